What follows belongs to an exercise in optimizing a design on an open flow for small area; a production flow would make more cautious choices.
At most, simulation tests tie the RTL to the original design; equivalence was not proved.
Order is by start time. A run may have started before the one above it ended, and the first run may already hold edits.
The series may have gaps, and a smaller design here may also do less where the tests do not look.
Only the layout flow was run in runs 1, 3 to 7, 10 and 11; the RTL was not checked for function there.

==> flow/design.v <==
`timescale 1ns/1ps
module divdiv ( dividend, divisor,div_state, clk, rstn, enable, result);
input	[31:0] dividend;
input	[31:0] divisor;
input	clk;
input	rstn;
input	enable;
output reg div_state;
output	reg[13:0]result;
reg [31:0]temp, counter;
reg [13:0]result_pre;
always@(posedge clk or negedge rstn)
begin
	if (!rstn) 
		temp <=  32'd0;
	else if (enable && (temp > divisor) )
		temp <=  temp - divisor;
	else if (enable)
		temp <=  temp;
	else
		temp <=  dividend;
end
always@(posedge clk or negedge rstn)
begin
	if (!rstn) 
		counter <=  32'd0;
	else if (enable && (temp > divisor) )
		counter <=  counter + 32'd1;
	else if (enable)
		counter <=  counter;
	else
		counter <=  32'd0;
end
always@(posedge clk or negedge rstn)
begin
	if (!rstn) 
		result_pre <=  14'd0;
	else if ( enable )
		result_pre <=  counter;
	else 
		result_pre <=  result_pre;
end
always@(posedge clk or negedge rstn)
begin
	if (!rstn) 
		div_state <=  1'b0;
	else if (temp <divisor)
		div_state <=  1'b1;
	else 
		div_state <=  1'b0;
end
always@(posedge clk or negedge rstn)
begin
	if (!rstn) 
		result <=  14'b0;
	else if (div_state==1)
		result <=  result_pre;
	else 
		result <=  result;
end
endmodule
`timescale 1ns/1ps
module adaptive_filter(adap_filter_state, rstn, clk, reff_0, reff_1, reff_2, reff_3, reff_4, reff_5, reff_6, reff_7, reff_8, reff_9, reff_10, reff_11, reff_12, reff_13, reff_14, reff_15, reff_16, reff_17, reff_18, reff_19, reff_20, reff_21, reff_22, reff_23, reff_24, reff_25, reff_26, reff_27, reff_28, reff_29, reff_30, reff_31, reff_32, buffer_in_0, buffer_in_1, buffer_in_2, buffer_in_3, buffer_in_4, buffer_in_5, buffer_in_6, buffer_in_7, buffer_in_8, buffer_in_9, buffer_in_10, buffer_in_11, buffer_in_12, buffer_in_13, buffer_in_14, buffer_in_15, buffer_in_16, buffer_in_17, buffer_in_18, buffer_in_19, buffer_in_20, buffer_in_21, buffer_in_22, buffer_in_23, buffer_in_24, buffer_in_25, buffer_in_26, buffer_in_27, buffer_in_28, buffer_in_29, buffer_in_30, buffer_in_31, buffer_in_32, weight_in_0, weight_in_1, weight_in_2, weight_in_3, weight_in_4, weight_in_5, weight_in_6, weight_in_7, weight_in_8, weight_in_9, weight_in_10, weight_in_11, weight_in_12, weight_in_13, weight_in_14, weight_in_15, weight_in_16, weight_in_17, weight_in_18, weight_in_19, weight_in_20, weight_in_21, weight_in_22, weight_in_23, weight_in_24, weight_in_25, weight_in_26, weight_in_27, weight_in_28, weight_in_29, weight_in_30, weight_in_31, d, e);
input rstn, clk, adap_filter_state;
input [13:0] reff_0;
input [13:0] reff_1;
input [13:0] reff_2;
input [13:0] reff_3;
input [13:0] reff_4;
input [13:0] reff_5;
input [13:0] reff_6;
input [13:0] reff_7;
input [13:0] reff_8;
input [13:0] reff_9;
input [13:0] reff_10;
input [13:0] reff_11;
input [13:0] reff_12;
input [13:0] reff_13;
input [13:0] reff_14;
input [13:0] reff_15;
input [13:0] reff_16;
input [13:0] reff_17;
input [13:0] reff_18;
input [13:0] reff_19;
input [13:0] reff_20;
input [13:0] reff_21;
input [13:0] reff_22;
input [13:0] reff_23;
input [13:0] reff_24;
input [13:0] reff_25;
input [13:0] reff_26;
input [13:0] reff_27;
input [13:0] reff_28;
input [13:0] reff_29;
input [13:0] reff_30;
input [13:0] reff_31;
input [13:0] reff_32;
input [13:0] buffer_in_0;
input [13:0] buffer_in_1;
input [13:0] buffer_in_2;
input [13:0] buffer_in_3;
input [13:0] buffer_in_4;
input [13:0] buffer_in_5;
input [13:0] buffer_in_6;
input [13:0] buffer_in_7;
input [13:0] buffer_in_8;
input [13:0] buffer_in_9;
input [13:0] buffer_in_10;
input [13:0] buffer_in_11;
input [13:0] buffer_in_12;
input [13:0] buffer_in_13;
input [13:0] buffer_in_14;
input [13:0] buffer_in_15;
input [13:0] buffer_in_16;
input [13:0] buffer_in_17;
input [13:0] buffer_in_18;
input [13:0] buffer_in_19;
input [13:0] buffer_in_20;
input [13:0] buffer_in_21;
input [13:0] buffer_in_22;
input [13:0] buffer_in_23;
input [13:0] buffer_in_24;
input [13:0] buffer_in_25;
input [13:0] buffer_in_26;
input [13:0] buffer_in_27;
input [13:0] buffer_in_28;
input [13:0] buffer_in_29;
input [13:0] buffer_in_30;
input [13:0] buffer_in_31;
input [13:0] buffer_in_32;
input [31:0] weight_in_0;
input [31:0] weight_in_1;
input [31:0] weight_in_2;
input [31:0] weight_in_3;
input [31:0] weight_in_4;
input [31:0] weight_in_5;
input [31:0] weight_in_6;
input [31:0] weight_in_7;
input [31:0] weight_in_8;
input [31:0] weight_in_9;
input [31:0] weight_in_10;
input [31:0] weight_in_11;
input [31:0] weight_in_12;
input [31:0] weight_in_13;
input [31:0] weight_in_14;
input [31:0] weight_in_15;
input [31:0] weight_in_16;
input [31:0] weight_in_17;
input [31:0] weight_in_18;
input [31:0] weight_in_19;
input [31:0] weight_in_20;
input [31:0] weight_in_21;
input [31:0] weight_in_22;
input [31:0] weight_in_23;
input [31:0] weight_in_24;
input [31:0] weight_in_25;
input [31:0] weight_in_26;
input [31:0] weight_in_27;
input [31:0] weight_in_28;
input [31:0] weight_in_29;
input [31:0] weight_in_30;
input [31:0] weight_in_31;
output reg [13:0] e;   
output [13:0] d ;   
wire [13:0] d;
reg [31:0] dreg;
reg [31:0] rreg;
reg [5:0]counter;
always@(posedge clk or negedge rstn)
begin
if (rstn == 0)
	counter <=    6'd0;
else if (adap_filter_state == 1'b0)
	counter <=    6'd0;	
else if (counter == 6'd34)
	counter <=   counter;
else
	counter <=   counter + 1'd1;
end
wire div_state;
wire flag_15;
wire flag_n;
reg flag_16;
assign flag_15 = (counter == 6'd33) ? 1'd1 : 1'd0;
assign flag_n =|buffer_in_32;
always@(posedge clk or negedge rstn)
begin
if (rstn == 0)
	flag_16 <=   1'd0;
else
	flag_16 <=   flag_15;
end
reg [13:0] reff;
	always@(posedge clk or negedge rstn)
	begin
	if (rstn == 0)
		reff <=    14'd1;
	else	
		case (counter) 
		6'd0      :	reff <=  buffer_in_32;
		6'd1      :	reff <=  buffer_in_31;
		6'd2      :	reff <=  buffer_in_30;
		6'd3      :	reff <=  buffer_in_29;
		6'd4      :	reff <=  buffer_in_28;
		6'd5      :	reff <=  buffer_in_27;
		6'd6      :	reff <=  buffer_in_26;
		6'd7      :	reff <=  buffer_in_25;
		6'd8      :	reff <=  buffer_in_24;
		6'd9      :	reff <=  buffer_in_23;
		6'd10      :	reff <=  buffer_in_22;
		6'd11      :	reff <=  buffer_in_21;
		6'd12      :	reff <=  buffer_in_20;
		6'd13      :	reff <=  buffer_in_19;
		6'd14      :	reff <=  buffer_in_18;
		6'd15      :	reff <=  buffer_in_17;
		6'd16      :	reff <=  buffer_in_16;
		6'd17      :	reff <=  buffer_in_15;
		6'd18      :	reff <=  buffer_in_14;
		6'd19      :	reff <=  buffer_in_13;
		6'd20      :	reff <=  buffer_in_12;
		6'd21      :	reff <=  buffer_in_11;
		6'd22      :	reff <=  buffer_in_10;
		6'd23      :	reff <=  buffer_in_9;
		6'd24      :	reff <=  buffer_in_8;
		6'd25      :	reff <=  buffer_in_7;
		6'd26      :	reff <=  buffer_in_6;
		6'd27      :	reff <=  buffer_in_5;
		6'd28      :	reff <=  buffer_in_4;
		6'd29      :	reff <=  buffer_in_3;
		6'd30      :	reff <=  buffer_in_2;
		6'd31      :	reff <=  buffer_in_1;
		default	   :	reff <=  14'd1;
		endcase
	end	
reg [31:0] weight_in;	
	always@(posedge clk or negedge rstn)
	begin
	if (rstn == 0)
		weight_in <=    32'd1;
	else	
		case (counter) 
		6'd0      :	weight_in <= weight_in_31;
		6'd1      :	weight_in <= weight_in_30;
		6'd2      :	weight_in <= weight_in_29;
		6'd3      :	weight_in <= weight_in_28;
		6'd4      :	weight_in <= weight_in_27;
		6'd5      :	weight_in <= weight_in_26;
		6'd6      :	weight_in <= weight_in_25;
		6'd7      :	weight_in <= weight_in_24;
		6'd8      :	weight_in <= weight_in_23;
		6'd9      :	weight_in <= weight_in_22;
		6'd10      :	weight_in <= weight_in_21;
		6'd11      :	weight_in <= weight_in_20;
		6'd12      :	weight_in <= weight_in_19;
		6'd13      :	weight_in <= weight_in_18;
		6'd14      :	weight_in <= weight_in_17;
		6'd15      :	weight_in <= weight_in_16;
		6'd16      :	weight_in <= weight_in_15;
		6'd17      :	weight_in <= weight_in_14;
		6'd18      :	weight_in <= weight_in_13;
		6'd19      :	weight_in <= weight_in_12;
		6'd20      :	weight_in <= weight_in_11;
		6'd21      :	weight_in <= weight_in_10;
		6'd22      :	weight_in <= weight_in_9;
		6'd23      :	weight_in <= weight_in_8;
		6'd24      :	weight_in <= weight_in_7;
		6'd25      :	weight_in <= weight_in_6;
		6'd26      :	weight_in <= weight_in_5;
		6'd27      :	weight_in <= weight_in_4;
		6'd28      :	weight_in <= weight_in_3;
		6'd29      :	weight_in <= weight_in_2;
		6'd30      :	weight_in <= weight_in_1;
		6'd31      :	weight_in <= weight_in_0;
		default	   :	weight_in <=  32'd1;
		endcase
	end		
reg [45:0] multiple;
reg [31:0] nref;
reg [31:0] n;
reg [31:0] d_sum;
wire counter_flag;
reg adap_filter_state_dly;			
	always@(posedge clk or negedge rstn)
	begin
	if (rstn == 0)
		adap_filter_state_dly <=   45'd0;
	else
		adap_filter_state_dly <=    adap_filter_state;
	end			
always@(posedge clk or negedge rstn)
begin
if (rstn == 0)
	multiple <=   45'd0;
else if (adap_filter_state_dly == 1'b0)
	multiple <=   45'd0;
else if (counter<6'd34)
	multiple <=    weight_in * {17'd0, reff};
else
	multiple <=    multiple;
end
always@(posedge clk or negedge rstn)
begin
if (rstn == 0)
	dreg <=   32'd0;
else if (adap_filter_state_dly == 1'b1 && counter<6'd34)
	dreg <=   dreg + multiple[45:5];
else if (adap_filter_state_dly == 1'b0)
	dreg <=   32'd0;
else
	dreg <=   dreg;
end
always@(posedge clk or negedge rstn)
begin
if (rstn == 0)
	nref <=   32'd0;
else if (adap_filter_state_dly == 1'b0)
	nref <=   32'd0;
else if (counter<6'd34)
	nref <=  {17'd0, reff} * {17'd0, reff};
else
	nref <=   nref;
end
always@(posedge clk or negedge rstn)
begin
if (rstn == 0)
	rreg <=   32'd0;
else if (adap_filter_state_dly == 1'b0)
	rreg <=   32'd0;
else if (adap_filter_state_dly == 1'b1 && counter<6'd34)
	rreg <=   rreg + nref ;
else
	rreg <=   rreg;
end
always@(posedge clk or negedge rstn)
begin
if(rstn==0)
	n <= 14'd0;	
else if (counter == 6'd33&&flag_15==1&&flag_n==1)
	n <=   rreg + nref;
else
	n <=  n;
end
always@(posedge clk or negedge rstn)
begin
if(rstn==0)
	d_sum <= 14'd0;	
else if (counter == 6'd33&&flag_15==1&&flag_n==1)
	d_sum <=   dreg + multiple[45:5];
else
	d_sum <=  d_sum;
end
always@(posedge clk or negedge rstn)
begin
if (rstn == 0)
	e <=   14'd0;
else if (div_state == 1'b1 && adap_filter_state_dly == 1'b1 && counter == 6'd34 && d[13] == 0)
	e <=   reff_31 - d;	
else if (div_state == 1'b1 && adap_filter_state_dly == 1'b1 && counter == 6'd34 && d[13] == 1)
	e <=   reff_31 + d;	
else
	e <=   e;
end
divdiv divdiv_1(.dividend(d_sum), .divisor(n),.div_state(div_state) ,.clk(clk), .rstn(rstn), .enable(~flag_16&flag_n), .result(d));
endmodule
`timescale 1ns/1ps
module ram_weight (counter, weight_cal_state, rstn, clk, e, reff_0, reff_1, reff_2, reff_3, reff_4, reff_5, reff_6, reff_7, reff_8, reff_9, reff_10, reff_11, reff_12, reff_13, reff_14, reff_15,reff_16,reff_17,reff_18,reff_19,reff_20,reff_21,reff_22,reff_23,reff_24,reff_25,reff_26,reff_27,reff_28,reff_29,reff_30,reff_31, weight_in_0, weight_in_1, weight_in_2, weight_in_3, weight_in_4, weight_in_5, weight_in_6, weight_in_7, weight_in_8, weight_in_9, weight_in_10, weight_in_11, weight_in_12, weight_in_13, weight_in_14, weight_in_15 ,weight_in_16,weight_in_17,weight_in_18,weight_in_19,weight_in_20,weight_in_21,weight_in_22,weight_in_23,weight_in_24,weight_in_25,weight_in_26,weight_in_27,weight_in_28,weight_in_29,weight_in_30,weight_in_31);
input [11:0] counter;
input rstn, clk, weight_cal_state;
input [13:0] e;
input [13:0] reff_0;
input [13:0] reff_1;
input [13:0] reff_2;
input [13:0] reff_3;
input [13:0] reff_4;
input [13:0] reff_5;
input [13:0] reff_6;
input [13:0] reff_7;
input [13:0] reff_8;
input [13:0] reff_9;
input [13:0] reff_10;
input [13:0] reff_11;
input [13:0] reff_12;
input [13:0] reff_13;
input [13:0] reff_14;
input [13:0] reff_15;
input [13:0] reff_16;
input [13:0] reff_17;
input [13:0] reff_18;
input [13:0] reff_19;
input [13:0] reff_20;
input [13:0] reff_21;
input [13:0] reff_22;
input [13:0] reff_23;
input [13:0] reff_24;
input [13:0] reff_25;
input [13:0] reff_26;
input [13:0] reff_27;
input [13:0] reff_28;
input [13:0] reff_29;
input [13:0] reff_30;
input [13:0] reff_31;
output reg [31:0] weight_in_0;
output reg [31:0] weight_in_1;
output reg [31:0] weight_in_2;
output reg [31:0] weight_in_3;
output reg [31:0] weight_in_4;
output reg [31:0] weight_in_5;
output reg [31:0] weight_in_6;
output reg [31:0] weight_in_7;
output reg [31:0] weight_in_8;
output reg [31:0] weight_in_9;
output reg [31:0] weight_in_10;
output reg [31:0] weight_in_11;
output reg [31:0] weight_in_12;
output reg [31:0] weight_in_13;
output reg [31:0] weight_in_14;
output reg [31:0] weight_in_15;
output reg [31:0] weight_in_16;
output reg [31:0] weight_in_17;
output reg [31:0] weight_in_18;
output reg [31:0] weight_in_19;
output reg [31:0] weight_in_20;
output reg [31:0] weight_in_21;
output reg [31:0] weight_in_22;
output reg [31:0] weight_in_23;
output reg [31:0] weight_in_24;
output reg [31:0] weight_in_25;
output reg [31:0] weight_in_26;
output reg [31:0] weight_in_27;
output reg [31:0] weight_in_28;
output reg [31:0] weight_in_29;
output reg [31:0] weight_in_30;
output reg [31:0] weight_in_31;
reg [32:0]counter_dly;	
	always@(posedge clk or negedge rstn)
	begin
	if (rstn == 0)
		counter_dly <=    32'd0;
	else if (weight_cal_state == 1'b0)
		counter_dly <= 32'd0;	
	else
		counter_dly <= {counter_dly[31:0],weight_cal_state};
	end
wire [31:0]pipeline_sel;
	assign pipeline_sel[0] = counter_dly[0] & ~counter_dly[1];
	assign pipeline_sel[1] = counter_dly[1] & ~counter_dly[2];
	assign pipeline_sel[2] = counter_dly[2] & ~counter_dly[3];
	assign pipeline_sel[3] = counter_dly[3] & ~counter_dly[4];
	assign pipeline_sel[4] = counter_dly[4] & ~counter_dly[5];
	assign pipeline_sel[5] = counter_dly[5] & ~counter_dly[6];
	assign pipeline_sel[6] = counter_dly[6] & ~counter_dly[7];
	assign pipeline_sel[7] = counter_dly[7] & ~counter_dly[8];	
	assign pipeline_sel[8] = counter_dly[8] & ~counter_dly[9];
	assign pipeline_sel[9] = counter_dly[9] & ~counter_dly[10];
	assign pipeline_sel[10] = counter_dly[10] & ~counter_dly[11];
	assign pipeline_sel[11] = counter_dly[11] & ~counter_dly[12];
	assign pipeline_sel[12] = counter_dly[12] & ~counter_dly[13];
	assign pipeline_sel[13] = counter_dly[13] & ~counter_dly[14];
	assign pipeline_sel[14] = counter_dly[14] & ~counter_dly[15];
	assign pipeline_sel[15] = counter_dly[15] & ~counter_dly[16];		
	assign pipeline_sel[16] = counter_dly[16] & ~counter_dly[17];
	assign pipeline_sel[17] = counter_dly[17] & ~counter_dly[18];
	assign pipeline_sel[18] = counter_dly[18] & ~counter_dly[19];
	assign pipeline_sel[19] = counter_dly[19] & ~counter_dly[20];
	assign pipeline_sel[20] = counter_dly[20] & ~counter_dly[21];
	assign pipeline_sel[21] = counter_dly[21] & ~counter_dly[22];
	assign pipeline_sel[22] = counter_dly[22] & ~counter_dly[23];
	assign pipeline_sel[23] = counter_dly[23] & ~counter_dly[24];	
	assign pipeline_sel[24] = counter_dly[24] & ~counter_dly[25];
	assign pipeline_sel[25] = counter_dly[25] & ~counter_dly[26];
	assign pipeline_sel[26] = counter_dly[26] & ~counter_dly[27];
	assign pipeline_sel[27] = counter_dly[27] & ~counter_dly[28];
	assign pipeline_sel[28] = counter_dly[28] & ~counter_dly[29];
	assign pipeline_sel[29] = counter_dly[29] & ~counter_dly[30];
	assign pipeline_sel[30] = counter_dly[30] & ~counter_dly[31];
	assign pipeline_sel[31] = counter_dly[31] & ~counter_dly[32];	
wire [13:0] reff;
wire [31:0] weight_pre;
assign reff =   {14{pipeline_sel[0]}} & reff_0 |
		{14{pipeline_sel[1]}} & reff_1 |
		{14{pipeline_sel[2]}} & reff_2 |		
		{14{pipeline_sel[3]}} & reff_3 |
		{14{pipeline_sel[4]}} & reff_4 |
		{14{pipeline_sel[5]}} & reff_5 |		
		{14{pipeline_sel[6]}} & reff_6 |	
		{14{pipeline_sel[7]}} & reff_7 |
		{14{pipeline_sel[8]}} & reff_8 |		
		{14{pipeline_sel[9]}} & reff_9 |
		{14{pipeline_sel[10]}} & reff_10 |
		{14{pipeline_sel[11]}} & reff_11 |		
		{14{pipeline_sel[12]}} & reff_12 |			
		{14{pipeline_sel[13]}} & reff_13 |
		{14{pipeline_sel[14]}} & reff_14 |
		{14{pipeline_sel[15]}} & reff_15 |
		{14{pipeline_sel[16]}} & reff_16 |
		{14{pipeline_sel[17]}} & reff_17 |		
		{14{pipeline_sel[18]}} & reff_18 |
		{14{pipeline_sel[19]}} & reff_19 |
		{14{pipeline_sel[20]}} & reff_20 |		
		{14{pipeline_sel[21]}} & reff_21 |	
		{14{pipeline_sel[22]}} & reff_22 |
		{14{pipeline_sel[23]}} & reff_23 |		
		{14{pipeline_sel[24]}} & reff_24 |
		{14{pipeline_sel[25]}} & reff_25 |
		{14{pipeline_sel[26]}} & reff_26 |		
		{14{pipeline_sel[27]}} & reff_27 |			
		{14{pipeline_sel[28]}} & reff_28 |
		{14{pipeline_sel[29]}} & reff_29 |
		{14{pipeline_sel[30]}} & reff_30 |
		{14{pipeline_sel[31]}} & reff_31;
assign weight_pre ={32{pipeline_sel[0]}} & weight_in_0 |
			{32{pipeline_sel[1]}} & weight_in_1 |
			{32{pipeline_sel[2]}} & weight_in_2 |		
			{32{pipeline_sel[3]}} & weight_in_3 |
			{32{pipeline_sel[4]}} & weight_in_4 |
			{32{pipeline_sel[5]}} & weight_in_5 |		
			{32{pipeline_sel[6]}} & weight_in_6 |	
			{32{pipeline_sel[7]}} & weight_in_7 |
			{32{pipeline_sel[8]}} & weight_in_8 |		
			{32{pipeline_sel[9]}} & weight_in_9 |
			{32{pipeline_sel[10]}} & weight_in_10 |
			{32{pipeline_sel[11]}} & weight_in_11 |		
			{32{pipeline_sel[12]}} & weight_in_12 |			
			{32{pipeline_sel[13]}} & weight_in_13 |
			{32{pipeline_sel[14]}} & weight_in_14 |		
			{32{pipeline_sel[15]}} & weight_in_15 |
			{32{pipeline_sel[16]}} & weight_in_16 |
			{32{pipeline_sel[17]}} & weight_in_17 |		
			{32{pipeline_sel[18]}} & weight_in_18 |
			{32{pipeline_sel[19]}} & weight_in_19 |
			{32{pipeline_sel[20]}} & weight_in_20 |		
			{32{pipeline_sel[21]}} & weight_in_21 |	
			{32{pipeline_sel[22]}} & weight_in_22 |
			{32{pipeline_sel[23]}} & weight_in_23 |		
			{32{pipeline_sel[24]}} & weight_in_24 |
			{32{pipeline_sel[25]}} & weight_in_25 |
			{32{pipeline_sel[26]}} & weight_in_26 |		
			{32{pipeline_sel[27]}} & weight_in_27 |			
			{32{pipeline_sel[28]}} & weight_in_28 |
			{32{pipeline_sel[29]}} & weight_in_29 |		
			{32{pipeline_sel[30]}} & weight_in_30 |
			{32{pipeline_sel[31]}} & weight_in_31;	
reg [31:0] weight;
wire [24:0] multiple;
wire [31:0] dsp_result;
assign multiple = {11'd0, e} * {11'd0, reff};
assign dsp_result = weight_pre + {7'd0, multiple};
    always@(posedge clk or negedge rstn)
    begin
    if (rstn == 0)
        weight <=   32'd0;
    else if(weight_cal_state == 1'b1)
	weight <=  dsp_result;
    else
        weight <=   weight;
    end 
    always@(posedge clk or negedge rstn)
    begin
    if (rstn == 0)
        weight_in_0 <=  32'd0;
    else if(counter == 12'd2082)
	weight_in_0 <=  weight;
    else
        weight_in_0 <=  weight_in_0;
    end 
    always@(posedge clk or negedge rstn)
    begin
    if (rstn == 0)
        weight_in_1 <=  32'd0;
    else if(counter == 12'd2083)
	weight_in_1 <=  weight;
    else
        weight_in_1 <=  weight_in_1;
    end 
    always@(posedge clk or negedge rstn)
    begin
    if (rstn == 0)
        weight_in_2 <=  32'd0;
    else if(counter == 12'd2084)
	weight_in_2 <=  weight;
    else
        weight_in_2 <=  weight_in_2;
    end 
    always@(posedge clk or negedge rstn)
    begin
    if (rstn == 0)
        weight_in_3 <=  32'd0;
    else if(counter == 12'd2085)
	weight_in_3 <=  weight;
    else
        weight_in_3 <=  weight_in_3;
    end 
    always@(posedge clk or negedge rstn)
    begin
    if (rstn == 0)
        weight_in_4 <=  32'd0;
    else if(counter == 12'd2086)
	weight_in_4 <=  weight;
    else
        weight_in_4 <=  weight_in_4;
    end 
    always@(posedge clk or negedge rstn)
    begin
    if (rstn == 0)
        weight_in_5 <=  32'd0;
    else if(counter == 12'd2087)
	weight_in_5 <=  weight;
    else
        weight_in_5 <=  weight_in_5;
    end 
    always@(posedge clk or negedge rstn)
    begin
    if (rstn == 0)
        weight_in_6 <=  32'd0;
    else if(counter == 12'd2088)
	weight_in_6 <=  weight;
    else
        weight_in_6 <=  weight_in_6;
    end 
    always@(posedge clk or negedge rstn)
    begin
    if (rstn == 0)
        weight_in_7 <=  32'd0;
    else if(counter == 12'd2089)
	weight_in_7 <=  weight;
    else
        weight_in_7 <=  weight_in_7;
    end 
    always@(posedge clk or negedge rstn)
    begin
    if (rstn == 0)
        weight_in_8 <=  32'd0;
    else if(counter == 12'd2090)
	weight_in_8 <=  weight;
    else
        weight_in_8 <=  weight_in_8;
    end 
    always@(posedge clk or negedge rstn)
    begin
    if (rstn == 0)
        weight_in_9 <=  32'd0;
    else if(counter == 12'd2091)
	weight_in_9 <=  weight;
    else
        weight_in_9 <=  weight_in_9;
    end 
    always@(posedge clk or negedge rstn)
    begin
    if (rstn == 0)
        weight_in_10 <=  32'd0;
    else if(counter == 12'd2092)
	weight_in_10 <=  weight;
    else
        weight_in_10 <=  weight_in_10;
    end 
    always@(posedge clk or negedge rstn)
    begin
    if (rstn == 0)
        weight_in_11 <=  32'd0;
    else if(counter == 12'd2093)
	weight_in_11 <=  weight;
    else
        weight_in_11 <=  weight_in_11;
    end 
    always@(posedge clk or negedge rstn)
    begin
    if (rstn == 0)
        weight_in_12 <=  32'd0;
    else if(counter == 12'd2094)
	weight_in_12 <=  weight;
    else
        weight_in_12 <=  weight_in_12;
    end 
    always@(posedge clk or negedge rstn)
    begin
    if (rstn == 0)
        weight_in_13 <=  32'd0;
    else if(counter == 12'd2095)
	weight_in_13 <=  weight;
    else
        weight_in_13 <=  weight_in_13;
    end 
    always@(posedge clk or negedge rstn)
    begin
    if (rstn == 0)
        weight_in_14 <=  32'd0;
    else if(counter == 12'd2096)
	weight_in_14 <=  weight;
    else
        weight_in_14 <=  weight_in_14;
    end 
    always@(posedge clk or negedge rstn)
    begin
    if (rstn == 0)
        weight_in_15 <=  32'd0;
    else if(counter == 12'd2097)
	weight_in_15 <=  weight;
    else
        weight_in_15 <=  weight_in_15;
    end 
   always@(posedge clk or negedge rstn)
    begin
    if (rstn == 0)
        weight_in_16 <=  32'd0;
    else if(counter == 12'd2098)
	weight_in_16 <=  weight;
    else
        weight_in_16 <=  weight_in_16;
    end 
    always@(posedge clk or negedge rstn)
    begin
    if (rstn == 0)
        weight_in_17 <=  32'd0;
    else if(counter == 12'd2099)
	weight_in_17 <=  weight;
    else
        weight_in_17 <=  weight_in_17;
    end 
    always@(posedge clk or negedge rstn)
    begin
    if (rstn == 0)
        weight_in_18 <=  32'd0;
    else if(counter == 12'd2100)
	weight_in_18 <=  weight;
    else
        weight_in_18 <=  weight_in_18;
    end 
    always@(posedge clk or negedge rstn)
    begin
    if (rstn == 0)
        weight_in_19 <=  32'd0;
    else if(counter == 12'd2101)
	weight_in_19 <=  weight;
    else
        weight_in_19 <=  weight_in_19;
    end 
    always@(posedge clk or negedge rstn)
    begin
    if (rstn == 0)
        weight_in_20 <=  32'd0;
    else if(counter == 12'd2102)
	weight_in_20 <=  weight;
    else
        weight_in_20 <=  weight_in_20;
    end 
    always@(posedge clk or negedge rstn)
    begin
    if (rstn == 0)
        weight_in_21 <=  32'd0;
    else if(counter == 12'd2103)
	weight_in_21 <=  weight;
    else
        weight_in_21 <=  weight_in_21;
    end 
    always@(posedge clk or negedge rstn)
    begin
    if (rstn == 0)
        weight_in_22 <=  32'd0;
    else if(counter == 12'd2104)
	weight_in_22 <=  weight;
    else
        weight_in_22 <=  weight_in_22;
    end 
    always@(posedge clk or negedge rstn)
    begin
    if (rstn == 0)
        weight_in_23 <=  32'd0;
    else if(counter == 12'd2105)
	weight_in_23 <=  weight;
    else
        weight_in_23 <=  weight_in_23;
    end 
    always@(posedge clk or negedge rstn)
    begin
    if (rstn == 0)
        weight_in_24 <=  32'd0;
    else if(counter == 12'd2106)
	weight_in_24 <=  weight;
    else
        weight_in_24 <=  weight_in_24;
    end 
    always@(posedge clk or negedge rstn)
    begin
    if (rstn == 0)
        weight_in_25 <=  32'd0;
    else if(counter == 12'd2107)
	weight_in_25 <=  weight;
    else
        weight_in_25 <=  weight_in_25;
    end 
    always@(posedge clk or negedge rstn)
    begin
    if (rstn == 0)
        weight_in_26 <=  32'd0;
    else if(counter == 12'd2108)
	weight_in_26 <=  weight;
    else
        weight_in_26 <=  weight_in_26;
    end 
    always@(posedge clk or negedge rstn)
    begin
    if (rstn == 0)
        weight_in_27 <=  32'd0;
    else if(counter == 12'd2109)
	weight_in_27 <=  weight;
    else
        weight_in_27 <=  weight_in_27;
    end 
    always@(posedge clk or negedge rstn)
    begin
    if (rstn == 0)
        weight_in_28 <=  32'd0;
    else if(counter == 12'd2110)
	weight_in_28 <=  weight;
    else
        weight_in_28 <=  weight_in_28;
    end 
    always@(posedge clk or negedge rstn)
    begin
    if (rstn == 0)
        weight_in_29 <=  32'd0;
    else if(counter == 12'd2111)
	weight_in_29 <=  weight;
    else
        weight_in_29 <=  weight_in_29;
    end 
    always@(posedge clk or negedge rstn)
    begin
    if (rstn == 0)
        weight_in_30 <=  32'd0;
    else if(counter == 12'd2112)
	weight_in_30 <=  weight;
    else
        weight_in_30 <=  weight_in_30;
    end 
    always@(posedge clk or negedge rstn)
    begin
    if (rstn == 0)
        weight_in_31 <=  32'd0;
    else if(counter == 12'd2113)
	weight_in_31 <=  weight;
    else
        weight_in_31 <=  weight_in_31;
    end 
endmodule
`timescale 1ns/1ps
module ram_data (shift_data_state, rstn, clk, in, head_flag, ram_tmp_0, ram_tmp_1, ram_tmp_2, ram_tmp_3, ram_tmp_4, ram_tmp_5, ram_tmp_6, ram_tmp_7, ram_tmp_8, ram_tmp_9, ram_tmp_10, ram_tmp_11, ram_tmp_12, ram_tmp_13, ram_tmp_14, ram_tmp_15,ram_tmp_16,ram_tmp_17,ram_tmp_18,ram_tmp_19,ram_tmp_20,ram_tmp_21,ram_tmp_22,ram_tmp_23,ram_tmp_24,ram_tmp_25,ram_tmp_26,ram_tmp_27,ram_tmp_28,ram_tmp_29,ram_tmp_30,ram_tmp_31,ram_tmp_32);
input rstn, clk, head_flag, shift_data_state;
input [13:0] in;
output reg [13:0] ram_tmp_0;
output reg [13:0] ram_tmp_1;
output reg [13:0] ram_tmp_2;
output reg [13:0] ram_tmp_3;
output reg [13:0] ram_tmp_4;
output reg [13:0] ram_tmp_5;
output reg [13:0] ram_tmp_6;
output reg [13:0] ram_tmp_7;
output reg [13:0] ram_tmp_8;
output reg [13:0] ram_tmp_9;
output reg [13:0] ram_tmp_10;
output reg [13:0] ram_tmp_11;
output reg [13:0] ram_tmp_12;
output reg [13:0] ram_tmp_13;
output reg [13:0] ram_tmp_14;
output reg [13:0] ram_tmp_15;
output reg [13:0] ram_tmp_16;
output reg [13:0] ram_tmp_17;
output reg [13:0] ram_tmp_18;
output reg [13:0] ram_tmp_19;
output reg [13:0] ram_tmp_20;
output reg [13:0] ram_tmp_21;
output reg [13:0] ram_tmp_22;
output reg [13:0] ram_tmp_23;
output reg [13:0] ram_tmp_24;
output reg [13:0] ram_tmp_25;
output reg [13:0] ram_tmp_26;
output reg [13:0] ram_tmp_27;
output reg [13:0] ram_tmp_28;
output reg [13:0] ram_tmp_29;
output reg [13:0] ram_tmp_30;
output reg [13:0] ram_tmp_31;
output reg [13:0] ram_tmp_32;
    always@(posedge clk or negedge rstn)
    begin
    if (rstn == 1'b0)
        ram_tmp_0 <=   14'd0;
    else if (shift_data_state == 1'b1)
        ram_tmp_0 <=   in;
    else
	ram_tmp_0 <=   ram_tmp_0;
    end  
    always@(posedge clk or negedge rstn)
    begin
    if (rstn == 1'b0)
        ram_tmp_1 <=   14'd0;
    else if (shift_data_state == 1'b1)
        ram_tmp_1 <=   ram_tmp_0;
    else
	ram_tmp_1 <=   ram_tmp_1;
    end    
    always@(posedge clk or negedge rstn)
    begin
    if (rstn == 1'b0)
        ram_tmp_2 <=   14'd0;
    else if (shift_data_state == 1'b1)
        ram_tmp_2 <=   ram_tmp_1;
    else
	ram_tmp_2 <=   ram_tmp_2;
    end    
    always@(posedge clk or negedge rstn)
    begin
    if (rstn == 1'b0)
        ram_tmp_3 <=   14'd0;
    else if (shift_data_state == 1'b1)
        ram_tmp_3 <=   ram_tmp_2;
    else
	ram_tmp_3 <=   ram_tmp_3;
    end    
    always@(posedge clk or negedge rstn)
    begin
    if (rstn == 1'b0)
        ram_tmp_4 <=   14'd0;
    else if (shift_data_state == 1'b1)
        ram_tmp_4 <=   ram_tmp_3;
    else
	ram_tmp_4 <=   ram_tmp_4;
    end    
    always@(posedge clk or negedge rstn)
    begin
    if (rstn == 1'b0)
        ram_tmp_5 <=   14'd0;
    else if (shift_data_state == 1'b1)
        ram_tmp_5 <=   ram_tmp_4;
    else
	ram_tmp_5 <=   ram_tmp_5;
    end    
    always@(posedge clk or negedge rstn)
    begin
    if (rstn == 1'b0)
        ram_tmp_6 <=   14'd0;
    else if (shift_data_state == 1'b1)
        ram_tmp_6 <=   ram_tmp_5;
    else
	ram_tmp_6 <=   ram_tmp_6;
    end    
    always@(posedge clk or negedge rstn)
    begin
    if (rstn == 1'b0)
        ram_tmp_7 <=   14'd0;
    else if (shift_data_state == 1'b1)
        ram_tmp_7 <=   ram_tmp_6;
    else
	ram_tmp_7 <=   ram_tmp_7;
    end    
    always@(posedge clk or negedge rstn)
    begin
    if (rstn == 1'b0)
        ram_tmp_8 <=   14'd0;
    else if (shift_data_state == 1'b1)
        ram_tmp_8 <=   ram_tmp_7;
    else
	ram_tmp_8 <=   ram_tmp_8;
    end    
    always@(posedge clk or negedge rstn)
    begin
    if (rstn == 1'b0)
        ram_tmp_9 <=   14'd0;
    else if (shift_data_state == 1'b1)
        ram_tmp_9 <=   ram_tmp_8;
    else
	ram_tmp_9 <=   ram_tmp_9;
    end    
    always@(posedge clk or negedge rstn)
    begin
    if (rstn == 1'b0)
        ram_tmp_10 <=   14'd0;
    else if (shift_data_state == 1'b1)
        ram_tmp_10 <=   ram_tmp_9;
    else
	ram_tmp_10 <=   ram_tmp_10;
    end    
    always@(posedge clk or negedge rstn)
    begin
    if (rstn == 1'b0)
        ram_tmp_11 <=   14'd0;
    else if (shift_data_state == 1'b1)
        ram_tmp_11 <=   ram_tmp_10;
    else
	ram_tmp_11 <=   ram_tmp_11;
    end    
    always@(posedge clk or negedge rstn)
    begin
    if (rstn == 1'b0)
        ram_tmp_12 <=   14'd0;
    else if (shift_data_state == 1'b1)
        ram_tmp_12 <=   ram_tmp_11;
    else
	ram_tmp_12 <=   ram_tmp_12;
    end    
    always@(posedge clk or negedge rstn)
    begin
    if (rstn == 1'b0)
        ram_tmp_13 <=   14'd0;
    else if (shift_data_state == 1'b1)
        ram_tmp_13 <=   ram_tmp_12;
    else
	ram_tmp_13 <=   ram_tmp_13;
    end    
    always@(posedge clk or negedge rstn)
    begin
    if (rstn == 1'b0)
        ram_tmp_14 <=   14'd0;
    else if (shift_data_state == 1'b1)
        ram_tmp_14 <=   ram_tmp_13;
    else
	ram_tmp_14 <=   ram_tmp_14;
    end    
    always@(posedge clk or negedge rstn)
    begin
    if (rstn == 1'b0)
        ram_tmp_15 <=   14'd0;
    else if (shift_data_state == 1'b1)
        ram_tmp_15 <=   ram_tmp_14;
    else
	ram_tmp_15 <=   ram_tmp_15;
    end
	always@(posedge clk or negedge rstn)
    begin
    if (rstn == 1'b0)
        ram_tmp_16 <=   14'd0;
    else if (shift_data_state == 1'b1)
        ram_tmp_16 <=   ram_tmp_15;
    else
	ram_tmp_16 <=   ram_tmp_16;
    end
	always@(posedge clk or negedge rstn)
    begin
    if (rstn == 1'b0)
        ram_tmp_17 <=   14'd0;
    else if (shift_data_state == 1'b1)
        ram_tmp_17 <=   ram_tmp_16;
    else
	ram_tmp_17 <=   ram_tmp_17;
    end  
    always@(posedge clk or negedge rstn)
    begin
    if (rstn == 1'b0)
        ram_tmp_18 <=   14'd0;
    else if (shift_data_state == 1'b1)
        ram_tmp_18 <=   ram_tmp_17;
    else
	ram_tmp_18 <=   ram_tmp_18;
    end    
    always@(posedge clk or negedge rstn)
    begin
    if (rstn == 1'b0)
        ram_tmp_19 <=   14'd0;
    else if (shift_data_state == 1'b1)
        ram_tmp_19 <=   ram_tmp_18;
    else
	ram_tmp_19 <=   ram_tmp_19;
    end    
    always@(posedge clk or negedge rstn)
    begin
    if (rstn == 1'b0)
        ram_tmp_20 <=   14'd0;
    else if (shift_data_state == 1'b1)
        ram_tmp_20 <=   ram_tmp_19;
    else
	ram_tmp_20 <=   ram_tmp_20;
    end    
    always@(posedge clk or negedge rstn)
    begin
    if (rstn == 1'b0)
        ram_tmp_21 <=   14'd0;
    else if (shift_data_state == 1'b1)
        ram_tmp_21 <=   ram_tmp_20;
    else
	ram_tmp_21 <=   ram_tmp_21;
    end    
    always@(posedge clk or negedge rstn)
    begin
    if (rstn == 1'b0)
        ram_tmp_22 <=   14'd0;
    else if (shift_data_state == 1'b1)
        ram_tmp_22 <=   ram_tmp_21;
    else
	ram_tmp_22 <=   ram_tmp_22;
    end    
    always@(posedge clk or negedge rstn)
    begin
    if (rstn == 1'b0)
        ram_tmp_23 <=   14'd0;
    else if (shift_data_state == 1'b1)
        ram_tmp_23 <=   ram_tmp_22;
    else
	ram_tmp_23 <=   ram_tmp_23;
    end    
    always@(posedge clk or negedge rstn)
    begin
    if (rstn == 1'b0)
        ram_tmp_24 <=   14'd0;
    else if (shift_data_state == 1'b1)
        ram_tmp_24 <=   ram_tmp_23;
    else
	ram_tmp_24 <=   ram_tmp_24;
    end    
    always@(posedge clk or negedge rstn)
    begin
    if (rstn == 1'b0)
        ram_tmp_25 <=   14'd0;
    else if (shift_data_state == 1'b1)
        ram_tmp_25 <=   ram_tmp_24;
    else
	ram_tmp_25 <=   ram_tmp_25;
    end    
    always@(posedge clk or negedge rstn)
    begin
    if (rstn == 1'b0)
        ram_tmp_26 <=   14'd0;
    else if (shift_data_state == 1'b1)
        ram_tmp_26 <=   ram_tmp_25;
    else
	ram_tmp_26 <=   ram_tmp_26;
    end    
    always@(posedge clk or negedge rstn)
    begin
    if (rstn == 1'b0)
        ram_tmp_27 <=   14'd0;
    else if (shift_data_state == 1'b1)
        ram_tmp_27 <=   ram_tmp_26;
    else
	ram_tmp_27 <=   ram_tmp_27;
    end    
    always@(posedge clk or negedge rstn)
    begin
    if (rstn == 1'b0)
        ram_tmp_28 <=   14'd0;
    else if (shift_data_state == 1'b1)
        ram_tmp_28 <=   ram_tmp_27;
    else
	ram_tmp_28 <=   ram_tmp_28;
    end    
    always@(posedge clk or negedge rstn)
    begin
    if (rstn == 1'b0)
        ram_tmp_29 <=   14'd0;
    else if (shift_data_state == 1'b1)
        ram_tmp_29 <=   ram_tmp_28;
    else
	ram_tmp_29 <=   ram_tmp_29;
    end    
    always@(posedge clk or negedge rstn)
    begin
    if (rstn == 1'b0)
        ram_tmp_30 <=   14'd0;
    else if (shift_data_state == 1'b1)
        ram_tmp_30 <=   ram_tmp_29;
    else
	ram_tmp_30 <=   ram_tmp_30;
    end    
    always@(posedge clk or negedge rstn)
    begin
    if (rstn == 1'b0)
        ram_tmp_31 <=   14'd0;
    else if (shift_data_state == 1'b1)
        ram_tmp_31 <=   ram_tmp_30;
    else
	ram_tmp_31 <=   ram_tmp_31;
    end    
    always@(posedge clk or negedge rstn)
    begin
    if (rstn == 1'b0)
        ram_tmp_32 <=   14'd0;
    else if (shift_data_state == 1'b1)
        ram_tmp_32 <=   ram_tmp_31;
    else
	ram_tmp_32 <=   ram_tmp_32;
    end
endmodule
`timescale 1ns/1ps
module alog_top (rstn, clk,buffer_2,buffer_3,reff,head_flag,dout,weight_2_in_0);
input rstn, clk, head_flag;
input [13:0] buffer_2,buffer_3,reff;
output [31:0] weight_2_in_0;
output reg [13:0] dout;
wire [13:0]d_2, d_3;
wire [13:0]e_2, e_3;
wire [13:0] buffer_2_in_0;
wire [13:0] buffer_2_in_1;
wire [13:0] buffer_2_in_2;
wire [13:0] buffer_2_in_3;
wire [13:0] buffer_2_in_4;
wire [13:0] buffer_2_in_5;
wire [13:0] buffer_2_in_6;
wire [13:0] buffer_2_in_7;
wire [13:0] buffer_2_in_8;
wire [13:0] buffer_2_in_9;
wire [13:0] buffer_2_in_10;
wire [13:0] buffer_2_in_11;
wire [13:0] buffer_2_in_12;
wire [13:0] buffer_2_in_13;
wire [13:0] buffer_2_in_14;
wire [13:0] buffer_2_in_15;
wire [13:0] buffer_2_in_16;
wire [13:0] buffer_2_in_17;
wire [13:0] buffer_2_in_18;
wire [13:0] buffer_2_in_19;
wire [13:0] buffer_2_in_20;
wire [13:0] buffer_2_in_21;
wire [13:0] buffer_2_in_22;
wire [13:0] buffer_2_in_23;
wire [13:0] buffer_2_in_24;
wire [13:0] buffer_2_in_25;
wire [13:0] buffer_2_in_26;
wire [13:0] buffer_2_in_27;
wire [13:0] buffer_2_in_28;
wire [13:0] buffer_2_in_29;
wire [13:0] buffer_2_in_30;
wire [13:0] buffer_2_in_31;
wire [13:0] buffer_2_in_32;
wire [13:0] buffer_3_in_0;
wire [13:0] buffer_3_in_1;
wire [13:0] buffer_3_in_2;
wire [13:0] buffer_3_in_3;
wire [13:0] buffer_3_in_4;
wire [13:0] buffer_3_in_5;
wire [13:0] buffer_3_in_6;
wire [13:0] buffer_3_in_7;
wire [13:0] buffer_3_in_8;
wire [13:0] buffer_3_in_9;
wire [13:0] buffer_3_in_10;
wire [13:0] buffer_3_in_11;
wire [13:0] buffer_3_in_12;
wire [13:0] buffer_3_in_13;
wire [13:0] buffer_3_in_14;
wire [13:0] buffer_3_in_15;
wire [13:0] buffer_3_in_16;
wire [13:0] buffer_3_in_17;
wire [13:0] buffer_3_in_18;
wire [13:0] buffer_3_in_19;
wire [13:0] buffer_3_in_20;
wire [13:0] buffer_3_in_21;
wire [13:0] buffer_3_in_22;
wire [13:0] buffer_3_in_23;
wire [13:0] buffer_3_in_24;
wire [13:0] buffer_3_in_25;
wire [13:0] buffer_3_in_26;
wire [13:0] buffer_3_in_27;
wire [13:0] buffer_3_in_28;
wire [13:0] buffer_3_in_29;
wire [13:0] buffer_3_in_30;
wire [13:0] buffer_3_in_31;
wire [13:0] buffer_3_in_32;
wire [31:0] weight_2_in_0;
wire [31:0] weight_2_in_1;
wire [31:0] weight_2_in_2;
wire [31:0] weight_2_in_3;
wire [31:0] weight_2_in_4;
wire [31:0] weight_2_in_5;
wire [31:0] weight_2_in_6;
wire [31:0] weight_2_in_7;
wire [31:0] weight_2_in_8;
wire [31:0] weight_2_in_9;
wire [31:0] weight_2_in_10;
wire [31:0] weight_2_in_11;
wire [31:0] weight_2_in_12;
wire [31:0] weight_2_in_13;
wire [31:0] weight_2_in_14;
wire [31:0] weight_2_in_15;
wire [31:0] weight_2_in_16;
wire [31:0] weight_2_in_17;
wire [31:0] weight_2_in_18;
wire [31:0] weight_2_in_19;
wire [31:0] weight_2_in_20;
wire [31:0] weight_2_in_21;
wire [31:0] weight_2_in_22;
wire [31:0] weight_2_in_23;
wire [31:0] weight_2_in_24;
wire [31:0] weight_2_in_25;
wire [31:0] weight_2_in_26;
wire [31:0] weight_2_in_27;
wire [31:0] weight_2_in_28;
wire [31:0] weight_2_in_29;
wire [31:0] weight_2_in_30;
wire [31:0] weight_2_in_31;
wire [31:0] weight_3_in_0;
wire [31:0] weight_3_in_1;
wire [31:0] weight_3_in_2;
wire [31:0] weight_3_in_3;
wire [31:0] weight_3_in_4;
wire [31:0] weight_3_in_5;
wire [31:0] weight_3_in_6;
wire [31:0] weight_3_in_7;
wire [31:0] weight_3_in_8;
wire [31:0] weight_3_in_9;
wire [31:0] weight_3_in_10;
wire [31:0] weight_3_in_11;
wire [31:0] weight_3_in_12;
wire [31:0] weight_3_in_13;
wire [31:0] weight_3_in_14;
wire [31:0] weight_3_in_15;
wire [31:0] weight_3_in_16;
wire [31:0] weight_3_in_17;
wire [31:0] weight_3_in_18;
wire [31:0] weight_3_in_19;
wire [31:0] weight_3_in_20;
wire [31:0] weight_3_in_21;
wire [31:0] weight_3_in_22;
wire [31:0] weight_3_in_23;
wire [31:0] weight_3_in_24;
wire [31:0] weight_3_in_25;
wire [31:0] weight_3_in_26;
wire [31:0] weight_3_in_27;
wire [31:0] weight_3_in_28;
wire [31:0] weight_3_in_29;
wire [31:0] weight_3_in_30;
wire [31:0] weight_3_in_31;
wire [13:0] reff_0;
wire [13:0] reff_1;
wire [13:0] reff_2;
wire [13:0] reff_3;
wire [13:0] reff_4;
wire [13:0] reff_5;
wire [13:0] reff_6;
wire [13:0] reff_7;
wire [13:0] reff_8;
wire [13:0] reff_9;
wire [13:0] reff_10;
wire [13:0] reff_11;
wire [13:0] reff_12;
wire [13:0] reff_13;
wire [13:0] reff_14;
wire [13:0] reff_15;
wire [13:0] reff_16;
wire [13:0] reff_17;
wire [13:0] reff_18;
wire [13:0] reff_19;
wire [13:0] reff_20;
wire [13:0] reff_21;
wire [13:0] reff_22;
wire [13:0] reff_23;
wire [13:0] reff_24;
wire [13:0] reff_25;
wire [13:0] reff_26;
wire [13:0] reff_27;
wire [13:0] reff_28;
wire [13:0] reff_29;
wire [13:0] reff_30;
wire [13:0] reff_31;
wire [13:0] reff_32;
reg [11:0]counter, counter_pre;
reg [5:0]curr_state, next_state;
reg stop_state, stb_state, adap_filter_state, weight_cal_state, shift_data_state;
    always @(posedge clk or negedge rstn)
    begin
        if (rstn == 0)
             {stb_state, shift_data_state, weight_cal_state, adap_filter_state, stop_state} <=   6'd0;
   	else
		{stb_state, shift_data_state, weight_cal_state, adap_filter_state, stop_state} <=   curr_state;
    end
    always @(posedge clk or negedge rstn)
    begin
        if (rstn == 0)
             counter_pre <=   12'd0;
        else if (counter_pre == 12'd2128)
             counter_pre <=   12'd0;
	else if (stop_state | stb_state)
		counter_pre <=   12'd0;
	else
		counter_pre <=   counter_pre + 12'd1;
    end	
    always @(posedge clk or negedge rstn)
    begin
        if (rstn == 0)
             counter <=   12'd0;
   	else
		counter <=   counter_pre;
    end
    always @(posedge clk or negedge rstn)
    begin
        if (rstn == 0)
             curr_state <=   6'd1;
        else 
             curr_state <=   next_state;
    end
  always@(*)
    case (curr_state)  
    6'd1      : if (head_flag) 		next_state = 6'd2;
           		     else        next_state = 6'd1;
    6'd2      : if (counter == 12'd2078) next_state = 6'd4;
            		     else        next_state = 6'd2;
    6'd4      : if (counter == 12'd2113) next_state = 6'd8;
              		     else        next_state = 6'd4;
    6'd8      : if (counter == 12'd2114) next_state = 6'd16;
              		     else 	 next_state = 6'd8;
    6'd16     : if (~head_flag)		next_state = 6'd1;
              		     else     	next_state = 6'd16;
    default   :        		      next_state = 6'd1;
  endcase 
    always @(posedge clk or negedge rstn)
    begin
        if (rstn == 0)
             dout <=   14'd0;
        else
             dout <=   d_2 + d_3;
    end
adaptive_filter adaptive_filter_2 (
				.adap_filter_state(adap_filter_state),
				.rstn(rstn),
				.clk(clk),
				.reff_0(reff_0),
				.reff_1(reff_1),
				.reff_2(reff_2),
				.reff_3(reff_3),
				.reff_4(reff_4),
				.reff_5(reff_5),
				.reff_6(reff_6),
				.reff_7(reff_7),
				.reff_8(reff_8),
				.reff_9(reff_9),
				.reff_10(reff_10),
				.reff_11(reff_11),
				.reff_12(reff_12),
				.reff_13(reff_13),
				.reff_14(reff_14),
				.reff_15(reff_15),
				.reff_16(reff_16),
				.reff_17(reff_17),
				.reff_18(reff_18),
				.reff_19(reff_19),
				.reff_20(reff_20),
				.reff_21(reff_21),
				.reff_22(reff_22),
				.reff_23(reff_23),
				.reff_24(reff_24),
				.reff_25(reff_25),
				.reff_26(reff_26),
				.reff_27(reff_27),
				.reff_28(reff_28),
				.reff_29(reff_29),
				.reff_30(reff_30),
				.reff_31(reff_31),
				.reff_32(reff_32),
				.buffer_in_0(buffer_2_in_0),
				.buffer_in_1(buffer_2_in_1),
				.buffer_in_2(buffer_2_in_2),
				.buffer_in_3(buffer_2_in_3),
				.buffer_in_4(buffer_2_in_4),
				.buffer_in_5(buffer_2_in_5),
				.buffer_in_6(buffer_2_in_6),
				.buffer_in_7(buffer_2_in_7),
				.buffer_in_8(buffer_2_in_8),
				.buffer_in_9(buffer_2_in_9),
				.buffer_in_10(buffer_2_in_10),
				.buffer_in_11(buffer_2_in_11),
				.buffer_in_12(buffer_2_in_12),
				.buffer_in_13(buffer_2_in_13),
				.buffer_in_14(buffer_2_in_14),
				.buffer_in_15(buffer_2_in_15),
				.buffer_in_16(buffer_2_in_16),
				.buffer_in_17(buffer_2_in_17),
				.buffer_in_18(buffer_2_in_18),
				.buffer_in_19(buffer_2_in_19),
				.buffer_in_20(buffer_2_in_20),
				.buffer_in_21(buffer_2_in_21),
				.buffer_in_22(buffer_2_in_22),
				.buffer_in_23(buffer_2_in_23),
				.buffer_in_24(buffer_2_in_24),
				.buffer_in_25(buffer_2_in_25),
				.buffer_in_26(buffer_2_in_26),
				.buffer_in_27(buffer_2_in_27),
				.buffer_in_28(buffer_2_in_28),
				.buffer_in_29(buffer_2_in_29),
				.buffer_in_30(buffer_2_in_30),
				.buffer_in_31(buffer_2_in_31),
				.buffer_in_32(buffer_2_in_32),
				.weight_in_0(weight_2_in_0),
				.weight_in_1(weight_2_in_1),
				.weight_in_2(weight_2_in_2),
				.weight_in_3(weight_2_in_3),
				.weight_in_4(weight_2_in_4),
				.weight_in_5(weight_2_in_5),
				.weight_in_6(weight_2_in_6),
				.weight_in_7(weight_2_in_7),
				.weight_in_8(weight_2_in_8),
				.weight_in_9(weight_2_in_9),
				.weight_in_10(weight_2_in_10),
				.weight_in_11(weight_2_in_11),
				.weight_in_12(weight_2_in_12),
				.weight_in_13(weight_2_in_13),
				.weight_in_14(weight_2_in_14),
				.weight_in_15(weight_2_in_15),
				.weight_in_16(weight_2_in_16),
				.weight_in_17(weight_2_in_17),
				.weight_in_18(weight_2_in_18),
				.weight_in_19(weight_2_in_19),
				.weight_in_20(weight_2_in_20),
				.weight_in_21(weight_2_in_21),
				.weight_in_22(weight_2_in_22),
				.weight_in_23(weight_2_in_23),
				.weight_in_24(weight_2_in_24),
				.weight_in_25(weight_2_in_25),
				.weight_in_26(weight_2_in_26),
				.weight_in_27(weight_2_in_27),
				.weight_in_28(weight_2_in_28),
				.weight_in_29(weight_2_in_29),
				.weight_in_30(weight_2_in_30),
				.weight_in_31(weight_2_in_31),
				.d(d_2),
				.e(e_2)
);
adaptive_filter adaptive_filter_3 (
				.adap_filter_state(adap_filter_state),
				.rstn(rstn),
				.clk(clk),
				.reff_0(reff_0),
				.reff_1(reff_1),
				.reff_2(reff_2),
				.reff_3(reff_3),
				.reff_4(reff_4),
				.reff_5(reff_5),
				.reff_6(reff_6),
				.reff_7(reff_7),
				.reff_8(reff_8),
				.reff_9(reff_9),
				.reff_10(reff_10),
				.reff_11(reff_11),
				.reff_12(reff_12),
				.reff_13(reff_13),
				.reff_14(reff_14),
				.reff_15(reff_15),
				.reff_16(reff_16),
				.reff_17(reff_17),
				.reff_18(reff_18),
				.reff_19(reff_19),
				.reff_20(reff_20),
				.reff_21(reff_21),
				.reff_22(reff_22),
				.reff_23(reff_23),
				.reff_24(reff_24),
				.reff_25(reff_25),
				.reff_26(reff_26),
				.reff_27(reff_27),
				.reff_28(reff_28),
				.reff_29(reff_29),
				.reff_30(reff_30),
				.reff_31(reff_31),
				.reff_32(reff_32),
				.buffer_in_0(buffer_3_in_0),
				.buffer_in_1(buffer_3_in_1),
				.buffer_in_2(buffer_3_in_2),
				.buffer_in_3(buffer_3_in_3),
				.buffer_in_4(buffer_3_in_4),
				.buffer_in_5(buffer_3_in_5),
				.buffer_in_6(buffer_3_in_6),
				.buffer_in_7(buffer_3_in_7),
				.buffer_in_8(buffer_3_in_8),
				.buffer_in_9(buffer_3_in_9),
				.buffer_in_10(buffer_3_in_10),
				.buffer_in_11(buffer_3_in_11),
				.buffer_in_12(buffer_3_in_12),
				.buffer_in_13(buffer_3_in_13),
				.buffer_in_14(buffer_3_in_14),
				.buffer_in_15(buffer_3_in_15),
				.buffer_in_16(buffer_3_in_16),
				.buffer_in_17(buffer_3_in_17),
				.buffer_in_18(buffer_3_in_18),
				.buffer_in_19(buffer_3_in_19),
				.buffer_in_20(buffer_3_in_20),
				.buffer_in_21(buffer_3_in_21),
				.buffer_in_22(buffer_3_in_22),
				.buffer_in_23(buffer_3_in_23),
				.buffer_in_24(buffer_3_in_24),
				.buffer_in_25(buffer_3_in_25),
				.buffer_in_26(buffer_3_in_26),
				.buffer_in_27(buffer_3_in_27),
				.buffer_in_28(buffer_3_in_28),
				.buffer_in_29(buffer_3_in_29),
				.buffer_in_30(buffer_3_in_30),
				.buffer_in_31(buffer_3_in_31),
				.buffer_in_32(buffer_3_in_32),
				.weight_in_0(weight_3_in_0),
				.weight_in_1(weight_3_in_1),
				.weight_in_2(weight_3_in_2),
				.weight_in_3(weight_3_in_3),
				.weight_in_4(weight_3_in_4),
				.weight_in_5(weight_3_in_5),
				.weight_in_6(weight_3_in_6),
				.weight_in_7(weight_3_in_7),
				.weight_in_8(weight_3_in_8),
				.weight_in_9(weight_3_in_9),
				.weight_in_10(weight_3_in_10),
				.weight_in_11(weight_3_in_11),
				.weight_in_12(weight_3_in_12),
				.weight_in_13(weight_3_in_13),
				.weight_in_14(weight_3_in_14),
				.weight_in_15(weight_3_in_15),
				.weight_in_16(weight_3_in_16),
				.weight_in_17(weight_3_in_17),
				.weight_in_18(weight_3_in_18),
				.weight_in_19(weight_3_in_19),
				.weight_in_20(weight_3_in_20),
				.weight_in_21(weight_3_in_21),
				.weight_in_22(weight_3_in_22),
				.weight_in_23(weight_3_in_23),
				.weight_in_24(weight_3_in_24),
				.weight_in_25(weight_3_in_25),
				.weight_in_26(weight_3_in_26),
				.weight_in_27(weight_3_in_27),
				.weight_in_28(weight_3_in_28),
				.weight_in_29(weight_3_in_29),
				.weight_in_30(weight_3_in_30),
				.weight_in_31(weight_3_in_31),
				.d(d_3),
				.e(e_3)
);
ram_weight ram_weight_2 (.counter(counter),
			.weight_cal_state(weight_cal_state),
			.rstn(rstn),
			.clk(clk),
			.e(e_2),
			.reff_0(buffer_2_in_1),
			.reff_1(buffer_2_in_2),
			.reff_2(buffer_2_in_3),
			.reff_3(buffer_2_in_4),
			.reff_4(buffer_2_in_5),
			.reff_5(buffer_2_in_6),
			.reff_6(buffer_2_in_7),
			.reff_7(buffer_2_in_8),
			.reff_8(buffer_2_in_9),
			.reff_9(buffer_2_in_10),
			.reff_10(buffer_2_in_11),
			.reff_11(buffer_2_in_12),
			.reff_12(buffer_2_in_13),
			.reff_13(buffer_2_in_14),
			.reff_14(buffer_2_in_15),
			.reff_15(buffer_2_in_16),
			.reff_16(buffer_2_in_17),
			.reff_17(buffer_2_in_18),
			.reff_18(buffer_2_in_19),
			.reff_19(buffer_2_in_20),
			.reff_20(buffer_2_in_21),
			.reff_21(buffer_2_in_22),
			.reff_22(buffer_2_in_23),
			.reff_23(buffer_2_in_24),
			.reff_24(buffer_2_in_25),
			.reff_25(buffer_2_in_26),
			.reff_26(buffer_2_in_27),
			.reff_27(buffer_2_in_28),
			.reff_28(buffer_2_in_29),
			.reff_29(buffer_2_in_30),
			.reff_30(buffer_2_in_31),
			.reff_31(buffer_2_in_32),
			.weight_in_0(weight_2_in_0),
			.weight_in_1(weight_2_in_1),
			.weight_in_2(weight_2_in_2),
			.weight_in_3(weight_2_in_3),
			.weight_in_4(weight_2_in_4),
			.weight_in_5(weight_2_in_5),
			.weight_in_6(weight_2_in_6),
			.weight_in_7(weight_2_in_7),
			.weight_in_8(weight_2_in_8),
			.weight_in_9(weight_2_in_9),
			.weight_in_10(weight_2_in_10),
			.weight_in_11(weight_2_in_11),
			.weight_in_12(weight_2_in_12),
			.weight_in_13(weight_2_in_13),
			.weight_in_14(weight_2_in_14),
			.weight_in_15(weight_2_in_15),
			.weight_in_16(weight_2_in_16),
			.weight_in_17(weight_2_in_17),
			.weight_in_18(weight_2_in_18),
			.weight_in_19(weight_2_in_19),
			.weight_in_20(weight_2_in_20),
			.weight_in_21(weight_2_in_21),
			.weight_in_22(weight_2_in_22),
			.weight_in_23(weight_2_in_23),
			.weight_in_24(weight_2_in_24),
			.weight_in_25(weight_2_in_25),
			.weight_in_26(weight_2_in_26),
			.weight_in_27(weight_2_in_27),
			.weight_in_28(weight_2_in_28),
			.weight_in_29(weight_2_in_29),
			.weight_in_30(weight_2_in_30),
			.weight_in_31(weight_2_in_31)
);
ram_weight ram_weight_3 (.counter(counter),
			.weight_cal_state(weight_cal_state),
			.rstn(rstn),
			.clk(clk),
			.e(e_3),
			.reff_0(buffer_3_in_1),
			.reff_1(buffer_3_in_2),
			.reff_2(buffer_3_in_3),
			.reff_3(buffer_3_in_4),
			.reff_4(buffer_3_in_5),
			.reff_5(buffer_3_in_6),
			.reff_6(buffer_3_in_7),
			.reff_7(buffer_3_in_8),
			.reff_8(buffer_3_in_9),
			.reff_9(buffer_3_in_10),
			.reff_10(buffer_3_in_11),
			.reff_11(buffer_3_in_12),
			.reff_12(buffer_3_in_13),
			.reff_13(buffer_3_in_14),
			.reff_14(buffer_3_in_15),
			.reff_15(buffer_3_in_16),
			.reff_16(buffer_3_in_17),
			.reff_17(buffer_3_in_18),
			.reff_18(buffer_3_in_19),
			.reff_19(buffer_3_in_20),
			.reff_20(buffer_3_in_21),
			.reff_21(buffer_3_in_22),
			.reff_22(buffer_3_in_23),
			.reff_23(buffer_3_in_24),
			.reff_24(buffer_3_in_25),
			.reff_25(buffer_3_in_26),
			.reff_26(buffer_3_in_27),
			.reff_27(buffer_3_in_28),
			.reff_28(buffer_3_in_29),
			.reff_29(buffer_3_in_30),
			.reff_30(buffer_3_in_31),
			.reff_31(buffer_3_in_32),
			.weight_in_0(weight_3_in_0),
			.weight_in_1(weight_3_in_1),
			.weight_in_2(weight_3_in_2),
			.weight_in_3(weight_3_in_3),
			.weight_in_4(weight_3_in_4),
			.weight_in_5(weight_3_in_5),
			.weight_in_6(weight_3_in_6),
			.weight_in_7(weight_3_in_7),
			.weight_in_8(weight_3_in_8),
			.weight_in_9(weight_3_in_9),
			.weight_in_10(weight_3_in_10),
			.weight_in_11(weight_3_in_11),
			.weight_in_12(weight_3_in_12),
			.weight_in_13(weight_3_in_13),
			.weight_in_14(weight_3_in_14),
			.weight_in_15(weight_3_in_15),
			.weight_in_16(weight_3_in_16),
			.weight_in_17(weight_3_in_17),
			.weight_in_18(weight_3_in_18),
			.weight_in_19(weight_3_in_19),
			.weight_in_20(weight_3_in_20),
			.weight_in_21(weight_3_in_21),
			.weight_in_22(weight_3_in_22),
			.weight_in_23(weight_3_in_23),
			.weight_in_24(weight_3_in_24),
			.weight_in_25(weight_3_in_25),
			.weight_in_26(weight_3_in_26),
			.weight_in_27(weight_3_in_27),
			.weight_in_28(weight_3_in_28),
			.weight_in_29(weight_3_in_29),
			.weight_in_30(weight_3_in_30),
			.weight_in_31(weight_3_in_31)
);
ram_data ram_data_2 (
			.shift_data_state(shift_data_state),
			.rstn(rstn),
			.clk(clk),
			.in(buffer_2),
			.head_flag(head_flag),
			.ram_tmp_0(buffer_2_in_0),
			.ram_tmp_1(buffer_2_in_1),
			.ram_tmp_2(buffer_2_in_2),
			.ram_tmp_3(buffer_2_in_3),
			.ram_tmp_4(buffer_2_in_4),
			.ram_tmp_5(buffer_2_in_5),
			.ram_tmp_6(buffer_2_in_6),
			.ram_tmp_7(buffer_2_in_7),
			.ram_tmp_8(buffer_2_in_8),
			.ram_tmp_9(buffer_2_in_9),
			.ram_tmp_10(buffer_2_in_10),
			.ram_tmp_11(buffer_2_in_11),
			.ram_tmp_12(buffer_2_in_12),
			.ram_tmp_13(buffer_2_in_13),
			.ram_tmp_14(buffer_2_in_14),
			.ram_tmp_15(buffer_2_in_15),
			.ram_tmp_16(buffer_2_in_16),
			.ram_tmp_17(buffer_2_in_17),
			.ram_tmp_18(buffer_2_in_18),
			.ram_tmp_19(buffer_2_in_19),
			.ram_tmp_20(buffer_2_in_20),
			.ram_tmp_21(buffer_2_in_21),
			.ram_tmp_22(buffer_2_in_22),
			.ram_tmp_23(buffer_2_in_23),
			.ram_tmp_24(buffer_2_in_24),
			.ram_tmp_25(buffer_2_in_25),
			.ram_tmp_26(buffer_2_in_26),
			.ram_tmp_27(buffer_2_in_27),
			.ram_tmp_28(buffer_2_in_28),
			.ram_tmp_29(buffer_2_in_29),
			.ram_tmp_30(buffer_2_in_30),
			.ram_tmp_31(buffer_2_in_31),
			.ram_tmp_32(buffer_2_in_32)
);   
ram_data ram_data_3 (
			.shift_data_state(shift_data_state),
			.rstn(rstn),
			.clk(clk),
			.in(buffer_3),
			.head_flag(head_flag),
			.ram_tmp_0(buffer_3_in_0),
			.ram_tmp_1(buffer_3_in_1),
			.ram_tmp_2(buffer_3_in_2),
			.ram_tmp_3(buffer_3_in_3),
			.ram_tmp_4(buffer_3_in_4),
			.ram_tmp_5(buffer_3_in_5),
			.ram_tmp_6(buffer_3_in_6),
			.ram_tmp_7(buffer_3_in_7),
			.ram_tmp_8(buffer_3_in_8),
			.ram_tmp_9(buffer_3_in_9),
			.ram_tmp_10(buffer_3_in_10),
			.ram_tmp_11(buffer_3_in_11),
			.ram_tmp_12(buffer_3_in_12),
			.ram_tmp_13(buffer_3_in_13),
			.ram_tmp_14(buffer_3_in_14),
			.ram_tmp_15(buffer_3_in_15),
			.ram_tmp_16(buffer_3_in_16),
			.ram_tmp_17(buffer_3_in_17),
			.ram_tmp_18(buffer_3_in_18),
			.ram_tmp_19(buffer_3_in_19),
			.ram_tmp_20(buffer_3_in_20),
			.ram_tmp_21(buffer_3_in_21),
			.ram_tmp_22(buffer_3_in_22),
			.ram_tmp_23(buffer_3_in_23),
			.ram_tmp_24(buffer_3_in_24),
			.ram_tmp_25(buffer_3_in_25),
			.ram_tmp_26(buffer_3_in_26),
			.ram_tmp_27(buffer_3_in_27),
			.ram_tmp_28(buffer_3_in_28),
			.ram_tmp_29(buffer_3_in_29),
			.ram_tmp_30(buffer_3_in_30),
			.ram_tmp_31(buffer_3_in_31),
			.ram_tmp_32(buffer_3_in_32)			
);   
ram_data ram_data_r (
			.shift_data_state(shift_data_state),
			.rstn(rstn),
			.clk(clk),
			.in(reff),
			.head_flag(head_flag),
			.ram_tmp_0(reff_0),		
			.ram_tmp_1(reff_1),
			.ram_tmp_2(reff_2),
			.ram_tmp_3(reff_3),
			.ram_tmp_4(reff_4),
			.ram_tmp_5(reff_5),
			.ram_tmp_6(reff_6),
			.ram_tmp_7(reff_7),
			.ram_tmp_8(reff_8),
			.ram_tmp_9(reff_9),
			.ram_tmp_10(reff_10),
			.ram_tmp_11(reff_11),
			.ram_tmp_12(reff_12),
			.ram_tmp_13(reff_13),
			.ram_tmp_14(reff_14),
			.ram_tmp_15(reff_15),
			.ram_tmp_16(reff_16),
			.ram_tmp_17(reff_17),		
			.ram_tmp_18(reff_18),
			.ram_tmp_19(reff_19),
			.ram_tmp_20(reff_20),
			.ram_tmp_21(reff_21),
			.ram_tmp_22(reff_22),
			.ram_tmp_23(reff_23),
			.ram_tmp_24(reff_24),
			.ram_tmp_25(reff_25),
			.ram_tmp_26(reff_26),
			.ram_tmp_27(reff_27),
			.ram_tmp_28(reff_28),
			.ram_tmp_29(reff_29),
			.ram_tmp_30(reff_30),
			.ram_tmp_31(reff_31),
			.ram_tmp_32(reff_32)
);   
endmodule
==> flow/run.sh <==
#!/bin/bash
# synth_recipe.tcl (not shown) runs the flow's synth.tcl, then flattens the netlist and writes it again
# the make line also repeats each setting of config.mk as NAME=value (left out here)
make -C /OpenROAD-flow-scripts/flow DESIGN_CONFIG=/design/flow/config.mk WORK_HOME=/design/flow/orfs CLKGATE_MAP_FILE= SYNTH_SCRIPT=/design/flow/synth_recipe.tcl finish
==> flow/config.mk <==
export PLATFORM = sky130hd
export DESIGN_NAME = alog_top
export DESIGN_NICKNAME = alog_top
export VERILOG_FILES = /design/flow/design.v
export SDC_FILE = /design/flow/constraint.sdc
export NUM_CORES = 4
export LEC_CHECK = 0
export CAP_MARGIN = 20
export CORE_MARGIN = 2
export CORE_UTILIZATION = 25
export PLACE_DENSITY = 0.35
export SLEW_MARGIN = 20
==> flow/constraint.sdc <==
create_clock -name core_clock -period 12.0 [get_ports {clk}]
set_input_delay 2.4000 -clock core_clock [delete_from_list [all_inputs] [get_ports {clk}]]
set_output_delay 2.4000 -clock core_clock [all_outputs]
set_load 0.01 [all_outputs]
==> impl_metrics.toml, run 1 <==
[clock_tree]
numCtsBuffers = 560
postCtsHoldBufs = 0
cts.sinks = 4224
cts_resized = 0
cts_tree = "built"
post_cts_buffers = 0
clockBufferDepth = 5
htreeDepth = 6
clk_latency_ns = 1.14
clk_pin_slew_ns = 0.06
cts_root_buf = "clkbuf_16"

[timing]
tightest_slew_ns = 1.30
fin_tns_setup_ns = 0
setup_viol = 0
final_max_slew_viol_count = 0
final_hold_viol_count = 0
skew_ns = 0.162
final.min_clock_period_ns = 11.02
finalCritPeriodShare = 0.919
layout_setup_ws_ns = 0.976
rsz0062_at_grt = "false"
max_freq_mhz = 90.7
relSlewSlack = 0.137

[drt]
ant_nets = 0
wl_mm = 1250
avgRoutedWirePerCell_um = 35.5
drtPass1Iterations = 9
viasPerCell = 5.54
vias = 194690
drtIter0Drc = 21648
post-route-drc-count = 0

[flow_run]
maxCapViolCount = 0

[setup_path]
r2r-end = "ram_weight_3.weight[29]"
endpoint = "ram_weight_3.weight[29]"
cp-end-kind = "register"
path_max_fanout = 17
crit_required_ns = 13.00
cp.arrival_ns = 12.02
r2r_cells = 37
slowest_delay_ns = 0.91
critPathLaunch = "ram_weight_3.counter_dly[24]"
path_delay_family = "adder cells"
worst_setup_path_start_kind = "register"
cp_num_cells = 37
r2r-start = "ram_weight_3.counter_dly[24]"
critPathBufInv = 8
critical_path_class = "register to register"
cp_slowest_cell = "or4_1"
regToRegSetupSlack_ns = 0.98

[logic_synthesis]
synth-async-reset-ratio = 1.00
synth_area_per_cell_um2 = 11.4
synth_top_area_frac = 0.426
yosys.cell_types.count = 98
synth-edff-count = 0
netlist_instances = 21794
synth_seq_cells = 4224
synthFlopType = "dfrtp_1"
synth_fp_nets = 23746
netlist_area_um2 = 248000
yosysTopAreaCell = "dfrtp_1"
yosysSeqAreaShare = 0.427
synth_area_leaders = "dfrtp_1 43%, mux2_2 16%, fa_1 9.4%"
yosys_warnings = 5

[run_status]
status = "no timing/DRC/antenna violations"

[layout]
drive_above_1_share = 0.241
fin_nets = 23366
syn_to_final_growth_pct = 14.6
instances_no_fill = 35130

[floorplanning]
pin_count = 91
fp.dieH_um = 999
initial_utilization = 0.251
rows = 365
core_um2 = 988000
die_area_um2 = 999000
die_w_um = 999

[grt]
grtUsageTotal = 0.244
grt_pass1_vias = 196449
antenna_found_initial = 130
grt_max_degree = 175
grt_pass1_wl_mm = 1710
gr-total-overflow = 0

[placed_design]
dp_cells = 34064
port_buffers = 90
dp_hpwl_mm = 794
place_congestion = 0.869
preCtsSetupSlack_ns = 1.25

[worst_hold_path]
hp-class = "register to register"
==> how the worst min path moves through the flow <==
stage                               from                   endpoint  slack [ns]  cells past startpoint
2_1_floorplan              curr_state[2]           weight_cal_state        0.35                      0
3_3_place_gp              counter_pre[9]                 counter[9]        0.44                      0
3_5_place_dp              counter_pre[9]                 counter[9]        0.44                      0
4_1_cts        ram_data_r.ram_tmp_18[10]  ram_data_r.ram_tmp_19[10]        0.45                      1
5_1_grt         ram_data_r.ram_tmp_11[3]   ram_data_r.ram_tmp_12[3]        0.46                      1
6_report                 counter_pre[11]                counter[11]        0.44                      0
==> synth_stat cells (49+ instances only) <==
master and count:
a31oi_1 57, ha_1 743, a221oi_1 569, inv_1 1323
buf_2 53, clkbuf_1 1381, or3_1 141, fa_1 1164
o21ai_0 322, or4_1 112, o21a_1 60, nand2_1 1551
dfrtp_1 4219, a211oi_1 49, nand3_1 380, nand2b_1 60
and3_1 79, a22oi_1 1805, and2_1 697, a21o_1 159
xnor2_1 289, nand4_1 476, buf_1 206, nor3_1 97
nor2b_1 91, a22o_1 569, a21oi_1 531, nor2_1 413
o31ai_1 52, xor2_1 174, mux2_2 3523
==> worst reg2reg max path: cells and delay by family, from the launching register on <==
family                     cells  cell delay (ns)
AOI/OAI and AO/OA             11             3.01
xor gates and xnor gates       2             0.44
adders and majority gates      8             3.70
buffers and inverters          8             1.05
DFF                            1             0.44
muxes                          1             0.27
and+or+nand+nor                7             2.03
==> cell families (layout without fill, tap and decap cells) <==
family                   after synthesis  after routing  share of synthesized area
buffers and inverters               2963           2994                     0.0452
other                                  0             93                          0
AND/OR/NAND/NOR                     4242           4242                     0.0862
flip-flops                          4224           4224                      0.427
XOR/XNOR                             463            463                     0.0164
adder cells (fa/ha/maj)             1907           1907                      0.132
multiplexers                        3550           3550                      0.161
AO/OA/AOI/OAI                       4445           4445                      0.133
==> cell type report <==
class	instances	area (µm²)
diodes	93	233
clock buffers	791	16100
clock inverters	182	2110
fillers	101946	704000
inverters	1323	4970
multi-input cells	14607	132000
flip-flops and latches	4224	106000
well taps	13212	16500
repair buffers	698	6330
==> metrics by stage <==
| step | cell area (µm²) | util | hold slack, ns |
|---|---|---|---|
| detailed placement | 265000 | 0.269 | 0.441 |
| global placement | 265000 | 0.269 | 0.439 |
| global route | 284000 | 0.287 | 0.457 |
| CTS | 284000 | 0.287 | 0.449 |
| floorplan | 248000 | - | 0.349 |
| finish | 284000 | 0.287 | 0.440 |
==> layout by cell type, fill, tap and decap left out, types with 371 or more instances in the layout <==
cell type and instances:
a21oi_1 531, a221oi_1 569, a22o_1 569, a22oi_1 1805
and2_1 681, buf_4 538, clkbuf_16 568, dfrtp_1 4163
fa_1 1164, ha_1 743, inv_1 1321, mux2_2 3523
nand2_1 1530, nand3_1 371, nand4_1 476, nor2_1 394
==> per-layer routing <==
| metal | track usage | vias to the layer above | share of wire |
|---|---|---|---|
| li1 | - | 78096 | - |
| met1 | 0.336 | 103563 | 0.44 |
| met5 | 0.00350 | - | 0.00040 |
| met3 | 0.0558 | 3029 | 0.080 |
| met4 | 0.0911 | 62 | 0.046 |
| met2 | 0.373 | 9940 | 0.43 |
Power of run 1 is not shown: the default activity estimate is doubtful for this run.
==> run 2, diff against run 1 <==
==> flow/design.v (replaced) <==
`timescale 1ns/1ps
module divdiv (dividend, divisor, div_state, clk, rstn, enable, result);
input  [31:0] dividend;
input  [31:0] divisor;
input  clk;
input  rstn;
input  enable;
output reg div_state;
output reg [13:0] result;
reg [31:0] temp;
reg [13:0] counter;
reg [13:0] result_pre;
wire [32:0] diff = {1'b0, temp} - {1'b0, divisor};
wire lt = diff[32];
wire gt = ~lt & (|diff[31:0]);
always @(posedge clk or negedge rstn)
    if (!rstn)
        temp <= 32'd0;
    else if (!enable)
        temp <= dividend;
    else if (gt)
        temp <= diff[31:0];
always @(posedge clk or negedge rstn)
    if (!rstn)
        counter <= 14'd0;
    else if (!enable)
        counter <= 14'd0;
    else if (gt)
        counter <= counter + 14'd1;
always @(posedge clk or negedge rstn)
    if (!rstn)
        result_pre <= 14'd0;
    else if (enable)
        result_pre <= counter;
always @(posedge clk or negedge rstn)
    if (!rstn)
        div_state <= 1'b0;
    else
        div_state <= lt;
always @(posedge clk or negedge rstn)
    if (!rstn)
        result <= 14'd0;
    else if (div_state)
        result <= result_pre;
endmodule
`timescale 1ns/1ps
module adaptive_filter (clk, rstn, x, flag_n, wv, mac_first, mac_ring, capture, flag_16, flag_17,
                        e_load, upd_w0, upd_ring, reff_31, w0, d);
input clk, rstn;
input [13:0] x;           
input flag_n, wv;
input mac_first, mac_ring, capture, flag_16, flag_17;
input e_load, upd_w0, upd_ring;
input [13:0] reff_31;
output reg [31:0] w0;
output [13:0] d;
reg [13:0] e;
reg [31:0] d_sum, n, sq;
wire [31:0] w_tap;
wire [31:0] w_ring = wv ? w_tap : 32'd0;
wire sq_mode  = flag_16 | flag_17;
wire upd_mode = upd_w0 | upd_ring;
wire [31:0] a = mac_first ? w0 :
                upd_mode  ? {18'd0, e} :
                sq_mode   ? {18'd0, x} : w_ring;
wire [36:0] p = a * x;
wire [31:0] w_new = (upd_w0 ? w0 : w_ring) + {7'd0, p[24:0]};
ram_weight ram_weight_1 (.clk(clk), .wr_en(upd_ring), .wr_data(w_new), .tap(w_tap));
always @(posedge clk or negedge rstn)
    if (rstn == 0)
        w0 <= 32'd0;
    else if (upd_w0)
        w0 <= w_new;
always @(posedge clk or negedge rstn)
    if (rstn == 0)
        d_sum <= 32'd0;
    else if (flag_n & (mac_first | mac_ring))
        d_sum <= (mac_first ? 32'd0 : d_sum) + p[36:5];
always @(posedge clk or negedge rstn)
    if (rstn == 0)
        sq <= 32'd0;
    else if (flag_16)
        sq <= sq + {4'd0, p[27:0]};
    else if (flag_17)
        sq <= sq - {4'd0, p[27:0]};
always @(posedge clk or negedge rstn)
    if (rstn == 0)
        n <= 32'd0;
    else if (capture & flag_n)
        n <= sq;
wire div_state;
divdiv divdiv_1 (.dividend(d_sum), .divisor(n), .div_state(div_state), .clk(clk), .rstn(rstn),
                 .enable(~flag_16 & flag_n), .result(d));
always @(posedge clk or negedge rstn)
    if (rstn == 0)
        e <= 14'd0;
    else if (div_state & e_load)
        e <= d[13] ? reff_31 + d : reff_31 - d;
endmodule
`timescale 1ns/1ps
module ram_weight (clk, wr_en, wr_data, tap);
input clk, wr_en;
input [31:0] wr_data;
output [31:0] tap;
reg [31*32-1:0] ring;
assign tap = ring[31:0];
always @(posedge clk)
    ring <= {wr_en ? wr_data : ring[31:0], ring[31*32-1:32]};
endmodule
`timescale 1ns/1ps
module ram_data (clk, rstn, shift, in, j, sel, q_sel, q_tap);
input clk, rstn, shift;
input [13:0] in;
input [5:0] j;
input [5:0] sel;
output [13:0] q_sel;
output [13:0] q_tap;
reg [13:0] in_q;
always @(posedge clk or negedge rstn)
    if (rstn == 0)
        in_q <= 14'd0;
    else if (shift)
        in_q <= in;
reg [33*14-1:0] ring;
assign q_tap = ring[13:0];
always @(posedge clk)
    ring <= {(j == 6'd0) ? in_q : ring[13:0], ring[33*14-1:14]};
assign q_sel = ring[sel*14 +: 14];
endmodule
`timescale 1ns/1ps
module alog_top (rstn, clk, buffer_2, buffer_3, reff, head_flag, dout, weight_2_in_0);
input rstn, clk, head_flag;
input [13:0] buffer_2, buffer_3, reff;
output [31:0] weight_2_in_0;
output reg [13:0] dout;
wire [13:0] d_2, d_3;
reg [11:0] counter, counter_pre;
reg [5:0] curr_state, next_state;
reg stop_state, stb_state, adap_filter_state, weight_cal_state, shift_data_state;
always @(posedge clk or negedge rstn)
    if (rstn == 0)
        {stb_state, shift_data_state, weight_cal_state, adap_filter_state, stop_state} <= 5'd0;
    else
        {stb_state, shift_data_state, weight_cal_state, adap_filter_state, stop_state} <= curr_state[4:0];
always @(posedge clk or negedge rstn)
    if (rstn == 0)
        counter_pre <= 12'd0;
    else if (counter_pre == 12'd2128)
        counter_pre <= 12'd0;
    else if (stop_state | stb_state)
        counter_pre <= 12'd0;
    else
        counter_pre <= counter_pre + 12'd1;
always @(posedge clk or negedge rstn)
    if (rstn == 0)
        counter <= 12'd0;
    else
        counter <= counter_pre;
always @(posedge clk or negedge rstn)
    if (rstn == 0)
        curr_state <= 6'd1;
    else
        curr_state <= next_state;
always @(*)
    case (curr_state)
    6'd1    : next_state = head_flag ? 6'd2 : 6'd1;
    6'd2    : next_state = (counter == 12'd2078) ? 6'd4 : 6'd2;
    6'd4    : next_state = (counter == 12'd2113) ? 6'd8 : 6'd4;
    6'd8    : next_state = (counter == 12'd2114) ? 6'd16 : 6'd8;
    6'd16   : next_state = (~head_flag) ? 6'd1 : 6'd16;
    default : next_state = 6'd1;
    endcase
always @(posedge clk or negedge rstn)
    if (rstn == 0)
        dout <= 14'd0;
    else
        dout <= d_2 + d_3;
reg [5:0] fcnt;
reg af_dly, flag_16, flag_17;
always @(posedge clk or negedge rstn)
    if (rstn == 0)
        fcnt <= 6'd0;
    else if (adap_filter_state == 1'b0)
        fcnt <= 6'd0;
    else if (fcnt != 6'd34)
        fcnt <= fcnt + 6'd1;
always @(posedge clk or negedge rstn)
    if (rstn == 0) begin
        af_dly <= 1'b0;
        flag_16 <= 1'b0;
        flag_17 <= 1'b0;
    end else begin
        af_dly <= adap_filter_state;
        flag_16 <= (fcnt == 6'd33);
        flag_17 <= flag_16;
    end
wire mac_first = adap_filter_state & (fcnt == 6'd1);                      
wire mac_ring  = adap_filter_state & (fcnt >= 6'd2) & (fcnt <= 6'd32);   
wire capture   = (fcnt == 6'd33);
wire e_load    = af_dly & (fcnt == 6'd34);
wire upd_w0    = (counter == 12'd2082);
wire upd_ring  = (counter >= 12'd2083) & (counter <= 12'd2113);
wire upd_last  = (counter == 12'd2113);
wire shift     = shift_data_state;
reg [4:0] k;
always @(posedge clk or negedge rstn)
    if (rstn == 0)
        k <= 5'd1;
    else
        k <= (k == 5'd31) ? 5'd1 : k + 5'd1;
reg [5:0] j;
wire [5:0] j1 = (j == 6'd32) ? 6'd0 : j + 6'd1;
always @(posedge clk or negedge rstn)
    if (rstn == 0)
        j <= 6'd0;
    else if (shift)
        j <= (j1 == 6'd32) ? 6'd0 : j1 + 6'd1;
    else
        j <= j1;
reg [5:0] v;
always @(posedge clk or negedge rstn)
    if (rstn == 0)
        v <= 6'd0;
    else if (shift && v != 6'd33)
        v <= v + 6'd1;
reg [5:0] lbl;
always @(*)
    if (mac_first | upd_w0)
        lbl = 6'd1;
    else if (flag_16)
        lbl = 6'd0;
    else if (flag_17)
        lbl = 6'd32;
    else if (shift)
        lbl = 6'd31;
    else
        lbl = {1'b0, k} + 6'd1;
wire [6:0] ldiff = {1'b0, lbl} - {1'b0, j};
wire [5:0] sel = ldiff[6] ? ldiff[5:0] + 6'd33 : ldiff[5:0];
wire lvalid = (v > lbl);
wire [13:0] x2_sel, x3_sel, r_tap;
ram_data ram_data_2 (.clk(clk), .rstn(rstn), .shift(shift), .in(buffer_2), .j(j), .sel(sel), .q_sel(x2_sel), .q_tap());
ram_data ram_data_3 (.clk(clk), .rstn(rstn), .shift(shift), .in(buffer_3), .j(j), .sel(sel), .q_sel(x3_sel), .q_tap());
ram_data ram_data_r (.clk(clk), .rstn(rstn), .shift(shift), .in(reff), .j(j), .sel(6'd0), .q_sel(), .q_tap(r_tap));
reg [13:0] reff_31;
always @(posedge clk or negedge rstn)
    if (rstn == 0)
        reff_31 <= 14'd0;
    else if (j == 6'd31)
        reff_31 <= (v >= 6'd32) ? r_tap : 14'd0;
reg flag_n2, flag_n3;
always @(posedge clk or negedge rstn)
    if (rstn == 0) begin
        flag_n2 <= 1'b0;
        flag_n3 <= 1'b0;
    end else if (shift) begin
        flag_n2 <= lvalid & (|x2_sel);
        flag_n3 <= lvalid & (|x3_sel);
    end
reg wv;
always @(posedge clk or negedge rstn)
    if (rstn == 0)
        wv <= 1'b0;
    else if (upd_last)
        wv <= 1'b1;
adaptive_filter adaptive_filter_2 (.clk(clk), .rstn(rstn), .x(lvalid ? x2_sel : 14'd0), .flag_n(flag_n2),
    .wv(wv), .mac_first(mac_first), .mac_ring(mac_ring), .capture(capture), .flag_16(flag_16), .flag_17(flag_17),
    .e_load(e_load), .upd_w0(upd_w0), .upd_ring(upd_ring), .reff_31(reff_31), .w0(weight_2_in_0), .d(d_2));
adaptive_filter adaptive_filter_3 (.clk(clk), .rstn(rstn), .x(lvalid ? x3_sel : 14'd0), .flag_n(flag_n3),
    .wv(wv), .mac_first(mac_first), .mac_ring(mac_ring), .capture(capture), .flag_16(flag_16), .flag_17(flag_17),
    .e_load(e_load), .upd_w0(upd_w0), .upd_ring(upd_ring), .reff_31(reff_31), .w0(), .d(d_3));
endmodule
==> run 2 against run 1 <==
Now fails the layout checks on setup timing. First-iteration DRC count down 76%. Fmax decreased by 19%. Sequential cell count shrank 288. Hold slack got worse by 0.16 ns. Non-clock buffer count up 1143. Clock skew decreased by 0.050 ns. Synthesized cell count is 42% lower. Register-to-register slack got worse by 2.6 ns. Critical path depth grew 30.
==> impl_metrics.toml, run 2 <==
[clock_tree]
cts_tree = "built"
clockBufferDepth = 4
clk_latency_ns = 1.04
htreeDepth = 5
cts.sinks = 3936
postCtsHoldBufs = 0
numCtsBuffers = 418
clk_pin_slew_ns = 0.06
cts_root_buf = "clkbuf_16"

[setup_path]
critPathBufInv = 16
critical_path_class = "register to register"
cp-end-kind = "register"
worst_setup_path_start_kind = "register"
path_delay_family = "adder cells"
cpMostUsedCell = "fa_1"
slowest_delay_ns = 0.57
cp.arrival_ns = 14.50
cp_slowest_cell = "or4_4"
crit_required_ns = 12.93
path_max_fanout = 4

[drt]
avgRoutedWirePerCell_um = 20.0
vias = 94464
post-route-drc-count = 0
wl_mm = 445
viasPerCell = 4.23
drtIter0Drc = 5213
drtPass1Iterations = 5
ant_nets = 0

[logic_synthesis]
synth_top_area_frac = 0.474
yosysTopAreaCell = "dfxtp_1"
netlist_top_cells_count = "3370 x dfxtp_1, 1609 x nand2_1, 843 x inv_1"
synthSimpleGateAreaFrac = 0.112
yosysMostFrequentCell = "dfxtp_1"
synth_fp_nets = 13817
synth.area.mux_share = 0.0254
synth_top_family_by_area = "adder cells"
synth-edff-count = 0
netlist_area_um2 = 142000
synth_xor_area_frac = 0.0295
yosys.cell_types.count = 113
synth_seq_cells = 3936
synthAdderAreaFrac = 0.133
yosys_warnings = 5
synthFlopType = "dfxtp_1"
synth_area_leaders = "dfxtp_1 47%, dfrtp_1 9.9%, fa_1 9.3%"
synth_area_per_cell_um2 = 11.2
netlist_instances = 12658
yosysSeqAreaShare = 0.574
synth-async-reset-ratio = 0.144
synth-compound-area-share = 0.0895

[layout]
fin_nets = 15563
most-common-layout-cells = "3370 x dfxtp_1, 1575 x nand2_1, 1551 x buf_4"
drive_above_1_share = 0.232
final_common_cell = "dfxtp_1"
biggestRegsByFlops = "adaptive_filter_2.ram_weight_1.ring x992, adaptive_filter_3.ram_weight_1.ring x992"
syn_to_final_growth_pct = 29.6
post-route-util = 0.325

[floorplanning]
fp.dieH_um = 758
pin_count = 91
core_um2 = 568000
die_w_um = 758
rows = 277
initial_utilization = 0.251
die_area_um2 = 575000

[grt]
gr-total-overflow = 0
grtUsageTotal = 0.153
grt_util_met1 = 0.212
grt_max_degree = 129
met3_usage = 0.0202
antenna_found_initial = 37
met2_usage = 0.250
grt-busiest-layer = "met2"
grt_pass1_wl_mm = 658
grt_pass1_vias = 97414

[timing]
fin_tns_setup_ns = -105.43
layout_setup_ws_ns = -1.58
relSlewSlack = 0.235
skew_ns = 0.112
final.min_clock_period_ns = 13.58
final_max_slew_viol_count = 0
finalCritPeriodShare = 1.13
final_hold_viol_count = 0
setup_viol = 142
tightest_slew_ns = 1.15
rsz0062_at_grt = "true"
max_freq_mhz = 73.6

[run_status]
violatedChecks = "setup timing"
status = "finished with violations"

[placed_design]
preCtsSetupSlack_ns = -2.71
dp_hpwl_mm = 331
place_congestion = 0.824
port_buffers = 90

[worst_hold_path]
hp-class = "register to register"

[flow_run]
maxCapViolCount = 0
[run 2: changes by cell type after synthesis, moves of 550 or more]
cell,before,now
and2_1,697,147
mux2_2,3523,206
dfrtp_1,4219,564
a221oi_1,569,14
a22oi_1,1805,80
clkbuf_1,1381,326
dfxtp_1,0,3370
[run 2: layout make-up]
| class | instances | area [µm²] |
|---|---|---|
| well taps | 7533 | 9430 |
| fillers | 57767 | 384000 |
| clock buffers | 606 | 12500 |
| flip-flops and latches | 3936 | 81600 |
| diodes | 15 | 37.5 |
| clock inverters | 173 | 2200 |
| inverters | 843 | 3170 |
| multi-input cells | 7364 | 59600 |
| repair buffers | 1841 | 15800 |
[run 2: path summary, 6_finish.rpt]
check	depth (start not counted)	from	slack (ns)	end
worst max-delay path	67	counter[9]	-1.58	adaptive_filter_3.sq[31]
worst min-delay path	0	adaptive_filter_2.ram_weight_1.ring[401]	0.28	adaptive_filter_2.ram_weight_1.ring[369]
worst max register to register	67	counter[9]	-1.58	adaptive_filter_3.sq[31]
worst min register to register	0	adaptive_filter_2.ram_weight_1.ring[401]	0.28	adaptive_filter_2.ram_weight_1.ring[369]
max in group asynchronous	3	rstn	8.39	adaptive_filter_2.divdiv_1.result[7]
min in group asynchronous	1	rstn	1.46	adaptive_filter_2.w0[30]
[run 2: timing repair]
action	CTS	global route
pin swaps	176	232
resized for setup	455	362
setup buffers	139	95
endpoints found under the setup margin	189	180
cloned	4	10
[run 2: layer usage]
| metal | share of wire | up-vias |
|---|---|---|
| li1 | - | 45703 |
| met1 | 0.47 | 46767 |
| met2 | 0.46 | 1477 |
| met3 | 0.039 | 517 |
| met4 | 0.026 | 0 |
| met5 | 0 | - |
[run 2: cells by family (layout without fill, tap and decap cells)]
kind of cell	after synthesis	after routing
AO/OA/AOI/OAI	1944	1944
buffers and inverters	1359	3463
AND/OR/NAND/NOR	3530	3531
other	0	15
adder cells (fa/ha/maj)	1114	1114
XOR/XNOR	470	470
multiplexers	305	305
flip-flops	3936	3936
[run 2: metrics by stage]
stage / hold WS [ns] / cell area [µm²] / instances
2_1_floorplan: 0.310 / 143000 / 12658
3_3_place_gp: 0.309 / 164000 / 21284
3_5_place_dp: 0.312 / 164000 / 21284
4_1_cts: 0.279 / 182000 / 22199
5_1_grt: 0.289 / 184000 / 22299
6_report: 0.277 / 184000 / 22311
Power of run 2 is not shown: the default activity estimate is doubtful for this run.
==> run 3, diff against run 2 <==
==> flow/design.v (replaced) <==
`timescale 1ns/1ps
module divdiv (dividend, divisor, div_state, clk, rstn, enable, result);
input  [31:0] dividend;
input  [31:0] divisor;
input  clk;
input  rstn;
input  enable;
output reg div_state;
output reg [13:0] result;
reg [31:0] temp;
reg [13:0] counter;
reg [13:0] result_pre;
wire [32:0] diff = {1'b0, temp} - {1'b0, divisor};
wire lt = diff[32];
wire gt = ~lt & (|diff[31:0]);
always @(posedge clk or negedge rstn)
    if (!rstn)
        temp <= 32'd0;
    else if (!enable)
        temp <= dividend;
    else if (gt)
        temp <= diff[31:0];
always @(posedge clk or negedge rstn)
    if (!rstn)
        counter <= 14'd0;
    else if (!enable)
        counter <= 14'd0;
    else if (gt)
        counter <= counter + 14'd1;
always @(posedge clk or negedge rstn)
    if (!rstn)
        result_pre <= 14'd0;
    else if (enable)
        result_pre <= counter;
always @(posedge clk or negedge rstn)
    if (!rstn)
        div_state <= 1'b0;
    else
        div_state <= lt;
always @(posedge clk or negedge rstn)
    if (!rstn)
        result <= 14'd0;
    else if (div_state)
        result <= result_pre;
endmodule
`timescale 1ns/1ps
module adaptive_filter (clk, rstn, shift, j, v, x_t0, x_t1, x_in, wv, mac, mac_first, mac_ok,
                        capture, flag_16, e_load, upd_w0, upd, upd_ok, sq_add, sq_sub, byp,
                        reff_31, w0, d);
parameter CH2 = 1;
input clk, rstn, shift;
input [5:0] j, v;
input [13:0] x_t0, x_t1, x_in;
input wv, mac, mac_first, mac_ok, capture, flag_16, e_load, upd_w0, upd, upd_ok, sq_add, sq_sub, byp;
input [13:0] reff_31;
output [31:0] w0;
output [13:0] d;
reg [13:0] e;
reg [31:0] d_sum, n, sq;
reg flag_n, nz31;
wire [31:0] w_tap;
wire [31:0] w_ring = wv ? w_tap : 32'd0;
reg [13:0] x1;
reg [31:0] w0_r;
generate if (CH2) begin : g_w0
    always @(posedge clk or negedge rstn)
        if (rstn == 0)
            x1 <= 14'd0;
        else if (shift)
            x1 <= x_in;
end endgenerate
wire is_w0 = CH2 && (j == 6'd1);
wire [13:0] b = mac      ? (mac_ok ? x_t0 : 14'd0) :
                upd      ? (upd_ok ? x_t1 : 14'd0) :
                upd_w0   ? x1 :
                sq_add   ? x_in :
                sq_sub   ? ((v == 6'd33) ? x_t0 : 14'd0) : 14'd0;
wire [31:0] a = mac ? (is_w0 ? w0_r : w_ring) :
                {18'd0, (upd | upd_w0) ? e : b};
wire [36:0] p = a * b;
wire [31:0] w_new = (upd_w0 ? w0_r : w_ring) + {7'd0, p[24:0]};
wire wr_ring = upd & (j != 6'd32) & !(CH2 && j == 6'd0);
ram_weight ram_weight_1 (.clk(clk), .wr_en(wr_ring), .wr_data(w_new), .byp(byp), .tap(w_tap));
generate if (CH2) begin : g_w0r
    always @(posedge clk or negedge rstn)
        if (rstn == 0)
            w0_r <= 32'd0;
        else if (upd_w0)
            w0_r <= w_new;
end endgenerate
assign w0 = w0_r;
always @(posedge clk or negedge rstn)
    if (rstn == 0)
        d_sum <= 32'd0;
    else if (flag_n & mac)
        d_sum <= (mac_first ? 32'd0 : d_sum) + p[36:5];
always @(posedge clk or negedge rstn)
    if (rstn == 0)
        sq <= 32'd0;
    else if (sq_add)
        sq <= sq + {4'd0, p[27:0]};
    else if (sq_sub)
        sq <= sq - {4'd0, p[27:0]};
always @(posedge clk or negedge rstn)
    if (rstn == 0)
        n <= 32'd0;
    else if (capture & flag_n)
        n <= sq;
always @(posedge clk or negedge rstn)
    if (rstn == 0) begin
        nz31 <= 1'b0;
        flag_n <= 1'b0;
    end else begin
        if (j == 6'd31)
            nz31 <= (v >= 6'd32) & (|x_t0);
        if (shift)
            flag_n <= nz31;
    end
wire div_state;
divdiv divdiv_1 (.dividend(d_sum), .divisor(n), .div_state(div_state), .clk(clk), .rstn(rstn),
                 .enable(~flag_16 & flag_n), .result(d));
always @(posedge clk or negedge rstn)
    if (rstn == 0)
        e <= 14'd0;
    else if (div_state & e_load)
        e <= d[13] ? reff_31 + d : reff_31 - d;
endmodule
`timescale 1ns/1ps
module ram_weight (clk, wr_en, wr_data, byp, tap);
input clk, wr_en, byp;
input [31:0] wr_data;
output [31:0] tap;
reg [33*32-1:0] ring;
assign tap = ring[31:0];
wire [31:0] back = wr_en ? wr_data : ring[31:0];
always @(posedge clk)
    ring <= {back, byp ? ring[31:0] : ring[32*32 +: 32], ring[32*32-1:32]};
endmodule
`timescale 1ns/1ps
module ram_data (clk, rstn, shift, in, wr, in_q, tap0, tap1);
input clk, rstn, shift, wr;
input [13:0] in;
output reg [13:0] in_q;
output [13:0] tap0, tap1;
always @(posedge clk or negedge rstn)
    if (rstn == 0)
        in_q <= 14'd0;
    else if (shift)
        in_q <= in;
reg [33*14-1:0] ring;
assign tap0 = ring[13:0];
assign tap1 = ring[27:14];
always @(posedge clk)
    ring <= {wr ? in_q : ring[13:0], ring[33*14-1:14]};
endmodule
`timescale 1ns/1ps
module alog_top (rstn, clk, buffer_2, buffer_3, reff, head_flag, dout, weight_2_in_0);
input rstn, clk, head_flag;
input [13:0] buffer_2, buffer_3, reff;
output [31:0] weight_2_in_0;
output reg [13:0] dout;
wire [13:0] d_2, d_3;
reg [11:0] counter, counter_pre;
reg [5:0] curr_state, next_state;
reg stop_state, stb_state, adap_filter_state, weight_cal_state, shift_data_state;
always @(posedge clk or negedge rstn)
    if (rstn == 0)
        {stb_state, shift_data_state, weight_cal_state, adap_filter_state, stop_state} <= 5'd0;
    else
        {stb_state, shift_data_state, weight_cal_state, adap_filter_state, stop_state} <= curr_state[4:0];
always @(posedge clk or negedge rstn)
    if (rstn == 0)
        counter_pre <= 12'd0;
    else if (counter_pre == 12'd2128)
        counter_pre <= 12'd0;
    else if (stop_state | stb_state)
        counter_pre <= 12'd0;
    else
        counter_pre <= counter_pre + 12'd1;
always @(posedge clk or negedge rstn)
    if (rstn == 0)
        counter <= 12'd0;
    else
        counter <= counter_pre;
always @(posedge clk or negedge rstn)
    if (rstn == 0)
        curr_state <= 6'd1;
    else
        curr_state <= next_state;
always @(*)
    case (curr_state)
    6'd1    : next_state = head_flag ? 6'd2 : 6'd1;
    6'd2    : next_state = (counter == 12'd2078) ? 6'd4 : 6'd2;
    6'd4    : next_state = (counter == 12'd2113) ? 6'd8 : 6'd4;
    6'd8    : next_state = (counter == 12'd2114) ? 6'd16 : 6'd8;
    6'd16   : next_state = (~head_flag) ? 6'd1 : 6'd16;
    default : next_state = 6'd1;
    endcase
always @(posedge clk or negedge rstn)
    if (rstn == 0)
        dout <= 14'd0;
    else
        dout <= d_2 + d_3;
reg [5:0] fcnt;
reg af_dly, flag_16;
always @(posedge clk or negedge rstn)
    if (rstn == 0)
        fcnt <= 6'd0;
    else if (adap_filter_state == 1'b0)
        fcnt <= 6'd0;
    else if (fcnt != 6'd34)
        fcnt <= fcnt + 6'd1;
always @(posedge clk or negedge rstn)
    if (rstn == 0) begin
        af_dly <= 1'b0;
        flag_16 <= 1'b0;
    end else begin
        af_dly <= adap_filter_state;
        flag_16 <= (fcnt == 6'd33);
    end
wire shift = shift_data_state;
reg [5:0] j;
wire [5:0] j1 = (j == 6'd32) ? 6'd0 : j + 6'd1;
wire [5:0] j2 = (j1 == 6'd32) ? 6'd0 : j1 + 6'd1;
always @(posedge clk or negedge rstn)
    if (rstn == 0)
        j <= 6'd0;
    else
        j <= shift ? j2 : j1;
reg [5:0] v;
always @(posedge clk or negedge rstn)
    if (rstn == 0)
        v <= 6'd0;
    else if (shift && v != 6'd33)
        v <= v + 6'd1;
wire mac     = adap_filter_state & (fcnt != 6'd0) & (fcnt != 6'd34);
wire mac_ok  = (j != 6'd0) & (v > j);
wire capture = (fcnt == 6'd33);
wire e_load  = af_dly & (fcnt == 6'd34);
wire upd_w0  = (counter == 12'd2082);
wire upd     = (counter >= 12'd2083) & (counter <= 12'd2115);
wire upd_end = (counter == 12'd2115);
wire upd_ok  = (v > j1);             
reg sq_pend;
always @(posedge clk or negedge rstn)
    if (rstn == 0)
        sq_pend <= 1'b0;
    else if (flag_16)
        sq_pend <= 1'b1;
    else if (j == 6'd32)
        sq_pend <= 1'b0;
wire sq_add = flag_16;
wire sq_sub = sq_pend & (j == 6'd32);
reg byp_pend;
reg [5:0] byp_cnt;
wire byp_start = byp_pend & (j == 6'd1);
always @(posedge clk or negedge rstn)
    if (rstn == 0) begin
        byp_pend <= 1'b0;
        byp_cnt <= 6'd0;
    end else begin
        if (flag_16)
            byp_pend <= 1'b1;
        else if (byp_start)
            byp_pend <= 1'b0;
        if (byp_start)
            byp_cnt <= 6'd32;
        else if (byp_cnt != 6'd0)
            byp_cnt <= byp_cnt - 6'd1;
    end
wire byp = byp_start | (byp_cnt > 6'd1);
reg wv;
always @(posedge clk or negedge rstn)
    if (rstn == 0)
        wv <= 1'b0;
    else if (upd_end)
        wv <= 1'b1;
wire [13:0] x2_t0, x2_t1, x2_in, x3_t0, x3_t1, x3_in, r_t0;
ram_data ram_data_2 (.clk(clk), .rstn(rstn), .shift(shift), .in(buffer_2), .wr(j == 6'd0), .in_q(x2_in), .tap0(x2_t0), .tap1(x2_t1));
ram_data ram_data_3 (.clk(clk), .rstn(rstn), .shift(shift), .in(buffer_3), .wr(j == 6'd0), .in_q(x3_in), .tap0(x3_t0), .tap1(x3_t1));
ram_data ram_data_r (.clk(clk), .rstn(rstn), .shift(shift), .in(reff), .wr(j == 6'd0), .in_q(), .tap0(r_t0), .tap1());
reg [13:0] reff_31;
always @(posedge clk or negedge rstn)
    if (rstn == 0)
        reff_31 <= 14'd0;
    else if (j == 6'd31)
        reff_31 <= (v >= 6'd32) ? r_t0 : 14'd0;
adaptive_filter #(.CH2(1)) adaptive_filter_2 (.clk(clk), .rstn(rstn), .shift(shift), .j(j), .v(v),
    .x_t0(x2_t0), .x_t1(x2_t1), .x_in(x2_in), .wv(wv), .mac(mac), .mac_first(fcnt == 6'd1), .mac_ok(mac_ok),
    .capture(capture), .flag_16(flag_16), .e_load(e_load), .upd_w0(upd_w0), .upd(upd), .upd_ok(upd_ok),
    .sq_add(sq_add), .sq_sub(sq_sub), .byp(byp), .reff_31(reff_31), .w0(weight_2_in_0), .d(d_2));
adaptive_filter #(.CH2(0)) adaptive_filter_3 (.clk(clk), .rstn(rstn), .shift(shift), .j(j), .v(v),
    .x_t0(x3_t0), .x_t1(x3_t1), .x_in(x3_in), .wv(wv), .mac(mac), .mac_first(fcnt == 6'd1), .mac_ok(mac_ok),
    .capture(capture), .flag_16(flag_16), .e_load(e_load), .upd_w0(upd_w0), .upd(upd), .upd_ok(upd_ok),
    .sq_add(sq_add), .sq_sub(sq_sub), .byp(byp), .reff_31(reff_31), .w0(), .d(d_3));
endmodule
--- a/flow/config.mk
+++ b/flow/config.mk
@@ -7,6 +7,6 @@
 export LEC_CHECK = 0
 export CAP_MARGIN = 20
 export CORE_MARGIN = 2
-export CORE_UTILIZATION = 25
-export PLACE_DENSITY = 0.35
+export CORE_UTILIZATION = 45
+export PLACE_DENSITY = 0.55
 export SLEW_MARGIN = 20
==> run 3 against run 2 <==
The run now finishes clean. Routed wire length is 28% lower. Setup slack improved by 2.1 ns. Final area fell by 12%. Global-route usage grew 5.8 points. Count of clock-buffer cells in the layout decreased by 69. Cell count down 26%. Hold slack barely moved. Register-to-register slack improved by 2.1 ns. Non-clock buffer count shrank 834. Critical endpoint is now adaptive_filter_2.sq[31].
==> impl_metrics.toml, run 3 <==
[run_status]
status = "no timing/DRC/antenna violations"

[logic_synthesis]
synth_area_per_cell_um2 = 12.1
yosysTopAreaCell = "dfxtp_1"
synthFlopType = "dfxtp_1"
netlist_area_um2 = 136000
synth-edff-count = 0
netlist_top_cells_count = "3498 x dfxtp_1, 1160 x nand2_1, 843 x inv_1"
yosys.cell_types.count = 101
synth_top_area_frac = 0.517
synth_fp_nets = 12386
netlist_instances = 11229
synth_seq_cells = 4050
yosysSeqAreaShare = 0.619
synth_area_leaders = "dfxtp_1 52%, dfrtp_1 10%, fa_1 9.7%"
yosysMostFrequentCell = "dfxtp_1"
yosys_warnings = 52
synth-async-reset-ratio = 0.136

[layout]
stdcell_area_um2 = 162000
biggestRegsByFlops = "adaptive_filter_2.ram_weight_1.ring x1056, adaptive_filter_3.ram_weight_1.ring x1056"
post-route-util = 0.540
drive_above_1_share = 0.167
syn_to_final_growth_pct = 19.5
fin_nets = 13467
final_common_cell = "dfxtp_1"
most-common-layout-cells = "3498 x dfxtp_1, 1154 x nand2_1, 885 x buf_4"

[setup_path]
worst_setup_path_start_kind = "register"
regToRegSetupSlack_ns = 0.50
cpMostUsedCell = "fa_1"
path_delay_family = "adder cells"
cp_slowest_cell = "fa_1"
path_max_fanout = 5
crit_required_ns = 12.78
critPathBufInv = 11
critical_path_class = "register to register"
slowest_delay_ns = 0.56
cp-end-kind = "register"
cp.arrival_ns = 12.28

[floorplanning]
core_um2 = 300000
initial_utilization = 0.452
pin_count = 91
fp.dieH_um = 553
rows = 201
die_w_um = 553
die_area_um2 = 306000

[clock_tree]
cts_root_buf = "clkbuf_16"
cts.sinks = 4050
postCtsHoldBufs = 0
cts_tree = "built"
clk_pin_slew_ns = 0.07
htreeDepth = 5
clockBufferDepth = 4
numCtsBuffers = 380
clk_latency_ns = 0.95

[drt]
wl_mm = 321
avgRoutedWirePerCell_um = 19.4
drtPass1Iterations = 6
viasPerCell = 4.84
post-route-drc-count = 0
vias = 80238
ant_nets = 0
drtIter0Drc = 4361

[grt]
antenna_found_initial = 10
gr-total-overflow = 0
grt_max_degree = 111
grtUsageTotal = 0.210
grt_pass1_vias = 83983
grt_pass1_wl_mm = 499

[placed_design]
port_buffers = 90
dp_hpwl_mm = 237
place_congestion = 0.931
place_area_um2 = 147000

[timing]
fin_tns_setup_ns = 0
final.min_clock_period_ns = 11.50
final_max_slew_viol_count = 0
tightest_slew_ns = 1.13
max_freq_mhz = 86.9
finalCritPeriodShare = 0.958
relSlewSlack = 0.244
rsz0062_at_grt = "true"
skew_ns = 0.0680
setup_viol = 0
final_hold_viol_count = 0

[worst_hold_path]
hp-class = "register to register"

[flow_run]
maxCapViolCount = 0
## run 3: changes by cell type after synthesis, moves of 67 or more
cell,before,now
a22oi_1,80,12
nand2_1,1609,1160
nor3_1,182,94
buf_2,89,7
nand3_1,296,209
o22ai_1,134,4
mux2_2,206,273
nand2b_1,154,76
dfxtp_1,3370,3498
a311oi_1,74,7
## run 3: kinds of logic (layout without fill, tap and decap cells)
family	count (synthesis)	in the layout	synth area share
flops	4050	4050	0.619
simple gates	2741	2741	0.0903
compound gates	1414	1414	0.0651
buf+inv	1151	2550	0.0323
fa+ha+maj	1114	1114	0.139
xor+xnor	441	441	0.0285
mux	318	318	0.0260
other cells	0	5	0
## run 3: area by class of cell
cell class | instances | area [µm²]
antenna | 5 | 12.5
sequential | 4050 | 83900
clock buffer | 537 | 11200
clock inverter | 163 | 2310
multi-input combinational | 6028 | 48500
tap | 3958 | 4950
timing repair buffer | 1007 | 8040
fill | 25722 | 138000
inverter | 843 | 3160
## run 3: metrics by stage
step	hold WS, ns	worst slack [ns]	instances
floorplan	0.310	0.147	11229
global placement	0.310	-0.613	15846
detailed placement	0.312	-0.583	15846
CTS	0.263	0.00441	16549
global route	0.270	-0.0665	16587
finish	0.277	0.498	16591
## run 3: repair_timing
item | CTS | global route
setup endpoints to repair | 25 | 44
gates cloned | 0 | 3
gates resized for setup | 37 | 235
pin swaps | 9 | 123
buffers inserted | 3 | 37
endpoints found under the hold margin | 0 | 0
## run 3: layer usage
layer,part of all wire,vias to the layer above,global-route usage
met5,0.000040,-,0
met2,0.46,1554,0.340
met4,0.039,2,0.0794
met1,0.46,39560,0.286
li1,-,38601,-
met3,0.045,521,0.0307
## run 3: path summary, 6_finish.rpt
kind / from / end / depth (start not counted)
min in group asynchronous: rstn / ram_data_3.in_q[7] / 1
hold / removal: adaptive_filter_2.ram_weight_1.ring[534] / adaptive_filter_2.ram_weight_1.ring[502] / 0
max in group asynchronous: rstn / adaptive_filter_3.divdiv_1.temp[3] / 3
setup / recovery: j[0] / adaptive_filter_2.sq[31] / 52
hold reg to reg: adaptive_filter_2.ram_weight_1.ring[534] / adaptive_filter_2.ram_weight_1.ring[502] / 0
setup reg to reg: j[0] / adaptive_filter_2.sq[31] / 52
Power of run 3 is not shown: the default activity estimate is doubtful for this run.
==> run 4, diff against run 3 <==
--- a/flow/config.mk
+++ b/flow/config.mk
@@ -7,6 +7,6 @@
 export LEC_CHECK = 0
 export CAP_MARGIN = 20
 export CORE_MARGIN = 2
-export CORE_UTILIZATION = 45
-export PLACE_DENSITY = 0.55
+export CORE_UTILIZATION = 60
+export PLACE_DENSITY = 0.7
 export SLEW_MARGIN = 20
==> run 4 against run 3 <==
Register-to-register slack got worse by 0.09 ns. Non-clock buffer count down 220. Routed wire length up 1.5%. Final area fell by 2.8%. Via count is 1.1% higher. Synthesized cell count did not move. Setup slack worse by 0.094 ns. Synthesized area stayed put. Die area is 25% lower. Clock skew increased by 0.055 ns. Utilization rose by 16 points.
==> impl_metrics.toml, run 4 <==
[timing]
setup_viol = 0
max_freq_mhz = 86.2
rsz0062_at_grt = "true"
final_max_slew_viol_count = 0
final.min_clock_period_ns = 11.60
tightest_slew_ns = 1.13
relSlewSlack = 0.238
skew_ns = 0.123
finalCritPeriodShare = 0.966
final_hold_viol_count = 0

[grt]
grt_max_degree = 176
antenna_found_initial = 15
grt_pass1_vias = 86173
grtUsageTotal = 0.286
grt_pass1_wl_mm = 503
gr-total-overflow = 0

[setup_path]
worst_setup_path_start_kind = "register"
critPathBufInv = 14
cp_slowest_cell = "fa_1"
slowest_delay_ns = 0.56
critical_path_class = "register to register"
path_delay_family = "adder cells"
cp.arrival_ns = 12.39
path_max_fanout = 5
cp-end-kind = "register"
crit_required_ns = 12.79

[floorplanning]
pin_count = 91
fp.dieH_um = 479
rows = 174
die_w_um = 479
die_area_um2 = 230000
initial_utilization = 0.603
core_um2 = 225000

[placed_design]
port_buffers = 90
place_congestion = 0.955
dp_hpwl_mm = 224

[layout]
fin_nets = 13236
final_common_cell = "dfxtp_1"
most-common-layout-cells = "3498 x dfxtp_1, 1158 x nand2_1, 834 x inv_1"
drive_above_1_share = 0.143
syn_to_final_growth_pct = 16.2
post-route-util = 0.701
fillers = 15638
biggestRegsByFlops = "adaptive_filter_2.ram_weight_1.ring x1056, adaptive_filter_3.ram_weight_1.ring x1056"

[clock_tree]
cts.sinks = 4050
numCtsBuffers = 369
htreeDepth = 5
cts_root_buf = "clkbuf_16"
clk_pin_slew_ns = 0.06
clockBufferDepth = 4
cts_tree = "built"
clk_latency_ns = 0.98

[logic_synthesis]
synth_area_per_cell_um2 = 12.1
netlist_top_cells_count = "3498 x dfxtp_1, 1160 x nand2_1, 843 x inv_1"
yosysMostFrequentCell = "dfxtp_1"
synth_top_area_frac = 0.517
synthFlopType = "dfxtp_1"
yosysTopAreaCell = "dfxtp_1"
synth_area_leaders = "dfxtp_1 52%, dfrtp_1 10%, fa_1 9.7%"
synth-async-reset-ratio = 0.136
netlist_instances = 11229
synth_seq_cells = 4050
yosysSeqAreaShare = 0.619
synth-edff-count = 0
netlist_area_um2 = 136000
yosys_warnings = 52
synth_fp_nets = 12386
yosys.cell_types.count = 101

[drt]
drtIter0Drc = 5421
drtPass1Iterations = 6
vias = 81126
avgRoutedWirePerCell_um = 21.2
post-route-drc-count = 0
wl_mm = 326
ant_nets = 0
viasPerCell = 5.28

[flow_run]
maxCapViolCount = 0

[worst_hold_path]
hp-class = "register to register"

[run_status]
status = "no timing/DRC/antenna violations"
[run 4: cell counts after synthesis]
No cell type changed its count.
[run 4: through the flow]
stage / TNS, ns / area (µm²) / hold WS, ns / worst slack [ns] / cells
floorplan: 0 / 136000 / 0.310 / 0.147 / 11229
global placement: -0.251 / 144000 / 0.310 / -0.251 / 14664
detailed placement: -0.467 / 144000 / 0.312 / -0.369 / 14664
CTS: -0.122 / 156000 / 0.246 / -0.122 / 15312
global route: -0.364 / 157000 / 0.266 / -0.112 / 15348
finish: 0 / 157000 / 0.247 / 0.404 / 15355
[run 4: cell families after synthesis]
logic type	synth area share
muxes	0.0260
and+or+nand+nor	0.0903
adders and majority gates	0.139
buffers and inverters	0.0323
AOI/OAI and AO/OA	0.0651
xor gates and xnor gates	0.0285
DFF	0.619
[run 4: worst paths after layout]
kind                                                     startpoint                                        to  slack [ns]  cells after the start
max                                                            j[1]                  adaptive_filter_3.sq[31]        0.40                     55
min                        adaptive_filter_2.ram_weight_1.ring[268]  adaptive_filter_2.ram_weight_1.ring[236]        0.25                      0
max reg2reg                                                    j[1]                  adaptive_filter_3.sq[31]        0.40                     55
min reg2reg                adaptive_filter_2.ram_weight_1.ring[268]  adaptive_filter_2.ram_weight_1.ring[236]        0.25                      0
max in group asynchronous                                      rstn                   adaptive_filter_2.x1[5]        8.40                      3
min in group asynchronous                                      rstn                       ram_data_3.in_q[11]        1.51                      1
[run 4: per-layer routing]
layer / track usage / vias up / wire length (µm)
met5: 0 / - / 23
met4: 0.128 / 4 / 16600
met3: 0.0406 / 804 / 15700
met2: 0.480 / 2243 / 156000
met1: 0.371 / 39996 / 138000
li1: - / 38079 / -
[run 4: final cells by class]
type | instances | area, µm² | area share
Multi-Input combinational cell | 6028 | 48100 | 0.306
Timing Repair Buffer | 787 | 6340 | 0.0403
Sequential cell | 4050 | 83900 | 0.532
Antenna cell | 8 | 20.0 | 0.000127
Tap cell | 2992 | 3740 | 0.0238
Inverter | 843 | 3160 | 0.0201
Clock inverter | 141 | 1560 | 0.00992
Clock buffer | 506 | 10700 | 0.0678
[run 4: what timing repair did]
| action | CTS | global route |
|---|---|---|
| hold endpoints to repair | 0 | 0 |
| setup endpoints to repair | 8 | 46 |
| gates resized for setup | 6 | 178 |
| pin swaps | 1 | 87 |
| hold buffers | 0 | 0 |
| setup buffers | 1 | 32 |
| gates cloned | 0 | 1 |
Power of run 4 is not shown: the default activity estimate is doubtful for this run.
==> run 5, diff against run 4 <==
--- a/flow/config.mk
+++ b/flow/config.mk
@@ -7,6 +7,7 @@
 export LEC_CHECK = 0
 export CAP_MARGIN = 20
 export CORE_MARGIN = 2
-export CORE_UTILIZATION = 60
-export PLACE_DENSITY = 0.7
+export CORE_UTILIZATION = 45
+export CTS_BUF_LIST = sky130_fd_sc_hd__clkbuf_4 sky130_fd_sc_hd__clkbuf_8
+export PLACE_DENSITY = 0.55
 export SLEW_MARGIN = 20
==> run 5 against run 4 <==
Register-to-register slack better by 0.08 ns. Via count rose by 0.34%. Synthesized cell count did not move. Clock skew down 0.042 ns. Routed wire length decreased by 0.87%. Final area is 2.9% higher.
==> impl_metrics.toml, run 5 <==
[run_status]
status = "no timing/DRC/antenna violations"

[floorplanning]
pin_count = 91
die_w_um = 553
rows = 201
fp.dieH_um = 553
die_area_um2 = 306000
initial_utilization = 0.452
core_um2 = 300000

[placed_design]
dp_cells = 15846
dp_hpwl_mm = 237
place_congestion = 0.931
port_buffers = 90
preCtsSetupSlack_ns = -0.583

[setup_path]
cpMostUsedCell = "fa_1"
path_max_fanout = 5
r2r-start = "j[0]"
cp_slowest_cell = "fa_1"
cp.arrival_ns = 12.54
slowest_delay_ns = 0.56
critical_path_class = "register to register"
cp-end-kind = "register"
worst_setup_path_start_kind = "register"
critPathLaunch = "j[0]"
crit_required_ns = 13.02

[timing]
tightest_slew_ns = 1.13
layout_setup_ws_ns = 0.480
skew_ns = 0.0810
finalCritPeriodShare = 0.960
max_freq_mhz = 86.8
rsz0062_at_grt = "true"
fin_tns_setup_ns = 0
final.min_clock_period_ns = 11.52
relSlewSlack = 0.249
final_hold_viol_count = 0
setup_viol = 0
final_max_slew_viol_count = 0

[logic_synthesis]
yosysTopAreaCell = "dfxtp_1"
yosys_warnings = 52
yosys.cell_types.count = 101
synth-async-reset-ratio = 0.136
synth-edff-count = 0
synth_top_area_frac = 0.517
yosysMostFrequentCell = "dfxtp_1"
yosysSeqAreaShare = 0.619
netlist_top_cells_count = "3498 x dfxtp_1, 1160 x nand2_1, 843 x inv_1"
netlist_area_um2 = 136000
synth_seq_cells = 4050
synth_area_leaders = "dfxtp_1 52%, dfrtp_1 10%, fa_1 9.7%"
synth_area_per_cell_um2 = 12.1
synthFlopType = "dfxtp_1"
netlist_instances = 11229
synth_fp_nets = 12386

[grt]
gr-total-overflow = 0
antenna_found_initial = 12
grtUsageTotal = 0.212
grt_pass1_wl_mm = 503
grt_pass1_vias = 85995
grt_max_degree = 111

[clock_tree]
postCtsHoldBufs = 0
clk_pin_slew_ns = 0.06
cts_root_buf = "clkbuf_8"
cts.sinks = 4050
cts_tree = "built"
numCtsBuffers = 611
htreeDepth = 6
clockBufferDepth = 4
clk_latency_ns = 1.18

[drt]
drtPass1Iterations = 7
vias = 81399
viasPerCell = 4.80
ant_nets = 0
drtIter0Drc = 4263
post-route-drc-count = 0
avgRoutedWirePerCell_um = 19.1
wl_mm = 323

[worst_hold_path]
hp-class = "register to register"
hold_start = "ram_data_r.ring[69]"

[layout]
post-route-util = 0.541
drive_above_1_share = 0.194
most-common-layout-cells = "3498 x dfxtp_1, 1153 x nand2_1, 888 x buf_4"
syn_to_final_growth_pct = 19.6
instances_no_fill = 16956
final_common_cell = "dfxtp_1"
fin_nets = 13695
biggestRegsByFlops = "adaptive_filter_2.ram_weight_1.ring x1056, adaptive_filter_3.ram_weight_1.ring x1056"

[flow_run]
maxCapViolCount = 0
==> run 5: cell counts after synthesis <==
No cell type changed its count.
==> run 5: cell families after synthesis <==
logic type / after synthesis / synth area share
DFF: 4050 / 0.619
xor gates and xnor gates: 441 / 0.0285
AOI/OAI and AO/OA: 1414 / 0.0651
and+or+nand+nor: 2741 / 0.0903
buffers and inverters: 1151 / 0.0323
adders and majority gates: 1114 / 0.139
muxes: 318 / 0.0260
==> run 5: repair_timing <==
action                                  4_1_cts  5_1_grt
pin swaps                                     7      112
gates cloned                                  0        1
gates resized for setup                      29      222
endpoints found under the setup margin       25       48
setup buffers                                 3       35
endpoints found under the hold margin         0        0
==> run 5: layer usage <==
layer	vias to the layer above	wire length, µm	track usage
met4	2	12800	0.0857
met1	39952	149000	0.286
met3	608	14100	0.0341
met5	-	13	0
li1	39181	-	-
met2	1656	147000	0.340
==> run 5: final cells by class <==
class	count	area [µm²]
Fill cell	25936	138000
Antenna cell	3	7.51
Multi-Input combinational cell	6028	48500
Tap cell	3958	4950
Clock inverter	156	2100
Clock buffer	914	11600
Sequential cell	4050	83900
Timing Repair Buffer	1004	7990
Inverter	843	3160
==> run 5: critical path, delay by kind of cell (launching register included) <==
family / cells / cell delay (ns)
compound gates: 14 / 2.04
fa+ha+maj: 9 / 3.59
simple gates: 16 / 3.09
flops: 1 / 0.39
mux: 1 / 0.10
xor+xnor: 3 / 0.56
buf+inv: 14 / 1.60
==> run 5: path summary, 6_finish.rpt <==
kind | end | slack, ns | depth (start not counted)
max in group asynchronous | adaptive_filter_3.divdiv_1.temp[0] | 8.26 | 3
min in group asynchronous | ram_data_3.in_q[5] | 1.34 | 1
hold reg to reg | ram_data_r.ring[55] | 0.28 | 0
setup reg to reg | adaptive_filter_3.sq[31] | 0.48 | 57
hold / removal | ram_data_r.ring[55] | 0.28 | 0
setup / recovery | adaptive_filter_3.sq[31] | 0.48 | 57
==> run 5: metrics by stage <==
stage	cell area [µm²]	hold WS, ns
floorplan	136000	0.310
global placement	147000	0.310
detailed placement	147000	0.312
CTS	161000	0.261
global route	162000	0.272
finish	162000	0.275
Power of run 5 is not shown: the default activity estimate is doubtful for this run.
==> run 6, diff against run 5 <==
--- a/flow/design.v
+++ b/flow/design.v
@@ -44,44 +44,40 @@
         result <= result_pre;
 endmodule
 `timescale 1ns/1ps
-module adaptive_filter (clk, rstn, shift, j, v, x_t0, x_t1, x_in, wv, mac, mac_first, mac_ok,
-                        capture, flag_16, e_load, upd_w0, upd, upd_ok, sq_add, sq_sub, byp,
-                        reff_31, w0, d);
+module adaptive_filter (clk, rstn, shift, x_t0, x_t1, x_in, b_t0, b_t1, b_x1, b_in,
+                        a_e, a_ring, a_w0, wv, mac, mac_first, capture, flag_16, e_load, upd_w0, wr_ring,
+                        sq_add, sq_sub, nz_load, v32, byp, reff_31, w0, d);
 parameter CH2 = 1;
 input clk, rstn, shift;
-input [5:0] j, v;
 input [13:0] x_t0, x_t1, x_in;
-input wv, mac, mac_first, mac_ok, capture, flag_16, e_load, upd_w0, upd, upd_ok, sq_add, sq_sub, byp;
+input b_t0, b_t1, b_x1, b_in, a_e, a_ring, a_w0;
+input wv, mac, mac_first, capture, flag_16, e_load, upd_w0, wr_ring, sq_add, sq_sub, nz_load, v32, byp;
 input [13:0] reff_31;
 output [31:0] w0;
 output [13:0] d;
 reg [13:0] e;
 reg [31:0] d_sum, n, sq;
 reg flag_n, nz31;
-wire [31:0] w_tap;
-wire [31:0] w_ring = wv ? w_tap : 32'd0;
 reg [13:0] x1;
 reg [31:0] w0_r;
-generate if (CH2) begin : g_w0
+wire [31:0] w_tap;
+generate if (CH2) begin : g_x1
     always @(posedge clk or negedge rstn)
         if (rstn == 0)
             x1 <= 14'd0;
         else if (shift)
             x1 <= x_in;
 end endgenerate
-wire is_w0 = CH2 && (j == 6'd1);
-wire [13:0] b = mac      ? (mac_ok ? x_t0 : 14'd0) :
-                upd      ? (upd_ok ? x_t1 : 14'd0) :
-                upd_w0   ? x1 :
-                sq_add   ? x_in :
-                sq_sub   ? ((v == 6'd33) ? x_t0 : 14'd0) : 14'd0;
-wire [31:0] a = mac ? (is_w0 ? w0_r : w_ring) :
-                {18'd0, (upd | upd_w0) ? e : b};
-wire [36:0] p = a * b;
-wire [31:0] w_new = (upd_w0 ? w0_r : w_ring) + {7'd0, p[24:0]};
-wire wr_ring = upd & (j != 6'd32) & !(CH2 && j == 6'd0);
+wire [13:0] b = ({14{b_t0}} & x_t0) | ({14{b_t1}} & x_t1) | ({14{b_in}} & x_in) |
+                ((CH2 != 0) ? ({14{b_x1}} & x1) : 14'd0);
+wire [31:0] a = ({32{a_ring}} & w_tap) | ((CH2 != 0) ? ({32{a_w0}} & w0_r) : 32'd0) |
+                {18'd0, ({14{a_e}} & e) | ({14{sq_add | sq_sub}} & b)};
+wire [36:0] p;
+mul32x14 mul (.a(a), .b(b), .p(p));
+wire [31:0] w_old = ((CH2 != 0) && upd_w0) ? w0_r : (wv ? w_tap : 32'd0);
+wire [31:0] w_new = w_old + {7'd0, p[24:0]};
 ram_weight ram_weight_1 (.clk(clk), .wr_en(wr_ring), .wr_data(w_new), .byp(byp), .tap(w_tap));
-generate if (CH2) begin : g_w0r
+generate if (CH2) begin : g_w0
     always @(posedge clk or negedge rstn)
         if (rstn == 0)
             w0_r <= 32'd0;
@@ -111,8 +107,8 @@
         nz31 <= 1'b0;
         flag_n <= 1'b0;
     end else begin
-        if (j == 6'd31)
-            nz31 <= (v >= 6'd32) & (|x_t0);
+        if (nz_load)
+            nz31 <= v32 & (|x_t0);
         if (shift)
             flag_n <= nz31;
     end
@@ -125,6 +121,34 @@
     else if (div_state & e_load)
         e <= d[13] ? reff_31 + d : reff_31 - d;
 endmodule
+module mul32x14 (a, b, p);
+input [31:0] a;
+input [13:0] b;
+output [36:0] p;
+wire [16:0] bb = {2'b00, b, 1'b0};
+wire [33:0] a2 = {1'b0, a, 1'b0};
+wire [33:0] a1 = {2'b00, a};
+reg [36:0] rows [0:7];
+reg [6:0] neg;
+reg b0, b1, bm, s1, s2, ng;
+reg [33:0] r;
+integer i;
+always @(*) begin
+    for (i = 0; i < 7; i = i + 1) begin
+        bm = bb[2*i]; b0 = bb[2*i+1]; b1 = bb[2*i+2];
+        s1 = b0 ^ bm;                                 
+        s2 = (b1 & ~b0 & ~bm) | (~b1 & b0 & bm);     
+        ng = b1 & ~(b0 & bm);                        
+        r = (({34{s1}} & a1) | ({34{s2}} & a2)) ^ {34{ng}};
+        neg[i] = ng;
+        rows[i] = {3'b000, r[32:0]} << (2*i);
+    end
+    rows[7] = ({37{b[13]}} & {5'd0, a}) << 14;       
+end
+wire [36:0] negs = {23'd0, neg[6], 1'b0, neg[5], 1'b0, neg[4], 1'b0, neg[3], 1'b0, neg[2], 1'b0, neg[1], 1'b0, neg[0]};
+wire [36:0] corr = {neg[0], neg[0], neg[0], neg[0], 33'd0} + {neg[1], neg[1], 35'd0};
+assign p = rows[0] + rows[1] + rows[2] + rows[3] + rows[4] + rows[5] + rows[6] + rows[7] + negs + corr;
+endmodule
 `timescale 1ns/1ps
 module ram_weight (clk, wr_en, wr_data, byp, tap);
 input clk, wr_en, byp;
@@ -233,27 +257,59 @@
         v <= 6'd0;
     else if (shift && v != 6'd33)
         v <= v + 6'd1;
-wire mac     = adap_filter_state & (fcnt != 6'd0) & (fcnt != 6'd34);
-wire mac_ok  = (j != 6'd0) & (v > j);
-wire capture = (fcnt == 6'd33);
-wire e_load  = af_dly & (fcnt == 6'd34);
-wire upd_w0  = (counter == 12'd2082);
-wire upd     = (counter >= 12'd2083) & (counter <= 12'd2115);
-wire upd_end = (counter == 12'd2115);
-wire upd_ok  = (v > j1);             
-reg sq_pend;
-always @(posedge clk or negedge rstn)
-    if (rstn == 0)
-        sq_pend <= 1'b0;
-    else if (flag_16)
-        sq_pend <= 1'b1;
-    else if (j == 6'd32)
-        sq_pend <= 1'b0;
+wire [5:0] j_n = shift ? j2 : j1;
+wire [5:0] j_n1 = (j_n == 6'd32) ? 6'd0 : j_n + 6'd1;
+wire [5:0] v_n = (shift && v != 6'd33) ? v + 6'd1 : v;
+reg jeq0, jeq1, jeq31, jeq32;       
+reg v32, v33;                      
+reg mac, mac_first, capture;       
+reg upd_w0, upd, upd_end;          
+reg sq_pend, sq_sub;               
+reg b_t0, b_t1, b_x1, b_in;        
+reg a_e, a_ring2, a_ring3, a_w0;   
+reg wv;                            
+wire sq_pend_n = flag_16 | (sq_pend & ~jeq32);
+wire wv_n = wv | upd_end;
+wire mac_n = adap_filter_state & (fcnt <= 6'd32);
+wire upd_n = (counter_pre >= 12'd2083) & (counter_pre <= 12'd2115);
+wire upd_w0_n = (counter_pre == 12'd2082);
+wire sq_sub_n = sq_pend_n & (j_n == 6'd32);
+wire sq_add_n = adap_filter_state & (fcnt == 6'd33);      
+always @(posedge clk or negedge rstn)
+    if (rstn == 0) begin
+        {jeq0, jeq1, jeq31, jeq32, v32, v33} <= 6'd0;
+        {mac, mac_first, capture, upd_w0, upd, upd_end, sq_pend, sq_sub} <= 8'd0;
+        {b_t0, b_t1, b_x1, b_in, a_e, a_ring2, a_ring3, a_w0, wv} <= 9'd0;
+    end else begin
+        jeq0 <= (j_n == 6'd0);
+        jeq1 <= (j_n == 6'd1);
+        jeq31 <= (j_n == 6'd31);
+        jeq32 <= (j_n == 6'd32);
+        v32 <= (v_n >= 6'd32);
+        v33 <= (v_n == 6'd33);
+        mac <= mac_n;
+        mac_first <= adap_filter_state & (fcnt == 6'd0);
+        capture <= adap_filter_state & (fcnt == 6'd32);
+        upd_w0 <= upd_w0_n;
+        upd <= upd_n;
+        upd_end <= (counter_pre == 12'd2115);
+        sq_pend <= sq_pend_n;
+        sq_sub <= sq_sub_n;
+        b_t0 <= (mac_n & (j_n != 6'd0) & (v_n > j_n)) | (sq_sub_n & (v_n == 6'd33));
+        b_t1 <= upd_n & (v_n > j_n1);
+        b_x1 <= upd_w0_n;
+        b_in <= sq_add_n;
+        a_e <= upd_n | upd_w0_n;
+        a_ring2 <= mac_n & wv_n & (j_n != 6'd1);
+        a_ring3 <= mac_n & wv_n;
+        a_w0 <= mac_n & (j_n == 6'd1);
+        wv <= wv_n;
+    end
+wire e_load = af_dly & (fcnt == 6'd34);
 wire sq_add = flag_16;
-wire sq_sub = sq_pend & (j == 6'd32);
 reg byp_pend;
 reg [5:0] byp_cnt;
-wire byp_start = byp_pend & (j == 6'd1);
+wire byp_start = byp_pend & jeq1;
 always @(posedge clk or negedge rstn)
     if (rstn == 0) begin
         byp_pend <= 1'b0;
@@ -269,28 +325,24 @@
             byp_cnt <= byp_cnt - 6'd1;
     end
 wire byp = byp_start | (byp_cnt > 6'd1);
-reg wv;
-always @(posedge clk or negedge rstn)
-    if (rstn == 0)
-        wv <= 1'b0;
-    else if (upd_end)
-        wv <= 1'b1;
 wire [13:0] x2_t0, x2_t1, x2_in, x3_t0, x3_t1, x3_in, r_t0;
-ram_data ram_data_2 (.clk(clk), .rstn(rstn), .shift(shift), .in(buffer_2), .wr(j == 6'd0), .in_q(x2_in), .tap0(x2_t0), .tap1(x2_t1));
-ram_data ram_data_3 (.clk(clk), .rstn(rstn), .shift(shift), .in(buffer_3), .wr(j == 6'd0), .in_q(x3_in), .tap0(x3_t0), .tap1(x3_t1));
-ram_data ram_data_r (.clk(clk), .rstn(rstn), .shift(shift), .in(reff), .wr(j == 6'd0), .in_q(), .tap0(r_t0), .tap1());
+ram_data ram_data_2 (.clk(clk), .rstn(rstn), .shift(shift), .in(buffer_2), .wr(jeq0), .in_q(x2_in), .tap0(x2_t0), .tap1(x2_t1));
+ram_data ram_data_3 (.clk(clk), .rstn(rstn), .shift(shift), .in(buffer_3), .wr(jeq0), .in_q(x3_in), .tap0(x3_t0), .tap1(x3_t1));
+ram_data ram_data_r (.clk(clk), .rstn(rstn), .shift(shift), .in(reff), .wr(jeq0), .in_q(), .tap0(r_t0), .tap1());
 reg [13:0] reff_31;
 always @(posedge clk or negedge rstn)
     if (rstn == 0)
         reff_31 <= 14'd0;
-    else if (j == 6'd31)
-        reff_31 <= (v >= 6'd32) ? r_t0 : 14'd0;
-adaptive_filter #(.CH2(1)) adaptive_filter_2 (.clk(clk), .rstn(rstn), .shift(shift), .j(j), .v(v),
-    .x_t0(x2_t0), .x_t1(x2_t1), .x_in(x2_in), .wv(wv), .mac(mac), .mac_first(fcnt == 6'd1), .mac_ok(mac_ok),
-    .capture(capture), .flag_16(flag_16), .e_load(e_load), .upd_w0(upd_w0), .upd(upd), .upd_ok(upd_ok),
-    .sq_add(sq_add), .sq_sub(sq_sub), .byp(byp), .reff_31(reff_31), .w0(weight_2_in_0), .d(d_2));
-adaptive_filter #(.CH2(0)) adaptive_filter_3 (.clk(clk), .rstn(rstn), .shift(shift), .j(j), .v(v),
-    .x_t0(x3_t0), .x_t1(x3_t1), .x_in(x3_in), .wv(wv), .mac(mac), .mac_first(fcnt == 6'd1), .mac_ok(mac_ok),
-    .capture(capture), .flag_16(flag_16), .e_load(e_load), .upd_w0(upd_w0), .upd(upd), .upd_ok(upd_ok),
-    .sq_add(sq_add), .sq_sub(sq_sub), .byp(byp), .reff_31(reff_31), .w0(), .d(d_3));
+    else if (jeq31)
+        reff_31 <= v32 ? r_t0 : 14'd0;
+adaptive_filter #(.CH2(1)) adaptive_filter_2 (.clk(clk), .rstn(rstn), .shift(shift),
+    .x_t0(x2_t0), .x_t1(x2_t1), .x_in(x2_in), .b_t0(b_t0), .b_t1(b_t1), .b_x1(b_x1), .b_in(b_in),
+    .a_e(a_e), .a_ring(a_ring2), .a_w0(a_w0), .wv(wv), .mac(mac), .mac_first(mac_first), .capture(capture),
+    .flag_16(flag_16), .e_load(e_load), .upd_w0(upd_w0), .wr_ring(upd & ~jeq32 & ~jeq0), .sq_add(sq_add), .sq_sub(sq_sub),
+    .nz_load(jeq31), .v32(v32), .byp(byp), .reff_31(reff_31), .w0(weight_2_in_0), .d(d_2));
+adaptive_filter #(.CH2(0)) adaptive_filter_3 (.clk(clk), .rstn(rstn), .shift(shift),
+    .x_t0(x3_t0), .x_t1(x3_t1), .x_in(x3_in), .b_t0(b_t0), .b_t1(b_t1), .b_x1(1'b0), .b_in(b_in),
+    .a_e(a_e), .a_ring(a_ring3), .a_w0(1'b0), .wv(wv), .mac(mac), .mac_first(mac_first), .capture(capture),
+    .flag_16(flag_16), .e_load(e_load), .upd_w0(1'b0), .wr_ring(upd & ~jeq32), .sq_add(sq_add), .sq_sub(sq_sub),
+    .nz_load(jeq31), .v32(v32), .byp(byp), .reff_31(reff_31), .w0(), .d(d_3));
 endmodule
--- a/flow/config.mk
+++ b/flow/config.mk
@@ -7,7 +7,6 @@
 export LEC_CHECK = 0
 export CAP_MARGIN = 20
 export CORE_MARGIN = 2
-export CORE_UTILIZATION = 45
-export CTS_BUF_LIST = sky130_fd_sc_hd__clkbuf_4 sky130_fd_sc_hd__clkbuf_8
-export PLACE_DENSITY = 0.55
+export CORE_UTILIZATION = 60
+export PLACE_DENSITY = 0.7
 export SLEW_MARGIN = 20
==> run 6 against run 5 <==
Sequential cell count up 19. Final area down 6.8%. Largest cell class unchanged. Utilization up 14 points. Die area down 26%. Still clean. Synthesized area down 1.6%. Count of clock-buffer cells in the layout down 389.
==> impl_metrics.toml, run 6 <==
[timing]
setup_viol = 0
max_freq_mhz = 89.0
fin_tns_setup_ns = 0
final_hold_viol_count = 0
finalCritPeriodShare = 0.936
final.min_clock_period_ns = 11.23
final_max_slew_viol_count = 0
layout_setup_ws_ns = 0.770
rsz0062_at_grt = "false"
tightest_slew_ns = 1.26
skew_ns = 0.105
relSlewSlack = 0.154
hold_ws_ns = 0.255

[clock_tree]
clk_pin_slew_ns = 0.07
postCtsHoldBufs = 0
numCtsBuffers = 373
htreeDepth = 5
cts.sinks = 4069
cts_tree = "built"
clockBufferDepth = 4
cts_root_buf = "clkbuf_16"
clk_latency_ns = 1.01

[logic_synthesis]
synth_area_leaders = "dfxtp_1 52%, dfrtp_1 11%, ha_1 5.1%"
synth_fp_nets = 11763
synth_top_area_frac = 0.525
yosys.cell_types.count = 95
yosys_warnings = 8
netlist_instances = 10894
yosysSeqAreaShare = 0.632
yosysMostFrequentCell = "dfxtp_1"
synthFlopType = "dfxtp_1"
synth_area_per_cell_um2 = 12.2
synth-async-reset-ratio = 0.140
synth_seq_cells = 4069
yosysTopAreaCell = "dfxtp_1"
synth-edff-count = 0
netlist_area_um2 = 133000
netlist_top_cells_count = "3498 x dfxtp_1, 665 x nand2_1, 570 x dfrtp_1"

[drt]
vias = 78978
ant_nets = 0
avgRoutedWirePerCell_um = 21.3
wl_mm = 308
drtIter0Drc = 6269
viasPerCell = 5.47
drtPass1Iterations = 10
post-route-drc-count = 0

[setup_path]
path_max_fanout = 21
critical_path_class = "register to register"
cp.arrival_ns = 12.01
crit_required_ns = 12.78
cp-end-kind = "register"
worst_setup_path_start_kind = "register"
cp_slowest_cell = "fa_1"
cpMostUsedCell = "a21oi_1"
slowest_delay_ns = 0.51

[floorplanning]
pin_count = 91
die_area_um2 = 226000
rows = 173
core_um2 = 222000
initial_utilization = 0.602
die_w_um = 476
fp.dieH_um = 476

[grt]
antenna_found_initial = 15
grtUsageTotal = 0.273
grt_pass1_wl_mm = 475
grt_pass1_vias = 80107
grt_max_degree = 132
gr-total-overflow = 0

[worst_hold_path]
hp-class = "register to register"

[placed_design]
place_congestion = 0.947
preCtsSetupSlack_ns = 0.276
dp_hpwl_mm = 206
port_buffers = 90

[layout]
syn_to_final_growth_pct = 13.2
fin_nets = 12053
drive_above_1_share = 0.106
biggestRegsByFlops = "adaptive_filter_2.ram_weight_1.ring x1056, adaptive_filter_3.ram_weight_1.ring x1056"
final_common_cell = "dfxtp_1"
most-common-layout-cells = "3498 x dfxtp_1, 661 x nand2_1, 564 x dfrtp_1"

[run_status]
status = "no timing/DRC/antenna violations"

[flow_run]
maxCapViolCount = 0
[run 6: changes by cell type in the layout (fill, tap and decap cells not counted), moves of 282 or more]
cell | previous run | this run
a22oi_1 | 12 | 335
buf_4 | 888 | 222
fa_1 | 647 | 281
inv_1 | 833 | 543
nor2_1 | 720 | 438
clkbuf_8 | 755 | 82
nand2_1 | 1153 | 661
clkbuf_16 | 1 | 377
[run 6: path summary, 6_finish.rpt]
path                                                               start                                        to  slack [ns]  cells after the start
min in group asynchronous                                           rstn               adaptive_filter_3.d_sum[19]        1.52                      1
worst min-delay path            adaptive_filter_3.ram_weight_1.ring[775]  adaptive_filter_3.ram_weight_1.ring[743]        0.25                      0
max in group asynchronous                                           rstn                          shift_data_state        8.11                      3
worst max register to register                                      b_t1               adaptive_filter_3.d_sum[31]        0.77                     45
worst max-delay path                                                b_t1               adaptive_filter_3.d_sum[31]        0.77                     45
worst min register to register  adaptive_filter_3.ram_weight_1.ring[775]  adaptive_filter_3.ram_weight_1.ring[743]        0.25                      0
[run 6: cell type report]
cell class / instances / area [µm²]
sequential: 4069 / 84300
fill: 15600 / 70600
multi-input combinational: 5873 / 45800
clock buffer: 525 / 10800
tap: 2975 / 3720
timing repair buffer: 319 / 2700
inverter: 548 / 2060
clock inverter: 138 / 1650
antenna: 4 / 10.0
[run 6: metal layers]
layer | vias to the layer above | share of wire | GRT usage
li1 | 37307 | - | -
met1 | 38581 | 0.45 | 0.380
met2 | 2452 | 0.46 | 0.432
met3 | 634 | 0.056 | 0.0393
met4 | 4 | 0.039 | 0.104
met5 | - | 0.000078 | 0
[run 6: repair_timing]
action,in CTS,in global routing
buffers inserted,0,2
endpoints found under the setup margin,0,13
gates resized for setup,0,19
[run 6: through the flow]
step	util	cells	instance area, µm²
floorplan	-	10894	133000
global placement	0.625	13780	138000
detailed placement	0.625	13781	138000
CTS	0.681	14444	151000
global route	0.681	14448	151000
finish	0.681	14451	151000
[run 6: critical path, delay by kind of cell (launching register included)]
family / cells / cell delay [ns]
AOI/OAI and AO/OA: 25 / 5.47
adders and majority gates: 8 / 3.19
buffers and inverters: 5 / 0.90
xor gates and xnor gates: 4 / 0.69
DFF: 1 / 0.46
and+or+nand+nor: 3 / 0.34
[run 6: logic make-up after synthesis]
group | synth area share
DFF | 0.632
AOI/OAI and AO/OA | 0.0972
and+or+nand+nor | 0.0671
buffers and inverters | 0.0271
xor gates and xnor gates | 0.0567
adders and majority gates | 0.0931
muxes | 0.0267
Power of run 6 is not shown: the default activity estimate is doubtful for this run.
==> run 7, diff against run 6 <==
--- a/flow/config.mk
+++ b/flow/config.mk
@@ -8,5 +8,7 @@
 export CAP_MARGIN = 20
 export CORE_MARGIN = 2
 export CORE_UTILIZATION = 60
+export CTS_CLUSTER_DIAMETER = 80
+export CTS_CLUSTER_SIZE = 30
 export PLACE_DENSITY = 0.7
 export SLEW_MARGIN = 20
==> run 7 against run 6 <==
Highest routed layer is now met4. Fmax decreased by 0.49%. Register-to-register slack got worse by 0.06 ns. Non-clock buffer count decreased by 2. Sequential share of layout area increased by 2.6 points. Still clean. Cell count decreased by 2.7%.
==> impl_metrics.toml, run 7 <==
[logic_synthesis]
synth-async-reset-ratio = 0.140
synth_top_family_by_area = "compound AO/OA/AOI/OAI gates"
synth_xor_area_frac = 0.0567
yosys_warnings = 8
synth-compound-area-share = 0.0972
synth_area_leaders = "dfxtp_1 52%, dfrtp_1 11%, ha_1 5.1%"
yosys.cell_types.count = 95
synthAdderAreaFrac = 0.0931
netlist_area_um2 = 133000
synth_area_per_cell_um2 = 12.2
synth_top_area_frac = 0.525
synthSimpleGateAreaFrac = 0.0671
yosysTopAreaCell = "dfxtp_1"
synth_seq_cells = 4069
netlist_instances = 10894
netlist_top_cells_count = "3498 x dfxtp_1, 665 x nand2_1, 570 x dfrtp_1"
synthFlopType = "dfxtp_1"
synth_fp_nets = 11763
synth.area.mux_share = 0.0267
yosysMostFrequentCell = "dfxtp_1"
yosysSeqAreaShare = 0.632
synth-edff-count = 0

[setup_path]
path_max_fanout = 27
slowest_delay_ns = 0.68
r2r-start = "b_t0"
cp.arrival_ns = 12.02
cp-end-kind = "register"
r2r-end = "adaptive_filter_2.sq[31]"
cp_slowest_cell = "a221oi_1"
critical_path_class = "register to register"
r2r_cells = 41
regToRegSetupSlack_ns = 0.71
crit_required_ns = 12.73
worst_setup_path_start_kind = "register"

[timing]
fin_tns_setup_ns = 0
final_max_slew_viol_count = 0
final.min_clock_period_ns = 11.29
skew_ns = 0.104
tightest_slew_ns = 1.26
max_freq_mhz = 88.6
setup_viol = 0
rsz0062_at_grt = "false"
final_hold_viol_count = 0
relSlewSlack = 0.155
finalCritPeriodShare = 0.940

[drt]
wl_mm = 291
drtIter0Drc = 6171
viasPerCell = 5.46
avgRoutedWirePerCell_um = 20.7
drtPass1Iterations = 8
vias = 76782
post-route-drc-count = 0
ant_nets = 0

[grt]
grt_max_degree = 132
gr-total-overflow = 0
grt_pass1_wl_mm = 448
grt_pass1_vias = 76159
grtUsageTotal = 0.257
antenna_found_initial = 11

[placed_design]
dp_hpwl_mm = 206
place_congestion = 0.947
port_buffers = 90

[clock_tree]
postCtsHoldBufs = 0
cts.sinks = 4069
htreeDepth = 4
cts_tree = "built"
numCtsBuffers = 174
clk_pin_slew_ns = 0.11
clockBufferDepth = 3
clk_latency_ns = 0.91
cts_root_buf = "clkbuf_16"

[floorplanning]
pin_count = 91
core_um2 = 222000
die_w_um = 476
fp.dieH_um = 476
initial_utilization = 0.602
rows = 173
die_area_um2 = 226000

[run_status]
status = "no timing/DRC/antenna violations"

[layout]
final_common_cell = "dfxtp_1"
most-common-layout-cells = "3498 x dfxtp_1, 661 x nand2_1, 564 x dfrtp_1"
biggestRegsByFlops = "adaptive_filter_2.ram_weight_1.ring x1056, adaptive_filter_3.ram_weight_1.ring x1056"
syn_to_final_growth_pct = 8.13
drive_above_1_share = 0.0771
fin_nets = 11852

[worst_hold_path]
hp-class = "register to register"
min_to = "adaptive_filter_3.ram_weight_1.ring[305]"
min_path_cells = 0
hold_start = "adaptive_filter_3.ram_weight_1.ring[337]"

[flow_run]
maxCapViolCount = 0
==> run 7: metal layers <==
layer	routed length [µm]	GRT usage	vias up	share of wire
met5	0	0	-	0
met4	9960	0.0864	0	0.034
met3	15100	0.0325	451	0.052
met2	130000	0.401	2084	0.45
met1	135000	0.371	37552	0.47
li1	-	-	36695	-
==> run 7: kinds of logic after synthesis <==
group / after synthesis
flip-flops: 4069
AO/OA/AOI/OAI: 1963
AND/OR/NAND/NOR: 1902
buffers and inverters: 952
XOR/XNOR: 864
adder cells (fa/ha/maj): 824
multiplexers: 320
==> run 7: worst max-delay path: cells and delay by family (launching register included) <==
kind,cells,cell delay (ns)
simple gates,8,2.22
mux,2,0.76
xor+xnor,2,0.34
fa+ha+maj,7,2.89
buf+inv,4,0.55
compound gates,18,3.94
flops,1,0.40
==> run 7: worst max-delay path by stage <==
stage          start                       end  slack (ns)  cells after the start
2_1_floorplan   b_t0  adaptive_filter_2.sq[31]        0.24                     46
3_3_place_gp    b_t1  adaptive_filter_2.sq[31]        0.13                     43
3_5_place_dp    b_t1  adaptive_filter_2.sq[31]        0.28                     42
4_1_cts         b_t1  adaptive_filter_2.sq[31]        0.09                     42
5_1_grt         b_t1  adaptive_filter_2.sq[31]       0.002                     45
6_report        b_t0  adaptive_filter_2.sq[31]        0.71                     41
==> run 7: metrics by stage <==
stage / area, µm² / std cells / util / setup WS, ns / hold slack, ns
2_1_floorplan: 133000 / 10894 / - / 0.240 / 0.310
3_3_place_gp: 138000 / 13780 / 0.625 / 0.125 / 0.309
3_5_place_dp: 138000 / 13781 / 0.625 / 0.276 / 0.312
4_1_cts: 144000 / 14052 / 0.650 / 0.0911 / 0.291
5_1_grt: 144000 / 14054 / 0.651 / 0.00242 / 0.299
6_report: 144000 / 14057 / 0.651 / 0.714 / 0.295
==> run 7: cell type report <==
| cell class | instances | area (µm²) |
|---|---|---|
| sequential | 4069 | 84300 |
| inverter | 548 | 2060 |
| timing repair buffer | 317 | 2670 |
| fill | 16688 | 77400 |
| clock buffer | 216 | 4540 |
| tap | 2975 | 3720 |
| clock inverter | 55 | 1110 |
| multi-input combinational | 5873 | 45800 |
| antenna | 4 | 10.0 |
==> run 7: repair_timing <==
| action | in CTS | in global routing |
|---|---|---|
| buffers inserted | 0 | 1 |
| resized for setup | 0 | 27 |
| setup endpoints to repair | 0 | 14 |
Power of run 7 is not shown: the default activity estimate is doubtful for this run.
==> run 8, diff against run 7 <==
--- a/flow/design.v
+++ b/flow/design.v
@@ -72,8 +72,11 @@
                 ((CH2 != 0) ? ({14{b_x1}} & x1) : 14'd0);
 wire [31:0] a = ({32{a_ring}} & w_tap) | ((CH2 != 0) ? ({32{a_w0}} & w0_r) : 32'd0) |
                 {18'd0, ({14{a_e}} & e) | ({14{sq_add | sq_sub}} & b)};
+wire sq_op = sq_add | sq_sub;
+wire [36:0] addend = mac ? {(mac_first ? 32'd0 : d_sum), 5'd0} :
+                     sq_op ? {5'd0, sq ^ {32{sq_sub}}} : 37'd0;
 wire [36:0] p;
-mul32x14 mul (.a(a), .b(b), .p(p));
+mul32x14 mul (.a(a), .b(b), .c(addend), .p(p));
 wire [31:0] w_old = ((CH2 != 0) && upd_w0) ? w0_r : (wv ? w_tap : 32'd0);
 wire [31:0] w_new = w_old + {7'd0, p[24:0]};
 ram_weight ram_weight_1 (.clk(clk), .wr_en(wr_ring), .wr_data(w_new), .byp(byp), .tap(w_tap));
@@ -89,14 +92,12 @@
     if (rstn == 0)
         d_sum <= 32'd0;
     else if (flag_n & mac)
-        d_sum <= (mac_first ? 32'd0 : d_sum) + p[36:5];
+        d_sum <= p[36:5];
 always @(posedge clk or negedge rstn)
     if (rstn == 0)
         sq <= 32'd0;
-    else if (sq_add)
-        sq <= sq + {4'd0, p[27:0]};
-    else if (sq_sub)
-        sq <= sq - {4'd0, p[27:0]};
+    else if (sq_op)
+        sq <= p[31:0] ^ {32{sq_sub}};
 always @(posedge clk or negedge rstn)
     if (rstn == 0)
         n <= 32'd0;
@@ -121,9 +122,10 @@
     else if (div_state & e_load)
         e <= d[13] ? reff_31 + d : reff_31 - d;
 endmodule
-module mul32x14 (a, b, p);
+module mul32x14 (a, b, c, p);
 input [31:0] a;
 input [13:0] b;
+input [36:0] c;
 output [36:0] p;
 wire [16:0] bb = {2'b00, b, 1'b0};
 wire [33:0] a2 = {1'b0, a, 1'b0};
@@ -147,7 +149,7 @@
 end
 wire [36:0] negs = {23'd0, neg[6], 1'b0, neg[5], 1'b0, neg[4], 1'b0, neg[3], 1'b0, neg[2], 1'b0, neg[1], 1'b0, neg[0]};
 wire [36:0] corr = {neg[0], neg[0], neg[0], neg[0], 33'd0} + {neg[1], neg[1], 35'd0};
-assign p = rows[0] + rows[1] + rows[2] + rows[3] + rows[4] + rows[5] + rows[6] + rows[7] + negs + corr;
+assign p = rows[0] + rows[1] + rows[2] + rows[3] + rows[4] + rows[5] + rows[6] + rows[7] + negs + corr + c;
 endmodule
 `timescale 1ns/1ps
 module ram_weight (clk, wr_en, wr_data, byp, tap);
==> run 8 against run 7 <==
Synthesized area decreased by 0.92%. Largest cell class unchanged. Setup slack gained 0.044 ns. Count of clock-buffer cells in the layout decreased by 4. Still clean on timing, DRC and antenna. Fmax is 0.39% higher. Critical path depth unchanged. Utilization decreased by 0.25 points.
==> impl_metrics.toml, run 8 <==
[run_status]
status = "no timing/DRC/antenna violations"

[setup_path]
cp_slowest_cell = "a21oi_1"
crit_required_ns = 12.72
cp.arrival_ns = 11.97
critical_path_class = "register to register"
worst_setup_path_start_kind = "register"
r2r_cells = 41
cp-end-kind = "register"
regToRegSetupSlack_ns = 0.76
path_max_fanout = 25
cpMostUsedCell = "ha_1"
cp_num_cells = 41
path_delay_family = "compound AO/OA/AOI/OAI gates"
slowest_delay_ns = 0.63
critPathBufInv = 6

[logic_synthesis]
synth_area_leaders = "dfxtp_1 53%, dfrtp_1 11%, fa_1 5.3%"
synth-async-reset-ratio = 0.140
yosysSeqAreaShare = 0.638
yosysTopAreaCell = "dfxtp_1"
netlist_instances = 10671
yosys.cell_types.count = 85
synthFlopType = "dfxtp_1"
synth_area_per_cell_um2 = 12.4
synth_seq_cells = 4069
netlist_top_cells_count = "3498 x dfxtp_1, 661 x nand2_1, 596 x inv_1"
yosysMostFrequentCell = "dfxtp_1"
synth_top_area_frac = 0.530
synth-edff-count = 0
synth_fp_nets = 11542
yosys_warnings = 8
netlist_area_um2 = 132000

[grt]
grt_pass1_vias = 74332
antenna_found_initial = 20
grtUsageTotal = 0.275
gr-total-overflow = 0
grt_max_degree = 150
grt_pass1_wl_mm = 464

[floorplanning]
die_w_um = 473
die_area_um2 = 224000
pin_count = 91
rows = 172
core_um2 = 219000
initial_utilization = 0.603
fp.dieH_um = 473

[drt]
wl_met3_mm = 23.1
vias = 76153
wl_met2_mm = 130
drtIter0Drc = 7256
top_layer_used = "met5"
drtPass1Iterations = 9
ant_nets = 0
avgRoutedWirePerCell_um = 22.7
wl_mm = 309
viasPerCell = 5.59
wl_met1_mm = 144
post-route-drc-count = 0

[timing]
fin_tns_setup_ns = 0
setup_viol = 0
tightest_slew_ns = 1.13
final_max_slew_viol_count = 0
layout_setup_ws_ns = 0.758
hold_ws_ns = 0.272
max_freq_mhz = 89.0
skew_ns = 0.0672
final_hold_viol_count = 0
relSlewSlack = 0.248
final.min_clock_period_ns = 11.24
finalCritPeriodShare = 0.937
rsz0062_at_grt = "false"

[flow_run]
maxCapViolCount = 0

[clock_tree]
cts_root_buf = "clkbuf_16"
postCtsHoldBufs = 0
htreeDepth = 4
numCtsBuffers = 175
clockBufferDepth = 3
clk_latency_ns = 0.90
cts_resized = 0
clk_pin_slew_ns = 0.11
cts.sinks = 4069
post_cts_buffers = 0
cts_tree = "built"

[worst_hold_path]
min_path_cells = 0
hp-class = "register to register"

[placed_design]
preCtsSetupSlack_ns = 0.955
port_buffers = 90
place_congestion = 0.994
dp_hpwl_mm = 221

[layout]
fin_nets = 11527
syn_to_final_growth_pct = 7.56
most-common-layout-cells = "3498 x dfxtp_1, 657 x nand2_1, 596 x inv_1"
biggestRegsByFlops = "adaptive_filter_2.ram_weight_1.ring x1056, adaptive_filter_3.ram_weight_1.ring x1056"
drive_above_1_share = 0.0764
fillers = 16366
final_common_cell = "dfxtp_1"
[run 8: area by class of cell]
class	count	area (µm²)	area share
Timing Repair Buffer	246	2110	0.0148
Sequential cell	4069	84300	0.593
Inverter	602	2260	0.0159
Antenna cell	19	47.5	0.000334
Clock buffer	212	4600	0.0324
Tap cell	2871	3590	0.0253
Clock inverter	52	1060	0.00744
Multi-Input combinational cell	5562	44200	0.311
[run 8: logic make-up after synthesis]
family          after synthesis  synth area share
fa+ha+maj                   826            0.0980
flops                      4069             0.638
buf+inv                    1040            0.0296
xor+xnor                    689            0.0458
compound gates             1816            0.0899
mux                         414            0.0346
simple gates               1817            0.0643
[run 8: metal layers]
layer | vias up | GRT usage
met5 | - | 0
met4 | 6 | 0.104
met3 | 541 | 0.0528
met2 | 2568 | 0.398
met1 | 37457 | 0.409
li1 | 35581 | -
[run 8: worst paths after layout]
check	start	to
min	ram_data_2.ring[190]	ram_data_2.ring[176]
min reg2reg	ram_data_2.ring[190]	ram_data_2.ring[176]
max reg2reg	b_t1	adaptive_filter_2.ram_weight_1.ring[1050]
min in group asynchronous	rstn	adaptive_filter_2.n[17]
max	b_t1	adaptive_filter_2.ram_weight_1.ring[1050]
max in group asynchronous	rstn	dout[7]
[run 8: stage by stage]
stage,util,cell area [µm²],cells
final,0.648,142000,13633
after global routing,0.648,142000,13617
after CTS,0.648,142000,13612
after detailed placement,0.622,136000,13348
after global placement,0.622,136000,13348
after floorplan,-,132000,10671
Power of run 8 is not shown: the default activity estimate is doubtful for this run.
==> run 9, diff against run 8 <==
--- a/flow/config.mk
+++ b/flow/config.mk
@@ -10,5 +10,6 @@
 export CORE_UTILIZATION = 60
 export CTS_CLUSTER_DIAMETER = 80
 export CTS_CLUSTER_SIZE = 30
+export GPL_TIMING_DRIVEN = 0
 export PLACE_DENSITY = 0.7
 export SLEW_MARGIN = 20
==> run 9 against run 8 <==
Non-clock buffer count rose by 313. Die area did not move. Clock skew up 0.0074 ns. Still clean on timing, DRC and antenna. Register-to-register slack worse by 0.51 ns. Via count rose by 4.2%. Routed wire length increased by 16%. Fmax decreased by 4.3%. Cell count is 2.2% higher. Count of clock-buffer cells in the layout shrank 14. Critical path type unchanged. First-iteration DRC count rose by 5.4%.
==> impl_metrics.toml, run 9 <==
[grt]
grt_max_degree = 97
grtUsageTotal = 0.317
grt_pass1_wl_mm = 523
grt_pass1_vias = 79472
gr-total-overflow = 0
antenna_found_initial = 19

[logic_synthesis]
yosysTopAreaCell = "dfxtp_1"
synth_area_leaders = "dfxtp_1 53%, dfrtp_1 11%, fa_1 5.3%"
synth_top_area_frac = 0.530
yosysMostFrequentCell = "dfxtp_1"
synth_seq_cells = 4069
yosysSeqAreaShare = 0.638
yosys.cell_types.count = 85
synth_fp_nets = 11542
synth-async-reset-ratio = 0.140
netlist_area_um2 = 132000
netlist_instances = 10671
netlist_top_cells_count = "3498 x dfxtp_1, 661 x nand2_1, 596 x inv_1"
synthFlopType = "dfxtp_1"
yosys_warnings = 8
synth-edff-count = 0
synth_area_per_cell_um2 = 12.4

[layout]
final_common_cell = "dfxtp_1"
syn_to_final_growth_pct = 8.14
most-common-layout-cells = "3498 x dfxtp_1, 658 x nand2_1, 595 x inv_1"
multi_input_area_um2 = 44300
drive_above_1_share = 0.0692
post-route-util = 0.652
biggestRegsByFlops = "adaptive_filter_2.ram_weight_1.ring x1056, adaptive_filter_3.ram_weight_1.ring x1056"
fin_nets = 11837
seqCellArea_um2 = 84300
fillers = 15819

[clock_tree]
cts_tree = "built"
cts.sinks = 4069
clk_pin_slew_ns = 0.11
numCtsBuffers = 172
cts_root_buf = "clkbuf_16"
clockBufferDepth = 3
htreeDepth = 4
postCtsHoldBufs = 0
clk_latency_ns = 0.89

[drt]
drtPass1Iterations = 10
avgRoutedWirePerCell_um = 25.7
ant_nets = 0
viasPerCell = 5.70
vias = 79333
wl_mm = 358
post-route-drc-count = 0
drtIter0Drc = 7650

[worst_hold_path]
hold_start = "ram_data_2.ring[40]"
min_path_cells = 0
min_to = "ram_data_2.ring[26]"
hp-class = "register to register"

[timing]
final.min_clock_period_ns = 11.75
skew_ns = 0.0746
rsz0062_at_grt = "false"
final_hold_viol_count = 0
finalCritPeriodShare = 0.979
final_max_slew_viol_count = 0
max_freq_mhz = 85.1
tightest_slew_ns = 1.25
relSlewSlack = 0.167
setup_viol = 0

[setup_path]
critical_path_class = "register to register"
worst_setup_path_start_kind = "register"
cp.arrival_ns = 12.47
slowest_delay_ns = 0.86
r2r_cells = 38
cp_slowest_cell = "a222oi_1"
regToRegSetupSlack_ns = 0.25
cp-end-kind = "register"
path_max_fanout = 10
r2r-start = "a_w0"
crit_required_ns = 12.72
r2r-end = "adaptive_filter_2.ram_weight_1.ring[1055]"

[placed_design]
port_buffers = 90
place_congestion = 1.05
dp_hpwl_mm = 261

[floorplanning]
core_um2 = 219000
fp.dieH_um = 473
die_w_um = 473
die_area_um2 = 224000
pin_count = 91
initial_utilization = 0.603
rows = 172

[run_status]
status = "no timing/DRC/antenna violations"

[flow_run]
maxCapViolCount = 0
==> run 9: cell counts after synthesis <==
No cell type changed its count.
==> run 9: cells by family after synthesis <==
logic type,Yosys count,synth area share
mux,414,0.0346
flops,4069,0.638
simple gates,1817,0.0643
compound gates,1816,0.0899
fa+ha+maj,826,0.0980
xor+xnor,689,0.0458
buf+inv,1040,0.0296
==> run 9: through the flow <==
step	setup TNS, ns	std cells	area, µm²	hold WS [ns]	setup slack [ns]
floorplan	0	10671	132000	0.310	1.93
global placement	-	13632	137000	0.309	-17.74
detailed placement	-134.67	13655	137000	0.312	-3.09
CTS	0	13905	143000	0.293	0.0428
global route	0	13921	143000	0.302	0.00487
finish	0	13930	143000	0.295	0.253
==> run 9: timing repair <==
action,4_1_cts,5_1_grt
pin swaps,3,4
setup buffers,7,9
resized for setup,74,71
setup endpoints to repair,122,38
==> run 9: area by class of cell <==
type                            count  area share
Clock buffer                      198      0.0309
Antenna cell                       17    0.000298
Buffer                            429      0.0120
Tap cell                         2871      0.0251
Inverter                          602      0.0158
Multi-Input combinational cell   5562       0.310
Timing Repair Buffer              130     0.00931
Sequential cell                  4069       0.590
Clock inverter                     52     0.00683
==> run 9: routing by layer <==
layer  vias to the layer above  part of all wire  track usage
met1                     39247              0.44        0.445
met4                         8             0.045        0.125
met5                         -           0.00014            0
met3                       702             0.078       0.0609
met2                      3163              0.44        0.488
li1                      36213                 -            -
==> run 9: worst max-delay path by stage <==
stage               from                                         to  slack [ns]  depth (start not counted)
floorplan           b_t0  adaptive_filter_3.ram_weight_1.ring[1055]        1.93                         42
global placement    rstn                         ram_data_2.in_q[6]      -17.74                          1
detailed placement  b_in  adaptive_filter_3.ram_weight_1.ring[1055]       -3.09                         42
CTS                 b_t1  adaptive_filter_3.ram_weight_1.ring[1055]        0.04                         43
global route        b_in  adaptive_filter_2.ram_weight_1.ring[1052]       0.005                         43
finish              a_w0  adaptive_filter_2.ram_weight_1.ring[1055]        0.25                         38
==> run 9: critical path, delay by kind of cell, from the launching register on <==
kind            cells  cell delay, ns
xor+xnor            2            0.55
buf+inv             5            1.19
simple gates        3            0.63
flops               1            0.53
fa+ha+maj           8            3.22
compound gates     19            4.98
mux                 1            0.42
Power of run 9 is not shown: the default activity estimate is doubtful for this run.
==> run 10, diff against run 9 <==
--- a/flow/design.v
+++ b/flow/design.v
@@ -44,60 +44,32 @@
         result <= result_pre;
 endmodule
 `timescale 1ns/1ps
-module adaptive_filter (clk, rstn, shift, x_t0, x_t1, x_in, b_t0, b_t1, b_x1, b_in,
-                        a_e, a_ring, a_w0, wv, mac, mac_first, capture, flag_16, e_load, upd_w0, wr_ring,
-                        sq_add, sq_sub, nz_load, v32, byp, reff_31, w0, d);
-parameter CH2 = 1;
+module adaptive_filter (clk, rstn, shift, w_wr, w_data, byp, sq_ld, sq_d, ds_ld, ds_d, capture,
+                        flag_16, e_load, nz_load, v32, x_t0, reff_31, w_t0, w_t32, sq, e, d, flag_n, d_sum_q);
 input clk, rstn, shift;
-input [13:0] x_t0, x_t1, x_in;
-input b_t0, b_t1, b_x1, b_in, a_e, a_ring, a_w0;
-input wv, mac, mac_first, capture, flag_16, e_load, upd_w0, wr_ring, sq_add, sq_sub, nz_load, v32, byp;
-input [13:0] reff_31;
-output [31:0] w0;
+input w_wr, byp, sq_ld, ds_ld, capture, flag_16, e_load, nz_load, v32;
+input [31:0] w_data, sq_d, ds_d;
+input [13:0] x_t0, reff_31;
+output [31:0] w_t0, w_t32;
+output reg [31:0] sq;
+output reg [13:0] e;
 output [13:0] d;
-reg [13:0] e;
-reg [31:0] d_sum, n, sq;
-reg flag_n, nz31;
-reg [13:0] x1;
-reg [31:0] w0_r;
-wire [31:0] w_tap;
-generate if (CH2) begin : g_x1
-    always @(posedge clk or negedge rstn)
-        if (rstn == 0)
-            x1 <= 14'd0;
-        else if (shift)
-            x1 <= x_in;
-end endgenerate
-wire [13:0] b = ({14{b_t0}} & x_t0) | ({14{b_t1}} & x_t1) | ({14{b_in}} & x_in) |
-                ((CH2 != 0) ? ({14{b_x1}} & x1) : 14'd0);
-wire [31:0] a = ({32{a_ring}} & w_tap) | ((CH2 != 0) ? ({32{a_w0}} & w0_r) : 32'd0) |
-                {18'd0, ({14{a_e}} & e) | ({14{sq_add | sq_sub}} & b)};
-wire sq_op = sq_add | sq_sub;
-wire [36:0] addend = mac ? {(mac_first ? 32'd0 : d_sum), 5'd0} :
-                     sq_op ? {5'd0, sq ^ {32{sq_sub}}} : 37'd0;
-wire [36:0] p;
-mul32x14 mul (.a(a), .b(b), .c(addend), .p(p));
-wire [31:0] w_old = ((CH2 != 0) && upd_w0) ? w0_r : (wv ? w_tap : 32'd0);
-wire [31:0] w_new = w_old + {7'd0, p[24:0]};
-ram_weight ram_weight_1 (.clk(clk), .wr_en(wr_ring), .wr_data(w_new), .byp(byp), .tap(w_tap));
-generate if (CH2) begin : g_w0
-    always @(posedge clk or negedge rstn)
-        if (rstn == 0)
-            w0_r <= 32'd0;
-        else if (upd_w0)
-            w0_r <= w_new;
-end endgenerate
-assign w0 = w0_r;
+output reg flag_n;
+output [31:0] d_sum_q;
+reg [31:0] d_sum, n;
+assign d_sum_q = d_sum;
+reg nz31;
+ram_weight ram_weight_1 (.clk(clk), .wr_en(w_wr), .wr_data(w_data), .byp(byp), .tap(w_t0), .tap32(w_t32));
 always @(posedge clk or negedge rstn)
     if (rstn == 0)
         d_sum <= 32'd0;
-    else if (flag_n & mac)
-        d_sum <= p[36:5];
+    else if (ds_ld)
+        d_sum <= ds_d;
 always @(posedge clk or negedge rstn)
     if (rstn == 0)
         sq <= 32'd0;
-    else if (sq_op)
-        sq <= p[31:0] ^ {32{sq_sub}};
+    else if (sq_ld)
+        sq <= sq_d;
 always @(posedge clk or negedge rstn)
     if (rstn == 0)
         n <= 32'd0;
@@ -152,22 +124,23 @@
 assign p = rows[0] + rows[1] + rows[2] + rows[3] + rows[4] + rows[5] + rows[6] + rows[7] + negs + corr + c;
 endmodule
 `timescale 1ns/1ps
-module ram_weight (clk, wr_en, wr_data, byp, tap);
+module ram_weight (clk, wr_en, wr_data, byp, tap, tap32);
 input clk, wr_en, byp;
 input [31:0] wr_data;
-output [31:0] tap;
+output [31:0] tap, tap32;
 reg [33*32-1:0] ring;
 assign tap = ring[31:0];
+assign tap32 = ring[32*32 +: 32];
 wire [31:0] back = wr_en ? wr_data : ring[31:0];
 always @(posedge clk)
     ring <= {back, byp ? ring[31:0] : ring[32*32 +: 32], ring[32*32-1:32]};
 endmodule
 `timescale 1ns/1ps
-module ram_data (clk, rstn, shift, in, wr, in_q, tap0, tap1);
+module ram_data (clk, rstn, shift, in, wr, in_q, tap0, tap1, tap32);
 input clk, rstn, shift, wr;
 input [13:0] in;
 output reg [13:0] in_q;
-output [13:0] tap0, tap1;
+output [13:0] tap0, tap1, tap32;
 always @(posedge clk or negedge rstn)
     if (rstn == 0)
         in_q <= 14'd0;
@@ -176,6 +149,7 @@
 reg [33*14-1:0] ring;
 assign tap0 = ring[13:0];
 assign tap1 = ring[27:14];
+assign tap32 = ring[32*14 +: 14];
 always @(posedge clk)
     ring <= {wr ? in_q : ring[13:0], ring[33*14-1:14]};
 endmodule
@@ -259,29 +233,31 @@
         v <= 6'd0;
     else if (shift && v != 6'd33)
         v <= v + 6'd1;
+reg [6:0] ps;
+wire [6:0] ps_n = (counter_pre == 12'd2082) ? 7'd1 : ((ps != 7'd0) && (ps != 7'd68)) ? ps + 7'd1 : 7'd0;
+always @(posedge clk or negedge rstn)
+    if (rstn == 0)
+        ps <= 7'd0;
+    else
+        ps <= ps_n;
 wire [5:0] j_n = shift ? j2 : j1;
 wire [5:0] j_n1 = (j_n == 6'd32) ? 6'd0 : j_n + 6'd1;
 wire [5:0] v_n = (shift && v != 6'd33) ? v + 6'd1 : v;
-reg jeq0, jeq1, jeq31, jeq32;       
-reg v32, v33;                      
-reg mac, mac_first, capture;       
-reg upd_w0, upd, upd_end;          
-reg sq_pend, sq_sub;               
-reg b_t0, b_t1, b_x1, b_in;        
-reg a_e, a_ring2, a_ring3, a_w0;   
-reg wv;                            
-wire sq_pend_n = flag_16 | (sq_pend & ~jeq32);
-wire wv_n = wv | upd_end;
-wire mac_n = adap_filter_state & (fcnt <= 6'd32);
-wire upd_n = (counter_pre >= 12'd2083) & (counter_pre <= 12'd2115);
-wire upd_w0_n = (counter_pre == 12'd2082);
-wire sq_sub_n = sq_pend_n & (j_n == 6'd32);
-wire sq_add_n = adap_filter_state & (fcnt == 6'd33);      
+reg vold33;                         
+wire vold33_n = shift ? (v == 6'd33) : vold33;
+reg jeq0, jeq1, jeq31, jeq32, v32, v33;
+reg capture, flag_17;
+reg w0u, m_w0, ua, ma, ub, mb, mb_first, blk;
+reg wa, wb, oku_a, oku_b, okm_a, okm_b;
+reg sq_pend2, sq_pend3, sub2, sub3;
+reg wv;
+wire upd_ab_n = ((ps_n >= 7'd2) && (ps_n <= 7'd34)) | ((ps_n >= 7'd35) && (ps_n <= 7'd67));
 always @(posedge clk or negedge rstn)
     if (rstn == 0) begin
-        {jeq0, jeq1, jeq31, jeq32, v32, v33} <= 6'd0;
-        {mac, mac_first, capture, upd_w0, upd, upd_end, sq_pend, sq_sub} <= 8'd0;
-        {b_t0, b_t1, b_x1, b_in, a_e, a_ring2, a_ring3, a_w0, wv} <= 9'd0;
+        {jeq0, jeq1, jeq31, jeq32, v32, v33, vold33, capture, flag_17} <= 9'd0;
+        {w0u, m_w0, ua, ma, ub, mb, mb_first, blk} <= 8'd0;
+        {wa, wb, oku_a, oku_b, okm_a, okm_b} <= 6'd0;
+        {sq_pend2, sq_pend3, sub2, sub3, wv} <= 5'd0;
     end else begin
         jeq0 <= (j_n == 6'd0);
         jeq1 <= (j_n == 6'd1);
@@ -289,26 +265,31 @@
         jeq32 <= (j_n == 6'd32);
         v32 <= (v_n >= 6'd32);
         v33 <= (v_n == 6'd33);
-        mac <= mac_n;
-        mac_first <= adap_filter_state & (fcnt == 6'd0);
+        vold33 <= vold33_n;
         capture <= adap_filter_state & (fcnt == 6'd32);
-        upd_w0 <= upd_w0_n;
-        upd <= upd_n;
-        upd_end <= (counter_pre == 12'd2115);
-        sq_pend <= sq_pend_n;
-        sq_sub <= sq_sub_n;
-        b_t0 <= (mac_n & (j_n != 6'd0) & (v_n > j_n)) | (sq_sub_n & (v_n == 6'd33));
-        b_t1 <= upd_n & (v_n > j_n1);
-        b_x1 <= upd_w0_n;
-        b_in <= sq_add_n;
-        a_e <= upd_n | upd_w0_n;
-        a_ring2 <= mac_n & wv_n & (j_n != 6'd1);
-        a_ring3 <= mac_n & wv_n;
-        a_w0 <= mac_n & (j_n == 6'd1);
-        wv <= wv_n;
+        flag_17 <= flag_16;
+        w0u <= (ps_n == 7'd1);
+        m_w0 <= (ps_n == 7'd2);
+        ua <= (ps_n >= 7'd2) && (ps_n <= 7'd34);
+        ma <= (ps_n >= 7'd3) && (ps_n <= 7'd35);
+        ub <= (ps_n >= 7'd35) && (ps_n <= 7'd67);
+        mb <= (ps_n >= 7'd36);
+        mb_first <= (ps_n == 7'd36);
+        blk <= (ps_n >= 7'd35);
+        wa <= (ps_n >= 7'd2) && (ps_n <= 7'd34) && (j_n != 6'd0) && (j_n != 6'd32);
+        oku_a <= (v_n > j_n1);
+        wb <= (ps_n >= 7'd35) && (ps_n <= 7'd67) && (j_n != 6'd0);
+        oku_b <= (j_n1 != 6'd0) ? (v_n > j_n1) : vold33_n;
+        okm_a <= (v > j) && (j != 6'd0) && (j != 6'd32);
+        okm_b <= (v > j) && (j != 6'd0);
+        sq_pend2 <= flag_17 | (sq_pend2 & ~sub2);
+        sq_pend3 <= flag_17 | (sq_pend3 & ~sub3);
+        sub2 <= (flag_17 | (sq_pend2 & ~sub2)) & (j_n == 6'd32);
+        sub3 <= (flag_17 | (sq_pend3 & ~sub3)) & (j_n == 6'd31);
+        if (ps_n == 7'd68)
+            wv <= 1'b1;
     end
 wire e_load = af_dly & (fcnt == 6'd34);
-wire sq_add = flag_16;
 reg byp_pend;
 reg [5:0] byp_cnt;
 wire byp_start = byp_pend & jeq1;
@@ -327,24 +308,60 @@
             byp_cnt <= byp_cnt - 6'd1;
     end
 wire byp = byp_start | (byp_cnt > 6'd1);
-wire [13:0] x2_t0, x2_t1, x2_in, x3_t0, x3_t1, x3_in, r_t0;
-ram_data ram_data_2 (.clk(clk), .rstn(rstn), .shift(shift), .in(buffer_2), .wr(jeq0), .in_q(x2_in), .tap0(x2_t0), .tap1(x2_t1));
-ram_data ram_data_3 (.clk(clk), .rstn(rstn), .shift(shift), .in(buffer_3), .wr(jeq0), .in_q(x3_in), .tap0(x3_t0), .tap1(x3_t1));
-ram_data ram_data_r (.clk(clk), .rstn(rstn), .shift(shift), .in(reff), .wr(jeq0), .in_q(), .tap0(r_t0), .tap1());
+wire [13:0] x2_t0, x2_t1, x2_t32, x2_in, x3_t0, x3_t1, x3_t32, x3_in, r_t0;
+wire dwr = jeq0 & ~blk;
+ram_data ram_data_2 (.clk(clk), .rstn(rstn), .shift(shift), .in(buffer_2), .wr(dwr), .in_q(x2_in), .tap0(x2_t0), .tap1(x2_t1), .tap32(x2_t32));
+ram_data ram_data_3 (.clk(clk), .rstn(rstn), .shift(shift), .in(buffer_3), .wr(dwr), .in_q(x3_in), .tap0(x3_t0), .tap1(x3_t1), .tap32(x3_t32));
+ram_data ram_data_r (.clk(clk), .rstn(rstn), .shift(shift), .in(reff), .wr(dwr), .in_q(), .tap0(r_t0), .tap1(), .tap32());
 reg [13:0] reff_31;
 always @(posedge clk or negedge rstn)
     if (rstn == 0)
         reff_31 <= 14'd0;
     else if (jeq31)
         reff_31 <= v32 ? r_t0 : 14'd0;
-adaptive_filter #(.CH2(1)) adaptive_filter_2 (.clk(clk), .rstn(rstn), .shift(shift),
-    .x_t0(x2_t0), .x_t1(x2_t1), .x_in(x2_in), .b_t0(b_t0), .b_t1(b_t1), .b_x1(b_x1), .b_in(b_in),
-    .a_e(a_e), .a_ring(a_ring2), .a_w0(a_w0), .wv(wv), .mac(mac), .mac_first(mac_first), .capture(capture),
-    .flag_16(flag_16), .e_load(e_load), .upd_w0(upd_w0), .wr_ring(upd & ~jeq32 & ~jeq0), .sq_add(sq_add), .sq_sub(sq_sub),
-    .nz_load(jeq31), .v32(v32), .byp(byp), .reff_31(reff_31), .w0(weight_2_in_0), .d(d_2));
-adaptive_filter #(.CH2(0)) adaptive_filter_3 (.clk(clk), .rstn(rstn), .shift(shift),
-    .x_t0(x3_t0), .x_t1(x3_t1), .x_in(x3_in), .b_t0(b_t0), .b_t1(b_t1), .b_x1(1'b0), .b_in(b_in),
-    .a_e(a_e), .a_ring(a_ring3), .a_w0(1'b0), .wv(wv), .mac(mac), .mac_first(mac_first), .capture(capture),
-    .flag_16(flag_16), .e_load(e_load), .upd_w0(1'b0), .wr_ring(upd & ~jeq32), .sq_add(sq_add), .sq_sub(sq_sub),
-    .nz_load(jeq31), .v32(v32), .byp(byp), .reff_31(reff_31), .w0(), .d(d_3));
+reg [13:0] x1;
+always @(posedge clk or negedge rstn)
+    if (rstn == 0)
+        x1 <= 14'd0;
+    else if (shift)
+        x1 <= x2_in;
+wire [31:0] w2_t0, w2_t32, w3_t0, w3_t32, sq2, sq3;
+wire [13:0] e_2, e_3;
+wire flag_n2, flag_n3;
+reg [31:0] w0_r;
+reg [31:0] acc2;
+wire [31:0] d_sum3_q;
+assign weight_2_in_0 = w0_r;
+wire add2 = flag_16, add3 = flag_17;
+wire sq_op = add2 | add3 | sub2 | sub3;
+wire [13:0] bu = ({14{w0u}} & x1) | ({14{ua & oku_a}} & x2_t1) | ({14{ub & oku_b}} & x3_t1) |
+                 ({14{add2}} & x2_in) | ({14{add3}} & x3_in) |
+                 ({14{sub2 & v33}} & x2_t0) | ({14{sub3 & v33}} & x3_t1);
+wire [13:0] au = ({14{w0u | ua}} & e_2) | ({14{ub}} & e_3) | ({14{sq_op}} & bu);
+wire [27:0] pu = au * bu;
+wire [31:0] xu = ({32{w0u}} & w0_r) | ({32{ua & wv}} & w2_t0) | ({32{ub & wv}} & w3_t0) |
+                 ({32{add2}} & sq2) | ({32{sub2}} & ~sq2) | ({32{add3}} & sq3) | ({32{sub3}} & ~sq3);
+wire [31:0] su = xu + (sq_op ? {4'd0, pu} : {7'd0, pu[24:0]});
+wire [31:0] sq_new = su ^ {32{sub2 | sub3}};
+always @(posedge clk or negedge rstn)
+    if (rstn == 0)
+        w0_r <= 32'd0;
+    else if (w0u)
+        w0_r <= su;
+wire [31:0] am = ({32{m_w0}} & w0_r) | ({32{ma}} & w2_t32) | ({32{mb}} & w3_t32);
+wire [13:0] bm = ({14{m_w0}} & x2_in) | ({14{ma & okm_a}} & x2_t32) | ({14{mb & okm_b}} & x3_t32);
+wire [31:0] cm = ({32{ma}} & acc2) | ({32{mb & ~mb_first}} & d_sum3_q);
+wire [36:0] pm;
+mul32x14 mul (.a(am), .b(bm), .c({cm, 5'd0}), .p(pm));
+always @(posedge clk)
+    if (m_w0 | ma)
+        acc2 <= pm[36:5];
+adaptive_filter adaptive_filter_2 (.clk(clk), .rstn(rstn), .shift(shift), .w_wr(wa), .w_data(su), .byp(byp),
+    .sq_ld(add2 | sub2), .sq_d(sq_new), .ds_ld(capture & flag_n2), .ds_d(acc2), .capture(capture),
+    .flag_16(flag_16), .e_load(e_load), .nz_load(jeq31), .v32(v32), .x_t0(x2_t0), .reff_31(reff_31),
+    .w_t0(w2_t0), .w_t32(w2_t32), .sq(sq2), .e(e_2), .d(d_2), .flag_n(flag_n2), .d_sum_q());
+adaptive_filter adaptive_filter_3 (.clk(clk), .rstn(rstn), .shift(shift), .w_wr(wb), .w_data(su), .byp(byp),
+    .sq_ld(add3 | sub3), .sq_d(sq_new), .ds_ld(mb & flag_n3), .ds_d(pm[36:5]), .capture(capture),
+    .flag_16(flag_16), .e_load(e_load), .nz_load(jeq31), .v32(v32), .x_t0(x3_t0), .reff_31(reff_31),
+    .w_t0(w3_t0), .w_t32(w3_t32), .sq(sq3), .e(e_3), .d(d_3), .flag_n(flag_n3), .d_sum_q(d_sum3_q));
 endmodule
--- a/flow/config.mk
+++ b/flow/config.mk
@@ -10,6 +10,5 @@
 export CORE_UTILIZATION = 60
 export CTS_CLUSTER_DIAMETER = 80
 export CTS_CLUSTER_SIZE = 30
-export GPL_TIMING_DRIVEN = 0
 export PLACE_DENSITY = 0.7
 export SLEW_MARGIN = 20
==> run 10 against run 9 <==
The layout now fails its checks (antenna rules). Routed wire length is 20% lower. Hold slack better by 0.0040 ns. Non-clock buffer count shrank 371. Die area down 6.2%. First-iteration DRC count fell by 28%. Synthesized area decreased by 6.2%. Largest cell class unchanged.
==> impl_metrics.toml, run 10 <==
[run_status]
status = "finished with violations"
violatedChecks = "antenna rules"

[logic_synthesis]
synth-edff-count = 32
yosysSeqAreaShare = 0.691
netlist_top_cells_count = "3498 x dfxtp_1, 583 x dfrtp_1, 580 x nand2_1"
synth_seq_cells = 4114
synth_area_leaders = "dfxtp_1 57%, dfrtp_1 12%, fa_1 5.5%"
yosysTopAreaCell = "dfxtp_1"
yosys.cell_types.count = 94
yosys_warnings = 7
synth_fp_nets = 9980
synthFlopType = "dfxtp_1"
synth-async-reset-ratio = 0.142
yosysMostFrequentCell = "dfxtp_1"
netlist_instances = 9282
synth_area_per_cell_um2 = 13.4
synth_top_area_frac = 0.565
netlist_area_um2 = 124000

[clock_tree]
post_cts_buffers = 0
cts_root_buf = "clkbuf_16"
clk_latency_ns = 0.88
postCtsHoldBufs = 0
cts_tree = "built"
htreeDepth = 4
cts_resized = 0
numCtsBuffers = 171
clockBufferDepth = 3
cts.sinks = 4114
clk_pin_slew_ns = 0.11

[setup_path]
cp-end-kind = "register"
regToRegSetupSlack_ns = 1.19
cp_slowest_cell = "a21boi_0"
slowest_delay_ns = 0.84
critPathLaunch = "sub2"
crit_required_ns = 12.70
r2r_cells = 34
worst_setup_path_start_kind = "register"
cp.arrival_ns = 11.51
r2r-end = "adaptive_filter_2.sq[29]"
path_max_fanout = 14
cpMostUsedCell = "fa_1"
r2r-start = "sub2"
critical_path_class = "register to register"

[floorplanning]
die_w_um = 458
rows = 166
core_um2 = 205000
pin_count = 91
die_area_um2 = 210000
fp.dieH_um = 458
initial_utilization = 0.605

[drt]
post-route-drc-count = 0
vias = 66326
drtPass1Iterations = 9
avgRoutedWirePerCell_um = 23.7
ant_nets = 1
viasPerCell = 5.47
wl_mm = 288
drtIter0Drc = 5523

[flow_run]
maxCapViolCount = 0

[timing]
tightest_slew_ns = 1.19
setup_viol = 0
final_hold_viol_count = 0
final.min_clock_period_ns = 10.81
skew_ns = 0.0901
finalCritPeriodShare = 0.901
max_freq_mhz = 92.5
relSlewSlack = 0.199
rsz0062_at_grt = "false"
fin_tns_setup_ns = 0
final_max_slew_viol_count = 0

[layout]
drive_above_1_share = 0.0860
instances_no_fill = 12119
most-common-layout-cells = "3498 x dfxtp_1, 577 x nand2_1, 577 x dfrtp_1"
final_common_cell = "dfxtp_1"
fin_nets = 10034
biggestRegsByFlops = "adaptive_filter_2.ram_weight_1.ring x1056, adaptive_filter_3.ram_weight_1.ring x1056"
post-route-util = 0.651
syn_to_final_growth_pct = 7.67
stdcell_area_um2 = 133000

[placed_design]
dp_cells = 11851
port_buffers = 90
place_area_um2 = 128000
dp_hpwl_mm = 203
place_congestion = 0.961

[worst_hold_path]
hold_start = "ram_data_2.ring[434]"
hp-class = "register to register"
min_to = "ram_data_2.ring[420]"
min_path_cells = 0

[grt]
gr-total-overflow = 0
grt_pass1_wl_mm = 433
grt_pass1_vias = 67491
antenna_found_initial = 12
grtUsageTotal = 0.276
grt_max_degree = 151
-- run 10: cell types whose count changed after synthesis, sizes merged, moves of 80 or more --
cell    before  now
clkbuf     390  259
nand2      661  581
mux2       339  419
a22oi      351  267
xnor2      468  244
ha         477  312
a21oi      434  229
o21ai      393  254
-- run 10: layer usage --
layer / part of all wire / global-route usage / vias up
met3: 0.062 / 0.0506 / 547
met2: 0.45 / 0.434 / 2055
li1: - / - / 30829
met5: 0.00015 / 0 / -
met4: 0.051 / 0.122 / 6
met1: 0.43 / 0.375 / 32889
-- run 10: worst max-delay path: cells and delay by family, from the launching register on --
family	cells	cell delay (ns)
compound gates	13	3.70
xor+xnor	2	0.49
fa+ha+maj	8	3.77
buf+inv	4	0.21
flops	1	0.51
mux	1	0.29
simple gates	6	1.70
-- run 10: kinds of logic (layout without fill, tap and decap cells) --
family,Yosys count,after routing,synth area share
flip-flops,4114,4114,0.691
AND/OR/NAND/NOR,1534,1534,0.0567
AO/OA/AOI/OAI,1268,1268,0.0696
buffers and inverters,837,976,0.0256
adder cells (fa/ha/maj),653,653,0.0866
multiplexers,453,453,0.0408
XOR/XNOR,423,423,0.0299
other,0,10,0
-- run 10: worst max path at each step --
stage | end | slack, ns | depth (start not counted)
after floorplan | adaptive_filter_2.sq[29] | 3.18 | 35
after detailed placement | adaptive_filter_2.sq[29] | 1.36 | 34
after global routing | adaptive_filter_3.sq[29] | 0.59 | 34
after CTS | adaptive_filter_2.sq[29] | 1.30 | 34
after global placement | adaptive_filter_3.sq[31] | 1.51 | 34
final | adaptive_filter_2.sq[29] | 1.19 | 34
-- run 10: final cells by class --
class / instances / area (µm²)
fill: 14855 / 71600
sequential: 4114 / 85600
clock buffer: 215 / 4540
clock inverter: 43 / 926
inverter: 530 / 1990
timing repair buffer: 188 / 1670
antenna: 10 / 25.0
multi-input combinational: 4331 / 35300
tap: 2688 / 3360
-- run 10: through the flow --
stage	worst slack, ns	hold slack, ns
after global routing	0.595	0.300
after global placement	1.51	0.310
after floorplan	3.18	0.310
after detailed placement	1.36	0.312
final	1.19	0.299
after CTS	1.30	0.293
Power of run 10 is not shown: the default activity estimate is doubtful for this run.
==> run 11, diff against run 10 <==
--- a/flow/config.mk
+++ b/flow/config.mk
@@ -8,7 +8,7 @@
 export CAP_MARGIN = 20
 export CORE_MARGIN = 2
 export CORE_UTILIZATION = 60
-export CTS_CLUSTER_DIAMETER = 80
-export CTS_CLUSTER_SIZE = 30
+export CTS_CLUSTER_DIAMETER = 60
+export CTS_CLUSTER_SIZE = 24
 export PLACE_DENSITY = 0.7
 export SLEW_MARGIN = 20
==> run 11 against run 10 <==
The run now finishes clean. Final area grew 0.89%. Utilization rose by 0.58 points. Register-to-register slack better by 0.08 ns. First-iteration DRC count is 0.71% higher. Critical path depth is the same. Synthesized area stayed put. Largest cell class unchanged. Highest routed layer unchanged.
==> impl_metrics.toml, run 11 <==
[floorplanning]
fp.dieH_um = 458
die_w_um = 458
pin_count = 91
rows = 166
initial_utilization = 0.605
die_area_um2 = 210000
core_um2 = 205000

[clock_tree]
postCtsHoldBufs = 0
cts.sinks = 4114
clk_pin_slew_ns = 0.09
cts_resized = 0
htreeDepth = 4
cts_tree = "built"
clockBufferDepth = 3
clk_latency_ns = 0.90
cts_root_buf = "clkbuf_16"
post_cts_buffers = 0
numCtsBuffers = 214

[drt]
drtPass1Iterations = 7
viasPerCell = 5.49
top_layer_used = "met5"
wl_met1_mm = 126
post-route-drc-count = 0
avgRoutedWirePerCell_um = 24.0
vias = 66922
wl_met2_mm = 134
drtIter0Drc = 5562
wl_mm = 293
wl_met3_mm = 18.0
ant_nets = 0

[timing]
rsz0062_at_grt = "false"
tightest_slew_ns = 1.20
final_max_slew_viol_count = 0
hold_ws_ns = 0.285
finalCritPeriodShare = 0.894
final_hold_viol_count = 0
skew_ns = 0.0653
max_freq_mhz = 93.2
layout_setup_ws_ns = 1.27
relSlewSlack = 0.193
fin_tns_setup_ns = 0
setup_viol = 0
final.min_clock_period_ns = 10.73

[layout]
final_common_cell = "dfxtp_1"
drive_above_1_share = 0.0914
most-common-layout-cells = "3498 x dfxtp_1, 577 x nand2_1, 577 x dfrtp_1"
fin_nets = 10077
fillers = 14624
syn_to_final_growth_pct = 8.63
biggestRegsByFlops = "adaptive_filter_2.ram_weight_1.ring x1056, adaptive_filter_3.ram_weight_1.ring x1056"
stdcell_area_um2 = 135000

[run_status]
status = "no timing/DRC/antenna violations"

[setup_path]
slowest_delay_ns = 0.83
cp.arrival_ns = 11.49
crit_required_ns = 12.76
cpMostUsedCell = "fa_1"
cp_slowest_cell = "a21boi_0"
cp-end-kind = "register"
path_max_fanout = 14
critical_path_class = "register to register"
worst_setup_path_start_kind = "register"

[placed_design]
port_buffers = 90
place_area_um2 = 128000
dp_hpwl_mm = 203
preCtsSetupSlack_ns = 1.36
place_congestion = 0.961

[logic_synthesis]
netlist_area_um2 = 124000
synth_area_leaders = "dfxtp_1 57%, dfrtp_1 12%, fa_1 5.5%"
synth_fp_nets = 9980
yosysSeqAreaShare = 0.691
yosys_warnings = 7
netlist_instances = 9282
synth_area_per_cell_um2 = 13.4
synth_top_area_frac = 0.565
synth-async-reset-ratio = 0.142
synthFlopType = "dfxtp_1"
yosysMostFrequentCell = "dfxtp_1"
netlist_top_cells_count = "3498 x dfxtp_1, 583 x dfrtp_1, 580 x nand2_1"
yosys.cell_types.count = 94
yosysTopAreaCell = "dfxtp_1"
synth_seq_cells = 4114
synth-edff-count = 32

[grt]
antenna_found_initial = 19
grt_pass1_vias = 68515
gr-total-overflow = 0
grtUsageTotal = 0.280
grt_max_degree = 151
grt_pass1_wl_mm = 440

[flow_run]
maxCapViolCount = 0

[worst_hold_path]
hp-class = "register to register"
run 11: kinds of logic after synthesis:
| logic type | Yosys count | share of synthesized area |
|---|---|---|
| mux | 453 | 0.0408 |
| simple gates | 1534 | 0.0567 |
| flops | 4114 | 0.691 |
| fa+ha+maj | 653 | 0.0866 |
| xor+xnor | 423 | 0.0299 |
| buf+inv | 837 | 0.0256 |
| compound gates | 1268 | 0.0696 |
run 11: path summary, 6_finish.rpt:
kind,to,cells past startpoint,from,slack [ns]
max,adaptive_filter_2.sq[29],34,sub2,1.27
min,ram_data_3.ring[383],0,ram_data_3.ring[397],0.29
max reg2reg,adaptive_filter_2.sq[29],34,sub2,1.27
min reg2reg,ram_data_3.ring[383],0,ram_data_3.ring[397],0.29
max in group asynchronous,adaptive_filter_3.divdiv_1.temp[6],3,rstn,7.96
min in group asynchronous,w0_r[6],1,rstn,1.57
run 11: critical path: cells and delay by family (launching register included):
kind | cells | cell delay [ns]
multiplexers | 1 | 0.29
AO/OA/AOI/OAI | 13 | 3.68
adder cells (fa/ha/maj) | 8 | 3.77
buffers and inverters | 4 | 0.21
AND/OR/NAND/NOR | 6 | 1.68
XOR/XNOR | 2 | 0.48
flip-flops | 1 | 0.50
run 11: metal layers:
metal / up-vias / global-route usage
met5: - / 0
met4: 8 / 0.128
met3: 606 / 0.0470
met2: 2160 / 0.442
met1: 33194 / 0.382
li1: 30954 / -
run 11: area by class of cell:
class	count	area [µm²]	area share
clock buffer	265	5610	0.0417
multi-input combinational	4331	35300	0.262
timing repair buffer	188	1670	0.0124
antenna	4	10.0	0.0000744
clock inverter	59	1050	0.00783
inverter	530	1990	0.0148
tap	2688	3360	0.0250
sequential	4114	85600	0.636
run 11: metrics by stage:
| step | util | instances |
|---|---|---|
| global route | 0.657 | 12177 |
| finish | 0.657 | 12179 |
| CTS | 0.657 | 12175 |
| floorplan | - | 9282 |
| global placement | 0.624 | 11851 |
| detailed placement | 0.624 | 11851 |
Power of run 11 is not shown: the default activity estimate is doubtful for this run.
==> run 12, diff against run 11 <==
--- a/flow/design.v
+++ b/flow/design.v
@@ -11,19 +11,15 @@
 reg [13:0] counter;
 reg [13:0] result_pre;
 wire [32:0] diff = {1'b0, temp} - {1'b0, divisor};
-wire lt = diff[32];
+wire lt = diff[32] & (|divisor);    
 wire gt = ~lt & (|diff[31:0]);
-always @(posedge clk or negedge rstn)
-    if (!rstn)
-        temp <= 32'd0;
-    else if (!enable)
+always @(posedge clk)
+    if (!enable)
         temp <= dividend;
     else if (gt)
         temp <= diff[31:0];
-always @(posedge clk or negedge rstn)
-    if (!rstn)
-        counter <= 14'd0;
-    else if (!enable)
+always @(posedge clk)
+    if (!enable)
         counter <= 14'd0;
     else if (gt)
         counter <= counter + 14'd1;
@@ -314,10 +310,8 @@
 ram_data ram_data_3 (.clk(clk), .rstn(rstn), .shift(shift), .in(buffer_3), .wr(dwr), .in_q(x3_in), .tap0(x3_t0), .tap1(x3_t1), .tap32(x3_t32));
 ram_data ram_data_r (.clk(clk), .rstn(rstn), .shift(shift), .in(reff), .wr(dwr), .in_q(), .tap0(r_t0), .tap1(), .tap32());
 reg [13:0] reff_31;
-always @(posedge clk or negedge rstn)
-    if (rstn == 0)
-        reff_31 <= 14'd0;
-    else if (jeq31)
+always @(posedge clk)
+    if (jeq31)
         reff_31 <= v32 ? r_t0 : 14'd0;
 reg [13:0] x1;
 always @(posedge clk or negedge rstn)
==> run 12 against run 11 <==
Still clean. Final area is 0.47% lower. Count of clock-buffer cells in the layout is 13 lower. Non-clock buffer count is 14 lower. First-iteration DRC count is 9.7% higher. Die area is 0.57% lower. Clock skew is 0.027 ns higher. Routed wire length is 1.4% lower. Fmax is 1.7% lower. Utilization is 0.11 points lower. Highest routed layer unchanged.
==> impl_metrics.toml, run 12 <==
[setup_path]
cp-end-kind = "register"
critPathLaunch = "sub2"
cp_slowest_cell = "a21boi_0"
crit_required_ns = 12.78
endpoint = "adaptive_filter_2.sq[31]"
r2r-start = "sub2"
r2r-end = "adaptive_filter_2.sq[31]"
regToRegSetupSlack_ns = 1.08
path_max_fanout = 14
cp_num_cells = 35
critical_path_class = "register to register"
critPathBufInv = 4
worst_setup_path_start_kind = "register"
path_delay_family = "adder cells"
slowest_delay_ns = 0.92
r2r_cells = 35
cpMostUsedCell = "fa_1"
cp.arrival_ns = 11.70

[placed_design]
port_buffers = 90
place_area_um2 = 127000
place_congestion = 0.952
dp_hpwl_mm = 200

[logic_synthesis]
synth_seq_cells = 4114
yosys.cell_types.count = 91
netlist_area_um2 = 123000
synth_area_per_cell_um2 = 13.5
synth-edff-count = 110
synth_fp_nets = 9822
synth_top_area_frac = 0.573
yosys_warnings = 7
yosysMostFrequentCell = "dfxtp_1"
synthFlopType = "dfxtp_1"
synth_area_leaders = "dfxtp_1 57%, dfrtp_1 9.7%, fa_1 5.5%"
yosysTopAreaCell = "dfxtp_1"
synth-async-reset-ratio = 0.116
netlist_instances = 9124
netlist_top_cells_count = "3526 x dfxtp_1, 624 x nand2_1, 519 x inv_1"
yosysSeqAreaShare = 0.697

[timing]
fin_tns_setup_ns = 0
final.min_clock_period_ns = 10.92
tightest_slew_ns = 1.12
max_freq_mhz = 91.6
final_max_slew_viol_count = 0
skew_ns = 0.0920
hold_ws_ns = 0.283
rsz0062_at_grt = "false"
relSlewSlack = 0.249
final_hold_viol_count = 0
finalCritPeriodShare = 0.910
setup_viol = 0

[grt]
antenna_found_initial = 35
grtUsageTotal = 0.278
grt_util_met1 = 0.406
grt_pass1_vias = 66275
met2_usage = 0.427
grt_max_degree = 142
grt-busiest-layer = "met2"
grt_pass1_wl_mm = 430
met3_usage = 0.0452
gr-total-overflow = 0

[drt]
vias = 65549
drtIter0Drc = 6102
post-route-drc-count = 0
ant_nets = 0
viasPerCell = 5.45
wl_mm = 289
drtPass1Iterations = 9
avgRoutedWirePerCell_um = 24.0

[run_status]
status = "no timing/DRC/antenna violations"

[clock_tree]
clk_pin_slew_ns = 0.09
cts_root_buf = "clkbuf_16"
cts_tree = "built"
cts.sinks = 4114
cts_resized = 0
post_cts_buffers = 0
postCtsHoldBufs = 0
clockBufferDepth = 3
numCtsBuffers = 216
htreeDepth = 4
clk_latency_ns = 0.92

[floorplanning]
fp.dieH_um = 457
core_um2 = 204000
die_w_um = 457
rows = 166
initial_utilization = 0.603
die_area_um2 = 209000
pin_count = 91

[layout]
drive_above_1_share = 0.0914
stdcell_area_um2 = 134000
biggestRegsByFlops = "adaptive_filter_2.ram_weight_1.ring x1056, adaptive_filter_3.ram_weight_1.ring x1056"
fin_nets = 9935
syn_to_final_growth_pct = 8.74
final_common_cell = "dfxtp_1"
most-common-layout-cells = "3526 x dfxtp_1, 620 x nand2_1, 517 x inv_1"

[flow_run]
maxCapViolCount = 0

[worst_hold_path]
hold_start = "ram_data_r.ring[183]"
hp-class = "register to register"
[run 12: cell types whose count changed in the layout (fill, tap and decap cells not counted), moves of 22 or more]
cell / previous run / this run
a21oi_1: 227 / 201
edfxtp_1: 32 / 110
nand2_1: 577 / 620
dfxtp_1: 3498 / 3526
nor2_1: 403 / 361
nor4_1: 23 / 45
dfrtp_1: 577 / 471
[run 12: cell type report]
cell class                      count  area [µm²]
Fill cell                       14567       70400
Antenna cell                        9        22.5
Tap cell                         2688        3360
Clock inverter                     62        1150
Clock buffer                      252        5580
Sequential cell                  4114       85900
Inverter                          520        1950
Timing Repair Buffer              174        1560
Multi-Input combinational cell   4211       34500
[run 12: stage by stage]
stage	setup WS [ns]	cells	utilization
finish	1.08	12030	0.656
global placement	1.30	11707	0.623
CTS	1.15	12021	0.655
global route	0.252	12022	0.655
floorplan	2.76	9124	-
detailed placement	1.19	11707	0.623
[run 12: logic make-up (layout without fill, tap and decap cells)]
| family | after synthesis | in the layout | synth area share |
|---|---|---|---|
| XOR/XNOR | 428 | 428 | 0.0305 |
| buffers and inverters | 799 | 1008 | 0.0245 |
| flip-flops | 4114 | 4114 | 0.697 |
| AND/OR/NAND/NOR | 1548 | 1548 | 0.0575 |
| other | 0 | 9 | 0 |
| AO/OA/AOI/OAI | 1130 | 1130 | 0.0626 |
| adder cells (fa/ha/maj) | 653 | 653 | 0.0871 |
| multiplexers | 452 | 452 | 0.0410 |
[run 12: worst min path at each step]
stage	to	cells after the start
CTS	ram_data_r.ring[169]	0
detailed placement	adaptive_filter_2.ram_weight_1.ring[722]	0
global route	adaptive_filter_3.ram_weight_1.ring[482]	0
global placement	ram_data_3.ring[418]	0
floorplan	adaptive_filter_2.ram_weight_1.ring[0]	0
finish	ram_data_r.ring[169]	0
[run 12: per-layer routing]
layer | share of wire | vias to the layer above | wire length [µm]
met5 | 0.00019 | - | 56
met2 | 0.45 | 2017 | 129000
li1 | - | 30380 | -
met1 | 0.45 | 32662 | 131000
met4 | 0.033 | 8 | 9380
met3 | 0.067 | 482 | 19400
Power of run 12 is not shown: the default activity estimate is doubtful for this run.
==> run 13, diff against run 12 <==
--- a/flow/config.mk
+++ b/flow/config.mk
@@ -7,8 +7,8 @@
 export LEC_CHECK = 0
 export CAP_MARGIN = 20
 export CORE_MARGIN = 2
-export CORE_UTILIZATION = 60
+export CORE_UTILIZATION = 70
 export CTS_CLUSTER_DIAMETER = 60
 export CTS_CLUSTER_SIZE = 24
-export PLACE_DENSITY = 0.7
+export PLACE_DENSITY = 0.8
 export SLEW_MARGIN = 20
==> run 13 against run 12 <==
Die area down 14%. Count of clock-buffer cells in the layout up 7. First-iteration DRC count up 69%. Synthesized cell count unchanged. Largest cell class unchanged.
==> impl_metrics.toml, run 13 <==
[run_status]
status = "no timing/DRC/antenna violations"

[grt]
grtUsageTotal = 0.392
grt_max_degree = 153
grt_pass1_vias = 74652
grt_pass1_wl_mm = 508
gr-total-overflow = 0
antenna_found_initial = 66

[floorplanning]
initial_utilization = 0.707
die_area_um2 = 179000
pin_count = 91
fp.dieH_um = 424
rows = 153
core_um2 = 174000
die_w_um = 424

[setup_path]
endpoint = "adaptive_filter_3.sq[31]"
path_max_fanout = 16
worst_setup_path_start_kind = "register"
slowest_delay_ns = 0.82
r2r_cells = 37
crit_required_ns = 12.86
r2r-end = "adaptive_filter_3.sq[31]"
cp.arrival_ns = 12.40
cp-end-kind = "register"
critPathLaunch = "ub"
regToRegSetupSlack_ns = 0.46
critical_path_class = "register to register"
r2r-start = "ub"
cp_slowest_cell = "o21ai_1"

[drt]
avgRoutedWirePerCell_um = 29.9
drtIter0Drc = 10327
ant_nets = 0
vias = 71988
post-route-drc-count = 0
wl_mm = 350
viasPerCell = 6.17
drtPass1Iterations = 14

[logic_synthesis]
synth.area.mux_share = 0.0410
synthAdderAreaFrac = 0.0871
synth-compound-area-share = 0.0626
yosys.cell_types.count = 91
synth_top_family_by_area = "adder cells"
netlist_top_cells_count = "3526 x dfxtp_1, 624 x nand2_1, 519 x inv_1"
synth_area_leaders = "dfxtp_1 57%, dfrtp_1 9.7%, fa_1 5.5%"
synth_xor_area_frac = 0.0305
synth-async-reset-ratio = 0.116
synth_area_per_cell_um2 = 13.5
synthFlopType = "dfxtp_1"
yosys_warnings = 7
yosysMostFrequentCell = "dfxtp_1"
synth_fp_nets = 9822
synth_top_area_frac = 0.573
synth_seq_cells = 4114
synth-edff-count = 110
synthSimpleGateAreaFrac = 0.0575
yosysTopAreaCell = "dfxtp_1"
netlist_area_um2 = 123000
yosysSeqAreaShare = 0.697
netlist_instances = 9124

[timing]
final.min_clock_period_ns = 11.54
final_max_slew_viol_count = 0
setup_viol = 0
relSlewSlack = 0.191
skew_ns = 0.0974
tightest_slew_ns = 1.21
fin_tns_setup_ns = 0
hold_ws_ns = 0.282
finalCritPeriodShare = 0.962
rsz0062_at_grt = "false"
final_hold_viol_count = 0
max_freq_mhz = 86.6

[layout]
drive_above_1_share = 0.0896
fillers = 9463
most-common-layout-cells = "3526 x dfxtp_1, 620 x nand2_1, 517 x inv_1"
fin_nets = 9932
final_common_cell = "dfxtp_1"
biggestRegsByFlops = "adaptive_filter_2.ram_weight_1.ring x1056, adaptive_filter_3.ram_weight_1.ring x1056"
syn_to_final_growth_pct = 7.98
post-route-util = 0.763

[clock_tree]
clk_latency_ns = 0.97
numCtsBuffers = 206
postCtsHoldBufs = 0
cts_resized = 0
cts.sinks = 4114
cts_tree = "built"
clk_pin_slew_ns = 0.11
cts_root_buf = "clkbuf_16"
post_cts_buffers = 0
clockBufferDepth = 3
htreeDepth = 4

[placed_design]
place_congestion = 0.981
dp_hpwl_mm = 224
port_buffers = 90

[flow_run]
maxCapViolCount = 0

[worst_hold_path]
hold_start = "adaptive_filter_3.ram_weight_1.ring[308]"
hp-class = "register to register"
==> run 13: cell types whose count changed in the layout (fill, tap and decap cells not counted), moves of 3 or more <==
cell | previous run | this run
clkinv_16 | 16 | 8
inv_16 | 10 | 6
buf_4 | 82 | 88
inv_8 | 7 | 4
clkinv_8 | 8 | 5
diode_2 | 9 | 15
clkbuf_1 | 33 | 48
clkbuf_16 | 217 | 207
==> run 13: worst min-delay path by stage <==
stage	end	slack, ns	depth (start not counted)
2_1_floorplan	adaptive_filter_2.ram_weight_1.ring[0]	0.31	0
3_3_place_gp	adaptive_filter_2.ram_weight_1.ring[612]	0.31	0
3_5_place_dp	adaptive_filter_2.ram_weight_1.ring[940]	0.31	0
4_1_cts	adaptive_filter_2.ram_weight_1.ring[123]	0.28	0
5_1_grt	adaptive_filter_2.ram_weight_1.ring[123]	0.28	0
6_report	adaptive_filter_3.ram_weight_1.ring[276]	0.28	0
==> run 13: cell families (layout without fill, tap and decap cells) <==
| kind of cell | count (synthesis) | after routing |
|---|---|---|
| DFF | 4114 | 4114 |
| and+or+nand+nor | 1548 | 1548 |
| adders and majority gates | 653 | 653 |
| muxes | 452 | 452 |
| xor gates and xnor gates | 428 | 428 |
| AOI/OAI and AO/OA | 1130 | 1130 |
| other | 0 | 15 |
| buffers and inverters | 799 | 1008 |
==> run 13: layer usage <==
layer / vias up / global-route usage / part of all wire
met2: 4779 / 0.608 / 0.45
met4: 50 / 0.212 / 0.066
met5: - / 0.0126 / 0.0017
met3: 1470 / 0.122 / 0.11
li1: 30379 / - / -
met1: 35310 / 0.491 / 0.37
==> run 13: cell type report <==
type                       count  area [µm²]  area share
tap                         2325        2910      0.0219
clock inverter                48         764     0.00575
timing repair buffer         181        1610      0.0121
clock buffer                 259        5420      0.0407
inverter                     520        1950      0.0147
multi-input combinational   4211       34500       0.259
sequential                  4114       85900       0.645
antenna                       15        37.5    0.000282
==> run 13: worst max-delay path: cells and delay by family, from the launching register on <==
family                     cells  cell delay (ns)
AOI/OAI and AO/OA             11             3.43
xor gates and xnor gates       2             0.38
adders and majority gates      7             3.20
buffers and inverters          6             0.47
DFF                            1             0.77
muxes                          2             0.64
and+or+nand+nor                9             2.60
==> run 13: through the flow <==
stage | cell area (µm²) | setup WS, ns | cells
2_1_floorplan | 123000 | 2.76 | 9124
3_3_place_gp | 127000 | 1.47 | 11350
3_5_place_dp | 127000 | 1.16 | 11350
4_1_cts | 133000 | 0.923 | 11657
5_1_grt | 133000 | 0.164 | 11661
6_report | 133000 | 0.456 | 11673
Power of run 13 is not shown: the default activity estimate is doubtful for this run.
==> run 14, diff against run 13 <==
--- a/flow/design.v
+++ b/flow/design.v
@@ -156,7 +156,8 @@
 output [31:0] weight_2_in_0;
 output reg [13:0] dout;
 wire [13:0] d_2, d_3;
-reg [11:0] counter, counter_pre;
+reg [11:0] counter_pre;
+reg c2078, c2113, c2114;    
 reg [5:0] curr_state, next_state;
 reg stop_state, stb_state, adap_filter_state, weight_cal_state, shift_data_state;
 always @(posedge clk or negedge rstn)
@@ -175,9 +176,9 @@
         counter_pre <= counter_pre + 12'd1;
 always @(posedge clk or negedge rstn)
     if (rstn == 0)
-        counter <= 12'd0;
+        {c2078, c2113, c2114} <= 3'd0;
     else
-        counter <= counter_pre;
+        {c2078, c2113, c2114} <= {counter_pre == 12'd2078, counter_pre == 12'd2113, counter_pre == 12'd2114};
 always @(posedge clk or negedge rstn)
     if (rstn == 0)
         curr_state <= 6'd1;
@@ -186,9 +187,9 @@
 always @(*)
     case (curr_state)
     6'd1    : next_state = head_flag ? 6'd2 : 6'd1;
-    6'd2    : next_state = (counter == 12'd2078) ? 6'd4 : 6'd2;
-    6'd4    : next_state = (counter == 12'd2113) ? 6'd8 : 6'd4;
-    6'd8    : next_state = (counter == 12'd2114) ? 6'd16 : 6'd8;
+    6'd2    : next_state = c2078 ? 6'd4 : 6'd2;
+    6'd4    : next_state = c2113 ? 6'd8 : 6'd4;
+    6'd8    : next_state = c2114 ? 6'd16 : 6'd8;
     6'd16   : next_state = (~head_flag) ? 6'd1 : 6'd16;
     default : next_state = 6'd1;
     endcase
--- a/flow/config.mk
+++ b/flow/config.mk
@@ -7,8 +7,8 @@
 export LEC_CHECK = 0
 export CAP_MARGIN = 20
 export CORE_MARGIN = 2
-export CORE_UTILIZATION = 70
+export CORE_UTILIZATION = 60
 export CTS_CLUSTER_DIAMETER = 60
 export CTS_CLUSTER_SIZE = 24
-export PLACE_DENSITY = 0.8
+export PLACE_DENSITY = 0.7
 export SLEW_MARGIN = 20
==> run 14 against run 13 <==
Utilization is 10 points lower. Count of clock-buffer cells in the layout is 7 higher. Via count is 9.4% lower. Still clean. Sequential cell count is 9 lower. Synthesized area is 0.57% lower. Cell count is 2.5% higher. Setup slack better by 0.81 ns. Fmax is 7.5% higher. Die area is 16% higher. Sequential share of layout area is 0.29 points lower. Critical path depth is 4 lower.
==> impl_metrics.toml, run 14 <==
[grt]
grt_pass1_vias = 65247
grtUsageTotal = 0.275
antenna_found_initial = 36
gr-total-overflow = 0
grt_pass1_wl_mm = 424
grt_max_degree = 144

[logic_synthesis]
synth_area_leaders = "dfxtp_1 58%, dfrtp_1 9.6%, fa_1 5.6%"
synth_top_area_frac = 0.576
synthFlopType = "dfxtp_1"
synth-edff-count = 110
synth_seq_cells = 4105
yosysSeqAreaShare = 0.699
yosys.cell_types.count = 78
netlist_top_cells_count = "3526 x dfxtp_1, 605 x nand2_1, 517 x inv_1"
netlist_area_um2 = 123000
yosys_warnings = 7
synth-async-reset-ratio = 0.114
netlist_instances = 9046
synth_area_per_cell_um2 = 13.5
synth_fp_nets = 9745
yosysTopAreaCell = "dfxtp_1"
yosysMostFrequentCell = "dfxtp_1"

[floorplanning]
pin_count = 91
fp.dieH_um = 456
rows = 165
die_w_um = 456
initial_utilization = 0.605
die_area_um2 = 208000
core_um2 = 203000

[clock_tree]
cts.sinks = 4105
clk_latency_ns = 0.91
postCtsHoldBufs = 0
post_cts_buffers = 0
clk_pin_slew_ns = 0.09
numCtsBuffers = 216
cts_root_buf = "clkbuf_16"
cts_resized = 0
cts_tree = "built"
clockBufferDepth = 3
htreeDepth = 4

[timing]
rsz0062_at_grt = "false"
setup_viol = 0
fin_tns_setup_ns = 0
max_freq_mhz = 93.1
final.min_clock_period_ns = 10.74
final_hold_viol_count = 0
relSlewSlack = 0.247
finalCritPeriodShare = 0.895
tightest_slew_ns = 1.13
skew_ns = 0.0852
final_max_slew_viol_count = 0

[drt]
ant_nets = 0
wl_mm = 285
post-route-drc-count = 0
drtIter0Drc = 6156
vias = 65219
viasPerCell = 5.45
drtPass1Iterations = 6
avgRoutedWirePerCell_um = 23.8

[setup_path]
cp-end-kind = "register"
crit_required_ns = 12.71
cp_slowest_cell = "a21boi_0"
slowest_delay_ns = 0.90
path_delay_family = "compound AO/OA/AOI/OAI gates"
cpMostUsedCell = "fa_1"
worst_setup_path_start_kind = "register"
r2r-end = "adaptive_filter_3.sq[28]"
r2r-start = "ub"
path_max_fanout = 16
critPathBufInv = 5
regToRegSetupSlack_ns = 1.26
cp.arrival_ns = 11.45
critical_path_class = "register to register"
r2r_cells = 33

[layout]
drive_above_1_share = 0.0924
final_common_cell = "dfxtp_1"
biggestRegsByFlops = "adaptive_filter_2.ram_weight_1.ring x1056, adaptive_filter_3.ram_weight_1.ring x1056"
most-common-layout-cells = "3526 x dfxtp_1, 602 x nand2_1, 517 x inv_1"
syn_to_final_growth_pct = 8.82
fin_nets = 9855

[placed_design]
dp_hpwl_mm = 201
port_buffers = 90
place_congestion = 0.940

[flow_run]
maxCapViolCount = 0

[worst_hold_path]
min_to = "ram_data_2.ring[67]"
min_path_cells = 0
hp-class = "register to register"
hold_start = "ram_data_2.ring[81]"

[run_status]
status = "no timing/DRC/antenna violations"
run 14: changes by cell type after synthesis, moves of 10 or more:
cell / previous run / this run
and2_1: 64 / 54
or4_1: 26 / 10
nand3_1: 120 / 98
a21oi_1: 202 / 214
o21ai_0: 219 / 195
xnor2_1: 251 / 270
o21ai_1: 16 / 32
nand2_1: 624 / 605
nor2_1: 369 / 385
run 14: through the flow:
step	instances	area [µm²]	setup WS, ns	hold slack, ns	util
after floorplan	9046	123000	3.33	0.310	-
after global placement	11610	127000	1.46	0.309	0.625
after detailed placement	11610	127000	1.40	0.312	0.625
after CTS	11942	133000	1.36	0.277	0.658
after global routing	11944	133000	0.522	0.283	0.658
final	11962	133000	1.26	0.283	0.658
run 14: area by class of cell:
type / instances / area (µm²)
inverter: 519 / 1950
multi-input combinational: 4142 / 34000
tap: 2672 / 3340
antenna: 20 / 50.0
timing repair buffer: 172 / 1540
clock inverter: 66 / 1080
clock buffer: 266 / 5670
fill: 14272 / 69200
sequential: 4105 / 85600
run 14: logic make-up (layout without fill, tap and decap cells):
logic type                 after synthesis  after routing  synth area share
other                                    0             20                 0
adders and majority gates              654            654            0.0877
muxes                                  448            448            0.0409
xor gates and xnor gates               446            446            0.0319
AOI/OAI and AO/OA                     1112           1112            0.0614
and+or+nand+nor                       1482           1482            0.0547
buffers and inverters                  799           1023            0.0245
DFF                                   4105           4105             0.699
run 14: worst max path at each step:
stage | cells after the start | start | endpoint | slack (ns)
after floorplan | 33 | flag_16 | adaptive_filter_2.sq[26] | 3.33
after global placement | 33 | ub | adaptive_filter_2.sq[28] | 1.46
after detailed placement | 31 | ub | adaptive_filter_2.sq[26] | 1.40
after CTS | 31 | ub | adaptive_filter_2.sq[26] | 1.36
after global routing | 33 | ub | adaptive_filter_3.sq[28] | 0.52
final | 33 | ub | adaptive_filter_3.sq[28] | 1.26
run 14: metal layers:
layer / wire length [µm] / global-route usage / vias to the layer above / share of wire
li1: - / - / 30080 / -
met1: 132000 / 0.417 / 32203 / 0.46
met2: 120000 / 0.400 / 2414 / 0.42
met3: 23800 / 0.0537 / 516 / 0.083
met4: 9250 / 0.0808 / 6 / 0.032
met5: 37 / 0 / - / 0.00013
Power of run 14 is not shown: the default activity estimate is doubtful for this run.
==> run 15, diff against run 14 <==
==> flow/config.mk (replaced) <==
export PLATFORM = sky130hd
export DESIGN_NAME = alog_top
export DESIGN_NICKNAME = alog_top
export VERILOG_FILES = /design/flow/design.v
export SDC_FILE = /design/flow/constraint.sdc
export NUM_CORES = 4
export LEC_CHECK = 0
export CAP_MARGIN = 5
export CORE_MARGIN = 2
export CORE_UTILIZATION = 60
export CTS_CLUSTER_DIAMETER = 50
export CTS_CLUSTER_SIZE = 26
export GPL_TIMING_DRIVEN = 0
export PLACE_DENSITY = 0.7
export SLEW_MARGIN = 5
==> run 15 against run 14 <==
Highest routed layer unchanged. Global-route usage up 3.3 points. Critical path depth down 5. Die area unchanged. Still clean on timing, DRC and antenna. Clock skew up 0.022 ns. Cell count up 2.4%.
==> impl_metrics.toml, run 15 <==
[grt]
grt_pass1_wl_mm = 464
gr-total-overflow = 0
grtUsageTotal = 0.308
grt_util_met1 = 0.439
grt_pass1_vias = 68381
grt-busiest-layer = "met2"
antenna_found_initial = 40
met2_usage = 0.476
met3_usage = 0.0496
grt_max_degree = 119

[clock_tree]
cts.sinks = 4105
clk_pin_slew_ns = 0.10
clk_latency_ns = 0.93
htreeDepth = 4
cts_root_buf = "clkbuf_16"
cts_tree = "built"
numCtsBuffers = 240
clockBufferDepth = 3

[setup_path]
critical_path_class = "register to register"
r2r-start = "m_w0"
path_max_fanout = 10
cp.arrival_ns = 12.37
critPathLaunch = "m_w0"
crit_required_ns = 12.72
r2r_cells = 28
regToRegSetupSlack_ns = 0.36
slowest_delay_ns = 1.01
endpoint = "adaptive_filter_3.d_sum[30]"
worst_setup_path_start_kind = "register"
cp-end-kind = "register"
cp_slowest_cell = "buf_1"
cpMostUsedCell = "fa_1"
r2r-end = "adaptive_filter_3.d_sum[30]"

[logic_synthesis]
synth_area_per_cell_um2 = 13.5
synthFlopType = "dfxtp_1"
netlist_top_cells_count = "3526 x dfxtp_1, 605 x nand2_1, 517 x inv_1"
netlist_instances = 9046
synth_xor_area_frac = 0.0319
synth_seq_cells = 4105
synth-async-reset-ratio = 0.114
yosys_warnings = 7
synthSimpleGateAreaFrac = 0.0547
synth-compound-area-share = 0.0614
synth_fp_nets = 9745
synth_area_leaders = "dfxtp_1 58%, dfrtp_1 9.6%, fa_1 5.6%"
yosysMostFrequentCell = "dfxtp_1"
synth_top_family_by_area = "adder cells"
yosysTopAreaCell = "dfxtp_1"
synth-edff-count = 110
yosysSeqAreaShare = 0.699
synth.area.mux_share = 0.0409
synth_top_area_frac = 0.576
netlist_area_um2 = 123000
yosys.cell_types.count = 78
synthAdderAreaFrac = 0.0877

[run_status]
status = "no timing/DRC/antenna violations"

[timing]
finalCritPeriodShare = 0.970
skew_ns = 0.108
setup_viol = 0
relSlewSlack = 0.0919
final.min_clock_period_ns = 11.64
final_hold_viol_count = 0
tightest_slew_ns = 1.36
max_freq_mhz = 85.9
final_max_slew_viol_count = 0
rsz0062_at_grt = "false"

[floorplanning]
fp.dieH_um = 456
rows = 165
pin_count = 91
die_w_um = 456
initial_utilization = 0.605
core_um2 = 203000
die_area_um2 = 208000

[drt]
ant_nets = 0
post-route-drc-count = 0
vias = 67281
drtPass1Iterations = 9
drtIter0Drc = 6481
avgRoutedWirePerCell_um = 26.2
viasPerCell = 5.49
wl_mm = 321

[placed_design]
dp_hpwl_mm = 231
place_congestion = 0.980
port_buffers = 90

[layout]
final_common_cell = "dfxtp_1"
post-route-util = 0.669
syn_to_final_growth_pct = 10.7
fin_nets = 10091
biggestRegsByFlops = "adaptive_filter_2.ram_weight_1.ring x1056, adaptive_filter_3.ram_weight_1.ring x1056"
drive_above_1_share = 0.0919
most-common-layout-cells = "3526 x dfxtp_1, 604 x nand2_1, 517 x inv_1"

[worst_hold_path]
hp-class = "register to register"

[flow_run]
maxCapViolCount = 0
## run 15: layout make-up
| cell class | instances | area (µm²) |
|---|---|---|
| clock buffers | 269 | 6210 |
| multi-input cells | 4142 | 33900 |
| clock inverters | 152 | 2300 |
| plain buffers | 280 | 1060 |
| flip-flops and latches | 4105 | 85600 |
| diodes | 7 | 17.5 |
| well taps | 2672 | 3340 |
| fillers | 13766 | 67000 |
| inverters | 519 | 1950 |
| repair buffers | 104 | 1130 |
## run 15: worst min path at each step
stage                                                   startpoint                                        to  depth (start not counted)
final                                          ram_data_r.ring[46]                       ram_data_r.ring[32]                          0
after global routing                           ram_data_r.ring[33]                       ram_data_r.ring[19]                          0
after CTS                                      ram_data_r.ring[46]                       ram_data_r.ring[32]                          0
after detailed placement  adaptive_filter_3.ram_weight_1.ring[437]  adaptive_filter_3.ram_weight_1.ring[405]                          0
after global placement                        ram_data_2.ring[285]                      ram_data_2.ring[271]                          0
after floorplan            adaptive_filter_2.ram_weight_1.ring[32]    adaptive_filter_2.ram_weight_1.ring[0]                          0
## run 15: through the flow
stage / worst slack, ns / hold slack (ns) / instance area, µm² / cells / TNS [ns]
floorplan: 3.33 / 0.310 / 123000 / 9046 / 0
global placement: -13.53 / 0.309 / 127000 / 11808 / -6246.35
detailed placement: -0.284 / 0.312 / 127000 / 11817 / -1.04
CTS: 0.0381 / 0.243 / 136000 / 12242 / 0
global route: 0.00347 / 0.246 / 136000 / 12244 / 0
finish: 0.358 / 0.240 / 136000 / 12250 / 0
## run 15: what timing repair did
action,CTS,global route
gates resized for setup,1,12
pin swaps,2,0
hold buffers,0,0
endpoints found under the setup margin,15,27
setup buffers,4,0
## run 15: logic make-up after synthesis
family	after synthesis
XOR/XNOR	446
AO/OA/AOI/OAI	1112
buffers and inverters	799
multiplexers	448
adder cells (fa/ha/maj)	654
flip-flops	4105
AND/OR/NAND/NOR	1482
## run 15: worst max-delay path, delay by kind of cell, from the launching register on
| kind | cells | cell delay, ns |
|---|---|---|
| fa+ha+maj | 5 | 2.39 |
| xor+xnor | 2 | 0.39 |
| flops | 1 | 0.65 |
| compound gates | 11 | 2.94 |
| mux | 1 | 0.29 |
| buf+inv | 6 | 3.97 |
| simple gates | 3 | 0.80 |
## run 15: layer usage
layer / vias up / wire, µm
met1: 33562 / 141000
met5: - / 37
met2: 2556 / 143000
met4: 6 / 13700
met3: 517 / 22300
li1: 30640 / -
Power of run 15 is not shown: the default activity estimate is doubtful for this run.
==> run 16, diff against run 15 <==
==> flow/config.mk (replaced) <==
export PLATFORM = sky130hd
export DESIGN_NAME = alog_top
export DESIGN_NICKNAME = alog_top
export VERILOG_FILES = /design/flow/design.v
export SDC_FILE = /design/flow/constraint.sdc
export NUM_CORES = 4
export LEC_CHECK = 0
export CAP_MARGIN = 20
export CORE_MARGIN = 2
export CORE_UTILIZATION = 60
export CTS_CLUSTER_DIAMETER = 45
export CTS_CLUSTER_SIZE = 28
export PLACE_DENSITY = 0.7
export SLEW_MARGIN = 20
==> run 16 against run 15 <==
Critical endpoint is now adaptive_filter_2.sq[26]. Via count shrank 0.72%. Critical path depth up 3. Non-clock buffer count decreased by 212. Die area did not move. Clock skew is 0.0034 ns higher. Fmax is 8.0% higher. Routed wire length decreased by 7.3%. Synthesized area did not move. Sequential cell count unchanged. Hold slack improved by 0.021 ns. Highest routed layer unchanged.
==> impl_metrics.toml, run 16 <==
[run_status]
status = "no timing/DRC/antenna violations"

[layout]
stdcell_area_um2 = 139000
most-common-layout-cells = "3526 x dfxtp_1, 602 x nand2_1, 517 x inv_1"
drive_above_1_share = 0.121
syn_to_final_growth_pct = 13.3
instances_no_fill = 12232
fin_nets = 9978
biggestRegsByFlops = "adaptive_filter_2.ram_weight_1.ring x1056, adaptive_filter_3.ram_weight_1.ring x1056"
final_common_cell = "dfxtp_1"
fillers = 13557

[logic_synthesis]
yosysTopAreaCell = "dfxtp_1"
yosysSeqAreaShare = 0.699
synth_top_area_frac = 0.576
synth_fp_nets = 9745
synth_seq_cells = 4105
netlist_area_um2 = 123000
synth-async-reset-ratio = 0.114
synthFlopType = "dfxtp_1"
netlist_top_cells_count = "3526 x dfxtp_1, 605 x nand2_1, 517 x inv_1"
netlist_instances = 9046
yosys_warnings = 7
yosysMostFrequentCell = "dfxtp_1"
synth_area_per_cell_um2 = 13.5
synth-edff-count = 110
yosys.cell_types.count = 78
synth_area_leaders = "dfxtp_1 58%, dfrtp_1 9.6%, fa_1 5.6%"

[drt]
ant_nets = 0
drtIter0Drc = 6016
avgRoutedWirePerCell_um = 24.3
post-route-drc-count = 0
vias = 66796
wl_mm = 297
drtPass1Iterations = 6
viasPerCell = 5.46

[placed_design]
place_area_um2 = 127000
port_buffers = 90
place_congestion = 0.940
preCtsSetupSlack_ns = 1.40
dp_cells = 11610
dp_hpwl_mm = 201

[timing]
final_max_slew_viol_count = 0
final_hold_viol_count = 0
layout_setup_ws_ns = 1.22
finalCritPeriodShare = 0.898
max_freq_mhz = 92.8
setup_viol = 0
rsz0062_at_grt = "false"
final.min_clock_period_ns = 10.78
relSlewSlack = 0.223
skew_ns = 0.111
fin_tns_setup_ns = 0
tightest_slew_ns = 1.15

[setup_path]
cp-end-kind = "register"
worst_setup_path_start_kind = "register"
cp.arrival_ns = 11.56
crit_required_ns = 12.79
cpMostUsedCell = "fa_1"
critical_path_class = "register to register"
critPathBufInv = 4
cp_slowest_cell = "a21boi_0"
path_max_fanout = 16
path_delay_family = "compound AO/OA/AOI/OAI gates"
slowest_delay_ns = 0.94

[clock_tree]
cts.sinks = 4105
postCtsHoldBufs = 0
numCtsBuffers = 339
clk_latency_ns = 0.97
cts_resized = 0
cts_root_buf = "clkbuf_16"
clk_pin_slew_ns = 0.08
post_cts_buffers = 0
htreeDepth = 5
cts_tree = "built"
clockBufferDepth = 4

[grt]
antenna_found_initial = 41
grtUsageTotal = 0.287
grt_max_degree = 144
grt_pass1_vias = 68267
gr-total-overflow = 0
grt_pass1_wl_mm = 443

[floorplanning]
initial_utilization = 0.605
core_um2 = 203000
die_w_um = 456
die_area_um2 = 208000
pin_count = 91
fp.dieH_um = 456
rows = 165

[flow_run]
maxCapViolCount = 0

[worst_hold_path]
hp-class = "register to register"
run 16: cell count changes in the layout (fill, tap and decap cells not counted), sizes merged:
cell           change
buf               +37
clkinvlp           +3
clkbuf           -145
clkdlybuf4s15      -1
clkinv            +38
diode              +7
bufinv             +8
inv               +35
run 16: final timing paths:
kind / start / endpoint / slack [ns] / cells after the start
setup reg to reg: ub / adaptive_filter_2.sq[26] / 1.22 / 31
max in group asynchronous: rstn / adaptive_filter_2.n[30] / 8.81 / 2
min in group asynchronous: rstn / w0_r[28] / 1.53 / 1
hold / removal: adaptive_filter_2.ram_weight_1.ring[1007] / adaptive_filter_2.ram_weight_1.ring[975] / 0.26 / 0
hold reg to reg: adaptive_filter_2.ram_weight_1.ring[1007] / adaptive_filter_2.ram_weight_1.ring[975] / 0.26 / 0
setup / recovery: ub / adaptive_filter_2.sq[26] / 1.22 / 31
run 16: cell type report:
type	instances	area (µm²)	area share
multi-input combinational	4142	34000	0.245
clock inverter	236	3420	0.0247
tap	2672	3340	0.0241
timing repair buffer	172	1540	0.0111
inverter	519	1950	0.0140
clock buffer	372	8820	0.0636
antenna	14	35.0	0.000252
sequential	4105	85600	0.617
run 16: layer usage:
| metal | vias to the layer above | routed length [µm] | track usage |
|---|---|---|---|
| met1 | 33176 | 134000 | 0.418 |
| met2 | 2481 | 128000 | 0.425 |
| met5 | - | 68 | 0 |
| met4 | 10 | 10300 | 0.0962 |
| met3 | 596 | 24400 | 0.0644 |
| li1 | 30533 | - | - |
run 16: worst reg2reg max path: cells and delay by family, from the launching register on:
kind	cells	cell delay, ns
muxes	1	0.30
buffers and inverters	4	0.21
adders and majority gates	8	3.78
and+or+nand+nor	7	1.51
xor gates and xnor gates	2	0.43
AOI/OAI and AO/OA	9	3.79
DFF	1	0.64
run 16: kinds of logic (layout without fill, tap and decap cells):
| logic type | Yosys count | count (layout) | share of synthesized area |
|---|---|---|---|
| flip-flops | 4105 | 4105 | 0.699 |
| AND/OR/NAND/NOR | 1482 | 1482 | 0.0547 |
| AO/OA/AOI/OAI | 1112 | 1112 | 0.0614 |
| buffers and inverters | 799 | 1299 | 0.0245 |
| adder cells (fa/ha/maj) | 654 | 654 | 0.0877 |
| multiplexers | 448 | 448 | 0.0409 |
| XOR/XNOR | 446 | 446 | 0.0319 |
| other | 0 | 14 | 0 |
run 16: through the flow:
stage,util,hold WS [ns]
3_5_place_dp,0.625,0.312
6_report,0.685,0.261
3_3_place_gp,0.625,0.309
5_1_grt,0.685,0.249
4_1_cts,0.685,0.248
2_1_floorplan,-,0.310
Power of run 16 is not shown: the default activity estimate is doubtful for this run.
==> run 17, diff against run 16 <==
==> flow/config.mk (replaced) <==
export PLATFORM = sky130hd
export DESIGN_NAME = alog_top
export DESIGN_NICKNAME = alog_top
export VERILOG_FILES = /design/flow/design.v
export SDC_FILE = /design/flow/constraint.sdc
export NUM_CORES = 4
export LEC_CHECK = 0
export CAP_MARGIN = 5
export CORE_MARGIN = 2
export CORE_UTILIZATION = 60
export CTS_CLUSTER_DIAMETER = 60
export CTS_CLUSTER_SIZE = 24
export PLACE_DENSITY = 0.7
export SLEW_MARGIN = 5
==> run 17 against run 16 <==
Still clean on timing, DRC and antenna. Setup slack better by 0.031 ns. Cell count fell by 2.2%. Final area is 3.9% lower. Fmax is 0.29% higher. Via count is 2.4% lower. Synthesized area is the same. Global-route usage fell by 1.2 points.
==> impl_metrics.toml, run 17 <==
[grt]
grt_pass1_vias = 65247
grt_pass1_wl_mm = 424
gr-total-overflow = 0
antenna_found_initial = 36
grtUsageTotal = 0.275
grt_max_degree = 144

[floorplanning]
pin_count = 91
rows = 165
die_area_um2 = 208000
core_um2 = 203000
fp.dieH_um = 456
die_w_um = 456
initial_utilization = 0.605

[logic_synthesis]
synth_area_per_cell_um2 = 13.5
synth-async-reset-ratio = 0.114
yosys_warnings = 7
synth_top_family_by_area = "adder cells"
yosysSeqAreaShare = 0.699
synth_fp_nets = 9745
yosys.cell_types.count = 78
synth_xor_area_frac = 0.0319
synth.area.mux_share = 0.0409
synth_seq_cells = 4105
synthSimpleGateAreaFrac = 0.0547
netlist_top_cells_count = "3526 x dfxtp_1, 605 x nand2_1, 517 x inv_1"
netlist_area_um2 = 123000
synth-edff-count = 110
synthFlopType = "dfxtp_1"
yosysMostFrequentCell = "dfxtp_1"
yosysTopAreaCell = "dfxtp_1"
synth_area_leaders = "dfxtp_1 58%, dfrtp_1 9.6%, fa_1 5.6%"
synth_top_area_frac = 0.576
synthAdderAreaFrac = 0.0877
netlist_instances = 9046
synth-compound-area-share = 0.0614

[drt]
ant_nets = 0
avgRoutedWirePerCell_um = 23.8
wl_mm = 285
drtIter0Drc = 6147
drtPass1Iterations = 8
post-route-drc-count = 0
vias = 65192
viasPerCell = 5.45

[run_status]
status = "no timing/DRC/antenna violations"

[setup_path]
r2r-start = "ub"
cp.arrival_ns = 11.51
crit_required_ns = 12.76
endpoint = "adaptive_filter_2.sq[26]"
critPathLaunch = "ub"
slowest_delay_ns = 0.93
worst_setup_path_start_kind = "register"
r2r_cells = 31
critical_path_class = "register to register"
r2r-end = "adaptive_filter_2.sq[26]"
regToRegSetupSlack_ns = 1.25
path_max_fanout = 16
cpMostUsedCell = "fa_1"
cp-end-kind = "register"
cp_slowest_cell = "a21boi_0"

[layout]
biggestRegsByFlops = "adaptive_filter_2.ram_weight_1.ring x1056, adaptive_filter_3.ram_weight_1.ring x1056"
most-common-layout-cells = "3526 x dfxtp_1, 602 x nand2_1, 517 x inv_1"
drive_above_1_share = 0.0924
fillers = 14272
final_common_cell = "dfxtp_1"
fin_nets = 9855
syn_to_final_growth_pct = 8.81

[clock_tree]
htreeDepth = 4
numCtsBuffers = 216
post_cts_buffers = 0
cts.sinks = 4105
cts_root_buf = "clkbuf_16"
clk_pin_slew_ns = 0.09
postCtsHoldBufs = 0
cts_tree = "built"
clk_latency_ns = 0.91
clockBufferDepth = 3
cts_resized = 0

[timing]
setup_viol = 0
skew_ns = 0.0836
fin_tns_setup_ns = 0
relSlewSlack = 0.239
max_freq_mhz = 93.1
final.min_clock_period_ns = 10.75
tightest_slew_ns = 1.14
final_max_slew_viol_count = 0
rsz0062_at_grt = "false"
finalCritPeriodShare = 0.896
final_hold_viol_count = 0

[flow_run]
maxCapViolCount = 0

[placed_design]
dp_hpwl_mm = 201
port_buffers = 90
place_congestion = 0.940

[worst_hold_path]
hold_start = "ram_data_2.ring[81]"
hp-class = "register to register"
[run 17: cells by family (layout without fill, tap and decap cells)]
| family | count (synthesis) | in the layout |
|---|---|---|
| DFF | 4105 | 4105 |
| and+or+nand+nor | 1482 | 1482 |
| AOI/OAI and AO/OA | 1112 | 1112 |
| buffers and inverters | 799 | 1023 |
| adders and majority gates | 654 | 654 |
| muxes | 448 | 448 |
| xor gates and xnor gates | 446 | 446 |
| other | 0 | 21 |
[run 17: final cells by class]
class | instances | area, µm² | share of cell area
repair buffers | 172 | 1530 | 0.0115
clock inverters | 66 | 1080 | 0.00811
well taps | 2672 | 3340 | 0.0251
flip-flops and latches | 4105 | 85600 | 0.642
multi-input cells | 4142 | 34000 | 0.255
clock buffers | 266 | 5670 | 0.0426
diodes | 21 | 52.6 | 0.000394
inverters | 519 | 1950 | 0.0146
[run 17: metal layers]
layer	GRT usage	wire length [µm]	up-vias
li1	-	-	30071
met2	0.400	120000	2396
met1	0.417	133000	32201
met3	0.0537	22900	518
met4	0.0808	9300	6
met5	0	37	-
[run 17: metrics by stage]
step	setup WS (ns)	hold WS (ns)	cell area, µm²	utilization	instances
final	1.25	0.281	133000	0.658	11963
after global placement	1.46	0.309	127000	0.625	11610
after floorplan	3.33	0.310	123000	-	9046
after detailed placement	1.40	0.312	127000	0.625	11610
after global routing	0.522	0.283	133000	0.658	11944
after CTS	1.36	0.277	133000	0.658	11942
[run 17: worst max-delay path, delay by kind of cell (launching register included)]
kind / cells / cell delay, ns
AOI/OAI and AO/OA: 9 / 3.72
xor gates and xnor gates: 2 / 0.43
DFF: 1 / 0.65
adders and majority gates: 8 / 3.64
buffers and inverters: 4 / 0.20
muxes: 1 / 0.30
and+or+nand+nor: 7 / 1.69
[run 17: worst min-delay path by stage]
stage / end / slack [ns] / depth (start not counted)
6_report: ram_data_2.ring[67] / 0.28 / 0
5_1_grt: ram_data_2.ring[67] / 0.28 / 0
4_1_cts: ram_data_2.ring[57] / 0.28 / 0
3_5_place_dp: adaptive_filter_2.ram_weight_1.ring[163] / 0.31 / 0
3_3_place_gp: adaptive_filter_3.ram_weight_1.ring[478] / 0.31 / 0
2_1_floorplan: adaptive_filter_2.ram_weight_1.ring[0] / 0.31 / 0
Power of run 17 is not shown: the default activity estimate is doubtful for this run.
==> run 18, diff against run 17 <==
--- a/flow/design.v
+++ b/flow/design.v
@@ -119,6 +119,638 @@
 wire [36:0] corr = {neg[0], neg[0], neg[0], neg[0], 33'd0} + {neg[1], neg[1], 35'd0};
 assign p = rows[0] + rows[1] + rows[2] + rows[3] + rows[4] + rows[5] + rows[6] + rows[7] + negs + corr + c;
 endmodule
+module mul14x14 (a, b, p);
+input [13:0] a;
+input [13:0] b;
+output [27:0] p;
+wire s1;
+wire c2;
+wire s3;
+wire c4;
+wire s5;
+wire c6;
+wire s7;
+wire c8;
+wire s9;
+wire c10;
+wire s11;
+wire c12;
+wire s13;
+wire c14;
+wire s15;
+wire c16;
+wire s17;
+wire c18;
+wire s19;
+wire c20;
+wire s21;
+wire c22;
+wire s23;
+wire c24;
+wire s25;
+wire c26;
+wire s27;
+wire c28;
+wire s29;
+wire c30;
+wire s31;
+wire c32;
+wire s33;
+wire c34;
+wire s35;
+wire c36;
+wire s37;
+wire c38;
+wire s39;
+wire c40;
+wire s41;
+wire c42;
+wire s43;
+wire c44;
+wire s45;
+wire c46;
+wire s47;
+wire c48;
+wire s49;
+wire c50;
+wire s51;
+wire c52;
+wire s53;
+wire c54;
+wire s55;
+wire c56;
+wire s57;
+wire c58;
+wire s59;
+wire c60;
+wire s61;
+wire c62;
+wire s63;
+wire c64;
+wire s65;
+wire c66;
+wire s67;
+wire c68;
+wire s69;
+wire c70;
+wire s71;
+wire c72;
+wire s73;
+wire c74;
+wire s75;
+wire c76;
+wire s77;
+wire c78;
+wire s79;
+wire c80;
+wire s81;
+wire c82;
+wire s83;
+wire c84;
+wire s85;
+wire c86;
+wire s87;
+wire c88;
+wire s89;
+wire c90;
+wire s91;
+wire c92;
+wire s93;
+wire c94;
+wire s95;
+wire c96;
+wire s97;
+wire c98;
+wire s99;
+wire c100;
+wire s101;
+wire c102;
+wire s103;
+wire c104;
+wire s105;
+wire c106;
+wire s107;
+wire c108;
+wire s109;
+wire c110;
+wire s111;
+wire c112;
+wire s113;
+wire c114;
+wire s115;
+wire c116;
+wire s117;
+wire c118;
+wire s119;
+wire c120;
+wire s121;
+wire c122;
+wire s123;
+wire c124;
+wire s125;
+wire c126;
+wire s127;
+wire c128;
+wire s129;
+wire c130;
+wire s131;
+wire c132;
+wire s133;
+wire c134;
+wire s135;
+wire c136;
+wire s137;
+wire c138;
+wire s139;
+wire c140;
+wire s141;
+wire c142;
+wire s143;
+wire c144;
+wire s145;
+wire c146;
+wire s147;
+wire c148;
+wire s149;
+wire c150;
+wire s151;
+wire c152;
+wire s153;
+wire c154;
+wire s155;
+wire c156;
+wire s157;
+wire c158;
+wire s159;
+wire c160;
+wire s161;
+wire c162;
+wire s163;
+wire c164;
+wire s165;
+wire c166;
+wire s167;
+wire c168;
+wire s169;
+wire c170;
+wire s171;
+wire c172;
+wire s173;
+wire c174;
+wire s175;
+wire c176;
+wire s177;
+wire c178;
+wire s179;
+wire c180;
+wire s181;
+wire c182;
+wire s183;
+wire c184;
+wire s185;
+wire c186;
+wire s187;
+wire c188;
+wire s189;
+wire c190;
+wire s191;
+wire c192;
+wire s193;
+wire c194;
+wire s195;
+wire c196;
+wire s197;
+wire c198;
+wire s199;
+wire c200;
+wire s201;
+wire c202;
+wire s203;
+wire c204;
+wire s205;
+wire c206;
+wire s207;
+wire c208;
+wire s209;
+wire c210;
+wire s211;
+wire c212;
+wire s213;
+wire c214;
+wire s215;
+wire c216;
+wire s217;
+wire c218;
+wire s219;
+wire c220;
+wire s221;
+wire c222;
+wire s223;
+wire c224;
+wire s225;
+wire c226;
+wire s227;
+wire c228;
+wire s229;
+wire c230;
+wire s231;
+wire c232;
+wire s233;
+wire c234;
+wire s235;
+wire c236;
+wire s237;
+wire c238;
+wire s239;
+wire c240;
+wire s241;
+wire c242;
+wire s243;
+wire c244;
+wire s245;
+wire c246;
+wire s247;
+wire c248;
+wire s249;
+wire c250;
+wire s251;
+wire c252;
+wire s253;
+wire c254;
+wire s255;
+wire c256;
+wire s257;
+wire c258;
+wire s259;
+wire c260;
+wire s261;
+wire c262;
+wire s263;
+wire c264;
+wire s265;
+wire c266;
+wire s267;
+wire c268;
+wire s269;
+wire c270;
+wire s271;
+wire c272;
+wire s273;
+wire c274;
+wire s275;
+wire c276;
+wire s277;
+wire c278;
+wire s279;
+wire c280;
+wire s281;
+wire c282;
+wire s283;
+wire c284;
+wire s285;
+wire c286;
+wire s287;
+wire c288;
+wire s289;
+wire c290;
+wire s291;
+wire c292;
+wire s293;
+wire c294;
+wire s295;
+wire c296;
+wire s297;
+wire c298;
+wire s299;
+wire c300;
+wire s301;
+wire c302;
+wire s303;
+wire c304;
+wire s305;
+wire c306;
+wire s307;
+wire c308;
+wire s309;
+wire c310;
+wire s311;
+wire c312;
+assign s1 = (a[0] & b[13]) ^ (a[1] & b[12]);
+assign c2 = (a[0] & b[13]) & (a[1] & b[12]);
+assign s3 = (a[1] & b[13]) ^ (a[2] & b[12]);
+assign c4 = (a[1] & b[13]) & (a[2] & b[12]);
+assign s5 = (a[0] & b[9]) ^ (a[1] & b[8]);
+assign c6 = (a[0] & b[9]) & (a[1] & b[8]);
+assign s7 = (a[0] & b[10]) ^ (a[1] & b[9]) ^ (a[2] & b[8]);
+assign c8 = ((a[0] & b[10]) & (a[1] & b[9])) | ((a[0] & b[10]) & (a[2] & b[8])) | ((a[1] & b[9]) & (a[2] & b[8]));
+assign s9 = (a[3] & b[7]) ^ (a[4] & b[6]);
+assign c10 = (a[3] & b[7]) & (a[4] & b[6]);
+assign s11 = (a[0] & b[11]) ^ (a[1] & b[10]) ^ (a[2] & b[9]);
+assign c12 = ((a[0] & b[11]) & (a[1] & b[10])) | ((a[0] & b[11]) & (a[2] & b[9])) | ((a[1] & b[10]) & (a[2] & b[9]));
+assign s13 = (a[3] & b[8]) ^ (a[4] & b[7]) ^ (a[5] & b[6]);
+assign c14 = ((a[3] & b[8]) & (a[4] & b[7])) | ((a[3] & b[8]) & (a[5] & b[6])) | ((a[4] & b[7]) & (a[5] & b[6]));
+assign s15 = (a[6] & b[5]) ^ (a[7] & b[4]);
+assign c16 = (a[6] & b[5]) & (a[7] & b[4]);
+assign s17 = (a[0] & b[12]) ^ (a[1] & b[11]) ^ (a[2] & b[10]);
+assign c18 = ((a[0] & b[12]) & (a[1] & b[11])) | ((a[0] & b[12]) & (a[2] & b[10])) | ((a[1] & b[11]) & (a[2] & b[10]));
+assign s19 = (a[3] & b[9]) ^ (a[4] & b[8]) ^ (a[5] & b[7]);
+assign c20 = ((a[3] & b[9]) & (a[4] & b[8])) | ((a[3] & b[9]) & (a[5] & b[7])) | ((a[4] & b[8]) & (a[5] & b[7]));
+assign s21 = (a[6] & b[6]) ^ (a[7] & b[5]) ^ (a[8] & b[4]);
+assign c22 = ((a[6] & b[6]) & (a[7] & b[5])) | ((a[6] & b[6]) & (a[8] & b[4])) | ((a[7] & b[5]) & (a[8] & b[4]));
+assign s23 = (a[9] & b[3]) ^ (a[10] & b[2]);
+assign c24 = (a[9] & b[3]) & (a[10] & b[2]);
+assign s25 = s1 ^ (a[2] & b[11]) ^ (a[3] & b[10]);
+assign c26 = (s1 & (a[2] & b[11])) | (s1 & (a[3] & b[10])) | ((a[2] & b[11]) & (a[3] & b[10]));
+assign s27 = (a[4] & b[9]) ^ (a[5] & b[8]) ^ (a[6] & b[7]);
+assign c28 = ((a[4] & b[9]) & (a[5] & b[8])) | ((a[4] & b[9]) & (a[6] & b[7])) | ((a[5] & b[8]) & (a[6] & b[7]));
+assign s29 = (a[7] & b[6]) ^ (a[8] & b[5]) ^ (a[9] & b[4]);
+assign c30 = ((a[7] & b[6]) & (a[8] & b[5])) | ((a[7] & b[6]) & (a[9] & b[4])) | ((a[8] & b[5]) & (a[9] & b[4]));
+assign s31 = (a[10] & b[3]) ^ (a[11] & b[2]) ^ (a[12] & b[1]);
+assign c32 = ((a[10] & b[3]) & (a[11] & b[2])) | ((a[10] & b[3]) & (a[12] & b[1])) | ((a[11] & b[2]) & (a[12] & b[1]));
+assign s33 = c2 ^ s3 ^ (a[3] & b[11]);
+assign c34 = (c2 & s3) | (c2 & (a[3] & b[11])) | (s3 & (a[3] & b[11]));
+assign s35 = (a[4] & b[10]) ^ (a[5] & b[9]) ^ (a[6] & b[8]);
+assign c36 = ((a[4] & b[10]) & (a[5] & b[9])) | ((a[4] & b[10]) & (a[6] & b[8])) | ((a[5] & b[9]) & (a[6] & b[8]));
+assign s37 = (a[7] & b[7]) ^ (a[8] & b[6]) ^ (a[9] & b[5]);
+assign c38 = ((a[7] & b[7]) & (a[8] & b[6])) | ((a[7] & b[7]) & (a[9] & b[5])) | ((a[8] & b[6]) & (a[9] & b[5]));
+assign s39 = (a[10] & b[4]) ^ (a[11] & b[3]) ^ (a[12] & b[2]);
+assign c40 = ((a[10] & b[4]) & (a[11] & b[3])) | ((a[10] & b[4]) & (a[12] & b[2])) | ((a[11] & b[3]) & (a[12] & b[2]));
+assign s41 = c4 ^ (a[2] & b[13]) ^ (a[3] & b[12]);
+assign c42 = (c4 & (a[2] & b[13])) | (c4 & (a[3] & b[12])) | ((a[2] & b[13]) & (a[3] & b[12]));
+assign s43 = (a[4] & b[11]) ^ (a[5] & b[10]) ^ (a[6] & b[9]);
+assign c44 = ((a[4] & b[11]) & (a[5] & b[10])) | ((a[4] & b[11]) & (a[6] & b[9])) | ((a[5] & b[10]) & (a[6] & b[9]));
+assign s45 = (a[7] & b[8]) ^ (a[8] & b[7]) ^ (a[9] & b[6]);
+assign c46 = ((a[7] & b[8]) & (a[8] & b[7])) | ((a[7] & b[8]) & (a[9] & b[6])) | ((a[8] & b[7]) & (a[9] & b[6]));
+assign s47 = (a[10] & b[5]) ^ (a[11] & b[4]) ^ (a[12] & b[3]);
+assign c48 = ((a[10] & b[5]) & (a[11] & b[4])) | ((a[10] & b[5]) & (a[12] & b[3])) | ((a[11] & b[4]) & (a[12] & b[3]));
+assign s49 = (a[3] & b[13]) ^ (a[4] & b[12]) ^ (a[5] & b[11]);
+assign c50 = ((a[3] & b[13]) & (a[4] & b[12])) | ((a[3] & b[13]) & (a[5] & b[11])) | ((a[4] & b[12]) & (a[5] & b[11]));
+assign s51 = (a[6] & b[10]) ^ (a[7] & b[9]) ^ (a[8] & b[8]);
+assign c52 = ((a[6] & b[10]) & (a[7] & b[9])) | ((a[6] & b[10]) & (a[8] & b[8])) | ((a[7] & b[9]) & (a[8] & b[8]));
+assign s53 = (a[9] & b[7]) ^ (a[10] & b[6]) ^ (a[11] & b[5]);
+assign c54 = ((a[9] & b[7]) & (a[10] & b[6])) | ((a[9] & b[7]) & (a[11] & b[5])) | ((a[10] & b[6]) & (a[11] & b[5]));
+assign s55 = (a[4] & b[13]) ^ (a[5] & b[12]) ^ (a[6] & b[11]);
+assign c56 = ((a[4] & b[13]) & (a[5] & b[12])) | ((a[4] & b[13]) & (a[6] & b[11])) | ((a[5] & b[12]) & (a[6] & b[11]));
+assign s57 = (a[7] & b[10]) ^ (a[8] & b[9]) ^ (a[9] & b[8]);
+assign c58 = ((a[7] & b[10]) & (a[8] & b[9])) | ((a[7] & b[10]) & (a[9] & b[8])) | ((a[8] & b[9]) & (a[9] & b[8]));
+assign s59 = (a[5] & b[13]) ^ (a[6] & b[12]) ^ (a[7] & b[11]);
+assign c60 = ((a[5] & b[13]) & (a[6] & b[12])) | ((a[5] & b[13]) & (a[7] & b[11])) | ((a[6] & b[12]) & (a[7] & b[11]));
+assign s61 = (a[0] & b[6]) ^ (a[1] & b[5]);
+assign c62 = (a[0] & b[6]) & (a[1] & b[5]);
+assign s63 = (a[0] & b[7]) ^ (a[1] & b[6]) ^ (a[2] & b[5]);
+assign c64 = ((a[0] & b[7]) & (a[1] & b[6])) | ((a[0] & b[7]) & (a[2] & b[5])) | ((a[1] & b[6]) & (a[2] & b[5]));
+assign s65 = (a[3] & b[4]) ^ (a[4] & b[3]);
+assign c66 = (a[3] & b[4]) & (a[4] & b[3]);
+assign s67 = (a[0] & b[8]) ^ (a[1] & b[7]) ^ (a[2] & b[6]);
+assign c68 = ((a[0] & b[8]) & (a[1] & b[7])) | ((a[0] & b[8]) & (a[2] & b[6])) | ((a[1] & b[7]) & (a[2] & b[6]));
+assign s69 = (a[3] & b[5]) ^ (a[4] & b[4]) ^ (a[5] & b[3]);
+assign c70 = ((a[3] & b[5]) & (a[4] & b[4])) | ((a[3] & b[5]) & (a[5] & b[3])) | ((a[4] & b[4]) & (a[5] & b[3]));
+assign s71 = (a[6] & b[2]) ^ (a[7] & b[1]);
+assign c72 = (a[6] & b[2]) & (a[7] & b[1]);
+assign s73 = s5 ^ (a[2] & b[7]) ^ (a[3] & b[6]);
+assign c74 = (s5 & (a[2] & b[7])) | (s5 & (a[3] & b[6])) | ((a[2] & b[7]) & (a[3] & b[6]));
+assign s75 = (a[4] & b[5]) ^ (a[5] & b[4]) ^ (a[6] & b[3]);
+assign c76 = ((a[4] & b[5]) & (a[5] & b[4])) | ((a[4] & b[5]) & (a[6] & b[3])) | ((a[5] & b[4]) & (a[6] & b[3]));
+assign s77 = (a[7] & b[2]) ^ (a[8] & b[1]) ^ (a[9] & b[0]);
+assign c78 = ((a[7] & b[2]) & (a[8] & b[1])) | ((a[7] & b[2]) & (a[9] & b[0])) | ((a[8] & b[1]) & (a[9] & b[0]));
+assign s79 = c6 ^ s7 ^ s9;
+assign c80 = (c6 & s7) | (c6 & s9) | (s7 & s9);
+assign s81 = (a[5] & b[5]) ^ (a[6] & b[4]) ^ (a[7] & b[3]);
+assign c82 = ((a[5] & b[5]) & (a[6] & b[4])) | ((a[5] & b[5]) & (a[7] & b[3])) | ((a[6] & b[4]) & (a[7] & b[3]));
+assign s83 = (a[8] & b[2]) ^ (a[9] & b[1]) ^ (a[10] & b[0]);
+assign c84 = ((a[8] & b[2]) & (a[9] & b[1])) | ((a[8] & b[2]) & (a[10] & b[0])) | ((a[9] & b[1]) & (a[10] & b[0]));
+assign s85 = c8 ^ c10 ^ s11;
+assign c86 = (c8 & c10) | (c8 & s11) | (c10 & s11);
+assign s87 = s13 ^ s15 ^ (a[8] & b[3]);
+assign c88 = (s13 & s15) | (s13 & (a[8] & b[3])) | (s15 & (a[8] & b[3]));
+assign s89 = (a[9] & b[2]) ^ (a[10] & b[1]) ^ (a[11] & b[0]);
+assign c90 = ((a[9] & b[2]) & (a[10] & b[1])) | ((a[9] & b[2]) & (a[11] & b[0])) | ((a[10] & b[1]) & (a[11] & b[0]));
+assign s91 = c12 ^ c14 ^ c16;
+assign c92 = (c12 & c14) | (c12 & c16) | (c14 & c16);
+assign s93 = s17 ^ s19 ^ s21;
+assign c94 = (s17 & s19) | (s17 & s21) | (s19 & s21);
+assign s95 = s23 ^ (a[11] & b[1]) ^ (a[12] & b[0]);
+assign c96 = (s23 & (a[11] & b[1])) | (s23 & (a[12] & b[0])) | ((a[11] & b[1]) & (a[12] & b[0]));
+assign s97 = c18 ^ c20 ^ c22;
+assign c98 = (c18 & c20) | (c18 & c22) | (c20 & c22);
+assign s99 = c24 ^ s25 ^ s27;
+assign c100 = (c24 & s25) | (c24 & s27) | (s25 & s27);
+assign s101 = s29 ^ s31 ^ (a[13] & b[0]);
+assign c102 = (s29 & s31) | (s29 & (a[13] & b[0])) | (s31 & (a[13] & b[0]));
+assign s103 = c26 ^ c28 ^ c30;
+assign c104 = (c26 & c28) | (c26 & c30) | (c28 & c30);
+assign s105 = c32 ^ s33 ^ s35;
+assign c106 = (c32 & s33) | (c32 & s35) | (s33 & s35);
+assign s107 = s37 ^ s39 ^ (a[13] & b[1]);
+assign c108 = (s37 & s39) | (s37 & (a[13] & b[1])) | (s39 & (a[13] & b[1]));
+assign s109 = c34 ^ c36 ^ c38;
+assign c110 = (c34 & c36) | (c34 & c38) | (c36 & c38);
+assign s111 = c40 ^ s41 ^ s43;
+assign c112 = (c40 & s41) | (c40 & s43) | (s41 & s43);
+assign s113 = s45 ^ s47 ^ (a[13] & b[2]);
+assign c114 = (s45 & s47) | (s45 & (a[13] & b[2])) | (s47 & (a[13] & b[2]));
+assign s115 = c42 ^ c44 ^ c46;
+assign c116 = (c42 & c44) | (c42 & c46) | (c44 & c46);
+assign s117 = c48 ^ s49 ^ s51;
+assign c118 = (c48 & s49) | (c48 & s51) | (s49 & s51);
+assign s119 = s53 ^ (a[12] & b[4]) ^ (a[13] & b[3]);
+assign c120 = (s53 & (a[12] & b[4])) | (s53 & (a[13] & b[3])) | ((a[12] & b[4]) & (a[13] & b[3]));
+assign s121 = c50 ^ c52 ^ c54;
+assign c122 = (c50 & c52) | (c50 & c54) | (c52 & c54);
+assign s123 = s55 ^ s57 ^ (a[10] & b[7]);
+assign c124 = (s55 & s57) | (s55 & (a[10] & b[7])) | (s57 & (a[10] & b[7]));
+assign s125 = (a[11] & b[6]) ^ (a[12] & b[5]) ^ (a[13] & b[4]);
+assign c126 = ((a[11] & b[6]) & (a[12] & b[5])) | ((a[11] & b[6]) & (a[13] & b[4])) | ((a[12] & b[5]) & (a[13] & b[4]));
+assign s127 = c56 ^ c58 ^ s59;
+assign c128 = (c56 & c58) | (c56 & s59) | (c58 & s59);
+assign s129 = (a[8] & b[10]) ^ (a[9] & b[9]) ^ (a[10] & b[8]);
+assign c130 = ((a[8] & b[10]) & (a[9] & b[9])) | ((a[8] & b[10]) & (a[10] & b[8])) | ((a[9] & b[9]) & (a[10] & b[8]));
+assign s131 = (a[11] & b[7]) ^ (a[12] & b[6]) ^ (a[13] & b[5]);
+assign c132 = ((a[11] & b[7]) & (a[12] & b[6])) | ((a[11] & b[7]) & (a[13] & b[5])) | ((a[12] & b[6]) & (a[13] & b[5]));
+assign s133 = c60 ^ (a[6] & b[13]) ^ (a[7] & b[12]);
+assign c134 = (c60 & (a[6] & b[13])) | (c60 & (a[7] & b[12])) | ((a[6] & b[13]) & (a[7] & b[12]));
+assign s135 = (a[8] & b[11]) ^ (a[9] & b[10]) ^ (a[10] & b[9]);
+assign c136 = ((a[8] & b[11]) & (a[9] & b[10])) | ((a[8] & b[11]) & (a[10] & b[9])) | ((a[9] & b[10]) & (a[10] & b[9]));
+assign s137 = (a[11] & b[8]) ^ (a[12] & b[7]) ^ (a[13] & b[6]);
+assign c138 = ((a[11] & b[8]) & (a[12] & b[7])) | ((a[11] & b[8]) & (a[13] & b[6])) | ((a[12] & b[7]) & (a[13] & b[6]));
+assign s139 = (a[7] & b[13]) ^ (a[8] & b[12]) ^ (a[9] & b[11]);
+assign c140 = ((a[7] & b[13]) & (a[8] & b[12])) | ((a[7] & b[13]) & (a[9] & b[11])) | ((a[8] & b[12]) & (a[9] & b[11]));
+assign s141 = (a[10] & b[10]) ^ (a[11] & b[9]) ^ (a[12] & b[8]);
+assign c142 = ((a[10] & b[10]) & (a[11] & b[9])) | ((a[10] & b[10]) & (a[12] & b[8])) | ((a[11] & b[9]) & (a[12] & b[8]));
+assign s143 = (a[8] & b[13]) ^ (a[9] & b[12]) ^ (a[10] & b[11]);
+assign c144 = ((a[8] & b[13]) & (a[9] & b[12])) | ((a[8] & b[13]) & (a[10] & b[11])) | ((a[9] & b[12]) & (a[10] & b[11]));
+assign s145 = (a[0] & b[4]) ^ (a[1] & b[3]);
+assign c146 = (a[0] & b[4]) & (a[1] & b[3]);
+assign s147 = (a[0] & b[5]) ^ (a[1] & b[4]) ^ (a[2] & b[3]);
+assign c148 = ((a[0] & b[5]) & (a[1] & b[4])) | ((a[0] & b[5]) & (a[2] & b[3])) | ((a[1] & b[4]) & (a[2] & b[3]));
+assign s149 = (a[3] & b[2]) ^ (a[4] & b[1]);
+assign c150 = (a[3] & b[2]) & (a[4] & b[1]);
+assign s151 = s61 ^ (a[2] & b[4]) ^ (a[3] & b[3]);
+assign c152 = (s61 & (a[2] & b[4])) | (s61 & (a[3] & b[3])) | ((a[2] & b[4]) & (a[3] & b[3]));
+assign s153 = (a[4] & b[2]) ^ (a[5] & b[1]) ^ (a[6] & b[0]);
+assign c154 = ((a[4] & b[2]) & (a[5] & b[1])) | ((a[4] & b[2]) & (a[6] & b[0])) | ((a[5] & b[1]) & (a[6] & b[0]));
+assign s155 = c62 ^ s63 ^ s65;
+assign c156 = (c62 & s63) | (c62 & s65) | (s63 & s65);
+assign s157 = (a[5] & b[2]) ^ (a[6] & b[1]) ^ (a[7] & b[0]);
+assign c158 = ((a[5] & b[2]) & (a[6] & b[1])) | ((a[5] & b[2]) & (a[7] & b[0])) | ((a[6] & b[1]) & (a[7] & b[0]));
+assign s159 = c64 ^ c66 ^ s67;
+assign c160 = (c64 & c66) | (c64 & s67) | (c66 & s67);
+assign s161 = s69 ^ s71 ^ (a[8] & b[0]);
+assign c162 = (s69 & s71) | (s69 & (a[8] & b[0])) | (s71 & (a[8] & b[0]));
+assign s163 = c68 ^ c70 ^ c72;
+assign c164 = (c68 & c70) | (c68 & c72) | (c70 & c72);
+assign s165 = s73 ^ s75 ^ s77;
+assign c166 = (s73 & s75) | (s73 & s77) | (s75 & s77);
+assign s167 = c74 ^ c76 ^ c78;
+assign c168 = (c74 & c76) | (c74 & c78) | (c76 & c78);
+assign s169 = s79 ^ s81 ^ s83;
+assign c170 = (s79 & s81) | (s79 & s83) | (s81 & s83);
+assign s171 = c80 ^ c82 ^ c84;
+assign c172 = (c80 & c82) | (c80 & c84) | (c82 & c84);
+assign s173 = s85 ^ s87 ^ s89;
+assign c174 = (s85 & s87) | (s85 & s89) | (s87 & s89);
+assign s175 = c86 ^ c88 ^ c90;
+assign c176 = (c86 & c88) | (c86 & c90) | (c88 & c90);
+assign s177 = s91 ^ s93 ^ s95;
+assign c178 = (s91 & s93) | (s91 & s95) | (s93 & s95);
+assign s179 = c92 ^ c94 ^ c96;
+assign c180 = (c92 & c94) | (c92 & c96) | (c94 & c96);
+assign s181 = s97 ^ s99 ^ s101;
+assign c182 = (s97 & s99) | (s97 & s101) | (s99 & s101);
+assign s183 = c98 ^ c100 ^ c102;
+assign c184 = (c98 & c100) | (c98 & c102) | (c100 & c102);
+assign s185 = s103 ^ s105 ^ s107;
+assign c186 = (s103 & s105) | (s103 & s107) | (s105 & s107);
+assign s187 = c104 ^ c106 ^ c108;
+assign c188 = (c104 & c106) | (c104 & c108) | (c106 & c108);
+assign s189 = s109 ^ s111 ^ s113;
+assign c190 = (s109 & s111) | (s109 & s113) | (s111 & s113);
+assign s191 = c110 ^ c112 ^ c114;
+assign c192 = (c110 & c112) | (c110 & c114) | (c112 & c114);
+assign s193 = s115 ^ s117 ^ s119;
+assign c194 = (s115 & s117) | (s115 & s119) | (s117 & s119);
+assign s195 = c116 ^ c118 ^ c120;
+assign c196 = (c116 & c118) | (c116 & c120) | (c118 & c120);
+assign s197 = s121 ^ s123 ^ s125;
+assign c198 = (s121 & s123) | (s121 & s125) | (s123 & s125);
+assign s199 = c122 ^ c124 ^ c126;
+assign c200 = (c122 & c124) | (c122 & c126) | (c124 & c126);
+assign s201 = s127 ^ s129 ^ s131;
+assign c202 = (s127 & s129) | (s127 & s131) | (s129 & s131);
+assign s203 = c128 ^ c130 ^ c132;
+assign c204 = (c128 & c130) | (c128 & c132) | (c130 & c132);
+assign s205 = s133 ^ s135 ^ s137;
+assign c206 = (s133 & s135) | (s133 & s137) | (s135 & s137);
+assign s207 = c134 ^ c136 ^ c138;
+assign c208 = (c134 & c136) | (c134 & c138) | (c136 & c138);
+assign s209 = s139 ^ s141 ^ (a[13] & b[7]);
+assign c210 = (s139 & s141) | (s139 & (a[13] & b[7])) | (s141 & (a[13] & b[7]));
+assign s211 = c140 ^ c142 ^ s143;
+assign c212 = (c140 & c142) | (c140 & s143) | (c142 & s143);
+assign s213 = (a[11] & b[10]) ^ (a[12] & b[9]) ^ (a[13] & b[8]);
+assign c214 = ((a[11] & b[10]) & (a[12] & b[9])) | ((a[11] & b[10]) & (a[13] & b[8])) | ((a[12] & b[9]) & (a[13] & b[8]));
+assign s215 = c144 ^ (a[9] & b[13]) ^ (a[10] & b[12]);
+assign c216 = (c144 & (a[9] & b[13])) | (c144 & (a[10] & b[12])) | ((a[9] & b[13]) & (a[10] & b[12]));
+assign s217 = (a[11] & b[11]) ^ (a[12] & b[10]) ^ (a[13] & b[9]);
+assign c218 = ((a[11] & b[11]) & (a[12] & b[10])) | ((a[11] & b[11]) & (a[13] & b[9])) | ((a[12] & b[10]) & (a[13] & b[9]));
+assign s219 = (a[10] & b[13]) ^ (a[11] & b[12]) ^ (a[12] & b[11]);
+assign c220 = ((a[10] & b[13]) & (a[11] & b[12])) | ((a[10] & b[13]) & (a[12] & b[11])) | ((a[11] & b[12]) & (a[12] & b[11]));
+assign s221 = (a[0] & b[3]) ^ (a[1] & b[2]);
+assign c222 = (a[0] & b[3]) & (a[1] & b[2]);
+assign s223 = s145 ^ (a[2] & b[2]) ^ (a[3] & b[1]);
+assign c224 = (s145 & (a[2] & b[2])) | (s145 & (a[3] & b[1])) | ((a[2] & b[2]) & (a[3] & b[1]));
+assign s225 = c146 ^ s147 ^ s149;
+assign c226 = (c146 & s147) | (c146 & s149) | (s147 & s149);
+assign s227 = c148 ^ c150 ^ s151;
+assign c228 = (c148 & c150) | (c148 & s151) | (c150 & s151);
+assign s229 = c152 ^ c154 ^ s155;
+assign c230 = (c152 & c154) | (c152 & s155) | (c154 & s155);
+assign s231 = c156 ^ c158 ^ s159;
+assign c232 = (c156 & c158) | (c156 & s159) | (c158 & s159);
+assign s233 = c160 ^ c162 ^ s163;
+assign c234 = (c160 & c162) | (c160 & s163) | (c162 & s163);
+assign s235 = c164 ^ c166 ^ s167;
+assign c236 = (c164 & c166) | (c164 & s167) | (c166 & s167);
+assign s237 = c168 ^ c170 ^ s171;
+assign c238 = (c168 & c170) | (c168 & s171) | (c170 & s171);
+assign s239 = c172 ^ c174 ^ s175;
+assign c240 = (c172 & c174) | (c172 & s175) | (c174 & s175);
+assign s241 = c176 ^ c178 ^ s179;
+assign c242 = (c176 & c178) | (c176 & s179) | (c178 & s179);
+assign s243 = c180 ^ c182 ^ s183;
+assign c244 = (c180 & c182) | (c180 & s183) | (c182 & s183);
+assign s245 = c184 ^ c186 ^ s187;
+assign c246 = (c184 & c186) | (c184 & s187) | (c186 & s187);
+assign s247 = c188 ^ c190 ^ s191;
+assign c248 = (c188 & c190) | (c188 & s191) | (c190 & s191);
+assign s249 = c192 ^ c194 ^ s195;
+assign c250 = (c192 & c194) | (c192 & s195) | (c194 & s195);
+assign s251 = c196 ^ c198 ^ s199;
+assign c252 = (c196 & c198) | (c196 & s199) | (c198 & s199);
+assign s253 = c200 ^ c202 ^ s203;
+assign c254 = (c200 & c202) | (c200 & s203) | (c202 & s203);
+assign s255 = c204 ^ c206 ^ s207;
+assign c256 = (c204 & c206) | (c204 & s207) | (c206 & s207);
+assign s257 = c208 ^ c210 ^ s211;
+assign c258 = (c208 & c210) | (c208 & s211) | (c210 & s211);
+assign s259 = c212 ^ c214 ^ s215;
+assign c260 = (c212 & c214) | (c212 & s215) | (c214 & s215);
+assign s261 = c216 ^ c218 ^ s219;
+assign c262 = (c216 & c218) | (c216 & s219) | (c218 & s219);
+assign s263 = c220 ^ (a[11] & b[13]) ^ (a[12] & b[12]);
+assign c264 = (c220 & (a[11] & b[13])) | (c220 & (a[12] & b[12])) | ((a[11] & b[13]) & (a[12] & b[12]));
+assign s265 = (a[0] & b[2]) ^ (a[1] & b[1]);
+assign c266 = (a[0] & b[2]) & (a[1] & b[1]);
+assign s267 = s221 ^ (a[2] & b[1]) ^ (a[3] & b[0]);
+assign c268 = (s221 & (a[2] & b[1])) | (s221 & (a[3] & b[0])) | ((a[2] & b[1]) & (a[3] & b[0]));
+assign s269 = c222 ^ s223 ^ (a[4] & b[0]);
+assign c270 = (c222 & s223) | (c222 & (a[4] & b[0])) | (s223 & (a[4] & b[0]));
+assign s271 = c224 ^ s225 ^ (a[5] & b[0]);
+assign c272 = (c224 & s225) | (c224 & (a[5] & b[0])) | (s225 & (a[5] & b[0]));
+assign s273 = c226 ^ s227 ^ s153;
+assign c274 = (c226 & s227) | (c226 & s153) | (s227 & s153);
+assign s275 = c228 ^ s229 ^ s157;
+assign c276 = (c228 & s229) | (c228 & s157) | (s229 & s157);
+assign s277 = c230 ^ s231 ^ s161;
+assign c278 = (c230 & s231) | (c230 & s161) | (s231 & s161);
+assign s279 = c232 ^ s233 ^ s165;
+assign c280 = (c232 & s233) | (c232 & s165) | (s233 & s165);
+assign s281 = c234 ^ s235 ^ s169;
+assign c282 = (c234 & s235) | (c234 & s169) | (s235 & s169);
+assign s283 = c236 ^ s237 ^ s173;
+assign c284 = (c236 & s237) | (c236 & s173) | (s237 & s173);
+assign s285 = c238 ^ s239 ^ s177;
+assign c286 = (c238 & s239) | (c238 & s177) | (s239 & s177);
+assign s287 = c240 ^ s241 ^ s181;
+assign c288 = (c240 & s241) | (c240 & s181) | (s241 & s181);
+assign s289 = c242 ^ s243 ^ s185;
+assign c290 = (c242 & s243) | (c242 & s185) | (s243 & s185);
+assign s291 = c244 ^ s245 ^ s189;
+assign c292 = (c244 & s245) | (c244 & s189) | (s245 & s189);
+assign s293 = c246 ^ s247 ^ s193;
+assign c294 = (c246 & s247) | (c246 & s193) | (s247 & s193);
+assign s295 = c248 ^ s249 ^ s197;
+assign c296 = (c248 & s249) | (c248 & s197) | (s249 & s197);
+assign s297 = c250 ^ s251 ^ s201;
+assign c298 = (c250 & s251) | (c250 & s201) | (s251 & s201);
+assign s299 = c252 ^ s253 ^ s205;
+assign c300 = (c252 & s253) | (c252 & s205) | (s253 & s205);
+assign s301 = c254 ^ s255 ^ s209;
+assign c302 = (c254 & s255) | (c254 & s209) | (s255 & s209);
+assign s303 = c256 ^ s257 ^ s213;
+assign c304 = (c256 & s257) | (c256 & s213) | (s257 & s213);
+assign s305 = c258 ^ s259 ^ s217;
+assign c306 = (c258 & s259) | (c258 & s217) | (s259 & s217);
+assign s307 = c260 ^ s261 ^ (a[13] & b[10]);
+assign c308 = (c260 & s261) | (c260 & (a[13] & b[10])) | (s261 & (a[13] & b[10]));
+assign s309 = c262 ^ s263 ^ (a[13] & b[11]);
+assign c310 = (c262 & s263) | (c262 & (a[13] & b[11])) | (s263 & (a[13] & b[11]));
+assign s311 = c264 ^ (a[12] & b[13]) ^ (a[13] & b[12]);
+assign c312 = (c264 & (a[12] & b[13])) | (c264 & (a[13] & b[12])) | ((a[12] & b[13]) & (a[13] & b[12]));
+wire [27:0] ra = {1'b0, c312, c310, c308, c306, c304, c302, c300, c298, c296, c294, c292, c290, c288, c286, c284, c282, c280, c278, c276, c274, c272, c270, c268, c266, s265, (a[0] & b[1]), (a[0] & b[0])};
+wire [27:0] rb = {1'b0, (a[13] & b[13]), s311, s309, s307, s305, s303, s301, s299, s297, s295, s293, s291, s289, s287, s285, s283, s281, s279, s277, s275, s273, s271, s269, s267, (a[2] & b[0]), (a[1] & b[0]), 1'b0};
+assign p = ra + rb;
+endmodule
 `timescale 1ns/1ps
 module ram_weight (clk, wr_en, wr_data, byp, tap, tap32);
 input clk, wr_en, byp;
@@ -287,24 +919,20 @@
             wv <= 1'b1;
     end
 wire e_load = af_dly & (fcnt == 6'd34);
-reg byp_pend;
-reg [5:0] byp_cnt;
+reg byp_pend, byp_run;
 wire byp_start = byp_pend & jeq1;
+wire byp = byp_start | byp_run;      
 always @(posedge clk or negedge rstn)
     if (rstn == 0) begin
         byp_pend <= 1'b0;
-        byp_cnt <= 6'd0;
+        byp_run <= 1'b0;
     end else begin
         if (flag_16)
             byp_pend <= 1'b1;
         else if (byp_start)
             byp_pend <= 1'b0;
-        if (byp_start)
-            byp_cnt <= 6'd32;
-        else if (byp_cnt != 6'd0)
-            byp_cnt <= byp_cnt - 6'd1;
+        byp_run <= byp & ~jeq32;
     end
-wire byp = byp_start | (byp_cnt > 6'd1);
 wire [13:0] x2_t0, x2_t1, x2_t32, x2_in, x3_t0, x3_t1, x3_t32, x3_in, r_t0;
 wire dwr = jeq0 & ~blk;
 ram_data ram_data_2 (.clk(clk), .rstn(rstn), .shift(shift), .in(buffer_2), .wr(dwr), .in_q(x2_in), .tap0(x2_t0), .tap1(x2_t1), .tap32(x2_t32));
@@ -333,7 +961,8 @@
                  ({14{add2}} & x2_in) | ({14{add3}} & x3_in) |
                  ({14{sub2 & v33}} & x2_t0) | ({14{sub3 & v33}} & x3_t1);
 wire [13:0] au = ({14{w0u | ua}} & e_2) | ({14{ub}} & e_3) | ({14{sq_op}} & bu);
-wire [27:0] pu = au * bu;
+wire [27:0] pu;
+mul14x14 mul_u (.a(au), .b(bu), .p(pu));
 wire [31:0] xu = ({32{w0u}} & w0_r) | ({32{ua & wv}} & w2_t0) | ({32{ub & wv}} & w3_t0) |
                  ({32{add2}} & sq2) | ({32{sub2}} & ~sq2) | ({32{add3}} & sq3) | ({32{sub3}} & ~sq3);
 wire [31:0] su = xu + (sq_op ? {4'd0, pu} : {7'd0, pu[24:0]});
==> flow/config.mk (replaced) <==
export PLATFORM = sky130hd
export DESIGN_NAME = alog_top
export DESIGN_NICKNAME = alog_top
export VERILOG_FILES = /design/flow/design.v
export SDC_FILE = /design/flow/constraint.sdc
export NUM_CORES = 4
export LEC_CHECK = 0
export CAP_MARGIN = 20
export CORE_MARGIN = 2
export CORE_UTILIZATION = 60
export CTS_CLUSTER_DIAMETER = 65
export CTS_CLUSTER_SIZE = 27
export PLACE_DENSITY = 0.7
export SLEW_MARGIN = 20
==> run 18 against run 17 <==
Clock skew increased by 0.025 ns. Largest cell class unchanged. Synthesized cell count is 1.4% lower. Highest routed layer unchanged. Final area is 1.2% lower. Setup slack better by 0.27 ns. Hold slack lost 0.024 ns. Global-route usage down 0.67 points. Critical endpoint is now adaptive_filter_3.sq[30]. Cell count is 1.3% lower.
==> impl_metrics.toml, run 18 <==
[logic_synthesis]
netlist_top_cells_count = "3526 x dfxtp_1, 640 x nand2_1, 501 x inv_1"
netlist_area_um2 = 122000
netlist_instances = 8922
synth_area_leaders = "dfxtp_1 58%, dfrtp_1 9.6%, fa_1 5.7%"
synth_seq_cells = 4101
yosysSeqAreaShare = 0.704
yosys.cell_types.count = 92
synth_top_area_frac = 0.581
synth-async-reset-ratio = 0.113
yosysTopAreaCell = "dfxtp_1"
yosysMostFrequentCell = "dfxtp_1"
synth_area_per_cell_um2 = 13.6
synth_fp_nets = 9569
yosys_warnings = 7
synthFlopType = "dfxtp_1"
synth-edff-count = 110

[timing]
layout_setup_ws_ns = 1.53
relSlewSlack = 0.207
rsz0062_at_grt = "false"
max_freq_mhz = 95.5
final_hold_viol_count = 0
final_max_slew_viol_count = 0
skew_ns = 0.108
finalCritPeriodShare = 0.873
final.min_clock_period_ns = 10.47
fin_tns_setup_ns = 0
tightest_slew_ns = 1.18
setup_viol = 0

[clock_tree]
clk_pin_slew_ns = 0.10
clk_latency_ns = 0.91
post_cts_buffers = 0
numCtsBuffers = 193
clockBufferDepth = 3
cts_resized = 0
htreeDepth = 4
cts.sinks = 4101
cts_root_buf = "clkbuf_16"
cts_tree = "built"
postCtsHoldBufs = 0

[layout]
biggestRegsByFlops = "adaptive_filter_2.ram_weight_1.ring x1056, adaptive_filter_3.ram_weight_1.ring x1056"
fin_nets = 9677
final_common_cell = "dfxtp_1"
drive_above_1_share = 0.0919
most-common-layout-cells = "3526 x dfxtp_1, 637 x nand2_1, 499 x inv_1"
syn_to_final_growth_pct = 8.44

[worst_hold_path]
hold_start = "ram_data_2.ring[231]"
hp-class = "register to register"

[drt]
drtIter0Drc = 5664
ant_nets = 0
wl_mm = 274
post-route-drc-count = 0
avgRoutedWirePerCell_um = 23.2
drtPass1Iterations = 7
vias = 63148
viasPerCell = 5.35

[floorplanning]
pin_count = 91
rows = 165
fp.dieH_um = 454
core_um2 = 202000
initial_utilization = 0.602
die_w_um = 454
die_area_um2 = 206000

[setup_path]
critPathLaunch = "sub2"
critical_path_class = "register to register"
crit_required_ns = 12.76
cp-end-kind = "register"
r2r-start = "sub2"
path_max_fanout = 14
slowest_delay_ns = 0.87
cpMostUsedCell = "fa_1"
worst_setup_path_start_kind = "register"
cp_slowest_cell = "a21boi_1"
cp.arrival_ns = 11.23

[grt]
gr-total-overflow = 0
grt_pass1_vias = 63910
grtUsageTotal = 0.268
grt_max_degree = 138
antenna_found_initial = 30
grt_pass1_wl_mm = 407

[placed_design]
preCtsSetupSlack_ns = 1.46
place_congestion = 0.965
port_buffers = 90
dp_hpwl_mm = 196

[run_status]
status = "no timing/DRC/antenna violations"

[flow_run]
maxCapViolCount = 0
run 18: cell count changes after synthesis, sizes merged, moves of 16 or more:
cell / previous run / this run
nor2: 385 / 324
xor2: 176 / 196
a21oi: 214 / 194
inv: 518 / 502
ha: 313 / 258
o21a: 35 / 13
nand2: 605 / 640
xnor2: 270 / 246
a21o: 53 / 78
run 18: path summary, 6_finish.rpt:
kind | end | slack (ns) | cells past startpoint
max | adaptive_filter_3.sq[30] | 1.53 | 34
min | ram_data_2.ring[217] | 0.26 | 0
max reg2reg | adaptive_filter_3.sq[30] | 1.53 | 34
min reg2reg | ram_data_2.ring[217] | 0.26 | 0
max in group asynchronous | w0_r[28] | 8.33 | 3
min in group asynchronous | adaptive_filter_2.divdiv_1.result[4] | 1.50 | 1
run 18: area by class of cell:
| cell class | count | area [µm²] |
|---|---|---|
| flip-flops and latches | 4101 | 85500 |
| fillers | 14299 | 69900 |
| multi-input cells | 4042 | 33200 |
| clock buffers | 230 | 5000 |
| well taps | 2672 | 3340 |
| inverters | 502 | 1880 |
| repair buffers | 190 | 1680 |
| clock inverters | 58 | 1090 |
| diodes | 11 | 27.5 |
run 18: cell families after synthesis:
group / Yosys count / synth area share
simple gates: 1471 / 0.0553
compound gates: 1068 / 0.0594
fa+ha+maj: 602 / 0.0832
mux: 459 / 0.0421
xor+xnor: 442 / 0.0319
buf+inv: 779 / 0.0242
flops: 4101 / 0.704
run 18: through the flow:
stage | std cells | utilization | instance area [µm²] | hold WS, ns
global route | 11796 | 0.653 | 132000 | 0.254
CTS | 11793 | 0.653 | 132000 | 0.239
detailed placement | 11505 | 0.623 | 126000 | 0.312
finish | 11806 | 0.653 | 132000 | 0.257
floorplan | 8922 | - | 122000 | 0.310
global placement | 11505 | 0.623 | 126000 | 0.309
run 18: worst max-delay path: cells and delay by family (launching register included):
family / cells / cell delay [ns]
compound gates: 13 / 3.77
xor+xnor: 3 / 0.50
fa+ha+maj: 8 / 3.37
buf+inv: 3 / 0.17
flops: 1 / 0.52
mux: 1 / 0.29
simple gates: 6 / 1.78
run 18: layer usage:
metal,wire (µm),track usage
met4,9490,0.0882
met3,19000,0.0571
met5,87,0.00187
met2,122000,0.411
met1,124000,0.381
Power of run 18 is not shown: the default activity estimate is doubtful for this run.
==> run 19, diff against run 18 <==
--- a/flow/config.mk
+++ b/flow/config.mk
@@ -8,7 +8,7 @@
 export CAP_MARGIN = 20
 export CORE_MARGIN = 2
 export CORE_UTILIZATION = 60
-export CTS_CLUSTER_DIAMETER = 65
-export CTS_CLUSTER_SIZE = 27
+export CTS_CLUSTER_DIAMETER = 80
+export CTS_CLUSTER_SIZE = 24
 export PLACE_DENSITY = 0.7
 export SLEW_MARGIN = 20
==> run 19 against run 18 <==
Hold slack better by 0.019 ns. Highest routed layer unchanged. Routed wire length grew 0.58%. Clock skew decreased by 0.033 ns. Final area down 0.27%. First-iteration DRC count shrank 2.3%. Die area unchanged. Utilization shrank 0.17 points. Sequential cell count unchanged. Register-to-register slack got worse by 0.08 ns. Global-route usage is 0.075 points higher.
==> impl_metrics.toml, run 19 <==
[run_status]
status = "no timing/DRC/antenna violations"

[flow_run]
maxCapViolCount = 0

[timing]
skew_ns = 0.0754
final.min_clock_period_ns = 10.55
tightest_slew_ns = 1.20
fin_tns_setup_ns = 0
setup_viol = 0
final_max_slew_viol_count = 0
hold_ws_ns = 0.276
rsz0062_at_grt = "false"
relSlewSlack = 0.196
finalCritPeriodShare = 0.879
max_freq_mhz = 94.8
final_hold_viol_count = 0

[grt]
grt_max_degree = 138
grt_pass1_vias = 64079
grt_pass1_wl_mm = 409
grtUsageTotal = 0.269
antenna_found_initial = 30
gr-total-overflow = 0

[layout]
biggestRegsByFlops = "adaptive_filter_2.ram_weight_1.ring x1056, adaptive_filter_3.ram_weight_1.ring x1056"
drive_above_1_share = 0.0904
fin_nets = 9681
fillers = 14328
final_common_cell = "dfxtp_1"
seqCellArea_um2 = 85500
most-common-layout-cells = "3526 x dfxtp_1, 637 x nand2_1, 499 x inv_1"
multi_input_area_um2 = 33200
syn_to_final_growth_pct = 8.15

[logic_synthesis]
synthFlopType = "dfxtp_1"
yosysSeqAreaShare = 0.704
yosys_warnings = 7
synth-async-reset-ratio = 0.113
netlist_instances = 8922
yosysTopAreaCell = "dfxtp_1"
yosysMostFrequentCell = "dfxtp_1"
synth_area_leaders = "dfxtp_1 58%, dfrtp_1 9.6%, fa_1 5.7%"
netlist_top_cells_count = "3526 x dfxtp_1, 640 x nand2_1, 501 x inv_1"
synth-edff-count = 110
synth_area_per_cell_um2 = 13.6
synth_seq_cells = 4101
yosys.cell_types.count = 92
synth_fp_nets = 9569
synth_top_area_frac = 0.581
netlist_area_um2 = 122000

[setup_path]
cp-end-kind = "register"
critical_path_class = "register to register"
cp_slowest_cell = "a21boi_1"
slowest_delay_ns = 0.92
cpMostUsedCell = "fa_1"
worst_setup_path_start_kind = "register"
cp.arrival_ns = 11.32
path_max_fanout = 14
crit_required_ns = 12.77

[drt]
wl_mm = 276
ant_nets = 0
drtIter0Drc = 5536
vias = 63232
viasPerCell = 5.36
avgRoutedWirePerCell_um = 23.4
post-route-drc-count = 0
drtPass1Iterations = 7

[clock_tree]
cts.sinks = 4101
post_cts_buffers = 0
cts_resized = 0
cts_tree = "built"
postCtsHoldBufs = 0
clk_latency_ns = 0.90
numCtsBuffers = 197
clockBufferDepth = 3
cts_root_buf = "clkbuf_16"
clk_pin_slew_ns = 0.10
htreeDepth = 4

[placed_design]
place_congestion = 0.965
dp_hpwl_mm = 196
port_buffers = 90

[worst_hold_path]
hp-class = "register to register"

[floorplanning]
initial_utilization = 0.602
fp.dieH_um = 454
die_w_um = 454
rows = 165
die_area_um2 = 206000
core_um2 = 202000
pin_count = 91
## run 19: cell counts after synthesis
Identical to the previous run, type by type.
## run 19: final timing paths
path,end,from,slack [ns],cells after the start
setup / recovery,adaptive_filter_3.sq[30],sub2,1.45,34
hold reg to reg,adaptive_filter_3.ram_weight_1.ring[322],adaptive_filter_3.ram_weight_1.ring[354],0.28,0
setup reg to reg,adaptive_filter_3.sq[30],sub2,1.45,34
min in group asynchronous,adaptive_filter_2.divdiv_1.result[4],rstn,1.48,1
hold / removal,adaptive_filter_3.ram_weight_1.ring[322],adaptive_filter_3.ram_weight_1.ring[354],0.28,0
max in group asynchronous,adaptive_filter_2.sq[4],rstn,8.33,3
## run 19: final cells by class
cell class	instances	area share
well taps	2672	0.0254
multi-input cells	4042	0.253
clock inverters	36	0.00436
inverters	502	0.0143
diodes	7	0.000133
clock buffers	241	0.0394
repair buffers	190	0.0128
flip-flops and latches	4101	0.651
## run 19: layer usage
metal,GRT usage,wire length (µm),up-vias
met2,0.413,123000,1880
li1,-,-,29574
met3,0.0555,18900,449
met5,0.00187,98,-
met4,0.0902,9840,10
met1,0.382,124000,31319
## run 19: logic make-up (layout without fill, tap and decap cells)
family / Yosys count / after routing / share of synthesized area
multiplexers: 459 / 459 / 0.0421
other: 0 / 7 / 0
AO/OA/AOI/OAI: 1068 / 1068 / 0.0594
buffers and inverters: 779 / 969 / 0.0242
adder cells (fa/ha/maj): 602 / 602 / 0.0832
XOR/XNOR: 442 / 442 / 0.0319
flip-flops: 4101 / 4101 / 0.704
AND/OR/NAND/NOR: 1471 / 1471 / 0.0553
## run 19: critical path, delay by kind of cell (launching register included)
| family | cells | cell delay (ns) |
|---|---|---|
| xor+xnor | 3 | 0.50 |
| compound gates | 13 | 3.84 |
| mux | 1 | 0.29 |
| simple gates | 6 | 1.79 |
| buf+inv | 3 | 0.17 |
| flops | 1 | 0.53 |
| fa+ha+maj | 8 | 3.36 |
## run 19: metrics by stage
step           area (µm²)  setup WS (ns)  cells   util
4_1_cts            131000           1.47  11782  0.651
3_5_place_dp       126000           1.46  11505  0.623
3_3_place_gp       126000           1.55  11505  0.623
6_report           131000           1.45  11791  0.652
2_1_floorplan      122000           3.09   8922      -
5_1_grt            131000          0.902  11785  0.651
Power of run 19 is not shown: the default activity estimate is doubtful for this run.
==> run 20, diff against run 19 <==
--- a/flow/config.mk
+++ b/flow/config.mk
@@ -8,7 +8,7 @@
 export CAP_MARGIN = 20
 export CORE_MARGIN = 2
 export CORE_UTILIZATION = 60
-export CTS_CLUSTER_DIAMETER = 80
-export CTS_CLUSTER_SIZE = 24
+export CTS_CLUSTER_DIAMETER = 110
+export CTS_CLUSTER_SIZE = 26
 export PLACE_DENSITY = 0.7
 export SLEW_MARGIN = 20
==> run 20 against run 19 <==
Non-clock buffer count unchanged. Fmax decreased by 0.66%. Highest routed layer unchanged. Synthesized area unchanged. Cell count decreased by 0.17%. Still clean.
==> impl_metrics.toml, run 20 <==
[placed_design]
port_buffers = 90
dp_hpwl_mm = 196
place_congestion = 0.965

[floorplanning]
rows = 165
fp.dieH_um = 454
initial_utilization = 0.602
pin_count = 91
die_area_um2 = 206000
die_w_um = 454
core_um2 = 202000

[layout]
fin_nets = 9662
syn_to_final_growth_pct = 7.68
biggestRegsByFlops = "adaptive_filter_2.ram_weight_1.ring x1056, adaptive_filter_3.ram_weight_1.ring x1056"
final_common_cell = "dfxtp_1"
most-common-layout-cells = "3526 x dfxtp_1, 637 x nand2_1, 499 x inv_1"
fillers = 14379
drive_above_1_share = 0.0866

[timing]
finalCritPeriodShare = 0.885
final_max_slew_viol_count = 0
max_freq_mhz = 94.2
relSlewSlack = 0.208
final.min_clock_period_ns = 10.62
setup_viol = 0
rsz0062_at_grt = "false"
fin_tns_setup_ns = 0
final_hold_viol_count = 0
tightest_slew_ns = 1.18
skew_ns = 0.0647

[setup_path]
path_max_fanout = 14
cp.arrival_ns = 11.35
cp_slowest_cell = "a21boi_1"
cp-end-kind = "register"
critical_path_class = "register to register"
crit_required_ns = 12.73
slowest_delay_ns = 0.93
worst_setup_path_start_kind = "register"
cpMostUsedCell = "fa_1"

[drt]
vias = 62846
viasPerCell = 5.34
wl_mm = 274
drtPass1Iterations = 8
avgRoutedWirePerCell_um = 23.3
ant_nets = 0
post-route-drc-count = 0
drtIter0Drc = 5535

[clock_tree]
cts.sinks = 4101
postCtsHoldBufs = 0
post_cts_buffers = 0
numCtsBuffers = 178
clockBufferDepth = 3
clk_pin_slew_ns = 0.11
cts_root_buf = "clkbuf_16"
cts_resized = 0
clk_latency_ns = 0.88
htreeDepth = 4
cts_tree = "built"

[flow_run]
maxCapViolCount = 0

[logic_synthesis]
synthAdderAreaFrac = 0.0832
synth_area_leaders = "dfxtp_1 58%, dfrtp_1 9.6%, fa_1 5.7%"
synth_fp_nets = 9569
netlist_instances = 8922
netlist_top_cells_count = "3526 x dfxtp_1, 640 x nand2_1, 501 x inv_1"
synthFlopType = "dfxtp_1"
yosys.cell_types.count = 92
synth_top_area_frac = 0.581
yosysMostFrequentCell = "dfxtp_1"
synth_top_family_by_area = "adder cells"
synth-edff-count = 110
synth_seq_cells = 4101
netlist_area_um2 = 122000
synthSimpleGateAreaFrac = 0.0553
synth_xor_area_frac = 0.0319
synth.area.mux_share = 0.0421
yosys_warnings = 7
yosysSeqAreaShare = 0.704
synth-async-reset-ratio = 0.113
yosysTopAreaCell = "dfxtp_1"
synth-compound-area-share = 0.0594
synth_area_per_cell_um2 = 13.6

[run_status]
status = "no timing/DRC/antenna violations"

[grt]
antenna_found_initial = 33
grt_pass1_vias = 63664
gr-total-overflow = 0
grt_max_degree = 138
grtUsageTotal = 0.267
grt_pass1_wl_mm = 407

[worst_hold_path]
hp-class = "register to register"
run 20: path summary, 6_finish.rpt:
kind	end	slack [ns]	cells after the start	from
worst max-delay path	adaptive_filter_2.sq[30]	1.38	34	sub2
worst min-delay path	adaptive_filter_3.ram_weight_1.ring[749]	0.28	0	adaptive_filter_3.ram_weight_1.ring[781]
worst max register to register	adaptive_filter_2.sq[30]	1.38	34	sub2
worst min register to register	adaptive_filter_3.ram_weight_1.ring[749]	0.28	0	adaptive_filter_3.ram_weight_1.ring[781]
max in group asynchronous	adaptive_filter_2.sq[22]	8.33	3	rstn
min in group asynchronous	dout[3]	1.51	1	rstn
run 20: cell families after synthesis:
group                      count (synthesis)
AOI/OAI and AO/OA                       1068
xor gates and xnor gates                 442
adders and majority gates                602
buffers and inverters                    779
DFF                                     4101
muxes                                    459
and+or+nand+nor                         1471
run 20: final cells by class:
type	count	area (µm²)	area share
Multi-Input combinational cell	4042	33200	0.254
Sequential cell	4101	85500	0.654
Clock inverter	21	478	0.00365
Tap cell	2672	3340	0.0256
Clock buffer	235	4700	0.0359
Antenna cell	8	20.0	0.000153
Timing Repair Buffer	190	1680	0.0128
Inverter	502	1880	0.0144
run 20: worst max-delay path, delay by kind of cell (launching register included):
family | cells | cell delay [ns]
mux | 1 | 0.28
simple gates | 6 | 1.79
fa+ha+maj | 8 | 3.37
flops | 1 | 0.55
xor+xnor | 3 | 0.50
compound gates | 13 | 3.80
buf+inv | 3 | 0.17
run 20: layer usage:
metal  global-route usage  wire (µm)  vias to the layer above
met5              0.00187         88                        -
met4               0.0857       9570                        8
met3               0.0577      19400                      441
met2                0.412     122000                     1876
met1                0.378     123000                    30997
li1                     -          -                    29524
run 20: per-stage QoR:
step / hold slack [ns] / cell area (µm²) / std cells / setup WS (ns) / utilization
2_1_floorplan: 0.310 / 122000 / 8922 / 3.09 / -
3_3_place_gp: 0.309 / 126000 / 11505 / 1.55 / 0.623
3_5_place_dp: 0.312 / 126000 / 11505 / 1.46 / 0.623
4_1_cts: 0.281 / 131000 / 11761 / 1.42 / 0.648
5_1_grt: 0.283 / 131000 / 11765 / 0.856 / 0.649
6_report: 0.284 / 131000 / 11771 / 1.38 / 0.649
Power of run 20 is not shown: the default activity estimate is doubtful for this run.
==> run 21, diff against run 20 <==
--- a/flow/config.mk
+++ b/flow/config.mk
@@ -7,8 +7,8 @@
 export LEC_CHECK = 0
 export CAP_MARGIN = 20
 export CORE_MARGIN = 2
-export CORE_UTILIZATION = 60
-export CTS_CLUSTER_DIAMETER = 110
-export CTS_CLUSTER_SIZE = 26
-export PLACE_DENSITY = 0.7
+export CORE_UTILIZATION = 65
+export CTS_CLUSTER_DIAMETER = 80
+export CTS_CLUSTER_SIZE = 24
+export PLACE_DENSITY = 0.75
 export SLEW_MARGIN = 20
==> run 21 against run 20 <==
Sequential cell count is the same. Final area grew 0.33%. Non-clock buffer count shrank 8. Critical endpoint unchanged. Via count grew 5.4%. Fmax grew 1.5%. Global-route usage grew 6.0 points. Sequential share of layout area shrank 0.22 points. Still clean. Synthesized cell count is the same. Register-to-register slack gained 0.15 ns. First-iteration DRC count grew 15%.
==> impl_metrics.toml, run 21 <==
[run_status]
status = "no timing/DRC/antenna violations"

[clock_tree]
cts_tree = "built"
post_cts_buffers = 0
clk_latency_ns = 0.93
cts.sinks = 4101
cts_root_buf = "clkbuf_16"
postCtsHoldBufs = 0
numCtsBuffers = 199
htreeDepth = 4
clockBufferDepth = 3
clk_pin_slew_ns = 0.10
cts_resized = 0

[setup_path]
cpMostUsedCell = "fa_1"
crit_required_ns = 12.79
slowest_delay_ns = 0.99
critical_path_class = "register to register"
path_max_fanout = 14
cp-end-kind = "register"
worst_setup_path_start_kind = "register"
cp_slowest_cell = "a21boi_1"
cp.arrival_ns = 11.26

[logic_synthesis]
yosys_warnings = 7
yosys.cell_types.count = 92
synth_top_area_frac = 0.581
synth_fp_nets = 9569
netlist_area_um2 = 122000
yosysSeqAreaShare = 0.704
synth_area_per_cell_um2 = 13.6
netlist_top_cells_count = "3526 x dfxtp_1, 640 x nand2_1, 501 x inv_1"
synth_area_leaders = "dfxtp_1 58%, dfrtp_1 9.6%, fa_1 5.7%"
synth-edff-count = 110
yosysMostFrequentCell = "dfxtp_1"
synth-async-reset-ratio = 0.113
synthFlopType = "dfxtp_1"
netlist_instances = 8922
yosysTopAreaCell = "dfxtp_1"
synth_seq_cells = 4101

[timing]
finalCritPeriodShare = 0.872
tightest_slew_ns = 1.20
relSlewSlack = 0.187
rsz0062_at_grt = "false"
final_hold_viol_count = 0
final_max_slew_viol_count = 0
fin_tns_setup_ns = 0
max_freq_mhz = 95.5
skew_ns = 0.0999
setup_viol = 0
final.min_clock_period_ns = 10.47

[grt]
grt_max_degree = 128
antenna_found_initial = 36
grt_pass1_vias = 68881
grtUsageTotal = 0.327
grt_pass1_wl_mm = 455
gr-total-overflow = 0

[drt]
wl_mm = 310
drtPass1Iterations = 17
avgRoutedWirePerCell_um = 26.7
post-route-drc-count = 0
drtIter0Drc = 6342
viasPerCell = 5.70
ant_nets = 0
vias = 66211

[floorplanning]
rows = 158
pin_count = 91
core_um2 = 186000
die_w_um = 436
fp.dieH_um = 436
initial_utilization = 0.655
die_area_um2 = 190000

[placed_design]
dp_cells = 11306
place_congestion = 0.990
dp_hpwl_mm = 210
port_buffers = 90

[flow_run]
maxCapViolCount = 0

[layout]
final_common_cell = "dfxtp_1"
drive_above_1_share = 0.0898
most-common-layout-cells = "3526 x dfxtp_1, 636 x nand2_1, 500 x inv_1"
biggestRegsByFlops = "adaptive_filter_2.ram_weight_1.ring x1056, adaptive_filter_3.ram_weight_1.ring x1056"
syn_to_final_growth_pct = 8.03
instances_no_fill = 11606
fin_nets = 9675

[worst_hold_path]
hp-class = "register to register"
[run 21: worst max-delay path: cells and delay by family (launching register included)]
family / cells / cell delay (ns)
simple gates: 6 / 1.81
xor+xnor: 3 / 0.58
buf+inv: 3 / 0.18
compound gates: 13 / 3.92
flops: 1 / 0.53
mux: 1 / 0.31
fa+ha+maj: 7 / 3.11
[run 21: logic make-up (layout without fill, tap and decap cells)]
group	Yosys count	in the layout	synth area share
DFF	4101	4101	0.704
and+or+nand+nor	1471	1471	0.0553
muxes	459	459	0.0421
xor gates and xnor gates	442	442	0.0319
adders and majority gates	602	602	0.0832
AOI/OAI and AO/OA	1068	1068	0.0594
other	0	10	0
buffers and inverters	779	973	0.0242
[run 21: stage by stage]
step / hold slack (ns) / util / cell area (µm²) / worst slack, ns
floorplan: 0.310 / - / 122000 / 3.09
global placement: 0.309 / 0.675 / 125000 / 1.63
detailed placement: 0.312 / 0.675 / 125000 / 1.69
CTS: 0.275 / 0.707 / 131000 / 1.62
global route: 0.279 / 0.707 / 131000 / 1.03
finish: 0.274 / 0.707 / 131000 / 1.53
[run 21: final timing paths]
kind	end	cells after the start	from	slack [ns]
worst max-delay path	adaptive_filter_2.sq[30]	33	sub2	1.53
worst min-delay path	ram_data_3.ring[34]	0	ram_data_3.ring[48]	0.27
worst max register to register	adaptive_filter_2.sq[30]	33	sub2	1.53
worst min register to register	ram_data_3.ring[34]	0	ram_data_3.ring[48]	0.27
max in group asynchronous	w0u	3	rstn	8.00
min in group asynchronous	adaptive_filter_2.divdiv_1.result[5]	1	rstn	1.51
[run 21: per-layer routing]
layer  track usage  wire length (µm)  part of all wire
met5             0               111           0.00036
met3        0.0649             24200             0.078
met4         0.134             14200             0.046
met1         0.437            126000              0.41
met2         0.526            145000              0.47
[run 21: area by class of cell]
type	instances	area (µm²)
tap	2480	3100
clock buffer	252	5220
multi-input combinational	4042	33200
inverter	502	1880
clock inverter	37	687
sequential	4101	85500
fill	11598	54400
timing repair buffer	182	1610
antenna	10	25.0
Power of run 21 is not shown: the default activity estimate is doubtful for this run.
==> run 22, diff against run 21 <==
--- a/flow/config.mk
+++ b/flow/config.mk
@@ -7,8 +7,8 @@
 export LEC_CHECK = 0
 export CAP_MARGIN = 20
 export CORE_MARGIN = 2
-export CORE_UTILIZATION = 65
-export CTS_CLUSTER_DIAMETER = 80
-export CTS_CLUSTER_SIZE = 24
-export PLACE_DENSITY = 0.75
+export CORE_UTILIZATION = 60
+export CTS_CLUSTER_DIAMETER = 90
+export CTS_CLUSTER_SIZE = 25
+export PLACE_DENSITY = 0.7
 export SLEW_MARGIN = 20
==> run 22 against run 21 <==
Synthesized cell count is the same. Register-to-register slack lost 0.05 ns. Global-route usage shrank 5.7 points. Via count shrank 4.5%. Routed wire length shrank 11%.
==> impl_metrics.toml, run 22 <==
[clock_tree]
numCtsBuffers = 187
cts_root_buf = "clkbuf_16"
postCtsHoldBufs = 0
cts_tree = "built"
cts_resized = 0
clk_pin_slew_ns = 0.11
htreeDepth = 4
clk_latency_ns = 0.90
post_cts_buffers = 0
cts.sinks = 4101
clockBufferDepth = 3

[timing]
final_max_slew_viol_count = 0
max_freq_mhz = 95.1
final_hold_viol_count = 0
setup_viol = 0
skew_ns = 0.0770
finalCritPeriodShare = 0.877
hold_ws_ns = 0.269
final.min_clock_period_ns = 10.52
fin_tns_setup_ns = 0
tightest_slew_ns = 1.24
relSlewSlack = 0.168
rsz0062_at_grt = "false"

[drt]
drtIter0Drc = 5269
viasPerCell = 5.36
vias = 63226
wl_mm = 276
ant_nets = 0
avgRoutedWirePerCell_um = 23.4
drtPass1Iterations = 8
post-route-drc-count = 0

[layout]
fin_nets = 9671
multi_input_area_um2 = 33200
fillers = 14331
most-common-layout-cells = "3526 x dfxtp_1, 637 x nand2_1, 499 x inv_1"
biggestRegsByFlops = "adaptive_filter_2.ram_weight_1.ring x1056, adaptive_filter_3.ram_weight_1.ring x1056"
syn_to_final_growth_pct = 7.97
final_common_cell = "dfxtp_1"
seqCellArea_um2 = 85500
drive_above_1_share = 0.0887

[setup_path]
critical_path_class = "register to register"
slowest_delay_ns = 0.90
cpMostUsedCell = "fa_1"
worst_setup_path_start_kind = "register"
path_max_fanout = 14
cp_slowest_cell = "a21boi_1"
cp.arrival_ns = 11.29
r2r-start = "sub2"
critPathLaunch = "sub2"
cp-end-kind = "register"
regToRegSetupSlack_ns = 1.48
crit_required_ns = 12.77

[logic_synthesis]
synth-async-reset-ratio = 0.113
yosysTopAreaCell = "dfxtp_1"
yosysSeqAreaShare = 0.704
yosys.cell_types.count = 92
netlist_instances = 8922
synth-edff-count = 110
synth_seq_cells = 4101
synthFlopType = "dfxtp_1"
synth_top_area_frac = 0.581
yosys_warnings = 7
synth_fp_nets = 9569
netlist_area_um2 = 122000
synth_area_leaders = "dfxtp_1 58%, dfrtp_1 9.6%, fa_1 5.7%"
netlist_top_cells_count = "3526 x dfxtp_1, 640 x nand2_1, 501 x inv_1"
synth_area_per_cell_um2 = 13.6
yosysMostFrequentCell = "dfxtp_1"

[placed_design]
port_buffers = 90
place_congestion = 0.965
dp_hpwl_mm = 196

[grt]
grt_pass1_wl_mm = 411
grt_pass1_vias = 64383
antenna_found_initial = 34
gr-total-overflow = 0
grt_max_degree = 138
grtUsageTotal = 0.270

[floorplanning]
core_um2 = 202000
pin_count = 91
initial_utilization = 0.602
die_area_um2 = 206000
die_w_um = 454
fp.dieH_um = 454
rows = 165

[worst_hold_path]
hp-class = "register to register"
hold_start = "ram_data_r.ring[149]"

[flow_run]
maxCapViolCount = 0

[run_status]
status = "no timing/DRC/antenna violations"
## run 22: layout make-up
class,instances,share of cell area
timing repair buffer,190,0.0128
tap,2672,0.0255
clock inverter,27,0.00373
multi-input combinational,4042,0.253
sequential,4101,0.652
antenna,13,0.000248
clock buffer,240,0.0383
inverter,502,0.0144
## run 22: final timing paths
kind | endpoint | cells past startpoint
max | adaptive_filter_3.sq[30] | 34
min | ram_data_r.ring[135] | 0
max reg2reg | adaptive_filter_3.sq[30] | 34
min reg2reg | ram_data_r.ring[135] | 0
max in group asynchronous | w0_r[13] | 3
min in group asynchronous | adaptive_filter_2.divdiv_1.result[4] | 1
## run 22: kinds of logic (layout without fill, tap and decap cells)
logic type,count (synthesis),after routing,synth area share
xor+xnor,442,442,0.0319
mux,459,459,0.0421
buf+inv,779,959,0.0242
fa+ha+maj,602,602,0.0832
flops,4101,4101,0.704
compound gates,1068,1068,0.0594
other cells,0,13,0
simple gates,1471,1471,0.0553
## run 22: metal layers
layer | routed length [µm] | track usage
met5 | 122 | 0.00187
met4 | 9910 | 0.0910
met3 | 18600 | 0.0586
met2 | 123000 | 0.415
met1 | 124000 | 0.381
## run 22: critical path, delay by kind of cell, from the launching register on
family / cells / cell delay, ns
simple gates: 6 / 1.79
fa+ha+maj: 8 / 3.36
compound gates: 13 / 3.78
buf+inv: 3 / 0.17
mux: 1 / 0.29
flops: 1 / 0.53
xor+xnor: 3 / 0.50
## run 22: per-stage QoR
step	setup WS [ns]	cells	instance area [µm²]	util
3_5_place_dp	1.46	11505	126000	0.623
3_3_place_gp	1.55	11505	126000	0.623
2_1_floorplan	3.09	8922	122000	-
6_report	1.48	11787	131000	0.650
5_1_grt	0.938	11776	131000	0.650
4_1_cts	1.49	11772	131000	0.650
Power of run 22 is not shown: the default activity estimate is doubtful for this run.

==> port drivers added, routing unchanged <==
The flow's constraints put no driver on any port. The routed layouts listed below were extracted and timed again, unchanged, in two steps.
Step 1 (the two cells are an assumption about what drives the block):
set clk [get_ports {clk}]
set_driving_cell -lib_cell sky130_fd_sc_hd__clkbuf_16 $clk
set_driving_cell -lib_cell sky130_fd_sc_hd__buf_2 [delete_from_list [all_inputs] $clk]
Step 2 also shifts input and output timing later by t, the mid clock arrival at the registers, as if the neighbouring blocks saw the same clock.
Slacks: ideal / step 1 / step 2; pairs: ideal / step 1.
| run | shift t [ns] | slack for setup (ns) | worst slew at a driven data input, ns |
|---|---|---|---|
| run 1 | 1.217 | 0.976 / 0.976 / 0.976 | 0.09 |
| run 2 | 1.118 | -1.578 / -1.578 / -1.578 | 0.10 |
| run 3 | 1.013 | 0.498 / 0.498 / 0.498 | 0.17 |
| run 4 | 1.035 | 0.404 / 0.404 / 0.404 | 0.11 |
| run 5 | 1.230 | 0.480 / 0.480 / 0.480 | 0.17 |
| run 6 | 1.038 | 0.770 / 0.770 / 0.770 | 0.08 |
| run 7 | 0.950 | 0.714 / 0.714 / 0.714 | 0.08 |
| run 8 | 0.958 | 0.758 / 0.758 / 0.758 | 0.12 |
| run 9 | 0.952 | 0.253 / 0.253 / 0.253 | 0.09 |
| run 10 | 0.927 | 1.188 / 1.188 / 1.188 | 0.06 |
| run 11 | 0.960 | 1.266 / 1.266 / 1.266 | 0.07 |
| run 12 | 0.977 | 1.083 / 1.083 / 1.083 | 0.09 |
| run 13 | 1.010 | 0.456 / 0.456 / 0.456 | 0.12 |
| run 14 | 0.960 | 1.262 / 1.262 / 1.262 | 0.12 |
| run 15 | 0.970 | 0.358 / 0.358 / 0.358 | 0.05 |
| run 16 | 1.012 | 1.222 / 1.222 / 1.222 | 0.14 |
| run 17 | 0.960 | 1.253 / 1.253 / 1.253 | 0.12 |
| run 18 | 0.945 | 1.526 / 1.526 / 1.526 | 0.08 |
| run 19 | 0.953 | 1.449 / 1.449 / 1.449 | 0.07 |
| run 20 | 0.931 | 1.379 / 1.379 / 1.379 | 0.08 |
| run 21 | 0.974 | 1.533 / 1.533 / 1.533 | 0.07 |
| run 22 | 0.947 | 1.482 / 1.482 / 1.482 | 0.07 |
